What follows belongs to an exercise in optimizing a design on an open flow for small area; a production flow would make more cautious choices. Where RTL was checked, it was by simulation tests only, not by an equivalence proof against the original. The runs stand in the order in which they began. Some may have run side by side, so a run need not build on the results above it, and the first need not be the original design. Some runs may be left out. An edit can pass the tests and still lose a function that they never use. The RTL of runs 5, 6, 9 to 13 and 20 was laid out without a check of its function. The clock port is modelled as an ideal driver, which makes a skipped or thinned clock tree look cheaper than it is; a real chip needs a root buffer or a tree. Power figures rest on the tool's default switching activity, not on a simulated workload.

<file path="design.v">
module mux2_1(out, in1, in2, select);
output out;
input in1, in2, select;
wire T1, T2, selectbar;
and (T1, in2, select);
nor (T2, ~in1, select);
or (out, T1, T2);
endmodule
module mux2_1_10b(out, in1, in2, select);
input  [9:0] in1;
input  [9:0] in2;
input        select;
output [9:0] out;
mux2_1 mux0(.out(out[0]), .in1(in1[0]), .in2(in2[0]), .select(select));
mux2_1 mux1(.out(out[1]), .in1(in1[1]), .in2(in2[1]), .select(select));
mux2_1 mux2(.out(out[2]), .in1(in1[2]), .in2(in2[2]), .select(select));
mux2_1 mux3(.out(out[3]), .in1(in1[3]), .in2(in2[3]), .select(select));
mux2_1 mux4(.out(out[4]), .in1(in1[4]), .in2(in2[4]), .select(select));
mux2_1 mux5(.out(out[5]), .in1(in1[5]), .in2(in2[5]), .select(select));
mux2_1 mux6(.out(out[6]), .in1(in1[6]), .in2(in2[6]), .select(select));
mux2_1 mux7(.out(out[7]), .in1(in1[7]), .in2(in2[7]), .select(select));
mux2_1 mux8(.out(out[8]), .in1(in1[8]), .in2(in2[8]), .select(select));
mux2_1 mux9(.out(out[9]), .in1(in1[9]), .in2(in2[9]), .select(select));
endmodule 
module mux2_1_16b(out, in1, in2, select);
input  [15:0] in1;
input  [15:0] in2;
input         select;
output [15:0] out;
mux2_1 mux0 (.out(out[ 0]), .in1(in1[ 0]), .in2(in2[ 0]), .select(select));
mux2_1 mux1 (.out(out[ 1]), .in1(in1[ 1]), .in2(in2[ 1]), .select(select));
mux2_1 mux2 (.out(out[ 2]), .in1(in1[ 2]), .in2(in2[ 2]), .select(select));
mux2_1 mux3 (.out(out[ 3]), .in1(in1[ 3]), .in2(in2[ 3]), .select(select));
mux2_1 mux4 (.out(out[ 4]), .in1(in1[ 4]), .in2(in2[ 4]), .select(select));
mux2_1 mux5 (.out(out[ 5]), .in1(in1[ 5]), .in2(in2[ 5]), .select(select));
mux2_1 mux6 (.out(out[ 6]), .in1(in1[ 6]), .in2(in2[ 6]), .select(select));
mux2_1 mux7 (.out(out[ 7]), .in1(in1[ 7]), .in2(in2[ 7]), .select(select));
mux2_1 mux8 (.out(out[ 8]), .in1(in1[ 8]), .in2(in2[ 8]), .select(select));
mux2_1 mux9 (.out(out[ 9]), .in1(in1[ 9]), .in2(in2[ 9]), .select(select));
mux2_1 mux10(.out(out[10]), .in1(in1[10]), .in2(in2[10]), .select(select));
mux2_1 mux11(.out(out[11]), .in1(in1[11]), .in2(in2[11]), .select(select));
mux2_1 mux12(.out(out[12]), .in1(in1[12]), .in2(in2[12]), .select(select));
mux2_1 mux13(.out(out[13]), .in1(in1[13]), .in2(in2[13]), .select(select));
mux2_1 mux14(.out(out[14]), .in1(in1[14]), .in2(in2[14]), .select(select));
mux2_1 mux15(.out(out[15]), .in1(in1[15]), .in2(in2[15]), .select(select));
endmodule
module select_m(out, in, sel);
output [9:0] out;
input  [7:0] in;
input  [2:0] sel;
wire         _inv   = sel[2];
wire   [1:0] _shift = sel[1:0];
wire   [8:0] _in    = {in[7], in};  
wire   [8:0] in_b   = ~_in + 1'b1;
wire   [9:0] out1;
wire   [9:0] out2;
wire   [9:0] out3;
mux2_1_10b muxA(.out(out1), .in1({_in, 1'b0} ), .in2({_in[8], _in}  ), .select(_shift[0]));
mux2_1_10b muxB(.out(out2), .in1({in_b, 1'b0}), .in2({in_b[8], in_b}), .select(_shift[0]));
mux2_1_10b muxC(.out(out3), .in1(out1        ), .in2(out2           ), .select(_inv));
mux2_1_10b muxD(.out(out),  .in1(out3        ), .in2(10'b0          ), .select(~_shift[0] & ~_shift[1]));
endmodule
module booth_encoder(inv, shift, in);
output reg       inv;
output reg [1:0] shift;  
input  [2:0] in;
wire a = in[2];
wire b = in[1];
wire c = in[0];
reg high;
reg low;
always @(in) begin
	inv = a & ~(b & c);
	high = (~a & b & c) | ~(~a | b | c);
	low = ~(b | ~c) | ~(~b | c);
	shift = {high, low};
end
endmodule
module cla_1b(s, cin, p, g, a, b);
	input a, b, cin;
	output s;
    output p;
    output g;
    wire p;
    wire g;
    xor(p, a, b);
    xor(s, p, cin);
    and(g, a, b);
endmodule
module cla_logic(pg, gg, cout, p, g, cin);
  input [3:0] p;
  input [3:0] g;
  input cin;
  output reg [3:0] cout;
  output reg pg;
  output reg gg;
  always @(*) begin
    cout[0] = g[0] | (p[0] & cin);
    cout[1] = g[1] | (g[0] & p[1]) | (cin & p[0] & p[1]);
    cout[2] = g[2] | (g[1] & p[2]) | (g[0] & p[1] & p[2]) |
              (cin & p[0] & p[1] & p[2]);
    cout[3] = g[3] | (g[2] & p[3]) | (g[1] & p[2] & p[3]) |
              (g[0] & p[1] & p[2] & p[3]) | (cin & p[0] & p[1] & p[2] & p[3]);
    pg = p[0] & p[1] & p[2] & p[3];
    gg = g[3] | (g[2] & p[3]) | (g[1] & p[2] & p[3]) |
              (g[0] & p[1] & p[2] & p[3]);
  end
endmodule
module cla_4b(s, cin, pg, gg, cout, a, b);
  input [3:0] a;
  input [3:0] b;
  input       cin;
  output [3:0] s;
  output       pg;
  output       gg;
  output reg   cout;
  wire [3:0] p;
  wire [3:0] g;
  wire [3:0] c;
  cla_1b fa0(.s(s[0]), .cin(cin ), .p(p[0]), .g(g[0]), .a(a[0]), .b(b[0]));
  cla_1b fa1(.s(s[1]), .cin(c[0]), .p(p[1]), .g(g[1]), .a(a[1]), .b(b[1]));
  cla_1b fa2(.s(s[2]), .cin(c[1]), .p(p[2]), .g(g[2]), .a(a[2]), .b(b[2]));
  cla_1b fa3(.s(s[3]), .cin(c[2]), .p(p[3]), .g(g[3]), .a(a[3]), .b(b[3]));
  cla_logic cla_l1(.pg(pg), .gg(gg), .cout(c), .p(p), .g(g), .cin(cin));
  always @(*) begin
    cout = c[3];
  end
endmodule
module cla_16b(s, cin, pg, gg, cout, a, b);
  input [15:0] a;
  input [15:0] b;
  input        cin;
  output [15:0] s;
  output        pg;
  output        gg;
  output reg    cout;
  wire [3:0] p;
  wire [3:0] g;
  wire [3:0] c;
  cla_4b ca0(.s(s[3 :0 ]), .cin(cin ), .pg(p[0]), .gg(g[0]), .a(a[3 :0 ]), .b(b[3 :0 ]));
  cla_4b ca1(.s(s[7 :4 ]), .cin(c[0]), .pg(p[1]), .gg(g[1]), .a(a[7 :4 ]), .b(b[7 :4 ]));
  cla_4b ca2(.s(s[11:8 ]), .cin(c[1]), .pg(p[2]), .gg(g[2]), .a(a[11:8 ]), .b(b[11:8 ]));
  cla_4b ca3(.s(s[15:12]), .cin(c[2]), .pg(p[3]), .gg(g[3]), .a(a[15:12]), .b(b[15:12]));
  cla_logic cla_l2(.pg(pg), .gg(gg), .cout(c), .p(p), .g(g), .cin(cin));
  always @(*) begin
    cout = c[3];
  end
endmodule
module booth_mult(product, multiplicand, multiplier);
input  [8-1:0]   multiplicand;
input  [8-1:0]   multiplier;
output [2*8-1:0] product;
wire   [8-1:0]   m   = multiplier;
wire   [8-1:0]   md  = multiplicand;
wire [3:0] inv;
wire [1:0] shift [0:3];
wire [8+1:0]   temp_a [0:3];  
wire [2*8-1:0] a      [0:3];  
wire [2*8-1:0] p_sum  [0:1];  
wire [2*8-1:0] sum;           
assign product = sum;
booth_encoder be1(.inv(inv[0]), .shift(shift[0]), .in({m[1:0], 1'b0}));
booth_encoder be2(.inv(inv[1]), .shift(shift[1]), .in(m[3:1]        ));
booth_encoder be3(.inv(inv[2]), .shift(shift[2]), .in(m[5:3]        ));
booth_encoder be4(.inv(inv[3]), .shift(shift[3]), .in(m[7:5]        ));
select_m sm1(.out(temp_a[0]), .in(md), .sel({inv[0], shift[0]}));
select_m sm2(.out(temp_a[1]), .in(md), .sel({inv[1], shift[1]}));
select_m sm3(.out(temp_a[2]), .in(md), .sel({inv[2], shift[2]}));
select_m sm4(.out(temp_a[3]), .in(md), .sel({inv[3], shift[3]}));
mux2_1_16b m1(.out(a[0]), .in1({6'b0, temp_a[0]}      ), .in2({6'b11_1111, temp_a[0]}      ), .select(temp_a[0][8+1]));
mux2_1_16b m2(.out(a[1]), .in1({4'b0, temp_a[1], 2'b0}), .in2({4'b1111,    temp_a[1], 2'b0}), .select(temp_a[1][8+1]));
mux2_1_16b m3(.out(a[2]), .in1({2'b0, temp_a[2], 4'b0}), .in2({2'b11,      temp_a[2], 4'b0}), .select(temp_a[2][8+1]));
mux2_1_16b m4(.out(a[3]), .in1({      temp_a[3], 6'b0}), .in2({            temp_a[3], 6'b0}), .select(temp_a[3][8+1]));
cla_16b cla_16b_1(.s(p_sum[0]), .cin(1'b0), .a(a[0]    ), .b(a[1]    ));
cla_16b cla_16b_2(.s(p_sum[1]), .cin(1'b0), .a(a[2]    ), .b(a[3]    ));
cla_16b cla_16b_3(.s(sum     ), .cin(1'b0), .a(p_sum[0]), .b(p_sum[1]));
endmodule
module dff_16b(dout, din, clk, rst);
  input             clk;
  input             rst;
  input [15:0]      din;
  output reg [15:0] dout;
  always @(posedge clk) begin
    if (rst)
      dout <= 0;
    else 
      dout <= din;
    end
endmodule
module top(y, x, c0, c1, c2, clk, rst);
input                        clk;
input                        rst;
input  [8-1:0]   x;
input  [8-1:0]   c0;
input  [8-1:0]   c1;
input  [8-1:0]   c2;
output [2*8-1:0] y;
wire   [8-1:0]   c      [0:2];
wire   [2*8-1:0] cx     [0:2];
wire   [2*8-1:0] dff_in;
wire   [2*8-1:0] dff    [0:1];
assign c[0] = c0;
assign c[1] = c1;
assign c[2] = c2;
booth_mult m1(.product(cx[0]), .multiplicand(x), .multiplier(c[0]));
booth_mult m2(.product(cx[1]), .multiplicand(x), .multiplier(c[1]));
booth_mult m3(.product(cx[2]), .multiplicand(x), .multiplier(c[2]));
dff_16b d1(.clk(clk), .rst(rst), .din(cx[0] ), .dout(dff[0]));
dff_16b d2(.clk(clk), .rst(rst), .din(dff_in), .dout(dff[1]));
cla_16b ca1(.s(dff_in), .cin(1'b0), .a(dff[0]), .b(cx[1]));
cla_16b ca2(.s(y),      .cin(1'b0), .a(dff[1]), .b(cx[2]));
endmodule
</file>
<file path="constraint.sdc">
create_clock -name core_clock -period 10.0 [get_ports {clk}]
set_input_delay 2.0000 -clock core_clock [delete_from_list [all_inputs] [get_ports {clk}]]
set_output_delay 2.0000 -clock core_clock [all_outputs]
set_load 0.01 [all_outputs]
</file>
<file path="config.mk">
export PLATFORM = sky130hd
export DESIGN_NAME = top
export DESIGN_NICKNAME = top
export VERILOG_FILES = /design/flow/design.v
export SDC_FILE = /design/flow/constraint.sdc
export NUM_CORES = 4
export LEC_CHECK = 0
export CAP_MARGIN = 20
export CORE_MARGIN = 2
export CORE_UTILIZATION = 40
export SLEW_MARGIN = 20
</file>
<file path="run.sh">
#!/bin/bash
# synth_recipe.tcl (not shown) runs the flow's synth.tcl, then flattens the netlist and writes it again
# the make line also repeats each setting of config.mk as NAME=value (left out here)
make -C /OpenROAD-flow-scripts/flow DESIGN_CONFIG=/design/flow/config.mk WORK_HOME=/design/flow/orfs CLKGATE_MAP_FILE= SYNTH_SCRIPT=/design/flow/synth_recipe.tcl finish
</file>
==> impl_metrics.yaml, run 1 <==
yosys:
  ys.warnings.count: 7
  synthTopCellsByArea: "ha_1 21%, xnor2_1 8.7%, fa_1 8.2%"
  synth_cells: 1238
  yosys.cell_count.top_type: "nor2_1"
  synth-seq-cells: 32
  synth_cell_types: 59
  syn_area_um2: 9300
  async_flop_share_pct: 0
  synth_common_cells: "191 x nor2_1, 153 x ha_1, 92 x xnor2_1"
  ys.flop_type: "dfxtp_1"
  synth_enable_flop_cells: 0
  yosysSeqAreaShare_pct: 6.89
  yosysTopAreaCellShare_pct: 20.6
  synth_top_area_cell: "ha_1"
  syn_avg_cell_area_um2: 7.51
grt:
  grt_pass1_wl_mm: 41.6
  grt_usage_pct: 21.4
  grt_max_degree: 33
  grt_pass1_vias: 7902
  overflow: 0
  antenna_found_initial: 0
detailed_routing:
  drc: 0
  firstDrtPassIters: 6
  vias: 8608
  wl_per_cell_um: 16.1
  viasPerCell: 5.31
  antenna_left: 0
  routed_wl_mm: 26.2
  drtIter0Drc: 537
timing:
  tightest_slew_ps: 995
  max_freq_ghz: 0.104
  tns_ps: 0
  rsz0062_at_grt: "no"
  slew-limit-headroom_pct: 33.2
  period_share_pct: 96.5
  fin_ws_ps: 354
  period_needed_ps: 9650
  drv_slew: 0
  clock_skew_ps: 4.25
  hold_viol: 0
  setup_viol: 0
pwr:
  ir_drop_v: 0.000198
  power.density_nw_per_um2: 254
  pwr-share-seq_pct: 7.3
  p_int_w: 0.00151
  power.switching_w: 0.00130
  p_clk_share_pct: 5.5
  comb_power_share_pct: 87.2
  finalPower_w: 0.00281
  swShare_pct: 46.3
  leakage_nw: 5.30
setup_path:
  critPathArrivalTime_ps: 7650
  crit_path_start_kind: "primary input"
  critPathRequiredTime_ps: 8000
  critical_path_class: "primary input to primary output"
  cp_common_cell: "o21a_1"
  crit_fanout: 4
  critPathMaxStageDelay_ps: 510
  slowest_stage: "fa_1"
  cp-end-kind: "primary output"
die:
  die_w_um: 156
  die-area_um2: 24500
  die_y_um: 156
  fp-row-count: 55
  core-area_um2: 22700
  initial_utilization_pct: 41.0
  pin_count: 50
clocking:
  tritoncts: "built"
  clk_latency_ps: 280
  clock-sinks: 32
  cts-root-buf: "clkbuf_16"
  cts.htree.levels: 2
  clk_pin_slew_ps: 50
  postCtsHoldBufs: 0
  cts_buffers: 5
  ctsLongestPathBuffers: 2
cells_and_area:
  area_growth_pct: 18.6
  layout.cells.non_filler: 1622
  drive_above_1_share_pct: 14.7
  diodes: 0
  finalNetCount: 1562
  final_util_pct: 48.6
placement:
  dp.cells: 1608
  place.gp.congestion: 0.929
  dp_hpwl_mm: 21.4
  dpl_worst_slack_ps: -542
  port-buffer-count: 49
min_path:
  min-delay-path-class: "flop to flop"
run:
  cap_violations: 0
run_status:
  outcome: "timing/DRC/antenna clean"
-- worst max-delay path, delay by kind of cell --
kind,cells,cell delay (ps)
fa+ha+maj,7,1830
compound gates,10,1370
simple gates,5,1110
buf+inv,7,770
xor+xnor,4,570
-- flip-flops by register name (all words and copies together) (netlist names) --
name	flops
d2.dout	16
d1.dout	16
-- final timing paths --
| kind | start | to | slack [ps] | cells after the start |
|---|---|---|---|---|
| setup reg to reg | d1.dout[1] | d2.dout[15] | 6430 | 15 |
| hold / removal | d1.dout[0] | d2.dout[0] | 600 | 2 |
| setup / recovery | x[1] | y[15] | 350 | 33 |
| hold reg to reg | d1.dout[0] | d2.dout[0] | 600 | 2 |
-- final cells by class --
cell class,count,area (um2)
fill,2248,11700
sequential,32,641
multi-input combinational,1036,8090
timing repair buffer,177,1470
tap,285,357
clock buffer,7,153
inverter,85,319
-- power groups by stage --
stage	Sequential, W	Clock [W]	Combinational, W
after floorplan	0.000193	0	0.00176
after global placement	0.000211	0	0.00239
after detailed placement	0.000212	0	0.00241
after CTS	0.000209	0.000157	0.00243
after global routing	0.000209	0.000163	0.00273
final	0.000206	0.000155	0.00245
-- metal layers --
metal  wire length [um]  GRT usage [%]
met1              12500           29.8
met5                  0              0
met4                509           5.20
met3               1150           1.50
met2              12000           36.1
-- cells in the final DEF, fill, tap and decap left out, types with 37 or more instances in the layout --
| master | instances |
|---|---|
| nand2_1 | 69 |
| o21a_1 | 44 |
| buf_4 | 124 |
| inv_1 | 78 |
| ha_1 | 148 |
| fa_1 | 37 |
| nor2_1 | 185 |
| a21oi_1 | 82 |
| xnor2_1 | 92 |
| o21ai_0 | 42 |
| clkdlybuf4s50_1 | 41 |
-- cell families (layout without fill, tap and decap cells) --
group | after synthesis | after routing | synth area share [%]
AOI/OAI and AO/OA | 296 | 296 | 21.8
xor gates and xnor gates | 131 | 131 | 12.5
adders and majority gates | 191 | 191 | 28.8
buffers and inverters | 170 | 269 | 7.72
DFF | 32 | 32 | 6.89
muxes | 26 | 26 | 2.89
and+or+nand+nor | 392 | 392 | 19.5
-- per-stage QoR --
step	hold WS (ps)	cell area, um2
6_report	601	11000
5_1_grt	628	11000
4_1_cts	601	10800
3_5_place_dp	583	10700
3_3_place_gp	568	10700
2_1_floorplan	524	9300
-- timing repair --
item,in CTS,in global routing
endpoints found under the setup margin,2,4
pin swaps,3,28
setup buffers,0,7
resized for setup,12,42
==> inputs of run 2 (changes only) <==
==> design.v (replaced) <==
module top(y, x, c0, c1, c2, clk, rst);
input clk;
input rst;
input [7:0] x;
input [7:0] c0;
input [7:0] c1;
input [7:0] c2;
output [15:0] y;
reg [7:0] xd;
reg [7:0] c0d;
reg [15:0] s2;
wire [7:0] xg = x & {8{~rst}};
wire [7:0] xdg = xd & {8{~rst}};
wire [15:0] s2n;
wire p1;
wire p2;
wire p3;
wire p4;
wire p5;
wire p6;
wire p7;
wire p8;
wire p9;
wire p10;
wire p11;
wire p12;
wire p13;
wire p14;
wire p15;
wire p16;
wire p17;
wire p18;
wire p19;
wire p20;
wire p21;
wire p22;
wire p23;
wire p24;
wire p25;
wire p26;
wire p27;
wire p28;
wire p29;
wire p30;
wire p31;
wire p32;
wire p33;
wire p34;
wire p35;
wire p36;
wire p37;
wire p38;
wire p39;
wire p40;
wire p41;
wire p42;
wire p43;
wire p44;
wire p45;
wire p46;
wire p47;
wire p48;
wire p49;
wire p50;
wire p51;
wire p52;
wire p53;
wire p54;
wire p55;
wire p56;
wire p57;
wire p58;
wire p59;
wire p60;
wire p61;
wire p62;
wire p63;
wire p64;
wire p65;
wire p66;
wire p67;
wire p68;
wire p69;
wire p70;
wire p71;
wire p72;
wire p73;
wire p74;
wire p75;
wire p76;
wire p77;
wire p78;
wire p79;
wire p80;
wire p81;
wire p82;
wire p83;
wire p84;
wire p85;
wire p86;
wire p87;
wire p88;
wire p89;
wire p90;
wire p91;
wire p92;
wire p93;
wire p94;
wire p95;
wire p96;
wire p97;
wire p98;
wire p99;
wire p100;
wire p101;
wire p102;
wire p103;
wire p104;
wire p105;
wire p106;
wire p107;
wire p108;
wire p109;
wire p110;
wire p111;
wire p112;
wire p113;
wire p114;
wire p115;
wire p116;
wire p117;
wire p118;
wire p119;
wire p120;
wire p121;
wire p122;
wire p123;
wire p124;
wire p125;
wire p126;
wire p127;
wire p128;
wire s129;
wire c130;
wire s131;
wire c132;
wire s133;
wire c134;
wire s135;
wire c136;
wire s137;
wire c138;
wire s139;
wire c140;
wire s141;
wire c142;
wire s143;
wire c144;
wire s145;
wire c146;
wire s147;
wire c148;
wire s149;
wire c150;
wire s151;
wire c152;
wire s153;
wire c154;
wire s155;
wire c156;
wire s157;
wire c158;
wire s159;
wire c160;
wire s161;
wire c162;
wire s163;
wire c164;
wire s165;
wire c166;
wire s167;
wire c168;
wire s169;
wire c170;
wire s171;
wire c172;
wire s173;
wire c174;
wire s175;
wire c176;
wire s177;
wire c178;
wire s179;
wire c180;
wire s181;
wire c182;
wire s183;
wire c184;
wire s185;
wire c186;
wire s187;
wire c188;
wire s189;
wire c190;
wire s191;
wire c192;
wire s193;
wire c194;
wire s195;
wire c196;
wire s197;
wire c198;
wire s199;
wire c200;
wire s201;
wire c202;
wire s203;
wire c204;
wire s205;
wire c206;
wire s207;
wire c208;
wire s209;
wire c210;
wire s211;
wire c212;
wire s213;
wire c214;
wire s215;
wire c216;
wire s217;
wire c218;
wire s219;
wire c220;
wire s221;
wire c222;
wire s223;
wire c224;
wire s225;
wire c226;
wire s227;
wire c228;
wire s229;
wire c230;
wire s231;
wire c232;
wire s233;
wire c234;
wire s235;
wire c236;
wire s237;
wire c238;
wire s239;
wire c240;
wire s241;
wire c242;
wire s243;
wire c244;
wire s245;
wire c246;
wire s247;
wire c248;
wire s249;
wire c250;
wire s251;
wire c252;
wire s253;
wire c254;
wire s255;
wire c256;
wire s257;
wire c258;
wire s259;
wire c260;
wire s261;
wire c262;
wire s263;
wire c264;
wire s265;
wire c266;
wire s267;
wire c268;
wire n269;
wire n270;
wire s271;
wire c272;
wire s273;
wire c274;
wire s275;
wire c276;
wire s277;
wire c278;
wire s279;
wire c280;
wire s281;
wire c282;
wire s283;
wire c284;
wire s285;
wire c286;
wire s287;
wire c288;
wire s289;
wire c290;
wire s291;
wire c292;
wire s293;
wire c294;
wire s295;
wire c296;
wire n297;
wire s298;
wire c299;
wire s300;
wire c301;
wire s302;
wire c303;
wire s304;
wire c305;
wire s306;
wire c307;
wire s308;
wire c309;
wire s310;
wire c311;
wire s312;
wire c313;
wire s314;
wire c315;
wire s316;
wire c317;
wire s318;
wire c319;
wire n320;
wire s321;
wire c322;
wire s323;
wire c324;
wire s325;
wire c326;
wire s327;
wire c328;
wire s329;
wire c330;
wire s331;
wire c332;
wire s333;
wire c334;
wire s335;
wire c336;
wire s337;
wire c338;
wire s339;
wire c340;
wire s341;
wire c342;
wire s343;
wire c344;
wire s345;
wire c346;
wire s347;
wire c348;
wire s349;
wire c350;
wire s351;
wire c352;
wire s353;
wire c354;
wire s355;
wire c356;
wire s357;
wire c358;
wire s359;
wire c360;
wire s361;
wire c362;
wire s363;
wire c364;
wire s365;
wire c366;
wire s367;
wire c368;
wire s369;
wire c370;
wire x371;
wire x372;
wire p373;
wire p374;
wire p375;
wire p376;
wire p377;
wire p378;
wire p379;
wire p380;
wire p381;
wire p382;
wire p383;
wire p384;
wire p385;
wire p386;
wire p387;
wire p388;
wire p389;
wire p390;
wire p391;
wire p392;
wire p393;
wire p394;
wire p395;
wire p396;
wire p397;
wire p398;
wire p399;
wire p400;
wire p401;
wire p402;
wire p403;
wire p404;
wire p405;
wire p406;
wire p407;
wire p408;
wire p409;
wire p410;
wire p411;
wire p412;
wire p413;
wire p414;
wire p415;
wire p416;
wire p417;
wire p418;
wire p419;
wire p420;
wire p421;
wire p422;
wire p423;
wire p424;
wire p425;
wire p426;
wire p427;
wire p428;
wire p429;
wire p430;
wire p431;
wire p432;
wire p433;
wire p434;
wire p435;
wire p436;
wire n437;
wire s438;
wire c439;
wire n440;
wire s441;
wire c442;
wire n443;
wire s444;
wire c445;
wire n446;
wire s447;
wire c448;
wire s449;
wire c450;
wire n451;
wire s452;
wire c453;
wire n454;
wire s455;
wire c456;
wire s457;
wire c458;
wire s459;
wire c460;
wire n461;
wire s462;
wire c463;
wire n464;
wire s465;
wire c466;
wire s467;
wire c468;
wire s469;
wire c470;
wire s471;
wire c472;
wire n473;
wire s474;
wire c475;
wire n476;
wire s477;
wire c478;
wire s479;
wire c480;
wire s481;
wire c482;
wire s483;
wire c484;
wire s485;
wire c486;
wire n487;
wire s488;
wire c489;
wire n490;
wire s491;
wire c492;
wire s493;
wire c494;
wire s495;
wire c496;
wire s497;
wire c498;
wire s499;
wire c500;
wire s501;
wire c502;
wire n503;
wire s504;
wire c505;
wire n506;
wire s507;
wire c508;
wire s509;
wire c510;
wire s511;
wire c512;
wire s513;
wire c514;
wire s515;
wire c516;
wire s517;
wire c518;
wire s519;
wire c520;
wire n521;
wire s522;
wire c523;
wire s524;
wire c525;
wire s526;
wire c527;
wire s528;
wire c529;
wire s530;
wire c531;
wire s532;
wire c533;
wire s534;
wire c535;
wire s536;
wire c537;
wire n538;
wire s539;
wire c540;
wire s541;
wire c542;
wire s543;
wire c544;
wire s545;
wire c546;
wire s547;
wire c548;
wire s549;
wire c550;
wire s551;
wire c552;
wire n553;
wire s554;
wire c555;
wire n556;
wire s557;
wire c558;
wire s559;
wire c560;
wire s561;
wire c562;
wire s563;
wire c564;
wire s565;
wire c566;
wire s567;
wire c568;
wire n569;
wire s570;
wire c571;
wire s572;
wire c573;
wire s574;
wire c575;
wire s576;
wire c577;
wire s578;
wire c579;
wire n580;
wire s581;
wire c582;
wire s583;
wire c584;
wire s585;
wire c586;
wire s587;
wire c588;
wire n589;
wire s590;
wire c591;
wire s592;
wire c593;
wire s594;
wire c595;
wire n596;
wire s597;
wire c598;
wire s599;
wire c600;
wire x601;
wire x602;
assign p1 = xdg[0] & c0d[0];
assign p2 = xdg[0] & c0d[1];
assign p3 = xdg[0] & c0d[2];
assign p4 = xdg[0] & c0d[3];
assign p5 = xdg[0] & c0d[4];
assign p6 = xdg[0] & c0d[5];
assign p7 = xdg[0] & c0d[6];
assign p8 = ~(xdg[0] & c0d[7]);
assign p9 = xdg[1] & c0d[0];
assign p10 = xdg[1] & c0d[1];
assign p11 = xdg[1] & c0d[2];
assign p12 = xdg[1] & c0d[3];
assign p13 = xdg[1] & c0d[4];
assign p14 = xdg[1] & c0d[5];
assign p15 = xdg[1] & c0d[6];
assign p16 = ~(xdg[1] & c0d[7]);
assign p17 = xdg[2] & c0d[0];
assign p18 = xdg[2] & c0d[1];
assign p19 = xdg[2] & c0d[2];
assign p20 = xdg[2] & c0d[3];
assign p21 = xdg[2] & c0d[4];
assign p22 = xdg[2] & c0d[5];
assign p23 = xdg[2] & c0d[6];
assign p24 = ~(xdg[2] & c0d[7]);
assign p25 = xdg[3] & c0d[0];
assign p26 = xdg[3] & c0d[1];
assign p27 = xdg[3] & c0d[2];
assign p28 = xdg[3] & c0d[3];
assign p29 = xdg[3] & c0d[4];
assign p30 = xdg[3] & c0d[5];
assign p31 = xdg[3] & c0d[6];
assign p32 = ~(xdg[3] & c0d[7]);
assign p33 = xdg[4] & c0d[0];
assign p34 = xdg[4] & c0d[1];
assign p35 = xdg[4] & c0d[2];
assign p36 = xdg[4] & c0d[3];
assign p37 = xdg[4] & c0d[4];
assign p38 = xdg[4] & c0d[5];
assign p39 = xdg[4] & c0d[6];
assign p40 = ~(xdg[4] & c0d[7]);
assign p41 = xdg[5] & c0d[0];
assign p42 = xdg[5] & c0d[1];
assign p43 = xdg[5] & c0d[2];
assign p44 = xdg[5] & c0d[3];
assign p45 = xdg[5] & c0d[4];
assign p46 = xdg[5] & c0d[5];
assign p47 = xdg[5] & c0d[6];
assign p48 = ~(xdg[5] & c0d[7]);
assign p49 = xdg[6] & c0d[0];
assign p50 = xdg[6] & c0d[1];
assign p51 = xdg[6] & c0d[2];
assign p52 = xdg[6] & c0d[3];
assign p53 = xdg[6] & c0d[4];
assign p54 = xdg[6] & c0d[5];
assign p55 = xdg[6] & c0d[6];
assign p56 = ~(xdg[6] & c0d[7]);
assign p57 = ~(xdg[7] & c0d[0]);
assign p58 = ~(xdg[7] & c0d[1]);
assign p59 = ~(xdg[7] & c0d[2]);
assign p60 = ~(xdg[7] & c0d[3]);
assign p61 = ~(xdg[7] & c0d[4]);
assign p62 = ~(xdg[7] & c0d[5]);
assign p63 = ~(xdg[7] & c0d[6]);
assign p64 = xdg[7] & c0d[7];
assign p65 = xg[0] & c1[0];
assign p66 = xg[0] & c1[1];
assign p67 = xg[0] & c1[2];
assign p68 = xg[0] & c1[3];
assign p69 = xg[0] & c1[4];
assign p70 = xg[0] & c1[5];
assign p71 = xg[0] & c1[6];
assign p72 = ~(xg[0] & c1[7]);
assign p73 = xg[1] & c1[0];
assign p74 = xg[1] & c1[1];
assign p75 = xg[1] & c1[2];
assign p76 = xg[1] & c1[3];
assign p77 = xg[1] & c1[4];
assign p78 = xg[1] & c1[5];
assign p79 = xg[1] & c1[6];
assign p80 = ~(xg[1] & c1[7]);
assign p81 = xg[2] & c1[0];
assign p82 = xg[2] & c1[1];
assign p83 = xg[2] & c1[2];
assign p84 = xg[2] & c1[3];
assign p85 = xg[2] & c1[4];
assign p86 = xg[2] & c1[5];
assign p87 = xg[2] & c1[6];
assign p88 = ~(xg[2] & c1[7]);
assign p89 = xg[3] & c1[0];
assign p90 = xg[3] & c1[1];
assign p91 = xg[3] & c1[2];
assign p92 = xg[3] & c1[3];
assign p93 = xg[3] & c1[4];
assign p94 = xg[3] & c1[5];
assign p95 = xg[3] & c1[6];
assign p96 = ~(xg[3] & c1[7]);
assign p97 = xg[4] & c1[0];
assign p98 = xg[4] & c1[1];
assign p99 = xg[4] & c1[2];
assign p100 = xg[4] & c1[3];
assign p101 = xg[4] & c1[4];
assign p102 = xg[4] & c1[5];
assign p103 = xg[4] & c1[6];
assign p104 = ~(xg[4] & c1[7]);
assign p105 = xg[5] & c1[0];
assign p106 = xg[5] & c1[1];
assign p107 = xg[5] & c1[2];
assign p108 = xg[5] & c1[3];
assign p109 = xg[5] & c1[4];
assign p110 = xg[5] & c1[5];
assign p111 = xg[5] & c1[6];
assign p112 = ~(xg[5] & c1[7]);
assign p113 = xg[6] & c1[0];
assign p114 = xg[6] & c1[1];
assign p115 = xg[6] & c1[2];
assign p116 = xg[6] & c1[3];
assign p117 = xg[6] & c1[4];
assign p118 = xg[6] & c1[5];
assign p119 = xg[6] & c1[6];
assign p120 = ~(xg[6] & c1[7]);
assign p121 = ~(xg[7] & c1[0]);
assign p122 = ~(xg[7] & c1[1]);
assign p123 = ~(xg[7] & c1[2]);
assign p124 = ~(xg[7] & c1[3]);
assign p125 = ~(xg[7] & c1[4]);
assign p126 = ~(xg[7] & c1[5]);
assign p127 = ~(xg[7] & c1[6]);
assign p128 = xg[7] & c1[7];
ha_cell u130 (.a(p1), .b(p65), .s(s129), .co(c130));
fa_cell u132 (.a(p2), .b(p9), .c(p66), .s(s131), .co(c132));
fa_cell u134 (.a(p73), .b(c130), .c(s131), .s(s133), .co(c134));
fa_cell u136 (.a(p3), .b(p10), .c(p17), .s(s135), .co(c136));
fa_cell u138 (.a(p67), .b(p74), .c(p81), .s(s137), .co(c138));
fa_cell u140 (.a(c132), .b(s135), .c(s137), .s(s139), .co(c140));
ha_cell u142 (.a(c134), .b(s139), .s(s141), .co(c142));
fa_cell u144 (.a(p4), .b(p11), .c(p18), .s(s143), .co(c144));
fa_cell u146 (.a(p25), .b(p68), .c(p75), .s(s145), .co(c146));
fa_cell u148 (.a(p82), .b(p89), .c(c136), .s(s147), .co(c148));
fa_cell u150 (.a(c138), .b(s143), .c(s145), .s(s149), .co(c150));
fa_cell u152 (.a(c140), .b(s147), .c(s149), .s(s151), .co(c152));
ha_cell u154 (.a(c142), .b(s151), .s(s153), .co(c154));
fa_cell u156 (.a(p5), .b(p12), .c(p19), .s(s155), .co(c156));
fa_cell u158 (.a(p26), .b(p33), .c(p69), .s(s157), .co(c158));
fa_cell u160 (.a(p76), .b(p83), .c(p90), .s(s159), .co(c160));
fa_cell u162 (.a(p97), .b(c144), .c(c146), .s(s161), .co(c162));
fa_cell u164 (.a(s155), .b(s157), .c(s159), .s(s163), .co(c164));
fa_cell u166 (.a(c148), .b(c150), .c(s161), .s(s165), .co(c166));
fa_cell u168 (.a(s163), .b(c152), .c(s165), .s(s167), .co(c168));
ha_cell u170 (.a(c154), .b(s167), .s(s169), .co(c170));
fa_cell u172 (.a(p6), .b(p13), .c(p20), .s(s171), .co(c172));
fa_cell u174 (.a(p27), .b(p34), .c(p41), .s(s173), .co(c174));
fa_cell u176 (.a(p70), .b(p77), .c(p84), .s(s175), .co(c176));
fa_cell u178 (.a(p91), .b(p98), .c(p105), .s(s177), .co(c178));
fa_cell u180 (.a(c156), .b(c158), .c(c160), .s(s179), .co(c180));
fa_cell u182 (.a(s171), .b(s173), .c(s175), .s(s181), .co(c182));
fa_cell u184 (.a(s177), .b(c162), .c(c164), .s(s183), .co(c184));
fa_cell u186 (.a(s179), .b(s181), .c(c166), .s(s185), .co(c186));
fa_cell u188 (.a(s183), .b(c168), .c(s185), .s(s187), .co(c188));
ha_cell u190 (.a(c170), .b(s187), .s(s189), .co(c190));
fa_cell u192 (.a(p7), .b(p14), .c(p21), .s(s191), .co(c192));
fa_cell u194 (.a(p28), .b(p35), .c(p42), .s(s193), .co(c194));
fa_cell u196 (.a(p49), .b(p71), .c(p78), .s(s195), .co(c196));
fa_cell u198 (.a(p85), .b(p92), .c(p99), .s(s197), .co(c198));
fa_cell u200 (.a(p106), .b(p113), .c(c172), .s(s199), .co(c200));
fa_cell u202 (.a(c174), .b(c176), .c(c178), .s(s201), .co(c202));
fa_cell u204 (.a(s191), .b(s193), .c(s195), .s(s203), .co(c204));
fa_cell u206 (.a(s197), .b(c180), .c(c182), .s(s205), .co(c206));
fa_cell u208 (.a(s199), .b(s201), .c(s203), .s(s207), .co(c208));
fa_cell u210 (.a(c184), .b(s205), .c(s207), .s(s209), .co(c210));
fa_cell u212 (.a(c186), .b(s209), .c(c188), .s(s211), .co(c212));
ha_cell u214 (.a(c190), .b(s211), .s(s213), .co(c214));
fa_cell u216 (.a(p8), .b(p15), .c(p22), .s(s215), .co(c216));
fa_cell u218 (.a(p29), .b(p36), .c(p43), .s(s217), .co(c218));
fa_cell u220 (.a(p50), .b(p57), .c(p72), .s(s219), .co(c220));
fa_cell u222 (.a(p79), .b(p86), .c(p93), .s(s221), .co(c222));
fa_cell u224 (.a(p100), .b(p107), .c(p114), .s(s223), .co(c224));
fa_cell u226 (.a(p121), .b(c192), .c(c194), .s(s225), .co(c226));
fa_cell u228 (.a(c196), .b(c198), .c(s215), .s(s227), .co(c228));
fa_cell u230 (.a(s217), .b(s219), .c(s221), .s(s229), .co(c230));
fa_cell u232 (.a(s223), .b(c200), .c(c202), .s(s231), .co(c232));
fa_cell u234 (.a(c204), .b(s225), .c(s227), .s(s233), .co(c234));
fa_cell u236 (.a(s229), .b(c206), .c(s231), .s(s235), .co(c236));
fa_cell u238 (.a(c208), .b(s233), .c(s235), .s(s237), .co(c238));
fa_cell u240 (.a(c210), .b(s237), .c(c212), .s(s239), .co(c240));
ha_cell u242 (.a(c214), .b(s239), .s(s241), .co(c242));
fa_cell u244 (.a(p16), .b(p23), .c(p30), .s(s243), .co(c244));
fa_cell u246 (.a(p37), .b(p44), .c(p51), .s(s245), .co(c246));
fa_cell u248 (.a(p58), .b(p80), .c(p87), .s(s247), .co(c248));
fa_cell u250 (.a(p94), .b(p101), .c(p108), .s(s249), .co(c250));
fa_cell u252 (.a(p115), .b(p122), .c(c216), .s(s251), .co(c252));
fa_cell u254 (.a(c218), .b(c220), .c(c222), .s(s253), .co(c254));
fa_cell u256 (.a(c224), .b(s243), .c(s245), .s(s255), .co(c256));
fa_cell u258 (.a(s247), .b(s249), .c(c226), .s(s257), .co(c258));
fa_cell u260 (.a(c228), .b(c230), .c(s251), .s(s259), .co(c260));
fa_cell u262 (.a(s253), .b(s255), .c(c232), .s(s261), .co(c262));
fa_cell u264 (.a(s257), .b(c234), .c(s259), .s(s263), .co(c264));
fa_cell u266 (.a(c236), .b(s261), .c(s263), .s(s265), .co(c266));
fa_cell u268 (.a(c238), .b(s265), .c(c240), .s(s267), .co(c268));
assign n269 = ~c242;
assign n270 = ~s267;
ha_cell u272 (.a(n269), .b(n270), .s(s271), .co(c272));
fa_cell u274 (.a(p24), .b(p31), .c(p38), .s(s273), .co(c274));
fa_cell u276 (.a(p45), .b(p52), .c(p59), .s(s275), .co(c276));
fa_cell u278 (.a(p88), .b(p95), .c(p102), .s(s277), .co(c278));
fa_cell u280 (.a(p109), .b(p116), .c(p123), .s(s279), .co(c280));
fa_cell u282 (.a(c244), .b(c246), .c(c248), .s(s281), .co(c282));
fa_cell u284 (.a(c250), .b(s273), .c(s275), .s(s283), .co(c284));
fa_cell u286 (.a(s277), .b(s279), .c(c252), .s(s285), .co(c286));
fa_cell u288 (.a(c254), .b(c256), .c(s281), .s(s287), .co(c288));
fa_cell u290 (.a(s283), .b(c258), .c(c260), .s(s289), .co(c290));
fa_cell u292 (.a(s285), .b(s287), .c(c262), .s(s291), .co(c292));
fa_cell u294 (.a(c264), .b(s289), .c(s291), .s(s293), .co(c294));
fa_cell u296 (.a(c266), .b(s293), .c(c268), .s(s295), .co(c296));
assign n297 = ~s295;
ha_cell u299 (.a(c272), .b(n297), .s(s298), .co(c299));
fa_cell u301 (.a(p32), .b(p39), .c(p46), .s(s300), .co(c301));
fa_cell u303 (.a(p53), .b(p60), .c(p96), .s(s302), .co(c303));
fa_cell u305 (.a(p103), .b(p110), .c(p117), .s(s304), .co(c305));
fa_cell u307 (.a(p124), .b(c274), .c(c276), .s(s306), .co(c307));
fa_cell u309 (.a(c278), .b(c280), .c(s300), .s(s308), .co(c309));
fa_cell u311 (.a(s302), .b(s304), .c(c282), .s(s310), .co(c311));
fa_cell u313 (.a(c284), .b(s306), .c(s308), .s(s312), .co(c313));
fa_cell u315 (.a(c286), .b(c288), .c(s310), .s(s314), .co(c315));
fa_cell u317 (.a(s312), .b(c290), .c(s314), .s(s316), .co(c317));
fa_cell u319 (.a(c292), .b(s316), .c(c294), .s(s318), .co(c319));
assign n320 = ~c299;
fa_cell u322 (.a(s318), .b(c296), .c(n320), .s(s321), .co(c322));
fa_cell u324 (.a(p40), .b(p47), .c(p54), .s(s323), .co(c324));
fa_cell u326 (.a(p61), .b(p104), .c(p111), .s(s325), .co(c326));
fa_cell u328 (.a(p118), .b(p125), .c(c301), .s(s327), .co(c328));
fa_cell u330 (.a(c303), .b(c305), .c(s323), .s(s329), .co(c330));
fa_cell u332 (.a(s325), .b(c307), .c(c309), .s(s331), .co(c332));
fa_cell u334 (.a(s327), .b(s329), .c(c311), .s(s333), .co(c334));
fa_cell u336 (.a(c313), .b(s331), .c(c315), .s(s335), .co(c336));
fa_cell u338 (.a(s333), .b(c317), .c(s335), .s(s337), .co(c338));
fa_cell u340 (.a(s337), .b(c319), .c(c322), .s(s339), .co(c340));
fa_cell u342 (.a(p48), .b(p55), .c(p62), .s(s341), .co(c342));
fa_cell u344 (.a(p112), .b(p119), .c(p126), .s(s343), .co(c344));
fa_cell u346 (.a(c324), .b(c326), .c(s341), .s(s345), .co(c346));
fa_cell u348 (.a(s343), .b(c328), .c(c330), .s(s347), .co(c348));
fa_cell u350 (.a(s345), .b(c332), .c(s347), .s(s349), .co(c350));
fa_cell u352 (.a(c334), .b(s349), .c(c336), .s(s351), .co(c352));
fa_cell u354 (.a(c338), .b(s351), .c(c340), .s(s353), .co(c354));
fa_cell u356 (.a(p56), .b(p63), .c(p120), .s(s355), .co(c356));
fa_cell u358 (.a(p127), .b(c342), .c(c344), .s(s357), .co(c358));
fa_cell u360 (.a(s355), .b(c346), .c(s357), .s(s359), .co(c360));
fa_cell u362 (.a(c348), .b(s359), .c(c350), .s(s361), .co(c362));
fa_cell u364 (.a(s361), .b(c352), .c(c354), .s(s363), .co(c364));
fa_cell u366 (.a(p64), .b(p128), .c(c356), .s(s365), .co(c366));
fa_cell u368 (.a(c358), .b(s365), .c(c360), .s(s367), .co(c368));
fa_cell u370 (.a(s367), .b(c362), .c(c364), .s(s369), .co(c370));
assign x371 = c366 ^ c368;
assign x372 = x371 ^ c370;
assign p373 = ~(x[0] & c2[0]);
assign p374 = ~(x[0] & c2[1]);
assign p375 = ~(x[0] & c2[2]);
assign p376 = ~(x[0] & c2[3]);
assign p377 = ~(x[0] & c2[4]);
assign p378 = ~(x[0] & c2[5]);
assign p379 = ~(x[0] & c2[6]);
assign p380 = x[0] & c2[7];
assign p381 = ~(x[1] & c2[0]);
assign p382 = ~(x[1] & c2[1]);
assign p383 = ~(x[1] & c2[2]);
assign p384 = ~(x[1] & c2[3]);
assign p385 = ~(x[1] & c2[4]);
assign p386 = ~(x[1] & c2[5]);
assign p387 = ~(x[1] & c2[6]);
assign p388 = x[1] & c2[7];
assign p389 = ~(x[2] & c2[0]);
assign p390 = ~(x[2] & c2[1]);
assign p391 = ~(x[2] & c2[2]);
assign p392 = ~(x[2] & c2[3]);
assign p393 = ~(x[2] & c2[4]);
assign p394 = ~(x[2] & c2[5]);
assign p395 = ~(x[2] & c2[6]);
assign p396 = x[2] & c2[7];
assign p397 = ~(x[3] & c2[0]);
assign p398 = ~(x[3] & c2[1]);
assign p399 = ~(x[3] & c2[2]);
assign p400 = ~(x[3] & c2[3]);
assign p401 = ~(x[3] & c2[4]);
assign p402 = ~(x[3] & c2[5]);
assign p403 = ~(x[3] & c2[6]);
assign p404 = x[3] & c2[7];
assign p405 = ~(x[4] & c2[0]);
assign p406 = ~(x[4] & c2[1]);
assign p407 = ~(x[4] & c2[2]);
assign p408 = ~(x[4] & c2[3]);
assign p409 = ~(x[4] & c2[4]);
assign p410 = ~(x[4] & c2[5]);
assign p411 = ~(x[4] & c2[6]);
assign p412 = x[4] & c2[7];
assign p413 = ~(x[5] & c2[0]);
assign p414 = ~(x[5] & c2[1]);
assign p415 = ~(x[5] & c2[2]);
assign p416 = ~(x[5] & c2[3]);
assign p417 = ~(x[5] & c2[4]);
assign p418 = ~(x[5] & c2[5]);
assign p419 = ~(x[5] & c2[6]);
assign p420 = x[5] & c2[7];
assign p421 = ~(x[6] & c2[0]);
assign p422 = ~(x[6] & c2[1]);
assign p423 = ~(x[6] & c2[2]);
assign p424 = ~(x[6] & c2[3]);
assign p425 = ~(x[6] & c2[4]);
assign p426 = ~(x[6] & c2[5]);
assign p427 = ~(x[6] & c2[6]);
assign p428 = x[6] & c2[7];
assign p429 = x[7] & c2[0];
assign p430 = x[7] & c2[1];
assign p431 = x[7] & c2[2];
assign p432 = x[7] & c2[3];
assign p433 = x[7] & c2[4];
assign p434 = x[7] & c2[5];
assign p435 = x[7] & c2[6];
assign p436 = ~(x[7] & c2[7]);
assign n437 = ~p373;
ha_cell u439 (.a(s2[0]), .b(n437), .s(s438), .co(c439));
assign n440 = ~s2[1];
fa_cell u442 (.a(n440), .b(p374), .c(p381), .s(s441), .co(c442));
assign n443 = ~s441;
ha_cell u445 (.a(c439), .b(n443), .s(s444), .co(c445));
assign n446 = ~s2[2];
fa_cell u448 (.a(n446), .b(p375), .c(p382), .s(s447), .co(c448));
fa_cell u450 (.a(p389), .b(c442), .c(s447), .s(s449), .co(c450));
assign n451 = ~s449;
ha_cell u453 (.a(c445), .b(n451), .s(s452), .co(c453));
assign n454 = ~s2[3];
fa_cell u456 (.a(n454), .b(p376), .c(p383), .s(s455), .co(c456));
fa_cell u458 (.a(p390), .b(p397), .c(c448), .s(s457), .co(c458));
fa_cell u460 (.a(s455), .b(c450), .c(s457), .s(s459), .co(c460));
assign n461 = ~s459;
ha_cell u463 (.a(c453), .b(n461), .s(s462), .co(c463));
assign n464 = ~s2[4];
fa_cell u466 (.a(n464), .b(p377), .c(p384), .s(s465), .co(c466));
fa_cell u468 (.a(p391), .b(p398), .c(p405), .s(s467), .co(c468));
fa_cell u470 (.a(c456), .b(s465), .c(s467), .s(s469), .co(c470));
fa_cell u472 (.a(c458), .b(s469), .c(c460), .s(s471), .co(c472));
assign n473 = ~s471;
ha_cell u475 (.a(c463), .b(n473), .s(s474), .co(c475));
assign n476 = ~s2[5];
fa_cell u478 (.a(n476), .b(p378), .c(p385), .s(s477), .co(c478));
fa_cell u480 (.a(p392), .b(p399), .c(p406), .s(s479), .co(c480));
fa_cell u482 (.a(p413), .b(c466), .c(c468), .s(s481), .co(c482));
fa_cell u484 (.a(s477), .b(s479), .c(c470), .s(s483), .co(c484));
fa_cell u486 (.a(s481), .b(s483), .c(c472), .s(s485), .co(c486));
assign n487 = ~s485;
ha_cell u489 (.a(c475), .b(n487), .s(s488), .co(c489));
assign n490 = ~s2[6];
fa_cell u492 (.a(n490), .b(p379), .c(p386), .s(s491), .co(c492));
fa_cell u494 (.a(p393), .b(p400), .c(p407), .s(s493), .co(c494));
fa_cell u496 (.a(p414), .b(p421), .c(c478), .s(s495), .co(c496));
fa_cell u498 (.a(c480), .b(s491), .c(s493), .s(s497), .co(c498));
fa_cell u500 (.a(c482), .b(s495), .c(s497), .s(s499), .co(c500));
fa_cell u502 (.a(c484), .b(s499), .c(c486), .s(s501), .co(c502));
assign n503 = ~s501;
ha_cell u505 (.a(c489), .b(n503), .s(s504), .co(c505));
assign n506 = ~s2[7];
fa_cell u508 (.a(n506), .b(p380), .c(p387), .s(s507), .co(c508));
fa_cell u510 (.a(p394), .b(p401), .c(p408), .s(s509), .co(c510));
fa_cell u512 (.a(p415), .b(p422), .c(p429), .s(s511), .co(c512));
fa_cell u514 (.a(c492), .b(c494), .c(s507), .s(s513), .co(c514));
fa_cell u516 (.a(s509), .b(s511), .c(c496), .s(s515), .co(c516));
fa_cell u518 (.a(c498), .b(s513), .c(s515), .s(s517), .co(c518));
fa_cell u520 (.a(c500), .b(s517), .c(c502), .s(s519), .co(c520));
assign n521 = ~s519;
ha_cell u523 (.a(c505), .b(n521), .s(s522), .co(c523));
fa_cell u525 (.a(s2[8]), .b(p388), .c(p395), .s(s524), .co(c525));
fa_cell u527 (.a(p402), .b(p409), .c(p416), .s(s526), .co(c527));
fa_cell u529 (.a(p423), .b(p430), .c(c508), .s(s528), .co(c529));
fa_cell u531 (.a(c510), .b(c512), .c(s524), .s(s530), .co(c531));
fa_cell u533 (.a(s526), .b(c514), .c(s528), .s(s532), .co(c533));
fa_cell u535 (.a(s530), .b(c516), .c(s532), .s(s534), .co(c535));
fa_cell u537 (.a(c518), .b(s534), .c(c520), .s(s536), .co(c537));
assign n538 = ~s536;
ha_cell u540 (.a(c523), .b(n538), .s(s539), .co(c540));
fa_cell u542 (.a(s2[9]), .b(p396), .c(p403), .s(s541), .co(c542));
fa_cell u544 (.a(p410), .b(p417), .c(p424), .s(s543), .co(c544));
fa_cell u546 (.a(p431), .b(c525), .c(c527), .s(s545), .co(c546));
fa_cell u548 (.a(s541), .b(s543), .c(c529), .s(s547), .co(c548));
fa_cell u550 (.a(c531), .b(s545), .c(c533), .s(s549), .co(c550));
fa_cell u552 (.a(s547), .b(c535), .c(s549), .s(s551), .co(c552));
assign n553 = ~c540;
fa_cell u555 (.a(s551), .b(c537), .c(n553), .s(s554), .co(c555));
assign n556 = ~s2[10];
fa_cell u558 (.a(n556), .b(p404), .c(p411), .s(s557), .co(c558));
fa_cell u560 (.a(p418), .b(p425), .c(p432), .s(s559), .co(c560));
fa_cell u562 (.a(c542), .b(c544), .c(s557), .s(s561), .co(c562));
fa_cell u564 (.a(s559), .b(c546), .c(s561), .s(s563), .co(c564));
fa_cell u566 (.a(c548), .b(s563), .c(c550), .s(s565), .co(c566));
fa_cell u568 (.a(c552), .b(s565), .c(c555), .s(s567), .co(c568));
assign n569 = ~s2[11];
fa_cell u571 (.a(n569), .b(p412), .c(p419), .s(s570), .co(c571));
fa_cell u573 (.a(p426), .b(p433), .c(c558), .s(s572), .co(c573));
fa_cell u575 (.a(c560), .b(s570), .c(c562), .s(s574), .co(c575));
fa_cell u577 (.a(s572), .b(c564), .c(s574), .s(s576), .co(c577));
fa_cell u579 (.a(s576), .b(c566), .c(c568), .s(s578), .co(c579));
assign n580 = ~s2[12];
fa_cell u582 (.a(n580), .b(p420), .c(p427), .s(s581), .co(c582));
fa_cell u584 (.a(p434), .b(c571), .c(s581), .s(s583), .co(c584));
fa_cell u586 (.a(c573), .b(s583), .c(c575), .s(s585), .co(c586));
fa_cell u588 (.a(c577), .b(s585), .c(c579), .s(s587), .co(c588));
assign n589 = ~s2[13];
fa_cell u591 (.a(n589), .b(p428), .c(p435), .s(s590), .co(c591));
fa_cell u593 (.a(c582), .b(s590), .c(c584), .s(s592), .co(c593));
fa_cell u595 (.a(s592), .b(c586), .c(c588), .s(s594), .co(c595));
assign n596 = ~s2[14];
fa_cell u598 (.a(n596), .b(p436), .c(c591), .s(s597), .co(c598));
fa_cell u600 (.a(s597), .b(c593), .c(c595), .s(s599), .co(c600));
assign x601 = s2[15] ^ c598;
assign x602 = x601 ^ c600;
assign y[0] = s438;
assign s2n[0] = s129;
assign y[1] = s444;
assign s2n[1] = s133;
assign y[2] = s452;
assign s2n[2] = s141;
assign y[3] = s462;
assign s2n[3] = s153;
assign y[4] = s474;
assign s2n[4] = s169;
assign y[5] = s488;
assign s2n[5] = s189;
assign y[6] = s504;
assign s2n[6] = s213;
assign y[7] = s522;
assign s2n[7] = s241;
assign y[8] = s539;
assign s2n[8] = s271;
assign y[9] = ~s554;
assign s2n[9] = s298;
assign y[10] = ~s567;
assign s2n[10] = s321;
assign y[11] = ~s578;
assign s2n[11] = s339;
assign y[12] = ~s587;
assign s2n[12] = s353;
assign y[13] = ~s594;
assign s2n[13] = s363;
assign y[14] = ~s599;
assign s2n[14] = s369;
assign y[15] = ~x602;
assign s2n[15] = x372;
always @(posedge clk) begin
  xd <= xg;
  c0d <= c0;
  s2 <= s2n;
end
endmodule
module fa_cell(input a, input b, input c, output s, output co);
assign s = a ^ b ^ c;
assign co = (a & b) | (a & c) | (b & c);
endmodule
module ha_cell(input a, input b, output s, output co);
assign s = a ^ b;
assign co = a & b;
endmodule
--- a/config.mk
+++ b/config.mk
@@ -5,7 +5,10 @@
 export SDC_FILE = /design/flow/constraint.sdc
 export NUM_CORES = 4
 export LEC_CHECK = 0
+export ABC_AREA = 1
 export CAP_MARGIN = 20
 export CORE_MARGIN = 2
 export CORE_UTILIZATION = 40
 export SLEW_MARGIN = 20
+export SYNTH_HIERARCHICAL = 1
+export SYNTH_MINIMUM_KEEP_SIZE = 0
==> run 2 against run 1 <==
Still clean; core utilization is 0.80 points lower; routed wire length is 53% lower; setup slack worse by 200 ps; sequential power is 9.7% lower; via count is 56% lower; die area is 38% lower; worst hold slack better by 200 ps; fmax is 2.0% lower; sequential share of layout area is 3.9 points higher; largest power group unchanged; highest routed layer unchanged.
==> impl_metrics.yaml, run 2 <==
cells_and_area:
  fill_cells: 1301
  diodes: 0
  largest_reg_flops: 16
  mostFrequentLayoutCells: "157 x fa_1, 99 x nor2_1, 92 x nand2_1"
  area_growth_pct: 17.1
  layout_commonest_cell: "fa_1"
  drive_above_1_share_pct: 13.9
  finalNetCount: 821
  layout.cells.non_filler: 778
  reg_top3: "s2 x16, c0d x8, xd x8"
  top_register: "s2"
timing:
  max_freq_ghz: 0.102
  tightest_slew_ps: 467
  worst_hold_slack_ps: 806
  period_share_pct: 98.4
  drv_slew: 0
  period_needed_ps: 9840
  hold_viol: 0
  tns_ps: 0
  rsz0062_at_grt: "yes"
  clock_skew_ps: 7.57
  setup_viol: 0
  slew-limit-headroom_pct: 68.8
detailed_routing:
  antenna_left: 0
  vias: 3797
  viasPerCell: 4.88
  wl_per_cell_um: 15.8
  drc: 0
  firstDrtPassIters: 5
  drtIter0Drc: 262
  routed_wl_mm: 12.3
yosys:
  ys.flop_type: "dfxtp_1"
  synth_enable_flop_cells: 0
  yosys.area_share.adder_pct: 65.0
  syn_area_um2: 5640
  synth_top_family_by_area: "adder cells"
  synth_cells: 547
  synth_top_area_cell: "fa_1"
  async_flop_share_pct: 0
  synth_mux_area_share_pct: 0
  syn_avg_cell_area_um2: 10.3
  synth-seq-cells: 32
  synth_common_cells: "172 x fa_1, 99 x nand2_1, 99 x nor2_1"
  synth_cell_types: 17
  synthTopCellsByArea: "fa_1 61%, dfxtp_1 11%, nand2_1 6.6%"
  synthSimpleGateAreaFrac_pct: 15.8
  yosys.cell_count.top_type: "fa_1"
  yosys.area_share.xor_xnor_pct: 0
  ys.warnings.count: 7
  yosysSeqAreaShare_pct: 11.4
  synth-compound-area-share_pct: 0
  yosysTopAreaCellShare_pct: 61.0
min_path:
  min-delay-path-class: "flop to flop"
die:
  pin_count: 50
  die_w_um: 123
  die-area_um2: 15100
  initial_utilization_pct: 40.8
  fp-row-count: 43
  core-area_um2: 13800
  die_y_um: 123
clocking:
  clock-sinks: 32
  cts_buffers: 5
  clk_pin_slew_ps: 60
  clk_latency_ps: 290
  cts.htree.levels: 2
  tritoncts: "built"
  cts-root-buf: "clkbuf_16"
  ctsLongestPathBuffers: 2
grt:
  overflow: 0
  grt_pass1_vias: 4461
  antenna_found_initial: 0
  grt_pass1_wl_mm: 21.3
  grt_usage_pct: 18.8
  grt_max_degree: 13
pwr:
  p_int_w: 0.00115
  ir_drop_v: 0.000234
  power.density_nw_per_um2: 303
  comb_power_share_pct: 82.8
  p_clk_share_pct: 8.0
  pwr-share-seq_pct: 9.3
  finalPower_w: 0.00200
  swShare_pct: 42.6
  leakage_nw: 3.12
  power.switching_w: 0.000853
run_status:
  outcome: "timing/DRC/antenna clean"
run:
  cap_violations: 0
setup_path:
  crit_path_start_kind: "primary input"
  crit_fanout: 3
  critPathArrivalTime_ps: 7840
  cp-end-kind: "primary output"
  critPathRequiredTime_ps: 8000
  critical_path_class: "primary input to primary output"
placement:
  port-buffer-count: 49
  place.gp.congestion: 0.918
  dp_hpwl_mm: 10.9
  dp.cells: 769
run 2: area by class of cell:
| cell class | count | area, um2 | area share, % |
|---|---|---|---|
| Timing Repair Buffer | 72 | 686 | 10.4 |
| Inverter | 76 | 285 | 4.32 |
| Multi-Input combinational cell | 410 | 4620 | 69.9 |
| Clock buffer | 5 | 125 | 1.89 |
| Clock inverter | 3 | 23.8 | 0.360 |
| Tap cell | 180 | 225 | 3.41 |
| Sequential cell | 32 | 641 | 9.70 |
run 2: path summary, 6_finish.rpt:
path,depth (start not counted),from,slack (ps),to
hold / removal,3,c0d[0],810,s2[0]
setup reg to reg,21,xd[0],3100,s2[15]
hold reg to reg,3,c0d[0],810,s2[0]
setup / recovery,25,x[0],160,y[15]
run 2: critical path, stage by stage:
cell and delay [ps]:
buf_6 100, nand2_2 60, fa_2 440, fa_2 360, fa_2 370, fa_2 350
fa_2 350, fa_2 350, fa_2 340, fa_1 430, inv_1 70, ha_2 160
inv_2 30, fa_2 330, fa_2 340, fa_2 340, fa_2 340, fa_2 340
fa_2 360, inv_2 60, nand2_2 40, nand2_1 50, nand2_1 50, nand2_2 60
buf_6 90
run 2: cells by family (layout without fill, tap and decap cells):
group,Yosys count,in the layout
buffers and inverters,105,156
adder cells (fa/ha/maj),190,190
flip-flops,32,32
AND/OR/NAND/NOR,220,220
run 2: layer usage:
| metal | share of wire (%) | GRT usage [%] | wire length [um] |
|---|---|---|---|
| met1 | 38 | 23.4 | 4740 |
| met2 | 53 | 33.7 | 6540 |
| met3 | 6.6 | 3.58 | 812 |
| met4 | 2.0 | 4.74 | 241 |
| met5 | 0 | 0 | 0 |
run 2: timing repair:
item	4_1_cts	5_1_grt
buffers inserted	1	0
hold buffers	0	0
pin swaps	22	19
gates resized for setup	62	22
gates cloned	0	0
endpoints found under the setup margin	4	3
run 2: power by group through the flow:
stage	Clock, W	Sequential [W]	Combinational, W
detailed placement	0	0.000188	0.00168
global route	0.000168	0.000189	0.00195
floorplan	0	0.000185	0.00110
finish	0.000159	0.000186	0.00166
CTS	0.000163	0.000186	0.00172
global placement	0	0.000188	0.00166
run 2: Yosys stat by module, one instance, submodules excluded:
module | flip-flops and latches | area, um2 | cells
fa_cell | 0 | 20.0 | 1
top | 32 | 1970 | 357
ha_cell | 0 | 12.5 | 1
run 2: stage by stage:
| stage | setup slack, ps | cell area [um2] | utilization [%] |
|---|---|---|---|
| 3_3_place_gp | -1070 | 6380 | 46.1 |
| 5_1_grt | -7.08 | 6610 | 47.8 |
| 3_5_place_dp | -1120 | 6380 | 46.1 |
| 4_1_cts | -242 | 6590 | 47.7 |
| 6_report | 155 | 6610 | 47.8 |
| 2_1_floorplan | 11.2 | 5680 | - |
==> inputs of run 3 (changes only) <==
--- a/config.mk
+++ b/config.mk
@@ -9,6 +9,7 @@
 export CAP_MARGIN = 20
 export CORE_MARGIN = 2
 export CORE_UTILIZATION = 40
+export GPL_TIMING_DRIVEN = 0
 export SLEW_MARGIN = 20
 export SYNTH_HIERARCHICAL = 1
 export SYNTH_MINIMUM_KEEP_SIZE = 0
==> run 3 against run 2 <==
Power grew 2.8%; combinational power grew 3%; worst hold slack lost 4.8 ps; clock power is essentially flat; register-to-register slack lost 30 ps; fmax is essentially flat; global-route usage shrank 0.73 points; routed wire length shrank 3.5%; setup slack lost 8.6 ps; count of clock-buffer cells in the layout is the same; largest cell class unchanged; largest power group unchanged; highest routed layer unchanged.
==> impl_metrics.yaml, run 3 <==
run_status:
  outcome: "timing/DRC/antenna clean"
timing:
  worst_hold_slack_ps: 801
  tightest_slew_ps: 484
  rsz0062_at_grt: "yes"
  hold_viol: 0
  period_needed_ps: 9850
  slew-limit-headroom_pct: 67.6
  drv_slew: 0
  tns_ps: 0
  clock_skew_ps: 6.62
  setup_viol: 0
  max_freq_ghz: 0.101
  period_share_pct: 98.5
yosys:
  yosys.area_share.adder_pct: 65.0
  synthSimpleGateAreaFrac_pct: 15.8
  synth_common_cells: "172 x fa_1, 99 x nand2_1, 99 x nor2_1"
  synthTopCellsByArea: "fa_1 61%, dfxtp_1 11%, nand2_1 6.6%"
  syn_avg_cell_area_um2: 10.3
  yosysTopAreaCellShare_pct: 61.0
  syn_area_um2: 5640
  synth_enable_flop_cells: 0
  yosys.cell_count.top_type: "fa_1"
  synth_top_family_by_area: "adder cells"
  synth_cells: 547
  synth_mux_area_share_pct: 0
  synth-compound-area-share_pct: 0
  ys.flop_type: "dfxtp_1"
  synth_cell_types: 17
  async_flop_share_pct: 0
  yosysSeqAreaShare_pct: 11.4
  yosys.area_share.xor_xnor_pct: 0
  ys.warnings.count: 7
  synth_top_area_cell: "fa_1"
  synth-seq-cells: 32
clocking:
  cts_buffers: 5
  tritoncts: "built"
  clk_pin_slew_ps: 60
  clock-sinks: 32
  ctsLongestPathBuffers: 2
  clk_latency_ps: 290
  cts.htree.levels: 2
  cts-root-buf: "clkbuf_16"
die:
  die_w_um: 123
  die_y_um: 123
  fp-row-count: 43
  die-area_um2: 15100
  pin_count: 50
  core-area_um2: 13800
  initial_utilization_pct: 40.8
grt:
  grt_usage_pct: 18.1
  grt_use_met3_pct: 3.02
  antenna_found_initial: 0
  top_usage_layer: "met2"
  grt_pass1_wl_mm: 20.9
  grt_pass1_vias: 4375
  met1_usage_pct: 22.6
  grt_max_degree: 13
  use_met2_pct: 33.0
  overflow: 0
setup_path:
  crit_fanout: 9
  critPathRequiredTime_ps: 8000
  crit_path_start_kind: "primary input"
  critical_path_class: "primary input to primary output"
  critPathArrivalTime_ps: 7850
  cp-end-kind: "primary output"
cells_and_area:
  postLayoutCellArea_um2: 6490
  layout_commonest_cell: "fa_1"
  mostFrequentLayoutCells: "157 x fa_1, 99 x nor2_1, 93 x nand2_1"
  reg_top3: "s2 x16, c0d x8, xd x8"
  finalNetCount: 812
  top_register: "s2"
  area_growth_pct: 15.0
  drive_above_1_share_pct: 12.7
  fill_cells: 1304
  largest_reg_flops: 16
  diodes: 0
detailed_routing:
  wl_per_cell_um: 15.5
  drc: 0
  antenna_left: 0
  routed_wl_mm: 11.9
  vias: 3763
  viasPerCell: 4.89
  drtIter0Drc: 221
  firstDrtPassIters: 7
pwr:
  p_int_w: 0.00121
  power.density_nw_per_um2: 317
  ir_drop_v: 0.000217
  p_clk_share_pct: 7.7
  comb_power_share_pct: 83.3
  power.switching_w: 0.000851
  swShare_pct: 41.3
  pwr-share-seq_pct: 9.0
  leakage_nw: 3.05
placement:
  postPlaceCellArea_um2: 6220
  dp_hpwl_mm: 10.2
  port-buffer-count: 32
  place.gp.congestion: 0.887
run:
  cap_violations: 0
min_path:
  min-delay-path-class: "flop to flop"
## run 3: routing by layer
metal | part of all wire [%] | vias to the layer above
met5 | 0 | -
met4 | 1.5 | 0
met3 | 5.5 | 16
met2 | 55 | 117
met1 | 38 | 1980
li1 | - | 1650
## run 3: per-stage QoR
step                      setup WS, ps  power (W)  std cells  utilization [%]
after floorplan                   11.2    0.00129        547                -
final                              147    0.00206        769             46.9
after global placement            -914    0.00189        759             45.0
after CTS                         17.1    0.00210        767             46.5
after detailed placement          -921    0.00193        759             45.0
after global routing             -78.2    0.00238        769             46.9
## run 3: cell type report
class                           instances  area (um2)  area share [%]
Buffer                                 29         235            3.62
Inverter                               76         285            4.40
Timing Repair Buffer                   34         332            5.11
Tap cell                              180         225            3.47
Sequential cell                        32         641            9.87
Clock buffer                            5         125            1.93
Multi-Input combinational cell        410        4620            71.2
Clock inverter                          3        23.8           0.366
## run 3: worst max-delay path, cell delays in order
cell and delay, ps:
buf_8 130, nand2_4 50, fa_2 430, fa_2 360
fa_2 370, fa_2 350, fa_2 350, fa_2 350
fa_2 340, fa_1 430, inv_1 70, ha_2 160
inv_2 40, fa_2 330, fa_2 340, fa_2 350
fa_2 340, fa_2 350, fa_2 350, nand2_1 100
nand2_2 50, nand2_2 50, nand2_2 50, buf_6 110
## run 3: modules after synthesis, one instance, submodules excluded
module	flops+latches	area [um2]
fa_cell	0	20.0
ha_cell	0	12.5
top	32	1970
## run 3: power by group through the flow
stage               registers, W  clock network, W  logic [W]
floorplan               0.000185                 0    0.00110
global placement        0.000187                 0    0.00170
detailed placement      0.000188                 0    0.00174
CTS                     0.000185          0.000163    0.00175
global route            0.000189          0.000172    0.00202
finish                  0.000185          0.000159    0.00171
## run 3: kinds of logic (layout without fill, tap and decap cells)
group / after synthesis / count (layout)
AND/OR/NAND/NOR: 220 / 220
buffers and inverters: 105 / 147
adder cells (fa/ha/maj): 190 / 190
flip-flops: 32 / 32
## run 3: repair_timing
action	CTS	global route
hold buffers	0	0
buffers inserted	0	2
pin swaps	0	3
cloned	0	0
setup endpoints to repair	4	3
resized for setup	28	26
## run 3: path summary, 6_finish.rpt
kind	from	endpoint	slack, ps	cells past startpoint
min reg2reg	c0d[0]	s2[0]	800	3
max	x[1]	y[15]	150	24
min	c0d[0]	s2[0]	800	3
max reg2reg	c0d[3]	s2[15]	3070	21
==> inputs of run 4 (changes only) <==
--- a/config.mk
+++ b/config.mk
@@ -8,8 +8,8 @@
 export ABC_AREA = 1
 export CAP_MARGIN = 20
 export CORE_MARGIN = 2
-export CORE_UTILIZATION = 40
-export GPL_TIMING_DRIVEN = 0
+export CORE_UTILIZATION = 60
+export CTS_BUF_LIST = sky130_fd_sc_hd__clkbuf_4 sky130_fd_sc_hd__clkbuf_8
 export SLEW_MARGIN = 20
 export SYNTH_HIERARCHICAL = 1
 export SYNTH_MINIMUM_KEEP_SIZE = 0
==> run 4 against run 3 <==
Still clean on timing, DRC and antenna; die area down 32%; critical path depth unchanged; final area hardly changed; power shrank 2.6%; register-to-register slack about the same; first-iteration DRC count rose by 0.45%; sequential power about the same; clock power down 31%; global-route usage rose by 9.6 points; count of clock-buffer cells in the layout unchanged; non-clock buffer count rose by 13; largest cell class unchanged.
==> impl_metrics.yaml, run 4 <==
run_status:
  outcome: "timing/DRC/antenna clean"
die:
  core-area_um2: 9200
  die_y_um: 101
  pin_count: 50
  initial_utilization_pct: 61.4
  fp-row-count: 35
  die-area_um2: 10200
  die_w_um: 101
clocking:
  cts-root-buf: "clkbuf_8"
  cts_buffers: 5
  tritoncts: "built"
  clk_pin_slew_ps: 80
  clk_latency_ps: 300
  ctsLongestPathBuffers: 2
  clock-sinks: 32
  cts.htree.levels: 2
yosys:
  syn_area_um2: 5640
  synthTopCellsByArea: "fa_1 61%, dfxtp_1 11%, nand2_1 6.6%"
  ys.flop_type: "dfxtp_1"
  synth_cell_types: 17
  synth_enable_flop_cells: 0
  ys.warnings.count: 7
  syn_avg_cell_area_um2: 10.3
  async_flop_share_pct: 0
  synth_common_cells: "172 x fa_1, 99 x nand2_1, 99 x nor2_1"
  yosysTopAreaCellShare_pct: 61.0
  synth-seq-cells: 32
  yosys.cell_count.top_type: "fa_1"
  synth_top_area_cell: "fa_1"
  yosysSeqAreaShare_pct: 11.4
  synth_cells: 547
run:
  cap_violations: 0
cells_and_area:
  layout.cells.non_filler: 713
  drive_above_1_share_pct: 14.3
  top_register: "s2"
  diodes: 0
  area_growth_pct: 14.9
  finalNetCount: 825
  mostFrequentLayoutCells: "157 x fa_1, 99 x nor2_1, 92 x nand2_1"
  layout_commonest_cell: "fa_1"
  reg_top3: "s2 x16, c0d x8, xd x8"
  largest_reg_flops: 16
  fill_cells: 739
grt:
  overflow: 0
  use_met2_pct: 47.2
  grt_max_degree: 15
  grt_pass1_wl_mm: 21.1
  top_usage_layer: "met2"
  met1_usage_pct: 37.4
  grt_usage_pct: 27.7
  grt_pass1_vias: 4375
  grt_use_met3_pct: 5.27
  antenna_found_initial: 0
setup_path:
  cp-end-kind: "primary output"
  critical_path_class: "primary input to primary output"
  crit_fanout: 2
  crit_path_start_kind: "primary input"
  critPathRequiredTime_ps: 8000
  critPathArrivalTime_ps: 7870
timing:
  worst_hold_slack_ps: 842
  drv_slew: 0
  tightest_slew_ps: 505
  period_share_pct: 98.7
  period_needed_ps: 9870
  rsz0062_at_grt: "yes"
  slew-limit-headroom_pct: 66.2
  max_freq_ghz: 0.101
  clock_skew_ps: 10.8
  setup_viol: 0
  hold_viol: 0
placement:
  place.gp.congestion: 0.893
  port-buffer-count: 49
  dp.cells: 703
  dp_hpwl_mm: 10.7
min_path:
  min-delay-path-class: "flop to flop"
pwr:
  ir_drop_v: 0.000579
  leakage_nw: 3.10
  power.density_nw_per_um2: 309
detailed_routing:
  drc: 0
  drtIter0Drc: 222
  viasPerCell: 5.26
  vias: 3753
  routed_wl_mm: 12.1
  wl_per_cell_um: 17.0
  firstDrtPassIters: 5
  antenna_left: 0
-- run 4: cell families (layout without fill, tap and decap cells) --
logic type | after synthesis | in the layout | synth area share, %
AND/OR/NAND/NOR | 220 | 220 | 15.8
buffers and inverters | 105 | 160 | 7.87
adder cells (fa/ha/maj) | 190 | 190 | 65.0
flip-flops | 32 | 32 | 11.4
-- run 4: per-stage QoR --
stage / total power, W / area, um2 / setup WS, ps / util [%] / setup TNS (ps)
after floorplan: 0.00129 / 5680 / 11.2 / - / 0
after global placement: 0.00186 / 6320 / -1050 / 68.7 / -2680
after detailed placement: 0.00188 / 6320 / -1130 / 68.7 / -2990
after CTS: 0.00204 / 6460 / -188 / 70.3 / -331
after global routing: 0.00228 / 6490 / -46.5 / 70.5 / -46.5
final: 0.00200 / 6490 / 133 / 70.5 / 0
-- run 4: Yosys stat by module, one instance, submodules excluded --
module / cells / times used / flops+latches / cell area, um2
fa_cell: 1 / 172 / 0 / 20.0
top: 357 / 1 / 32 / 1970
ha_cell: 1 / 18 / 0 / 12.5
-- run 4: cell type report --
class	count	area (um2)	area share (%)
well taps	111	139	2.14
flip-flops and latches	32	641	9.88
inverters	76	285	4.40
clock buffers	5	68.8	1.06
clock inverters	3	23.8	0.367
multi-input cells	410	4630	71.3
repair buffers	76	703	10.8
-- run 4: final timing paths --
kind | startpoint | endpoint | slack, ps | cells past startpoint
hold / removal | xd[0] | s2[0] | 840 | 3
setup / recovery | x[3] | y[15] | 130 | 24
hold reg to reg | xd[0] | s2[0] | 840 | 3
setup reg to reg | c0d[3] | s2[15] | 3070 | 21
-- run 4: where the power goes --
part | switching, W | internal (W)
registers | 0.0000131 | 0.000174
logic | 0.000805 | 0.000905
clock network | 0.0000592 | 0.0000493
-- run 4: per-layer routing --
metal,wire [um],up-vias,share of wire (%)
met5,0,-,0
met4,184,0,1.5
met3,762,16,6.3
met2,6310,132,52
met1,4830,1928,40
li1,-,1677,-
-- run 4: worst max-delay path, cell delays in order --
cell and delay, ps:
clkdlybuf4s15_1 240, nand2_1 110, fa_1 540, fa_2 450
fa_2 370, fa_2 340, fa_2 340, fa_2 340
fa_1 430, inv_1 70, ha_2 160, inv_2 30
fa_2 330, fa_2 340, fa_2 340, fa_2 340
fa_2 340, fa_2 360, inv_2 60, nand2_2 40
nand2_1 60, nand2_1 50, nand2_2 60, buf_6 90
-- run 4: timing repair --
item,in CTS,in global routing
endpoints found under the setup margin,4,3
hold buffers,0,0
setup buffers,1,1
gates resized for setup,62,18
pin swaps,19,18
gates cloned,0,0
==> inputs of run 5 (changes only) <==
==> design.v (replaced) <==
module top(y, x, c0, c1, c2, clk, rst);
input clk;
input rst;
input [7:0] x;
input [7:0] c0;
input [7:0] c1;
input [7:0] c2;
output [15:0] y;
reg [7:0] xd;
reg [7:0] c0d;
reg [15:0] s2q;
wire [7:0] xg = x & {8{~rst}};
wire [7:0] xdg = xd & {8{~rst}};
wire [15:0] s2n;
wire p1;
wire p2;
wire p3;
wire p4;
wire p5;
wire p6;
wire p7;
wire p8;
wire p9;
wire p10;
wire p11;
wire p12;
wire p13;
wire p14;
wire p15;
wire p16;
wire p17;
wire p18;
wire p19;
wire p20;
wire p21;
wire p22;
wire p23;
wire p24;
wire p25;
wire p26;
wire p27;
wire p28;
wire p29;
wire p30;
wire p31;
wire p32;
wire p33;
wire p34;
wire p35;
wire p36;
wire p37;
wire p38;
wire p39;
wire p40;
wire p41;
wire p42;
wire p43;
wire p44;
wire p45;
wire p46;
wire p47;
wire p48;
wire p49;
wire p50;
wire p51;
wire p52;
wire p53;
wire p54;
wire p55;
wire p56;
wire p57;
wire p58;
wire p59;
wire p60;
wire p61;
wire p62;
wire p63;
wire p64;
wire p65;
wire p66;
wire p67;
wire p68;
wire p69;
wire p70;
wire p71;
wire p72;
wire p73;
wire p74;
wire p75;
wire p76;
wire p77;
wire p78;
wire p79;
wire p80;
wire p81;
wire p82;
wire p83;
wire p84;
wire p85;
wire p86;
wire p87;
wire p88;
wire p89;
wire p90;
wire p91;
wire p92;
wire p93;
wire p94;
wire p95;
wire p96;
wire p97;
wire p98;
wire p99;
wire p100;
wire p101;
wire p102;
wire p103;
wire p104;
wire p105;
wire p106;
wire p107;
wire p108;
wire p109;
wire p110;
wire p111;
wire p112;
wire p113;
wire p114;
wire p115;
wire p116;
wire p117;
wire p118;
wire p119;
wire p120;
wire p121;
wire p122;
wire p123;
wire p124;
wire p125;
wire p126;
wire p127;
wire p128;
wire n129;
wire n130;
wire s131;
wire c132;
wire s133;
wire c134;
wire n135;
wire s136;
wire c137;
wire s138;
wire c139;
wire s140;
wire c141;
wire s142;
wire c143;
wire n144;
wire n145;
wire s146;
wire c147;
wire s148;
wire c149;
wire s150;
wire c151;
wire s152;
wire c153;
wire s154;
wire c155;
wire s156;
wire c157;
wire n158;
wire s159;
wire c160;
wire s161;
wire c162;
wire s163;
wire c164;
wire s165;
wire c166;
wire s167;
wire c168;
wire s169;
wire c170;
wire s171;
wire c172;
wire s173;
wire c174;
wire n175;
wire s176;
wire c177;
wire s178;
wire c179;
wire s180;
wire c181;
wire s182;
wire c183;
wire s184;
wire c185;
wire s186;
wire c187;
wire s188;
wire c189;
wire s190;
wire c191;
wire s192;
wire c193;
wire s194;
wire c195;
wire n196;
wire s197;
wire c198;
wire s199;
wire c200;
wire s201;
wire c202;
wire s203;
wire c204;
wire s205;
wire c206;
wire s207;
wire c208;
wire s209;
wire c210;
wire s211;
wire c212;
wire s213;
wire c214;
wire s215;
wire c216;
wire s217;
wire c218;
wire s219;
wire c220;
wire n221;
wire s222;
wire c223;
wire s224;
wire c225;
wire s226;
wire c227;
wire s228;
wire c229;
wire s230;
wire c231;
wire s232;
wire c233;
wire s234;
wire c235;
wire s236;
wire c237;
wire s238;
wire c239;
wire s240;
wire c241;
wire s242;
wire c243;
wire s244;
wire c245;
wire s246;
wire c247;
wire s248;
wire c249;
wire n250;
wire s251;
wire c252;
wire s253;
wire c254;
wire s255;
wire c256;
wire s257;
wire c258;
wire s259;
wire c260;
wire s261;
wire c262;
wire s263;
wire c264;
wire s265;
wire c266;
wire s267;
wire c268;
wire s269;
wire c270;
wire s271;
wire c272;
wire s273;
wire c274;
wire s275;
wire c276;
wire s277;
wire c278;
wire n279;
wire s280;
wire c281;
wire s282;
wire c283;
wire s284;
wire c285;
wire s286;
wire c287;
wire s288;
wire c289;
wire s290;
wire c291;
wire s292;
wire c293;
wire s294;
wire c295;
wire s296;
wire c297;
wire s298;
wire c299;
wire s300;
wire c301;
wire s302;
wire c303;
wire s304;
wire c305;
wire s306;
wire c307;
wire s308;
wire c309;
wire s310;
wire c311;
wire s312;
wire c313;
wire s314;
wire c315;
wire s316;
wire c317;
wire s318;
wire c319;
wire s320;
wire c321;
wire s322;
wire c323;
wire s324;
wire c325;
wire s326;
wire c327;
wire s328;
wire c329;
wire s330;
wire c331;
wire s332;
wire c333;
wire s334;
wire c335;
wire s336;
wire c337;
wire s338;
wire c339;
wire s340;
wire c341;
wire s342;
wire c343;
wire s344;
wire c345;
wire s346;
wire c347;
wire s348;
wire c349;
wire s350;
wire c351;
wire s352;
wire c353;
wire s354;
wire c355;
wire s356;
wire c357;
wire s358;
wire c359;
wire s360;
wire c361;
wire s362;
wire c363;
wire s364;
wire c365;
wire s366;
wire c367;
wire s368;
wire c369;
wire s370;
wire c371;
wire s372;
wire c373;
wire s374;
wire c375;
wire s376;
wire c377;
wire x378;
wire x379;
wire p380;
wire p381;
wire p382;
wire p383;
wire p384;
wire p385;
wire p386;
wire p387;
wire p388;
wire p389;
wire p390;
wire p391;
wire p392;
wire p393;
wire p394;
wire p395;
wire p396;
wire p397;
wire p398;
wire p399;
wire p400;
wire p401;
wire p402;
wire p403;
wire p404;
wire p405;
wire p406;
wire p407;
wire p408;
wire p409;
wire p410;
wire p411;
wire p412;
wire p413;
wire p414;
wire p415;
wire p416;
wire p417;
wire p418;
wire p419;
wire p420;
wire p421;
wire p422;
wire p423;
wire p424;
wire p425;
wire p426;
wire p427;
wire p428;
wire p429;
wire p430;
wire p431;
wire p432;
wire p433;
wire p434;
wire p435;
wire p436;
wire p437;
wire p438;
wire p439;
wire p440;
wire p441;
wire p442;
wire p443;
wire n444;
wire s445;
wire c446;
wire s447;
wire c448;
wire n449;
wire s450;
wire c451;
wire s452;
wire c453;
wire n454;
wire s455;
wire c456;
wire n457;
wire s458;
wire c459;
wire s460;
wire c461;
wire s462;
wire c463;
wire n464;
wire s465;
wire c466;
wire n467;
wire s468;
wire c469;
wire s470;
wire c471;
wire n472;
wire s473;
wire c474;
wire s475;
wire c476;
wire s477;
wire c478;
wire n479;
wire s480;
wire c481;
wire s482;
wire c483;
wire s484;
wire c485;
wire s486;
wire c487;
wire s488;
wire c489;
wire n490;
wire s491;
wire c492;
wire n493;
wire s494;
wire c495;
wire s496;
wire c497;
wire s498;
wire c499;
wire s500;
wire c501;
wire n502;
wire s503;
wire c504;
wire s505;
wire c506;
wire s507;
wire c508;
wire n509;
wire s510;
wire c511;
wire s512;
wire c513;
wire s514;
wire c515;
wire n516;
wire s517;
wire c518;
wire s519;
wire c520;
wire s521;
wire c522;
wire s523;
wire c524;
wire s525;
wire c526;
wire n527;
wire s528;
wire c529;
wire s530;
wire c531;
wire s532;
wire c533;
wire s534;
wire c535;
wire s536;
wire c537;
wire s538;
wire c539;
wire s540;
wire c541;
wire s542;
wire c543;
wire n544;
wire s545;
wire c546;
wire s547;
wire c548;
wire s549;
wire c550;
wire s551;
wire c552;
wire s553;
wire c554;
wire s555;
wire c556;
wire s557;
wire c558;
wire n559;
wire s560;
wire c561;
wire n562;
wire s563;
wire c564;
wire s565;
wire c566;
wire s567;
wire c568;
wire s569;
wire c570;
wire s571;
wire c572;
wire s573;
wire c574;
wire n575;
wire s576;
wire c577;
wire s578;
wire c579;
wire s580;
wire c581;
wire s582;
wire c583;
wire s584;
wire c585;
wire n586;
wire s587;
wire c588;
wire s589;
wire c590;
wire s591;
wire c592;
wire s593;
wire c594;
wire n595;
wire s596;
wire c597;
wire s598;
wire c599;
wire s600;
wire c601;
wire n602;
wire s603;
wire c604;
wire s605;
wire c606;
wire n607;
wire x608;
wire x609;
nand_cell u1 (.a(xdg[0]), .b(c0d[0]), .y(p1));
nand_cell u2 (.a(xdg[0]), .b(c0d[1]), .y(p2));
nand_cell u3 (.a(xdg[0]), .b(c0d[2]), .y(p3));
nand_cell u4 (.a(xdg[0]), .b(c0d[3]), .y(p4));
nand_cell u5 (.a(xdg[0]), .b(c0d[4]), .y(p5));
nand_cell u6 (.a(xdg[0]), .b(c0d[5]), .y(p6));
nand_cell u7 (.a(xdg[0]), .b(c0d[6]), .y(p7));
and_cell u8 (.a(xdg[0]), .b(c0d[7]), .y(p8));
nand_cell u9 (.a(xdg[1]), .b(c0d[0]), .y(p9));
nand_cell u10 (.a(xdg[1]), .b(c0d[1]), .y(p10));
nand_cell u11 (.a(xdg[1]), .b(c0d[2]), .y(p11));
nand_cell u12 (.a(xdg[1]), .b(c0d[3]), .y(p12));
nand_cell u13 (.a(xdg[1]), .b(c0d[4]), .y(p13));
nand_cell u14 (.a(xdg[1]), .b(c0d[5]), .y(p14));
nand_cell u15 (.a(xdg[1]), .b(c0d[6]), .y(p15));
and_cell u16 (.a(xdg[1]), .b(c0d[7]), .y(p16));
nand_cell u17 (.a(xdg[2]), .b(c0d[0]), .y(p17));
nand_cell u18 (.a(xdg[2]), .b(c0d[1]), .y(p18));
nand_cell u19 (.a(xdg[2]), .b(c0d[2]), .y(p19));
nand_cell u20 (.a(xdg[2]), .b(c0d[3]), .y(p20));
nand_cell u21 (.a(xdg[2]), .b(c0d[4]), .y(p21));
nand_cell u22 (.a(xdg[2]), .b(c0d[5]), .y(p22));
nand_cell u23 (.a(xdg[2]), .b(c0d[6]), .y(p23));
and_cell u24 (.a(xdg[2]), .b(c0d[7]), .y(p24));
nand_cell u25 (.a(xdg[3]), .b(c0d[0]), .y(p25));
nand_cell u26 (.a(xdg[3]), .b(c0d[1]), .y(p26));
nand_cell u27 (.a(xdg[3]), .b(c0d[2]), .y(p27));
nand_cell u28 (.a(xdg[3]), .b(c0d[3]), .y(p28));
nand_cell u29 (.a(xdg[3]), .b(c0d[4]), .y(p29));
nand_cell u30 (.a(xdg[3]), .b(c0d[5]), .y(p30));
nand_cell u31 (.a(xdg[3]), .b(c0d[6]), .y(p31));
and_cell u32 (.a(xdg[3]), .b(c0d[7]), .y(p32));
nand_cell u33 (.a(xdg[4]), .b(c0d[0]), .y(p33));
nand_cell u34 (.a(xdg[4]), .b(c0d[1]), .y(p34));
nand_cell u35 (.a(xdg[4]), .b(c0d[2]), .y(p35));
nand_cell u36 (.a(xdg[4]), .b(c0d[3]), .y(p36));
nand_cell u37 (.a(xdg[4]), .b(c0d[4]), .y(p37));
nand_cell u38 (.a(xdg[4]), .b(c0d[5]), .y(p38));
nand_cell u39 (.a(xdg[4]), .b(c0d[6]), .y(p39));
and_cell u40 (.a(xdg[4]), .b(c0d[7]), .y(p40));
nand_cell u41 (.a(xdg[5]), .b(c0d[0]), .y(p41));
nand_cell u42 (.a(xdg[5]), .b(c0d[1]), .y(p42));
nand_cell u43 (.a(xdg[5]), .b(c0d[2]), .y(p43));
nand_cell u44 (.a(xdg[5]), .b(c0d[3]), .y(p44));
nand_cell u45 (.a(xdg[5]), .b(c0d[4]), .y(p45));
nand_cell u46 (.a(xdg[5]), .b(c0d[5]), .y(p46));
nand_cell u47 (.a(xdg[5]), .b(c0d[6]), .y(p47));
and_cell u48 (.a(xdg[5]), .b(c0d[7]), .y(p48));
nand_cell u49 (.a(xdg[6]), .b(c0d[0]), .y(p49));
nand_cell u50 (.a(xdg[6]), .b(c0d[1]), .y(p50));
nand_cell u51 (.a(xdg[6]), .b(c0d[2]), .y(p51));
nand_cell u52 (.a(xdg[6]), .b(c0d[3]), .y(p52));
nand_cell u53 (.a(xdg[6]), .b(c0d[4]), .y(p53));
nand_cell u54 (.a(xdg[6]), .b(c0d[5]), .y(p54));
nand_cell u55 (.a(xdg[6]), .b(c0d[6]), .y(p55));
and_cell u56 (.a(xdg[6]), .b(c0d[7]), .y(p56));
and_cell u57 (.a(xdg[7]), .b(c0d[0]), .y(p57));
and_cell u58 (.a(xdg[7]), .b(c0d[1]), .y(p58));
and_cell u59 (.a(xdg[7]), .b(c0d[2]), .y(p59));
and_cell u60 (.a(xdg[7]), .b(c0d[3]), .y(p60));
and_cell u61 (.a(xdg[7]), .b(c0d[4]), .y(p61));
and_cell u62 (.a(xdg[7]), .b(c0d[5]), .y(p62));
and_cell u63 (.a(xdg[7]), .b(c0d[6]), .y(p63));
nand_cell u64 (.a(xdg[7]), .b(c0d[7]), .y(p64));
nand_cell u65 (.a(xg[0]), .b(c1[0]), .y(p65));
nand_cell u66 (.a(xg[0]), .b(c1[1]), .y(p66));
nand_cell u67 (.a(xg[0]), .b(c1[2]), .y(p67));
nand_cell u68 (.a(xg[0]), .b(c1[3]), .y(p68));
nand_cell u69 (.a(xg[0]), .b(c1[4]), .y(p69));
nand_cell u70 (.a(xg[0]), .b(c1[5]), .y(p70));
nand_cell u71 (.a(xg[0]), .b(c1[6]), .y(p71));
and_cell u72 (.a(xg[0]), .b(c1[7]), .y(p72));
nand_cell u73 (.a(xg[1]), .b(c1[0]), .y(p73));
nand_cell u74 (.a(xg[1]), .b(c1[1]), .y(p74));
nand_cell u75 (.a(xg[1]), .b(c1[2]), .y(p75));
nand_cell u76 (.a(xg[1]), .b(c1[3]), .y(p76));
nand_cell u77 (.a(xg[1]), .b(c1[4]), .y(p77));
nand_cell u78 (.a(xg[1]), .b(c1[5]), .y(p78));
nand_cell u79 (.a(xg[1]), .b(c1[6]), .y(p79));
and_cell u80 (.a(xg[1]), .b(c1[7]), .y(p80));
nand_cell u81 (.a(xg[2]), .b(c1[0]), .y(p81));
nand_cell u82 (.a(xg[2]), .b(c1[1]), .y(p82));
nand_cell u83 (.a(xg[2]), .b(c1[2]), .y(p83));
nand_cell u84 (.a(xg[2]), .b(c1[3]), .y(p84));
nand_cell u85 (.a(xg[2]), .b(c1[4]), .y(p85));
nand_cell u86 (.a(xg[2]), .b(c1[5]), .y(p86));
nand_cell u87 (.a(xg[2]), .b(c1[6]), .y(p87));
and_cell u88 (.a(xg[2]), .b(c1[7]), .y(p88));
nand_cell u89 (.a(xg[3]), .b(c1[0]), .y(p89));
nand_cell u90 (.a(xg[3]), .b(c1[1]), .y(p90));
nand_cell u91 (.a(xg[3]), .b(c1[2]), .y(p91));
nand_cell u92 (.a(xg[3]), .b(c1[3]), .y(p92));
nand_cell u93 (.a(xg[3]), .b(c1[4]), .y(p93));
nand_cell u94 (.a(xg[3]), .b(c1[5]), .y(p94));
nand_cell u95 (.a(xg[3]), .b(c1[6]), .y(p95));
and_cell u96 (.a(xg[3]), .b(c1[7]), .y(p96));
nand_cell u97 (.a(xg[4]), .b(c1[0]), .y(p97));
nand_cell u98 (.a(xg[4]), .b(c1[1]), .y(p98));
nand_cell u99 (.a(xg[4]), .b(c1[2]), .y(p99));
nand_cell u100 (.a(xg[4]), .b(c1[3]), .y(p100));
nand_cell u101 (.a(xg[4]), .b(c1[4]), .y(p101));
nand_cell u102 (.a(xg[4]), .b(c1[5]), .y(p102));
nand_cell u103 (.a(xg[4]), .b(c1[6]), .y(p103));
and_cell u104 (.a(xg[4]), .b(c1[7]), .y(p104));
nand_cell u105 (.a(xg[5]), .b(c1[0]), .y(p105));
nand_cell u106 (.a(xg[5]), .b(c1[1]), .y(p106));
nand_cell u107 (.a(xg[5]), .b(c1[2]), .y(p107));
nand_cell u108 (.a(xg[5]), .b(c1[3]), .y(p108));
nand_cell u109 (.a(xg[5]), .b(c1[4]), .y(p109));
nand_cell u110 (.a(xg[5]), .b(c1[5]), .y(p110));
nand_cell u111 (.a(xg[5]), .b(c1[6]), .y(p111));
and_cell u112 (.a(xg[5]), .b(c1[7]), .y(p112));
nand_cell u113 (.a(xg[6]), .b(c1[0]), .y(p113));
nand_cell u114 (.a(xg[6]), .b(c1[1]), .y(p114));
nand_cell u115 (.a(xg[6]), .b(c1[2]), .y(p115));
nand_cell u116 (.a(xg[6]), .b(c1[3]), .y(p116));
nand_cell u117 (.a(xg[6]), .b(c1[4]), .y(p117));
nand_cell u118 (.a(xg[6]), .b(c1[5]), .y(p118));
nand_cell u119 (.a(xg[6]), .b(c1[6]), .y(p119));
and_cell u120 (.a(xg[6]), .b(c1[7]), .y(p120));
and_cell u121 (.a(xg[7]), .b(c1[0]), .y(p121));
and_cell u122 (.a(xg[7]), .b(c1[1]), .y(p122));
and_cell u123 (.a(xg[7]), .b(c1[2]), .y(p123));
and_cell u124 (.a(xg[7]), .b(c1[3]), .y(p124));
and_cell u125 (.a(xg[7]), .b(c1[4]), .y(p125));
and_cell u126 (.a(xg[7]), .b(c1[5]), .y(p126));
and_cell u127 (.a(xg[7]), .b(c1[6]), .y(p127));
nand_cell u128 (.a(xg[7]), .b(c1[7]), .y(p128));
assign n129 = ~p1;
assign n130 = ~p65;
ha_cell u132 (.a(n129), .b(n130), .s(s131), .co(c132));
fa_cell u134 (.a(p2), .b(p9), .c(p66), .s(s133), .co(c134));
assign n135 = ~c132;
fa_cell u137 (.a(p73), .b(n135), .c(s133), .s(s136), .co(c137));
fa_cell u139 (.a(p3), .b(p10), .c(p17), .s(s138), .co(c139));
fa_cell u141 (.a(p67), .b(p74), .c(p81), .s(s140), .co(c141));
fa_cell u143 (.a(c134), .b(s138), .c(s140), .s(s142), .co(c143));
assign n144 = ~c137;
assign n145 = ~s142;
ha_cell u147 (.a(n144), .b(n145), .s(s146), .co(c147));
fa_cell u149 (.a(p4), .b(p11), .c(p18), .s(s148), .co(c149));
fa_cell u151 (.a(p25), .b(p68), .c(p75), .s(s150), .co(c151));
fa_cell u153 (.a(p82), .b(p89), .c(c139), .s(s152), .co(c153));
fa_cell u155 (.a(c141), .b(s148), .c(s150), .s(s154), .co(c155));
fa_cell u157 (.a(s152), .b(c143), .c(s154), .s(s156), .co(c157));
assign n158 = ~s156;
ha_cell u160 (.a(c147), .b(n158), .s(s159), .co(c160));
fa_cell u162 (.a(p5), .b(p12), .c(p19), .s(s161), .co(c162));
fa_cell u164 (.a(p26), .b(p33), .c(p69), .s(s163), .co(c164));
fa_cell u166 (.a(p76), .b(p83), .c(p90), .s(s165), .co(c166));
fa_cell u168 (.a(p97), .b(c149), .c(c151), .s(s167), .co(c168));
fa_cell u170 (.a(s161), .b(s163), .c(s165), .s(s169), .co(c170));
fa_cell u172 (.a(c153), .b(s167), .c(c155), .s(s171), .co(c172));
fa_cell u174 (.a(s169), .b(c157), .c(s171), .s(s173), .co(c174));
assign n175 = ~s173;
ha_cell u177 (.a(c160), .b(n175), .s(s176), .co(c177));
fa_cell u179 (.a(p6), .b(p13), .c(p20), .s(s178), .co(c179));
fa_cell u181 (.a(p27), .b(p34), .c(p41), .s(s180), .co(c181));
fa_cell u183 (.a(p70), .b(p77), .c(p84), .s(s182), .co(c183));
fa_cell u185 (.a(p91), .b(p98), .c(p105), .s(s184), .co(c185));
fa_cell u187 (.a(c162), .b(c164), .c(c166), .s(s186), .co(c187));
fa_cell u189 (.a(s178), .b(s180), .c(s182), .s(s188), .co(c189));
fa_cell u191 (.a(s184), .b(c168), .c(s186), .s(s190), .co(c191));
fa_cell u193 (.a(c170), .b(s188), .c(c172), .s(s192), .co(c193));
fa_cell u195 (.a(s190), .b(c174), .c(s192), .s(s194), .co(c195));
assign n196 = ~s194;
ha_cell u198 (.a(c177), .b(n196), .s(s197), .co(c198));
fa_cell u200 (.a(p7), .b(p14), .c(p21), .s(s199), .co(c200));
fa_cell u202 (.a(p28), .b(p35), .c(p42), .s(s201), .co(c202));
fa_cell u204 (.a(p49), .b(p71), .c(p78), .s(s203), .co(c204));
fa_cell u206 (.a(p85), .b(p92), .c(p99), .s(s205), .co(c206));
fa_cell u208 (.a(p106), .b(p113), .c(c179), .s(s207), .co(c208));
fa_cell u210 (.a(c181), .b(c183), .c(c185), .s(s209), .co(c210));
fa_cell u212 (.a(s199), .b(s201), .c(s203), .s(s211), .co(c212));
fa_cell u214 (.a(s205), .b(c187), .c(s207), .s(s213), .co(c214));
fa_cell u216 (.a(s209), .b(c189), .c(s211), .s(s215), .co(c216));
fa_cell u218 (.a(c191), .b(s213), .c(s215), .s(s217), .co(c218));
fa_cell u220 (.a(c193), .b(s217), .c(c195), .s(s219), .co(c220));
assign n221 = ~s219;
ha_cell u223 (.a(c198), .b(n221), .s(s222), .co(c223));
fa_cell u225 (.a(p8), .b(p15), .c(p22), .s(s224), .co(c225));
fa_cell u227 (.a(p29), .b(p36), .c(p43), .s(s226), .co(c227));
fa_cell u229 (.a(p50), .b(p57), .c(p72), .s(s228), .co(c229));
fa_cell u231 (.a(p79), .b(p86), .c(p93), .s(s230), .co(c231));
fa_cell u233 (.a(p100), .b(p107), .c(p114), .s(s232), .co(c233));
fa_cell u235 (.a(p121), .b(c200), .c(c202), .s(s234), .co(c235));
fa_cell u237 (.a(c204), .b(c206), .c(s224), .s(s236), .co(c237));
fa_cell u239 (.a(s226), .b(s228), .c(s230), .s(s238), .co(c239));
fa_cell u241 (.a(s232), .b(c208), .c(c210), .s(s240), .co(c241));
fa_cell u243 (.a(s234), .b(c212), .c(s236), .s(s242), .co(c243));
fa_cell u245 (.a(s238), .b(c214), .c(s240), .s(s244), .co(c245));
fa_cell u247 (.a(c216), .b(s242), .c(s244), .s(s246), .co(c247));
fa_cell u249 (.a(c218), .b(s246), .c(c220), .s(s248), .co(c249));
assign n250 = ~s248;
ha_cell u252 (.a(c223), .b(n250), .s(s251), .co(c252));
ha_cell u254 (.a(p16), .b(p23), .s(s253), .co(c254));
fa_cell u256 (.a(p30), .b(p37), .c(p44), .s(s255), .co(c256));
fa_cell u258 (.a(p51), .b(p58), .c(p80), .s(s257), .co(c258));
fa_cell u260 (.a(p87), .b(p94), .c(p101), .s(s259), .co(c260));
fa_cell u262 (.a(p108), .b(p115), .c(p122), .s(s261), .co(c262));
fa_cell u264 (.a(s253), .b(c225), .c(c227), .s(s263), .co(c264));
fa_cell u266 (.a(c229), .b(c231), .c(c233), .s(s265), .co(c266));
fa_cell u268 (.a(s255), .b(s257), .c(s259), .s(s267), .co(c268));
fa_cell u270 (.a(s261), .b(c235), .c(c237), .s(s269), .co(c270));
fa_cell u272 (.a(s263), .b(s265), .c(c239), .s(s271), .co(c272));
fa_cell u274 (.a(s267), .b(c241), .c(c243), .s(s273), .co(c274));
fa_cell u276 (.a(s269), .b(s271), .c(c245), .s(s275), .co(c276));
fa_cell u278 (.a(s273), .b(c247), .c(s275), .s(s277), .co(c278));
assign n279 = ~c252;
fa_cell u281 (.a(s277), .b(c249), .c(n279), .s(s280), .co(c281));
ha_cell u283 (.a(p24), .b(p31), .s(s282), .co(c283));
fa_cell u285 (.a(p38), .b(p45), .c(p52), .s(s284), .co(c285));
fa_cell u287 (.a(p59), .b(p88), .c(p95), .s(s286), .co(c287));
fa_cell u289 (.a(p102), .b(p109), .c(p116), .s(s288), .co(c289));
fa_cell u291 (.a(p123), .b(c254), .c(s282), .s(s290), .co(c291));
fa_cell u293 (.a(c256), .b(c258), .c(c260), .s(s292), .co(c293));
fa_cell u295 (.a(c262), .b(s284), .c(s286), .s(s294), .co(c295));
fa_cell u297 (.a(s288), .b(s290), .c(c264), .s(s296), .co(c297));
fa_cell u299 (.a(c266), .b(s292), .c(c268), .s(s298), .co(c299));
fa_cell u301 (.a(s294), .b(c270), .c(s296), .s(s300), .co(c301));
fa_cell u303 (.a(c272), .b(s298), .c(c274), .s(s302), .co(c303));
fa_cell u305 (.a(s300), .b(c276), .c(s302), .s(s304), .co(c305));
fa_cell u307 (.a(c278), .b(s304), .c(c281), .s(s306), .co(c307));
fa_cell u309 (.a(p32), .b(p39), .c(p46), .s(s308), .co(c309));
fa_cell u311 (.a(p53), .b(p60), .c(p96), .s(s310), .co(c311));
fa_cell u313 (.a(p103), .b(p110), .c(p117), .s(s312), .co(c313));
fa_cell u315 (.a(p124), .b(c283), .c(c285), .s(s314), .co(c315));
fa_cell u317 (.a(c287), .b(c289), .c(s308), .s(s316), .co(c317));
fa_cell u319 (.a(s310), .b(s312), .c(c291), .s(s318), .co(c319));
fa_cell u321 (.a(c293), .b(s314), .c(c295), .s(s320), .co(c321));
fa_cell u323 (.a(s316), .b(s318), .c(c297), .s(s322), .co(c323));
fa_cell u325 (.a(c299), .b(s320), .c(s322), .s(s324), .co(c325));
fa_cell u327 (.a(c301), .b(c303), .c(s324), .s(s326), .co(c327));
fa_cell u329 (.a(c305), .b(s326), .c(c307), .s(s328), .co(c329));
fa_cell u331 (.a(p40), .b(p47), .c(p54), .s(s330), .co(c331));
fa_cell u333 (.a(p61), .b(p104), .c(p111), .s(s332), .co(c333));
fa_cell u335 (.a(p118), .b(p125), .c(c309), .s(s334), .co(c335));
fa_cell u337 (.a(c311), .b(c313), .c(s330), .s(s336), .co(c337));
fa_cell u339 (.a(s332), .b(c315), .c(c317), .s(s338), .co(c339));
fa_cell u341 (.a(s334), .b(s336), .c(c319), .s(s340), .co(c341));
fa_cell u343 (.a(c321), .b(s338), .c(s340), .s(s342), .co(c343));
fa_cell u345 (.a(c323), .b(s342), .c(c325), .s(s344), .co(c345));
fa_cell u347 (.a(c327), .b(s344), .c(c329), .s(s346), .co(c347));
fa_cell u349 (.a(p48), .b(p55), .c(p62), .s(s348), .co(c349));
fa_cell u351 (.a(p112), .b(p119), .c(p126), .s(s350), .co(c351));
fa_cell u353 (.a(c331), .b(c333), .c(s348), .s(s352), .co(c353));
fa_cell u355 (.a(s350), .b(c335), .c(c337), .s(s354), .co(c355));
fa_cell u357 (.a(s352), .b(c339), .c(s354), .s(s356), .co(c357));
fa_cell u359 (.a(c341), .b(s356), .c(c343), .s(s358), .co(c359));
fa_cell u361 (.a(s358), .b(c345), .c(c347), .s(s360), .co(c361));
fa_cell u363 (.a(p56), .b(p63), .c(p120), .s(s362), .co(c363));
fa_cell u365 (.a(p127), .b(c349), .c(c351), .s(s364), .co(c365));
fa_cell u367 (.a(s362), .b(c353), .c(s364), .s(s366), .co(c367));
fa_cell u369 (.a(c355), .b(s366), .c(c357), .s(s368), .co(c369));
fa_cell u371 (.a(s368), .b(c359), .c(c361), .s(s370), .co(c371));
fa_cell u373 (.a(p64), .b(p128), .c(c363), .s(s372), .co(c373));
fa_cell u375 (.a(c365), .b(s372), .c(c367), .s(s374), .co(c375));
fa_cell u377 (.a(s374), .b(c369), .c(c371), .s(s376), .co(c377));
assign x378 = c373 ^ c375;
assign x379 = x378 ^ c377;
nand_cell u380 (.a(x[0]), .b(c2[0]), .y(p380));
nand_cell u381 (.a(x[0]), .b(c2[1]), .y(p381));
nand_cell u382 (.a(x[0]), .b(c2[2]), .y(p382));
nand_cell u383 (.a(x[0]), .b(c2[3]), .y(p383));
nand_cell u384 (.a(x[0]), .b(c2[4]), .y(p384));
nand_cell u385 (.a(x[0]), .b(c2[5]), .y(p385));
nand_cell u386 (.a(x[0]), .b(c2[6]), .y(p386));
and_cell u387 (.a(x[0]), .b(c2[7]), .y(p387));
nand_cell u388 (.a(x[1]), .b(c2[0]), .y(p388));
nand_cell u389 (.a(x[1]), .b(c2[1]), .y(p389));
nand_cell u390 (.a(x[1]), .b(c2[2]), .y(p390));
nand_cell u391 (.a(x[1]), .b(c2[3]), .y(p391));
nand_cell u392 (.a(x[1]), .b(c2[4]), .y(p392));
nand_cell u393 (.a(x[1]), .b(c2[5]), .y(p393));
nand_cell u394 (.a(x[1]), .b(c2[6]), .y(p394));
and_cell u395 (.a(x[1]), .b(c2[7]), .y(p395));
nand_cell u396 (.a(x[2]), .b(c2[0]), .y(p396));
nand_cell u397 (.a(x[2]), .b(c2[1]), .y(p397));
nand_cell u398 (.a(x[2]), .b(c2[2]), .y(p398));
nand_cell u399 (.a(x[2]), .b(c2[3]), .y(p399));
nand_cell u400 (.a(x[2]), .b(c2[4]), .y(p400));
nand_cell u401 (.a(x[2]), .b(c2[5]), .y(p401));
nand_cell u402 (.a(x[2]), .b(c2[6]), .y(p402));
and_cell u403 (.a(x[2]), .b(c2[7]), .y(p403));
nand_cell u404 (.a(x[3]), .b(c2[0]), .y(p404));
nand_cell u405 (.a(x[3]), .b(c2[1]), .y(p405));
nand_cell u406 (.a(x[3]), .b(c2[2]), .y(p406));
nand_cell u407 (.a(x[3]), .b(c2[3]), .y(p407));
nand_cell u408 (.a(x[3]), .b(c2[4]), .y(p408));
nand_cell u409 (.a(x[3]), .b(c2[5]), .y(p409));
nand_cell u410 (.a(x[3]), .b(c2[6]), .y(p410));
and_cell u411 (.a(x[3]), .b(c2[7]), .y(p411));
nand_cell u412 (.a(x[4]), .b(c2[0]), .y(p412));
nand_cell u413 (.a(x[4]), .b(c2[1]), .y(p413));
nand_cell u414 (.a(x[4]), .b(c2[2]), .y(p414));
nand_cell u415 (.a(x[4]), .b(c2[3]), .y(p415));
nand_cell u416 (.a(x[4]), .b(c2[4]), .y(p416));
nand_cell u417 (.a(x[4]), .b(c2[5]), .y(p417));
nand_cell u418 (.a(x[4]), .b(c2[6]), .y(p418));
and_cell u419 (.a(x[4]), .b(c2[7]), .y(p419));
nand_cell u420 (.a(x[5]), .b(c2[0]), .y(p420));
nand_cell u421 (.a(x[5]), .b(c2[1]), .y(p421));
nand_cell u422 (.a(x[5]), .b(c2[2]), .y(p422));
nand_cell u423 (.a(x[5]), .b(c2[3]), .y(p423));
nand_cell u424 (.a(x[5]), .b(c2[4]), .y(p424));
nand_cell u425 (.a(x[5]), .b(c2[5]), .y(p425));
nand_cell u426 (.a(x[5]), .b(c2[6]), .y(p426));
and_cell u427 (.a(x[5]), .b(c2[7]), .y(p427));
nand_cell u428 (.a(x[6]), .b(c2[0]), .y(p428));
nand_cell u429 (.a(x[6]), .b(c2[1]), .y(p429));
nand_cell u430 (.a(x[6]), .b(c2[2]), .y(p430));
nand_cell u431 (.a(x[6]), .b(c2[3]), .y(p431));
nand_cell u432 (.a(x[6]), .b(c2[4]), .y(p432));
nand_cell u433 (.a(x[6]), .b(c2[5]), .y(p433));
nand_cell u434 (.a(x[6]), .b(c2[6]), .y(p434));
and_cell u435 (.a(x[6]), .b(c2[7]), .y(p435));
and_cell u436 (.a(x[7]), .b(c2[0]), .y(p436));
and_cell u437 (.a(x[7]), .b(c2[1]), .y(p437));
and_cell u438 (.a(x[7]), .b(c2[2]), .y(p438));
and_cell u439 (.a(x[7]), .b(c2[3]), .y(p439));
and_cell u440 (.a(x[7]), .b(c2[4]), .y(p440));
and_cell u441 (.a(x[7]), .b(c2[5]), .y(p441));
and_cell u442 (.a(x[7]), .b(c2[6]), .y(p442));
nand_cell u443 (.a(x[7]), .b(c2[7]), .y(p443));
assign n444 = ~p380;
ha_cell u446 (.a(s2q[0]), .b(n444), .s(s445), .co(c446));
fa_cell u448 (.a(s2q[1]), .b(p381), .c(p388), .s(s447), .co(c448));
assign n449 = ~s447;
ha_cell u451 (.a(c446), .b(n449), .s(s450), .co(c451));
fa_cell u453 (.a(p382), .b(p389), .c(p396), .s(s452), .co(c453));
assign n454 = ~s2q[2];
fa_cell u456 (.a(n454), .b(c448), .c(s452), .s(s455), .co(c456));
assign n457 = ~s455;
ha_cell u459 (.a(c451), .b(n457), .s(s458), .co(c459));
fa_cell u461 (.a(p383), .b(p390), .c(p397), .s(s460), .co(c461));
fa_cell u463 (.a(p404), .b(c453), .c(s460), .s(s462), .co(c463));
assign n464 = ~s2q[3];
fa_cell u466 (.a(n464), .b(c456), .c(s462), .s(s465), .co(c466));
assign n467 = ~s465;
ha_cell u469 (.a(c459), .b(n467), .s(s468), .co(c469));
fa_cell u471 (.a(p384), .b(p391), .c(p398), .s(s470), .co(c471));
assign n472 = ~s2q[4];
fa_cell u474 (.a(n472), .b(p405), .c(p412), .s(s473), .co(c474));
fa_cell u476 (.a(c461), .b(s470), .c(s473), .s(s475), .co(c476));
fa_cell u478 (.a(c463), .b(s475), .c(c466), .s(s477), .co(c478));
assign n479 = ~s477;
ha_cell u481 (.a(c469), .b(n479), .s(s480), .co(c481));
fa_cell u483 (.a(p385), .b(p392), .c(p399), .s(s482), .co(c483));
fa_cell u485 (.a(p406), .b(p413), .c(p420), .s(s484), .co(c485));
fa_cell u487 (.a(c471), .b(c474), .c(s482), .s(s486), .co(c487));
fa_cell u489 (.a(s484), .b(c476), .c(s486), .s(s488), .co(c489));
assign n490 = ~s2q[5];
fa_cell u492 (.a(n490), .b(s488), .c(c478), .s(s491), .co(c492));
assign n493 = ~s491;
ha_cell u495 (.a(c481), .b(n493), .s(s494), .co(c495));
fa_cell u497 (.a(p386), .b(p393), .c(p400), .s(s496), .co(c497));
fa_cell u499 (.a(p407), .b(p414), .c(p421), .s(s498), .co(c499));
fa_cell u501 (.a(p428), .b(c483), .c(c485), .s(s500), .co(c501));
assign n502 = ~s2q[6];
fa_cell u504 (.a(n502), .b(s496), .c(s498), .s(s503), .co(c504));
fa_cell u506 (.a(c487), .b(s500), .c(s503), .s(s505), .co(c506));
fa_cell u508 (.a(c489), .b(s505), .c(c492), .s(s507), .co(c508));
assign n509 = ~s507;
ha_cell u511 (.a(c495), .b(n509), .s(s510), .co(c511));
fa_cell u513 (.a(p387), .b(p394), .c(p401), .s(s512), .co(c513));
fa_cell u515 (.a(p408), .b(p415), .c(p422), .s(s514), .co(c515));
assign n516 = ~s2q[7];
fa_cell u518 (.a(n516), .b(p429), .c(p436), .s(s517), .co(c518));
fa_cell u520 (.a(c497), .b(c499), .c(s512), .s(s519), .co(c520));
fa_cell u522 (.a(s514), .b(s517), .c(c501), .s(s521), .co(c522));
fa_cell u524 (.a(c504), .b(s519), .c(s521), .s(s523), .co(c524));
fa_cell u526 (.a(c506), .b(s523), .c(c508), .s(s525), .co(c526));
assign n527 = ~s525;
ha_cell u529 (.a(c511), .b(n527), .s(s528), .co(c529));
fa_cell u531 (.a(s2q[8]), .b(p395), .c(p402), .s(s530), .co(c531));
fa_cell u533 (.a(p409), .b(p416), .c(p423), .s(s532), .co(c533));
fa_cell u535 (.a(p430), .b(p437), .c(c513), .s(s534), .co(c535));
fa_cell u537 (.a(c515), .b(c518), .c(s530), .s(s536), .co(c537));
fa_cell u539 (.a(s532), .b(c520), .c(s534), .s(s538), .co(c539));
fa_cell u541 (.a(s536), .b(c522), .c(s538), .s(s540), .co(c541));
fa_cell u543 (.a(c524), .b(s540), .c(c526), .s(s542), .co(c543));
assign n544 = ~s542;
ha_cell u546 (.a(c529), .b(n544), .s(s545), .co(c546));
fa_cell u548 (.a(s2q[9]), .b(p403), .c(p410), .s(s547), .co(c548));
fa_cell u550 (.a(p417), .b(p424), .c(p431), .s(s549), .co(c550));
fa_cell u552 (.a(p438), .b(c531), .c(c533), .s(s551), .co(c552));
fa_cell u554 (.a(s547), .b(s549), .c(c535), .s(s553), .co(c554));
fa_cell u556 (.a(c537), .b(s551), .c(s553), .s(s555), .co(c556));
fa_cell u558 (.a(c539), .b(s555), .c(c541), .s(s557), .co(c558));
assign n559 = ~c546;
fa_cell u561 (.a(s557), .b(c543), .c(n559), .s(s560), .co(c561));
assign n562 = ~s560;
fa_cell u564 (.a(s2q[10]), .b(p411), .c(p418), .s(s563), .co(c564));
fa_cell u566 (.a(p425), .b(p432), .c(p439), .s(s565), .co(c566));
fa_cell u568 (.a(c548), .b(c550), .c(s563), .s(s567), .co(c568));
fa_cell u570 (.a(s565), .b(c552), .c(s567), .s(s569), .co(c570));
fa_cell u572 (.a(c554), .b(s569), .c(c556), .s(s571), .co(c572));
fa_cell u574 (.a(s571), .b(c558), .c(c561), .s(s573), .co(c574));
assign n575 = ~s573;
fa_cell u577 (.a(s2q[11]), .b(p419), .c(p426), .s(s576), .co(c577));
fa_cell u579 (.a(p433), .b(p440), .c(c564), .s(s578), .co(c579));
fa_cell u581 (.a(c566), .b(s576), .c(c568), .s(s580), .co(c581));
fa_cell u583 (.a(s578), .b(c570), .c(s580), .s(s582), .co(c583));
fa_cell u585 (.a(s582), .b(c572), .c(c574), .s(s584), .co(c585));
assign n586 = ~s584;
fa_cell u588 (.a(s2q[12]), .b(p427), .c(p434), .s(s587), .co(c588));
fa_cell u590 (.a(p441), .b(c577), .c(s587), .s(s589), .co(c590));
fa_cell u592 (.a(c579), .b(s589), .c(c581), .s(s591), .co(c592));
fa_cell u594 (.a(s591), .b(c583), .c(c585), .s(s593), .co(c594));
assign n595 = ~s593;
fa_cell u597 (.a(s2q[13]), .b(p435), .c(p442), .s(s596), .co(c597));
fa_cell u599 (.a(c588), .b(s596), .c(c590), .s(s598), .co(c599));
fa_cell u601 (.a(s598), .b(c592), .c(c594), .s(s600), .co(c601));
assign n602 = ~s600;
fa_cell u604 (.a(s2q[14]), .b(p443), .c(c597), .s(s603), .co(c604));
fa_cell u606 (.a(s603), .b(c599), .c(c601), .s(s605), .co(c606));
assign n607 = ~s605;
assign x608 = s2q[15] ^ c604;
assign x609 = x608 ^ c606;
assign y[0] = s445;
assign s2n[0] = s131;
assign y[1] = s450;
assign s2n[1] = s136;
assign y[2] = s458;
assign s2n[2] = s146;
assign y[3] = s468;
assign s2n[3] = s159;
assign y[4] = s480;
assign s2n[4] = s176;
assign y[5] = s494;
assign s2n[5] = s197;
assign y[6] = s510;
assign s2n[6] = s222;
assign y[7] = s528;
assign s2n[7] = s251;
assign y[8] = s545;
assign s2n[8] = s280;
assign y[9] = n562;
assign s2n[9] = s306;
assign y[10] = n575;
assign s2n[10] = s328;
assign y[11] = n586;
assign s2n[11] = s346;
assign y[12] = n595;
assign s2n[12] = s360;
assign y[13] = n602;
assign s2n[13] = s370;
assign y[14] = n607;
assign s2n[14] = s376;
assign y[15] = x609;
assign s2n[15] = x379;
always @(posedge clk) begin
  xd <= xg;
  c0d <= c0;
  s2q <= s2n;
end
endmodule
module fa_cell(input a, input b, input c, output s, output co);
assign s = a ^ b ^ c;
assign co = (a & b) | (a & c) | (b & c);
endmodule
module ha_cell(input a, input b, output s, output co);
assign s = a ^ b;
assign co = a & b;
endmodule
module nand_cell(input a, input b, output y);
assign y = ~(a & b);
endmodule
module and_cell(input a, input b, output y);
assign y = a & b;
endmodule
==> config.mk (replaced) <==
export PLATFORM = sky130hd
export DESIGN_NAME = top
export DESIGN_NICKNAME = top
export VERILOG_FILES = /design/flow/design.v
export SDC_FILE = /design/flow/constraint.sdc
export NUM_CORES = 4
export LEC_CHECK = 0
export CAP_MARGIN = 20
export CORE_MARGIN = 2
export CORE_UTILIZATION = 40
export SLEW_MARGIN = 20
export SYNTH_HIERARCHICAL = 1
export SYNTH_MINIMUM_KEEP_SIZE = 0
==> run 5 against run 4 <==
Now fails the layout checks on negative setup slack; sequential share of layout area down 0.25 points; power down 6.0%; core utilization fell by 21 points; register-to-register slack lost 80 ps; via count fell by 2.7%; clock skew down 7.7 ps; routed wire length increased by 1.5%; count of clock-buffer cells in the layout increased by 1.
==> impl_metrics.yaml, run 5 <==
detailed_routing:
  wl_per_cell_um: 16.6
  vias: 3652
  routed_wl_mm: 12.3
  drc: 0
  antenna_left: 0
  viasPerCell: 4.94
  firstDrtPassIters: 4
  drtIter0Drc: 225
setup_path:
  crit_path_start_kind: "primary input"
  critPathArrivalTime_ps: 8020
  reg2reg_from: "xd[1]"
  critPathRequiredTime_ps: 8000
  reg2reg_slack_ps: 2990
  crit_fanout: 5
  slowest_stage: "fa_1"
  cp_common_cell: "fa_2"
  cp-end-kind: "primary output"
  cp-endpoint: "y[14]"
  critPathLaunch: "x[0]"
  crit_chain: "buf_8, nand2_4, fa_1, fa_1, fa_2, fa_2, fa_2, fa_2, fa_2, fa_1, inv_1, ha_2, inv_2, fa_2, fa_2, fa_2, fa_2, fa_2, fa_2, inv_2, buf_6"
  r2r_end: "s2q[15]"
  critPathMaxStageDelay_ps: 570
  critical_path_class: "primary input to primary output"
  r2r_cells: 20
cells_and_area:
  largest_reg_flops: 16
  mostFrequentLayoutCells: "156 x fa_1, 146 x nand2_1, 42 x and2_1"
  drive_above_1_share_pct: 14.7
  finalNetCount: 786
  top_register: "s2q"
  postLayoutCellArea_um2: 6660
  reg_top3: "s2q x16, c0d x8, xd x8"
  diodes: 0
  area_growth_pct: 20.3
  fill_cells: 1232
  layout_commonest_cell: "fa_1"
  final_util_pct: 49.7
die:
  die_w_um: 122
  die_y_um: 122
  core-area_um2: 13400
  initial_utilization_pct: 41.3
  fp-row-count: 42
  die-area_um2: 14800
  pin_count: 50
pwr:
  power.switching_w: 0.000771
  swShare_pct: 40.9
  ir_drop_v: 0.000238
  comb_power_share_pct: 81.9
  power.density_nw_per_um2: 283
  pwr-share-seq_pct: 9.9
  p_int_w: 0.00111
  finalPower_w: 0.00188
  leakage_nw: 2.49
  p_clk_share_pct: 8.2
placement:
  port-buffer-count: 49
  postPlaceCellArea_um2: 6400
  place.gp.congestion: 0.863
  dp_hpwl_mm: 10.6
yosys:
  syn_area_um2: 5530
  yosys.cell_count.top_type: "fa_1"
  yosys.area_share.xor_xnor_pct: 0.859
  ys.flop_type: "dfxtp_1"
  synth_cells: 482
  synth_enable_flop_cells: 0
  synth_cell_types: 9
  yosys.area_share.adder_pct: 66.3
  synthSimpleGateAreaFrac_pct: 16.7
  yosysSeqAreaShare_pct: 11.6
  async_flop_share_pct: 0
  synth-compound-area-share_pct: 0
  synth_top_area_cell: "fa_1"
  yosysTopAreaCellShare_pct: 62.2
  synth-seq-cells: 32
  synth_top_family_by_area: "adder cells"
  syn_avg_cell_area_um2: 11.5
  synthTopCellsByArea: "fa_1 62%, dfxtp_1 12%, nand2_1 10%"
  synth_mux_area_share_pct: 0
  ys.warnings.count: 7
  synth_common_cells: "172 x fa_1, 150 x nand2_1, 42 x and2_1"
clocking:
  tritoncts: "built"
  ctsLongestPathBuffers: 2
  clk_latency_ps: 280
  cts-root-buf: "clkbuf_16"
  cts.htree.levels: 2
  clock-sinks: 32
  clk_pin_slew_ps: 50
  cts_buffers: 5
timing:
  setup_viol: 2
  drv_slew: 0
  period_share_pct: 100
  rsz0062_at_grt: "yes"
  clock_skew_ps: 3.14
  max_freq_ghz: 0.0998
  tns_ps: -31.2
  slew-limit-headroom_pct: 67.9
  tightest_slew_ps: 481
  hold_viol: 0
  fin_ws_ps: -21.3
  period_needed_ps: 10020
grt:
  antenna_found_initial: 0
  grt_pass1_wl_mm: 21.6
  grt_pass1_vias: 4388
  grt_usage_pct: 19.2
  overflow: 0
  grt_max_degree: 12
run_status:
  outcome: "complete, but fails checks"
  failed_checks: "negative setup slack"
run:
  cap_violations: 0
min_path:
  min-delay-path-class: "flop to flop"
## run 5: cell count changes in the layout (fill, tap and decap cells not counted), moves of 4 or more
cell       previous run  this run
inv_1                69        30
and2_1                0        42
nor2_1               99         0
inv_2                 7         3
clkbuf_16             0         5
buf_4                24        38
nand3_1               9         0
nand2_2              11         2
nand2_4               6         2
nor2b_1               0        16
nand2_1              92       146
clkbuf_8              5         1
## run 5: modules after synthesis, one instance, submodules excluded
module / area, um2 / times used / flops+latches / cells inside
top: 1040 / 1 / 32 / 100
fa_cell: 20.0 / 172 / 0 / 1
ha_cell: 12.5 / 18 / 0 / 1
and_cell: 6.26 / 42 / 0 / 1
nand_cell: 3.75 / 150 / 0 / 1
## run 5: logic make-up (layout without fill, tap and decap cells)
logic type | count (synthesis) | count (layout)
DFF | 32 | 32
and+or+nand+nor | 208 | 208
buffers and inverters | 50 | 131
xor gates and xnor gates | 2 | 2
adders and majority gates | 190 | 190
## run 5: final cells by class
class	count	area (um2)	share of cell area (%)
Timing Repair Buffer	90	820	12.3
Multi-Input combinational cell	400	4700	70.7
Inverter	33	124	1.86
Sequential cell	32	641	9.62
Clock buffer	6	139	2.09
Tap cell	176	220	3.31
Clock inverter	2	10.0	0.150
## run 5: per-layer routing
layer | vias up | wire length (um) | GRT usage, %
met5 | - | 0 | 0
met1 | 1938 | 4540 | 23.7
met4 | 0 | 228 | 4.02
met3 | 18 | 673 | 2.86
met2 | 113 | 6830 | 35.8
li1 | 1583 | - | -
## run 5: worst min path at each step
stage / slack (ps) / start / to / cells after the start
after detailed placement: 800 / c0d[0] / s2q[0] / 3
final: 820 / c0d[0] / s2q[0] / 3
after global routing: 870 / c0d[0] / s2q[0] / 3
after floorplan: 650 / c0d[0] / s2q[0] / 3
after global placement: 800 / c0d[0] / s2q[0] / 3
after CTS: 820 / c0d[0] / s2q[0] / 3
## run 5: per-stage QoR
stage	hold slack [ps]	worst slack [ps]	std cells
3_3_place_gp	802	-1190	727
6_report	819	-21.3	739
4_1_cts	824	-376	738
2_1_floorplan	646	7.01	482
5_1_grt	875	-210	739
3_5_place_dp	802	-1300	727
## run 5: worst max-delay path, delay by kind of cell
| kind | cells | cell delay [ps] |
|---|---|---|
| adder cells (fa/ha/maj) | 15 | 5610 |
| AND/OR/NAND/NOR | 1 | 50 |
| buffers and inverters | 5 | 350 |
## run 5: power groups by stage
stage / registers [W] / logic, W / clock network [W]
floorplan: 0.000186 / 0.00119 / 0
global placement: 0.000191 / 0.00153 / 0
detailed placement: 0.000190 / 0.00154 / 0
CTS: 0.000188 / 0.00160 / 0.000161
global route: 0.000193 / 0.00178 / 0.000166
finish: 0.000187 / 0.00154 / 0.000154
## run 5: timing repair
action,4_1_cts,5_1_grt
resized for setup,71,14
endpoints found under the hold margin,0,0
setup endpoints to repair,5,4
pin swaps,18,17
buffers inserted,3,1
hold buffers,0,0
==> inputs of run 6 (changes only) <==
==> design.v (replaced) <==
module top(y, x, c0, c1, c2, clk, rst);
input clk;
input rst;
input [7:0] x;
input [7:0] c0;
input [7:0] c1;
input [7:0] c2;
output [15:0] y;
reg [7:0] xd;
reg [7:0] c0d;
reg [15:0] s2q;
wire [7:0] xg = x & {8{~rst}};
wire [7:0] xdg = xd & {8{~rst}};
wire [15:0] s2n;
wire p1;
wire p2;
wire p3;
wire p4;
wire p5;
wire p6;
wire p7;
wire p8;
wire p9;
wire p10;
wire p11;
wire p12;
wire p13;
wire p14;
wire p15;
wire p16;
wire p17;
wire p18;
wire p19;
wire p20;
wire p21;
wire p22;
wire p23;
wire p24;
wire p25;
wire p26;
wire p27;
wire p28;
wire p29;
wire p30;
wire p31;
wire p32;
wire p33;
wire p34;
wire p35;
wire p36;
wire p37;
wire p38;
wire p39;
wire p40;
wire p41;
wire p42;
wire p43;
wire p44;
wire p45;
wire p46;
wire p47;
wire p48;
wire p49;
wire p50;
wire p51;
wire p52;
wire p53;
wire p54;
wire p55;
wire p56;
wire p57;
wire p58;
wire p59;
wire p60;
wire p61;
wire p62;
wire p63;
wire p64;
wire p65;
wire p66;
wire p67;
wire p68;
wire p69;
wire p70;
wire p71;
wire p72;
wire p73;
wire p74;
wire p75;
wire p76;
wire p77;
wire p78;
wire p79;
wire p80;
wire p81;
wire p82;
wire p83;
wire p84;
wire p85;
wire p86;
wire p87;
wire p88;
wire p89;
wire p90;
wire p91;
wire p92;
wire p93;
wire p94;
wire p95;
wire p96;
wire p97;
wire p98;
wire p99;
wire p100;
wire p101;
wire p102;
wire p103;
wire p104;
wire p105;
wire p106;
wire p107;
wire p108;
wire p109;
wire p110;
wire p111;
wire p112;
wire p113;
wire p114;
wire p115;
wire p116;
wire p117;
wire p118;
wire p119;
wire p120;
wire p121;
wire p122;
wire p123;
wire p124;
wire p125;
wire p126;
wire p127;
wire p128;
wire n129;
wire n130;
wire s131;
wire c132;
wire s133;
wire c134;
wire n135;
wire s136;
wire c137;
wire s138;
wire c139;
wire s140;
wire c141;
wire s142;
wire c143;
wire n144;
wire n145;
wire s146;
wire c147;
wire s148;
wire c149;
wire s150;
wire c151;
wire s152;
wire c153;
wire s154;
wire c155;
wire s156;
wire c157;
wire n158;
wire s159;
wire c160;
wire s161;
wire c162;
wire s163;
wire c164;
wire s165;
wire c166;
wire s167;
wire c168;
wire s169;
wire c170;
wire s171;
wire c172;
wire s173;
wire c174;
wire n175;
wire s176;
wire c177;
wire s178;
wire c179;
wire s180;
wire c181;
wire s182;
wire c183;
wire s184;
wire c185;
wire s186;
wire c187;
wire s188;
wire c189;
wire s190;
wire c191;
wire s192;
wire c193;
wire s194;
wire c195;
wire n196;
wire s197;
wire c198;
wire s199;
wire c200;
wire s201;
wire c202;
wire s203;
wire c204;
wire s205;
wire c206;
wire s207;
wire c208;
wire s209;
wire c210;
wire s211;
wire c212;
wire s213;
wire c214;
wire s215;
wire c216;
wire s217;
wire c218;
wire s219;
wire c220;
wire n221;
wire s222;
wire c223;
wire s224;
wire c225;
wire s226;
wire c227;
wire s228;
wire c229;
wire s230;
wire c231;
wire s232;
wire c233;
wire s234;
wire c235;
wire s236;
wire c237;
wire s238;
wire c239;
wire s240;
wire c241;
wire s242;
wire c243;
wire s244;
wire c245;
wire s246;
wire c247;
wire s248;
wire c249;
wire n250;
wire s251;
wire c252;
wire s253;
wire c254;
wire s255;
wire c256;
wire s257;
wire c258;
wire s259;
wire c260;
wire s261;
wire c262;
wire s263;
wire c264;
wire s265;
wire c266;
wire s267;
wire c268;
wire s269;
wire c270;
wire s271;
wire c272;
wire s273;
wire c274;
wire s275;
wire c276;
wire s277;
wire c278;
wire n279;
wire s280;
wire c281;
wire s282;
wire c283;
wire s284;
wire c285;
wire s286;
wire c287;
wire s288;
wire c289;
wire s290;
wire c291;
wire s292;
wire c293;
wire s294;
wire c295;
wire s296;
wire c297;
wire s298;
wire c299;
wire s300;
wire c301;
wire s302;
wire c303;
wire s304;
wire c305;
wire s306;
wire c307;
wire s308;
wire c309;
wire s310;
wire c311;
wire s312;
wire c313;
wire s314;
wire c315;
wire s316;
wire c317;
wire s318;
wire c319;
wire s320;
wire c321;
wire s322;
wire c323;
wire s324;
wire c325;
wire s326;
wire c327;
wire s328;
wire c329;
wire s330;
wire c331;
wire s332;
wire c333;
wire s334;
wire c335;
wire s336;
wire c337;
wire s338;
wire c339;
wire s340;
wire c341;
wire s342;
wire c343;
wire s344;
wire c345;
wire s346;
wire c347;
wire s348;
wire c349;
wire s350;
wire c351;
wire s352;
wire c353;
wire s354;
wire c355;
wire s356;
wire c357;
wire s358;
wire c359;
wire s360;
wire c361;
wire s362;
wire c363;
wire s364;
wire c365;
wire s366;
wire c367;
wire s368;
wire c369;
wire s370;
wire c371;
wire s372;
wire c373;
wire s374;
wire c375;
wire s376;
wire c377;
wire x378;
wire x379;
wire p380;
wire p381;
wire p382;
wire p383;
wire p384;
wire p385;
wire p386;
wire p387;
wire p388;
wire p389;
wire p390;
wire p391;
wire p392;
wire p393;
wire p394;
wire p395;
wire p396;
wire p397;
wire p398;
wire p399;
wire p400;
wire p401;
wire p402;
wire p403;
wire p404;
wire p405;
wire p406;
wire p407;
wire p408;
wire p409;
wire p410;
wire p411;
wire p412;
wire p413;
wire p414;
wire p415;
wire p416;
wire p417;
wire p418;
wire p419;
wire p420;
wire p421;
wire p422;
wire p423;
wire p424;
wire p425;
wire p426;
wire p427;
wire p428;
wire p429;
wire p430;
wire p431;
wire p432;
wire p433;
wire p434;
wire p435;
wire p436;
wire p437;
wire p438;
wire p439;
wire p440;
wire p441;
wire p442;
wire p443;
wire s444;
wire c445;
wire n446;
wire s447;
wire c448;
wire s449;
wire c450;
wire s451;
wire c452;
wire s453;
wire c454;
wire s455;
wire c456;
wire s457;
wire c458;
wire s459;
wire c460;
wire s461;
wire c462;
wire s463;
wire c464;
wire s465;
wire c466;
wire s467;
wire c468;
wire s469;
wire c470;
wire s471;
wire c472;
wire s473;
wire c474;
wire s475;
wire c476;
wire s477;
wire c478;
wire s479;
wire c480;
wire s481;
wire c482;
wire s483;
wire c484;
wire s485;
wire c486;
wire s487;
wire c488;
wire s489;
wire c490;
wire s491;
wire c492;
wire s493;
wire c494;
wire s495;
wire c496;
wire s497;
wire c498;
wire s499;
wire c500;
wire s501;
wire c502;
wire s503;
wire c504;
wire s505;
wire c506;
wire s507;
wire c508;
wire s509;
wire c510;
wire s511;
wire c512;
wire s513;
wire c514;
wire s515;
wire c516;
wire s517;
wire c518;
wire s519;
wire c520;
wire s521;
wire c522;
wire s523;
wire c524;
wire s525;
wire c526;
wire n527;
wire s528;
wire c529;
wire s530;
wire c531;
wire s532;
wire c533;
wire s534;
wire c535;
wire s536;
wire c537;
wire s538;
wire c539;
wire s540;
wire c541;
wire s542;
wire c543;
wire n544;
wire s545;
wire c546;
wire s547;
wire c548;
wire s549;
wire c550;
wire n551;
wire s552;
wire c553;
wire s554;
wire c555;
wire s556;
wire c557;
wire s558;
wire c559;
wire s560;
wire c561;
wire s562;
wire c563;
wire s564;
wire c565;
wire s566;
wire c567;
wire n568;
wire s569;
wire c570;
wire s571;
wire c572;
wire s573;
wire c574;
wire n575;
wire s576;
wire c577;
wire s578;
wire c579;
wire s580;
wire c581;
wire n582;
wire s583;
wire c584;
wire s585;
wire c586;
wire s587;
wire c588;
wire n589;
wire s590;
wire c591;
wire s592;
wire c593;
wire x594;
wire x595;
wire [5:0] t596;
wire y597;
wire y598;
wire y599;
wire y600;
wire y601;
wire y602;
assign p1 = ~(xdg[0] & c0d[0]);
assign p2 = ~(xdg[0] & c0d[1]);
assign p3 = ~(xdg[0] & c0d[2]);
assign p4 = ~(xdg[0] & c0d[3]);
assign p5 = ~(xdg[0] & c0d[4]);
assign p6 = ~(xdg[0] & c0d[5]);
assign p7 = ~(xdg[0] & c0d[6]);
assign p8 = xdg[0] & c0d[7];
assign p9 = ~(xdg[1] & c0d[0]);
assign p10 = ~(xdg[1] & c0d[1]);
assign p11 = ~(xdg[1] & c0d[2]);
assign p12 = ~(xdg[1] & c0d[3]);
assign p13 = ~(xdg[1] & c0d[4]);
assign p14 = ~(xdg[1] & c0d[5]);
assign p15 = ~(xdg[1] & c0d[6]);
assign p16 = xdg[1] & c0d[7];
assign p17 = ~(xdg[2] & c0d[0]);
assign p18 = ~(xdg[2] & c0d[1]);
assign p19 = ~(xdg[2] & c0d[2]);
assign p20 = ~(xdg[2] & c0d[3]);
assign p21 = ~(xdg[2] & c0d[4]);
assign p22 = ~(xdg[2] & c0d[5]);
assign p23 = ~(xdg[2] & c0d[6]);
assign p24 = xdg[2] & c0d[7];
assign p25 = ~(xdg[3] & c0d[0]);
assign p26 = ~(xdg[3] & c0d[1]);
assign p27 = ~(xdg[3] & c0d[2]);
assign p28 = ~(xdg[3] & c0d[3]);
assign p29 = ~(xdg[3] & c0d[4]);
assign p30 = ~(xdg[3] & c0d[5]);
assign p31 = ~(xdg[3] & c0d[6]);
assign p32 = xdg[3] & c0d[7];
assign p33 = ~(xdg[4] & c0d[0]);
assign p34 = ~(xdg[4] & c0d[1]);
assign p35 = ~(xdg[4] & c0d[2]);
assign p36 = ~(xdg[4] & c0d[3]);
assign p37 = ~(xdg[4] & c0d[4]);
assign p38 = ~(xdg[4] & c0d[5]);
assign p39 = ~(xdg[4] & c0d[6]);
assign p40 = xdg[4] & c0d[7];
assign p41 = ~(xdg[5] & c0d[0]);
assign p42 = ~(xdg[5] & c0d[1]);
assign p43 = ~(xdg[5] & c0d[2]);
assign p44 = ~(xdg[5] & c0d[3]);
assign p45 = ~(xdg[5] & c0d[4]);
assign p46 = ~(xdg[5] & c0d[5]);
assign p47 = ~(xdg[5] & c0d[6]);
assign p48 = xdg[5] & c0d[7];
assign p49 = ~(xdg[6] & c0d[0]);
assign p50 = ~(xdg[6] & c0d[1]);
assign p51 = ~(xdg[6] & c0d[2]);
assign p52 = ~(xdg[6] & c0d[3]);
assign p53 = ~(xdg[6] & c0d[4]);
assign p54 = ~(xdg[6] & c0d[5]);
assign p55 = ~(xdg[6] & c0d[6]);
assign p56 = xdg[6] & c0d[7];
assign p57 = xdg[7] & c0d[0];
assign p58 = xdg[7] & c0d[1];
assign p59 = xdg[7] & c0d[2];
assign p60 = xdg[7] & c0d[3];
assign p61 = xdg[7] & c0d[4];
assign p62 = xdg[7] & c0d[5];
assign p63 = xdg[7] & c0d[6];
assign p64 = ~(xdg[7] & c0d[7]);
assign p65 = ~(xg[0] & c1[0]);
assign p66 = ~(xg[0] & c1[1]);
assign p67 = ~(xg[0] & c1[2]);
assign p68 = ~(xg[0] & c1[3]);
assign p69 = ~(xg[0] & c1[4]);
assign p70 = ~(xg[0] & c1[5]);
assign p71 = ~(xg[0] & c1[6]);
assign p72 = xg[0] & c1[7];
assign p73 = ~(xg[1] & c1[0]);
assign p74 = ~(xg[1] & c1[1]);
assign p75 = ~(xg[1] & c1[2]);
assign p76 = ~(xg[1] & c1[3]);
assign p77 = ~(xg[1] & c1[4]);
assign p78 = ~(xg[1] & c1[5]);
assign p79 = ~(xg[1] & c1[6]);
assign p80 = xg[1] & c1[7];
assign p81 = ~(xg[2] & c1[0]);
assign p82 = ~(xg[2] & c1[1]);
assign p83 = ~(xg[2] & c1[2]);
assign p84 = ~(xg[2] & c1[3]);
assign p85 = ~(xg[2] & c1[4]);
assign p86 = ~(xg[2] & c1[5]);
assign p87 = ~(xg[2] & c1[6]);
assign p88 = xg[2] & c1[7];
assign p89 = ~(xg[3] & c1[0]);
assign p90 = ~(xg[3] & c1[1]);
assign p91 = ~(xg[3] & c1[2]);
assign p92 = ~(xg[3] & c1[3]);
assign p93 = ~(xg[3] & c1[4]);
assign p94 = ~(xg[3] & c1[5]);
assign p95 = ~(xg[3] & c1[6]);
assign p96 = xg[3] & c1[7];
assign p97 = ~(xg[4] & c1[0]);
assign p98 = ~(xg[4] & c1[1]);
assign p99 = ~(xg[4] & c1[2]);
assign p100 = ~(xg[4] & c1[3]);
assign p101 = ~(xg[4] & c1[4]);
assign p102 = ~(xg[4] & c1[5]);
assign p103 = ~(xg[4] & c1[6]);
assign p104 = xg[4] & c1[7];
assign p105 = ~(xg[5] & c1[0]);
assign p106 = ~(xg[5] & c1[1]);
assign p107 = ~(xg[5] & c1[2]);
assign p108 = ~(xg[5] & c1[3]);
assign p109 = ~(xg[5] & c1[4]);
assign p110 = ~(xg[5] & c1[5]);
assign p111 = ~(xg[5] & c1[6]);
assign p112 = xg[5] & c1[7];
assign p113 = ~(xg[6] & c1[0]);
assign p114 = ~(xg[6] & c1[1]);
assign p115 = ~(xg[6] & c1[2]);
assign p116 = ~(xg[6] & c1[3]);
assign p117 = ~(xg[6] & c1[4]);
assign p118 = ~(xg[6] & c1[5]);
assign p119 = ~(xg[6] & c1[6]);
assign p120 = xg[6] & c1[7];
assign p121 = xg[7] & c1[0];
assign p122 = xg[7] & c1[1];
assign p123 = xg[7] & c1[2];
assign p124 = xg[7] & c1[3];
assign p125 = xg[7] & c1[4];
assign p126 = xg[7] & c1[5];
assign p127 = xg[7] & c1[6];
assign p128 = ~(xg[7] & c1[7]);
assign n129 = ~p1;
assign n130 = ~p65;
ha_cell u132 (.a(n129), .b(n130), .s(s131), .co(c132));
fa_cell u134 (.a(p2), .b(p9), .c(p66), .s(s133), .co(c134));
assign n135 = ~c132;
fa_cell u137 (.a(p73), .b(n135), .c(s133), .s(s136), .co(c137));
fa_cell u139 (.a(p3), .b(p10), .c(p17), .s(s138), .co(c139));
fa_cell u141 (.a(p67), .b(p74), .c(p81), .s(s140), .co(c141));
fa_cell u143 (.a(c134), .b(s138), .c(s140), .s(s142), .co(c143));
assign n144 = ~c137;
assign n145 = ~s142;
ha_cell u147 (.a(n144), .b(n145), .s(s146), .co(c147));
fa_cell u149 (.a(p4), .b(p11), .c(p18), .s(s148), .co(c149));
fa_cell u151 (.a(p25), .b(p68), .c(p75), .s(s150), .co(c151));
fa_cell u153 (.a(p82), .b(p89), .c(c139), .s(s152), .co(c153));
fa_cell u155 (.a(c141), .b(s148), .c(s150), .s(s154), .co(c155));
fa_cell u157 (.a(s152), .b(c143), .c(s154), .s(s156), .co(c157));
assign n158 = ~s156;
ha_cell u160 (.a(c147), .b(n158), .s(s159), .co(c160));
fa_cell u162 (.a(p5), .b(p12), .c(p19), .s(s161), .co(c162));
fa_cell u164 (.a(p26), .b(p33), .c(p69), .s(s163), .co(c164));
fa_cell u166 (.a(p76), .b(p83), .c(p90), .s(s165), .co(c166));
fa_cell u168 (.a(p97), .b(c149), .c(c151), .s(s167), .co(c168));
fa_cell u170 (.a(s161), .b(s163), .c(s165), .s(s169), .co(c170));
fa_cell u172 (.a(c153), .b(s167), .c(c155), .s(s171), .co(c172));
fa_cell u174 (.a(s169), .b(c157), .c(s171), .s(s173), .co(c174));
assign n175 = ~s173;
ha_cell u177 (.a(c160), .b(n175), .s(s176), .co(c177));
fa_cell u179 (.a(p6), .b(p13), .c(p20), .s(s178), .co(c179));
fa_cell u181 (.a(p27), .b(p34), .c(p41), .s(s180), .co(c181));
fa_cell u183 (.a(p70), .b(p77), .c(p84), .s(s182), .co(c183));
fa_cell u185 (.a(p91), .b(p98), .c(p105), .s(s184), .co(c185));
fa_cell u187 (.a(c162), .b(c164), .c(c166), .s(s186), .co(c187));
fa_cell u189 (.a(s178), .b(s180), .c(s182), .s(s188), .co(c189));
fa_cell u191 (.a(s184), .b(c168), .c(s186), .s(s190), .co(c191));
fa_cell u193 (.a(c170), .b(s188), .c(c172), .s(s192), .co(c193));
fa_cell u195 (.a(s190), .b(c174), .c(s192), .s(s194), .co(c195));
assign n196 = ~s194;
ha_cell u198 (.a(c177), .b(n196), .s(s197), .co(c198));
fa_cell u200 (.a(p7), .b(p14), .c(p21), .s(s199), .co(c200));
fa_cell u202 (.a(p28), .b(p35), .c(p42), .s(s201), .co(c202));
fa_cell u204 (.a(p49), .b(p71), .c(p78), .s(s203), .co(c204));
fa_cell u206 (.a(p85), .b(p92), .c(p99), .s(s205), .co(c206));
fa_cell u208 (.a(p106), .b(p113), .c(c179), .s(s207), .co(c208));
fa_cell u210 (.a(c181), .b(c183), .c(c185), .s(s209), .co(c210));
fa_cell u212 (.a(s199), .b(s201), .c(s203), .s(s211), .co(c212));
fa_cell u214 (.a(s205), .b(c187), .c(s207), .s(s213), .co(c214));
fa_cell u216 (.a(s209), .b(c189), .c(s211), .s(s215), .co(c216));
fa_cell u218 (.a(c191), .b(s213), .c(s215), .s(s217), .co(c218));
fa_cell u220 (.a(c193), .b(s217), .c(c195), .s(s219), .co(c220));
assign n221 = ~s219;
ha_cell u223 (.a(c198), .b(n221), .s(s222), .co(c223));
fa_cell u225 (.a(p8), .b(p15), .c(p22), .s(s224), .co(c225));
fa_cell u227 (.a(p29), .b(p36), .c(p43), .s(s226), .co(c227));
fa_cell u229 (.a(p50), .b(p57), .c(p72), .s(s228), .co(c229));
fa_cell u231 (.a(p79), .b(p86), .c(p93), .s(s230), .co(c231));
fa_cell u233 (.a(p100), .b(p107), .c(p114), .s(s232), .co(c233));
fa_cell u235 (.a(p121), .b(c200), .c(c202), .s(s234), .co(c235));
fa_cell u237 (.a(c204), .b(c206), .c(s224), .s(s236), .co(c237));
fa_cell u239 (.a(s226), .b(s228), .c(s230), .s(s238), .co(c239));
fa_cell u241 (.a(s232), .b(c208), .c(c210), .s(s240), .co(c241));
fa_cell u243 (.a(s234), .b(c212), .c(s236), .s(s242), .co(c243));
fa_cell u245 (.a(s238), .b(c214), .c(s240), .s(s244), .co(c245));
fa_cell u247 (.a(c216), .b(s242), .c(s244), .s(s246), .co(c247));
fa_cell u249 (.a(c218), .b(s246), .c(c220), .s(s248), .co(c249));
assign n250 = ~s248;
ha_cell u252 (.a(c223), .b(n250), .s(s251), .co(c252));
ha_cell u254 (.a(p16), .b(p23), .s(s253), .co(c254));
fa_cell u256 (.a(p30), .b(p37), .c(p44), .s(s255), .co(c256));
fa_cell u258 (.a(p51), .b(p58), .c(p80), .s(s257), .co(c258));
fa_cell u260 (.a(p87), .b(p94), .c(p101), .s(s259), .co(c260));
fa_cell u262 (.a(p108), .b(p115), .c(p122), .s(s261), .co(c262));
fa_cell u264 (.a(s253), .b(c225), .c(c227), .s(s263), .co(c264));
fa_cell u266 (.a(c229), .b(c231), .c(c233), .s(s265), .co(c266));
fa_cell u268 (.a(s255), .b(s257), .c(s259), .s(s267), .co(c268));
fa_cell u270 (.a(s261), .b(c235), .c(c237), .s(s269), .co(c270));
fa_cell u272 (.a(s263), .b(s265), .c(c239), .s(s271), .co(c272));
fa_cell u274 (.a(s267), .b(c241), .c(c243), .s(s273), .co(c274));
fa_cell u276 (.a(s269), .b(s271), .c(c245), .s(s275), .co(c276));
fa_cell u278 (.a(s273), .b(c247), .c(s275), .s(s277), .co(c278));
assign n279 = ~c252;
fa_cell u281 (.a(s277), .b(c249), .c(n279), .s(s280), .co(c281));
ha_cell u283 (.a(p24), .b(p31), .s(s282), .co(c283));
fa_cell u285 (.a(p38), .b(p45), .c(p52), .s(s284), .co(c285));
fa_cell u287 (.a(p59), .b(p88), .c(p95), .s(s286), .co(c287));
fa_cell u289 (.a(p102), .b(p109), .c(p116), .s(s288), .co(c289));
fa_cell u291 (.a(p123), .b(c254), .c(s282), .s(s290), .co(c291));
fa_cell u293 (.a(c256), .b(c258), .c(c260), .s(s292), .co(c293));
fa_cell u295 (.a(c262), .b(s284), .c(s286), .s(s294), .co(c295));
fa_cell u297 (.a(s288), .b(s290), .c(c264), .s(s296), .co(c297));
fa_cell u299 (.a(c266), .b(s292), .c(c268), .s(s298), .co(c299));
fa_cell u301 (.a(s294), .b(c270), .c(s296), .s(s300), .co(c301));
fa_cell u303 (.a(c272), .b(s298), .c(c274), .s(s302), .co(c303));
fa_cell u305 (.a(s300), .b(c276), .c(s302), .s(s304), .co(c305));
fa_cell u307 (.a(c278), .b(s304), .c(c281), .s(s306), .co(c307));
fa_cell u309 (.a(p32), .b(p39), .c(p46), .s(s308), .co(c309));
fa_cell u311 (.a(p53), .b(p60), .c(p96), .s(s310), .co(c311));
fa_cell u313 (.a(p103), .b(p110), .c(p117), .s(s312), .co(c313));
fa_cell u315 (.a(p124), .b(c283), .c(c285), .s(s314), .co(c315));
fa_cell u317 (.a(c287), .b(c289), .c(s308), .s(s316), .co(c317));
fa_cell u319 (.a(s310), .b(s312), .c(c291), .s(s318), .co(c319));
fa_cell u321 (.a(c293), .b(s314), .c(c295), .s(s320), .co(c321));
fa_cell u323 (.a(s316), .b(s318), .c(c297), .s(s322), .co(c323));
fa_cell u325 (.a(c299), .b(s320), .c(s322), .s(s324), .co(c325));
fa_cell u327 (.a(c301), .b(c303), .c(s324), .s(s326), .co(c327));
fa_cell u329 (.a(c305), .b(s326), .c(c307), .s(s328), .co(c329));
fa_cell u331 (.a(p40), .b(p47), .c(p54), .s(s330), .co(c331));
fa_cell u333 (.a(p61), .b(p104), .c(p111), .s(s332), .co(c333));
fa_cell u335 (.a(p118), .b(p125), .c(c309), .s(s334), .co(c335));
fa_cell u337 (.a(c311), .b(c313), .c(s330), .s(s336), .co(c337));
fa_cell u339 (.a(s332), .b(c315), .c(c317), .s(s338), .co(c339));
fa_cell u341 (.a(s334), .b(s336), .c(c319), .s(s340), .co(c341));
fa_cell u343 (.a(c321), .b(s338), .c(s340), .s(s342), .co(c343));
fa_cell u345 (.a(c323), .b(s342), .c(c325), .s(s344), .co(c345));
fa_cell u347 (.a(c327), .b(s344), .c(c329), .s(s346), .co(c347));
fa_cell u349 (.a(p48), .b(p55), .c(p62), .s(s348), .co(c349));
fa_cell u351 (.a(p112), .b(p119), .c(p126), .s(s350), .co(c351));
fa_cell u353 (.a(c331), .b(c333), .c(s348), .s(s352), .co(c353));
fa_cell u355 (.a(s350), .b(c335), .c(c337), .s(s354), .co(c355));
fa_cell u357 (.a(s352), .b(c339), .c(s354), .s(s356), .co(c357));
fa_cell u359 (.a(c341), .b(s356), .c(c343), .s(s358), .co(c359));
fa_cell u361 (.a(s358), .b(c345), .c(c347), .s(s360), .co(c361));
fa_cell u363 (.a(p56), .b(p63), .c(p120), .s(s362), .co(c363));
fa_cell u365 (.a(p127), .b(c349), .c(c351), .s(s364), .co(c365));
fa_cell u367 (.a(s362), .b(c353), .c(s364), .s(s366), .co(c367));
fa_cell u369 (.a(c355), .b(s366), .c(c357), .s(s368), .co(c369));
fa_cell u371 (.a(s368), .b(c359), .c(c361), .s(s370), .co(c371));
fa_cell u373 (.a(p64), .b(p128), .c(c363), .s(s372), .co(c373));
fa_cell u375 (.a(c365), .b(s372), .c(c367), .s(s374), .co(c375));
fa_cell u377 (.a(s374), .b(c369), .c(c371), .s(s376), .co(c377));
assign x378 = c373 ^ c375;
assign x379 = x378 ^ c377;
assign p380 = x[0] & c2[0];
assign p381 = x[0] & c2[1];
assign p382 = x[0] & c2[2];
assign p383 = x[0] & c2[3];
assign p384 = x[0] & c2[4];
assign p385 = x[0] & c2[5];
assign p386 = x[0] & c2[6];
assign p387 = ~(x[0] & c2[7]);
assign p388 = x[1] & c2[0];
assign p389 = x[1] & c2[1];
assign p390 = x[1] & c2[2];
assign p391 = x[1] & c2[3];
assign p392 = x[1] & c2[4];
assign p393 = x[1] & c2[5];
assign p394 = x[1] & c2[6];
assign p395 = ~(x[1] & c2[7]);
assign p396 = x[2] & c2[0];
assign p397 = x[2] & c2[1];
assign p398 = x[2] & c2[2];
assign p399 = x[2] & c2[3];
assign p400 = x[2] & c2[4];
assign p401 = x[2] & c2[5];
assign p402 = x[2] & c2[6];
assign p403 = ~(x[2] & c2[7]);
assign p404 = x[3] & c2[0];
assign p405 = x[3] & c2[1];
assign p406 = x[3] & c2[2];
assign p407 = x[3] & c2[3];
assign p408 = x[3] & c2[4];
assign p409 = x[3] & c2[5];
assign p410 = x[3] & c2[6];
assign p411 = ~(x[3] & c2[7]);
assign p412 = x[4] & c2[0];
assign p413 = x[4] & c2[1];
assign p414 = x[4] & c2[2];
assign p415 = x[4] & c2[3];
assign p416 = x[4] & c2[4];
assign p417 = x[4] & c2[5];
assign p418 = x[4] & c2[6];
assign p419 = ~(x[4] & c2[7]);
assign p420 = x[5] & c2[0];
assign p421 = x[5] & c2[1];
assign p422 = x[5] & c2[2];
assign p423 = x[5] & c2[3];
assign p424 = x[5] & c2[4];
assign p425 = x[5] & c2[5];
assign p426 = x[5] & c2[6];
assign p427 = ~(x[5] & c2[7]);
assign p428 = x[6] & c2[0];
assign p429 = x[6] & c2[1];
assign p430 = x[6] & c2[2];
assign p431 = x[6] & c2[3];
assign p432 = x[6] & c2[4];
assign p433 = x[6] & c2[5];
assign p434 = x[6] & c2[6];
assign p435 = ~(x[6] & c2[7]);
assign p436 = ~(x[7] & c2[0]);
assign p437 = ~(x[7] & c2[1]);
assign p438 = ~(x[7] & c2[2]);
assign p439 = ~(x[7] & c2[3]);
assign p440 = ~(x[7] & c2[4]);
assign p441 = ~(x[7] & c2[5]);
assign p442 = ~(x[7] & c2[6]);
assign p443 = x[7] & c2[7];
ha_cell u445 (.a(s2q[0]), .b(p380), .s(s444), .co(c445));
assign n446 = ~s2q[1];
fa_cell u448 (.a(n446), .b(p381), .c(p388), .s(s447), .co(c448));
ha_cell u450 (.a(c445), .b(s447), .s(s449), .co(c450));
fa_cell u452 (.a(s2q[2]), .b(p382), .c(p389), .s(s451), .co(c452));
fa_cell u454 (.a(p396), .b(c448), .c(s451), .s(s453), .co(c454));
ha_cell u456 (.a(c450), .b(s453), .s(s455), .co(c456));
fa_cell u458 (.a(s2q[3]), .b(p383), .c(p390), .s(s457), .co(c458));
fa_cell u460 (.a(p397), .b(p404), .c(c452), .s(s459), .co(c460));
fa_cell u462 (.a(s457), .b(c454), .c(s459), .s(s461), .co(c462));
ha_cell u464 (.a(c456), .b(s461), .s(s463), .co(c464));
fa_cell u466 (.a(s2q[4]), .b(p384), .c(p391), .s(s465), .co(c466));
fa_cell u468 (.a(p398), .b(p405), .c(p412), .s(s467), .co(c468));
fa_cell u470 (.a(c458), .b(s465), .c(s467), .s(s469), .co(c470));
fa_cell u472 (.a(c460), .b(s469), .c(c462), .s(s471), .co(c472));
ha_cell u474 (.a(c464), .b(s471), .s(s473), .co(c474));
fa_cell u476 (.a(s2q[5]), .b(p385), .c(p392), .s(s475), .co(c476));
fa_cell u478 (.a(p399), .b(p406), .c(p413), .s(s477), .co(c478));
fa_cell u480 (.a(p420), .b(c466), .c(c468), .s(s479), .co(c480));
fa_cell u482 (.a(s475), .b(s477), .c(s479), .s(s481), .co(c482));
fa_cell u484 (.a(c470), .b(s481), .c(c472), .s(s483), .co(c484));
ha_cell u486 (.a(c474), .b(s483), .s(s485), .co(c486));
fa_cell u488 (.a(s2q[6]), .b(p386), .c(p393), .s(s487), .co(c488));
fa_cell u490 (.a(p400), .b(p407), .c(p414), .s(s489), .co(c490));
fa_cell u492 (.a(p421), .b(p428), .c(c476), .s(s491), .co(c492));
fa_cell u494 (.a(c478), .b(s487), .c(s489), .s(s493), .co(c494));
fa_cell u496 (.a(c480), .b(s491), .c(s493), .s(s495), .co(c496));
fa_cell u498 (.a(c482), .b(s495), .c(c484), .s(s497), .co(c498));
ha_cell u500 (.a(c486), .b(s497), .s(s499), .co(c500));
fa_cell u502 (.a(s2q[7]), .b(p387), .c(p394), .s(s501), .co(c502));
fa_cell u504 (.a(p401), .b(p408), .c(p415), .s(s503), .co(c504));
fa_cell u506 (.a(p422), .b(p429), .c(p436), .s(s505), .co(c506));
fa_cell u508 (.a(c488), .b(c490), .c(s501), .s(s507), .co(c508));
fa_cell u510 (.a(s503), .b(s505), .c(c492), .s(s509), .co(c510));
fa_cell u512 (.a(c494), .b(s507), .c(s509), .s(s511), .co(c512));
fa_cell u514 (.a(c496), .b(s511), .c(c498), .s(s513), .co(c514));
ha_cell u516 (.a(c500), .b(s513), .s(s515), .co(c516));
fa_cell u518 (.a(p395), .b(p402), .c(p409), .s(s517), .co(c518));
fa_cell u520 (.a(p416), .b(p423), .c(p430), .s(s519), .co(c520));
fa_cell u522 (.a(p437), .b(c502), .c(c504), .s(s521), .co(c522));
fa_cell u524 (.a(c506), .b(s517), .c(s519), .s(s523), .co(c524));
fa_cell u526 (.a(c508), .b(s521), .c(s523), .s(s525), .co(c526));
assign n527 = ~s2q[8];
fa_cell u529 (.a(n527), .b(c510), .c(s525), .s(s528), .co(c529));
fa_cell u531 (.a(c512), .b(s528), .c(c514), .s(s530), .co(c531));
ha_cell u533 (.a(c516), .b(s530), .s(s532), .co(c533));
fa_cell u535 (.a(p403), .b(p410), .c(p417), .s(s534), .co(c535));
fa_cell u537 (.a(p424), .b(p431), .c(p438), .s(s536), .co(c537));
fa_cell u539 (.a(c518), .b(c520), .c(s534), .s(s538), .co(c539));
fa_cell u541 (.a(s536), .b(c522), .c(c524), .s(s540), .co(c541));
fa_cell u543 (.a(s538), .b(c526), .c(s540), .s(s542), .co(c543));
assign n544 = ~s2q[9];
fa_cell u546 (.a(n544), .b(c529), .c(s542), .s(s545), .co(c546));
fa_cell u548 (.a(s545), .b(c531), .c(c533), .s(s547), .co(c548));
fa_cell u550 (.a(p411), .b(p418), .c(p425), .s(s549), .co(c550));
assign n551 = ~s2q[10];
fa_cell u553 (.a(n551), .b(p432), .c(p439), .s(s552), .co(c553));
fa_cell u555 (.a(c535), .b(c537), .c(s549), .s(s554), .co(c555));
fa_cell u557 (.a(s552), .b(c539), .c(s554), .s(s556), .co(c557));
fa_cell u559 (.a(c541), .b(s556), .c(c543), .s(s558), .co(c559));
ha_cell u561 (.a(c546), .b(s558), .s(s560), .co(c561));
fa_cell u563 (.a(p419), .b(p426), .c(p433), .s(s562), .co(c563));
fa_cell u565 (.a(p440), .b(c550), .c(c553), .s(s564), .co(c565));
fa_cell u567 (.a(s562), .b(c555), .c(s564), .s(s566), .co(c567));
assign n568 = ~s2q[11];
fa_cell u570 (.a(n568), .b(c557), .c(s566), .s(s569), .co(c570));
fa_cell u572 (.a(s569), .b(c559), .c(c561), .s(s571), .co(c572));
fa_cell u574 (.a(p427), .b(p434), .c(p441), .s(s573), .co(c574));
assign n575 = ~s2q[12];
fa_cell u577 (.a(n575), .b(c563), .c(s573), .s(s576), .co(c577));
fa_cell u579 (.a(c565), .b(s576), .c(c567), .s(s578), .co(c579));
fa_cell u581 (.a(s578), .b(c570), .c(c572), .s(s580), .co(c581));
assign n582 = ~s2q[13];
fa_cell u584 (.a(n582), .b(p435), .c(p442), .s(s583), .co(c584));
fa_cell u586 (.a(c574), .b(s583), .c(c577), .s(s585), .co(c586));
fa_cell u588 (.a(s585), .b(c579), .c(c581), .s(s587), .co(c588));
assign n589 = ~s2q[14];
fa_cell u591 (.a(n589), .b(p443), .c(c584), .s(s590), .co(c591));
fa_cell u593 (.a(s590), .b(c586), .c(c588), .s(s592), .co(c593));
assign x594 = s2q[15] ^ c591;
assign x595 = x594 ^ c593;
inc_and6 u596 (.a({s592, s587, s580, s571, s560, c548}), .t(t596));
assign y597 = s560 ^ t596[0];
assign y598 = s571 ^ t596[1];
assign y599 = s580 ^ t596[2];
assign y600 = s587 ^ t596[3];
assign y601 = s592 ^ t596[4];
assign y602 = x595 ^ t596[5];
assign y[0] = s444;
assign s2n[0] = s131;
assign y[1] = s449;
assign s2n[1] = s136;
assign y[2] = s455;
assign s2n[2] = s146;
assign y[3] = s463;
assign s2n[3] = s159;
assign y[4] = s473;
assign s2n[4] = s176;
assign y[5] = s485;
assign s2n[5] = s197;
assign y[6] = s499;
assign s2n[6] = s222;
assign y[7] = s515;
assign s2n[7] = s251;
assign y[8] = s532;
assign s2n[8] = s280;
assign y[9] = s547;
assign s2n[9] = s306;
assign y[10] = y597;
assign s2n[10] = s328;
assign y[11] = y598;
assign s2n[11] = s346;
assign y[12] = y599;
assign s2n[12] = s360;
assign y[13] = y600;
assign s2n[13] = s370;
assign y[14] = y601;
assign s2n[14] = s376;
assign y[15] = y602;
assign s2n[15] = x379;
always @(posedge clk) begin
  xd <= xg;
  c0d <= c0;
  s2q <= s2n;
end
endmodule
module fa_cell(input a, input b, input c, output s, output co);
assign s = a ^ b ^ c;
assign co = (a & b) | (a & c) | (b & c);
endmodule
module ha_cell(input a, input b, output s, output co);
assign s = a ^ b;
assign co = a & b;
endmodule
module inc_and6(input [5:0] a, output [5:0] t);
genvar i;
assign t[0] = a[0];
generate for (i = 1; i < 6; i = i + 1) begin : g
  assign t[i] = &a[i:0];
end endgenerate
endmodule
==> run 6 against run 5 <==
The run now finishes clean; setup slack better by 240 ps; global-route usage down 2.0 points; synthesized cell count up 5.4%; count of clock-buffer cells in the layout unchanged; via count down 1.2%; die area up 4.3%; critical path type unchanged; largest cell class unchanged; highest routed layer unchanged.
==> impl_metrics.yaml, run 6 <==
die:
  fp-row-count: 43
  core-area_um2: 14000
  die_w_um: 124
  pin_count: 50
  die_y_um: 124
  initial_utilization_pct: 41.3
  die-area_um2: 15400
yosys:
  yosysTopAreaCellShare_pct: 59.2
  synth_enable_flop_cells: 0
  syn_avg_cell_area_um2: 11.4
  ys.flop_type: "dfxtp_1"
  ys.warnings.count: 7
  synth_cells: 508
  synth-seq-cells: 32
  synth_cell_types: 21
  syn_area_um2: 5780
  yosys.cell_count.top_type: "fa_1"
  synthTopCellsByArea: "fa_1 59%, dfxtp_1 11%, and2_1 8.7%"
  synth_common_cells: "171 x fa_1, 113 x nand2_1, 80 x and2_1"
  yosysSeqAreaShare_pct: 11.1
  synth_top_area_cell: "fa_1"
  async_flop_share_pct: 0
timing:
  rsz0062_at_grt: "no"
  setup_viol: 0
  drv_slew: 0
  period_share_pct: 97.8
  period_needed_ps: 9780
  worst_hold_slack_ps: 586
  slew-limit-headroom_pct: 69.0
  hold_viol: 0
  clock_skew_ps: 7.80
  max_freq_ghz: 0.102
  tightest_slew_ps: 465
cells_and_area:
  final_util_pct: 47.6
  finalNetCount: 780
  layout_commonest_cell: "fa_1"
  mostFrequentLayoutCells: "170 x fa_1, 113 x nand2_1, 80 x and2_1"
  area_growth_pct: 15.1
  drive_above_1_share_pct: 8.26
  reg_top3: "s2q x16, c0d x8, xd x8"
  top_register: "s2q"
  layout.cells.non_filler: 737
  diodes: 0
  largest_reg_flops: 16
clocking:
  cts.htree.levels: 2
  clk_latency_ps: 280
  postCtsHoldBufs: 0
  clock-sinks: 32
  clk_pin_slew_ps: 50
  cts_setup_buffers: 0
  ctsLongestPathBuffers: 2
  cts-root-buf: "clkbuf_16"
  cts_buffers: 5
  tritoncts: "built"
setup_path:
  critical_path_class: "primary input to primary output"
  critPathArrivalTime_ps: 7780
  critPathRequiredTime_ps: 8000
  r2r_cells: 20
  crit_family: "adder cells"
  r2r_end: "s2q[15]"
  crit_path_start_kind: "primary input"
  cp_common_cell: "fa_1"
  reg2reg_from: "xd[3]"
  reg2reg_slack_ps: 2860
  path_buf_inv: 3
  crit_fanout: 6
  slowest_stage: "clkdlybuf4s50_1"
  cp-end-kind: "primary output"
  crit_chain: "clkdlybuf4s50_1, buf_4, and2_1, fa_1, fa_1, fa_1, fa_1, fa_1, fa_1, fa_1, fa_1, ha_1, fa_2, and2_4, and3_1, xor2_1, clkdlybuf4s50_1"
  critPathMaxStageDelay_ps: 550
grt:
  antenna_found_initial: 0
  overflow: 0
  grt_max_degree: 11
  grt_usage_pct: 17.2
  grt_pass1_wl_mm: 19.7
  grt_pass1_vias: 4024
detailed_routing:
  viasPerCell: 4.90
  drc: 0
  vias: 3610
  routed_wl_mm: 12.0
  antenna_left: 0
  drtIter0Drc: 190
  firstDrtPassIters: 6
  wl_per_cell_um: 16.2
run:
  cap_violations: 0
placement:
  dp.cells: 729
  place.gp.congestion: 0.871
  port-buffer-count: 49
  dp_hpwl_mm: 10.7
pwr:
  comb_power_share_pct: 81.9
  p_int_w: 0.00111
  power.density_nw_per_um2: 284
  pwr-share-seq_pct: 9.9
  ir_drop_v: 0.000238
  leakage_nw: 2.54
  swShare_pct: 41.2
  p_clk_share_pct: 8.2
  power.switching_w: 0.000776
min_path:
  hold_start: "c0d[0]"
  min-delay-path-class: "flop to flop"
  hold_path_depth: 2
  holdPathEnd: "s2q[0]"
run_status:
  outcome: "timing/DRC/antenna clean"
## run 6: layout make-up
class	instances	area [um2]
sequential	32	641
tap	180	225
clock inverter	2	10.0
clock buffer	6	139
fill	1316	7340
timing repair buffer	82	741
multi-input combinational	418	4830
inverter	17	63.8
## run 6: worst reg2reg max path: stages (launching register included)
cell	delay, ps
dfxtp_1	390
nor2b_1	430
nand2_1	150
fa_1	480
fa_1	520
fa_1	590
fa_1	440
fa_1	420
fa_1	430
inv_1	60
ha_1	130
inv_1	50
fa_1	370
fa_1	390
fa_1	390
fa_1	390
fa_1	380
fa_1	380
fa_1	380
xnor2_1	140
xnor2_1	120
## run 6: per-layer routing
metal  track usage (%)  vias to the layer above  wire (um)
met5                 0                        -          0
met3              3.66                        9        715
li1                  -                     1591          -
met2              29.7                       90       6240
met1              22.4                     1920       4890
met4              3.58                        0        121
## run 6: how the worst max path moves through the flow
stage	to	depth (start not counted)	from	slack, ps
3_5_place_dp	y[15]	17	c2[4]	-50
3_3_place_gp	y[15]	17	c2[4]	-6
4_1_cts	y[15]	17	c2[2]	6
2_1_floorplan	y[15]	17	c2[7]	990
5_1_grt	y[13]	17	x[1]	10
6_report	y[13]	17	x[1]	220
## run 6: through the flow
stage                     area, um2  TNS [ps]  setup WS (ps)  power, W
final                          6650         0            222   0.00189
after global routing           6650         0           11.3   0.00211
after CTS                      6640         0           5.70   0.00195
after detailed placement       6500     -54.4          -54.4   0.00178
after global placement         6500     -5.99          -5.99   0.00176
after floorplan                5780         0            990   0.00145
## run 6: Yosys stat by module, one instance, submodules excluded
module	flip-flops and latches	times used
top	32	1
inc_and6	0	1
fa_cell	0	171
ha_cell	0	19
## run 6: power by group through the flow
| stage | Sequential (W) | Combinational, W | Clock (W) |
|---|---|---|---|
| 2_1_floorplan | 0.000182 | 0.00127 | 0 |
| 5_1_grt | 0.000190 | 0.00176 | 0.000165 |
| 4_1_cts | 0.000187 | 0.00160 | 0.000160 |
| 3_5_place_dp | 0.000189 | 0.00159 | 0 |
| 6_report | 0.000186 | 0.00155 | 0.000155 |
| 3_3_place_gp | 0.000190 | 0.00157 | 0 |
## run 6: logic make-up after synthesis
family	share of synthesized area [%]
XOR/XNOR	1.52
adder cells (fa/ha/maj)	63.4
flip-flops	11.1
buffers and inverters	5.31
AND/OR/NAND/NOR	18.7
## run 6: timing repair
item,CTS,global route
setup endpoints to repair,1,2
resized for setup,6,5
endpoints found under the hold margin,0,0
pin swaps,0,0
cloned,0,0
==> inputs of run 7 (changes only) <==
==> design.v (replaced) <==
module top(y, x, c0, c1, c2, clk, rst);
input clk;
input rst;
input [7:0] x;
input [7:0] c0;
input [7:0] c1;
input [7:0] c2;
output [15:0] y;
reg [7:0] xd;
reg [7:0] c0d;
reg [15:0] s2q;
wire [7:0] xg = x & {8{~rst}};
wire [7:0] xdg = xd & {8{~rst}};
wire [15:0] s2n;
wire p1;
wire p2;
wire p3;
wire p4;
wire p5;
wire p6;
wire p7;
wire p8;
wire p9;
wire p10;
wire p11;
wire p12;
wire p13;
wire p14;
wire p15;
wire p16;
wire p17;
wire p18;
wire p19;
wire p20;
wire p21;
wire p22;
wire p23;
wire p24;
wire p25;
wire p26;
wire p27;
wire p28;
wire p29;
wire p30;
wire p31;
wire p32;
wire p33;
wire p34;
wire p35;
wire p36;
wire p37;
wire p38;
wire p39;
wire p40;
wire p41;
wire p42;
wire p43;
wire p44;
wire p45;
wire p46;
wire p47;
wire p48;
wire p49;
wire p50;
wire p51;
wire p52;
wire p53;
wire p54;
wire p55;
wire p56;
wire p57;
wire p58;
wire p59;
wire p60;
wire p61;
wire p62;
wire p63;
wire p64;
wire p65;
wire p66;
wire p67;
wire p68;
wire p69;
wire p70;
wire p71;
wire p72;
wire p73;
wire p74;
wire p75;
wire p76;
wire p77;
wire p78;
wire p79;
wire p80;
wire p81;
wire p82;
wire p83;
wire p84;
wire p85;
wire p86;
wire p87;
wire p88;
wire p89;
wire p90;
wire p91;
wire p92;
wire p93;
wire p94;
wire p95;
wire p96;
wire p97;
wire p98;
wire p99;
wire p100;
wire p101;
wire p102;
wire p103;
wire p104;
wire p105;
wire p106;
wire p107;
wire p108;
wire p109;
wire p110;
wire p111;
wire p112;
wire p113;
wire p114;
wire p115;
wire p116;
wire p117;
wire p118;
wire p119;
wire p120;
wire p121;
wire p122;
wire p123;
wire p124;
wire p125;
wire p126;
wire p127;
wire p128;
wire n129;
wire n130;
wire s131;
wire c132;
wire s133;
wire c134;
wire n135;
wire s136;
wire c137;
wire s138;
wire c139;
wire s140;
wire c141;
wire s142;
wire c143;
wire s144;
wire c145;
wire s146;
wire c147;
wire s148;
wire c149;
wire s150;
wire c151;
wire s152;
wire c153;
wire s154;
wire c155;
wire s156;
wire c157;
wire s158;
wire c159;
wire s160;
wire c161;
wire s162;
wire c163;
wire s164;
wire c165;
wire s166;
wire c167;
wire s168;
wire c169;
wire s170;
wire c171;
wire n172;
wire n173;
wire s174;
wire c175;
wire s176;
wire c177;
wire s178;
wire c179;
wire s180;
wire c181;
wire s182;
wire c183;
wire s184;
wire c185;
wire s186;
wire c187;
wire s188;
wire c189;
wire s190;
wire c191;
wire s192;
wire c193;
wire n194;
wire s195;
wire c196;
wire s197;
wire c198;
wire s199;
wire c200;
wire s201;
wire c202;
wire s203;
wire c204;
wire s205;
wire c206;
wire s207;
wire c208;
wire s209;
wire c210;
wire s211;
wire c212;
wire s213;
wire c214;
wire s215;
wire c216;
wire s217;
wire c218;
wire s219;
wire c220;
wire s221;
wire c222;
wire s223;
wire c224;
wire s225;
wire c226;
wire s227;
wire c228;
wire s229;
wire c230;
wire s231;
wire c232;
wire s233;
wire c234;
wire s235;
wire c236;
wire s237;
wire c238;
wire s239;
wire c240;
wire s241;
wire c242;
wire s243;
wire c244;
wire s245;
wire c246;
wire s247;
wire c248;
wire s249;
wire c250;
wire s251;
wire c252;
wire s253;
wire c254;
wire s255;
wire c256;
wire s257;
wire c258;
wire s259;
wire c260;
wire s261;
wire c262;
wire s263;
wire c264;
wire s265;
wire c266;
wire s267;
wire c268;
wire s269;
wire c270;
wire s271;
wire c272;
wire s273;
wire c274;
wire s275;
wire c276;
wire s277;
wire c278;
wire s279;
wire c280;
wire s281;
wire c282;
wire s283;
wire c284;
wire s285;
wire c286;
wire s287;
wire c288;
wire s289;
wire c290;
wire s291;
wire c292;
wire s293;
wire c294;
wire s295;
wire c296;
wire s297;
wire c298;
wire s299;
wire c300;
wire n301;
wire n302;
wire s303;
wire c304;
wire s305;
wire c306;
wire s307;
wire c308;
wire s309;
wire c310;
wire s311;
wire c312;
wire s313;
wire c314;
wire s315;
wire c316;
wire s317;
wire c318;
wire s319;
wire c320;
wire s321;
wire c322;
wire s323;
wire c324;
wire n325;
wire s326;
wire c327;
wire s328;
wire c329;
wire s330;
wire c331;
wire s332;
wire c333;
wire s334;
wire c335;
wire s336;
wire c337;
wire s338;
wire c339;
wire s340;
wire c341;
wire s342;
wire c343;
wire s344;
wire c345;
wire s346;
wire c347;
wire s348;
wire c349;
wire s350;
wire c351;
wire s352;
wire c353;
wire s354;
wire c355;
wire s356;
wire c357;
wire s358;
wire c359;
wire s360;
wire c361;
wire s362;
wire c363;
wire s364;
wire c365;
wire s366;
wire c367;
wire s368;
wire c369;
wire s370;
wire c371;
wire s372;
wire c373;
wire s374;
wire c375;
wire x376;
wire x377;
wire p378;
wire p379;
wire p380;
wire p381;
wire p382;
wire p383;
wire p384;
wire p385;
wire p386;
wire p387;
wire p388;
wire p389;
wire p390;
wire p391;
wire p392;
wire p393;
wire p394;
wire p395;
wire p396;
wire p397;
wire p398;
wire p399;
wire p400;
wire p401;
wire p402;
wire p403;
wire p404;
wire p405;
wire p406;
wire p407;
wire p408;
wire p409;
wire p410;
wire p411;
wire p412;
wire p413;
wire p414;
wire p415;
wire p416;
wire p417;
wire p418;
wire p419;
wire p420;
wire p421;
wire p422;
wire p423;
wire p424;
wire p425;
wire p426;
wire p427;
wire p428;
wire p429;
wire p430;
wire p431;
wire p432;
wire p433;
wire p434;
wire p435;
wire p436;
wire p437;
wire p438;
wire p439;
wire p440;
wire p441;
wire n442;
wire s443;
wire c444;
wire s445;
wire c446;
wire n447;
wire s448;
wire c449;
wire s450;
wire c451;
wire s452;
wire c453;
wire n454;
wire s455;
wire c456;
wire n457;
wire s458;
wire c459;
wire s460;
wire c461;
wire s462;
wire c463;
wire n464;
wire n465;
wire s466;
wire c467;
wire s468;
wire c469;
wire s470;
wire c471;
wire s472;
wire c473;
wire s474;
wire c475;
wire n476;
wire s477;
wire c478;
wire s479;
wire c480;
wire s481;
wire c482;
wire s483;
wire c484;
wire s485;
wire c486;
wire s487;
wire c488;
wire n489;
wire s490;
wire c491;
wire s492;
wire c493;
wire s494;
wire c495;
wire s496;
wire c497;
wire s498;
wire c499;
wire s500;
wire c501;
wire s502;
wire c503;
wire n504;
wire s505;
wire c506;
wire s507;
wire c508;
wire s509;
wire c510;
wire s511;
wire c512;
wire s513;
wire c514;
wire s515;
wire c516;
wire s517;
wire c518;
wire s519;
wire c520;
wire n521;
wire s522;
wire c523;
wire s524;
wire c525;
wire s526;
wire c527;
wire s528;
wire c529;
wire s530;
wire c531;
wire s532;
wire c533;
wire s534;
wire c535;
wire s536;
wire c537;
wire n538;
wire s539;
wire c540;
wire n541;
wire s542;
wire c543;
wire s544;
wire c545;
wire s546;
wire c547;
wire n548;
wire s549;
wire c550;
wire s551;
wire c552;
wire s553;
wire c554;
wire s555;
wire c556;
wire n557;
wire s558;
wire c559;
wire s560;
wire c561;
wire s562;
wire c563;
wire s564;
wire c565;
wire s566;
wire c567;
wire n568;
wire n569;
wire s570;
wire c571;
wire s572;
wire c573;
wire s574;
wire c575;
wire s576;
wire c577;
wire s578;
wire c579;
wire n580;
wire s581;
wire c582;
wire s583;
wire c584;
wire s585;
wire c586;
wire s587;
wire c588;
wire s589;
wire c590;
wire s591;
wire c592;
wire s593;
wire c594;
wire s595;
wire c596;
wire s597;
wire c598;
wire s599;
wire c600;
wire x601;
wire x602;
wire [5:0] t603;
wire y604;
wire y605;
wire n606;
wire y607;
wire n608;
wire y609;
wire n610;
wire y611;
wire n612;
wire y613;
assign p1 = ~(xdg[0] & c0d[0]);
assign p2 = ~(xdg[0] & c0d[1]);
assign p3 = ~(xdg[0] & c0d[2]);
assign p4 = ~(xdg[0] & c0d[3]);
assign p5 = ~(xdg[0] & c0d[4]);
assign p6 = ~(xdg[0] & c0d[5]);
assign p7 = ~(xdg[0] & c0d[6]);
assign p8 = xdg[0] & c0d[7];
assign p9 = ~(xdg[1] & c0d[0]);
assign p10 = ~(xdg[1] & c0d[1]);
assign p11 = ~(xdg[1] & c0d[2]);
assign p12 = ~(xdg[1] & c0d[3]);
assign p13 = ~(xdg[1] & c0d[4]);
assign p14 = ~(xdg[1] & c0d[5]);
assign p15 = ~(xdg[1] & c0d[6]);
assign p16 = xdg[1] & c0d[7];
assign p17 = ~(xdg[2] & c0d[0]);
assign p18 = ~(xdg[2] & c0d[1]);
assign p19 = ~(xdg[2] & c0d[2]);
assign p20 = ~(xdg[2] & c0d[3]);
assign p21 = ~(xdg[2] & c0d[4]);
assign p22 = ~(xdg[2] & c0d[5]);
assign p23 = ~(xdg[2] & c0d[6]);
assign p24 = xdg[2] & c0d[7];
assign p25 = ~(xdg[3] & c0d[0]);
assign p26 = ~(xdg[3] & c0d[1]);
assign p27 = ~(xdg[3] & c0d[2]);
assign p28 = ~(xdg[3] & c0d[3]);
assign p29 = ~(xdg[3] & c0d[4]);
assign p30 = ~(xdg[3] & c0d[5]);
assign p31 = ~(xdg[3] & c0d[6]);
assign p32 = xdg[3] & c0d[7];
assign p33 = ~(xdg[4] & c0d[0]);
assign p34 = ~(xdg[4] & c0d[1]);
assign p35 = ~(xdg[4] & c0d[2]);
assign p36 = ~(xdg[4] & c0d[3]);
assign p37 = ~(xdg[4] & c0d[4]);
assign p38 = ~(xdg[4] & c0d[5]);
assign p39 = ~(xdg[4] & c0d[6]);
assign p40 = xdg[4] & c0d[7];
assign p41 = ~(xdg[5] & c0d[0]);
assign p42 = ~(xdg[5] & c0d[1]);
assign p43 = ~(xdg[5] & c0d[2]);
assign p44 = ~(xdg[5] & c0d[3]);
assign p45 = ~(xdg[5] & c0d[4]);
assign p46 = ~(xdg[5] & c0d[5]);
assign p47 = ~(xdg[5] & c0d[6]);
assign p48 = xdg[5] & c0d[7];
assign p49 = ~(xdg[6] & c0d[0]);
assign p50 = ~(xdg[6] & c0d[1]);
assign p51 = ~(xdg[6] & c0d[2]);
assign p52 = ~(xdg[6] & c0d[3]);
assign p53 = ~(xdg[6] & c0d[4]);
assign p54 = ~(xdg[6] & c0d[5]);
assign p55 = ~(xdg[6] & c0d[6]);
assign p56 = xdg[6] & c0d[7];
assign p57 = xdg[7] & c0d[0];
assign p58 = xdg[7] & c0d[1];
assign p59 = xdg[7] & c0d[2];
assign p60 = xdg[7] & c0d[3];
assign p61 = xdg[7] & c0d[4];
assign p62 = xdg[7] & c0d[5];
assign p63 = xdg[7] & c0d[6];
assign p64 = ~(xdg[7] & c0d[7]);
assign p65 = ~(xg[0] & c1[0]);
assign p66 = ~(xg[0] & c1[1]);
assign p67 = ~(xg[0] & c1[2]);
assign p68 = ~(xg[0] & c1[3]);
assign p69 = ~(xg[0] & c1[4]);
assign p70 = ~(xg[0] & c1[5]);
assign p71 = ~(xg[0] & c1[6]);
assign p72 = xg[0] & c1[7];
assign p73 = ~(xg[1] & c1[0]);
assign p74 = ~(xg[1] & c1[1]);
assign p75 = ~(xg[1] & c1[2]);
assign p76 = ~(xg[1] & c1[3]);
assign p77 = ~(xg[1] & c1[4]);
assign p78 = ~(xg[1] & c1[5]);
assign p79 = ~(xg[1] & c1[6]);
assign p80 = xg[1] & c1[7];
assign p81 = ~(xg[2] & c1[0]);
assign p82 = ~(xg[2] & c1[1]);
assign p83 = ~(xg[2] & c1[2]);
assign p84 = ~(xg[2] & c1[3]);
assign p85 = ~(xg[2] & c1[4]);
assign p86 = ~(xg[2] & c1[5]);
assign p87 = ~(xg[2] & c1[6]);
assign p88 = xg[2] & c1[7];
assign p89 = ~(xg[3] & c1[0]);
assign p90 = ~(xg[3] & c1[1]);
assign p91 = ~(xg[3] & c1[2]);
assign p92 = ~(xg[3] & c1[3]);
assign p93 = ~(xg[3] & c1[4]);
assign p94 = ~(xg[3] & c1[5]);
assign p95 = ~(xg[3] & c1[6]);
assign p96 = xg[3] & c1[7];
assign p97 = ~(xg[4] & c1[0]);
assign p98 = ~(xg[4] & c1[1]);
assign p99 = ~(xg[4] & c1[2]);
assign p100 = ~(xg[4] & c1[3]);
assign p101 = ~(xg[4] & c1[4]);
assign p102 = ~(xg[4] & c1[5]);
assign p103 = ~(xg[4] & c1[6]);
assign p104 = xg[4] & c1[7];
assign p105 = ~(xg[5] & c1[0]);
assign p106 = ~(xg[5] & c1[1]);
assign p107 = ~(xg[5] & c1[2]);
assign p108 = ~(xg[5] & c1[3]);
assign p109 = ~(xg[5] & c1[4]);
assign p110 = ~(xg[5] & c1[5]);
assign p111 = ~(xg[5] & c1[6]);
assign p112 = xg[5] & c1[7];
assign p113 = ~(xg[6] & c1[0]);
assign p114 = ~(xg[6] & c1[1]);
assign p115 = ~(xg[6] & c1[2]);
assign p116 = ~(xg[6] & c1[3]);
assign p117 = ~(xg[6] & c1[4]);
assign p118 = ~(xg[6] & c1[5]);
assign p119 = ~(xg[6] & c1[6]);
assign p120 = xg[6] & c1[7];
assign p121 = xg[7] & c1[0];
assign p122 = xg[7] & c1[1];
assign p123 = xg[7] & c1[2];
assign p124 = xg[7] & c1[3];
assign p125 = xg[7] & c1[4];
assign p126 = xg[7] & c1[5];
assign p127 = xg[7] & c1[6];
assign p128 = ~(xg[7] & c1[7]);
assign n129 = ~p1;
assign n130 = ~p65;
ha_cell u132 (.a(n129), .b(n130), .s(s131), .co(c132));
fa_cell u134 (.a(p2), .b(p9), .c(p66), .s(s133), .co(c134));
assign n135 = ~c132;
fa_cell u137 (.a(p73), .b(n135), .c(s133), .s(s136), .co(c137));
ha_cell u139 (.a(p3), .b(p10), .s(s138), .co(c139));
fa_cell u141 (.a(p17), .b(p67), .c(p74), .s(s140), .co(c141));
fa_cell u143 (.a(p81), .b(s138), .c(c134), .s(s142), .co(c143));
fa_cell u145 (.a(s140), .b(c137), .c(s142), .s(s144), .co(c145));
ha_cell u147 (.a(p4), .b(p11), .s(s146), .co(c147));
fa_cell u149 (.a(p18), .b(p25), .c(p68), .s(s148), .co(c149));
fa_cell u151 (.a(p75), .b(p82), .c(p89), .s(s150), .co(c151));
fa_cell u153 (.a(c139), .b(s146), .c(c141), .s(s152), .co(c153));
fa_cell u155 (.a(s148), .b(s150), .c(c143), .s(s154), .co(c155));
fa_cell u157 (.a(s152), .b(s154), .c(c145), .s(s156), .co(c157));
fa_cell u159 (.a(p5), .b(p12), .c(p19), .s(s158), .co(c159));
fa_cell u161 (.a(p26), .b(p33), .c(p69), .s(s160), .co(c161));
fa_cell u163 (.a(p76), .b(p83), .c(p90), .s(s162), .co(c163));
fa_cell u165 (.a(p97), .b(c147), .c(c149), .s(s164), .co(c165));
fa_cell u167 (.a(c151), .b(s158), .c(s160), .s(s166), .co(c167));
fa_cell u169 (.a(s162), .b(c153), .c(s164), .s(s168), .co(c169));
fa_cell u171 (.a(s166), .b(c155), .c(s168), .s(s170), .co(c171));
assign n172 = ~c157;
assign n173 = ~s170;
ha_cell u175 (.a(n172), .b(n173), .s(s174), .co(c175));
ha_cell u177 (.a(p6), .b(p13), .s(s176), .co(c177));
fa_cell u179 (.a(p20), .b(p27), .c(p34), .s(s178), .co(c179));
fa_cell u181 (.a(p41), .b(p70), .c(p77), .s(s180), .co(c181));
fa_cell u183 (.a(p84), .b(p91), .c(p98), .s(s182), .co(c183));
fa_cell u185 (.a(p105), .b(s176), .c(c159), .s(s184), .co(c185));
fa_cell u187 (.a(c161), .b(c163), .c(s178), .s(s186), .co(c187));
fa_cell u189 (.a(s180), .b(s182), .c(c165), .s(s188), .co(c189));
fa_cell u191 (.a(s184), .b(c167), .c(s186), .s(s190), .co(c191));
fa_cell u193 (.a(c169), .b(s188), .c(s190), .s(s192), .co(c193));
assign n194 = ~c175;
fa_cell u196 (.a(c171), .b(s192), .c(n194), .s(s195), .co(c196));
ha_cell u198 (.a(p7), .b(p14), .s(s197), .co(c198));
fa_cell u200 (.a(p21), .b(p28), .c(p35), .s(s199), .co(c200));
fa_cell u202 (.a(p42), .b(p49), .c(p71), .s(s201), .co(c202));
fa_cell u204 (.a(p78), .b(p85), .c(p92), .s(s203), .co(c204));
fa_cell u206 (.a(p99), .b(p106), .c(p113), .s(s205), .co(c206));
fa_cell u208 (.a(c177), .b(s197), .c(c179), .s(s207), .co(c208));
fa_cell u210 (.a(c181), .b(c183), .c(s199), .s(s209), .co(c210));
fa_cell u212 (.a(s201), .b(s203), .c(s205), .s(s211), .co(c212));
fa_cell u214 (.a(c185), .b(c187), .c(s207), .s(s213), .co(c214));
fa_cell u216 (.a(s209), .b(s211), .c(c189), .s(s215), .co(c216));
fa_cell u218 (.a(c191), .b(s213), .c(s215), .s(s217), .co(c218));
fa_cell u220 (.a(c193), .b(s217), .c(c196), .s(s219), .co(c220));
ha_cell u222 (.a(p8), .b(p15), .s(s221), .co(c222));
fa_cell u224 (.a(p22), .b(p29), .c(p36), .s(s223), .co(c224));
fa_cell u226 (.a(p43), .b(p50), .c(p57), .s(s225), .co(c226));
fa_cell u228 (.a(p72), .b(p79), .c(p86), .s(s227), .co(c228));
fa_cell u230 (.a(p93), .b(p100), .c(p107), .s(s229), .co(c230));
fa_cell u232 (.a(p114), .b(p121), .c(c198), .s(s231), .co(c232));
fa_cell u234 (.a(s221), .b(c200), .c(c202), .s(s233), .co(c234));
fa_cell u236 (.a(c204), .b(c206), .c(s223), .s(s235), .co(c236));
fa_cell u238 (.a(s225), .b(s227), .c(s229), .s(s237), .co(c238));
fa_cell u240 (.a(s231), .b(c208), .c(c210), .s(s239), .co(c240));
fa_cell u242 (.a(s233), .b(c212), .c(s235), .s(s241), .co(c242));
fa_cell u244 (.a(s237), .b(c214), .c(s239), .s(s243), .co(c244));
fa_cell u246 (.a(s241), .b(c216), .c(s243), .s(s245), .co(c246));
fa_cell u248 (.a(c218), .b(s245), .c(c220), .s(s247), .co(c248));
ha_cell u250 (.a(p16), .b(p23), .s(s249), .co(c250));
fa_cell u252 (.a(p30), .b(p37), .c(p44), .s(s251), .co(c252));
fa_cell u254 (.a(p51), .b(p58), .c(p80), .s(s253), .co(c254));
fa_cell u256 (.a(p87), .b(p94), .c(p101), .s(s255), .co(c256));
fa_cell u258 (.a(p108), .b(p115), .c(p122), .s(s257), .co(c258));
fa_cell u260 (.a(c222), .b(s249), .c(c224), .s(s259), .co(c260));
fa_cell u262 (.a(c226), .b(c228), .c(c230), .s(s261), .co(c262));
fa_cell u264 (.a(s251), .b(s253), .c(s255), .s(s263), .co(c264));
fa_cell u266 (.a(s257), .b(c232), .c(c234), .s(s265), .co(c266));
fa_cell u268 (.a(c236), .b(s259), .c(s261), .s(s267), .co(c268));
fa_cell u270 (.a(c238), .b(s263), .c(c240), .s(s269), .co(c270));
fa_cell u272 (.a(s265), .b(c242), .c(s267), .s(s271), .co(c272));
fa_cell u274 (.a(s269), .b(c244), .c(s271), .s(s273), .co(c274));
fa_cell u276 (.a(c246), .b(s273), .c(c248), .s(s275), .co(c276));
fa_cell u278 (.a(p24), .b(p31), .c(p38), .s(s277), .co(c278));
fa_cell u280 (.a(p45), .b(p52), .c(p59), .s(s279), .co(c280));
fa_cell u282 (.a(p88), .b(p95), .c(p102), .s(s281), .co(c282));
fa_cell u284 (.a(p109), .b(p116), .c(p123), .s(s283), .co(c284));
fa_cell u286 (.a(c250), .b(c252), .c(c254), .s(s285), .co(c286));
fa_cell u288 (.a(c256), .b(c258), .c(s277), .s(s287), .co(c288));
fa_cell u290 (.a(s279), .b(s281), .c(s283), .s(s289), .co(c290));
fa_cell u292 (.a(c260), .b(c262), .c(s285), .s(s291), .co(c292));
fa_cell u294 (.a(c264), .b(s287), .c(s289), .s(s293), .co(c294));
fa_cell u296 (.a(c266), .b(c268), .c(s291), .s(s295), .co(c296));
fa_cell u298 (.a(s293), .b(c270), .c(c272), .s(s297), .co(c298));
fa_cell u300 (.a(s295), .b(c274), .c(s297), .s(s299), .co(c300));
assign n301 = ~s299;
assign n302 = ~c276;
ha_cell u304 (.a(n301), .b(n302), .s(s303), .co(c304));
fa_cell u306 (.a(p32), .b(p39), .c(p46), .s(s305), .co(c306));
fa_cell u308 (.a(p53), .b(p60), .c(p96), .s(s307), .co(c308));
fa_cell u310 (.a(p103), .b(p110), .c(p117), .s(s309), .co(c310));
fa_cell u312 (.a(p124), .b(c278), .c(c280), .s(s311), .co(c312));
fa_cell u314 (.a(c282), .b(c284), .c(s305), .s(s313), .co(c314));
fa_cell u316 (.a(s307), .b(s309), .c(c286), .s(s315), .co(c316));
fa_cell u318 (.a(c288), .b(s311), .c(c290), .s(s317), .co(c318));
fa_cell u320 (.a(s313), .b(c292), .c(s315), .s(s319), .co(c320));
fa_cell u322 (.a(c294), .b(s317), .c(c296), .s(s321), .co(c322));
fa_cell u324 (.a(s319), .b(c298), .c(s321), .s(s323), .co(c324));
assign n325 = ~c304;
fa_cell u327 (.a(c300), .b(s323), .c(n325), .s(s326), .co(c327));
fa_cell u329 (.a(p40), .b(p47), .c(p54), .s(s328), .co(c329));
fa_cell u331 (.a(p61), .b(p104), .c(p111), .s(s330), .co(c331));
fa_cell u333 (.a(p118), .b(p125), .c(c306), .s(s332), .co(c333));
fa_cell u335 (.a(c308), .b(c310), .c(s328), .s(s334), .co(c335));
fa_cell u337 (.a(s330), .b(c312), .c(c314), .s(s336), .co(c337));
fa_cell u339 (.a(s332), .b(s334), .c(c316), .s(s338), .co(c339));
fa_cell u341 (.a(c318), .b(s336), .c(s338), .s(s340), .co(c341));
fa_cell u343 (.a(c320), .b(c322), .c(s340), .s(s342), .co(c343));
fa_cell u345 (.a(c324), .b(s342), .c(c327), .s(s344), .co(c345));
fa_cell u347 (.a(p48), .b(p55), .c(p62), .s(s346), .co(c347));
fa_cell u349 (.a(p112), .b(p119), .c(p126), .s(s348), .co(c349));
fa_cell u351 (.a(c329), .b(c331), .c(s346), .s(s350), .co(c351));
fa_cell u353 (.a(s348), .b(c333), .c(c335), .s(s352), .co(c353));
fa_cell u355 (.a(s350), .b(c337), .c(s352), .s(s354), .co(c355));
fa_cell u357 (.a(c339), .b(s354), .c(c341), .s(s356), .co(c357));
fa_cell u359 (.a(s356), .b(c343), .c(c345), .s(s358), .co(c359));
fa_cell u361 (.a(p56), .b(p63), .c(p120), .s(s360), .co(c361));
fa_cell u363 (.a(p127), .b(c347), .c(c349), .s(s362), .co(c363));
fa_cell u365 (.a(s360), .b(c351), .c(s362), .s(s364), .co(c365));
fa_cell u367 (.a(c353), .b(s364), .c(c355), .s(s366), .co(c367));
fa_cell u369 (.a(s366), .b(c357), .c(c359), .s(s368), .co(c369));
fa_cell u371 (.a(p64), .b(p128), .c(c361), .s(s370), .co(c371));
fa_cell u373 (.a(c363), .b(s370), .c(c365), .s(s372), .co(c373));
fa_cell u375 (.a(s372), .b(c367), .c(c369), .s(s374), .co(c375));
assign x376 = c371 ^ c373;
assign x377 = x376 ^ c375;
assign p378 = ~(x[0] & c2[0]);
assign p379 = ~(x[0] & c2[1]);
assign p380 = ~(x[0] & c2[2]);
assign p381 = ~(x[0] & c2[3]);
assign p382 = ~(x[0] & c2[4]);
assign p383 = ~(x[0] & c2[5]);
assign p384 = ~(x[0] & c2[6]);
assign p385 = x[0] & c2[7];
assign p386 = ~(x[1] & c2[0]);
assign p387 = ~(x[1] & c2[1]);
assign p388 = ~(x[1] & c2[2]);
assign p389 = ~(x[1] & c2[3]);
assign p390 = ~(x[1] & c2[4]);
assign p391 = ~(x[1] & c2[5]);
assign p392 = ~(x[1] & c2[6]);
assign p393 = x[1] & c2[7];
assign p394 = ~(x[2] & c2[0]);
assign p395 = ~(x[2] & c2[1]);
assign p396 = ~(x[2] & c2[2]);
assign p397 = ~(x[2] & c2[3]);
assign p398 = ~(x[2] & c2[4]);
assign p399 = ~(x[2] & c2[5]);
assign p400 = ~(x[2] & c2[6]);
assign p401 = x[2] & c2[7];
assign p402 = ~(x[3] & c2[0]);
assign p403 = ~(x[3] & c2[1]);
assign p404 = ~(x[3] & c2[2]);
assign p405 = ~(x[3] & c2[3]);
assign p406 = ~(x[3] & c2[4]);
assign p407 = ~(x[3] & c2[5]);
assign p408 = ~(x[3] & c2[6]);
assign p409 = x[3] & c2[7];
assign p410 = ~(x[4] & c2[0]);
assign p411 = ~(x[4] & c2[1]);
assign p412 = ~(x[4] & c2[2]);
assign p413 = ~(x[4] & c2[3]);
assign p414 = ~(x[4] & c2[4]);
assign p415 = ~(x[4] & c2[5]);
assign p416 = ~(x[4] & c2[6]);
assign p417 = x[4] & c2[7];
assign p418 = ~(x[5] & c2[0]);
assign p419 = ~(x[5] & c2[1]);
assign p420 = ~(x[5] & c2[2]);
assign p421 = ~(x[5] & c2[3]);
assign p422 = ~(x[5] & c2[4]);
assign p423 = ~(x[5] & c2[5]);
assign p424 = ~(x[5] & c2[6]);
assign p425 = x[5] & c2[7];
assign p426 = ~(x[6] & c2[0]);
assign p427 = ~(x[6] & c2[1]);
assign p428 = ~(x[6] & c2[2]);
assign p429 = ~(x[6] & c2[3]);
assign p430 = ~(x[6] & c2[4]);
assign p431 = ~(x[6] & c2[5]);
assign p432 = ~(x[6] & c2[6]);
assign p433 = x[6] & c2[7];
assign p434 = x[7] & c2[0];
assign p435 = x[7] & c2[1];
assign p436 = x[7] & c2[2];
assign p437 = x[7] & c2[3];
assign p438 = x[7] & c2[4];
assign p439 = x[7] & c2[5];
assign p440 = x[7] & c2[6];
assign p441 = ~(x[7] & c2[7]);
assign n442 = ~p378;
ha_cell u444 (.a(s2q[0]), .b(n442), .s(s443), .co(c444));
fa_cell u446 (.a(s2q[1]), .b(p379), .c(p386), .s(s445), .co(c446));
assign n447 = ~s445;
ha_cell u449 (.a(c444), .b(n447), .s(s448), .co(c449));
ha_cell u451 (.a(s2q[2]), .b(p380), .s(s450), .co(c451));
fa_cell u453 (.a(p387), .b(p394), .c(s450), .s(s452), .co(c453));
assign n454 = ~c449;
fa_cell u456 (.a(c446), .b(s452), .c(n454), .s(s455), .co(c456));
assign n457 = ~s455;
fa_cell u459 (.a(s2q[3]), .b(p381), .c(p388), .s(s458), .co(c459));
fa_cell u461 (.a(p395), .b(p402), .c(c451), .s(s460), .co(c461));
fa_cell u463 (.a(s458), .b(c453), .c(s460), .s(s462), .co(c463));
assign n464 = ~s462;
assign n465 = ~c456;
ha_cell u467 (.a(n464), .b(n465), .s(s466), .co(c467));
ha_cell u469 (.a(p382), .b(p389), .s(s468), .co(c469));
fa_cell u471 (.a(p396), .b(p403), .c(p410), .s(s470), .co(c471));
fa_cell u473 (.a(s468), .b(c459), .c(s470), .s(s472), .co(c473));
fa_cell u475 (.a(c461), .b(s472), .c(c463), .s(s474), .co(c475));
assign n476 = ~s474;
fa_cell u478 (.a(s2q[4]), .b(n476), .c(c467), .s(s477), .co(c478));
fa_cell u480 (.a(s2q[5]), .b(p383), .c(p390), .s(s479), .co(c480));
fa_cell u482 (.a(p397), .b(p404), .c(p411), .s(s481), .co(c482));
fa_cell u484 (.a(p418), .b(c469), .c(c471), .s(s483), .co(c484));
fa_cell u486 (.a(s479), .b(s481), .c(c473), .s(s485), .co(c486));
fa_cell u488 (.a(s483), .b(s485), .c(c475), .s(s487), .co(c488));
assign n489 = ~s487;
ha_cell u491 (.a(n489), .b(c478), .s(s490), .co(c491));
fa_cell u493 (.a(s2q[6]), .b(p384), .c(p391), .s(s492), .co(c493));
fa_cell u495 (.a(p398), .b(p405), .c(p412), .s(s494), .co(c495));
fa_cell u497 (.a(p419), .b(p426), .c(c480), .s(s496), .co(c497));
fa_cell u499 (.a(c482), .b(s492), .c(s494), .s(s498), .co(c499));
fa_cell u501 (.a(c484), .b(s496), .c(s498), .s(s500), .co(c501));
fa_cell u503 (.a(c486), .b(s500), .c(c488), .s(s502), .co(c503));
assign n504 = ~s502;
ha_cell u506 (.a(n504), .b(c491), .s(s505), .co(c506));
fa_cell u508 (.a(s2q[7]), .b(p385), .c(p392), .s(s507), .co(c508));
fa_cell u510 (.a(p399), .b(p406), .c(p413), .s(s509), .co(c510));
fa_cell u512 (.a(p420), .b(p427), .c(p434), .s(s511), .co(c512));
fa_cell u514 (.a(c493), .b(c495), .c(s507), .s(s513), .co(c514));
fa_cell u516 (.a(s509), .b(s511), .c(c497), .s(s515), .co(c516));
fa_cell u518 (.a(c499), .b(s513), .c(s515), .s(s517), .co(c518));
fa_cell u520 (.a(c501), .b(s517), .c(c503), .s(s519), .co(c520));
assign n521 = ~s519;
ha_cell u523 (.a(c506), .b(n521), .s(s522), .co(c523));
ha_cell u525 (.a(s2q[8]), .b(p393), .s(s524), .co(c525));
fa_cell u527 (.a(p400), .b(p407), .c(p414), .s(s526), .co(c527));
fa_cell u529 (.a(p421), .b(p428), .c(p435), .s(s528), .co(c529));
fa_cell u531 (.a(s524), .b(c508), .c(c510), .s(s530), .co(c531));
fa_cell u533 (.a(c512), .b(s526), .c(s528), .s(s532), .co(c533));
fa_cell u535 (.a(c514), .b(s530), .c(s532), .s(s534), .co(c535));
fa_cell u537 (.a(c516), .b(s534), .c(c518), .s(s536), .co(c537));
assign n538 = ~c523;
fa_cell u540 (.a(s536), .b(c520), .c(n538), .s(s539), .co(c540));
assign n541 = ~s539;
fa_cell u543 (.a(p401), .b(p408), .c(p415), .s(s542), .co(c543));
fa_cell u545 (.a(p422), .b(p429), .c(p436), .s(s544), .co(c545));
fa_cell u547 (.a(c525), .b(c527), .c(c529), .s(s546), .co(c547));
assign n548 = ~s2q[9];
fa_cell u550 (.a(n548), .b(s542), .c(s544), .s(s549), .co(c550));
fa_cell u552 (.a(c531), .b(s546), .c(c533), .s(s551), .co(c552));
fa_cell u554 (.a(s549), .b(c535), .c(s551), .s(s553), .co(c554));
fa_cell u556 (.a(s553), .b(c537), .c(c540), .s(s555), .co(c556));
assign n557 = ~s555;
fa_cell u559 (.a(s2q[10]), .b(p409), .c(p416), .s(s558), .co(c559));
fa_cell u561 (.a(p423), .b(p430), .c(p437), .s(s560), .co(c561));
fa_cell u563 (.a(c543), .b(c545), .c(s558), .s(s562), .co(c563));
fa_cell u565 (.a(s560), .b(c547), .c(c550), .s(s564), .co(c565));
fa_cell u567 (.a(s562), .b(c552), .c(s564), .s(s566), .co(c567));
assign n568 = ~c554;
assign n569 = ~s566;
ha_cell u571 (.a(n568), .b(n569), .s(s570), .co(c571));
fa_cell u573 (.a(s2q[11]), .b(p417), .c(p424), .s(s572), .co(c573));
fa_cell u575 (.a(p431), .b(p438), .c(c559), .s(s574), .co(c575));
fa_cell u577 (.a(c561), .b(s572), .c(c563), .s(s576), .co(c577));
fa_cell u579 (.a(s574), .b(c565), .c(s576), .s(s578), .co(c579));
assign n580 = ~c571;
fa_cell u582 (.a(c567), .b(s578), .c(n580), .s(s581), .co(c582));
fa_cell u584 (.a(s2q[12]), .b(p425), .c(p432), .s(s583), .co(c584));
fa_cell u586 (.a(p439), .b(c573), .c(s583), .s(s585), .co(c586));
fa_cell u588 (.a(c575), .b(s585), .c(c577), .s(s587), .co(c588));
fa_cell u590 (.a(s587), .b(c579), .c(c582), .s(s589), .co(c590));
fa_cell u592 (.a(s2q[13]), .b(p433), .c(p440), .s(s591), .co(c592));
fa_cell u594 (.a(c584), .b(s591), .c(c586), .s(s593), .co(c594));
fa_cell u596 (.a(s593), .b(c588), .c(c590), .s(s595), .co(c596));
fa_cell u598 (.a(s2q[14]), .b(p441), .c(c592), .s(s597), .co(c598));
fa_cell u600 (.a(s597), .b(c594), .c(c596), .s(s599), .co(c600));
assign x601 = s2q[15] ^ c598;
assign x602 = x601 ^ c600;
inc_and6 u603 (.a({~s599, ~s595, ~s589, ~s581, s570, ~c556}), .t(t603));
assign y604 = s570 ^ t603[0];
assign y605 = s581 ^ t603[1];
assign n606 = ~y605;
assign y607 = s589 ^ t603[2];
assign n608 = ~y607;
assign y609 = s595 ^ t603[3];
assign n610 = ~y609;
assign y611 = s599 ^ t603[4];
assign n612 = ~y611;
assign y613 = x602 ^ t603[5];
assign y[0] = s443;
assign s2n[0] = s131;
assign y[1] = s448;
assign s2n[1] = s136;
assign y[2] = n457;
assign s2n[2] = s144;
assign y[3] = s466;
assign s2n[3] = s156;
assign y[4] = s477;
assign s2n[4] = s174;
assign y[5] = s490;
assign s2n[5] = s195;
assign y[6] = s505;
assign s2n[6] = s219;
assign y[7] = s522;
assign s2n[7] = s247;
assign y[8] = n541;
assign s2n[8] = s275;
assign y[9] = n557;
assign s2n[9] = s303;
assign y[10] = y604;
assign s2n[10] = s326;
assign y[11] = n606;
assign s2n[11] = s344;
assign y[12] = n608;
assign s2n[12] = s358;
assign y[13] = n610;
assign s2n[13] = s368;
assign y[14] = n612;
assign s2n[14] = s374;
assign y[15] = y613;
assign s2n[15] = x377;
always @(posedge clk) begin
  xd <= xg;
  c0d <= c0;
  s2q <= s2n;
end
endmodule
module fa_cell(input a, input b, input c, output s, output co);
assign s = a ^ b ^ c;
assign co = (a & b) | (a & c) | (b & c);
endmodule
module ha_cell(input a, input b, output s, output co);
assign s = a ^ b;
assign co = a & b;
endmodule
module inc_and6(input [5:0] a, output [5:0] t);
genvar i;
assign t[0] = a[0];
generate for (i = 1; i < 6; i = i + 1) begin : g
  assign t[i] = &a[i:0];
end endgenerate
endmodule
==> run 7 against run 6 <==
Power is 17% higher; count of clock-buffer cells in the layout is 1 lower; clock skew is 1.5 ps lower; still clean on timing, DRC and antenna; clock power is 15% higher; non-clock buffer count is 14 lower; setup slack better by 8.5 ps.
==> impl_metrics.yaml, run 7 <==
yosys:
  async_flop_share_pct: 0
  yosysTopAreaCellShare_pct: 59.2
  synth_enable_flop_cells: 0
  ys.warnings.count: 7
  yosys.cell_count.top_type: "fa_1"
  synthSimpleGateAreaFrac_pct: 17.2
  synth-compound-area-share_pct: 0
  synth_top_area_cell: "fa_1"
  yosys.area_share.adder_pct: 63.3
  synth_top_family_by_area: "adder cells"
  synth_cells: 530
  syn_area_um2: 5780
  yosys.area_share.xor_xnor_pct: 1.51
  yosysSeqAreaShare_pct: 11.1
  synth_mux_area_share_pct: 0
  synth-seq-cells: 32
  synth_common_cells: "171 x fa_1, 148 x nand2_1, 45 x and2_1"
  synth_cell_types: 21
  synthTopCellsByArea: "fa_1 59%, dfxtp_1 11%, nand2_1 9.6%"
  syn_avg_cell_area_um2: 10.9
  ys.flop_type: "dfxtp_1"
timing:
  period_share_pct: 97.7
  slew-limit-headroom_pct: 59.7
  drv_slew: 0
  max_freq_ghz: 0.102
  rsz0062_at_grt: "no"
  tightest_slew_ps: 602
  hold_viol: 0
  period_needed_ps: 9770
  tns_ps: 0
  clock_skew_ps: 6.30
  fin_ws_ps: 231
  setup_viol: 0
setup_path:
  critPathRequiredTime_ps: 8000
  crit_fanout: 8
  cp-end-kind: "primary output"
  critical_path_class: "primary input to primary output"
  crit_path_start_kind: "primary input"
  critPathArrivalTime_ps: 7770
grt:
  grt_pass1_vias: 4281
  grt_usage_pct: 17.0
  overflow: 0
  grt_max_degree: 12
  antenna_found_initial: 0
  grt_pass1_wl_mm: 20.8
die:
  core-area_um2: 14000
  pin_count: 50
  fp-row-count: 43
  die_w_um: 124
  die-area_um2: 15400
  initial_utilization_pct: 41.3
  die_y_um: 124
clocking:
  cts_setup_buffers: 0
  tritoncts: "built"
  cts-root-buf: "clkbuf_16"
  clk_latency_ps: 290
  clk_pin_slew_ps: 50
  cts_buffers: 5
  cts_resized: 0
  clock-sinks: 32
  postCtsHoldBufs: 0
  ctsLongestPathBuffers: 2
  cts.htree.levels: 2
pwr:
  finalPower_w: 0.00221
  p_int_w: 0.00129
  comb_power_share_pct: 83.1
  ir_drop_v: 0.000295
  pwr-share-seq_pct: 8.9
  p_clk_share_pct: 8.0
  leakage_nw: 2.41
  power.switching_w: 0.000924
  swShare_pct: 41.8
  power.density_nw_per_um2: 339
detailed_routing:
  routed_wl_mm: 12.1
  antenna_left: 0
  vias: 3647
  wl_per_cell_um: 16.4
  viasPerCell: 4.97
  drtIter0Drc: 184
  firstDrtPassIters: 5
  drc: 0
cells_and_area:
  reg_top3: "s2q x16, c0d x8, xd x8"
  finalNetCount: 777
  area_growth_pct: 12.9
  diodes: 0
  mostFrequentLayoutCells: "171 x fa_1, 148 x nand2_1, 45 x and2_1, 45 x clkdlybuf4s50_1, 32 x dfxtp_1"
  largest_reg_flops: 16
  top_register: "s2q"
  drive_above_1_share_pct: 5.78
  layout_commonest_cell: "fa_1"
run:
  cap_violations: 0
placement:
  dpl_worst_slack_ps: 217
  dp_hpwl_mm: 10.6
  place.gp.congestion: 0.912
  port-buffer-count: 49
run_status:
  outcome: "timing/DRC/antenna clean"
min_path:
  min-delay-path-class: "flop to flop"
-- run 7: cell count changes in the layout (fill, tap and decap cells not counted), moves of 4 or more --
cell | before | now
and2_1 | 80 | 45
nand2_1 | 113 | 148
buf_4 | 33 | 19
inv_1 | 17 | 28
clkdlybuf4s50_1 | 39 | 45
dlygate4sd2_1 | 6 | 0
xnor2_1 | 4 | 8
xor2_1 | 6 | 2
-- run 7: cell type report --
class	instances	area [um2]
inverter	28	105
sequential	32	641
tap	180	225
clock inverter	3	42.5
clock buffer	5	125
fill	1323	7460
timing repair buffer	68	643
multi-input combinational	418	4750
-- run 7: per-stage QoR --
step	instance area (um2)	cells	hold WS [ps]	utilization, %
2_1_floorplan	5780	530	545	-
3_3_place_gp	6350	726	616	45.4
3_5_place_dp	6350	726	615	45.4
4_1_cts	6520	734	638	46.6
5_1_grt	6530	734	655	46.7
6_report	6530	734	633	46.7
-- run 7: power by group through the flow --
stage               Combinational (W)  Sequential [W]  Clock, W
finish                        0.00184        0.000196  0.000178
global route                  0.00210        0.000200  0.000186
CTS                           0.00190        0.000197  0.000182
detailed placement            0.00189        0.000200         0
global placement              0.00187        0.000200         0
floorplan                     0.00151        0.000191         0
-- run 7: logic make-up (layout without fill, tap and decap cells) --
logic type | after synthesis | in the layout
buffers and inverters | 80 | 104
adders and majority gates | 190 | 190
xor gates and xnor gates | 10 | 10
DFF | 32 | 32
and+or+nand+nor | 218 | 218
-- run 7: worst paths after layout --
kind           from       to  slack (ps)  cells past startpoint
max           c2[2]    y[15]         230                     20
min reg2reg  c0d[0]   s2q[0]         630                      2
max reg2reg  c0d[0]  s2q[15]        3040                     23
min          c0d[0]   s2q[0]         630                      2
-- run 7: per-layer routing --
layer  track usage, %  share of wire, %  vias to the layer above
met5                0                 0                        -
met4             5.49               2.7                        0
met3             2.54               5.1                       25
met2             29.6                52                      109
met1             21.8                40                     1931
li1                 -                 -                     1582
-- run 7: modules after synthesis (local to each module, per instance) --
| module | copies in the design | cells | flops+latches |
|---|---|---|---|
| top | 1 | 331 | 32 |
| inc_and6 | 1 | 9 | 0 |
| fa_cell | 171 | 1 | 0 |
| ha_cell | 19 | 1 | 0 |
-- run 7: worst max-delay path, stage by stage --
cell and delay [ps]:
clkdlybuf4s50_1 660, nand2_1 120, ha_1 310, fa_1 390
fa_1 420, fa_1 390, fa_1 390, fa_1 380
fa_1 430, inv_1 60, ha_1 140, inv_1 50
fa_1 370, fa_1 360, inv_1 130, nand3_1 120
nor2_1 160, xor2_1 190, xnor2_1 130, clkdlybuf4s50_1 550
==> inputs of run 8 (changes only) <==
==> flow/run.sh (new file) <==
#!/bin/bash
# The standard layout (standard.sh, unchanged synthesis and steps), with
# one difference: the buffers that global placement puts on every input and
# output port are the platform's smallest buffer, not the delay buffer that
# buffer_ports picks by default. The resizer may still upsize them later.
set -euo pipefail
export BUFFER_PORTS_ARGS="-buffer_cell sky130_fd_sc_hd__buf_1"
bash standard.sh > standard.log 2>&1
==> standard.sh (new file) <==
#!/bin/bash
# synth_recipe.tcl (not shown) runs the flow's synth.tcl, then flattens the netlist and writes it again
# the make line also repeats each setting of config.mk as NAME=value (left out here)
make -C /OpenROAD-flow-scripts/flow DESIGN_CONFIG=/design/flow/config.mk WORK_HOME=/design/flow/orfs CLKGATE_MAP_FILE= SYNTH_SCRIPT=/design/flow/synth_recipe.tcl "${@:-finish}"
removed: run.sh
==> run 8 against run 7 <==
Still clean; non-clock buffer count is 16 lower; area after synthesis stayed put; power fell by 14%; combinational power down 18%; clock skew rose by 2.5 ps; sequential power hardly changed; via count is 0.69% lower; setup slack improved by 610 ps; final area fell by 6.5%; global-route usage fell by 0.38 points; first-iteration DRC count rose by 1.6%; sequential cell count did not move; critical endpoint unchanged; highest routed layer unchanged.
==> impl_metrics.yaml, run 8 <==
yosys:
  yosysSeqAreaShare_pct: 11.1
  ys.flop_type: "dfxtp_1"
  synth-seq-cells: 32
  synthTopCellsByArea: "fa_1 59%, dfxtp_1 11%, nand2_1 9.6%"
  synth_enable_flop_cells: 0
  yosysTopAreaCellShare_pct: 59.2
  synth_cells: 530
  async_flop_share_pct: 0
  synth_top_area_cell: "fa_1"
  ys.warnings.count: 7
  yosys.cell_count.top_type: "fa_1"
  synth_cell_types: 21
  syn_avg_cell_area_um2: 10.9
  syn_area_um2: 5780
  synth_common_cells: "171 x fa_1, 148 x nand2_1, 45 x and2_1"
clocking:
  tritoncts: "built"
  clk_pin_slew_ps: 60
  cts.htree.levels: 2
  ctsLongestPathBuffers: 2
  postCtsHoldBufs: 0
  cts_resized: 0
  cts_setup_buffers: 0
  clock-sinks: 32
  cts_buffers: 5
  clk_latency_ps: 290
  cts-root-buf: "clkbuf_16"
detailed_routing:
  viasPerCell: 5.04
  routed_wl_mm: 12.2
  vias: 3622
  firstDrtPassIters: 6
  drtIter0Drc: 187
  wl_per_cell_um: 17.0
  drc: 0
  antenna_left: 0
setup_path:
  crit_fanout: 8
  r2r_cells: 23
  critPathRequiredTime_ps: 8000
  cp-end-kind: "primary output"
  cp_common_cell: "fa_1"
  crit_chain: "buf_1, nand2_1, ha_1, fa_1, fa_1, fa_1, fa_1, fa_1, fa_1, inv_1, ha_1, inv_1, fa_1, fa_1, inv_1, nand3_1, nor2_1, xor2_1, xnor2_1, buf_1"
  crit_path_start_kind: "primary input"
  slowest_stage: "fa_1"
  critPathArrivalTime_ps: 7160
  critPathMaxStageDelay_ps: 430
  critical_path_class: "primary input to primary output"
timing:
  hold_viol: 0
  setup_viol: 0
  rsz0062_at_grt: "no"
  worst_hold_slack_ps: 631
  slew-limit-headroom_pct: 42.8
  tns_ps: 0
  tightest_slew_ps: 856
  period_share_pct: 91.6
  period_needed_ps: 9160
  clock_skew_ps: 8.82
  max_freq_ghz: 0.109
  drv_slew: 0
die:
  die_y_um: 124
  die-area_um2: 15400
  core-area_um2: 14000
  initial_utilization_pct: 41.3
  fp-row-count: 43
  die_w_um: 124
  pin_count: 50
cells_and_area:
  reg_top3: "s2q x16, c0d x8, xd x8"
  top_register: "s2q"
  final_util_pct: 43.6
  largest_reg_flops: 16
  diodes: 0
  drive_above_1_share_pct: 2.97
  finalNetCount: 761
  mostFrequentLayoutCells: "171 x fa_1, 148 x nand2_1, 49 x buf_1"
  area_growth_pct: 5.58
  layout_commonest_cell: "fa_1"
run:
  cap_violations: 0
min_path:
  min-delay-path-class: "flop to flop"
  hold_path_depth: 2
run_status:
  outcome: "timing/DRC/antenna clean"
grt:
  grt_pass1_wl_mm: 20.5
  overflow: 0
  grt_usage_pct: 16.6
  grt_max_degree: 11
  antenna_found_initial: 0
  grt_pass1_vias: 4277
placement:
  port-buffer-count: 49
  dp_hpwl_mm: 10.5
  place.gp.congestion: 0.869
pwr:
  ir_drop_v: 0.000259
  leakage_nw: 2.17
  power.density_nw_per_um2: 311
[run 8: metal layers]
| layer | GRT usage [%] | share of wire [%] |
|---|---|---|
| met5 | 0 | 0 |
| met4 | 5.29 | 2.2 |
| met3 | 3.66 | 6.0 |
| met2 | 28.4 | 52 |
| met1 | 21.0 | 40 |
[run 8: cells by family (layout without fill, tap and decap cells)]
family	count (synthesis)	count (layout)	share of synthesized area [%]
flops	32	32	11.1
fa+ha+maj	190	190	63.3
simple gates	218	218	17.2
buf+inv	80	88	6.86
xor+xnor	10	10	1.51
[run 8: worst paths after layout]
kind / start / to / slack [ps]
setup reg to reg: xd[2] / s2q[15] / 2970
hold / removal: c0d[0] / s2q[0] / 630
setup / recovery: c2[2] / y[15] / 840
hold reg to reg: c0d[0] / s2q[0] / 630
[run 8: power breakdown]
group | switching [W] | total (W) | internal (W)
sequential | 0.0000219 | 0.000196 | 0.000174
combinational | 0.000831 | 0.00151 | 0.000678
clock | 0.0000605 | 0.000192 | 0.000131
total | 0.000914 | 0.00190 | 0.000983
[run 8: modules after synthesis, one instance, submodules excluded]
module    flops+latches  cells  times used  area [um2]
fa_cell               0      1         171        20.0
ha_cell               0      1          19        12.5
inc_and6              0      9           1        51.3
top                  32    331           1        2070
[run 8: layout make-up]
class                   instances  area (um2)
clock buffers                   7         153
clock inverters                 1        30.0
fillers                      1336        7880
inverters                      28         105
multi-input cells             418        4750
flip-flops and latches         32         641
well taps                     180         225
repair buffers                 52         206
[run 8: worst max-delay path: cells and delay by family]
| kind | cells | cell delay (ps) |
|---|---|---|
| fa+ha+maj | 10 | 3660 |
| simple gates | 3 | 390 |
| buf+inv | 5 | 780 |
| xor+xnor | 2 | 330 |
[run 8: metrics by stage]
step	instance area (um2)	total power, W	worst slack, ps	cells
after global routing	6110	0.00216	544	718
final	6110	0.00190	840	718
after CTS	6110	0.00196	831	718
after detailed placement	5920	0.00176	804	710
after floorplan	5780	0.00170	1400	530
after global placement	5920	0.00172	910	710
==> inputs of run 9 (changes only) <==
==> design.v (replaced) <==
module top(y, x, c0, c1, c2, clk, rst);
input clk;
input rst;
input [7:0] x;
input [7:0] c0;
input [7:0] c1;
input [7:0] c2;
output [15:0] y;
reg [7:0] xd;
reg [7:0] c0d;
reg [15:0] s2q;
wire [7:0] xg = x & {8{~rst}};
wire [7:0] xdg = xd & {8{~rst}};
wire [15:0] s2n;
wire p1;
wire p2;
wire p3;
wire p4;
wire p5;
wire p6;
wire p7;
wire p8;
wire p9;
wire p10;
wire p11;
wire p12;
wire p13;
wire p14;
wire p15;
wire p16;
wire p17;
wire p18;
wire p19;
wire p20;
wire p21;
wire p22;
wire p23;
wire p24;
wire p25;
wire p26;
wire p27;
wire p28;
wire p29;
wire p30;
wire p31;
wire p32;
wire p33;
wire p34;
wire p35;
wire p36;
wire p37;
wire p38;
wire p39;
wire p40;
wire p41;
wire p42;
wire p43;
wire p44;
wire p45;
wire p46;
wire p47;
wire p48;
wire p49;
wire p50;
wire p51;
wire p52;
wire p53;
wire p54;
wire p55;
wire p56;
wire p57;
wire p58;
wire p59;
wire p60;
wire p61;
wire p62;
wire p63;
wire p64;
wire p65;
wire p66;
wire p67;
wire p68;
wire p69;
wire p70;
wire p71;
wire p72;
wire p73;
wire p74;
wire p75;
wire p76;
wire p77;
wire p78;
wire p79;
wire p80;
wire p81;
wire p82;
wire p83;
wire p84;
wire p85;
wire p86;
wire p87;
wire p88;
wire p89;
wire p90;
wire p91;
wire p92;
wire p93;
wire p94;
wire p95;
wire p96;
wire p97;
wire p98;
wire p99;
wire p100;
wire p101;
wire p102;
wire p103;
wire p104;
wire p105;
wire p106;
wire p107;
wire p108;
wire p109;
wire p110;
wire p111;
wire p112;
wire p113;
wire p114;
wire p115;
wire p116;
wire p117;
wire p118;
wire p119;
wire p120;
wire p121;
wire p122;
wire p123;
wire p124;
wire p125;
wire p126;
wire p127;
wire p128;
wire n129;
wire n130;
wire s131;
wire c132;
wire s133;
wire c134;
wire n135;
wire s136;
wire c137;
wire s138;
wire c139;
wire s140;
wire c141;
wire s142;
wire c143;
wire s144;
wire c145;
wire s146;
wire c147;
wire s148;
wire c149;
wire s150;
wire c151;
wire s152;
wire c153;
wire s154;
wire c155;
wire n156;
wire n157;
wire s158;
wire c159;
wire s160;
wire c161;
wire s162;
wire c163;
wire s164;
wire c165;
wire s166;
wire c167;
wire s168;
wire c169;
wire s170;
wire c171;
wire s172;
wire c173;
wire n174;
wire s175;
wire c176;
wire s177;
wire c178;
wire s179;
wire c180;
wire s181;
wire c182;
wire s183;
wire c184;
wire s185;
wire c186;
wire s187;
wire c188;
wire s189;
wire c190;
wire s191;
wire c192;
wire s193;
wire c194;
wire n195;
wire s196;
wire c197;
wire s198;
wire c199;
wire s200;
wire c201;
wire s202;
wire c203;
wire s204;
wire c205;
wire s206;
wire c207;
wire s208;
wire c209;
wire s210;
wire c211;
wire s212;
wire c213;
wire s214;
wire c215;
wire s216;
wire c217;
wire s218;
wire c219;
wire s220;
wire c221;
wire s222;
wire c223;
wire s224;
wire c225;
wire s226;
wire c227;
wire s228;
wire c229;
wire s230;
wire c231;
wire s232;
wire c233;
wire s234;
wire c235;
wire s236;
wire c237;
wire s238;
wire c239;
wire s240;
wire c241;
wire s242;
wire c243;
wire s244;
wire c245;
wire s246;
wire c247;
wire s248;
wire c249;
wire s250;
wire c251;
wire s252;
wire c253;
wire s254;
wire c255;
wire s256;
wire c257;
wire s258;
wire c259;
wire s260;
wire c261;
wire s262;
wire c263;
wire s264;
wire c265;
wire s266;
wire c267;
wire s268;
wire c269;
wire s270;
wire c271;
wire s272;
wire c273;
wire s274;
wire c275;
wire n276;
wire n277;
wire s278;
wire c279;
wire s280;
wire c281;
wire s282;
wire c283;
wire s284;
wire c285;
wire s286;
wire c287;
wire s288;
wire c289;
wire s290;
wire c291;
wire s292;
wire c293;
wire s294;
wire c295;
wire s296;
wire c297;
wire s298;
wire c299;
wire s300;
wire c301;
wire s302;
wire c303;
wire n304;
wire s305;
wire c306;
wire s307;
wire c308;
wire s309;
wire c310;
wire s311;
wire c312;
wire s313;
wire c314;
wire s315;
wire c316;
wire s317;
wire c318;
wire s319;
wire c320;
wire s321;
wire c322;
wire s323;
wire c324;
wire s325;
wire c326;
wire s327;
wire c328;
wire s329;
wire c330;
wire s331;
wire c332;
wire s333;
wire c334;
wire s335;
wire c336;
wire s337;
wire c338;
wire s339;
wire c340;
wire s341;
wire c342;
wire s343;
wire c344;
wire s345;
wire c346;
wire s347;
wire c348;
wire s349;
wire c350;
wire s351;
wire c352;
wire s353;
wire c354;
wire s355;
wire c356;
wire s357;
wire c358;
wire s359;
wire c360;
wire s361;
wire c362;
wire s363;
wire c364;
wire s365;
wire c366;
wire s367;
wire c368;
wire s369;
wire c370;
wire s371;
wire c372;
wire s373;
wire c374;
wire s375;
wire c376;
wire x377;
wire x378;
wire p379;
wire p380;
wire p381;
wire p382;
wire p383;
wire p384;
wire p385;
wire p386;
wire p387;
wire p388;
wire p389;
wire p390;
wire p391;
wire p392;
wire p393;
wire p394;
wire p395;
wire p396;
wire p397;
wire p398;
wire p399;
wire p400;
wire p401;
wire p402;
wire p403;
wire p404;
wire p405;
wire p406;
wire p407;
wire p408;
wire p409;
wire p410;
wire p411;
wire p412;
wire p413;
wire p414;
wire p415;
wire p416;
wire p417;
wire p418;
wire p419;
wire p420;
wire p421;
wire p422;
wire p423;
wire p424;
wire p425;
wire p426;
wire p427;
wire p428;
wire p429;
wire p430;
wire p431;
wire p432;
wire p433;
wire p434;
wire p435;
wire p436;
wire p437;
wire p438;
wire p439;
wire p440;
wire p441;
wire p442;
wire n443;
wire s444;
wire c445;
wire s446;
wire c447;
wire n448;
wire s449;
wire c450;
wire s451;
wire c452;
wire s453;
wire c454;
wire n455;
wire s456;
wire c457;
wire n458;
wire s459;
wire c460;
wire n461;
wire s462;
wire c463;
wire s464;
wire c465;
wire s466;
wire c467;
wire n468;
wire s469;
wire c470;
wire s471;
wire c472;
wire s473;
wire c474;
wire s475;
wire c476;
wire n477;
wire s478;
wire c479;
wire n480;
wire s481;
wire c482;
wire s483;
wire c484;
wire s485;
wire c486;
wire s487;
wire c488;
wire s489;
wire c490;
wire n491;
wire n492;
wire s493;
wire c494;
wire s495;
wire c496;
wire s497;
wire c498;
wire s499;
wire c500;
wire s501;
wire c502;
wire s503;
wire c504;
wire s505;
wire c506;
wire n507;
wire s508;
wire c509;
wire s510;
wire c511;
wire s512;
wire c513;
wire s514;
wire c515;
wire s516;
wire c517;
wire s518;
wire c519;
wire s520;
wire c521;
wire s522;
wire c523;
wire n524;
wire s525;
wire c526;
wire s527;
wire c528;
wire s529;
wire c530;
wire s531;
wire c532;
wire s533;
wire c534;
wire s535;
wire c536;
wire n537;
wire s538;
wire c539;
wire s540;
wire c541;
wire n542;
wire s543;
wire c544;
wire s545;
wire c546;
wire s547;
wire c548;
wire s549;
wire c550;
wire s551;
wire c552;
wire s553;
wire c554;
wire s555;
wire c556;
wire n557;
wire s558;
wire c559;
wire n560;
wire s561;
wire c562;
wire s563;
wire c564;
wire s565;
wire c566;
wire s567;
wire c568;
wire s569;
wire c570;
wire s571;
wire c572;
wire n573;
wire s574;
wire c575;
wire s576;
wire c577;
wire s578;
wire c579;
wire s580;
wire c581;
wire s582;
wire c583;
wire n584;
wire s585;
wire c586;
wire s587;
wire c588;
wire s589;
wire c590;
wire s591;
wire c592;
wire n593;
wire s594;
wire c595;
wire s596;
wire c597;
wire s598;
wire c599;
wire n600;
wire s601;
wire c602;
wire s603;
wire c604;
wire n605;
wire x606;
wire x607;
assign p1 = ~(xdg[0] & c0d[0]);
assign p2 = ~(xdg[0] & c0d[1]);
assign p3 = ~(xdg[0] & c0d[2]);
assign p4 = ~(xdg[0] & c0d[3]);
assign p5 = ~(xdg[0] & c0d[4]);
assign p6 = ~(xdg[0] & c0d[5]);
assign p7 = ~(xdg[0] & c0d[6]);
assign p8 = xdg[0] & c0d[7];
assign p9 = ~(xdg[1] & c0d[0]);
assign p10 = ~(xdg[1] & c0d[1]);
assign p11 = ~(xdg[1] & c0d[2]);
assign p12 = ~(xdg[1] & c0d[3]);
assign p13 = ~(xdg[1] & c0d[4]);
assign p14 = ~(xdg[1] & c0d[5]);
assign p15 = ~(xdg[1] & c0d[6]);
assign p16 = xdg[1] & c0d[7];
assign p17 = ~(xdg[2] & c0d[0]);
assign p18 = ~(xdg[2] & c0d[1]);
assign p19 = ~(xdg[2] & c0d[2]);
assign p20 = ~(xdg[2] & c0d[3]);
assign p21 = ~(xdg[2] & c0d[4]);
assign p22 = ~(xdg[2] & c0d[5]);
assign p23 = ~(xdg[2] & c0d[6]);
assign p24 = xdg[2] & c0d[7];
assign p25 = ~(xdg[3] & c0d[0]);
assign p26 = ~(xdg[3] & c0d[1]);
assign p27 = ~(xdg[3] & c0d[2]);
assign p28 = ~(xdg[3] & c0d[3]);
assign p29 = ~(xdg[3] & c0d[4]);
assign p30 = ~(xdg[3] & c0d[5]);
assign p31 = ~(xdg[3] & c0d[6]);
assign p32 = xdg[3] & c0d[7];
assign p33 = ~(xdg[4] & c0d[0]);
assign p34 = ~(xdg[4] & c0d[1]);
assign p35 = ~(xdg[4] & c0d[2]);
assign p36 = ~(xdg[4] & c0d[3]);
assign p37 = ~(xdg[4] & c0d[4]);
assign p38 = ~(xdg[4] & c0d[5]);
assign p39 = ~(xdg[4] & c0d[6]);
assign p40 = xdg[4] & c0d[7];
assign p41 = ~(xdg[5] & c0d[0]);
assign p42 = ~(xdg[5] & c0d[1]);
assign p43 = ~(xdg[5] & c0d[2]);
assign p44 = ~(xdg[5] & c0d[3]);
assign p45 = ~(xdg[5] & c0d[4]);
assign p46 = ~(xdg[5] & c0d[5]);
assign p47 = ~(xdg[5] & c0d[6]);
assign p48 = xdg[5] & c0d[7];
assign p49 = ~(xdg[6] & c0d[0]);
assign p50 = ~(xdg[6] & c0d[1]);
assign p51 = ~(xdg[6] & c0d[2]);
assign p52 = ~(xdg[6] & c0d[3]);
assign p53 = ~(xdg[6] & c0d[4]);
assign p54 = ~(xdg[6] & c0d[5]);
assign p55 = ~(xdg[6] & c0d[6]);
assign p56 = xdg[6] & c0d[7];
assign p57 = xdg[7] & c0d[0];
assign p58 = xdg[7] & c0d[1];
assign p59 = xdg[7] & c0d[2];
assign p60 = xdg[7] & c0d[3];
assign p61 = xdg[7] & c0d[4];
assign p62 = xdg[7] & c0d[5];
assign p63 = xdg[7] & c0d[6];
assign p64 = ~(xdg[7] & c0d[7]);
assign p65 = ~(xg[0] & c1[0]);
assign p66 = ~(xg[0] & c1[1]);
assign p67 = ~(xg[0] & c1[2]);
assign p68 = ~(xg[0] & c1[3]);
assign p69 = ~(xg[0] & c1[4]);
assign p70 = ~(xg[0] & c1[5]);
assign p71 = ~(xg[0] & c1[6]);
assign p72 = xg[0] & c1[7];
assign p73 = ~(xg[1] & c1[0]);
assign p74 = ~(xg[1] & c1[1]);
assign p75 = ~(xg[1] & c1[2]);
assign p76 = ~(xg[1] & c1[3]);
assign p77 = ~(xg[1] & c1[4]);
assign p78 = ~(xg[1] & c1[5]);
assign p79 = ~(xg[1] & c1[6]);
assign p80 = xg[1] & c1[7];
assign p81 = ~(xg[2] & c1[0]);
assign p82 = ~(xg[2] & c1[1]);
assign p83 = ~(xg[2] & c1[2]);
assign p84 = ~(xg[2] & c1[3]);
assign p85 = ~(xg[2] & c1[4]);
assign p86 = ~(xg[2] & c1[5]);
assign p87 = ~(xg[2] & c1[6]);
assign p88 = xg[2] & c1[7];
assign p89 = ~(xg[3] & c1[0]);
assign p90 = ~(xg[3] & c1[1]);
assign p91 = ~(xg[3] & c1[2]);
assign p92 = ~(xg[3] & c1[3]);
assign p93 = ~(xg[3] & c1[4]);
assign p94 = ~(xg[3] & c1[5]);
assign p95 = ~(xg[3] & c1[6]);
assign p96 = xg[3] & c1[7];
assign p97 = ~(xg[4] & c1[0]);
assign p98 = ~(xg[4] & c1[1]);
assign p99 = ~(xg[4] & c1[2]);
assign p100 = ~(xg[4] & c1[3]);
assign p101 = ~(xg[4] & c1[4]);
assign p102 = ~(xg[4] & c1[5]);
assign p103 = ~(xg[4] & c1[6]);
assign p104 = xg[4] & c1[7];
assign p105 = ~(xg[5] & c1[0]);
assign p106 = ~(xg[5] & c1[1]);
assign p107 = ~(xg[5] & c1[2]);
assign p108 = ~(xg[5] & c1[3]);
assign p109 = ~(xg[5] & c1[4]);
assign p110 = ~(xg[5] & c1[5]);
assign p111 = ~(xg[5] & c1[6]);
assign p112 = xg[5] & c1[7];
assign p113 = ~(xg[6] & c1[0]);
assign p114 = ~(xg[6] & c1[1]);
assign p115 = ~(xg[6] & c1[2]);
assign p116 = ~(xg[6] & c1[3]);
assign p117 = ~(xg[6] & c1[4]);
assign p118 = ~(xg[6] & c1[5]);
assign p119 = ~(xg[6] & c1[6]);
assign p120 = xg[6] & c1[7];
assign p121 = xg[7] & c1[0];
assign p122 = xg[7] & c1[1];
assign p123 = xg[7] & c1[2];
assign p124 = xg[7] & c1[3];
assign p125 = xg[7] & c1[4];
assign p126 = xg[7] & c1[5];
assign p127 = xg[7] & c1[6];
assign p128 = ~(xg[7] & c1[7]);
assign n129 = ~p1;
assign n130 = ~p65;
ha_cell u132 (.a(n129), .b(n130), .s(s131), .co(c132));
fa_cell u134 (.a(p2), .b(p9), .c(p66), .s(s133), .co(c134));
assign n135 = ~c132;
fa_cell u137 (.a(p73), .b(n135), .c(s133), .s(s136), .co(c137));
ha_cell u139 (.a(p3), .b(p10), .s(s138), .co(c139));
fa_cell u141 (.a(p17), .b(p67), .c(p74), .s(s140), .co(c141));
fa_cell u143 (.a(p81), .b(s138), .c(c134), .s(s142), .co(c143));
fa_cell u145 (.a(s140), .b(c137), .c(s142), .s(s144), .co(c145));
fa_cell u147 (.a(p4), .b(p11), .c(p18), .s(s146), .co(c147));
fa_cell u149 (.a(p25), .b(p68), .c(p75), .s(s148), .co(c149));
fa_cell u151 (.a(p82), .b(p89), .c(c139), .s(s150), .co(c151));
fa_cell u153 (.a(c141), .b(s146), .c(s148), .s(s152), .co(c153));
fa_cell u155 (.a(s150), .b(c143), .c(s152), .s(s154), .co(c155));
assign n156 = ~c145;
assign n157 = ~s154;
ha_cell u159 (.a(n156), .b(n157), .s(s158), .co(c159));
fa_cell u161 (.a(p5), .b(p12), .c(p19), .s(s160), .co(c161));
fa_cell u163 (.a(p26), .b(p33), .c(p69), .s(s162), .co(c163));
fa_cell u165 (.a(p76), .b(p83), .c(p90), .s(s164), .co(c165));
fa_cell u167 (.a(p97), .b(c147), .c(c149), .s(s166), .co(c167));
fa_cell u169 (.a(s160), .b(s162), .c(s164), .s(s168), .co(c169));
fa_cell u171 (.a(c151), .b(s166), .c(c153), .s(s170), .co(c171));
fa_cell u173 (.a(s168), .b(c155), .c(s170), .s(s172), .co(c173));
assign n174 = ~s172;
ha_cell u176 (.a(c159), .b(n174), .s(s175), .co(c176));
ha_cell u178 (.a(p6), .b(p13), .s(s177), .co(c178));
fa_cell u180 (.a(p20), .b(p27), .c(p34), .s(s179), .co(c180));
fa_cell u182 (.a(p41), .b(p70), .c(p77), .s(s181), .co(c182));
fa_cell u184 (.a(p84), .b(p91), .c(p98), .s(s183), .co(c184));
fa_cell u186 (.a(p105), .b(s177), .c(c161), .s(s185), .co(c186));
fa_cell u188 (.a(c163), .b(c165), .c(s179), .s(s187), .co(c188));
fa_cell u190 (.a(s181), .b(s183), .c(c167), .s(s189), .co(c190));
fa_cell u192 (.a(s185), .b(c169), .c(s187), .s(s191), .co(c192));
fa_cell u194 (.a(s189), .b(c171), .c(s191), .s(s193), .co(c194));
assign n195 = ~c176;
fa_cell u197 (.a(c173), .b(s193), .c(n195), .s(s196), .co(c197));
ha_cell u199 (.a(p7), .b(p14), .s(s198), .co(c199));
fa_cell u201 (.a(p21), .b(p28), .c(p35), .s(s200), .co(c201));
fa_cell u203 (.a(p42), .b(p49), .c(p71), .s(s202), .co(c203));
fa_cell u205 (.a(p78), .b(p85), .c(p92), .s(s204), .co(c205));
fa_cell u207 (.a(p99), .b(p106), .c(p113), .s(s206), .co(c207));
fa_cell u209 (.a(c178), .b(s198), .c(c180), .s(s208), .co(c209));
fa_cell u211 (.a(c182), .b(c184), .c(s200), .s(s210), .co(c211));
fa_cell u213 (.a(s202), .b(s204), .c(s206), .s(s212), .co(c213));
fa_cell u215 (.a(c186), .b(c188), .c(s208), .s(s214), .co(c215));
fa_cell u217 (.a(s210), .b(s212), .c(c190), .s(s216), .co(c217));
fa_cell u219 (.a(c192), .b(s214), .c(s216), .s(s218), .co(c219));
fa_cell u221 (.a(c194), .b(s218), .c(c197), .s(s220), .co(c221));
ha_cell u223 (.a(p8), .b(p15), .s(s222), .co(c223));
fa_cell u225 (.a(p22), .b(p29), .c(p36), .s(s224), .co(c225));
fa_cell u227 (.a(p43), .b(p50), .c(p57), .s(s226), .co(c227));
fa_cell u229 (.a(p72), .b(p79), .c(p86), .s(s228), .co(c229));
fa_cell u231 (.a(p93), .b(p100), .c(p107), .s(s230), .co(c231));
fa_cell u233 (.a(p114), .b(p121), .c(c199), .s(s232), .co(c233));
fa_cell u235 (.a(s222), .b(c201), .c(c203), .s(s234), .co(c235));
fa_cell u237 (.a(c205), .b(c207), .c(s224), .s(s236), .co(c237));
fa_cell u239 (.a(s226), .b(s228), .c(s230), .s(s238), .co(c239));
fa_cell u241 (.a(s232), .b(c209), .c(c211), .s(s240), .co(c241));
fa_cell u243 (.a(s234), .b(c213), .c(s236), .s(s242), .co(c243));
fa_cell u245 (.a(s238), .b(c215), .c(s240), .s(s244), .co(c245));
fa_cell u247 (.a(s242), .b(c217), .c(s244), .s(s246), .co(c247));
fa_cell u249 (.a(c219), .b(s246), .c(c221), .s(s248), .co(c249));
fa_cell u251 (.a(p16), .b(p23), .c(p30), .s(s250), .co(c251));
fa_cell u253 (.a(p37), .b(p44), .c(p51), .s(s252), .co(c253));
fa_cell u255 (.a(p58), .b(p80), .c(p87), .s(s254), .co(c255));
fa_cell u257 (.a(p94), .b(p101), .c(p108), .s(s256), .co(c257));
fa_cell u259 (.a(p115), .b(p122), .c(c223), .s(s258), .co(c259));
fa_cell u261 (.a(c225), .b(c227), .c(c229), .s(s260), .co(c261));
fa_cell u263 (.a(c231), .b(s250), .c(s252), .s(s262), .co(c263));
fa_cell u265 (.a(s254), .b(s256), .c(c233), .s(s264), .co(c265));
fa_cell u267 (.a(s258), .b(c235), .c(c237), .s(s266), .co(c267));
fa_cell u269 (.a(s260), .b(c239), .c(s262), .s(s268), .co(c269));
fa_cell u271 (.a(s264), .b(c241), .c(c243), .s(s270), .co(c271));
fa_cell u273 (.a(s266), .b(s268), .c(c245), .s(s272), .co(c273));
fa_cell u275 (.a(s270), .b(c247), .c(s272), .s(s274), .co(c275));
assign n276 = ~s274;
assign n277 = ~c249;
ha_cell u279 (.a(n276), .b(n277), .s(s278), .co(c279));
ha_cell u281 (.a(p24), .b(p31), .s(s280), .co(c281));
fa_cell u283 (.a(p38), .b(p45), .c(p52), .s(s282), .co(c283));
fa_cell u285 (.a(p59), .b(p88), .c(p95), .s(s284), .co(c285));
fa_cell u287 (.a(p102), .b(p109), .c(p116), .s(s286), .co(c287));
fa_cell u289 (.a(p123), .b(s280), .c(c251), .s(s288), .co(c289));
fa_cell u291 (.a(c253), .b(c255), .c(c257), .s(s290), .co(c291));
fa_cell u293 (.a(s282), .b(s284), .c(s286), .s(s292), .co(c293));
fa_cell u295 (.a(c259), .b(c261), .c(s288), .s(s294), .co(c295));
fa_cell u297 (.a(s290), .b(c263), .c(s292), .s(s296), .co(c297));
fa_cell u299 (.a(c265), .b(c267), .c(c269), .s(s298), .co(c299));
fa_cell u301 (.a(s294), .b(s296), .c(c271), .s(s300), .co(c301));
fa_cell u303 (.a(s298), .b(c273), .c(s300), .s(s302), .co(c303));
assign n304 = ~c279;
fa_cell u306 (.a(c275), .b(s302), .c(n304), .s(s305), .co(c306));
fa_cell u308 (.a(p32), .b(p39), .c(p46), .s(s307), .co(c308));
fa_cell u310 (.a(p53), .b(p60), .c(p96), .s(s309), .co(c310));
fa_cell u312 (.a(p103), .b(p110), .c(p117), .s(s311), .co(c312));
fa_cell u314 (.a(p124), .b(c281), .c(c283), .s(s313), .co(c314));
fa_cell u316 (.a(c285), .b(c287), .c(s307), .s(s315), .co(c316));
fa_cell u318 (.a(s309), .b(s311), .c(c289), .s(s317), .co(c318));
fa_cell u320 (.a(c291), .b(s313), .c(c293), .s(s319), .co(c320));
fa_cell u322 (.a(s315), .b(s317), .c(c295), .s(s321), .co(c322));
fa_cell u324 (.a(c297), .b(s319), .c(c299), .s(s323), .co(c324));
fa_cell u326 (.a(s321), .b(c301), .c(s323), .s(s325), .co(c326));
fa_cell u328 (.a(c303), .b(s325), .c(c306), .s(s327), .co(c328));
fa_cell u330 (.a(p40), .b(p47), .c(p54), .s(s329), .co(c330));
fa_cell u332 (.a(p61), .b(p104), .c(p111), .s(s331), .co(c332));
fa_cell u334 (.a(p118), .b(p125), .c(c308), .s(s333), .co(c334));
fa_cell u336 (.a(c310), .b(c312), .c(s329), .s(s335), .co(c336));
fa_cell u338 (.a(s331), .b(c314), .c(c316), .s(s337), .co(c338));
fa_cell u340 (.a(s333), .b(s335), .c(c318), .s(s339), .co(c340));
fa_cell u342 (.a(c320), .b(s337), .c(s339), .s(s341), .co(c342));
fa_cell u344 (.a(c322), .b(c324), .c(s341), .s(s343), .co(c344));
fa_cell u346 (.a(c326), .b(s343), .c(c328), .s(s345), .co(c346));
fa_cell u348 (.a(p48), .b(p55), .c(p62), .s(s347), .co(c348));
fa_cell u350 (.a(p112), .b(p119), .c(p126), .s(s349), .co(c350));
fa_cell u352 (.a(c330), .b(c332), .c(s347), .s(s351), .co(c352));
fa_cell u354 (.a(s349), .b(c334), .c(c336), .s(s353), .co(c354));
fa_cell u356 (.a(s351), .b(c338), .c(s353), .s(s355), .co(c356));
fa_cell u358 (.a(c340), .b(s355), .c(c342), .s(s357), .co(c358));
fa_cell u360 (.a(s357), .b(c344), .c(c346), .s(s359), .co(c360));
fa_cell u362 (.a(p56), .b(p63), .c(p120), .s(s361), .co(c362));
fa_cell u364 (.a(p127), .b(c348), .c(c350), .s(s363), .co(c364));
fa_cell u366 (.a(s361), .b(c352), .c(s363), .s(s365), .co(c366));
fa_cell u368 (.a(c354), .b(s365), .c(c356), .s(s367), .co(c368));
fa_cell u370 (.a(s367), .b(c358), .c(c360), .s(s369), .co(c370));
fa_cell u372 (.a(p64), .b(p128), .c(c362), .s(s371), .co(c372));
fa_cell u374 (.a(c364), .b(s371), .c(c366), .s(s373), .co(c374));
fa_cell u376 (.a(s373), .b(c368), .c(c370), .s(s375), .co(c376));
assign x377 = c372 ^ c374;
assign x378 = x377 ^ c376;
assign p379 = ~(x[0] & c2[0]);
assign p380 = ~(x[0] & c2[1]);
assign p381 = ~(x[0] & c2[2]);
assign p382 = ~(x[0] & c2[3]);
assign p383 = ~(x[0] & c2[4]);
assign p384 = ~(x[0] & c2[5]);
assign p385 = ~(x[0] & c2[6]);
assign p386 = x[0] & c2[7];
assign p387 = ~(x[1] & c2[0]);
assign p388 = ~(x[1] & c2[1]);
assign p389 = ~(x[1] & c2[2]);
assign p390 = ~(x[1] & c2[3]);
assign p391 = ~(x[1] & c2[4]);
assign p392 = ~(x[1] & c2[5]);
assign p393 = ~(x[1] & c2[6]);
assign p394 = x[1] & c2[7];
assign p395 = ~(x[2] & c2[0]);
assign p396 = ~(x[2] & c2[1]);
assign p397 = ~(x[2] & c2[2]);
assign p398 = ~(x[2] & c2[3]);
assign p399 = ~(x[2] & c2[4]);
assign p400 = ~(x[2] & c2[5]);
assign p401 = ~(x[2] & c2[6]);
assign p402 = x[2] & c2[7];
assign p403 = ~(x[3] & c2[0]);
assign p404 = ~(x[3] & c2[1]);
assign p405 = ~(x[3] & c2[2]);
assign p406 = ~(x[3] & c2[3]);
assign p407 = ~(x[3] & c2[4]);
assign p408 = ~(x[3] & c2[5]);
assign p409 = ~(x[3] & c2[6]);
assign p410 = x[3] & c2[7];
assign p411 = ~(x[4] & c2[0]);
assign p412 = ~(x[4] & c2[1]);
assign p413 = ~(x[4] & c2[2]);
assign p414 = ~(x[4] & c2[3]);
assign p415 = ~(x[4] & c2[4]);
assign p416 = ~(x[4] & c2[5]);
assign p417 = ~(x[4] & c2[6]);
assign p418 = x[4] & c2[7];
assign p419 = ~(x[5] & c2[0]);
assign p420 = ~(x[5] & c2[1]);
assign p421 = ~(x[5] & c2[2]);
assign p422 = ~(x[5] & c2[3]);
assign p423 = ~(x[5] & c2[4]);
assign p424 = ~(x[5] & c2[5]);
assign p425 = ~(x[5] & c2[6]);
assign p426 = x[5] & c2[7];
assign p427 = ~(x[6] & c2[0]);
assign p428 = ~(x[6] & c2[1]);
assign p429 = ~(x[6] & c2[2]);
assign p430 = ~(x[6] & c2[3]);
assign p431 = ~(x[6] & c2[4]);
assign p432 = ~(x[6] & c2[5]);
assign p433 = ~(x[6] & c2[6]);
assign p434 = x[6] & c2[7];
assign p435 = x[7] & c2[0];
assign p436 = x[7] & c2[1];
assign p437 = x[7] & c2[2];
assign p438 = x[7] & c2[3];
assign p439 = x[7] & c2[4];
assign p440 = x[7] & c2[5];
assign p441 = x[7] & c2[6];
assign p442 = ~(x[7] & c2[7]);
assign n443 = ~p379;
ha_cell u445 (.a(s2q[0]), .b(n443), .s(s444), .co(c445));
fa_cell u447 (.a(s2q[1]), .b(p380), .c(p387), .s(s446), .co(c447));
assign n448 = ~s446;
ha_cell u450 (.a(c445), .b(n448), .s(s449), .co(c450));
ha_cell u452 (.a(s2q[2]), .b(p381), .s(s451), .co(c452));
fa_cell u454 (.a(p388), .b(p395), .c(s451), .s(s453), .co(c454));
assign n455 = ~c450;
fa_cell u457 (.a(c447), .b(s453), .c(n455), .s(s456), .co(c457));
assign n458 = ~s456;
ha_cell u460 (.a(p382), .b(p389), .s(s459), .co(c460));
assign n461 = ~s2q[3];
fa_cell u463 (.a(n461), .b(p396), .c(p403), .s(s462), .co(c463));
fa_cell u465 (.a(c452), .b(s459), .c(s462), .s(s464), .co(c465));
fa_cell u467 (.a(c454), .b(s464), .c(c457), .s(s466), .co(c467));
assign n468 = ~s466;
ha_cell u470 (.a(p383), .b(p390), .s(s469), .co(c470));
fa_cell u472 (.a(p397), .b(p404), .c(p411), .s(s471), .co(c472));
fa_cell u474 (.a(c460), .b(s469), .c(c463), .s(s473), .co(c474));
fa_cell u476 (.a(s471), .b(c465), .c(s473), .s(s475), .co(c476));
assign n477 = ~s2q[4];
fa_cell u479 (.a(n477), .b(s475), .c(c467), .s(s478), .co(c479));
assign n480 = ~s478;
fa_cell u482 (.a(s2q[5]), .b(p384), .c(p391), .s(s481), .co(c482));
fa_cell u484 (.a(p398), .b(p405), .c(p412), .s(s483), .co(c484));
fa_cell u486 (.a(p419), .b(c470), .c(c472), .s(s485), .co(c486));
fa_cell u488 (.a(s481), .b(s483), .c(c474), .s(s487), .co(c488));
fa_cell u490 (.a(s485), .b(s487), .c(c476), .s(s489), .co(c490));
assign n491 = ~s489;
assign n492 = ~c479;
ha_cell u494 (.a(n491), .b(n492), .s(s493), .co(c494));
fa_cell u496 (.a(s2q[6]), .b(p385), .c(p392), .s(s495), .co(c496));
fa_cell u498 (.a(p399), .b(p406), .c(p413), .s(s497), .co(c498));
fa_cell u500 (.a(p420), .b(p427), .c(c482), .s(s499), .co(c500));
fa_cell u502 (.a(c484), .b(s495), .c(s497), .s(s501), .co(c502));
fa_cell u504 (.a(c486), .b(s499), .c(s501), .s(s503), .co(c504));
fa_cell u506 (.a(c488), .b(s503), .c(c490), .s(s505), .co(c506));
assign n507 = ~s505;
ha_cell u509 (.a(n507), .b(c494), .s(s508), .co(c509));
fa_cell u511 (.a(s2q[7]), .b(p386), .c(p393), .s(s510), .co(c511));
fa_cell u513 (.a(p400), .b(p407), .c(p414), .s(s512), .co(c513));
fa_cell u515 (.a(p421), .b(p428), .c(p435), .s(s514), .co(c515));
fa_cell u517 (.a(c496), .b(c498), .c(s510), .s(s516), .co(c517));
fa_cell u519 (.a(s512), .b(s514), .c(c500), .s(s518), .co(c519));
fa_cell u521 (.a(c502), .b(s516), .c(s518), .s(s520), .co(c521));
fa_cell u523 (.a(c504), .b(s520), .c(c506), .s(s522), .co(c523));
assign n524 = ~s522;
ha_cell u526 (.a(n524), .b(c509), .s(s525), .co(c526));
fa_cell u528 (.a(p394), .b(p401), .c(p408), .s(s527), .co(c528));
fa_cell u530 (.a(p415), .b(p422), .c(p429), .s(s529), .co(c530));
fa_cell u532 (.a(p436), .b(c511), .c(c513), .s(s531), .co(c532));
fa_cell u534 (.a(c515), .b(s527), .c(s529), .s(s533), .co(c534));
fa_cell u536 (.a(c517), .b(s531), .c(s533), .s(s535), .co(c536));
assign n537 = ~s2q[8];
fa_cell u539 (.a(n537), .b(c519), .c(s535), .s(s538), .co(c539));
fa_cell u541 (.a(c521), .b(s538), .c(c523), .s(s540), .co(c541));
assign n542 = ~s540;
ha_cell u544 (.a(n542), .b(c526), .s(s543), .co(c544));
fa_cell u546 (.a(s2q[9]), .b(p402), .c(p409), .s(s545), .co(c546));
fa_cell u548 (.a(p416), .b(p423), .c(p430), .s(s547), .co(c548));
fa_cell u550 (.a(p437), .b(c528), .c(c530), .s(s549), .co(c550));
fa_cell u552 (.a(s545), .b(s547), .c(c532), .s(s551), .co(c552));
fa_cell u554 (.a(s549), .b(c534), .c(s551), .s(s553), .co(c554));
fa_cell u556 (.a(c536), .b(s553), .c(c539), .s(s555), .co(c556));
assign n557 = ~c544;
fa_cell u559 (.a(s555), .b(c541), .c(n557), .s(s558), .co(c559));
assign n560 = ~s558;
fa_cell u562 (.a(s2q[10]), .b(p410), .c(p417), .s(s561), .co(c562));
fa_cell u564 (.a(p424), .b(p431), .c(p438), .s(s563), .co(c564));
fa_cell u566 (.a(c546), .b(c548), .c(s561), .s(s565), .co(c566));
fa_cell u568 (.a(s563), .b(c550), .c(s565), .s(s567), .co(c568));
fa_cell u570 (.a(c552), .b(s567), .c(c554), .s(s569), .co(c570));
fa_cell u572 (.a(s569), .b(c556), .c(c559), .s(s571), .co(c572));
assign n573 = ~s571;
fa_cell u575 (.a(s2q[11]), .b(p418), .c(p425), .s(s574), .co(c575));
fa_cell u577 (.a(p432), .b(p439), .c(c562), .s(s576), .co(c577));
fa_cell u579 (.a(c564), .b(s574), .c(c566), .s(s578), .co(c579));
fa_cell u581 (.a(s576), .b(c568), .c(s578), .s(s580), .co(c581));
fa_cell u583 (.a(s580), .b(c570), .c(c572), .s(s582), .co(c583));
assign n584 = ~s582;
fa_cell u586 (.a(s2q[12]), .b(p426), .c(p433), .s(s585), .co(c586));
fa_cell u588 (.a(p440), .b(c575), .c(s585), .s(s587), .co(c588));
fa_cell u590 (.a(c577), .b(s587), .c(c579), .s(s589), .co(c590));
fa_cell u592 (.a(s589), .b(c581), .c(c583), .s(s591), .co(c592));
assign n593 = ~s591;
fa_cell u595 (.a(s2q[13]), .b(p434), .c(p441), .s(s594), .co(c595));
fa_cell u597 (.a(c586), .b(s594), .c(c588), .s(s596), .co(c597));
fa_cell u599 (.a(s596), .b(c590), .c(c592), .s(s598), .co(c599));
assign n600 = ~s598;
fa_cell u602 (.a(s2q[14]), .b(p442), .c(c595), .s(s601), .co(c602));
fa_cell u604 (.a(s601), .b(c597), .c(c599), .s(s603), .co(c604));
assign n605 = ~s603;
assign x606 = s2q[15] ^ c602;
assign x607 = x606 ^ c604;
assign y[0] = s444;
assign s2n[0] = s131;
assign y[1] = s449;
assign s2n[1] = s136;
assign y[2] = n458;
assign s2n[2] = s144;
assign y[3] = n468;
assign s2n[3] = s158;
assign y[4] = n480;
assign s2n[4] = s175;
assign y[5] = s493;
assign s2n[5] = s196;
assign y[6] = s508;
assign s2n[6] = s220;
assign y[7] = s525;
assign s2n[7] = s248;
assign y[8] = s543;
assign s2n[8] = s278;
assign y[9] = n560;
assign s2n[9] = s305;
assign y[10] = n573;
assign s2n[10] = s327;
assign y[11] = n584;
assign s2n[11] = s345;
assign y[12] = n593;
assign s2n[12] = s359;
assign y[13] = n600;
assign s2n[13] = s369;
assign y[14] = n605;
assign s2n[14] = s375;
assign y[15] = x607;
assign s2n[15] = x378;
always @(posedge clk) begin
  xd <= xg;
  c0d <= c0;
  s2q <= s2n;
end
endmodule
module fa_cell(input a, input b, input c, output s, output co);
assign s = a ^ b ^ c;
assign co = (a & b) | (a & c) | (b & c);
endmodule
module ha_cell(input a, input b, output s, output co);
assign s = a ^ b;
assign co = a & b;
endmodule
==> run 9 against run 8 <==
First-iteration DRC count rose by 39%; area after synthesis rose by 6.6%; clock power barely moved; setup slack got worse by 630 ps; register-to-register slack improved by 190 ps; final area rose by 8.6%; worst hold slack improved by 250 ps; sequential share of layout area fell by 0.83 points; via count rose by 5.2%; combinational power fell by 11%; critical endpoint is now y[14].
==> impl_metrics.yaml, run 9 <==
run_status:
  outcome: "timing/DRC/antenna clean"
yosys:
  yosysSeqAreaShare_pct: 10.4
  synth_enable_flop_cells: 0
  synth-seq-cells: 32
  synth_cells: 520
  yosys.cell_count.top_type: "fa_1"
  ys.warnings.count: 7
  synth_top_area_cell: "fa_1"
  syn_avg_cell_area_um2: 11.9
  synth_common_cells: "172 x fa_1, 98 x nand3b_1, 49 x nand2_1"
  yosysTopAreaCellShare_pct: 55.9
  async_flop_share_pct: 0
  syn_area_um2: 6160
  synthTopCellsByArea: "fa_1 56%, nand3b_1 12%, dfxtp_1 10%"
  synth_cell_types: 17
  ys.flop_type: "dfxtp_1"
setup_path:
  slowest_stage: "fa_2"
  reg2reg_from: "c0d[3]"
  reg2reg_slack_ps: 3160
  cp-end-kind: "primary output"
  critPathRequiredTime_ps: 8000
  critPathMaxStageDelay_ps: 530
  r2r_end: "s2q[15]"
  critPathArrivalTime_ps: 7790
  cp_common_cell: "fa_2"
  crit_path_start_kind: "primary input"
  crit_chain: "buf_1, buf_4, nand2_1, fa_1, fa_2, fa_1, fa_2, fa_1, fa_1, fa_1, inv_1, ha_1, inv_1, fa_2, fa_2, fa_2, fa_2, fa_2, fa_2, inv_1, buf_1"
  r2r_cells: 21
  crit_fanout: 4
  critical_path_class: "primary input to primary output"
clocking:
  clk_pin_slew_ps: 60
  postCtsHoldBufs: 0
  cts_buffers: 5
  clk_latency_ps: 290
  cts-root-buf: "clkbuf_16"
  clock-sinks: 32
  cts.htree.levels: 2
  tritoncts: "built"
  ctsLongestPathBuffers: 2
cells_and_area:
  finalNetCount: 760
  layout_commonest_cell: "fa_1"
  diodes: 0
  largest_reg_flops: 16
  area_growth_pct: 7.61
  drive_above_1_share_pct: 9.50
  postLayoutCellArea_um2: 6630
  reg_top3: "s2q x16, c0d x8, xd x8"
  top_register: "s2q"
  mostFrequentLayoutCells: "162 x fa_1, 98 x nand3b_1, 49 x nand2_1"
grt:
  grt_usage_pct: 17.9
  grt_max_degree: 63
  antenna_found_initial: 0
  grt_pass1_vias: 4346
  overflow: 0
  grt_pass1_wl_mm: 22.5
pwr:
  power.density_nw_per_um2: 263
  leakage_nw: 2.39
  ir_drop_v: 0.000210
placement:
  dpl_worst_slack_ps: -210
  place.gp.congestion: 0.828
  port-buffer-count: 49
  postPlaceCellArea_um2: 6420
  dp_hpwl_mm: 11.0
die:
  initial_utilization_pct: 40.7
  die_y_um: 128
  pin_count: 50
  fp-row-count: 45
  die_w_um: 128
  die-area_um2: 16400
  core-area_um2: 15100
timing:
  hold_viol: 0
  rsz0062_at_grt: "no"
  tightest_slew_ps: 525
  max_freq_ghz: 0.102
  clock_skew_ps: 6.57
  slew-limit-headroom_pct: 65.0
  period_needed_ps: 9790
  setup_viol: 0
  period_share_pct: 97.9
  drv_slew: 0
  fin_ws_ps: 211
detailed_routing:
  drtIter0Drc: 259
  wl_per_cell_um: 18.5
  viasPerCell: 5.26
  drc: 0
  firstDrtPassIters: 7
  vias: 3811
  antenna_left: 0
  routed_wl_mm: 13.4
min_path:
  hold_start: "c0d[0]"
  hold_path_depth: 2
  min-delay-path-class: "flop to flop"
  holdPathEnd: "s2q[0]"
run:
  cap_violations: 0
[run 9: changes by cell type in the layout (fill, tap and decap cells not counted), sizes merged, moves of 8 or more]
cell,delta
buf,+23
and2,-31
and3b,+30
nand3b,+98
nor2b,-10
nand2,-99
xnor2,-8
[run 9: worst max-delay path by stage]
stage	from	end	slack, ps
2_1_floorplan	x[2]	y[15]	10
3_3_place_gp	x[2]	y[15]	-130
3_5_place_dp	x[2]	y[15]	-210
4_1_cts	x[3]	y[15]	40
5_1_grt	x[3]	y[15]	30
6_report	x[3]	y[14]	210
[run 9: power by group]
group	internal [W]	total, W	switching (W)
combinational	0.000610	0.00135	0.000742
sequential	0.000172	0.000197	0.0000245
clock	0.000131	0.000195	0.0000638
total	0.000913	0.00174	0.000830
[run 9: final cells by class]
class	instances	area [um2]
Multi-Input combinational cell	392	5070
Timing Repair Buffer	77	400
Sequential cell	32	641
Inverter	28	105
Clock buffer	7	153
Fill cell	1414	8510
Clock inverter	1	30.0
Tap cell	188	235
[run 9: cell families after synthesis]
group / synth area share, %
DFF: 10.4
buffers and inverters: 7.78
adders and majority gates: 59.5
xor gates and xnor gates: 0.772
and+or+nand+nor: 21.5
[run 9: repair_timing]
action | CTS | global route
setup buffers | 0 | 0
setup endpoints to repair | 2 | 2
pin swaps | 0 | 1
hold endpoints to repair | 0 | 0
resized for setup | 8 | 6
[run 9: critical path: cells and delay by family]
family                   cells  cell delay, ps
AND/OR/NAND/NOR              1              70
adder cells (fa/ha/maj)     14            5210
buffers and inverters        6             480
[run 9: per-module statistics from Yosys (local to each module, per instance)]
module   flip-flops and latches  cells
top                          32    330
fa_cell                       0      1
ha_cell                       0      1
[run 9: stage by stage]
stage / utilization, % / TNS [ps] / cells / hold slack, ps / power [W]
floorplan: - / 0 / 520 / 709 / 0.00148
global placement: 42.4 / -155 / 717 / 842 / 0.00156
detailed placement: 42.4 / -340 / 717 / 858 / 0.00158
global route: 43.8 / 0 / 725 / 933 / 0.00201
CTS: 43.7 / 0 / 725 / 874 / 0.00180
finish: 43.8 / 0 / 725 / 880 / 0.00174
[run 9: layer usage]
metal / GRT usage (%) / wire length (um) / vias up
li1: - / - / 1650
met1: 25.0 / 5650 / 2027
met2: 29.9 / 6820 / 123
met3: 2.88 / 799 / 11
met4: 3.04 / 144 / 0
met5: 0 / 0 / -
==> run 10: too many edits to list; what changed since run 9 <==
design.v: 1084 -> 1128 lines; modules unchanged: 2
  top: edited, 1076 -> 1104 lines, shown in part
  inc_and6: new, 7 lines
  nand_cell: new, 3 lines
  and_cell: new, 3 lines
  gate_cell: new, 3 lines
==> module top, changes in run 10, first 93 of 1611 lines <==
@@ -9,8 +9,24 @@
 reg [7:0] xd;
 reg [7:0] c0d;
 reg [15:0] s2q;
-wire [7:0] xg = x & {8{~rst}};
-wire [7:0] xdg = xd & {8{~rst}};
+wire [7:0] xg;
+wire [7:0] xdg;
+gate_cell ug0 (.a(x[0]), .r(rst), .y(xg[0]));
+gate_cell ugd0 (.a(xd[0]), .r(rst), .y(xdg[0]));
+gate_cell ug1 (.a(x[1]), .r(rst), .y(xg[1]));
+gate_cell ugd1 (.a(xd[1]), .r(rst), .y(xdg[1]));
+gate_cell ug2 (.a(x[2]), .r(rst), .y(xg[2]));
+gate_cell ugd2 (.a(xd[2]), .r(rst), .y(xdg[2]));
+gate_cell ug3 (.a(x[3]), .r(rst), .y(xg[3]));
+gate_cell ugd3 (.a(xd[3]), .r(rst), .y(xdg[3]));
+gate_cell ug4 (.a(x[4]), .r(rst), .y(xg[4]));
+gate_cell ugd4 (.a(xd[4]), .r(rst), .y(xdg[4]));
+gate_cell ug5 (.a(x[5]), .r(rst), .y(xg[5]));
+gate_cell ugd5 (.a(xd[5]), .r(rst), .y(xdg[5]));
+gate_cell ug6 (.a(x[6]), .r(rst), .y(xg[6]));
+gate_cell ugd6 (.a(xd[6]), .r(rst), .y(xdg[6]));
+gate_cell ug7 (.a(x[7]), .r(rst), .y(xg[7]));
+gate_cell ugd7 (.a(xd[7]), .r(rst), .y(xdg[7]));
 wire [15:0] s2n;
 wire p1;
 wire p2;
@@ -167,8 +183,8 @@
 wire c153;
 wire s154;
 wire c155;
-wire n156;
-wire n157;
+wire s156;
+wire c157;
 wire s158;
 wire c159;
 wire s160;
@@ -183,139 +199,139 @@
 wire c169;
 wire s170;
 wire c171;
-wire s172;
-wire c173;
-wire n174;
-wire s175;
-wire c176;
-wire s177;
-wire c178;
-wire s179;
-wire c180;
-wire s181;
-wire c182;
-wire s183;
-wire c184;
-wire s185;
-wire c186;
-wire s187;
-wire c188;
-wire s189;
-wire c190;
-wire s191;
-wire c192;
-wire s193;
-wire c194;
-wire n195;
-wire s196;
-wire c197;
-wire s198;
-wire c199;
-wire s200;
-wire c201;
-wire s202;
-wire c203;
-wire s204;
-wire c205;
-wire s206;
-wire c207;
-wire s208;
-wire c209;
-wire s210;
-wire c211;
-wire s212;
-wire c213;
-wire s214;
-wire c215;
-wire s216;
-wire c217;
-wire s218;
-wire c219;
-wire s220;
-wire c221;
-wire s222;
==> module inc_and6 as of run 10 <==
module inc_and6(input [5:0] a, output [5:0] t);
genvar i;
assign t[0] = a[0];
generate for (i = 1; i < 6; i = i + 1) begin : g
  assign t[i] = &a[i:0];
end endgenerate
endmodule
==> module nand_cell as of run 10 <==
module nand_cell(input a, input b, output y);
assign y = ~(a & b);
endmodule
==> module and_cell as of run 10 <==
module and_cell(input a, input b, output y);
assign y = a & b;
endmodule
==> module gate_cell as of run 10 <==
module gate_cell(input a, input r, output y);
assign y = a & ~r;
endmodule
==> run 10 against run 9 <==
Still clean; non-clock buffer count is 27 lower; clock power is about 20% lower; critical path depth is 2 lower; setup slack better by 630 ps; first-iteration DRC count is 45% lower; sequential cell count stayed put; via count is 4.1% lower; register-to-register slack better by 60 ps; sequential share of layout area is 0.74 points higher; area after synthesis is 7.1% lower; critical path type unchanged; largest cell class unchanged; highest routed layer unchanged.
==> impl_metrics.yaml, run 10 <==
yosys:
  synth_common_cells: "171 x fa_1, 151 x nand2_1, 42 x and2_1"
  yosysSeqAreaShare_pct: 11.2
  ys.flop_type: "dfxtp_1"
  syn_avg_cell_area_um2: 11.5
  synth_top_area_cell: "fa_1"
  async_flop_share_pct: 0
  syn_area_um2: 5720
  synth_cell_types: 15
  synthTopCellsByArea: "fa_1 60%, dfxtp_1 11%, nand2_1 9.9%"
  synth_cells: 496
  yosysTopAreaCellShare_pct: 59.8
  yosys.cell_count.top_type: "fa_1"
  synth-seq-cells: 32
  synth_enable_flop_cells: 0
  ys.warnings.count: 7
cells_and_area:
  fill_cells: 1317
  largest_reg_flops: 16
  postLayoutCellArea_um2: 6160
  finalNetCount: 760
  layout_commonest_cell: "fa_1"
  layout.cells.non_filler: 717
  reg_top3: "s2q x16, c0d x8, xd x8"
  diodes: 0
  top_register: "s2q"
  mostFrequentLayoutCells: "171 x fa_1, 151 x nand2_1, 48 x buf_1"
  area_growth_pct: 7.67
  drive_above_1_share_pct: 5.21
grt:
  met1_usage_pct: 22.8
  use_met2_pct: 32.4
  grt_pass1_vias: 4282
  grt_pass1_wl_mm: 21.0
  top_usage_layer: "met2"
  overflow: 0
  antenna_found_initial: 0
  grt_usage_pct: 18.5
  grt_use_met3_pct: 3.07
  grt_max_degree: 11
detailed_routing:
  drtIter0Drc: 142
  vias: 3656
  wl_per_cell_um: 17.1
  routed_wl_mm: 12.3
  drc: 0
  viasPerCell: 5.10
  antenna_left: 0
  firstDrtPassIters: 5
die:
  fp-row-count: 43
  die_w_um: 124
  die_y_um: 124
  core-area_um2: 13900
  die-area_um2: 15300
  pin_count: 50
  initial_utilization_pct: 41.1
clocking:
  cts-root-buf: "clkbuf_16"
  ctsLongestPathBuffers: 2
  cts.htree.levels: 2
  clk_latency_ps: 290
  tritoncts: "built"
  clk_pin_slew_ps: 60
  cts_buffers: 5
  cts_setup_buffers: 0
  cts_resized: 0
  clock-sinks: 32
  postCtsHoldBufs: 0
timing:
  tightest_slew_ps: 563
  slew-limit-headroom_pct: 62.4
  hold_viol: 0
  setup_viol: 0
  period_needed_ps: 9160
  tns_ps: 0
  rsz0062_at_grt: "no"
  fin_ws_ps: 839
  drv_slew: 0
  clock_skew_ps: 5.66
  max_freq_ghz: 0.109
  period_share_pct: 91.6
  worst_hold_slack_ps: 822
run_status:
  outcome: "timing/DRC/antenna clean"
setup_path:
  crit_path_start_kind: "primary input"
  critPathRequiredTime_ps: 8000
  reg2reg_from: "c0d[1]"
  cp-end-kind: "primary output"
  r2r_end: "s2q[15]"
  critical_path_class: "primary input to primary output"
  critPathArrivalTime_ps: 7160
  r2r_cells: 22
  crit_fanout: 9
  reg2reg_slack_ps: 3220
pwr:
  leakage_nw: 2.23
  ir_drop_v: 0.000195
  power.density_nw_per_um2: 304
min_path:
  hold_path_depth: 3
  holdPathEnd: "s2q[0]"
  hold_start: "c0d[0]"
  min-delay-path-class: "flop to flop"
placement:
  dp_hpwl_mm: 10.3
  dp.cells: 709
  place.gp.congestion: 0.872
  postPlaceCellArea_um2: 6010
  port-buffer-count: 49
  dpl_worst_slack_ps: 827
run:
  cap_violations: 0
run 10: cell types whose count changed after synthesis, moves of 16 or more:
cell      delta
and2_1      +27
and3b_1     -30
buf_1       -24
buf_2       -16
nand2_1    +102
nand3b_1    -98
nor2b_4     +16
run 10: logic make-up (layout without fill, tap and decap cells):
family / after synthesis / after routing / share of synthesized area (%)
buffers and inverters: 48 / 89 / 4.26
AND/OR/NAND/NOR: 216 / 216 / 19.0
flip-flops: 32 / 32 / 11.2
XOR/XNOR: 10 / 10 / 1.53
adder cells (fa/ha/maj): 190 / 190 / 64.0
run 10: cell type report:
class	count	area [um2]	area share [%]
clock inverter	2	10.0	0.162
inverter	31	116	1.89
multi-input combinational	416	4840	78.5
timing repair buffer	50	193	3.13
clock buffer	6	139	2.25
sequential	32	641	10.4
tap	180	225	3.65
run 10: worst max-delay path by stage:
stage,startpoint,endpoint,slack [ps],cells past startpoint
3_3_place_gp,x[2],y[15],870,19
5_1_grt,x[2],y[15],540,19
4_1_cts,x[2],y[15],810,19
6_report,x[2],y[15],840,19
2_1_floorplan,x[2],y[15],1570,18
3_5_place_dp,x[2],y[15],830,19
run 10: Yosys stat by module (local to each module, per instance):
module     cells inside  area [um2]
gate_cell             1        13.8
inc_and6              9        51.3
and_cell              1        6.26
fa_cell               1        20.0
ha_cell               1        12.5
nand_cell             1        3.75
top                  89         965
run 10: report_power, final:
part / switching [W] / internal, W
clock: 0.0000578 / 0.0000980
combinational: 0.000837 / 0.000684
sequential: 0.0000212 / 0.000174
total: 0.000916 / 0.000956
run 10: critical path, stage by stage:
cell and delay (ps):
buf_1 400, nand2_1 160, fa_1 570, fa_1 450, fa_1 460, fa_1 400
fa_1 390, fa_1 430, inv_1 60, ha_1 140, inv_1 50, fa_1 370
fa_1 380, inv_1 140, nand3_1 120, nor2_1 140, xor2_1 190, xnor2_1 140
buf_1 160
run 10: per-layer routing:
layer	vias up	routed length, um
met4	0	356
met3	25	888
met1	1918	4560
met5	-	0
met2	164	6450
li1	1549	-
run 10: through the flow:
step / total power (W) / util [%]
floorplan: 0.00170 / -
finish: 0.00187 / 44.2
CTS: 0.00194 / 44.2
global route: 0.00216 / 44.2
detailed placement: 0.00177 / 43.2
global placement: 0.00174 / 43.2
==> inputs of run 11 (changes only) <==
--- a/config.mk
+++ b/config.mk
@@ -8,6 +8,7 @@
 export CAP_MARGIN = 20
 export CORE_MARGIN = 2
 export CORE_UTILIZATION = 40
+export CTS_BUF_LIST = sky130_fd_sc_hd__clkbuf_8
 export SLEW_MARGIN = 20
 export SYNTH_HIERARCHICAL = 1
 export SYNTH_MINIMUM_KEEP_SIZE = 0
==> run 11 against run 10 <==
Largest power group unchanged; power fell by 2.8%; sequential share of layout area rose by 0.096 points; worst hold slack improved by 5.1 ps; non-clock buffer count did not move; combinational power barely moved; clock skew rose by 3.7 ps; highest routed layer unchanged; still clean; critical path type unchanged; count of clock-buffer cells in the layout did not move; die area did not move; largest cell class unchanged; register-to-register slack got worse by 20 ps; final cell count did not move; via count fell by 0.57%; fmax barely moved.
==> impl_metrics.yaml, run 11 <==
run_status:
  outcome: "timing/DRC/antenna clean"
pwr:
  pwr-share-seq_pct: 10.7
  comb_power_share_pct: 83.4
  ir_drop_v: 0.000195
  leakage_nw: 2.20
  power.switching_w: 0.000908
  power.density_nw_per_um2: 298
  p_int_w: 0.000911
  p_clk_share_pct: 5.8
  swShare_pct: 49.9
timing:
  rsz0062_at_grt: "no"
  tightest_slew_ps: 553
  period_share_pct: 91.6
  setup_viol: 0
  drv_slew: 0
  slew-limit-headroom_pct: 63.1
  hold_viol: 0
  clock_skew_ps: 9.32
  period_needed_ps: 9160
  tns_ps: 0
  max_freq_ghz: 0.109
  worst_hold_slack_ps: 827
cells_and_area:
  drive_above_1_share_pct: 5.21
  postLayoutCellArea_um2: 6110
  layout_commonest_cell: "fa_1"
  top_register: "s2q"
  finalNetCount: 760
  area_growth_pct: 6.69
  final_util_pct: 43.8
  fill_cells: 1318
  mostFrequentLayoutCells: "171 x fa_1, 151 x nand2_1, 48 x buf_1"
  reg_top3: "s2q x16, c0d x8, xd x8"
  largest_reg_flops: 16
  diodes: 0
clocking:
  postCtsHoldBufs: 0
  clk_pin_slew_ps: 80
  ctsLongestPathBuffers: 2
  cts-root-buf: "clkbuf_8"
  tritoncts: "built"
  cts_resized: 0
  clock-sinks: 32
  clk_latency_ps: 290
  cts.htree.levels: 2
  cts_setup_buffers: 0
  cts_buffers: 5
yosys:
  ys.flop_type: "dfxtp_1"
  synthTopCellsByArea: "fa_1 60%, dfxtp_1 11%, nand2_1 9.9%"
  synth_enable_flop_cells: 0
  yosysSeqAreaShare_pct: 11.2
  yosysTopAreaCellShare_pct: 59.8
  synth_cell_types: 15
  synth-seq-cells: 32
  synth_cells: 496
  syn_area_um2: 5720
  synth_common_cells: "171 x fa_1, 151 x nand2_1, 42 x and2_1"
  async_flop_share_pct: 0
  syn_avg_cell_area_um2: 11.5
  synth_top_area_cell: "fa_1"
  ys.warnings.count: 7
  yosys.cell_count.top_type: "fa_1"
detailed_routing:
  routed_wl_mm: 12.1
  firstDrtPassIters: 4
  drtIter0Drc: 179
  wl_per_cell_um: 16.9
  antenna_left: 0
  vias: 3635
  drc: 0
  viasPerCell: 5.07
placement:
  postPlaceCellArea_um2: 6010
  place.gp.congestion: 0.872
  dp_hpwl_mm: 10.3
  port-buffer-count: 49
grt:
  grt_pass1_vias: 4299
  overflow: 0
  antenna_found_initial: 0
  grt_usage_pct: 18.2
  grt_max_degree: 11
  grt_pass1_wl_mm: 21.0
setup_path:
  critPathArrivalTime_ps: 7160
  cp-end-kind: "primary output"
  crit_fanout: 9
  critPathRequiredTime_ps: 8000
  critical_path_class: "primary input to primary output"
  crit_path_start_kind: "primary input"
min_path:
  min-delay-path-class: "flop to flop"
run:
  cap_violations: 0
die:
  die_w_um: 124
  initial_utilization_pct: 41.1
  pin_count: 50
  fp-row-count: 43
  die_y_um: 124
  core-area_um2: 13900
  die-area_um2: 15300
run 11: cell counts after synthesis:
No cell type changed its count.
run 11: logic make-up (layout without fill, tap and decap cells):
group	after synthesis	in the layout	share of synthesized area, %
xor gates and xnor gates	10	10	1.53
adders and majority gates	190	190	64.0
and+or+nand+nor	216	216	19.0
DFF	32	32	11.2
buffers and inverters	48	89	4.26
run 11: through the flow:
step,cells,worst slack [ps],power (W)
2_1_floorplan,496,1570,0.00170
3_3_place_gp,709,870,0.00174
3_5_place_dp,709,827,0.00177
4_1_cts,717,812,0.00189
5_1_grt,717,539,0.00211
6_report,717,839,0.00182
run 11: final timing paths:
kind	startpoint	depth (start not counted)	slack [ps]	to
worst max-delay path	x[2]	19	840	y[15]
worst min-delay path	c0d[0]	3	830	s2q[0]
worst max register to register	xd[2]	23	3200	s2q[15]
worst min register to register	c0d[0]	3	830	s2q[0]
run 11: critical path, stage by stage:
cell     delay [ps]
buf_1           400
nand2_1         160
fa_1            580
fa_1            450
fa_1            450
fa_1            400
fa_1            390
fa_1            430
inv_1            60
ha_1            140
inv_1            50
fa_1            370
fa_1            380
inv_1           140
nand3_1         120
nor2_1          140
xor2_1          190
xnor2_1         140
buf_1           160
run 11: layer usage:
metal | wire, um | part of all wire, % | global-route usage [%]
met5 | 0 | 0 | 0
met4 | 335 | 2.8 | 6.18
met3 | 693 | 5.7 | 3.34
met2 | 6440 | 53 | 32.3
met1 | 4680 | 39 | 22.4
run 11: power groups by stage:
| stage | clock network, W | registers (W) | logic, W |
|---|---|---|---|
| after floorplan | 0 | 0.000193 | 0.00150 |
| final | 0.000106 | 0.000195 | 0.00152 |
| after CTS | 0.000110 | 0.000196 | 0.00158 |
| after detailed placement | 0 | 0.000199 | 0.00157 |
| after global placement | 0 | 0.000199 | 0.00154 |
| after global routing | 0.000115 | 0.000199 | 0.00180 |
run 11: area by class of cell:
| type | count | area, um2 | area share (%) |
|---|---|---|---|
| clock buffers | 6 | 82.6 | 1.35 |
| clock inverters | 2 | 10.0 | 0.164 |
| inverters | 31 | 116 | 1.91 |
| multi-input cells | 416 | 4840 | 79.2 |
| flip-flops and latches | 32 | 641 | 10.5 |
| well taps | 180 | 225 | 3.69 |
| repair buffers | 50 | 193 | 3.16 |
run 11: modules after synthesis, one instance, submodules excluded:
module | times used | cell area, um2 | flip-flops and latches
fa_cell | 171 | 20.0 | 0
nand_cell | 150 | 3.75 | 0
and_cell | 42 | 6.26 | 0
gate_cell | 16 | 13.8 | 0
ha_cell | 19 | 12.5 | 0
top | 1 | 965 | 32
inc_and6 | 1 | 51.3 | 0
==> inputs of run 12 (changes only) <==
--- a/design.v
+++ b/design.v
@@ -11,22 +11,23 @@
 reg [15:0] s2q;
 wire [7:0] xg;
 wire [7:0] xdg;
-gate_cell ug0 (.a(x[0]), .r(rst), .y(xg[0]));
-gate_cell ugd0 (.a(xd[0]), .r(rst), .y(xdg[0]));
-gate_cell ug1 (.a(x[1]), .r(rst), .y(xg[1]));
-gate_cell ugd1 (.a(xd[1]), .r(rst), .y(xdg[1]));
-gate_cell ug2 (.a(x[2]), .r(rst), .y(xg[2]));
-gate_cell ugd2 (.a(xd[2]), .r(rst), .y(xdg[2]));
-gate_cell ug3 (.a(x[3]), .r(rst), .y(xg[3]));
-gate_cell ugd3 (.a(xd[3]), .r(rst), .y(xdg[3]));
-gate_cell ug4 (.a(x[4]), .r(rst), .y(xg[4]));
-gate_cell ugd4 (.a(xd[4]), .r(rst), .y(xdg[4]));
-gate_cell ug5 (.a(x[5]), .r(rst), .y(xg[5]));
-gate_cell ugd5 (.a(xd[5]), .r(rst), .y(xdg[5]));
-gate_cell ug6 (.a(x[6]), .r(rst), .y(xg[6]));
-gate_cell ugd6 (.a(xd[6]), .r(rst), .y(xdg[6]));
-gate_cell ug7 (.a(x[7]), .r(rst), .y(xg[7]));
-gate_cell ugd7 (.a(xd[7]), .r(rst), .y(xdg[7]));
+wire rstn = ~rst;
+and_cell ug0 (.a(x[0]), .b(rstn), .y(xg[0]));
+and_cell ugd0 (.a(xd[0]), .b(rstn), .y(xdg[0]));
+and_cell ug1 (.a(x[1]), .b(rstn), .y(xg[1]));
+and_cell ugd1 (.a(xd[1]), .b(rstn), .y(xdg[1]));
+and_cell ug2 (.a(x[2]), .b(rstn), .y(xg[2]));
+and_cell ugd2 (.a(xd[2]), .b(rstn), .y(xdg[2]));
+and_cell ug3 (.a(x[3]), .b(rstn), .y(xg[3]));
+and_cell ugd3 (.a(xd[3]), .b(rstn), .y(xdg[3]));
+and_cell ug4 (.a(x[4]), .b(rstn), .y(xg[4]));
+and_cell ugd4 (.a(xd[4]), .b(rstn), .y(xdg[4]));
+and_cell ug5 (.a(x[5]), .b(rstn), .y(xg[5]));
+and_cell ugd5 (.a(xd[5]), .b(rstn), .y(xdg[5]));
+and_cell ug6 (.a(x[6]), .b(rstn), .y(xg[6]));
+and_cell ugd6 (.a(xd[6]), .b(rstn), .y(xdg[6]));
+and_cell ug7 (.a(x[7]), .b(rstn), .y(xg[7]));
+and_cell ugd7 (.a(xd[7]), .b(rstn), .y(xdg[7]));
 wire [15:0] s2n;
 wire p1;
 wire p2;
--- a/config.mk
+++ b/config.mk
@@ -8,7 +8,7 @@
 export CAP_MARGIN = 20
 export CORE_MARGIN = 2
 export CORE_UTILIZATION = 40
-export CTS_BUF_LIST = sky130_fd_sc_hd__clkbuf_8
+export CTS_BUF_LIST = sky130_fd_sc_hd__clkbuf_4 sky130_fd_sc_hd__clkbuf_8
 export SLEW_MARGIN = 20
 export SYNTH_HIERARCHICAL = 1
 export SYNTH_MINIMUM_KEEP_SIZE = 0
==> run 12 against run 11 <==
Sequential cell count unchanged; area after synthesis decreased by 2.0%; final cell count unchanged; first-iteration DRC count increased by 32%; highest routed layer unchanged.
==> impl_metrics.yaml, run 12 <==
cells_and_area:
  reg_top3: "s2q x16, c0d x8, xd x8"
  area_growth_pct: 6.67
  top_register: "s2q"
  diodes: 0
  layout_commonest_cell: "fa_1"
  mostFrequentLayoutCells: "171 x fa_1, 151 x nand2_1, 58 x and2_1"
  layout.cells.non_filler: 717
  finalNetCount: 760
  largest_reg_flops: 16
  postLayoutCellArea_um2: 5980
  fill_cells: 1362
  drive_above_1_share_pct: 1.86
setup_path:
  crit_path_start_kind: "primary input"
  critPathArrivalTime_ps: 7170
  crit_fanout: 9
  critical_path_class: "primary input to primary output"
  critPathRequiredTime_ps: 8000
  cp-end-kind: "primary output"
yosys:
  yosysSeqAreaShare_pct: 11.4
  synth_top_family_by_area: "adder cells"
  ys.warnings.count: 7
  synth-compound-area-share_pct: 0
  yosys.area_share.adder_pct: 65.3
  ys.flop_type: "dfxtp_1"
  synth_enable_flop_cells: 0
  synth_mux_area_share_pct: 0
  synth_cell_types: 14
  syn_avg_cell_area_um2: 11.3
  synth-seq-cells: 32
  async_flop_share_pct: 0
  synthTopCellsByArea: "fa_1 61%, dfxtp_1 11%, nand2_1 10%"
  syn_area_um2: 5610
  yosys.area_share.xor_xnor_pct: 1.56
  synthSimpleGateAreaFrac_pct: 17.3
  synth_common_cells: "171 x fa_1, 151 x nand2_1, 58 x and2_1"
  yosysTopAreaCellShare_pct: 61.1
  yosys.cell_count.top_type: "fa_1"
  synth_cells: 497
  synth_top_area_cell: "fa_1"
placement:
  place.gp.congestion: 0.884
  postPlaceCellArea_um2: 5890
  dp_hpwl_mm: 10.6
  dp.cells: 709
  port-buffer-count: 49
  dpl_worst_slack_ps: 802
die:
  core-area_um2: 13800
  pin_count: 50
  fp-row-count: 43
  initial_utilization_pct: 40.7
  die_w_um: 122
  die-area_um2: 15000
  die_y_um: 122
clocking:
  cts_buffers: 5
  tritoncts: "built"
  clk_pin_slew_ps: 80
  postCtsHoldBufs: 0
  cts.htree.levels: 2
  cts-root-buf: "clkbuf_8"
  clock-sinks: 32
  clk_latency_ps: 300
  cts_resized: 0
  ctsLongestPathBuffers: 2
  cts_setup_buffers: 0
run:
  cap_violations: 0
timing:
  hold_viol: 0
  max_freq_ghz: 0.109
  setup_viol: 0
  tightest_slew_ps: 550
  clock_skew_ps: 7.15
  period_needed_ps: 9170
  slew-limit-headroom_pct: 63.3
  rsz0062_at_grt: "no"
  fin_ws_ps: 831
  period_share_pct: 91.7
  drv_slew: 0
  tns_ps: 0
grt:
  overflow: 0
  grt_pass1_wl_mm: 20.8
  grt_pass1_vias: 4107
  grt_usage_pct: 18.4
  antenna_found_initial: 0
  grt_max_degree: 17
min_path:
  min-delay-path-class: "flop to flop"
detailed_routing:
  firstDrtPassIters: 4
  drtIter0Drc: 237
  vias: 3608
  wl_per_cell_um: 17.4
  drc: 0
  viasPerCell: 5.03
  antenna_left: 0
  routed_wl_mm: 12.5
pwr:
  power.density_nw_per_um2: 302
  leakage_nw: 2.14
  ir_drop_v: 0.000279
run_status:
  outcome: "timing/DRC/antenna clean"
run 12: changes by cell type after synthesis, sizes merged:
cell,change
and2,+16
inv,+1
nor2b,-16
run 12: metrics by stage:
stage	hold WS (ps)	power (W)	utilization [%]
CTS	843	0.00187	43.4
global route	918	0.00206	43.4
global placement	823	0.00172	42.8
finish	828	0.00181	43.4
detailed placement	820	0.00175	42.8
floorplan	644	0.00169	-
run 12: worst max-delay path, cell delays in order:
cell and delay, ps:
buf_1 400, nand2_1 160, fa_1 580, fa_1 440, fa_1 450, fa_1 390
fa_1 390, fa_1 440, inv_1 70, ha_1 140, inv_1 50, fa_1 380
fa_1 380, inv_1 130, nand3_1 120, nor2_1 150, xor2_1 190, xnor2_1 140
buf_1 160
run 12: per-module statistics from Yosys, one instance, submodules excluded:
module | area [um2] | times used | cells inside
and_cell | 6.26 | 58 | 1
fa_cell | 20.0 | 171 | 1
ha_cell | 12.5 | 19 | 1
inc_and6 | 51.3 | 1 | 9
nand_cell | 3.75 | 150 | 1
top | 968 | 1 | 90
run 12: cells by family after synthesis:
| kind of cell | count (synthesis) |
|---|---|
| DFF | 32 |
| adders and majority gates | 190 |
| and+or+nand+nor | 216 |
| buffers and inverters | 49 |
| xor gates and xnor gates | 10 |
run 12: area by class of cell:
class | count | area, um2 | share of cell area (%)
multi-input combinational | 416 | 4720 | 78.9
inverter | 32 | 120 | 2.01
clock buffer | 5 | 68.8 | 1.15
tap | 180 | 225 | 3.77
clock inverter | 3 | 23.8 | 0.397
sequential | 32 | 641 | 10.7
timing repair buffer | 49 | 184 | 3.08
run 12: metal layers:
metal	vias up	global-route usage [%]	routed length, um
met5	-	0	0
met4	0	4.81	216
met3	16	2.37	686
met2	131	32.3	6760
met1	1912	24.1	4800
li1	1549	-	-
run 12: final timing paths:
check | from | to | slack [ps] | cells past startpoint
setup / recovery | x[2] | y[15] | 830 | 19
hold reg to reg | c0d[0] | s2q[0] | 830 | 3
setup reg to reg | xd[2] | s2q[15] | 3130 | 23
hold / removal | c0d[0] | s2q[0] | 830 | 3
run 12: power by group:
| part | switching, W | internal (W) | total (W) |
|---|---|---|---|
| clock | 0.0000580 | 0.0000493 | 0.000107 |
| sequential | 0.0000204 | 0.000174 | 0.000194 |
| combinational | 0.000830 | 0.000678 | 0.00151 |
| total | 0.000909 | 0.000900 | 0.00181 |
==> inputs of run 13 (changes only) <==
--- a/config.mk
+++ b/config.mk
@@ -8,7 +8,7 @@
 export CAP_MARGIN = 20
 export CORE_MARGIN = 2
 export CORE_UTILIZATION = 40
-export CTS_BUF_LIST = sky130_fd_sc_hd__clkbuf_4 sky130_fd_sc_hd__clkbuf_8
+export CTS_BUF_LIST = sky130_fd_sc_hd__clkbuf_8
 export SLEW_MARGIN = 20
 export SYNTH_HIERARCHICAL = 1
 export SYNTH_MINIMUM_KEEP_SIZE = 0
==> run 13 against run 12 <==
Sequential power about the same; area after synthesis unchanged; non-clock buffer count unchanged; clock power about the same; largest cell class unchanged; highest routed layer unchanged.
==> impl_metrics.yaml, run 13 <==
detailed_routing:
  drtIter0Drc: 237
  viasPerCell: 5.03
  drc: 0
  routed_wl_mm: 12.5
  antenna_left: 0
  firstDrtPassIters: 4
  wl_per_cell_um: 17.4
  vias: 3608
clocking:
  tritoncts: "built"
  cts-root-buf: "clkbuf_8"
  clock-sinks: 32
  cts_buffers: 5
  clk_pin_slew_ps: 80
  cts_resized: 0
  cts.htree.levels: 2
  clk_latency_ps: 300
  ctsLongestPathBuffers: 2
  postCtsHoldBufs: 0
  cts_setup_buffers: 0
yosys:
  syn_avg_cell_area_um2: 11.3
  yosysSeqAreaShare_pct: 11.4
  synth_enable_flop_cells: 0
  synth_cell_types: 14
  yosys.cell_count.top_type: "fa_1"
  synth_top_area_cell: "fa_1"
  ys.flop_type: "dfxtp_1"
  synth-seq-cells: 32
  yosysTopAreaCellShare_pct: 61.1
  syn_area_um2: 5610
  async_flop_share_pct: 0
  ys.warnings.count: 7
  synth_common_cells: "171 x fa_1, 151 x nand2_1, 58 x and2_1"
  synthTopCellsByArea: "fa_1 61%, dfxtp_1 11%, nand2_1 10%"
  synth_cells: 497
timing:
  setup_viol: 0
  rsz0062_at_grt: "no"
  tns_ps: 0
  drv_slew: 0
  period_needed_ps: 9170
  slew-limit-headroom_pct: 63.3
  clock_skew_ps: 7.15
  max_freq_ghz: 0.109
  period_share_pct: 91.7
  hold_viol: 0
  tightest_slew_ps: 550
grt:
  antenna_found_initial: 0
  grt_usage_pct: 18.4
  grt_max_degree: 17
  grt_pass1_wl_mm: 20.8
  grt_pass1_vias: 4107
  overflow: 0
setup_path:
  r2r_end: "s2q[15]"
  critPathRequiredTime_ps: 8000
  cp-endpoint: "y[15]"
  crit_family: "adder cells"
  critPathLaunch: "x[2]"
  r2r_cells: 23
  crit_path_start_kind: "primary input"
  crit_chain: "buf_1, nand2_1, fa_1, fa_1, fa_1, fa_1, fa_1, fa_1, inv_1, ha_1, inv_1, fa_1, fa_1, inv_1, nand3_1, nor2_1, xor2_1, xnor2_1, buf_1"
  reg2reg_from: "xd[2]"
  cp.depth: 19
  critPathMaxStageDelay_ps: 580
  reg2reg_slack_ps: 3130
  slowest_stage: "fa_1"
  critPathArrivalTime_ps: 7170
  critical_path_class: "primary input to primary output"
  cp-end-kind: "primary output"
  cp_common_cell: "fa_1"
  crit_fanout: 9
  path_buf_inv: 5
cells_and_area:
  layout_commonest_cell: "fa_1"
  seq_area_um2: 641
  fill_cells: 1362
  largest_reg_flops: 16
  finalNetCount: 760
  area_growth_pct: 6.67
  mostFrequentLayoutCells: "171 x fa_1, 151 x nand2_1, 58 x and2_1"
  reg_top3: "s2q x16, c0d x8, xd x8"
  final_util_pct: 43.4
  drive_above_1_share_pct: 1.86
  multi_input_area_um2: 4720
  diodes: 0
  top_register: "s2q"
pwr:
  ir_drop_v: 0.000279
  leakage_nw: 2.14
  power.density_nw_per_um2: 302
placement:
  port-buffer-count: 49
  dp_hpwl_mm: 10.6
  place.gp.congestion: 0.884
min_path:
  min-delay-path-class: "flop to flop"
die:
  die_y_um: 122
  fp-row-count: 43
  initial_utilization_pct: 40.7
  die_w_um: 122
  core-area_um2: 13800
  die-area_um2: 15000
  pin_count: 50
run:
  cap_violations: 0
run_status:
  outcome: "timing/DRC/antenna clean"
==> run 13: cell counts after synthesis <==
No cell type changed its count.
==> run 13: metal layers <==
metal	routed length [um]	GRT usage (%)	vias to the layer above
li1	-	-	1549
met1	4800	24.1	1912
met2	6760	32.3	131
met3	686	2.37	16
met4	216	4.81	0
met5	0	0	-
==> run 13: layout make-up <==
cell class              count  share of cell area, %
clock inverters             3                  0.397
inverters                  32                   2.01
multi-input cells         416                   78.9
clock buffers               5                   1.15
well taps                 180                   3.77
flip-flops and latches     32                   10.7
repair buffers             49                   3.08
==> run 13: modules after synthesis (local to each module, per instance) <==
module,cells inside,flops+latches,area [um2],copies in the design
top,90,32,968,1
inc_and6,9,0,51.3,1
fa_cell,1,0,20.0,171
ha_cell,1,0,12.5,19
and_cell,1,0,6.26,58
nand_cell,1,0,3.75,150
==> run 13: stage by stage <==
stage          hold slack [ps]  setup slack [ps]  total power [W]  cell area (um2)  instances
4_1_cts                    843               784          0.00187             5980        717
3_5_place_dp               820               802          0.00175             5890        709
3_3_place_gp               823               853          0.00172             5890        709
2_1_floorplan              644              1520          0.00169             5610        497
6_report                   828               831          0.00181             5980        717
5_1_grt                    918               582          0.00206             5980        717
==> run 13: worst register-to-register path, stage by stage, from the launching register on <==
cell	delay (ps)
dfxtp_1	310
and2_1	320
nand2_1	150
fa_1	460
fa_1	460
fa_1	510
fa_1	410
inv_1	60
ha_1	130
inv_1	40
fa_1	370
fa_1	400
fa_1	390
fa_1	370
inv_1	60
ha_1	130
inv_1	50
fa_1	370
fa_1	380
fa_1	380
fa_1	380
fa_1	380
xnor2_1	170
xnor2_1	130
==> run 13: how the worst min path moves through the flow <==
stage                start      to  slack (ps)  cells after the start
finish              c0d[0]  s2q[0]         830                      3
global route        c0d[0]  s2q[0]         920                      3
CTS                 c0d[0]  s2q[0]         840                      3
detailed placement  c0d[0]  s2q[0]         820                      3
global placement    c0d[0]  s2q[0]         820                      3
floorplan           c0d[0]  s2q[0]         640                      3
==> run 13: cell families (layout without fill, tap and decap cells) <==
logic type | after synthesis | after routing | synth area share, %
xor gates and xnor gates | 10 | 10 | 1.56
adders and majority gates | 190 | 190 | 65.3
buffers and inverters | 49 | 89 | 4.42
DFF | 32 | 32 | 11.4
and+or+nand+nor | 216 | 216 | 17.3
==> run 13: power breakdown <==
part | total, W | leakage [nW] | switching, W | internal [W]
Sequential | 0.000194 | 0.269 | 0.0000204 | 0.000174
Clock | 0.000107 | 0.0404 | 0.0000580 | 0.0000493
Combinational | 0.00151 | 1.83 | 0.000830 | 0.000678
--- run 14: outline of the changes from run 13 ---
design.v: 1129 -> 1107 lines; modules unchanged: 6
  top: edited, 1105 -> 1083 lines, shown in part
==> module top, changes in run 14, first 147 of 1190 lines <==
@@ -157,72 +157,72 @@
 wire p126;
 wire p127;
 wire p128;
-wire n129;
-wire n130;
+wire s129;
+wire c130;
 wire s131;
 wire c132;
 wire s133;
 wire c134;
-wire n135;
-wire s136;
-wire c137;
-wire s138;
-wire c139;
-wire s140;
-wire c141;
-wire s142;
-wire c143;
-wire s144;
-wire c145;
-wire s146;
-wire c147;
-wire s148;
-wire c149;
-wire s150;
-wire c151;
-wire s152;
-wire c153;
-wire s154;
-wire c155;
-wire s156;
-wire c157;
-wire s158;
-wire c159;
-wire s160;
-wire c161;
-wire s162;
-wire c163;
-wire s164;
-wire c165;
-wire s166;
-wire c167;
-wire s168;
-wire c169;
-wire s170;
-wire c171;
-wire n172;
-wire n173;
-wire s174;
-wire c175;
-wire s176;
-wire c177;
-wire s178;
-wire c179;
-wire s180;
-wire c181;
-wire s182;
-wire c183;
-wire s184;
-wire c185;
-wire s186;
-wire c187;
-wire s188;
-wire c189;
-wire s190;
-wire c191;
-wire s192;
-wire c193;
-wire n194;
+wire s135;
+wire c136;
+wire s137;
+wire c138;
+wire s139;
+wire c140;
+wire s141;
+wire c142;
+wire s143;
+wire c144;
+wire s145;
+wire c146;
+wire s147;
+wire c148;
+wire s149;
+wire c150;
+wire s151;
+wire c152;
+wire s153;
+wire c154;
+wire s155;
+wire c156;
+wire s157;
+wire c158;
+wire s159;
+wire c160;
+wire s161;
+wire c162;
+wire s163;
+wire c164;
+wire s165;
+wire c166;
+wire s167;
+wire c168;
+wire s169;
+wire c170;
+wire s171;
+wire c172;
+wire s173;
+wire c174;
+wire s175;
+wire c176;
+wire s177;
+wire c178;
+wire s179;
+wire c180;
+wire s181;
+wire c182;
+wire s183;
+wire c184;
+wire s185;
+wire c186;
+wire s187;
+wire c188;
+wire s189;
+wire c190;
+wire s191;
+wire c192;
+wire s193;
+wire c194;
 wire s195;
 wire c196;
 wire s197;
@@ -297,8 +297,8 @@
 wire c266;
 wire s267;
 wire c268;
-wire s269;
-wire c270;
+wire n269;
+wire n270;
 wire s271;
 wire c272;
 wire s273;
@@ -325,35 +325,35 @@
--- a/config.mk
+++ b/config.mk
@@ -9,6 +9,8 @@
 export CORE_MARGIN = 2
 export CORE_UTILIZATION = 40
 export CTS_BUF_LIST = sky130_fd_sc_hd__clkbuf_8
+export CTS_CLUSTER_DIAMETER = 300
+export CTS_CLUSTER_SIZE = 40
 export SLEW_MARGIN = 20
 export SYNTH_HIERARCHICAL = 1
 export SYNTH_MINIMUM_KEEP_SIZE = 0
==> run 14 against run 13 <==
Clock power decreased by 5%; critical endpoint unchanged; synthesized cell count down 1.4%; sequential cell count is the same; register-to-register slack got worse by 150 ps; fmax decreased by 1.8%; largest power group unchanged; area after synthesis shrank 0.47%; sequential power barely moved; power grew 2.0%; core utilization shrank 0.082 points.
==> impl_metrics.yaml, run 14 <==
detailed_routing:
  vias: 3623
  drtIter0Drc: 173
  viasPerCell: 5.09
  routed_wl_mm: 12.6
  drc: 0
  firstDrtPassIters: 6
  wl_per_cell_um: 17.6
  antenna_left: 0
placement:
  postPlaceCellArea_um2: 5880
  dpl_worst_slack_ps: 608
  dp_hpwl_mm: 10.4
  place.gp.congestion: 0.912
  port-buffer-count: 49
cells_and_area:
  multi_input_area_um2: 4720
  postLayoutCellArea_um2: 5970
  largest_reg_flops: 16
  mostFrequentLayoutCells: "171 x fa_1, 151 x nand2_1, 58 x and2_1"
  top_register: "s2q"
  drive_above_1_share_pct: 2.26
  fill_cells: 1365
  finalNetCount: 755
  seq_area_um2: 641
  diodes: 0
  layout_commonest_cell: "fa_1"
  area_growth_pct: 6.97
  reg_top3: "s2q x16, c0d x8, xd x8"
yosys:
  syn_area_um2: 5580
  ys.warnings.count: 7
  yosysSeqAreaShare_pct: 11.5
  yosys.cell_count.top_type: "fa_1"
  async_flop_share_pct: 0
  synth_top_area_cell: "fa_1"
  synth_common_cells: "171 x fa_1, 151 x nand2_1, 58 x and2_1"
  synth_cells: 490
  synth_cell_types: 14
  ys.flop_type: "dfxtp_1"
  syn_avg_cell_area_um2: 11.4
  synthTopCellsByArea: "fa_1 61%, dfxtp_1 11%, nand2_1 10%"
  synth-seq-cells: 32
  yosysTopAreaCellShare_pct: 61.3
  synth_enable_flop_cells: 0
setup_path:
  crit_chain: "buf_1, nand2_1, fa_1, fa_1, fa_1, fa_1, fa_1, inv_1, ha_1, inv_1, fa_1, fa_1, fa_1, fa_1, inv_1, nand3_1, nor2_1, xor2_1, xnor2_1, buf_1"
  cp-endpoint: "y[15]"
  critPathRequiredTime_ps: 8000
  crit_fanout: 9
  r2r_end: "s2q[15]"
  critical_path_class: "primary input to primary output"
  slowest_stage: "fa_1"
  critPathMaxStageDelay_ps: 570
  crit_path_start_kind: "primary input"
  reg2reg_from: "xd[1]"
  crit_family: "adder cells"
  path_buf_inv: 5
  cp_common_cell: "fa_1"
  r2r_cells: 21
  cp.depth: 20
  critPathArrivalTime_ps: 7340
  cp-end-kind: "primary output"
  critPathLaunch: "x[4]"
  reg2reg_slack_ps: 2980
die:
  fp-row-count: 43
  die_w_um: 122
  core-area_um2: 13800
  pin_count: 50
  die_y_um: 122
  initial_utilization_pct: 40.5
  die-area_um2: 14900
timing:
  period_needed_ps: 9340
  rsz0062_at_grt: "no"
  hold_viol: 0
  clock_skew_ps: 8.33
  tns_ps: 0
  drv_slew: 0
  tightest_slew_ps: 543
  slew-limit-headroom_pct: 63.8
  max_freq_ghz: 0.107
  period_share_pct: 93.4
  setup_viol: 0
  fin_ws_ps: 662
grt:
  overflow: 0
  grt_max_degree: 17
  grt_pass1_vias: 4269
  grt_usage_pct: 18.6
  antenna_found_initial: 0
  grt_pass1_wl_mm: 20.7
clocking:
  postCtsHoldBufs: 0
  cts_buffers: 5
  tritoncts: "built"
  cts.htree.levels: 2
  ctsLongestPathBuffers: 2
  clk_pin_slew_ps: 70
  cts_setup_buffers: 0
  clk_latency_ps: 290
  cts-root-buf: "clkbuf_8"
  clock-sinks: 32
  cts_resized: 0
run:
  cap_violations: 0
pwr:
  p_int_w: 0.000920
  finalPower_w: 0.00185
  swShare_pct: 50.1
  comb_power_share_pct: 83.8
  power.switching_w: 0.000925
  ir_drop_v: 0.000289
  leakage_nw: 2.10
  p_clk_share_pct: 5.5
  power.density_nw_per_um2: 309
  pwr-share-seq_pct: 10.7
run_status:
  outcome: "timing/DRC/antenna clean"
min_path:
  min-delay-path-class: "flop to flop"
## run 14: changes by cell type in the layout (fill, tap and decap cells not counted), sizes merged
cell,change
clkbuf,+1
clkinv,+1
clkinvlp,-2
buf,+2
inv,-7
## run 14: per-layer routing
metal / up-vias / share of wire [%] / GRT usage (%)
li1: 1534 / - / -
met1: 1936 / 38 / 23.0
met2: 129 / 54 / 33.1
met3: 24 / 5.3 / 3.28
met4: 0 / 2.6 / 5.68
met5: - / 0 / 0
## run 14: how the worst min path moves through the flow
stage	start	endpoint	slack, ps	cells after the start
detailed placement	c0d[0]	s2q[0]	690	2
CTS	c0d[0]	s2q[0]	730	2
global placement	c0d[0]	s2q[0]	690	2
finish	c0d[0]	s2q[0]	730	2
global route	c0d[0]	s2q[0]	760	2
floorplan	c0d[0]	s2q[0]	550	2
## run 14: worst reg2reg max path: stages, from the launching register on
cell and delay (ps):
dfxtp_1 300, and2_1 380, nand2_1 140, fa_1 420, fa_1 390, fa_1 490, fa_1 420, fa_1 380
fa_1 380, fa_1 390, fa_1 360, inv_1 70, ha_1 140, inv_1 50, fa_1 370, fa_1 390
fa_1 390, fa_1 380, fa_1 400, fa_1 400, xnor2_1 180, xnor2_1 140
## run 14: power groups by stage
stage | combinational, W | clock (W) | sequential (W)
6_report | 0.00155 | 0.000102 | 0.000197
5_1_grt | 0.00181 | 0.000114 | 0.000202
4_1_cts | 0.00160 | 0.000107 | 0.000198
3_5_place_dp | 0.00160 | 0 | 0.000201
3_3_place_gp | 0.00156 | 0 | 0.000201
2_1_floorplan | 0.00153 | 0 | 0.000193
## run 14: per-module statistics from Yosys (local to each module, per instance)
module	cells	times used	flops+latches	cell area, um2
nand_cell	1	150	0	3.75
and_cell	1	58	0	6.26
inc_and6	9	1	0	51.3
ha_cell	1	19	0	12.5
top	83	1	32	942
fa_cell	1	171	0	20.0
## run 14: logic make-up after synthesis
family,Yosys count,share of synthesized area (%)
flops,32,11.5
fa+ha+maj,190,65.6
xor+xnor,10,1.57
simple gates,216,17.4
buf+inv,42,3.97
## run 14: final cells by class
cell class | instances | share of cell area (%)
Sequential cell | 32 | 10.7
Multi-Input combinational cell | 416 | 79.0
Tap cell | 180 | 3.77
Timing Repair Buffer | 51 | 3.33
Inverter | 25 | 1.57
Clock inverter | 2 | 0.168
Clock buffer | 6 | 1.38
## run 14: per-stage QoR
| step | hold WS, ps | util [%] | cells |
|---|---|---|---|
| after floorplan | 551 | - | 490 |
| after global placement | 693 | 42.7 | 704 |
| after detailed placement | 691 | 42.7 | 704 |
| after CTS | 725 | 43.3 | 712 |
| after global routing | 757 | 43.3 | 712 |
| final | 732 | 43.3 | 712 |
==> inputs of run 15 (changes only) <==
--- a/config.mk
+++ b/config.mk
@@ -9,8 +9,6 @@
 export CORE_MARGIN = 2
 export CORE_UTILIZATION = 40
 export CTS_BUF_LIST = sky130_fd_sc_hd__clkbuf_8
-export CTS_CLUSTER_DIAMETER = 300
-export CTS_CLUSTER_SIZE = 40
 export SLEW_MARGIN = 20
 export SYNTH_HIERARCHICAL = 1
 export SYNTH_MINIMUM_KEEP_SIZE = 0
==> run 15 against run 14 <==
Routed wire length stayed put; synthesized cell count stayed put; critical endpoint unchanged; core utilization stayed put; power stayed put; final cell count stayed put; largest cell class unchanged; fmax stayed put; first-iteration DRC count stayed put; setup slack stayed put; critical path depth stayed put.
==> impl_metrics.yaml, run 15 <==
yosys:
  synth_cell_types: 14
  ys.flop_type: "dfxtp_1"
  yosys.cell_count.top_type: "fa_1"
  yosysTopAreaCellShare_pct: 61.3
  ys.warnings.count: 7
  synthTopCellsByArea: "fa_1 61%, dfxtp_1 11%, nand2_1 10%"
  synth-seq-cells: 32
  synth_common_cells: "171 x fa_1, 151 x nand2_1, 58 x and2_1"
  syn_avg_cell_area_um2: 11.4
  yosysSeqAreaShare_pct: 11.5
  synth_top_area_cell: "fa_1"
  synth_cells: 490
  synth_enable_flop_cells: 0
  syn_area_um2: 5580
  async_flop_share_pct: 0
grt:
  grt_pass1_vias: 4269
  grt_usage_pct: 18.6
  grt_pass1_wl_mm: 20.7
  grt_max_degree: 17
  overflow: 0
  antenna_found_initial: 0
run_status:
  outcome: "timing/DRC/antenna clean"
die:
  core-area_um2: 13800
  die-area_um2: 14900
  initial_utilization_pct: 40.5
  pin_count: 50
  die_w_um: 122
  fp-row-count: 43
  die_y_um: 122
clocking:
  tritoncts: "built"
  ctsLongestPathBuffers: 2
  postCtsHoldBufs: 0
  cts_buffers: 5
  cts.htree.levels: 2
  cts_setup_buffers: 0
  clk_latency_ps: 290
  clk_pin_slew_ps: 70
  cts-root-buf: "clkbuf_8"
  cts_resized: 0
  clock-sinks: 32
min_path:
  min-delay-path-class: "flop to flop"
setup_path:
  critPathArrivalTime_ps: 7340
  crit_chain: "buf_1, nand2_1, fa_1, fa_1, fa_1, fa_1, fa_1, inv_1, ha_1, inv_1, fa_1, fa_1, fa_1, fa_1, inv_1, nand3_1, nor2_1, xor2_1, xnor2_1, buf_1"
  critPathMaxStageDelay_ps: 570
  cp-end-kind: "primary output"
  crit_fanout: 9
  slowest_stage: "fa_1"
  reg2reg_slack_ps: 2980
  cp_common_cell: "fa_1"
  crit_path_start_kind: "primary input"
  critical_path_class: "primary input to primary output"
  critPathRequiredTime_ps: 8000
timing:
  hold_viol: 0
  slew-limit-headroom_pct: 63.8
  tns_ps: 0
  max_freq_ghz: 0.107
  drv_slew: 0
  tightest_slew_ps: 543
  clock_skew_ps: 8.33
  period_share_pct: 93.4
  setup_viol: 0
  period_needed_ps: 9340
  rsz0062_at_grt: "no"
cells_and_area:
  top_register: "s2q"
  layout.cells.non_filler: 712
  finalNetCount: 755
  final_util_pct: 43.3
  largest_reg_flops: 16
  mostFrequentLayoutCells: "171 x fa_1, 151 x nand2_1, 58 x and2_1"
  area_growth_pct: 6.97
  reg_top3: "s2q x16, c0d x8, xd x8"
  diodes: 0
  drive_above_1_share_pct: 2.26
  postLayoutCellArea_um2: 5970
  layout_commonest_cell: "fa_1"
detailed_routing:
  drc: 0
  routed_wl_mm: 12.6
  vias: 3623
  firstDrtPassIters: 6
  wl_per_cell_um: 17.6
  viasPerCell: 5.09
  antenna_left: 0
  drtIter0Drc: 173
pwr:
  swShare_pct: 50.1
  comb_power_share_pct: 83.8
  ir_drop_v: 0.000289
  leakage_nw: 2.10
  p_clk_share_pct: 5.5
  finalPower_w: 0.00185
  power.switching_w: 0.000925
  p_int_w: 0.000920
  pwr-share-seq_pct: 10.7
  power.density_nw_per_um2: 309
placement:
  port-buffer-count: 49
  dp.cells: 704
  place.gp.congestion: 0.912
  postPlaceCellArea_um2: 5880
  dp_hpwl_mm: 10.4
run:
  cap_violations: 0
## run 15: cell counts in the layout (fill, tap and decap cells not counted)
Identical to the previous run, type by type.
## run 15: final cells by class
type,count,area [um2]
Tap cell,180,225
Timing Repair Buffer,51,199
Clock inverter,2,10.0
Sequential cell,32,641
Inverter,25,93.8
Multi-Input combinational cell,416,4720
Clock buffer,6,82.6
Fill cell,1365,7800
## run 15: worst paths after layout
kind / start / to / depth (start not counted)
min: c0d[0] / s2q[0] / 2
min reg2reg: c0d[0] / s2q[0] / 2
max: x[4] / y[15] / 20
max reg2reg: xd[1] / s2q[15] / 21
## run 15: modules after synthesis (local to each module, per instance)
module	cell area (um2)	cells
top	942	83
inc_and6	51.3	9
fa_cell	20.0	1
ha_cell	12.5	1
and_cell	6.26	1
nand_cell	3.75	1
## run 15: power by group through the flow
stage / registers [W] / logic (W) / clock network, W
floorplan: 0.000193 / 0.00153 / 0
global route: 0.000202 / 0.00181 / 0.000114
finish: 0.000197 / 0.00155 / 0.000102
global placement: 0.000201 / 0.00156 / 0
detailed placement: 0.000201 / 0.00160 / 0
CTS: 0.000198 / 0.00160 / 0.000107
## run 15: cell families (layout without fill, tap and decap cells)
| logic type | after synthesis | in the layout | synth area share, % |
|---|---|---|---|
| xor gates and xnor gates | 10 | 10 | 1.57 |
| adders and majority gates | 190 | 190 | 65.6 |
| buffers and inverters | 42 | 84 | 3.97 |
| DFF | 32 | 32 | 11.5 |
| and+or+nand+nor | 216 | 216 | 17.4 |
## run 15: metal layers
metal / part of all wire, % / GRT usage, % / vias to the layer above / wire [um]
li1: - / - / 1534 / -
met1: 38 / 23.0 / 1936 / 4750
met2: 54 / 33.1 / 129 / 6810
met3: 5.3 / 3.28 / 24 / 668
met4: 2.6 / 5.68 / 0 / 328
met5: 0 / 0 / - / 0
## run 15: stage by stage
step,hold WS [ps],worst slack (ps)
final,732,662
after CTS,725,607
after detailed placement,691,608
after global routing,757,386
after floorplan,551,1190
after global placement,693,715
## run 15: worst max-delay path: cells and delay by family
kind	cells	cell delay (ps)
adder cells (fa/ha/maj)	10	4000
buffers and inverters	5	680
AND/OR/NAND/NOR	3	330
XOR/XNOR	2	320
==> inputs of run 16 (changes only) <==
==> flow/run.sh (replaced) <==
#!/bin/bash
set -euo pipefail
export BUFFER_PORTS_ARGS="-buffer_cell sky130_fd_sc_hd__buf_1"
export CTS_ARGS="-buf_list sky130_fd_sc_hd__clkbuf_8 -sink_clustering_enable -dont_use_dummy_load -repair_clock_nets"
bash standard.sh > standard.log 2>&1
==> run 16 against run 15 <==
Combinational power is essentially flat; sequential share of layout area is essentially flat; sequential cell count is the same; largest cell class unchanged; first-iteration DRC count shrank 5.2%; critical path type unchanged; worst hold slack lost 6.4 ps.
==> impl_metrics.yaml, run 16 <==
cells_and_area:
  largest_reg_flops: 16
  reg_top3: "s2q x16, c0d x8, xd x8"
  top_register: "s2q"
  layout_commonest_cell: "fa_1"
  fill_cells: 1366
  area_growth_pct: 6.55
  mostFrequentLayoutCells: "171 x fa_1, 151 x nand2_1, 58 x and2_1"
  seq_area_um2: 641
  postLayoutCellArea_um2: 5950
  diodes: 0
  drive_above_1_share_pct: 1.70
  multi_input_area_um2: 4720
  finalNetCount: 755
yosys:
  synth_top_area_cell: "fa_1"
  yosysTopAreaCellShare_pct: 61.3
  synthTopCellsByArea: "fa_1 61%, dfxtp_1 11%, nand2_1 10%"
  ys.flop_type: "dfxtp_1"
  syn_area_um2: 5580
  synth_cell_types: 14
  synth_common_cells: "171 x fa_1, 151 x nand2_1, 58 x and2_1"
  ys.warnings.count: 7
  yosys.cell_count.top_type: "fa_1"
  async_flop_share_pct: 0
  synth_cells: 490
  yosysSeqAreaShare_pct: 11.5
  syn_avg_cell_area_um2: 11.4
  synth_enable_flop_cells: 0
  synth-seq-cells: 32
die:
  fp-row-count: 43
  initial_utilization_pct: 40.5
  die-area_um2: 14900
  die_w_um: 122
  die_y_um: 122
  core-area_um2: 13800
  pin_count: 50
detailed_routing:
  firstDrtPassIters: 4
  viasPerCell: 5.07
  drtIter0Drc: 164
  routed_wl_mm: 12.5
  antenna_left: 0
  drc: 0
  vias: 3596
  wl_per_cell_um: 17.7
pwr:
  power.density_nw_per_um2: 308
  ir_drop_v: 0.000289
  leakage_nw: 2.09
  finalPower_w: 0.00183
clocking:
  tritoncts: "built"
  cts.htree.levels: 2
  clk_latency_ps: 280
  cts_setup_buffers: 0
  cts_resized: 0
  clk_pin_slew_ps: 60
  cts_buffers: 5
  clock-sinks: 32
  ctsLongestPathBuffers: 2
  postCtsHoldBufs: 0
  cts-root-buf: "clkbuf_8"
min_path:
  min-delay-path-class: "flop to flop"
setup_path:
  cp-end-kind: "primary output"
  crit_fanout: 9
  critPathArrivalTime_ps: 7340
  crit_path_start_kind: "primary input"
  critical_path_class: "primary input to primary output"
  critPathRequiredTime_ps: 8000
timing:
  period_needed_ps: 9340
  tightest_slew_ps: 543
  slew-limit-headroom_pct: 63.8
  rsz0062_at_grt: "no"
  worst_hold_slack_ps: 725
  hold_viol: 0
  period_share_pct: 93.4
  setup_viol: 0
  tns_ps: 0
  clock_skew_ps: 10.4
  max_freq_ghz: 0.107
  drv_slew: 0
placement:
  port-buffer-count: 49
  dp_hpwl_mm: 10.4
  postPlaceCellArea_um2: 5880
  place.gp.congestion: 0.912
run:
  cap_violations: 0
grt:
  grt_pass1_vias: 4252
  grt_max_degree: 17
  grt_pass1_wl_mm: 20.7
  grt_usage_pct: 18.5
  overflow: 0
  antenna_found_initial: 0
run_status:
  outcome: "timing/DRC/antenna clean"
run 16: cell counts after synthesis:
Identical to the previous run, type by type.
run 16: cell families (layout without fill, tap and decap cells):
family / after synthesis / after routing / share of synthesized area (%)
DFF: 32 / 32 / 11.5
buffers and inverters: 42 / 81 / 3.97
adders and majority gates: 190 / 190 / 65.6
xor gates and xnor gates: 10 / 10 / 1.57
and+or+nand+nor: 216 / 216 / 17.4
run 16: layer usage:
metal | routed length [um] | share of wire (%) | GRT usage, % | vias up
met3 | 706 | 5.6 | 3.28 | 29
met2 | 6710 | 54 | 33.0 | 141
met1 | 4750 | 38 | 23.0 | 1893
met4 | 352 | 2.8 | 5.82 | 0
li1 | - | - | - | 1533
met5 | 0 | 0 | 0 | -
run 16: cell type report:
| class | instances | area share (%) |
|---|---|---|
| clock buffers | 5 | 1.16 |
| inverters | 25 | 1.58 |
| multi-input cells | 416 | 79.4 |
| flip-flops and latches | 32 | 10.8 |
| well taps | 180 | 3.79 |
| repair buffers | 51 | 3.35 |
run 16: final timing paths:
check / from / to / slack, ps / cells after the start
setup / recovery: x[6] / y[15] / 660 / 20
hold / removal: c0d[0] / s2q[0] / 730 / 2
setup reg to reg: xd[1] / s2q[15] / 2960 / 21
hold reg to reg: c0d[0] / s2q[0] / 730 / 2
run 16: power breakdown:
group          internal (W)  switching (W)  leakage (nW)
logic              0.000692       0.000854          1.78
clock network     0.0000447      0.0000420        0.0359
registers          0.000174      0.0000233         0.269
run 16: Yosys stat by module (local to each module, per instance):
module     copies in the design  cells  flip-flops and latches
top                           1     83                      32
inc_and6                      1      9                       0
fa_cell                     171      1                       0
ha_cell                      19      1                       0
and_cell                     58      1                       0
nand_cell                   150      1                       0
run 16: per-stage QoR:
stage	util [%]	setup slack (ps)	cells
detailed placement	42.7	608	704
finish	43.2	662	709
CTS	43.2	607	709
global placement	42.7	715	704
floorplan	-	1190	490
global route	43.2	386	709
run 16: worst max-delay path, cell delays in order:
cell and delay, ps:
buf_1 360, nand2_1 160, fa_1 440, fa_1 580, fa_1 430, fa_1 390, fa_1 380, inv_1 60
ha_1 130, inv_1 40, fa_1 370, fa_1 390, fa_1 390, fa_1 480, inv_1 70, nand3_1 70
nor2_1 110, xor2_1 190, xnor2_1 130, buf_1 160
==> inputs of run 17 (changes only) <==
==> flow/run.sh (replaced) <==
#!/bin/bash
set -euo pipefail
export BUFFER_PORTS_ARGS="-buffer_cell sky130_fd_sc_hd__buf_1"
export CTS_ARGS="-root_buf sky130_fd_sc_hd__clkbuf_8 -buf_list sky130_fd_sc_hd__clkbuf_4 -sink_clustering_enable -dont_use_dummy_load -repair_clock_nets"
bash standard.sh > standard.log 2>&1
==> run 17 against run 16 <==
First-iteration DRC count unchanged; clock power hardly changed; fmax unchanged; sequential cell count did not move; non-clock buffer count is the same; synthesized cell count is the same; final area did not move; count of clock-buffer cells in the layout unchanged; sequential power is essentially flat; via count is the same; final cell count did not move.
==> impl_metrics.yaml, run 17 <==
cells_and_area:
  fill_cells: 1366
  largest_reg_flops: 16
  multi_input_area_um2: 4720
  mostFrequentLayoutCells: "171 x fa_1, 151 x nand2_1, 58 x and2_1"
  drive_above_1_share_pct: 1.70
  finalNetCount: 755
  area_growth_pct: 6.55
  layout_commonest_cell: "fa_1"
  reg_top3: "s2q x16, c0d x8, xd x8"
  seq_area_um2: 641
  diodes: 0
  top_register: "s2q"
timing:
  period_share_pct: 93.4
  setup_viol: 0
  max_freq_ghz: 0.107
  tightest_slew_ps: 543
  worst_hold_slack_ps: 725
  rsz0062_at_grt: "no"
  period_needed_ps: 9340
  drv_slew: 0
  hold_viol: 0
  slew-limit-headroom_pct: 63.8
  clock_skew_ps: 10.4
  fin_ws_ps: 662
  tns_ps: 0
grt:
  antenna_found_initial: 0
  grt_pass1_vias: 4252
  grt_max_degree: 17
  grt_usage_pct: 18.5
  overflow: 0
  grt_pass1_wl_mm: 20.7
setup_path:
  critPathMaxStageDelay_ps: 580
  path_buf_inv: 5
  crit_chain: "buf_1, nand2_1, fa_1, fa_1, fa_1, fa_1, fa_1, inv_1, ha_1, inv_1, fa_1, fa_1, fa_1, fa_1, inv_1, nand3_1, nor2_1, xor2_1, xnor2_1, buf_1"
  cp-end-kind: "primary output"
  crit_fanout: 9
  slowest_stage: "fa_1"
  crit_path_start_kind: "primary input"
  critPathArrivalTime_ps: 7340
  critPathRequiredTime_ps: 8000
  crit_family: "adder cells"
  cp_common_cell: "fa_1"
  critical_path_class: "primary input to primary output"
die:
  fp-row-count: 43
  initial_utilization_pct: 40.5
  core-area_um2: 13800
  pin_count: 50
  die_y_um: 122
  die_w_um: 122
  die-area_um2: 14900
pwr:
  ir_drop_v: 0.000289
  leakage_nw: 2.09
  power.density_nw_per_um2: 308
yosys:
  ys.warnings.count: 7
  synth_enable_flop_cells: 0
  yosysTopAreaCellShare_pct: 61.3
  synthTopCellsByArea: "fa_1 61%, dfxtp_1 11%, nand2_1 10%"
  synth_cell_types: 14
  syn_area_um2: 5580
  syn_avg_cell_area_um2: 11.4
  synth_top_area_cell: "fa_1"
  synth_cells: 490
  synth-seq-cells: 32
  yosys.cell_count.top_type: "fa_1"
  yosysSeqAreaShare_pct: 11.5
  ys.flop_type: "dfxtp_1"
  async_flop_share_pct: 0
  synth_common_cells: "171 x fa_1, 151 x nand2_1, 58 x and2_1"
clocking:
  clock-sinks: 32
  clk_pin_slew_ps: 60
  postCtsHoldBufs: 0
  tritoncts: "built"
  cts.htree.levels: 2
  cts_setup_buffers: 0
  cts_resized: 0
  ctsLongestPathBuffers: 2
  clk_latency_ps: 280
  cts-root-buf: "clkbuf_8"
  cts_buffers: 5
placement:
  place.gp.congestion: 0.912
  port-buffer-count: 49
  dp_hpwl_mm: 10.4
  dpl_worst_slack_ps: 608
detailed_routing:
  drc: 0
  routed_wl_mm: 12.5
  firstDrtPassIters: 4
  antenna_left: 0
  wl_per_cell_um: 17.7
  vias: 3596
  drtIter0Drc: 164
  viasPerCell: 5.07
min_path:
  min-delay-path-class: "flop to flop"
run_status:
  outcome: "timing/DRC/antenna clean"
run:
  cap_violations: 0
-- run 17: path summary, 6_finish.rpt --
check | cells after the start | startpoint | to | slack (ps)
max | 20 | x[6] | y[15] | 660
min | 2 | c0d[0] | s2q[0] | 730
min reg2reg | 2 | c0d[0] | s2q[0] | 730
max reg2reg | 21 | xd[1] | s2q[15] | 2960
-- run 17: power breakdown --
part	internal [W]	switching (W)	total, W
Clock	0.0000447	0.0000420	0.0000867
Sequential	0.000174	0.0000233	0.000197
Combinational	0.000692	0.000854	0.00155
-- run 17: layer usage --
layer	global-route usage [%]	vias to the layer above	wire length, um
met2	33.0	141	6710
met3	3.28	29	706
met1	23.0	1893	4750
met4	5.82	0	352
met5	0	-	0
li1	-	1533	-
-- run 17: final cells by class --
cell class | instances | area share, %
Tap cell | 180 | 3.79
Inverter | 25 | 1.58
Timing Repair Buffer | 51 | 3.35
Clock buffer | 5 | 1.16
Sequential cell | 32 | 10.8
Multi-Input combinational cell | 416 | 79.4
-- run 17: cell families after synthesis --
| group | count (synthesis) | share of synthesized area [%] |
|---|---|---|
| XOR/XNOR | 10 | 1.57 |
| adder cells (fa/ha/maj) | 190 | 65.6 |
| buffers and inverters | 42 | 3.97 |
| flip-flops | 32 | 11.5 |
| AND/OR/NAND/NOR | 216 | 17.4 |
-- run 17: through the flow --
step                      instance area [um2]  power, W  std cells  util [%]
final                                    5950   0.00183        709      43.2
after floorplan                          5580   0.00173        490         -
after global placement                   5880   0.00176        704      42.7
after CTS                                5950   0.00189        709      43.2
after detailed placement                 5880   0.00180        704      42.7
after global routing                     5950   0.00211        709      43.2
-- run 17: Yosys stat by module, one instance, submodules excluded --
module | cells | times used | area (um2)
top | 83 | 1 | 942
inc_and6 | 9 | 1 | 51.3
fa_cell | 1 | 171 | 20.0
ha_cell | 1 | 19 | 12.5
and_cell | 1 | 58 | 6.26
nand_cell | 1 | 150 | 3.75
-- run 17: worst min-delay path: cells and delay by family, from the launching register on --
family	cells	cell delay, ps
flip-flops	1	440
adder cells (fa/ha/maj)	1	140
AND/OR/NAND/NOR	1	120
==> inputs of run 18 (changes only) <==
==> flow/run.sh (replaced) <==
#!/bin/bash
set -euo pipefail
export BUFFER_PORTS_ARGS="-buffer_cell sky130_fd_sc_hd__buf_1"
export CTS_ARGS="-buf_list sky130_fd_sc_hd__clkbuf_16 -sink_clustering_enable -sink_clustering_size 32 -sink_clustering_max_diameter 500 -dont_use_dummy_load -repair_clock_nets"
bash standard.sh > standard.log 2>&1
==> run 18 against run 17 <==
Still clean; final area rose by 0.95%; count of clock-buffer cells in the layout did not move; global-route usage grew 0.12 points; first-iteration DRC count is 10% lower; core utilization grew 0.41 points; non-clock buffer count unchanged; register-to-register slack about the same; critical path type unchanged.
==> impl_metrics.yaml, run 18 <==
run_status:
  outcome: "timing/DRC/antenna clean"
yosys:
  yosysTopAreaCellShare_pct: 61.3
  syn_area_um2: 5580
  yosysSeqAreaShare_pct: 11.5
  ys.warnings.count: 7
  synth_cell_types: 14
  ys.flop_type: "dfxtp_1"
  syn_avg_cell_area_um2: 11.4
  synth_enable_flop_cells: 0
  yosys.cell_count.top_type: "fa_1"
  async_flop_share_pct: 0
  synth-seq-cells: 32
  synth_top_area_cell: "fa_1"
  synth_common_cells: "171 x fa_1, 151 x nand2_1, 58 x and2_1"
  synthTopCellsByArea: "fa_1 61%, dfxtp_1 11%, nand2_1 10%"
  synth_cells: 490
cells_and_area:
  area_growth_pct: 7.56
  mostFrequentLayoutCells: "171 x fa_1, 151 x nand2_1, 58 x and2_1"
  reg_top3: "s2q x16, c0d x8, xd x8"
  diodes: 0
  drive_above_1_share_pct: 1.70
  largest_reg_flops: 16
  layout_commonest_cell: "fa_1"
  final_util_pct: 43.6
  top_register: "s2q"
  fill_cells: 1367
  finalNetCount: 755
setup_path:
  critPathMaxStageDelay_ps: 570
  cp-end-kind: "primary output"
  crit_fanout: 9
  cp_common_cell: "fa_1"
  critical_path_class: "primary input to primary output"
  crit_family: "adder cells"
  crit_chain: "buf_1, nand2_1, fa_1, fa_1, fa_1, fa_1, fa_1, inv_1, ha_1, inv_1, fa_1, fa_1, fa_1, fa_1, inv_1, nand3_1, nor2_1, xor2_1, xnor2_1, buf_1"
  critPathArrivalTime_ps: 7340
  critPathRequiredTime_ps: 8000
  slowest_stage: "fa_1"
  crit_path_start_kind: "primary input"
  path_buf_inv: 5
die:
  die_w_um: 122
  core-area_um2: 13800
  pin_count: 50
  initial_utilization_pct: 40.5
  die-area_um2: 14900
  fp-row-count: 43
  die_y_um: 122
pwr:
  power.density_nw_per_um2: 313
  leakage_nw: 2.11
  ir_drop_v: 0.000289
timing:
  slew-limit-headroom_pct: 64.4
  period_share_pct: 93.4
  rsz0062_at_grt: "no"
  tns_ps: 0
  hold_viol: 0
  setup_viol: 0
  tightest_slew_ps: 534
  period_needed_ps: 9340
  drv_slew: 0
  max_freq_ghz: 0.107
  clock_skew_ps: 9.50
clocking:
  cts_buffers: 5
  clk_pin_slew_ps: 50
  ctsLongestPathBuffers: 2
  cts-root-buf: "clkbuf_16"
  tritoncts: "built"
  cts_setup_buffers: 0
  cts_resized: 0
  cts.htree.levels: 2
  clock-sinks: 32
  clk_latency_ps: 280
  postCtsHoldBufs: 0
detailed_routing:
  viasPerCell: 5.06
  drtIter0Drc: 147
  antenna_left: 0
  wl_per_cell_um: 17.7
  firstDrtPassIters: 4
  drc: 0
  vias: 3591
  routed_wl_mm: 12.6
placement:
  port-buffer-count: 49
  place.gp.congestion: 0.912
  dp_hpwl_mm: 10.4
min_path:
  min-delay-path-class: "flop to flop"
grt:
  grt_pass1_vias: 4273
  antenna_found_initial: 0
  grt_pass1_wl_mm: 20.8
  overflow: 0
  grt_max_degree: 17
  grt_usage_pct: 18.7
run:
  cap_violations: 0
[run 18: tightest hold or removal path: cells and delay by family, from the launching register on]
kind | cells | cell delay, ps
DFF | 1 | 430
adders and majority gates | 1 | 140
and+or+nand+nor | 1 | 120
[run 18: per-module statistics from Yosys (local to each module, per instance)]
module,cells,cell area [um2],copies in the design
ha_cell,1,12.5,19
fa_cell,1,20.0,171
inc_and6,9,51.3,1
nand_cell,1,3.75,150
top,83,942,1
and_cell,1,6.26,58
[run 18: routing by layer]
metal  wire, um  global-route usage, %  vias up
li1           -                      -     1531
met1       4540                   22.8     1893
met2       6830                   33.0      136
met3        859                   4.21       31
met4        350                   5.75        0
met5          0                      0        -
[run 18: cell families (layout without fill, tap and decap cells)]
| family | after synthesis | after routing | synth area share [%] |
|---|---|---|---|
| simple gates | 216 | 216 | 17.4 |
| fa+ha+maj | 190 | 190 | 65.6 |
| buf+inv | 42 | 81 | 3.97 |
| flops | 32 | 32 | 11.5 |
| xor+xnor | 10 | 10 | 1.57 |
[run 18: cell type report]
| cell class | count | area [um2] | area share, % |
|---|---|---|---|
| Inverter | 25 | 93.8 | 1.56 |
| Multi-Input combinational cell | 416 | 4720 | 78.6 |
| Sequential cell | 32 | 641 | 10.7 |
| Clock buffer | 5 | 125 | 2.08 |
| Tap cell | 180 | 225 | 3.75 |
| Timing Repair Buffer | 51 | 199 | 3.31 |
[run 18: report_power, final]
part / leakage, nW / switching [W] / internal [W]
Combinational: 1.78 / 0.000854 / 0.000692
Sequential: 0.269 / 0.0000234 / 0.000174
Clock: 0.0616 / 0.0000477 / 0.0000873
Total: 2.11 / 0.000925 / 0.000953
[run 18: path summary, 6_finish.rpt]
check / slack, ps / start / endpoint / depth (start not counted)
setup reg to reg: 2960 / xd[1] / s2q[15] / 21
hold / removal: 720 / c0d[0] / s2q[0] / 2
hold reg to reg: 720 / c0d[0] / s2q[0] / 2
setup / recovery: 660 / x[4] / y[15] / 20
[run 18: per-stage QoR]
stage               instance area (um2)  power (W)  hold WS, ps  setup WS (ps)  std cells
floorplan                          5580    0.00173          551           1190        490
global placement                   5880    0.00176          693            715        704
detailed placement                 5880    0.00180          691            608        704
CTS                                6000    0.00194          711            607        709
global route                       6000    0.00216          743            386        709
finish                             6000    0.00188          723            662        709
==> inputs of run 19 (changes only) <==
==> flow/run.sh (replaced) <==
#!/bin/bash
set -euo pipefail
export BUFFER_PORTS_ARGS="-buffer_cell sky130_fd_sc_hd__buf_1"
export CTS_ARGS="-buf_list sky130_fd_sc_hd__clkbuf_8 -sink_clustering_enable -sink_clustering_size 32 -sink_clustering_max_diameter 500 -dont_use_dummy_load -repair_clock_nets"
bash standard.sh > standard.log 2>&1
==> run 19 against run 18 <==
Area after synthesis is the same; largest cell class unchanged; critical path type unchanged; clock skew grew 0.90 ps; routed wire length shrank 0.40%.
==> impl_metrics.yaml, run 19 <==
setup_path:
  cp-end-kind: "primary output"
  critPathArrivalTime_ps: 7340
  crit_chain: "buf_1, nand2_1, fa_1, fa_1, fa_1, fa_1, fa_1, inv_1, ha_1, inv_1, fa_1, fa_1, fa_1, fa_1, inv_1, nand3_1, nor2_1, xor2_1, xnor2_1, buf_1"
  r2r_end: "s2q[15]"
  path_buf_inv: 5
  crit_family: "adder cells"
  critical_path_class: "primary input to primary output"
  slowest_stage: "fa_1"
  cp_common_cell: "fa_1"
  critPathRequiredTime_ps: 8000
  reg2reg_from: "xd[1]"
  reg2reg_slack_ps: 2960
  crit_path_start_kind: "primary input"
  r2r_cells: 21
  crit_fanout: 9
  critPathMaxStageDelay_ps: 580
detailed_routing:
  met3_length_um: 706
  routed_wl_mm: 12.5
  wl_per_cell_um: 17.7
  firstDrtPassIters: 4
  dr_wl_met2_mm: 6.71
  drtIter0Drc: 164
  drt-met1-wl_mm: 4.75
  viasPerCell: 5.07
  antenna_left: 0
  topRoutingLayerUsed: "met4"
  drc: 0
  vias: 3596
cells_and_area:
  largest_reg_flops: 16
  top_register: "s2q"
  area_growth_pct: 6.55
  layout.cells.non_filler: 709
  mostFrequentLayoutCells: "171 x fa_1, 151 x nand2_1, 58 x and2_1"
  diodes: 0
  reg_top3: "s2q x16, c0d x8, xd x8"
  layout_commonest_cell: "fa_1"
  drive_above_1_share_pct: 1.70
  finalNetCount: 755
clocking:
  clk_latency_ps: 280
  cts.htree.levels: 2
  cts-root-buf: "clkbuf_8"
  cts_resized: 0
  cts_buffers: 5
  clock-sinks: 32
  tritoncts: "built"
  clk_pin_slew_ps: 60
  postCtsHoldBufs: 0
  cts_setup_buffers: 0
  ctsLongestPathBuffers: 2
timing:
  period_share_pct: 93.4
  rsz0062_at_grt: "no"
  clock_skew_ps: 10.4
  slew-limit-headroom_pct: 63.8
  tns_ps: 0
  drv_slew: 0
  tightest_slew_ps: 543
  period_needed_ps: 9340
  hold_viol: 0
  setup_viol: 0
  max_freq_ghz: 0.107
run_status:
  outcome: "timing/DRC/antenna clean"
yosys:
  yosys.cell_count.top_type: "fa_1"
  async_flop_share_pct: 0
  syn_area_um2: 5580
  syn_avg_cell_area_um2: 11.4
  synth-seq-cells: 32
  synth_cell_types: 14
  synth_cells: 490
  synth_enable_flop_cells: 0
  yosysTopAreaCellShare_pct: 61.3
  ys.warnings.count: 7
  ys.flop_type: "dfxtp_1"
  synth_common_cells: "171 x fa_1, 151 x nand2_1, 58 x and2_1"
  synthTopCellsByArea: "fa_1 61%, dfxtp_1 11%, nand2_1 10%"
  synth_top_area_cell: "fa_1"
  yosysSeqAreaShare_pct: 11.5
die:
  die_y_um: 122
  die-area_um2: 14900
  core-area_um2: 13800
  initial_utilization_pct: 40.5
  die_w_um: 122
  pin_count: 50
  fp-row-count: 43
placement:
  dp_hpwl_mm: 10.4
  place.gp.congestion: 0.912
  dp.cells: 704
  port-buffer-count: 49
run:
  cap_violations: 0
min_path:
  holdPathEnd: "s2q[0]"
  hold_start: "c0d[0]"
  hold_path_depth: 2
  min-delay-path-class: "flop to flop"
pwr:
  ir_drop_v: 0.000289
  leakage_nw: 2.09
  power.density_nw_per_um2: 308
grt:
  grt_pass1_wl_mm: 20.7
  grt_usage_pct: 18.5
  overflow: 0
  grt_max_degree: 17
  grt_pass1_vias: 4252
  antenna_found_initial: 0
## run 19: cell count changes in the layout (fill, tap and decap cells not counted)
cell and delta:
clkbuf_8 +5, clkbuf_16 -5
## run 19: cell families (layout without fill, tap and decap cells)
kind of cell / Yosys count / count (layout) / share of synthesized area (%)
XOR/XNOR: 10 / 10 / 1.57
flip-flops: 32 / 32 / 11.5
buffers and inverters: 42 / 81 / 3.97
AND/OR/NAND/NOR: 216 / 216 / 17.4
adder cells (fa/ha/maj): 190 / 190 / 65.6
## run 19: cell type report
class	count	area, um2
clock buffers	5	68.8
well taps	180	225
flip-flops and latches	32	641
multi-input cells	416	4720
fillers	1366	7830
repair buffers	51	199
inverters	25	93.8
## run 19: worst register-to-register path: stages (launching register included)
cell and delay [ps]:
dfxtp_1 300, and2_1 390, nand2_1 150, fa_1 430
fa_1 390, fa_1 500, fa_1 420, fa_1 380
fa_1 380, fa_1 390, fa_1 360, inv_1 70
ha_1 140, inv_1 50, fa_1 370, fa_1 390
fa_1 380, fa_1 380, fa_1 400, fa_1 400
xnor2_1 180, xnor2_1 140
## run 19: power breakdown
part           total [W]  internal (W)  switching (W)
Clock          0.0000867     0.0000447      0.0000420
Combinational    0.00155      0.000692       0.000854
Sequential      0.000197      0.000174      0.0000233
Total            0.00183      0.000910       0.000919
## run 19: modules after synthesis, one instance, submodules excluded
module | cell area [um2] | cells inside | copies in the design
and_cell | 6.26 | 1 | 58
fa_cell | 20.0 | 1 | 171
ha_cell | 12.5 | 1 | 19
inc_and6 | 51.3 | 9 | 1
nand_cell | 3.75 | 1 | 150
top | 942 | 83 | 1
## run 19: how the worst max path moves through the flow
stage / startpoint / end / cells past startpoint
2_1_floorplan: x[1] / y[15] / 19
3_3_place_gp: x[6] / y[15] / 20
3_5_place_dp: x[6] / y[15] / 20
4_1_cts: x[6] / y[15] / 20
5_1_grt: x[6] / y[15] / 20
6_report: x[6] / y[15] / 20
## run 19: metal layers
| metal | GRT usage [%] | up-vias |
|---|---|---|
| met4 | 5.82 | 0 |
| met2 | 33.0 | 141 |
| met3 | 3.28 | 29 |
| met1 | 23.0 | 1893 |
| li1 | - | 1533 |
| met5 | 0 | - |
## run 19: per-stage QoR
| stage | util, % | area [um2] | power [W] | hold slack, ps | setup slack, ps |
|---|---|---|---|---|---|
| 2_1_floorplan | - | 5580 | 0.00173 | 551 | 1190 |
| 3_3_place_gp | 42.7 | 5880 | 0.00176 | 693 | 715 |
| 3_5_place_dp | 42.7 | 5880 | 0.00180 | 691 | 608 |
| 4_1_cts | 43.2 | 5950 | 0.00189 | 715 | 607 |
| 5_1_grt | 43.2 | 5950 | 0.00211 | 747 | 386 |
| 6_report | 43.2 | 5950 | 0.00183 | 725 | 662 |
==> inputs of run 20 (changes only) <==
--- a/design.v
+++ b/design.v
@@ -589,18 +589,18 @@
 wire c558;
 wire s559;
 wire c560;
-wire n561;
-wire n562;
-wire s563;
-wire c564;
-wire s565;
-wire c566;
-wire s567;
-wire c568;
-wire s569;
-wire c570;
-wire s571;
-wire c572;
+wire s561;
+wire c562;
+wire n563;
+wire s564;
+wire c565;
+wire s566;
+wire c567;
+wire s568;
+wire c569;
+wire s570;
+wire c571;
+wire n572;
 wire n573;
 wire s574;
 wire c575;
@@ -610,22 +610,22 @@
 wire c579;
 wire s580;
 wire c581;
-wire s582;
-wire c583;
-wire s584;
-wire c585;
-wire s586;
-wire c587;
-wire s588;
-wire c589;
-wire s590;
-wire c591;
-wire s592;
-wire c593;
-wire x594;
+wire n582;
+wire s583;
+wire c584;
+wire s585;
+wire c586;
+wire s587;
+wire c588;
+wire s589;
+wire c590;
+wire s591;
+wire c592;
+wire s593;
+wire c594;
 wire x595;
-wire [5:0] t596;
-wire y597;
+wire x596;
+wire [4:0] t597;
 wire y598;
 wire y599;
 wire y600;
@@ -1016,33 +1016,33 @@
 fa_cell u556 (.a(c536), .b(c538), .c(s551), .s(s555), .co(c556));
 fa_cell u558 (.a(s553), .b(c540), .c(s555), .s(s557), .co(c558));
 fa_cell u560 (.a(c542), .b(s557), .c(c544), .s(s559), .co(c560));
-assign n561 = ~s559;
-assign n562 = ~c546;
-ha_cell u564 (.a(n561), .b(n562), .s(s563), .co(c564));
-fa_cell u566 (.a(s2q[11]), .b(p411), .c(p418), .s(s565), .co(c566));
-fa_cell u568 (.a(p425), .b(p432), .c(c552), .s(s567), .co(c568));
-fa_cell u570 (.a(c554), .b(s565), .c(c556), .s(s569), .co(c570));
-fa_cell u572 (.a(s567), .b(c558), .c(s569), .s(s571), .co(c572));
-assign n573 = ~c564;
-fa_cell u575 (.a(s571), .b(c560), .c(n573), .s(s574), .co(c575));
+fa_cell u562 (.a(s559), .b(c546), .c(c549), .s(s561), .co(c562));
+assign n563 = ~s561;
+fa_cell u565 (.a(s2q[11]), .b(p411), .c(p418), .s(s564), .co(c565));
+fa_cell u567 (.a(p425), .b(p432), .c(c552), .s(s566), .co(c567));
+fa_cell u569 (.a(c554), .b(s564), .c(c556), .s(s568), .co(c569));
+fa_cell u571 (.a(s566), .b(c558), .c(s568), .s(s570), .co(c571));
+assign n572 = ~s570;
+assign n573 = ~c560;
+ha_cell u575 (.a(n572), .b(n573), .s(s574), .co(c575));
 fa_cell u577 (.a(s2q[12]), .b(p419), .c(p426), .s(s576), .co(c577));
-fa_cell u579 (.a(p433), .b(c566), .c(s576), .s(s578), .co(c579));
-fa_cell u581 (.a(c568), .b(s578), .c(c570), .s(s580), .co(c581));
-fa_cell u583 (.a(s580), .b(c572), .c(c575), .s(s582), .co(c583));
-fa_cell u585 (.a(s2q[13]), .b(p427), .c(p434), .s(s584), .co(c585));
-fa_cell u587 (.a(c577), .b(s584), .c(c579), .s(s586), .co(c587));
-fa_cell u589 (.a(s586), .b(c581), .c(c583), .s(s588), .co(c589));
-fa_cell u591 (.a(s2q[14]), .b(p435), .c(c585), .s(s590), .co(c591));
-fa_cell u593 (.a(s590), .b(c587), .c(c589), .s(s592), .co(c593));
-assign x594 = s2q[15] ^ c591;
-assign x595 = x594 ^ c593;
-inc_and6 u596 (.a({~s592, ~s588, ~s582, ~s574, s563, ~c549}), .t(t596));
-assign y597 = s563 ^ t596[0];
-assign y598 = ~(s574 ^ t596[1]);
-assign y599 = ~(s582 ^ t596[2]);
-assign y600 = ~(s588 ^ t596[3]);
-assign y601 = ~(s592 ^ t596[4]);
-assign y602 = x595 ^ t596[5];
+fa_cell u579 (.a(p433), .b(c565), .c(s576), .s(s578), .co(c579));
+fa_cell u581 (.a(c567), .b(s578), .c(c569), .s(s580), .co(c581));
+assign n582 = ~c575;
+fa_cell u584 (.a(s580), .b(c571), .c(n582), .s(s583), .co(c584));
+fa_cell u586 (.a(s2q[13]), .b(p427), .c(p434), .s(s585), .co(c586));
+fa_cell u588 (.a(c577), .b(s585), .c(c579), .s(s587), .co(c588));
+fa_cell u590 (.a(s587), .b(c581), .c(c584), .s(s589), .co(c590));
+fa_cell u592 (.a(s2q[14]), .b(p435), .c(c586), .s(s591), .co(c592));
+fa_cell u594 (.a(s591), .b(c588), .c(c590), .s(s593), .co(c594));
+assign x595 = s2q[15] ^ c592;
+assign x596 = x595 ^ c594;
+inc_and5 u597 (.a({~s593, ~s589, ~s583, s574, ~c562}), .t(t597));
+assign y598 = s574 ^ t597[0];
+assign y599 = ~(s583 ^ t597[1]);
+assign y600 = ~(s589 ^ t597[2]);
+assign y601 = ~(s593 ^ t597[3]);
+assign y602 = x596 ^ t597[4];
 assign y[0] = n438;
 assign s2n[0] = s129;
 assign y[1] = n443;
@@ -1063,7 +1063,7 @@
 assign s2n[8] = s271;
 assign y[9] = n550;
 assign s2n[9] = s298;
-assign y[10] = y597;
+assign y[10] = n563;
 assign s2n[10] = s320;
 assign y[11] = y598;
 assign s2n[11] = s338;
@@ -1089,10 +1089,10 @@
 assign s = a ^ b;
 assign co = a & b;
 endmodule
-module inc_and6(input [5:0] a, output [5:0] t);
+module inc_and5(input [4:0] a, output [4:0] t);
 genvar i;
 assign t[0] = a[0];
-generate for (i = 1; i < 6; i = i + 1) begin : g
+generate for (i = 1; i < 5; i = i + 1) begin : g
   assign t[i] = &a[i:0];
 end endgenerate
 endmodule
==> run 20 against run 19 <==
Critical path type unchanged; sequential cell count unchanged; clock skew down 2.8 ps; core utilization up 0.42 points; highest routed layer unchanged; register-to-register slack better by 30 ps; via count down 1.3%; synthesized cell count down 1.0%; sequential power about the same; setup slack worse by 200 ps; worst hold slack worse by 22 ps; critical path depth up 1; die area down 0.43%; largest power group unchanged; clock power up 3.7%.
==> impl_metrics.yaml, run 20 <==
die:
  die_w_um: 122
  die-area_um2: 14800
  fp-row-count: 43
  pin_count: 50
  die_y_um: 122
  core-area_um2: 13700
  initial_utilization_pct: 40.5
placement:
  port-buffer-count: 49
  place.gp.congestion: 0.881
  dp_hpwl_mm: 10.5
  dpl_worst_slack_ps: 441
  dp.cells: 707
detailed_routing:
  routed_wl_mm: 12.4
  wl_per_cell_um: 17.4
  drc: 0
  antenna_left: 0
  drtIter0Drc: 175
  vias: 3548
  viasPerCell: 4.98
  firstDrtPassIters: 4
yosys:
  synth_top_area_cell: "fa_1"
  synth-seq-cells: 32
  synth_enable_flop_cells: 0
  synth_cell_types: 11
  ys.flop_type: "dfxtp_1"
  async_flop_share_pct: 0
  synth_common_cells: "171 x fa_1, 150 x nand2_1, 60 x and2_1"
  yosysTopAreaCellShare_pct: 61.6
  syn_avg_cell_area_um2: 11.5
  syn_area_um2: 5560
  synthTopCellsByArea: "fa_1 62%, dfxtp_1 12%, nand2_1 10%"
  yosys.cell_count.top_type: "fa_1"
  yosysSeqAreaShare_pct: 11.5
  synth_cells: 485
  ys.warnings.count: 7
cells_and_area:
  drive_above_1_share_pct: 2.82
  layout_commonest_cell: "fa_1"
  reg_top3: "s2q x16, c0d x8, xd x8"
  top_register: "s2q"
  diodes: 0
  seq_area_um2: 641
  largest_reg_flops: 16
  multi_input_area_um2: 4690
  final_util_pct: 43.6
  fill_cells: 1314
  mostFrequentLayoutCells: "171 x fa_1, 150 x nand2_1, 60 x and2_1"
  layout.cells.non_filler: 712
  finalNetCount: 758
  area_growth_pct: 7.66
timing:
  drv_slew: 0
  setup_viol: 0
  hold_viol: 0
  tns_ps: 0
  rsz0062_at_grt: "no"
  slew-limit-headroom_pct: 63.7
  period_needed_ps: 9540
  max_freq_ghz: 0.105
  period_share_pct: 95.4
  tightest_slew_ps: 545
  fin_ws_ps: 463
  clock_skew_ps: 7.57
pwr:
  p_int_w: 0.000881
  p_clk_share_pct: 5.1
  power.switching_w: 0.000883
  power.density_nw_per_um2: 295
  leakage_nw: 2.11
  swShare_pct: 50.0
  pwr-share-seq_pct: 11.2
  ir_drop_v: 0.000134
  comb_power_share_pct: 83.8
grt:
  antenna_found_initial: 0
  grt_pass1_wl_mm: 21.0
  overflow: 0
  grt_usage_pct: 18.9
  grt_pass1_vias: 4333
  grt_max_degree: 17
run_status:
  outcome: "timing/DRC/antenna clean"
clocking:
  tritoncts: "built"
  postCtsHoldBufs: 0
  cts_setup_buffers: 0
  cts-root-buf: "clkbuf_8"
  clk_pin_slew_ps: 70
  cts.htree.levels: 2
  cts_resized: 0
  cts_buffers: 5
  clk_latency_ps: 290
  clock-sinks: 32
  ctsLongestPathBuffers: 2
setup_path:
  critPathMaxStageDelay_ps: 490
  critical_path_class: "primary input to primary output"
  cp-end-kind: "primary output"
  crit_fanout: 4
  path_buf_inv: 5
  crit_path_start_kind: "primary input"
  crit_family: "adder cells"
  slowest_stage: "fa_1"
  critPathRequiredTime_ps: 8000
  critPathArrivalTime_ps: 7540
  crit_chain: "buf_1, nand2_1, fa_1, fa_1, fa_1, fa_1, fa_1, fa_1, fa_1, fa_1, inv_1, ha_1, inv_1, fa_1, fa_1, inv_1, and4_1, and2_1, xor2_1, xnor2_1, buf_1"
  cp_common_cell: "fa_1"
run:
  cap_violations: 0
min_path:
  min-delay-path-class: "flop to flop"
run 20: changes by cell type after synthesis:
cell / before / now
and2_4: 1 / 0
and3_2: 1 / 0
and2_1: 58 / 60
nor2_1: 2 / 0
nand3_1: 2 / 0
nand2_1: 151 / 150
xnor2_1: 8 / 7
and4_1: 0 / 1
run 20: cell type report:
type / instances / share of cell area (%)
Clock buffer: 5 / 1.15
Inverter: 25 / 1.57
Multi-Input combinational cell: 411 / 78.5
Sequential cell: 32 / 10.7
Tap cell: 180 / 3.77
Timing Repair Buffer: 59 / 4.33
run 20: metrics by stage:
stage                     hold slack [ps]  power [W]  instance area (um2)
after detailed placement              668    0.00173                 5910
after global routing                  741    0.00206                 5980
after global placement                679    0.00171                 5910
final                                 704    0.00176                 5980
after CTS                             701    0.00183                 5980
after floorplan                       551    0.00165                 5560
run 20: cells by family (layout without fill, tap and decap cells):
family	after synthesis	after routing	share of synthesized area [%]
DFF	32	32	11.5
and+or+nand+nor	212	212	17.2
xor gates and xnor gates	9	9	1.42
buffers and inverters	42	89	3.99
adders and majority gates	190	190	65.9
run 20: final timing paths:
kind | start | to | slack (ps) | cells past startpoint
min reg2reg | c0d[0] | s2q[0] | 700 | 2
min | c0d[0] | s2q[0] | 700 | 2
max | x[0] | y[15] | 460 | 21
max reg2reg | xd[0] | s2q[15] | 2990 | 21
run 20: per-layer routing:
layer / GRT usage, % / vias up / routed length, um
li1: - / 1530 / -
met1: 22.1 / 1873 / 4600
met2: 36.3 / 123 / 6860
met3: 2.57 / 22 / 672
met4: 4.67 / 0 / 255
met5: 0 / - / 0
run 20: worst reg2reg max path: stages (launching register included):
cell,delay (ps)
dfxtp_1,300
and2_1,330
nand2_1,140
fa_1,450
fa_1,390
fa_1,470
fa_1,430
fa_1,390
fa_1,390
fa_1,390
fa_1,380
inv_1,70
ha_1,130
inv_1,50
fa_1,380
fa_1,390
fa_1,380
fa_1,390
fa_1,390
fa_1,390
xnor2_1,170
xnor2_1,150
run 20: per-module statistics from Yosys (local to each module, per instance):
module / flip-flops and latches / area [um2]
top: 32 / 933
inc_and5: 0 / 35.0
fa_cell: 0 / 20.0
ha_cell: 0 / 12.5
and_cell: 0 / 6.26
nand_cell: 0 / 3.75
run 20: power groups by stage:
stage	Clock [W]	Combinational [W]	Sequential, W
2_1_floorplan	0	0.00146	0.000193
3_3_place_gp	0	0.00151	0.000201
3_5_place_dp	0	0.00153	0.000201
4_1_cts	0.0000932	0.00154	0.000198
5_1_grt	0.0000979	0.00176	0.000201
6_report	0.0000899	0.00148	0.000197
==> run 21: too many edits to list; what changed since run 20 <==
design.v: 1107 -> 1108 lines; modules unchanged: 5
  top: edited, 1083 -> 1060 lines, shown in part
  g_xor: new, 3 lines
  g_xnor: new, 3 lines
  g_and: new, 3 lines
  g_nand: new, 3 lines
  g_nor: new, 3 lines
  g_or: new, 3 lines
  g_andn: new, 3 lines
  g_nandn: new, 3 lines
  inc_and6: new, 7 lines
  removed: inc_and5
==> module top, changes in run 21, first 148 of 909 lines <==
@@ -297,8 +297,8 @@
 wire c266;
 wire s267;
 wire c268;
-wire n269;
-wire n270;
+wire s269;
+wire c270;
 wire s271;
 wire c272;
 wire s273;
@@ -325,81 +325,81 @@
 wire c294;
 wire s295;
 wire c296;
-wire n297;
-wire s298;
-wire c299;
-wire s300;
-wire c301;
-wire s302;
-wire c303;
-wire s304;
-wire c305;
-wire s306;
-wire c307;
-wire s308;
-wire c309;
-wire s310;
-wire c311;
-wire s312;
-wire c313;
-wire s314;
-wire c315;
-wire s316;
-wire c317;
-wire s318;
-wire c319;
-wire s320;
-wire c321;
-wire s322;
-wire c323;
-wire s324;
-wire c325;
-wire s326;
-wire c327;
-wire s328;
-wire c329;
-wire s330;
-wire c331;
-wire s332;
-wire c333;
-wire s334;
-wire c335;
-wire s336;
-wire c337;
-wire s338;
-wire c339;
-wire s340;
-wire c341;
-wire s342;
-wire c343;
-wire s344;
-wire c345;
-wire s346;
-wire c347;
-wire s348;
-wire c349;
-wire s350;
-wire c351;
-wire s352;
-wire c353;
-wire s354;
-wire c355;
-wire s356;
-wire c357;
-wire s358;
-wire c359;
-wire s360;
-wire c361;
-wire s362;
-wire c363;
-wire s364;
-wire c365;
-wire s366;
-wire c367;
-wire s368;
-wire c369;
-wire x370;
-wire x371;
+wire s297;
+wire c298;
+wire s299;
+wire c300;
+wire s301;
+wire c302;
+wire s303;
+wire c304;
+wire s305;
+wire c306;
+wire s307;
+wire c308;
+wire s309;
+wire c310;
+wire s311;
+wire c312;
+wire s313;
+wire c314;
+wire s315;
+wire c316;
+wire s317;
+wire c318;
+wire s319;
+wire c320;
+wire s321;
+wire c322;
+wire s323;
+wire c324;
+wire s325;
+wire c326;
+wire s327;
+wire c328;
+wire s329;
+wire c330;
+wire s331;
+wire c332;
+wire s333;
+wire c334;
+wire s335;
+wire c336;
+wire s337;
+wire c338;
+wire s339;
+wire c340;
+wire s341;
+wire c342;
+wire s343;
+wire c344;
+wire s345;
+wire c346;
+wire s347;
+wire c348;
+wire s349;
+wire c350;
+wire s351;
+wire c352;
+wire s353;
+wire c354;
==> module g_xor as of run 21 <==
module g_xor(input a, input b, output y);
assign y = a ^ b;
endmodule
==> module g_xnor as of run 21 <==
module g_xnor(input a, input b, output y);
assign y = ~(a ^ b);
endmodule
==> module g_and as of run 21 <==
module g_and(input a, input b, output y);
assign y = a & b;
endmodule
==> module g_nand as of run 21 <==
module g_nand(input a, input b, output y);
assign y = ~(a & b);
endmodule
==> module g_nor as of run 21 <==
module g_nor(input a, input b, output y);
assign y = ~(a | b);
endmodule
==> module g_or as of run 21 <==
module g_or(input a, input b, output y);
assign y = a | b;
endmodule
==> module g_andn as of run 21 <==
module g_andn(input a, input b, output y);
assign y = a & ~b;
endmodule
==> module g_nandn as of run 21 <==
module g_nandn(input a, input b, output y);
assign y = ~(a & ~b);
endmodule
==> module inc_and6 as of run 21 <==
module inc_and6(input [5:0] a, output [5:0] t);
genvar i;
assign t[0] = a[0];
generate for (i = 1; i < 6; i = i + 1) begin : g
  assign t[i] = &a[i:0];
end endgenerate
endmodule
==> run 21 against run 20 <==
Still clean on timing, DRC and antenna; clock skew increased by 3.7 ps; critical path depth decreased by 3; die area is 0.16% lower; combinational power is 11% higher; largest power group unchanged.
==> impl_metrics.yaml, run 21 <==
setup_path:
  r2r_cells: 19
  critPathArrivalTime_ps: 7330
  crit_path_start_kind: "primary input"
  critical_path_class: "primary input to primary output"
  critPathRequiredTime_ps: 8000
  cp-end-kind: "primary output"
  critPathLaunch: "x[0]"
  crit_fanout: 9
  reg2reg_from: "xd[0]"
die:
  fp-row-count: 43
  die_y_um: 122
  die_w_um: 122
  initial_utilization_pct: 40.4
  die-area_um2: 14800
  core-area_um2: 13700
  pin_count: 50
clocking:
  cts_resized: 0
  ctsLongestPathBuffers: 2
  cts_buffers: 5
  tritoncts: "built"
  cts-root-buf: "clkbuf_8"
  clk_pin_slew_ps: 70
  cts_setup_buffers: 0
  cts.htree.levels: 2
  postCtsHoldBufs: 0
  clock-sinks: 32
  clk_latency_ps: 290
placement:
  place.gp.congestion: 0.927
  port-buffer-count: 49
  dp_hpwl_mm: 10.4
  dp.cells: 703
yosys:
  synth_cells: 484
  ys.warnings.count: 7
  ys.flop_type: "dfxtp_1"
  yosysTopAreaCellShare_pct: 61.7
  synth_enable_flop_cells: 0
  syn_avg_cell_area_um2: 11.5
  yosys.cell_count.top_type: "fa_1"
  synth_cell_types: 15
  syn_area_um2: 5550
  synth_top_area_cell: "fa_1"
  synth-seq-cells: 32
  synthTopCellsByArea: "fa_1 62%, dfxtp_1 12%, nand2_1 10%"
  yosysSeqAreaShare_pct: 11.5
  synth_common_cells: "171 x fa_1, 151 x nand2_1, 58 x and2_1"
  async_flop_share_pct: 0
detailed_routing:
  drc: 0
  antenna_left: 0
  routed_wl_mm: 12.4
  viasPerCell: 4.95
  firstDrtPassIters: 4
  wl_per_cell_um: 17.5
  vias: 3503
  drtIter0Drc: 132
cells_and_area:
  drive_above_1_share_pct: 2.65
  area_growth_pct: 7.26
  mostFrequentLayoutCells: "171 x fa_1, 151 x nand2_1, 58 x and2_1"
  layout.cells.non_filler: 708
  diodes: 0
  finalNetCount: 745
  final_util_pct: 43.4
  top_register: "s2q"
  largest_reg_flops: 16
  reg_top3: "s2q x16, c0d x8, xd x8"
  layout_commonest_cell: "fa_1"
grt:
  grt_pass1_wl_mm: 21.3
  antenna_found_initial: 0
  grt_usage_pct: 19.0
  overflow: 0
  grt_max_degree: 17
  grt_pass1_vias: 4234
min_path:
  hold_path_depth: 2
  hold_start: "c0d[0]"
  min-delay-path-class: "flop to flop"
timing:
  setup_viol: 0
  period_needed_ps: 9330
  tns_ps: 0
  tightest_slew_ps: 512
  clock_skew_ps: 11.3
  rsz0062_at_grt: "no"
  drv_slew: 0
  worst_hold_slack_ps: 707
  period_share_pct: 93.3
  hold_viol: 0
  slew-limit-headroom_pct: 65.8
  max_freq_ghz: 0.107
run:
  cap_violations: 0
pwr:
  ir_drop_v: 0.000173
  leakage_nw: 2.00
  finalPower_w: 0.00193
  power.density_nw_per_um2: 325
run_status:
  outcome: "timing/DRC/antenna clean"
[run 21: changes by cell type after synthesis, moves of 2 or more]
| cell | delta |
|---|---|
| inv_1 | -15 |
| ha_1 | -9 |
| or2_1 | +9 |
| xor2_1 | +6 |
| xnor2_1 | +4 |
| and2_1 | -2 |
| nand3_1 | +2 |
| nor2_1 | +2 |
[run 21: worst paths after layout]
path | slack (ps) | end
setup / recovery | 670 | y[15]
hold / removal | 710 | s2q[0]
setup reg to reg | 2860 | s2q[15]
hold reg to reg | 710 | s2q[0]
[run 21: cell families after synthesis]
family	synth area share, %
buffers and inverters	2.98
adders and majority gates	64.0
DFF	11.5
and+or+nand+nor	18.5
xor gates and xnor gates	3.00
[run 21: layout make-up]
type                       count  area, um2
sequential                    32        641
clock buffer                   5       68.8
inverter                      10       37.5
tap                          180        225
multi-input combinational    425       4740
timing repair buffer          56        236
fill                        1337       7770
[run 21: layer usage]
metal  track usage, %  up-vias  routed length [um]
met1             23.9     1849                4790
met3             2.67       24                 639
met2             34.2       99                6640
li1                 -     1531                   -
met4             5.32        0                 320
met5                0        -                   0
[run 21: Yosys stat by module (local to each module, per instance), a selection]
module / times used / flip-flops and latches / cells inside / cell area, um2
and_cell: 58 / 0 / 1 / 6.26
g_xor: 7 / 0 / 1 / 8.76
top: 1 / 32 / 68 / 886
fa_cell: 171 / 0 / 1 / 20.0
ha_cell: 10 / 0 / 1 / 12.5
g_or: 9 / 0 / 1 / 6.26
nand_cell: 150 / 0 / 1 / 3.75
[run 21: power breakdown]
part           leakage (nW)  switching, W  internal (W)
sequential            0.269     0.0000261      0.000174
combinational          1.69      0.000888      0.000756
clock                0.0359     0.0000444     0.0000448
[run 21: worst max-delay path, cell delays in order]
cell and delay, ps:
buf_1 300, and2_1 210, fa_1 440, fa_1 420, fa_1 490, fa_1 410
fa_1 420, or2_1 260, fa_1 380, fa_1 380, fa_1 380, fa_1 480
inv_1 70, nand3_1 70, nor2_1 120, xor2_1 190, xnor2_1 130, buf_1 170
[run 21: stage by stage]
stage | instance area, um2 | worst slack [ps]
global route | 5950 | 283
finish | 5950 | 667
detailed placement | 5880 | 640
floorplan | 5550 | 1220
global placement | 5880 | 708
CTS | 5950 | 625
==> inputs of run 22 (changes only) <==
==> design.v: back to that of run 14 <==
==> flow/run.sh (replaced) <==
#!/bin/bash
set -euo pipefail
export BUFFER_PORTS_ARGS="-buffer_cell sky130_fd_sc_hd__buf_1"
export REMOVE_ABC_BUFFERS=1
export CTS_ARGS="-buf_list sky130_fd_sc_hd__clkbuf_8 -sink_clustering_enable -dont_use_dummy_load -repair_clock_nets"
bash standard.sh > standard.log 2>&1
--- a/config.mk
+++ b/config.mk
@@ -9,6 +9,7 @@
 export CORE_MARGIN = 2
 export CORE_UTILIZATION = 40
 export CTS_BUF_LIST = sky130_fd_sc_hd__clkbuf_8
+export GPL_TIMING_DRIVEN = 0
 export SLEW_MARGIN = 20
 export SYNTH_HIERARCHICAL = 1
 export SYNTH_MINIMUM_KEEP_SIZE = 0
==> run 22 against run 21 <==
Power is 5.2% lower; final cell count is 0.14% lower; clock power is 4.9% higher; synthesized cell count is 1.2% higher; register-to-register slack better by 140 ps; critical path type unchanged; largest power group unchanged.
==> impl_metrics.yaml, run 22 <==
yosys:
  synth_top_area_cell: "fa_1"
  yosys.cell_count.top_type: "fa_1"
  synth_enable_flop_cells: 0
  ys.warnings.count: 7
  synth_cells: 490
  synth_common_cells: "171 x fa_1, 151 x nand2_1, 58 x and2_1"
  async_flop_share_pct: 0
  syn_area_um2: 5580
  yosysSeqAreaShare_pct: 11.5
  synth_cell_types: 14
  ys.flop_type: "dfxtp_1"
  yosysTopAreaCellShare_pct: 61.3
  synth-seq-cells: 32
  syn_avg_cell_area_um2: 11.4
  synthTopCellsByArea: "fa_1 61%, dfxtp_1 11%, nand2_1 10%"
grt:
  grt_usage_pct: 18.2
  grt_pass1_vias: 4107
  antenna_found_initial: 0
  grt_pass1_wl_mm: 20.5
  grt_max_degree: 17
  overflow: 0
placement:
  place.gp.congestion: 0.870
  postPlaceCellArea_um2: 5860
  dp_hpwl_mm: 10.0
  port-buffer-count: 49
setup_path:
  crit_fanout: 9
  critPathRequiredTime_ps: 8000
  cp-end-kind: "primary output"
  crit_path_start_kind: "primary input"
  critPathArrivalTime_ps: 7440
  critical_path_class: "primary input to primary output"
detailed_routing:
  antenna_left: 0
  drtIter0Drc: 243
  drt-met1-wl_mm: 4.57
  viasPerCell: 5.01
  vias: 3540
  wl_per_cell_um: 17.4
  topRoutingLayerUsed: "met4"
  met3_length_um: 843
  drc: 0
  dr_wl_met2_mm: 6.72
  routed_wl_mm: 12.3
  firstDrtPassIters: 4
clocking:
  cts-root-buf: "clkbuf_8"
  cts_buffers: 5
  postCtsHoldBufs: 0
  cts_setup_buffers: 0
  cts.htree.levels: 2
  clock-sinks: 32
  ctsLongestPathBuffers: 2
  clk_pin_slew_ps: 70
  clk_latency_ps: 300
  cts_resized: 0
  tritoncts: "built"
cells_and_area:
  layout_commonest_cell: "fa_1"
  area_growth_pct: 6.28
  drive_above_1_share_pct: 1.33
  postLayoutCellArea_um2: 5930
  mostFrequentLayoutCells: "171 x fa_1, 151 x nand2_1, 58 x and2_1"
  finalNetCount: 753
  diodes: 0
  top_register: "s2q"
  largest_reg_flops: 16
  reg_top3: "s2q x16, c0d x8, xd x8"
timing:
  hold_viol: 0
  worst_hold_slack_ps: 711
  setup_viol: 0
  clock_skew_ps: 13.9
  tns_ps: 0
  period_share_pct: 94.4
  period_needed_ps: 9440
  slew-limit-headroom_pct: 63.3
  rsz0062_at_grt: "no"
  max_freq_ghz: 0.106
  tightest_slew_ps: 550
  drv_slew: 0
run:
  cap_violations: 0
die:
  initial_utilization_pct: 40.5
  fp-row-count: 43
  die_w_um: 122
  die-area_um2: 14900
  die_y_um: 122
  core-area_um2: 13800
  pin_count: 50
pwr:
  power.density_nw_per_um2: 309
  ir_drop_v: 0.000226
  finalPower_w: 0.00183
  leakage_nw: 2.08
min_path:
  min-delay-path-class: "flop to flop"
run_status:
  outcome: "timing/DRC/antenna clean"
run 22: changes by cell type in the layout (fill, tap and decap cells not counted):
cell,before,now
ha_1,10,19
xnor2_1,11,8
xor2_1,8,2
inv_1,10,25
buf_4,7,0
or2_1,9,0
run 22: logic make-up (layout without fill, tap and decap cells):
family | after synthesis | in the layout | synth area share [%]
buffers and inverters | 42 | 79 | 3.97
adder cells (fa/ha/maj) | 190 | 190 | 65.6
XOR/XNOR | 10 | 10 | 1.57
AND/OR/NAND/NOR | 216 | 216 | 17.4
flip-flops | 32 | 32 | 11.5
run 22: power breakdown:
group | leakage (nW) | total (W) | internal, W | switching, W
clock | 0.0359 | 0.0000936 | 0.0000449 | 0.0000487
sequential | 0.269 | 0.000196 | 0.000174 | 0.0000222
combinational | 1.77 | 0.00154 | 0.000691 | 0.000852
total | 2.08 | 0.00183 | 0.000909 | 0.000923
run 22: worst paths after layout:
| path | slack, ps | depth (start not counted) | endpoint | from |
|---|---|---|---|---|
| worst max-delay path | 560 | 20 | y[15] | x[2] |
| worst min register to register | 710 | 2 | s2q[0] | c0d[0] |
| worst min-delay path | 710 | 2 | s2q[0] | c0d[0] |
| worst max register to register | 3000 | 21 | s2q[15] | xd[0] |
run 22: per-layer routing:
metal / vias up / GRT usage, %
met3: 16 / 3.42
met4: 0 / 3.74
met2: 124 / 32.1
li1: 1526 / -
met1: 1874 / 23.7
met5: - / 0
run 22: Yosys stat by module, one instance, submodules excluded:
| module | area, um2 | cells inside | copies in the design | flip-flops and latches |
|---|---|---|---|---|
| and_cell | 6.26 | 1 | 58 | 0 |
| nand_cell | 3.75 | 1 | 150 | 0 |
| fa_cell | 20.0 | 1 | 171 | 0 |
| top | 942 | 83 | 1 | 32 |
| ha_cell | 12.5 | 1 | 19 | 0 |
| inc_and6 | 51.3 | 9 | 1 | 0 |
run 22: cell type report:
type	count	area, um2
fill	1356	7840
multi-input combinational	416	4720
sequential	32	641
tap	180	225
timing repair buffer	49	184
inverter	25	93.8
clock buffer	5	68.8
run 22: stage by stage:
step / instances / utilization (%) / setup slack, ps
floorplan: 473 / - / 1260
global placement: 702 / 42.6 / 519
detailed placement: 702 / 42.6 / 499
CTS: 707 / 43.1 / 482
global route: 707 / 43.1 / 255
finish: 707 / 43.1 / 562
run 22: worst max-delay path, stage by stage:
cell,delay [ps]
buf_1,370
nand2_1,170
fa_1,460
fa_1,390
fa_1,520
fa_1,440
fa_1,390
inv_1,70
ha_1,130
inv_1,40
fa_1,370
fa_1,390
fa_1,380
fa_1,480
inv_1,80
nand3_1,70
nor2_1,140
xor2_1,200
xnor2_1,140
buf_1,180
==> inputs of run 23 (changes only) <==
==> design.v: back to that of run 21 <==
==> run 23 against run 22 <==
Critical path depth down 2; fmax up 0.72%; setup slack better by 67 ps; clock skew down 3.2 ps; sequential cell count unchanged; highest routed layer unchanged; area after synthesis down 0.61%; final cell count down 0.85%; sequential share of layout area up 0.062 points; worst hold slack worse by 8.7 ps.
==> impl_metrics.yaml, run 23 <==
run_status:
  outcome: "timing/DRC/antenna clean"
cells_and_area:
  top_register: "s2q"
  mostFrequentLayoutCells: "171 x fa_1, 151 x nand2_1, 58 x and2_1"
  drive_above_1_share_pct: 1.34
  largest_reg_flops: 16
  area_growth_pct: 6.32
  finalNetCount: 738
  reg_top3: "s2q x16, c0d x8, xd x8"
  diodes: 0
  layout_commonest_cell: "fa_1"
setup_path:
  cp-end-kind: "primary output"
  critical_path_class: "primary input to primary output"
  critPathArrivalTime_ps: 7370
  reg2reg_slack_ps: 2920
  crit_fanout: 8
  critPathRequiredTime_ps: 8000
  crit_path_start_kind: "primary input"
yosys:
  synth_cells: 484
  synth-seq-cells: 32
  synth_enable_flop_cells: 0
  async_flop_share_pct: 0
  ys.flop_type: "dfxtp_1"
  yosys.cell_count.top_type: "fa_1"
  synthTopCellsByArea: "fa_1 62%, dfxtp_1 12%, nand2_1 10%"
  syn_avg_cell_area_um2: 11.5
  synth_common_cells: "171 x fa_1, 151 x nand2_1, 58 x and2_1"
  synth_top_area_cell: "fa_1"
  yosysSeqAreaShare_pct: 11.5
  synth_cell_types: 15
  yosysTopAreaCellShare_pct: 61.7
  ys.warnings.count: 7
  syn_area_um2: 5550
die:
  core-area_um2: 13700
  fp-row-count: 43
  initial_utilization_pct: 40.4
  die-area_um2: 14800
  die_y_um: 122
  die_w_um: 122
  pin_count: 50
detailed_routing:
  routed_wl_mm: 12.0
  drc: 0
  vias: 3537
  antenna_left: 0
  firstDrtPassIters: 4
  wl_per_cell_um: 17.1
  viasPerCell: 5.05
  drtIter0Drc: 195
grt:
  grt_max_degree: 17
  grt_pass1_wl_mm: 20.9
  grt_pass1_vias: 4242
  antenna_found_initial: 0
  grt_usage_pct: 18.6
  overflow: 0
placement:
  place.gp.congestion: 0.885
  dp_hpwl_mm: 9.91
  port-buffer-count: 49
clocking:
  ctsLongestPathBuffers: 2
  tritoncts: "built"
  cts_setup_buffers: 0
  cts_buffers: 5
  clk_pin_slew_ps: 60
  cts.htree.levels: 2
  clock-sinks: 32
  clk_latency_ps: 280
  cts_resized: 0
  postCtsHoldBufs: 0
  cts-root-buf: "clkbuf_8"
timing:
  slew-limit-headroom_pct: 62.1
  tns_ps: 0
  tightest_slew_ps: 568
  hold_viol: 0
  rsz0062_at_grt: "no"
  period_share_pct: 93.7
  max_freq_ghz: 0.107
  setup_viol: 0
  clock_skew_ps: 10.7
  drv_slew: 0
  period_needed_ps: 9370
pwr:
  ir_drop_v: 0.000201
  finalPower_w: 0.00191
  leakage_nw: 1.96
  power.density_nw_per_um2: 325
min_path:
  min-delay-path-class: "flop to flop"
run:
  cap_violations: 0
[run 23: cell count changes after synthesis]
cell	change
xnor2_1	+3
xor2_1	+6
or2_1	+9
ha_1	-9
inv_1	-15
[run 23: layout make-up]
cell class / count / area, um2
fill: 1305 / 7820
multi-input combinational: 425 / 4740
sequential: 32 / 641
tap: 180 / 225
timing repair buffer: 49 / 184
clock buffer: 5 / 68.8
inverter: 10 / 37.5
[run 23: where the power goes]
part	switching (W)	internal [W]	total, W
clock	0.0000417	0.0000447	0.0000864
combinational	0.000879	0.000750	0.00163
sequential	0.0000246	0.000174	0.000198
total	0.000945	0.000969	0.00191
[run 23: layer usage]
| metal | share of wire (%) | GRT usage, % |
|---|---|---|
| met5 | 0 | 0 |
| met4 | 2.4 | 6.03 |
| met1 | 38 | 23.4 |
| met2 | 53 | 32.8 |
| met3 | 6.8 | 2.90 |
[run 23: worst max-delay path, cell delays in order]
cell and delay [ps]:
buf_1 330, nand2_1 130, fa_1 490, fa_1 410, fa_1 430, fa_1 390
fa_1 390, fa_1 390, fa_1 390, fa_1 460, or2_1 260, fa_1 370
inv_1 130, nand3_1 120, nor2_1 160, xor2_1 200, xnor2_1 140, buf_1 160
[run 23: worst paths after layout]
path                   to  startpoint  cells past startpoint
setup reg to reg  s2q[15]       xd[0]                     19
hold reg to reg    s2q[0]      c0d[0]                      2
setup / recovery    y[15]       c2[2]                     18
hold / removal     s2q[0]      c0d[0]                      2
[run 23: cells by family (layout without fill, tap and decap cells)]
family                     after synthesis  after routing  share of synthesized area, %
xor gates and xnor gates                19             19                          3.00
adders and majority gates              181            181                          64.0
buffers and inverters                   27             64                          2.98
DFF                                     32             32                          11.5
and+or+nand+nor                        225            225                          18.5
[run 23: Yosys stat by module (local to each module, per instance)]
module,flip-flops and latches,cell area (um2),copies in the design,cells
and_cell,0,6.26,58,1
fa_cell,0,20.0,171,1
g_or,0,6.26,9,1
g_xnor,0,8.76,2,1
g_xor,0,8.76,7,1
ha_cell,0,12.5,10,1
inc_and6,0,51.3,1,9
nand_cell,0,3.75,150,1
top,32,886,1,68
[run 23: stage by stage]
| stage | worst slack [ps] | area (um2) | util [%] | hold WS, ps | std cells |
|---|---|---|---|---|---|
| 2_1_floorplan | 1280 | 5420 | - | 551 | 467 |
| 3_3_place_gp | 586 | 5830 | 42.5 | 681 | 696 |
| 3_5_place_dp | 610 | 5830 | 42.5 | 680 | 696 |
| 4_1_cts | 584 | 5900 | 43.0 | 703 | 701 |
| 5_1_grt | 285 | 5900 | 43.0 | 752 | 701 |
| 6_report | 629 | 5900 | 43.0 | 702 | 701 |
==> inputs of run 24 (changes only) <==
--- a/flow/run.sh
+++ b/flow/run.sh
@@ -1,4 +1,11 @@
 #!/bin/bash
+# The standard layout (standard.sh: the standard synthesis and ORFS steps,
+# unchanged), with these environment settings for the ORFS steps:
+#  - the buffers that global placement puts on every input and output port are
+#    the platform's smallest buffer (buf_1) instead of the delay buffer that
+#    buffer_ports picks by default; the resizer may still upsize them;
+#  - clock tree synthesis uses clkbuf_8 and inserts no dummy loads.
+# All of ORFS's output goes to standard.log here and to orfs/logs/.
 set -euo pipefail
 export BUFFER_PORTS_ARGS="-buffer_cell sky130_fd_sc_hd__buf_1"
 export REMOVE_ABC_BUFFERS=1
==> run 24 against run 23 <==
Critical endpoint unchanged; sequential cell count stayed put; final area stayed put; via count stayed put.
==> impl_metrics.yaml, run 24 <==
run_status:
  outcome: "timing/DRC/antenna clean"
detailed_routing:
  antenna_left: 0
  vias: 3537
  drc: 0
  routed_wl_mm: 12.0
  drtIter0Drc: 195
  wl_per_cell_um: 17.1
  viasPerCell: 5.05
  firstDrtPassIters: 4
yosys:
  ys.flop_type: "dfxtp_1"
  yosys.cell_count.top_type: "fa_1"
  async_flop_share_pct: 0
  synth_cell_types: 15
  yosysSeqAreaShare_pct: 11.5
  synth_cells: 484
  synthTopCellsByArea: "fa_1 62%, dfxtp_1 12%, nand2_1 10%"
  synth-seq-cells: 32
  syn_avg_cell_area_um2: 11.5
  synth_top_area_cell: "fa_1"
  syn_area_um2: 5550
  yosysTopAreaCellShare_pct: 61.7
  ys.warnings.count: 7
  synth_enable_flop_cells: 0
  synth_common_cells: "171 x fa_1, 151 x nand2_1, 58 x and2_1"
die:
  die_y_um: 122
  core-area_um2: 13700
  die-area_um2: 14800
  die_w_um: 122
  initial_utilization_pct: 40.4
  pin_count: 50
  fp-row-count: 43
cells_and_area:
  finalNetCount: 738
  area_growth_pct: 6.32
  diodes: 0
  largest_reg_flops: 16
  drive_above_1_share_pct: 1.34
  top_register: "s2q"
  mostFrequentLayoutCells: "171 x fa_1, 151 x nand2_1, 58 x and2_1"
  final_util_pct: 43.0
  layout_commonest_cell: "fa_1"
  reg_top3: "s2q x16, c0d x8, xd x8"
setup_path:
  cp-end-kind: "primary output"
  critPathRequiredTime_ps: 8000
  critPathLaunch: "c2[2]"
  critPathArrivalTime_ps: 7370
  cp_common_cell: "fa_1"
  critical_path_class: "primary input to primary output"
  reg2reg_slack_ps: 2920
  r2r_end: "s2q[15]"
  slowest_stage: "fa_1"
  crit_chain: "buf_1, nand2_1, fa_1, fa_1, fa_1, fa_1, fa_1, fa_1, fa_1, fa_1, or2_1, fa_1, inv_1, nand3_1, nor2_1, xor2_1, xnor2_1, buf_1"
  reg2reg_from: "xd[0]"
  r2r_cells: 19
  crit_path_start_kind: "primary input"
  crit_fanout: 8
  cp-endpoint: "y[15]"
  critPathMaxStageDelay_ps: 490
clocking:
  cts.htree.levels: 2
  clock-sinks: 32
  cts-root-buf: "clkbuf_8"
  tritoncts: "built"
  postCtsHoldBufs: 0
  cts_setup_buffers: 0
  ctsLongestPathBuffers: 2
  clk_pin_slew_ps: 60
  clk_latency_ps: 280
  cts_buffers: 5
  cts_resized: 0
grt:
  grt_max_degree: 17
  top_usage_layer: "met2"
  grt_use_met3_pct: 2.90
  met1_usage_pct: 23.4
  overflow: 0
  grt_usage_pct: 18.6
  antenna_found_initial: 0
  use_met2_pct: 32.8
  grt_pass1_wl_mm: 20.9
  grt_pass1_vias: 4242
timing:
  tns_ps: 0
  rsz0062_at_grt: "no"
  fin_ws_ps: 629
  period_needed_ps: 9370
  max_freq_ghz: 0.107
  drv_slew: 0
  hold_viol: 0
  period_share_pct: 93.7
  tightest_slew_ps: 568
  setup_viol: 0
  worst_hold_slack_ps: 702
  slew-limit-headroom_pct: 62.1
  clock_skew_ps: 10.7
min_path:
  min-delay-path-class: "flop to flop"
run:
  cap_violations: 0
placement:
  place.gp.congestion: 0.885
  port-buffer-count: 49
  dp_hpwl_mm: 9.91
  dpl_worst_slack_ps: 610
pwr:
  power.density_nw_per_um2: 325
  leakage_nw: 1.96
  ir_drop_v: 0.000201
run 24: kinds of logic after synthesis:
family / Yosys count / synth area share, %
simple gates: 225 / 18.5
fa+ha+maj: 181 / 64.0
flops: 32 / 11.5
buf+inv: 27 / 2.98
xor+xnor: 19 / 3.00
run 24: layer usage:
layer,part of all wire (%),vias up
met3,6.8,22
li1,-,1515
met5,0,-
met1,38,1862
met4,2.4,0
met2,53,138
run 24: worst min path at each step:
stage           start  endpoint  slack [ps]  cells past startpoint
2_1_floorplan  c0d[0]    s2q[0]         550                      2
3_3_place_gp   c0d[0]    s2q[0]         680                      2
3_5_place_dp   c0d[0]    s2q[0]         680                      2
4_1_cts        c0d[0]    s2q[0]         700                      2
5_1_grt        c0d[0]    s2q[0]         750                      2
6_report       c0d[0]    s2q[0]         700                      2
run 24: area by class of cell:
class | instances | area (um2)
clock buffers | 5 | 68.8
flip-flops and latches | 32 | 641
inverters | 10 | 37.5
fillers | 1305 | 7820
multi-input cells | 425 | 4740
well taps | 180 | 225
repair buffers | 49 | 184
run 24: per-module statistics from Yosys, one instance, submodules excluded:
| module | cells inside | copies in the design |
|---|---|---|
| top | 68 | 1 |
| g_xnor | 1 | 2 |
| inc_and6 | 9 | 1 |
| g_xor | 1 | 7 |
| fa_cell | 1 | 171 |
| ha_cell | 1 | 10 |
| nand_cell | 1 | 150 |
| and_cell | 1 | 58 |
| g_or | 1 | 9 |
run 24: stage by stage:
step / area (um2) / cells / power [W]
after floorplan: 5420 / 467 / 0.00146
after global placement: 5830 / 696 / 0.00186
after detailed placement: 5830 / 696 / 0.00187
after CTS: 5900 / 701 / 0.00197
after global routing: 5900 / 701 / 0.00224
final: 5900 / 701 / 0.00191
run 24: worst max-delay path: cells and delay by family:
kind / cells / cell delay [ps]
xor gates and xnor gates: 2 / 340
adders and majority gates: 9 / 3720
buffers and inverters: 3 / 620
and+or+nand+nor: 4 / 670
run 24: power breakdown:
| group | internal [W] | switching, W |
|---|---|---|
| Combinational | 0.000750 | 0.000879 |
| Sequential | 0.000174 | 0.0000246 |
| Clock | 0.0000447 | 0.0000417 |
==> inputs of run 25 (changes only) <==
--- a/flow/run.sh
+++ b/flow/run.sh
@@ -9,5 +9,5 @@
 set -euo pipefail
 export BUFFER_PORTS_ARGS="-buffer_cell sky130_fd_sc_hd__buf_1"
 export REMOVE_ABC_BUFFERS=1
-export CTS_ARGS="-buf_list sky130_fd_sc_hd__clkbuf_8 -sink_clustering_enable -dont_use_dummy_load -repair_clock_nets"
+export CTS_ARGS="-root_buf sky130_fd_sc_hd__clkbuf_16 -buf_list sky130_fd_sc_hd__clkbuf_16 -dont_use_dummy_load -repair_clock_nets"
 bash standard.sh > standard.log 2>&1
==> run 25 against run 24 <==
Sequential share of layout area down 0.10 points; die area unchanged; final area up 0.95%; power up 2.5%; critical endpoint unchanged; largest cell class unchanged; largest power group unchanged.
==> impl_metrics.yaml, run 25 <==
setup_path:
  critical_path_class: "primary input to primary output"
  critPathRequiredTime_ps: 8000
  slowest_stage: "fa_1"
  critPathMaxStageDelay_ps: 490
  crit_fanout: 8
  crit_path_start_kind: "primary input"
  cp_common_cell: "fa_1"
  crit_family: "adder cells"
  critPathArrivalTime_ps: 7370
  path_buf_inv: 3
  cp-end-kind: "primary output"
  crit_chain: "buf_1, nand2_1, fa_1, fa_1, fa_1, fa_1, fa_1, fa_1, fa_1, fa_1, or2_1, fa_1, inv_1, nand3_1, nor2_1, xor2_1, xnor2_1, buf_1"
yosys:
  synth_common_cells: "171 x fa_1, 151 x nand2_1, 58 x and2_1"
  ys.warnings.count: 7
  yosysTopAreaCellShare_pct: 61.7
  synth-seq-cells: 32
  synth_cell_types: 15
  async_flop_share_pct: 0
  yosys.cell_count.top_type: "fa_1"
  synth_enable_flop_cells: 0
  synthTopCellsByArea: "fa_1 62%, dfxtp_1 12%, nand2_1 10%"
  synth_cells: 484
  syn_area_um2: 5550
  synth_top_area_cell: "fa_1"
  ys.flop_type: "dfxtp_1"
  yosysSeqAreaShare_pct: 11.5
  syn_avg_cell_area_um2: 11.5
grt:
  overflow: 0
  grt_pass1_vias: 4274
  grt_max_degree: 17
  antenna_found_initial: 0
  grt_pass1_wl_mm: 21.0
  grt_usage_pct: 18.7
pwr:
  finalPower_w: 0.00196
  leakage_nw: 1.99
  power.density_nw_per_um2: 329
  ir_drop_v: 0.000201
die:
  die_y_um: 122
  die-area_um2: 14800
  core-area_um2: 13700
  fp-row-count: 43
  pin_count: 50
  initial_utilization_pct: 40.4
  die_w_um: 122
timing:
  tns_ps: 0
  hold_viol: 0
  max_freq_ghz: 0.107
  fin_ws_ps: 632
  setup_viol: 0
  period_share_pct: 93.7
  period_needed_ps: 9370
  clock_skew_ps: 7.14
  tightest_slew_ps: 576
  worst_hold_slack_ps: 694
  rsz0062_at_grt: "no"
  slew-limit-headroom_pct: 61.6
  drv_slew: 0
cells_and_area:
  layout_commonest_cell: "fa_1"
  top_register: "s2q"
  area_growth_pct: 7.33
  layout.cells.non_filler: 701
  mostFrequentLayoutCells: "171 x fa_1, 151 x nand2_1, 58 x and2_1"
  largest_reg_flops: 16
  reg_top3: "s2q x16, c0d x8, xd x8"
  finalNetCount: 738
  drive_above_1_share_pct: 1.34
  diodes: 0
clocking:
  postCtsHoldBufs: 0
  clk_pin_slew_ps: 50
  cts_resized: 0
  cts-root-buf: "clkbuf_16"
  cts.htree.levels: 2
  clock-sinks: 32
  clk_latency_ps: 270
  tritoncts: "built"
  ctsLongestPathBuffers: 2
  cts_buffers: 5
  cts_setup_buffers: 0
placement:
  port-buffer-count: 49
  place.gp.congestion: 0.885
  dp_hpwl_mm: 9.91
  dp.cells: 696
  dpl_worst_slack_ps: 610
detailed_routing:
  antenna_left: 0
  firstDrtPassIters: 4
  viasPerCell: 5.10
  vias: 3573
  drtIter0Drc: 206
  drc: 0
  routed_wl_mm: 12.1
  wl_per_cell_um: 17.2
run_status:
  outcome: "timing/DRC/antenna clean"
min_path:
  min-delay-path-class: "flop to flop"
run:
  cap_violations: 0
## run 25: routing by layer
layer	wire length [um]	vias to the layer above	GRT usage [%]	part of all wire, %
met1	4570	1885	23.2	38
li1	-	1517	-	-
met3	828	22	3.09	6.9
met2	6360	149	33.1	53
met4	309	0	6.75	2.6
met5	0	-	0	0
## run 25: worst paths after layout
| check | from | to | slack, ps | cells after the start |
|---|---|---|---|---|
| worst max-delay path | c2[2] | y[15] | 630 | 18 |
| worst min-delay path | c0d[0] | s2q[0] | 690 | 2 |
| worst max register to register | xd[0] | s2q[15] | 2910 | 19 |
| worst min register to register | c0d[0] | s2q[0] | 690 | 2 |
## run 25: per-stage QoR
| step | util [%] | instance area, um2 |
|---|---|---|
| 2_1_floorplan | - | 5420 |
| 3_3_place_gp | 42.5 | 5830 |
| 3_5_place_dp | 42.5 | 5830 |
| 4_1_cts | 43.4 | 5950 |
| 5_1_grt | 43.4 | 5950 |
| 6_report | 43.4 | 5950 |
## run 25: modules after synthesis (local to each module, per instance), a selection
module,cells inside,area (um2)
g_xor,1,8.76
and_cell,1,6.26
nand_cell,1,3.75
top,68,886
fa_cell,1,20.0
inc_and6,9,51.3
g_xnor,1,8.76
## run 25: power breakdown
group	total [W]	switching (W)	internal, W
clock	0.000133	0.0000458	0.0000872
sequential	0.000199	0.0000246	0.000174
combinational	0.00163	0.000879	0.000751
## run 25: area by class of cell
class | instances | area, um2
Clock buffer | 5 | 125
Fill cell | 1302 | 7770
Inverter | 10 | 37.5
Multi-Input combinational cell | 425 | 4740
Sequential cell | 32 | 641
Tap cell | 180 | 225
Timing Repair Buffer | 49 | 184
## run 25: worst reg2reg max path, cell delays in order, from the launching register on
cell and delay (ps):
dfxtp_1 290, and2_1 350, nand2_1 150, fa_1 520
fa_1 410, fa_1 420, fa_1 400, fa_1 390
fa_1 390, fa_1 390, fa_1 410, or2_1 250
fa_1 390, fa_1 390, fa_1 380, fa_1 380
fa_1 380, fa_1 390, xnor2_1 180, xnor2_1 150
## run 25: logic make-up (layout without fill, tap and decap cells)
family                     count (synthesis)  after routing  synth area share, %
xor gates and xnor gates                  19             19                 3.00
adders and majority gates                181            181                 64.0
buffers and inverters                     27             64                 2.98
DFF                                       32             32                 11.5
and+or+nand+nor                          225            225                 18.5
==> inputs of run 26 (changes only) <==
--- a/flow/run.sh
+++ b/flow/run.sh
@@ -9,5 +9,5 @@
 set -euo pipefail
 export BUFFER_PORTS_ARGS="-buffer_cell sky130_fd_sc_hd__buf_1"
 export REMOVE_ABC_BUFFERS=1
-export CTS_ARGS="-root_buf sky130_fd_sc_hd__clkbuf_16 -buf_list sky130_fd_sc_hd__clkbuf_16 -dont_use_dummy_load -repair_clock_nets"
+export CTS_ARGS="-buf_list sky130_fd_sc_hd__clkbuf_8 -sink_clustering_enable -sink_clustering_size 32 -sink_clustering_max_diameter 1000 -sink_clustering_levels 1 -dont_use_dummy_load -repair_clock_nets"
 bash standard.sh > standard.log 2>&1
==> run 26 against run 25 <==
Still clean; global-route usage is 0.14 points lower; first-iteration DRC count is 5.3% lower; combinational power hardly changed; area after synthesis stayed put; non-clock buffer count stayed put; sequential cell count stayed put; critical endpoint unchanged; largest power group unchanged.
==> impl_metrics.yaml, run 26 <==
grt:
  antenna_found_initial: 0
  overflow: 0
  grt_pass1_wl_mm: 20.9
  grt_max_degree: 17
  grt_usage_pct: 18.6
  grt_pass1_vias: 4242
yosys:
  syn_area_um2: 5550
  synthTopCellsByArea: "fa_1 62%, dfxtp_1 12%, nand2_1 10%"
  synth_cell_types: 15
  syn_avg_cell_area_um2: 11.5
  synth_cells: 484
  synth_common_cells: "171 x fa_1, 151 x nand2_1, 58 x and2_1"
  synth-seq-cells: 32
  yosys.cell_count.top_type: "fa_1"
  async_flop_share_pct: 0
  synth_enable_flop_cells: 0
  synth_top_area_cell: "fa_1"
  ys.flop_type: "dfxtp_1"
  ys.warnings.count: 7
  yosysSeqAreaShare_pct: 11.5
  yosysTopAreaCellShare_pct: 61.7
setup_path:
  path_buf_inv: 3
  reg2reg_from: "xd[0]"
  reg2reg_slack_ps: 2920
  critical_path_class: "primary input to primary output"
  critPathRequiredTime_ps: 8000
  critPathArrivalTime_ps: 7370
  cp_common_cell: "fa_1"
  cp.depth: 18
  r2r_cells: 19
  crit_fanout: 8
  slowest_stage: "fa_1"
  crit_chain: "buf_1, nand2_1, fa_1, fa_1, fa_1, fa_1, fa_1, fa_1, fa_1, fa_1, or2_1, fa_1, inv_1, nand3_1, nor2_1, xor2_1, xnor2_1, buf_1"
  cp-end-kind: "primary output"
  r2r_end: "s2q[15]"
  critPathMaxStageDelay_ps: 490
  critPathLaunch: "c2[2]"
  cp-endpoint: "y[15]"
  crit_path_start_kind: "primary input"
  crit_family: "adder cells"
timing:
  hold_viol: 0
  clock_skew_ps: 10.7
  rsz0062_at_grt: "no"
  tightest_slew_ps: 568
  max_freq_ghz: 0.107
  slew-limit-headroom_pct: 62.1
  setup_viol: 0
  period_needed_ps: 9370
  drv_slew: 0
  tns_ps: 0
  period_share_pct: 93.7
detailed_routing:
  antenna_left: 0
  drtIter0Drc: 195
  viasPerCell: 5.05
  vias: 3537
  wl_per_cell_um: 17.1
  firstDrtPassIters: 4
  drc: 0
  routed_wl_mm: 12.0
cells_and_area:
  fill_cells: 1305
  finalNetCount: 738
  top_register: "s2q"
  layout_commonest_cell: "fa_1"
  multi_input_area_um2: 4740
  drive_above_1_share_pct: 1.34
  largest_reg_flops: 16
  seq_area_um2: 641
  postLayoutCellArea_um2: 5900
  mostFrequentLayoutCells: "171 x fa_1, 151 x nand2_1, 58 x and2_1"
  layout.cells.non_filler: 701
  area_growth_pct: 6.32
  diodes: 0
  reg_top3: "s2q x16, c0d x8, xd x8"
  final_util_pct: 43.0
clocking:
  cts_buffers: 5
  clk_latency_ps: 280
  cts-root-buf: "clkbuf_8"
  cts_resized: 0
  postCtsHoldBufs: 0
  ctsLongestPathBuffers: 2
  cts_setup_buffers: 0
  clock-sinks: 32
  cts.htree.levels: 2
  clk_pin_slew_ps: 60
  tritoncts: "built"
pwr:
  leakage_nw: 1.96
  ir_drop_v: 0.000201
  power.density_nw_per_um2: 325
die:
  pin_count: 50
  core-area_um2: 13700
  die_y_um: 122
  die_w_um: 122
  initial_utilization_pct: 40.4
  die-area_um2: 14800
  fp-row-count: 43
min_path:
  min-delay-path-class: "flop to flop"
placement:
  port-buffer-count: 49
  place.gp.congestion: 0.885
  dp.cells: 696
  dp_hpwl_mm: 9.91
  postPlaceCellArea_um2: 5830
run_status:
  outcome: "timing/DRC/antenna clean"
run:
  cap_violations: 0
run 26: cell counts after synthesis:
Identical to the previous run, type by type.
run 26: power breakdown:
part	leakage [nW]	total (W)	switching, W	internal, W
clock	0.0359	0.0000864	0.0000417	0.0000447
combinational	1.66	0.00163	0.000879	0.000750
sequential	0.269	0.000198	0.0000246	0.000174
run 26: Yosys stat by module (local to each module, per instance), a selection:
| module | times used | cells inside | cell area, um2 | flip-flops and latches |
|---|---|---|---|---|
| inc_and6 | 1 | 9 | 51.3 | 0 |
| g_or | 9 | 1 | 6.26 | 0 |
| nand_cell | 150 | 1 | 3.75 | 0 |
| ha_cell | 10 | 1 | 12.5 | 0 |
| and_cell | 58 | 1 | 6.26 | 0 |
| g_xor | 7 | 1 | 8.76 | 0 |
| g_xnor | 2 | 1 | 8.76 | 0 |
run 26: worst register-to-register path, delay by kind of cell, from the launching register on:
| family | cells | cell delay [ps] |
|---|---|---|
| fa+ha+maj | 14 | 5630 |
| xor+xnor | 2 | 330 |
| flops | 1 | 300 |
| simple gates | 3 | 740 |
run 26: routing by layer:
layer	track usage [%]	wire length (um)	part of all wire, %
met5	0	0	0
met1	23.4	4510	38
met2	32.8	6400	53
met3	2.90	819	6.8
met4	6.03	289	2.4
run 26: cell families (layout without fill, tap and decap cells):
family | Yosys count | after routing | synth area share [%]
simple gates | 225 | 225 | 18.5
fa+ha+maj | 181 | 181 | 64.0
flops | 32 | 32 | 11.5
buf+inv | 27 | 64 | 2.98
xor+xnor | 19 | 19 | 3.00
run 26: area by class of cell:
| class | instances | share of cell area [%] |
|---|---|---|
| clock buffers | 5 | 1.17 |
| inverters | 10 | 0.637 |
| multi-input cells | 425 | 80.4 |
| flip-flops and latches | 32 | 10.9 |
| well taps | 180 | 3.82 |
| repair buffers | 49 | 3.12 |
run 26: worst min path at each step:
| stage | cells past startpoint | from | to | slack (ps) |
|---|---|---|---|---|
| floorplan | 2 | c0d[0] | s2q[0] | 550 |
| global placement | 2 | c0d[0] | s2q[0] | 680 |
| detailed placement | 2 | c0d[0] | s2q[0] | 680 |
| CTS | 2 | c0d[0] | s2q[0] | 700 |
| global route | 2 | c0d[0] | s2q[0] | 750 |
| finish | 2 | c0d[0] | s2q[0] | 700 |
run 26: stage by stage:
stage / worst slack [ps] / hold slack [ps] / total power, W
global route: 285 / 752 / 0.00224
detailed placement: 610 / 680 / 0.00187
floorplan: 1280 / 551 / 0.00146
CTS: 584 / 703 / 0.00197
global placement: 586 / 681 / 0.00186
finish: 629 / 702 / 0.00191
==> inputs of run 27 (changes only) <==
--- a/design.v
+++ b/design.v
@@ -578,38 +578,38 @@
 wire c547;
 wire s548;
 wire c549;
-wire s550;
-wire c551;
-wire s552;
-wire c553;
-wire s554;
-wire c555;
-wire s556;
-wire c557;
-wire s558;
-wire c559;
-wire s560;
-wire c561;
-wire s562;
-wire c563;
-wire s564;
-wire c565;
-wire s566;
-wire c567;
-wire s568;
-wire c569;
-wire s570;
-wire c571;
-wire s572;
-wire c573;
-wire s574;
-wire c575;
-wire s576;
-wire c577;
-wire x578;
+wire n550;
+wire s551;
+wire c552;
+wire s553;
+wire c554;
+wire s555;
+wire c556;
+wire s557;
+wire c558;
+wire s559;
+wire c560;
+wire s561;
+wire c562;
+wire s563;
+wire c564;
+wire s565;
+wire c566;
+wire s567;
+wire c568;
+wire s569;
+wire c570;
+wire s571;
+wire c572;
+wire s573;
+wire c574;
+wire s575;
+wire c576;
+wire s577;
+wire c578;
 wire x579;
-wire [5:0] t580;
-wire y581;
+wire x580;
+wire [4:0] t581;
 wire y582;
 wire y583;
 wire y584;
@@ -995,31 +995,31 @@
 fa_cell u543 (.a(c524), .b(c526), .c(s538), .s(s542), .co(c543));
 fa_cell u545 (.a(s540), .b(c528), .c(s542), .s(s544), .co(c545));
 fa_cell u547 (.a(c530), .b(s544), .c(c532), .s(s546), .co(c547));
-g_xnor u549 (.a(s546), .b(c534), .y(s548));
-g_or u549c (.a(s546), .b(c534), .y(c549));
-fa_cell u551 (.a(s2q[11]), .b(p408), .c(p415), .s(s550), .co(c551));
-fa_cell u553 (.a(p422), .b(p429), .c(c539), .s(s552), .co(c553));
-fa_cell u555 (.a(c541), .b(s550), .c(c543), .s(s554), .co(c555));
-fa_cell u557 (.a(s552), .b(c545), .c(s554), .s(s556), .co(c557));
-fa_cell u559 (.a(s556), .b(c547), .c(c549), .s(s558), .co(c559));
-fa_cell u561 (.a(s2q[12]), .b(p416), .c(p423), .s(s560), .co(c561));
-fa_cell u563 (.a(p430), .b(c551), .c(s560), .s(s562), .co(c563));
-fa_cell u565 (.a(c553), .b(s562), .c(c555), .s(s564), .co(c565));
-fa_cell u567 (.a(s564), .b(c557), .c(c559), .s(s566), .co(c567));
-fa_cell u569 (.a(s2q[13]), .b(p424), .c(p431), .s(s568), .co(c569));
-fa_cell u571 (.a(c561), .b(s568), .c(c563), .s(s570), .co(c571));
-fa_cell u573 (.a(s570), .b(c565), .c(c567), .s(s572), .co(c573));
-fa_cell u575 (.a(s2q[14]), .b(p432), .c(c569), .s(s574), .co(c575));
-fa_cell u577 (.a(s574), .b(c571), .c(c573), .s(s576), .co(c577));
-assign x578 = s2q[15] ^ c575;
-assign x579 = x578 ^ c577;
-inc_and6 u580 (.a({~s576, ~s572, ~s566, ~s558, ~s548, ~c536}), .t(t580));
-assign y581 = ~(s548 ^ t580[0]);
-assign y582 = ~(s558 ^ t580[1]);
-assign y583 = ~(s566 ^ t580[2]);
-assign y584 = ~(s572 ^ t580[3]);
-assign y585 = ~(s576 ^ t580[4]);
-assign y586 = x579 ^ t580[5];
+fa_cell u549 (.a(s546), .b(c534), .c(c536), .s(s548), .co(c549));
+assign n550 = ~s548;
+fa_cell u552 (.a(s2q[11]), .b(p408), .c(p415), .s(s551), .co(c552));
+fa_cell u554 (.a(p422), .b(p429), .c(c539), .s(s553), .co(c554));
+fa_cell u556 (.a(c541), .b(s551), .c(c543), .s(s555), .co(c556));
+fa_cell u558 (.a(s553), .b(c545), .c(s555), .s(s557), .co(c558));
+g_xnor u560 (.a(s557), .b(c547), .y(s559));
+g_or u560c (.a(s557), .b(c547), .y(c560));
+fa_cell u562 (.a(s2q[12]), .b(p416), .c(p423), .s(s561), .co(c562));
+fa_cell u564 (.a(p430), .b(c552), .c(s561), .s(s563), .co(c564));
+fa_cell u566 (.a(c554), .b(s563), .c(c556), .s(s565), .co(c566));
+fa_cell u568 (.a(s565), .b(c558), .c(c560), .s(s567), .co(c568));
+fa_cell u570 (.a(s2q[13]), .b(p424), .c(p431), .s(s569), .co(c570));
+fa_cell u572 (.a(c562), .b(s569), .c(c564), .s(s571), .co(c572));
+fa_cell u574 (.a(s571), .b(c566), .c(c568), .s(s573), .co(c574));
+fa_cell u576 (.a(s2q[14]), .b(p432), .c(c570), .s(s575), .co(c576));
+fa_cell u578 (.a(s575), .b(c572), .c(c574), .s(s577), .co(c578));
+assign x579 = s2q[15] ^ c576;
+assign x580 = x579 ^ c578;
+inc_and5 u581 (.a({~s577, ~s573, ~s567, ~s559, ~c549}), .t(t581));
+assign y582 = ~(s559 ^ t581[0]);
+assign y583 = ~(s567 ^ t581[1]);
+assign y584 = ~(s573 ^ t581[2]);
+assign y585 = ~(s577 ^ t581[3]);
+assign y586 = x580 ^ t581[4];
 assign y[0] = n435;
 assign s2n[0] = s129;
 assign y[1] = n440;
@@ -1040,7 +1040,7 @@
 assign s2n[8] = s269;
 assign y[9] = n537;
 assign s2n[9] = s295;
-assign y[10] = y581;
+assign y[10] = n550;
 assign s2n[10] = s317;
 assign y[11] = y582;
 assign s2n[11] = s335;
@@ -1090,10 +1090,10 @@
 module g_nandn(input a, input b, output y);
 assign y = ~(a & ~b);
 endmodule
-module inc_and6(input [5:0] a, output [5:0] t);
+module inc_and5(input [4:0] a, output [4:0] t);
 genvar i;
 assign t[0] = a[0];
-generate for (i = 1; i < 6; i = i + 1) begin : g
+generate for (i = 1; i < 5; i = i + 1) begin : g
   assign t[i] = &a[i:0];
 end endgenerate
 endmodule
--- a/flow/run.sh
+++ b/flow/run.sh
@@ -9,5 +9,5 @@
 set -euo pipefail
 export BUFFER_PORTS_ARGS="-buffer_cell sky130_fd_sc_hd__buf_1"
 export REMOVE_ABC_BUFFERS=1
-export CTS_ARGS="-buf_list sky130_fd_sc_hd__clkbuf_8 -sink_clustering_enable -sink_clustering_size 32 -sink_clustering_max_diameter 1000 -sink_clustering_levels 1 -dont_use_dummy_load -repair_clock_nets"
+export CTS_ARGS="-buf_list sky130_fd_sc_hd__clkbuf_8 -sink_clustering_enable -dont_use_dummy_load -repair_clock_nets"
 bash standard.sh > standard.log 2>&1
==> run 27 against run 26 <==
Highest routed layer unchanged; setup slack got worse by 350 ps; largest power group unchanged; first-iteration DRC count increased by 0.51%; combinational power shrank 6%; power is 5.0% lower; fmax shrank 3.6%.
==> impl_metrics.yaml, run 27 <==
run_status:
  outcome: "timing/DRC/antenna clean"
yosys:
  syn_area_um2: 5520
  synthTopCellsByArea: "fa_1 62%, dfxtp_1 12%, nand2_1 10%"
  syn_avg_cell_area_um2: 11.5
  synth_cells: 479
  yosys.area_share.xor_xnor_pct: 2.86
  ys.warnings.count: 7
  synth_top_area_cell: "fa_1"
  yosys.area_share.adder_pct: 64.3
  synth_top_family_by_area: "adder cells"
  synth_common_cells: "171 x fa_1, 150 x nand2_1, 60 x and2_1"
  yosys.cell_count.top_type: "fa_1"
  synth-seq-cells: 32
  synth_enable_flop_cells: 0
  synth_cell_types: 12
  async_flop_share_pct: 0
  yosysTopAreaCellShare_pct: 62.0
  yosysSeqAreaShare_pct: 11.6
  ys.flop_type: "dfxtp_1"
  synthSimpleGateAreaFrac_pct: 18.3
  synth_mux_area_share_pct: 0
  synth-compound-area-share_pct: 0
cells_and_area:
  postLayoutCellArea_um2: 5870
  layout_commonest_cell: "fa_1"
  top_register: "s2q"
  mostFrequentLayoutCells: "171 x fa_1, 150 x nand2_1, 60 x and2_1"
  drive_above_1_share_pct: 1.74
  diodes: 0
  layout.cells.non_filler: 692
  reg_top3: "s2q x16, c0d x8, xd x8"
  finalNetCount: 733
  area_growth_pct: 6.34
  largest_reg_flops: 16
die:
  die_y_um: 121
  fp-row-count: 42
  die-area_um2: 14800
  pin_count: 50
  core-area_um2: 13300
  initial_utilization_pct: 41.4
  die_w_um: 121
grt:
  overflow: 0
  grt_max_degree: 17
  antenna_found_initial: 0
  grt_pass1_wl_mm: 21.4
  grt_pass1_vias: 4217
  grt_usage_pct: 19.1
timing:
  tightest_slew_ps: 535
  setup_viol: 0
  drv_slew: 0
  hold_viol: 0
  worst_hold_slack_ps: 699
  period_needed_ps: 9730
  max_freq_ghz: 0.103
  slew-limit-headroom_pct: 64.3
  rsz0062_at_grt: "no"
  period_share_pct: 97.3
  clock_skew_ps: 6.35
  tns_ps: 0
min_path:
  min-delay-path-class: "flop to flop"
  hold_start: "c0d[0]"
detailed_routing:
  antenna_left: 0
  routed_wl_mm: 12.1
  drc: 0
  dr_wl_met2_mm: 6.35
  wl_per_cell_um: 17.4
  met3_length_um: 652
  vias: 3493
  topRoutingLayerUsed: "met4"
  viasPerCell: 5.05
  drtIter0Drc: 196
  firstDrtPassIters: 4
  drt-met1-wl_mm: 4.67
clocking:
  clock-sinks: 32
  clk_latency_ps: 290
  tritoncts: "built"
  cts_buffers: 5
  cts-root-buf: "clkbuf_8"
  cts_setup_buffers: 0
  postCtsHoldBufs: 0
  ctsLongestPathBuffers: 2
  clk_pin_slew_ps: 60
  cts.htree.levels: 2
setup_path:
  cp-end-kind: "primary output"
  reg2reg_slack_ps: 3010
  cp_common_cell: "fa_1"
  crit_family: "adder cells"
  slowest_stage: "fa_1"
  crit_chain: "clkbuf_2, nand2_1, fa_1, fa_1, fa_1, fa_1, fa_1, fa_1, fa_1, fa_1, or2_1, fa_1, fa_1, inv_1, and4_1, and2_1, xor2_1, xnor2_1, buf_1"
  crit_fanout: 8
  path_buf_inv: 3
  reg2reg_from: "xd[0]"
  crit_path_start_kind: "primary input"
  critical_path_class: "primary input to primary output"
  critPathLaunch: "c2[2]"
  critPathRequiredTime_ps: 8000
  critPathArrivalTime_ps: 7730
  critPathMaxStageDelay_ps: 480
pwr:
  leakage_nw: 1.97
  power.density_nw_per_um2: 310
  ir_drop_v: 0.000195
placement:
  dp_hpwl_mm: 10.0
  postPlaceCellArea_um2: 5800
  dp.cells: 687
  place.gp.congestion: 0.881
  port-buffer-count: 49
run:
  cap_violations: 0
[run 27: per-layer routing]
layer | vias to the layer above | GRT usage [%]
met4 | 0 | 6.25
met2 | 116 | 33.6
li1 | 1500 | -
met1 | 1848 | 24.2
met3 | 29 | 2.77
met5 | - | 0
[run 27: through the flow]
| step | setup WS, ps | power, W | utilization, % |
|---|---|---|---|
| floorplan | 939 | 0.00137 | - |
| global placement | 74.6 | 0.00177 | 43.4 |
| detailed placement | 97.0 | 0.00178 | 43.4 |
| CTS | 51.8 | 0.00188 | 44.0 |
| global route | 1.48 | 0.00210 | 44.0 |
| finish | 274 | 0.00182 | 44.0 |
[run 27: area by class of cell]
cell class              count  area [um2]
well taps                 176         220
inverters                  10        37.5
fillers                  1292        7480
multi-input cells         420        4720
repair buffers             49         189
clock buffers               5        68.8
flip-flops and latches     32         641
[run 27: worst reg2reg max path, cell delays in order (launching register included)]
cell	delay [ps]
dfxtp_1	300
and2_1	320
nand2_1	130
fa_1	450
fa_1	390
fa_1	470
fa_1	420
fa_1	390
fa_1	380
fa_1	390
fa_1	400
or2_1	250
fa_1	380
fa_1	390
fa_1	380
fa_1	380
fa_1	380
fa_1	390
xnor2_1	150
xnor2_1	120
[run 27: timing repair]
action                                 4_1_cts  5_1_grt
gates resized for setup                      0        4
endpoints found under the hold margin        0        0
setup endpoints to repair                    0        1
[run 27: cells by family after synthesis]
logic type,after synthesis
buf+inv,27
flops,32
fa+ha+maj,181
xor+xnor,18
simple gates,221
[run 27: final timing paths]
check / endpoint / cells after the start
min reg2reg: s2q[0] / 2
min: s2q[0] / 2
max reg2reg: s2q[15] / 19
max: y[15] / 19
[run 27: modules after synthesis, one instance, submodules excluded]
module,flip-flops and latches,times used
and_cell,0,58
fa_cell,0,171
g_or,0,9
g_xnor,0,2
g_xor,0,7
ha_cell,0,10
inc_and5,0,1
nand_cell,0,150
top,32,1
[run 27: power breakdown]
part,internal [W],total (W),switching (W),leakage [nW]
combinational,0.000709,0.00153,0.000825,1.66
sequential,0.000174,0.000197,0.0000237,0.269
clock,0.0000447,0.0000880,0.0000433,0.0359
==> inputs of run 28 (changes only) <==
==> flow/run.sh (replaced) <==
#!/bin/bash
# The standard layout (standard.sh: the standard synthesis and ORFS steps,
# unchanged), with these environment settings for the ORFS steps:
#  - the buffers that global placement puts on every input and output port are
#    the platform's smallest buffer (buf_1) instead of the delay buffer that
#    buffer_ports picks by default; the resizer may still upsize them;
#  - clock tree synthesis uses clkbuf_8 and inserts no dummy loads;
# and one extra step after CTS: onebuf.tcl replaces the two-level clock tree
# (a root buffer feeding four leaf buffers) by its root buffer, upsized to
# clkbuf_16, driving all 32 flip-flops directly. The layout then goes on with
# the standard steps (routing, repair, finish).
# Each tool's output: standard_cts.log, onebuf.log, standard.log (and the
# per-step logs in orfs/logs/).
set -euo pipefail
export BUFFER_PORTS_ARGS="-buffer_cell sky130_fd_sc_hd__buf_1"
export REMOVE_ABC_BUFFERS=1
export CTS_ARGS="-buf_list sky130_fd_sc_hd__clkbuf_8 -sink_clustering_enable -dont_use_dummy_load -repair_clock_nets"
bash standard.sh cts > standard_cts.log 2>&1
ONEBUF_ODB="$PWD/orfs/results/$FLOW_PLATFORM/top/base/4_cts.odb" \
  openroad -no_init -exit flow/onebuf.tcl > onebuf.log 2>&1
bash standard.sh finish > standard.log 2>&1
==> flow/onebuf.tcl (new file) <==
# Replace the clock tree that CTS built (a root buffer feeding leaf buffers)
# by its root buffer alone, upsized, driving every clock sink directly.
set odb_file $::env(ONEBUF_ODB)
read_db $odb_file
set block [ord::get_db_block]
set db [ord::get_db]
set clkport [$block findBTerm clk]
set clknet [$clkport getNet]
# the root buffer: the buffer the clock port drives
set roots {}
foreach it [$clknet getITerms] {
  if {[$it isInputSignal]} { lappend roots [$it getInst] }
}
if {[llength $roots] != 1} { error "expected one cell on the clock port, found [llength $roots]" }
set root [lindex $roots 0]
set rootout ""
foreach it [$root getITerms] {
  if {[$it isOutputSignal]} { set rootout [$it getNet] }
}
puts "root [$root getName] ([[$root getMaster] getName]) drives [$rootout getName]"
set leaves {}
foreach it [$rootout getITerms] {
  set inst [$it getInst]
  if {$inst eq $root} continue
  set m [[$inst getMaster] getName]
  if {[string match "sky130_fd_sc_hd__clkbuf_*" $m]} { lappend leaves $inst }
}
puts "leaf buffers: [llength $leaves]"
set moved 0
foreach leaf $leaves {
  set lout ""
  foreach it [$leaf getITerms] {
    if {[$it isOutputSignal]} { set lout [$it getNet] }
  }
  foreach it [$lout getITerms] {
    if {[$it getInst] eq $leaf} continue
    $it disconnect
    $it connect $rootout
    incr moved
  }
  odb::dbInst_destroy $leaf
  odb::dbNet_destroy $lout
}
puts "moved $moved sinks to [$rootout getName]"
set m16 [$db findMaster sky130_fd_sc_hd__clkbuf_16]
$root swapMaster $m16
detailed_placement
check_placement
write_db $odb_file
==> run 28 against run 27 <==
Still clean; first-iteration DRC count increased by 34%; combinational power about the same; sequential power about the same; routed wire length increased by 0.54%; core utilization decreased by 0.33 points; via count increased by 0.69%; global-route usage increased by 0.63 points; die area unchanged; area after synthesis unchanged; synthesized cell count unchanged; clock power decreased by about 40%; critical endpoint unchanged.
==> impl_metrics.yaml, run 28 <==
run_status:
  outcome: "timing/DRC/antenna clean"
cells_and_area:
  layout.cells.non_filler: 688
  largest_reg_flops: 16
  drive_above_1_share_pct: 0.977
  area_growth_pct: 5.55
  fill_cells: 1298
  reg_top3: "s2q x16, c0d x8, xd x8"
  diodes: 0
  seq_area_um2: 641
  finalNetCount: 729
  layout_commonest_cell: "fa_1"
  multi_input_area_um2: 4720
  postLayoutCellArea_um2: 5830
  top_register: "s2q"
  mostFrequentLayoutCells: "171 x fa_1, 150 x nand2_1, 60 x and2_1"
placement:
  place.gp.congestion: 0.881
  postPlaceCellArea_um2: 5800
  dp_hpwl_mm: 10.0
  dp.cells: 687
  port-buffer-count: 49
detailed_routing:
  antenna_left: 0
  drtIter0Drc: 262
  vias: 3517
  firstDrtPassIters: 4
  drc: 0
  viasPerCell: 5.11
  routed_wl_mm: 12.1
  wl_per_cell_um: 17.6
setup_path:
  cp-endpoint: "y[15]"
  crit_path_start_kind: "primary input"
  critPathArrivalTime_ps: 7730
  cp-end-kind: "primary output"
  reg2reg_slack_ps: 2980
  critical_path_class: "primary input to primary output"
  crit_fanout: 8
  critPathRequiredTime_ps: 8000
  reg2reg_from: "xd[0]"
  r2r_cells: 19
  critPathLaunch: "c2[2]"
  r2r_end: "s2q[15]"
min_path:
  hold_start: "c0d[0]"
  min-delay-path-class: "flop to flop"
yosys:
  synth_cells: 479
  synth-compound-area-share_pct: 0
  synth_enable_flop_cells: 0
  ys.flop_type: "dfxtp_1"
  synth-seq-cells: 32
  syn_area_um2: 5520
  ys.warnings.count: 7
  yosysSeqAreaShare_pct: 11.6
  synth_cell_types: 12
  synth_common_cells: "171 x fa_1, 150 x nand2_1, 60 x and2_1"
  synth_top_family_by_area: "adder cells"
  synth_top_area_cell: "fa_1"
  yosysTopAreaCellShare_pct: 62.0
  synthTopCellsByArea: "fa_1 62%, dfxtp_1 12%, nand2_1 10%"
  yosys.area_share.xor_xnor_pct: 2.86
  synth_mux_area_share_pct: 0
  yosys.cell_count.top_type: "fa_1"
  async_flop_share_pct: 0
  yosys.area_share.adder_pct: 64.3
  synthSimpleGateAreaFrac_pct: 18.3
  syn_avg_cell_area_um2: 11.5
grt:
  antenna_found_initial: 0
  grt_usage_pct: 19.7
  overflow: 0
  grt_pass1_wl_mm: 21.2
  grt_max_degree: 33
  grt_pass1_vias: 4207
die:
  fp-row-count: 42
  pin_count: 50
  die-area_um2: 14800
  initial_utilization_pct: 41.4
  die_w_um: 121
  die_y_um: 121
  core-area_um2: 13300
timing:
  period_share_pct: 97.3
  rsz0062_at_grt: "no"
  drv_slew: 0
  slew-limit-headroom_pct: 64.3
  worst_hold_slack_ps: 716
  hold_viol: 0
  period_needed_ps: 9730
  tightest_slew_ps: 535
  setup_viol: 0
  max_freq_ghz: 0.103
  clock_skew_ps: 4.32
  tns_ps: 0
pwr:
  finalPower_w: 0.00178
  ir_drop_v: 0.000195
  leakage_nw: 1.94
  power.density_nw_per_um2: 306
clocking:
  clk_pin_slew_ps: 120
  clk_latency_ps: 180
  cts_resized: 0
  cts_setup_buffers: 0
  clock-sinks: 32
  postCtsHoldBufs: 0
run:
  cap_violations: 0
==> run 28: cell counts after synthesis <==
No cell type changed its count.
==> run 28: worst min-delay path by stage <==
stage / slack (ps) / end / cells after the start
detailed placement: 680 / s2q[0] / 2
global placement: 680 / s2q[0] / 2
global route: 730 / s2q[0] / 2
floorplan: 550 / s2q[0] / 2
CTS: 700 / s2q[0] / 2
finish: 720 / s2q[0] / 2
==> run 28: logic make-up (layout without fill, tap and decap cells) <==
family	after synthesis	after routing
buffers and inverters	27	60
xor gates and xnor gates	18	18
and+or+nand+nor	221	221
adders and majority gates	181	181
DFF	32	32
==> run 28: per-module statistics from Yosys (local to each module, per instance), excerpt <==
module / flip-flops and latches / area (um2) / cells inside / times used
and_cell: 0 / 6.26 / 1 / 58
fa_cell: 0 / 20.0 / 1 / 171
g_or: 0 / 6.26 / 1 / 9
g_xnor: 0 / 8.76 / 1 / 2
ha_cell: 0 / 12.5 / 1 / 10
inc_and5: 0 / 35.0 / 5 / 1
nand_cell: 0 / 3.75 / 1 / 150
top: 32 / 877 / 67 / 1
==> run 28: final cells by class <==
class,instances,share of cell area (%)
multi-input cells,420,80.9
inverters,10,0.644
well taps,176,3.78
flip-flops and latches,32,11.0
repair buffers,49,3.24
clock buffers,1,0.429
==> run 28: routing by layer <==
layer / share of wire (%) / vias to the layer above / global-route usage, %
met3: 4.8 / 26 / 1.32
met4: 3.2 / 0 / 5.46
met5: 0 / - / 0
met1: 39 / 1871 / 26.2
li1: - / 1494 / -
met2: 53 / 126 / 35.0
==> run 28: where the power goes <==
group | switching, W | internal (W)
clock network | 0.0000343 | 0.0000188
registers | 0.0000235 | 0.000173
logic | 0.000825 | 0.000709
total | 0.000883 | 0.000901
==> run 28: worst max-delay path: stages <==
cell and delay [ps]:
clkbuf_2 200, nand2_1 110, fa_1 480, fa_1 410, fa_1 430, fa_1 400
fa_1 390, fa_1 400, fa_1 390, fa_1 460, or2_1 270, fa_1 380
fa_1 380, inv_1 130, and4_1 250, and2_1 160, xor2_1 180, xnor2_1 130
buf_1 190
==> run 28: metrics by stage <==
stage          util [%]  setup slack [ps]
6_report           43.7               267
5_1_grt            43.7              1.48
4_1_cts            44.0              51.8
3_5_place_dp       43.4              97.0
3_3_place_gp       43.4              74.6
2_1_floorplan         -               939
==> inputs of run 29 (changes only) <==
--- a/flow/onebuf.tcl
+++ b/flow/onebuf.tcl
@@ -44,6 +44,22 @@
 puts "moved $moved sinks to [$rootout getName]"
 set m16 [$db findMaster sky130_fd_sc_hd__clkbuf_16]
 $root swapMaster $m16
+# put the buffer at the middle of its sinks; detailed_placement legalizes it
+set sx 0; set sy 0; set n 0
+foreach it [$rootout getITerms] {
+  set inst [$it getInst]
+  if {$inst eq $root} continue
+  set bb [$inst getBBox]
+  set sx [expr {$sx + ([$bb xMin] + [$bb xMax]) / 2}]
+  set sy [expr {$sy + ([$bb yMin] + [$bb yMax]) / 2}]
+  incr n
+}
+set rb [$root getBBox]
+set w [expr {[$rb xMax] - [$rb xMin]}]
+set h [expr {[$rb yMax] - [$rb yMin]}]
+$root setLocation [expr {$sx / $n - $w / 2}] [expr {$sy / $n - $h / 2}]
+puts "root buffer moved to the sinks' centre"
+
 detailed_placement
 check_placement
 write_db $odb_file
==> run 29 against run 28 <==
Still clean on timing, DRC and antenna; sequential share of layout area unchanged; register-to-register slack is essentially flat; clock skew is the same; global-route usage unchanged; sequential power barely moved; worst hold slack stayed put; final area is the same; combinational power about the same; die area unchanged; non-clock buffer count unchanged; critical path type unchanged; largest cell class unchanged.
==> impl_metrics.yaml, run 29 <==
cells_and_area:
  diodes: 0
  seq_area_um2: 641
  mostFrequentLayoutCells: "171 x fa_1, 150 x nand2_1, 60 x and2_1"
  area_growth_pct: 5.55
  finalNetCount: 729
  drive_above_1_share_pct: 0.977
  multi_input_area_um2: 4720
  fill_cells: 1298
  largest_reg_flops: 16
  reg_top3: "s2q x16, c0d x8, xd x8"
  layout_commonest_cell: "fa_1"
  top_register: "s2q"
timing:
  tightest_slew_ps: 535
  fin_ws_ps: 267
  tns_ps: 0
  clock_skew_ps: 4.32
  rsz0062_at_grt: "no"
  drv_slew: 0
  setup_viol: 0
  hold_viol: 0
  period_share_pct: 97.3
  slew-limit-headroom_pct: 64.3
  period_needed_ps: 9730
  max_freq_ghz: 0.103
die:
  initial_utilization_pct: 41.4
  fp-row-count: 42
  die_w_um: 121
  core-area_um2: 13300
  die_y_um: 121
  die-area_um2: 14800
  pin_count: 50
yosys:
  ys.flop_type: "dfxtp_1"
  synth-seq-cells: 32
  synth_cells: 479
  syn_area_um2: 5520
  async_flop_share_pct: 0
  synth_enable_flop_cells: 0
  syn_avg_cell_area_um2: 11.5
  yosysTopAreaCellShare_pct: 62.0
  ys.warnings.count: 7
  yosys.cell_count.top_type: "fa_1"
  synth_common_cells: "171 x fa_1, 150 x nand2_1, 60 x and2_1"
  synthTopCellsByArea: "fa_1 62%, dfxtp_1 12%, nand2_1 10%"
  yosysSeqAreaShare_pct: 11.6
  synth_cell_types: 12
  synth_top_area_cell: "fa_1"
grt:
  antenna_found_initial: 0
  grt_max_degree: 33
  grt_usage_pct: 19.7
  overflow: 0
  grt_pass1_vias: 4207
  grt_pass1_wl_mm: 21.2
detailed_routing:
  drtIter0Drc: 262
  antenna_left: 0
  routed_wl_mm: 12.1
  vias: 3517
  firstDrtPassIters: 4
  wl_per_cell_um: 17.6
  viasPerCell: 5.11
  drc: 0
clocking:
  postCtsHoldBufs: 0
  cts_resized: 0
  clock-sinks: 32
  cts_setup_buffers: 0
  clk_pin_slew_ps: 120
  clk_latency_ps: 180
pwr:
  leakage_nw: 1.94
  p_int_w: 0.000901
  p_clk_share_pct: 3.0
  power.density_nw_per_um2: 306
  power.switching_w: 0.000883
  swShare_pct: 49.5
  comb_power_share_pct: 86.0
  ir_drop_v: 0.000195
  pwr-share-seq_pct: 11.0
setup_path:
  critPathRequiredTime_ps: 8000
  critPathArrivalTime_ps: 7730
  cp-end-kind: "primary output"
  crit_path_start_kind: "primary input"
  critical_path_class: "primary input to primary output"
  crit_fanout: 8
placement:
  dp_hpwl_mm: 10.0
  port-buffer-count: 49
  place.gp.congestion: 0.881
  dpl_worst_slack_ps: 97.0
run_status:
  outcome: "timing/DRC/antenna clean"
run:
  cap_violations: 0
min_path:
  min-delay-path-class: "flop to flop"
run 29: cell counts after synthesis:
Identical to the previous run, type by type.
run 29: final timing paths:
path	startpoint	to	slack, ps	cells after the start
worst max-delay path	c2[2]	y[15]	270	19
worst min register to register	c0d[0]	s2q[0]	720	2
worst max register to register	xd[0]	s2q[15]	2980	19
worst min-delay path	c0d[0]	s2q[0]	720	2
run 29: critical path: stages:
cell,delay (ps)
clkbuf_2,200
nand2_1,110
fa_1,480
fa_1,410
fa_1,430
fa_1,400
fa_1,390
fa_1,400
fa_1,390
fa_1,460
or2_1,270
fa_1,380
fa_1,380
inv_1,130
and4_1,250
and2_1,160
xor2_1,180
xnor2_1,130
buf_1,190
run 29: per-layer routing:
metal | share of wire, % | track usage, % | vias to the layer above
li1 | - | - | 1494
met1 | 39 | 26.2 | 1871
met2 | 53 | 35.0 | 126
met3 | 4.8 | 1.32 | 26
met4 | 3.2 | 5.46 | 0
met5 | 0 | 0 | -
run 29: layout make-up:
type | instances | area share [%]
multi-input cells | 420 | 80.9
flip-flops and latches | 32 | 11.0
well taps | 176 | 3.78
repair buffers | 49 | 3.24
inverters | 10 | 0.644
clock buffers | 1 | 0.429
run 29: stage by stage:
step                      power, W  cells  cell area, um2  utilization (%)  hold slack [ps]
after global routing       0.00207    688            5830             43.7              734
final                      0.00178    688            5830             43.7              716
after detailed placement   0.00178    687            5800             43.4              677
after global placement     0.00177    687            5800             43.4              685
after CTS                  0.00188    692            5870             44.0              698
after floorplan            0.00137    462            5390                -              551
run 29: modules after synthesis (local to each module, per instance):
module,flip-flops and latches,cell area [um2],times used
and_cell,0,6.26,58
fa_cell,0,20.0,171
g_or,0,6.26,9
g_xnor,0,8.76,2
g_xor,0,8.76,7
ha_cell,0,12.5,10
inc_and5,0,35.0,1
nand_cell,0,3.75,150
top,32,877,1
run 29: power by group through the flow:
stage | Sequential, W | Clock (W) | Combinational (W)
floorplan | 0.000194 | 0 | 0.00118
global placement | 0.000201 | 0 | 0.00157
detailed placement | 0.000201 | 0 | 0.00158
CTS | 0.000198 | 0.0000915 | 0.00159
global route | 0.000203 | 0.0000633 | 0.00180
finish | 0.000197 | 0.0000532 | 0.00153
run 29: logic make-up (layout without fill, tap and decap cells):
kind of cell             after synthesis  count (layout)  share of synthesized area [%]
XOR/XNOR                              18              18                           2.86
adder cells (fa/ha/maj)              181             181                           64.3
buffers and inverters                 27              60                           2.99
flip-flops                            32              32                           11.6
AND/OR/NAND/NOR                      221             221                           18.3
==> inputs of run 30 (changes only) <==
==> flow/run.sh (replaced) <==
#!/bin/bash
# The standard layout (standard.sh: the standard synthesis and ORFS steps,
# unchanged), with these environment settings for the ORFS steps:
#  - the buffers that global placement puts on every input and output port are
#    the platform's smallest buffer (buf_1) instead of the delay buffer that
#    buffer_ports picks by default; the resizer may still upsize them;
#  - clock tree synthesis uses clkbuf_8 and inserts no dummy loads;
# and one extra step after CTS: clksize.tcl resizes the clock tree's buffers
# (a root buffer and four leaf buffers of 7 to 9 flip-flops each) to clkbuf_2
# and clkbuf_4, keeping the tree's shape and placement. The layout then goes
# on with the standard steps (routing, repair, finish).
# Each tool's output: standard_cts.log, clksize.log, standard.log (and the
# per-step logs in orfs/logs/).
set -euo pipefail
export BUFFER_PORTS_ARGS="-buffer_cell sky130_fd_sc_hd__buf_1"
export REMOVE_ABC_BUFFERS=1
export CTS_ARGS="-buf_list sky130_fd_sc_hd__clkbuf_8 -sink_clustering_enable -dont_use_dummy_load -repair_clock_nets"
bash standard.sh cts > standard_cts.log 2>&1
CLKSIZE_ODB="$PWD/orfs/results/$FLOW_PLATFORM/top/base/4_cts.odb" \
  openroad -no_init -exit flow/clksize.tcl > clksize.log 2>&1
bash standard.sh finish > standard.log 2>&1
==> flow/clksize.tcl (new file) <==
# Resize the clock tree that CTS built (a root buffer feeding leaf buffers
# that drive the flip-flops) to small buffers: root clkbuf_2, leaves clkbuf_4.
# The tree's shape and placement stay as CTS made them.
read_db $::env(CLKSIZE_ODB)
set block [ord::get_db_block]
set db [ord::get_db]
set clknet [[$block findBTerm clk] getNet]
set roots {}
foreach it [$clknet getITerms] {
  if {[$it isInputSignal]} { lappend roots [$it getInst] }
}
if {[llength $roots] != 1} { error "expected one cell on the clock port, found [llength $roots]" }
set root [lindex $roots 0]
foreach it [$root getITerms] {
  if {[$it isOutputSignal]} { set rootout [$it getNet] }
}
set leaves {}
foreach it [$rootout getITerms] {
  set inst [$it getInst]
  if {$inst eq $root} continue
  if {![string match "sky130_fd_sc_hd__clkbuf_*" [[$inst getMaster] getName]]} {
    error "[$inst getName] on the root's net is not a clock buffer"
  }
  lappend leaves $inst
}
puts "root [$root getName] ([[$root getMaster] getName]), [llength $leaves] leaf buffers"
$root swapMaster [$db findMaster sky130_fd_sc_hd__clkbuf_2]
foreach leaf $leaves {
  $leaf swapMaster [$db findMaster sky130_fd_sc_hd__clkbuf_4]
}
detailed_placement
check_placement
write_db $::env(CLKSIZE_ODB)
removed: flow/onebuf.tcl
==> run 30 against run 29 <==
Sequential share of layout area hardly changed; via count fell by 0.54%; sequential cell count unchanged; worst hold slack got worse by 6.1 ps; clock power rose by 17%; critical endpoint unchanged; sequential power about the same; area after synthesis unchanged; power up 0.50%; still clean; core utilization rose by 0.075 points.
==> impl_metrics.yaml, run 30 <==
run_status:
  outcome: "timing/DRC/antenna clean"
pwr:
  p_clk_share_pct: 3.5
  pwr-share-seq_pct: 11.0
  leakage_nw: 1.95
  power.switching_w: 0.000890
  power.density_nw_per_um2: 307
  comb_power_share_pct: 85.6
  p_int_w: 0.000904
  swShare_pct: 49.6
  ir_drop_v: 0.000195
yosys:
  synth_common_cells: "171 x fa_1, 150 x nand2_1, 60 x and2_1"
  synthTopCellsByArea: "fa_1 62%, dfxtp_1 12%, nand2_1 10%"
  syn_avg_cell_area_um2: 11.5
  synth_top_area_cell: "fa_1"
  async_flop_share_pct: 0
  synth-seq-cells: 32
  yosysSeqAreaShare_pct: 11.6
  ys.warnings.count: 7
  synth_cells: 479
  yosysTopAreaCellShare_pct: 62.0
  syn_area_um2: 5520
  synth_cell_types: 12
  ys.flop_type: "dfxtp_1"
  yosys.cell_count.top_type: "fa_1"
  synth_enable_flop_cells: 0
die:
  pin_count: 50
  die_w_um: 121
  initial_utilization_pct: 41.4
  fp-row-count: 42
  core-area_um2: 13300
  die-area_um2: 14800
  die_y_um: 121
setup_path:
  critPathRequiredTime_ps: 8000
  crit_fanout: 8
  cp_common_cell: "fa_1"
  r2r_cells: 19
  critPathMaxStageDelay_ps: 480
  slowest_stage: "fa_1"
  crit_chain: "clkbuf_2, nand2_1, fa_1, fa_1, fa_1, fa_1, fa_1, fa_1, fa_1, fa_1, or2_1, fa_1, fa_1, inv_1, and4_1, and2_1, xor2_1, xnor2_1, buf_1"
  critPathArrivalTime_ps: 7720
  cp-end-kind: "primary output"
  critical_path_class: "primary input to primary output"
  crit_path_start_kind: "primary input"
  critPathLaunch: "c2[2]"
  reg2reg_from: "xd[0]"
timing:
  drv_slew: 0
  period_needed_ps: 9720
  slew-limit-headroom_pct: 64.4
  tns_ps: 0
  tightest_slew_ps: 534
  hold_viol: 0
  setup_viol: 0
  rsz0062_at_grt: "no"
  period_share_pct: 97.2
  max_freq_ghz: 0.103
  clock_skew_ps: 9.48
grt:
  grt_usage_pct: 19.1
  grt_pass1_vias: 4217
  antenna_found_initial: 0
  grt_pass1_wl_mm: 21.4
  grt_max_degree: 17
  overflow: 0
detailed_routing:
  firstDrtPassIters: 4
  routed_wl_mm: 12.0
  viasPerCell: 5.05
  drc: 0
  antenna_left: 0
  wl_per_cell_um: 17.4
  vias: 3498
  drtIter0Drc: 175
cells_and_area:
  layout.cells.non_filler: 692
  top_register: "s2q"
  drive_above_1_share_pct: 1.74
  diodes: 0
  mostFrequentLayoutCells: "171 x fa_1, 150 x nand2_1, 60 x and2_1"
  largest_reg_flops: 16
  finalNetCount: 733
  layout_commonest_cell: "fa_1"
  area_growth_pct: 5.73
  reg_top3: "s2q x16, c0d x8, xd x8"
placement:
  place.gp.congestion: 0.881
  dp_hpwl_mm: 10.0
  port-buffer-count: 49
  dp.cells: 687
min_path:
  min-delay-path-class: "flop to flop"
  hold_start: "c0d[0]"
  hold_path_depth: 2
clocking:
  clock-sinks: 32
  cts-root-buf: "clkbuf_8"
  clk_pin_slew_ps: 90
  cts.htree.levels: 2
  cts_buffers: 5
  ctsLongestPathBuffers: 2
  tritoncts: "built"
  clk_latency_ps: 370
run:
  cap_violations: 0
-- run 30: cell count changes in the layout (fill, tap and decap cells not counted) --
cell and change:
clkbuf_4 +4, clkbuf_2 +1, clkbuf_16 -1
-- run 30: path summary, 6_finish.rpt --
check	to	slack, ps
max	y[15]	280
min	s2q[0]	710
max reg2reg	s2q[15]	3000
min reg2reg	s2q[0]	710
-- run 30: kinds of logic after synthesis --
kind of cell / after synthesis / share of synthesized area, %
AND/OR/NAND/NOR: 221 / 18.3
flip-flops: 32 / 11.6
XOR/XNOR: 18 / 2.86
buffers and inverters: 27 / 2.99
adder cells (fa/ha/maj): 181 / 64.3
-- run 30: layout make-up --
| class | instances | area (um2) |
|---|---|---|
| Tap cell | 176 | 220 |
| Timing Repair Buffer | 49 | 189 |
| Multi-Input combinational cell | 420 | 4720 |
| Inverter | 10 | 37.5 |
| Clock buffer | 5 | 35.0 |
| Fill cell | 1301 | 7510 |
| Sequential cell | 32 | 641 |
-- run 30: modules after synthesis (local to each module, per instance) --
module | flops+latches | times used
inc_and5 | 0 | 1
g_xor | 0 | 7
g_xnor | 0 | 2
fa_cell | 0 | 171
top | 32 | 1
nand_cell | 0 | 150
g_or | 0 | 9
ha_cell | 0 | 10
and_cell | 0 | 58
-- run 30: critical path: cells and delay by family --
family | cells | cell delay, ps
xor+xnor | 2 | 310
fa+ha+maj | 10 | 4120
buf+inv | 3 | 520
simple gates | 4 | 780
-- run 30: per-stage QoR --
step | power, W | area, um2 | utilization, % | hold WS, ps | setup WS, ps
after CTS | 0.00188 | 5870 | 44.0 | 698 | 51.8
after floorplan | 0.00137 | 5390 | - | 551 | 939
after global routing | 0.00208 | 5840 | 43.7 | 744 | 1.48
final | 0.00179 | 5840 | 43.7 | 710 | 275
after detailed placement | 0.00178 | 5800 | 43.4 | 677 | 97.0
after global placement | 0.00177 | 5800 | 43.4 | 685 | 74.6
-- run 30: per-layer routing --
layer	up-vias	track usage [%]	routed length (um)
met4	0	6.25	318
met3	25	2.77	721
met2	119	33.6	6410
met5	-	0	0
li1	1503	-	-
met1	1851	24.2	4590
-- run 30: repair_timing --
item | in CTS | in global routing
hold buffers | 0 | 0
resized for setup | 0 | 4
setup endpoints to repair | 0 | 1
hold endpoints to repair | 0 | 0
setup buffers | 0 | 0
-- run 30: power by group through the flow --
stage / clock network (W) / logic [W] / registers, W
finish: 0.0000620 / 0.00153 / 0.000197
global route: 0.0000736 / 0.00180 / 0.000203
CTS: 0.0000915 / 0.00159 / 0.000198
detailed placement: 0 / 0.00158 / 0.000201
global placement: 0 / 0.00157 / 0.000201
floorplan: 0 / 0.00118 / 0.000194
==> inputs of run 31 (changes only) <==
--- a/config.mk
+++ b/config.mk
@@ -7,7 +7,7 @@
 export LEC_CHECK = 0
 export CAP_MARGIN = 20
 export CORE_MARGIN = 2
-export CORE_UTILIZATION = 40
+export CORE_UTILIZATION = 55
 export CTS_BUF_LIST = sky130_fd_sc_hd__clkbuf_8
 export GPL_TIMING_DRIVEN = 0
 export SLEW_MARGIN = 20
==> run 31 against run 30 <==
Sequential cell count did not move; synthesized cell count unchanged; clock power fell by 1%; power decreased by 0.65%; critical path depth is the same; largest cell class unchanged; highest routed layer unchanged.
==> impl_metrics.yaml, run 31 <==
yosys:
  synth_cells: 479
  synth_common_cells: "171 x fa_1, 150 x nand2_1, 60 x and2_1"
  synth-seq-cells: 32
  synth_mux_area_share_pct: 0
  ys.warnings.count: 7
  syn_avg_cell_area_um2: 11.5
  yosysTopAreaCellShare_pct: 62.0
  synth-compound-area-share_pct: 0
  synth_cell_types: 12
  yosys.area_share.xor_xnor_pct: 2.86
  synthSimpleGateAreaFrac_pct: 18.3
  synth_top_family_by_area: "adder cells"
  ys.flop_type: "dfxtp_1"
  async_flop_share_pct: 0
  synth_enable_flop_cells: 0
  yosys.cell_count.top_type: "fa_1"
  yosys.area_share.adder_pct: 64.3
  synthTopCellsByArea: "fa_1 62%, dfxtp_1 12%, nand2_1 10%"
  yosysSeqAreaShare_pct: 11.6
  synth_top_area_cell: "fa_1"
  syn_area_um2: 5520
setup_path:
  slowest_stage: "fa_1"
  crit_family: "adder cells"
  crit_chain: "clkbuf_2, nand2_1, fa_1, fa_1, fa_1, fa_1, fa_1, fa_1, fa_1, fa_1, or2_1, fa_1, fa_1, inv_1, and4_1, and2_1, xor2_1, xnor2_1, buf_1"
  cp_common_cell: "fa_1"
  path_buf_inv: 3
  critPathMaxStageDelay_ps: 480
  cp-end-kind: "primary output"
  critPathArrivalTime_ps: 7660
  critical_path_class: "primary input to primary output"
  critPathRequiredTime_ps: 8000
  crit_fanout: 9
  crit_path_start_kind: "primary input"
die:
  core-area_um2: 9770
  fp-row-count: 36
  die_y_um: 104
  die_w_um: 104
  pin_count: 50
  die-area_um2: 10900
  initial_utilization_pct: 56.5
timing:
  hold_viol: 0
  clock_skew_ps: 46.6
  max_freq_ghz: 0.104
  rsz0062_at_grt: "no"
  period_needed_ps: 9660
  fin_ws_ps: 339
  tightest_slew_ps: 509
  drv_slew: 0
  period_share_pct: 96.6
  tns_ps: 0
  setup_viol: 0
  slew-limit-headroom_pct: 66.0
grt:
  grt_usage_pct: 24.4
  antenna_found_initial: 0
  overflow: 0
  grt_max_degree: 17
  grt_pass1_wl_mm: 20.2
  grt_pass1_vias: 4125
cells_and_area:
  fill_cells: 882
  top_register: "s2q"
  diodes: 0
  drive_above_1_share_pct: 1.74
  area_growth_pct: 4.76
  mostFrequentLayoutCells: "171 x fa_1, 150 x nand2_1, 60 x and2_1"
  postLayoutCellArea_um2: 5780
  multi_input_area_um2: 4720
  layout_commonest_cell: "fa_1"
  finalNetCount: 733
  largest_reg_flops: 16
  seq_area_um2: 641
  reg_top3: "s2q x16, c0d x8, xd x8"
detailed_routing:
  drc: 0
  antenna_left: 0
  vias: 3470
  wl_per_cell_um: 17.8
  firstDrtPassIters: 4
  viasPerCell: 5.35
  routed_wl_mm: 11.5
  drtIter0Drc: 116
placement:
  port-buffer-count: 49
  dp_hpwl_mm: 9.66
  dpl_worst_slack_ps: 153
  place.gp.congestion: 0.862
  postPlaceCellArea_um2: 5740
clocking:
  cts-root-buf: "clkbuf_8"
  clk_pin_slew_ps: 110
  tritoncts: "built"
  clk_latency_ps: 340
  cts_buffers: 5
  cts.htree.levels: 2
  postCtsHoldBufs: 0
  clock-sinks: 32
  ctsLongestPathBuffers: 2
min_path:
  min-delay-path-class: "flop to flop"
pwr:
  leakage_nw: 1.95
  ir_drop_v: 0.000317
  power.density_nw_per_um2: 308
run:
  cap_violations: 0
run_status:
  outcome: "timing/DRC/antenna clean"
## run 31: layer usage
metal  vias up  share of wire, %  GRT usage, %
met5         -                 0             0
met4         0               2.9          8.11
met3        26               4.3          3.63
met2        98                54          43.1
met1      1842                39          31.1
li1       1504                 -             -
## run 31: per-module statistics from Yosys (local to each module, per instance)
module | times used | cells | flops+latches
and_cell | 58 | 1 | 0
fa_cell | 171 | 1 | 0
g_or | 9 | 1 | 0
g_xnor | 2 | 1 | 0
g_xor | 7 | 1 | 0
ha_cell | 10 | 1 | 0
inc_and5 | 1 | 5 | 0
nand_cell | 150 | 1 | 0
top | 1 | 67 | 32
## run 31: path summary, 6_finish.rpt
check	slack [ps]	cells after the start	from	end
setup / recovery	340	19	x[0]	y[15]
hold / removal	700	2	c0d[0]	s2q[0]
setup reg to reg	2930	19	xd[0]	s2q[15]
hold reg to reg	700	2	c0d[0]	s2q[0]
## run 31: through the flow
stage	hold WS [ps]	total power, W	util [%]	instances
2_1_floorplan	551	0.00137	-	462
3_3_place_gp	662	0.00173	58.8	644
3_5_place_dp	663	0.00177	58.8	644
4_1_cts	687	0.00186	59.5	649
5_1_grt	747	0.00205	59.2	649
6_report	698	0.00178	59.2	649
## run 31: cell type report
class                   instances  share of cell area, %
multi-input cells             420                   81.5
flip-flops and latches         32                   11.1
repair buffers                 49                   3.27
well taps                     133                   2.88
inverters                      10                  0.649
clock buffers                   5                  0.606
## run 31: timing repair
action,in CTS,in global routing
endpoints found under the setup margin,0,1
setup buffers,0,0
gates resized for setup,0,4
## run 31: cells by family (layout without fill, tap and decap cells)
logic type    Yosys count  in the layout
xor+xnor               18             18
fa+ha+maj             181            181
buf+inv                27             64
flops                  32             32
simple gates          221            221
## run 31: power breakdown
| part | switching, W | internal [W] |
|---|---|---|
| clock network | 0.0000400 | 0.0000214 |
| logic | 0.000816 | 0.000707 |
| registers | 0.0000231 | 0.000173 |
## run 31: tightest hold or removal path, cell delays in order (launching register included)
cell and delay, ps:
dfxtp_1 440, nand2_1 110, ha_1 130
==> inputs of run 32 (changes only) <==
--- a/config.mk
+++ b/config.mk
@@ -7,7 +7,7 @@
 export LEC_CHECK = 0
 export CAP_MARGIN = 20
 export CORE_MARGIN = 2
-export CORE_UTILIZATION = 55
+export CORE_UTILIZATION = 70
 export CTS_BUF_LIST = sky130_fd_sc_hd__clkbuf_8
 export GPL_TIMING_DRIVEN = 0
 export SLEW_MARGIN = 20
==> run 32 against run 31 <==
Final area shrank 0.67%; global-route usage rose by 7.3 points; clock skew down 5.2 ps; sequential power about the same; power rose by 2.0%; count of clock-buffer cells in the layout did not move; critical endpoint unchanged; still clean; sequential share of layout area is 0.075 points higher; largest power group unchanged; sequential cell count is the same; die area down 21%; via count rose by 6.0%; core utilization increased by 16 points; largest cell class unchanged.
==> impl_metrics.yaml, run 32 <==
setup_path:
  crit_path_start_kind: "primary input"
  crit_fanout: 8
  critPathLaunch: "c2[2]"
  cp-end-kind: "primary output"
  critical_path_class: "primary input to primary output"
  critPathRequiredTime_ps: 8000
  critPathArrivalTime_ps: 7680
  reg2reg_from: "xd[1]"
timing:
  rsz0062_at_grt: "no"
  hold_viol: 0
  slew-limit-headroom_pct: 67.6
  fin_ws_ps: 320
  clock_skew_ps: 41.4
  max_freq_ghz: 0.103
  tightest_slew_ps: 486
  period_needed_ps: 9680
  period_share_pct: 96.8
  drv_slew: 0
  tns_ps: 0
  setup_viol: 0
detailed_routing:
  drc: 0
  vias: 3678
  antenna_left: 0
  viasPerCell: 5.95
  routed_wl_mm: 11.7
  firstDrtPassIters: 5
  drtIter0Drc: 203
  wl_per_cell_um: 18.9
yosys:
  syn_avg_cell_area_um2: 11.5
  yosysTopAreaCellShare_pct: 62.0
  synth_enable_flop_cells: 0
  synth-seq-cells: 32
  synth_cells: 479
  yosysSeqAreaShare_pct: 11.6
  ys.flop_type: "dfxtp_1"
  synth_cell_types: 12
  synth_top_area_cell: "fa_1"
  syn_area_um2: 5520
  ys.warnings.count: 7
  synthTopCellsByArea: "fa_1 62%, dfxtp_1 12%, nand2_1 10%"
  synth_common_cells: "171 x fa_1, 150 x nand2_1, 60 x and2_1"
  yosys.cell_count.top_type: "fa_1"
  async_flop_share_pct: 0
cells_and_area:
  layout_commonest_cell: "fa_1"
  diodes: 0
  final_util_pct: 74.7
  fill_cells: 545
  drive_above_1_share_pct: 1.74
  finalNetCount: 733
  reg_top3: "s2q x16, c0d x8, xd x8"
  postLayoutCellArea_um2: 5750
  area_growth_pct: 4.06
  seq_area_um2: 641
  mostFrequentLayoutCells: "171 x fa_1, 150 x nand2_1, 60 x and2_1"
  largest_reg_flops: 16
  top_register: "s2q"
  multi_input_area_um2: 4720
pwr:
  ir_drop_v: 0.000366
  finalPower_w: 0.00182
  power.density_nw_per_um2: 316
  leakage_nw: 1.95
grt:
  grt_usage_pct: 31.7
  grt_pass1_vias: 4294
  use_met2_pct: 56.6
  top_usage_layer: "met2"
  antenna_found_initial: 0
  grt_use_met3_pct: 4.72
  overflow: 0
  grt_max_degree: 17
  grt_pass1_wl_mm: 20.3
  met1_usage_pct: 37.7
clocking:
  ctsLongestPathBuffers: 2
  tritoncts: "built"
  cts.htree.levels: 2
  cts_buffers: 5
  cts-root-buf: "clkbuf_8"
  clk_pin_slew_ps: 120
  clock-sinks: 32
  postCtsHoldBufs: 0
  clk_latency_ps: 370
placement:
  postPlaceCellArea_um2: 5710
  dp_hpwl_mm: 9.74
  place.gp.congestion: 0.931
  dpl_worst_slack_ps: 144
  port-buffer-count: 49
die:
  pin_count: 50
  initial_utilization_pct: 71.8
  fp-row-count: 32
  die_w_um: 92.8
  die_y_um: 92.8
  core-area_um2: 7690
  die-area_um2: 8610
run_status:
  outcome: "timing/DRC/antenna clean"
min_path:
  hold_start: "c0d[0]"
  min-delay-path-class: "flop to flop"
run:
  cap_violations: 0
run 32: cell counts after synthesis:
Identical to the previous run, type by type.
run 32: Yosys stat by module, one instance, submodules excluded:
| module | times used | cells | flops+latches | cell area (um2) |
|---|---|---|---|---|
| nand_cell | 150 | 1 | 0 | 3.75 |
| and_cell | 58 | 1 | 0 | 6.26 |
| top | 1 | 67 | 32 | 877 |
| inc_and5 | 1 | 5 | 0 | 35.0 |
| g_or | 9 | 1 | 0 | 6.26 |
| fa_cell | 171 | 1 | 0 | 20.0 |
| g_xnor | 2 | 1 | 0 | 8.76 |
| ha_cell | 10 | 1 | 0 | 12.5 |
| g_xor | 7 | 1 | 0 | 8.76 |
run 32: per-stage QoR:
| stage | hold WS, ps | instances |
|---|---|---|
| after floorplan | 551 | 462 |
| after global placement | 651 | 613 |
| after detailed placement | 646 | 613 |
| after CTS | 669 | 618 |
| after global routing | 732 | 618 |
| final | 683 | 618 |
run 32: kinds of logic after synthesis:
logic type / Yosys count / synth area share, %
XOR/XNOR: 18 / 2.86
adder cells (fa/ha/maj): 181 / 64.3
buffers and inverters: 27 / 2.99
AND/OR/NAND/NOR: 221 / 18.3
flip-flops: 32 / 11.6
run 32: where the power goes:
group / switching [W] / leakage (nW) / total, W / internal, W
Sequential: 0.0000237 / 0.269 / 0.000197 / 0.000173
Clock: 0.0000431 / 0.0226 / 0.0000645 / 0.0000213
Combinational: 0.000840 / 1.66 / 0.00156 / 0.000717
Total: 0.000907 / 1.95 / 0.00182 / 0.000911
run 32: final cells by class:
cell class | count | area share, %
multi-input cells | 420 | 82.1
inverters | 10 | 0.653
repair buffers | 49 | 3.29
clock buffers | 5 | 0.610
flip-flops and latches | 32 | 11.1
well taps | 102 | 2.22
run 32: worst paths after layout:
check | slack, ps | to | cells past startpoint
max | 320 | y[15] | 19
min | 680 | s2q[0] | 2
max reg2reg | 2950 | s2q[15] | 19
min reg2reg | 680 | s2q[0] | 2
run 32: per-layer routing:
layer | part of all wire, % | wire length (um) | vias to the layer above
met5 | 0 | 0 | -
met3 | 5.8 | 684 | 52
met4 | 5.2 | 612 | 0
li1 | - | - | 1507
met2 | 54 | 6270 | 179
met1 | 35 | 4130 | 1940
run 32: worst max-delay path, stage by stage:
cell	delay, ps
clkbuf_2	200
nand2_1	100
fa_1	470
fa_1	400
fa_1	440
fa_1	410
fa_1	420
fa_1	390
fa_1	380
fa_1	470
or2_1	260
fa_1	390
fa_1	370
inv_1	110
and4_1	240
and2_1	150
xor2_1	170
xnor2_1	130
buf_1	160
run 32: timing repair:
| item | 4_1_cts | 5_1_grt |
|---|---|---|
| resized for setup | 0 | 4 |
| buffers inserted | 0 | 0 |
| setup endpoints to repair | 0 | 1 |

## re-timing with driven ports
No port has a modelled driver above. Below, the same layouts with a new extraction and two added sets of constraints.
Step 1 sets driving cells, clkbuf_16 on the clock port and buf_2 on the other inputs (assumed; they add their load-dependent delay and slew).
Step 2 adds t to the input delays and takes it off the output delays; t is the mean of the earliest and latest rising clock arrival at the registers after step 1. Input paths then give back, and output paths get back, about the clock's delay inside the block.
Slacks: no drivers / after step 1 / after step 2; pairs: no drivers / after step 1.
run | t, ns | setup WS [ns] | worst data-port slew with drivers (ns) | pins driven straight from the clock port
run 1 | 0.308 | 0.354 / 0.332 / 0.332 | 0.07 | 1
run 2 | 0.324 | 0.155 / 0.107 / 0.107 | 0.05 | 1
run 3 | 0.318 | 0.147 / 0.095 / 0.095 | 0.07 | 1
run 4 | 0.326 | 0.133 / 0.097 / 0.097 | 0.05 | 1
run 5 | 0.311 | -0.021 / -0.083 / -0.083 | 0.06 | 1
run 6 | 0.317 | 0.222 / 0.190 / 0.190 | 0.04 | 1
run 7 | 0.320 | 0.231 / 0.206 / 0.206 | 0.05 | 1
run 8 | 0.319 | 0.840 / 0.813 / 0.791 | 0.05 | 1
run 9 | 0.318 | 0.211 / 0.175 / 0.175 | 0.04 | 1
run 10 | 0.323 | 0.839 / 0.813 / 0.813 | 0.04 | 1
run 11 | 0.322 | 0.839 / 0.813 / 0.813 | 0.04 | 1
run 12 | 0.331 | 0.831 / 0.799 / 0.799 | 0.04 | 1
run 13 | 0.331 | 0.831 / 0.799 / 0.799 | 0.04 | 1
run 14 | 0.318 | 0.662 / 0.637 / 0.637 | 0.04 | 1
run 15 | 0.318 | 0.662 / 0.637 / 0.637 | 0.04 | 1
run 16 | 0.312 | 0.662 / 0.641 / 0.641 | 0.04 | 1
run 17 | 0.312 | 0.662 / 0.641 / 0.641 | 0.04 | 1
run 18 | 0.311 | 0.662 / 0.636 / 0.636 | 0.04 | 1
run 19 | 0.312 | 0.662 / 0.641 / 0.641 | 0.04 | 1
run 20 | 0.318 | 0.463 / 0.441 / 0.441 | 0.04 | 1
run 21 | 0.309 | 0.667 / 0.640 / 0.640 | 0.04 | 1
run 22 | 0.320 | 0.562 / 0.539 / 0.539 | 0.04 | 1
run 23 | 0.310 | 0.629 / 0.601 / 0.601 | 0.04 | 1
run 24 | 0.310 | 0.629 / 0.601 / 0.601 | 0.04 | 1
run 25 | 0.308 | 0.632 / 0.604 / 0.604 | 0.04 | 1
run 26 | 0.310 | 0.629 / 0.601 / 0.601 | 0.04 | 1
run 27 | 0.316 | 0.274 / 0.251 / 0.251 | 0.04 | 1
run 28 | 0.214 | 0.267 / 0.244 / 0.244 | 0.04 | 1
run 29 | 0.214 | 0.267 / 0.244 / 0.244 | 0.04 | 1
run 30 | 0.397 | 0.275 / 0.252 / 0.252 | 0.04 | 1
run 31 | 0.351 | 0.339 / 0.314 / 0.314 | 0.03 | 1
run 32 | 0.378 | 0.320 / 0.297 / 0.297 | 0.03 | 1
For run 5, which loses most, drivers alone change the setup slack by -0.062 ns; drivers and shift together by -0.062 ns.
